Context: an optimization exercise on an open-source flow, tuned for small area and a short achievable clock period. The choices shown serve that exercise and are no tape-out recipe. Where RTL was checked, it was by simulation tests only, not by an equivalence proof against the original. Runs are listed by start time; runs that overlapped did not see each other's results, and the first one shown may already differ from the original design. Some runs may be left out. An edit can pass the tests and still lose a function that they never use. The RTL of runs 1 and 4 was laid out without a check of its function.

--- design/flow/run.sh ---
#!/bin/bash
# synth_recipe.tcl (not shown) runs the flow's synth.tcl, then flattens the netlist and writes it again
# the make line also repeats each setting of config.mk as NAME=value (left out here)
make -C /OpenROAD-flow-scripts/flow DESIGN_CONFIG=/design/flow/config.mk WORK_HOME=/design/flow/orfs CLKGATE_MAP_FILE= SYNTH_SCRIPT=/design/flow/synth_recipe.tcl finish
--- design/flow/config.mk ---
export PLATFORM = sky130hd
export DESIGN_NAME = PE
export DESIGN_NICKNAME = PE
export VERILOG_FILES = /design/flow/design.v
export SDC_FILE = /design/flow/constraint.sdc
export NUM_CORES = 4
export LEC_CHECK = 0
export CAP_MARGIN = 20
export CORE_MARGIN = 2
export CORE_UTILIZATION = 40
export SLEW_MARGIN = 20
--- design/flow/constraint.sdc ---
create_clock -name core_clock -period 26.5 [get_ports {clk}]
set_input_delay 5.3000 -clock core_clock [delete_from_list [all_inputs] [get_ports {clk}]]
set_output_delay 5.3000 -clock core_clock [all_outputs]
set_load 0.01 [all_outputs]
--- design/flow/design.v ---
`timescale 1ns / 1ps
module CompareAndShift32Bit (
    input [7:0] exp_a,
    input [7:0] exp_b,
    input [23:0] man_a,
    input [23:0] man_b,
    output reg [23:0] al_man_a,
    output reg [23:0] al_man_b,
    output reg [7:0] shift
);
    always @(*) begin
        if (exp_a > exp_b) begin
            shift = exp_a - exp_b;
            al_man_a = man_a;
            al_man_b = man_b >> shift;
        end else begin
            shift = exp_b - exp_a;
            al_man_a = man_a >> shift;
            al_man_b = man_b;
        end
    end
endmodule
`timescale 1ns / 1ps
module Addition32Bit (
    input sign_a,
    input sign_b,
    input [23:0] a,b,
    output reg [24:0] res,
    output reg sign_res
    );
    always @(*) begin
        if (sign_a == sign_b) begin
            sign_res = sign_a;   
            res = a+b;
        end
        else if (a >= b) begin
            res = a - b;
            sign_res = sign_a;
        end
        else begin
            res = b - a;
            sign_res = sign_b;
        end
    end
endmodule
`timescale 1ns / 1ps
module Normalization32Bit (
    input [24:0] res,
    input [7:0] exp_base,
    output reg [23:0] man_res,
    output reg [7:0] exp_res,
    output reg overflow
);
    reg [24:0] normalized_result;
    integer i;
    reg continue_shift;
    always @(*) begin
        normalized_result = res;
        exp_res = exp_base;
        overflow = 0;
        if (normalized_result == 0) begin  
            man_res = 0;
            exp_res = 0;
            overflow = 0;
        end 
        else begin
            if (normalized_result[24]) begin  
                normalized_result = normalized_result >> 1;
                exp_res = exp_base + 1;
                man_res = normalized_result[23:0];
            end 
            else begin  
                repeat (24) begin                
                    if(normalized_result[23] == 0) begin
                        normalized_result = normalized_result << 1;
                        exp_res = exp_res - 1;
                    end
		        end		    
            man_res = normalized_result[23:0];
                if(exp_res==8'b11111111) begin
                     overflow=1;
                end
            end
        end
    end
endmodule
`timescale 1ns / 1ps
module adder_32bit(
    input clk,
    input rst,
    input [31:0] i_a,
    input [31:0] i_b,
    input i_vld,
    output reg [31:0] o_res,
    output reg o_res_vld,
    output reg overflow );
    wire [7:0] shift;
    wire [23:0] al_man_a, al_man_b;
    wire sign_a, sign_b, sign_res;
    wire [7:0] exp_a, exp_b, exp_res;
    wire [23:0] man_a, man_b, man_res;
    wire [24:0] res;
    wire operation_overflow;
    assign sign_a = i_a[31];
    assign sign_b = i_b[31];
    assign exp_a = i_a[30:23];
    assign exp_b = i_b[30:23];
    assign man_a = (exp_a == 8'b0) ? {1'b0, i_a[22:0]} : {1'b1, i_a[22:0]};  
    assign man_b = (exp_b == 8'b0) ? {1'b0, i_b[22:0]} : {1'b1, i_b[22:0]};
    wire is_nan_a = ((exp_a == 8'b11111111) && (man_a[22:0] != 0));  
    wire is_nan_b = ((exp_b == 8'b11111111) && (man_b[22:0] != 0));
    wire is_inf_a = ((exp_a == 8'b11111111) && (man_a[22:0] == 0));
    wire is_inf_b = ((exp_b == 8'b11111111) && (man_b[22:0] == 0));
    wire is_zero_a = ((i_a[30:0] == 0));  
    wire is_zero_b = ((i_b[30:0] == 0));
    CompareAndShift32Bit u_CompareAndShift32Bit (
        .exp_a(exp_a),           
        .exp_b(exp_b),           
        .man_a(man_a),           
        .man_b(man_b),           
        .al_man_a(al_man_a),     
        .al_man_b(al_man_b),     
        .shift(shift)            
    );
    Addition32Bit u_Addition32Bit (
        .sign_a(sign_a),         
        .sign_b(sign_b),         
        .a(al_man_a),            
        .b(al_man_b),            
        .res(res),               
        .sign_res(sign_res)      
    );
    Normalization32Bit u_Normalization32Bit (
        .res(res),                                   
        .exp_base((exp_a > exp_b) ? exp_a : exp_b),  
        .man_res(man_res),                           
        .exp_res(exp_res),                           
        .overflow(operation_overflow)                
    );
    always @(posedge clk or posedge rst) begin
        if (rst) begin
            o_res_vld <= 1'b0;
            o_res <= 32'b0;
            overflow <=0;
        end
        else if (i_vld) begin
            if (is_nan_a || is_nan_b || (is_inf_a && is_inf_b && (sign_a != sign_b))) begin
                o_res <= 32'h7FC00000;  
                overflow <= 1'b1;
            end 
            else if (is_inf_a || is_inf_b) begin
                o_res <= is_inf_a ? i_a : i_b;  
                overflow <= 1'b1;
            end 
            else if (is_zero_a && is_zero_b) begin
                o_res <= 32'b0;  
            end 
            else begin
            o_res <= {sign_res, exp_res, man_res[22:0]};
            o_res_vld <= 1'b1;
            overflow <= operation_overflow;
            end
            o_res_vld <= 1'b1;
        end 
        else begin
            o_res_vld <= 1'b0;
            o_res <= 32'b0;
        end
    end
endmodule
`timescale 1ns / 1ps
module Multiplication32bit(
    input [23:0] man_a,
    input [23:0] man_b,
    input [7:0] exp_a,
    input [7:0] exp_b,
    output [22:0] final_mantissa,
    output [7:0] final_exp,
    output overflow
);
    wire [47:0] product = man_a * man_b;  
    wire norm_shift = product[47];  
    wire [22:0] man_norm = norm_shift ? product[46:24] : product[45:23];  
    wire guard_bit = norm_shift ? product[23] : product[22];  
    wire sticky_bit = norm_shift ? |product[22:0] : |product[21:0];  
    wire round = guard_bit & sticky_bit;  
    wire [23:0] rounded = {1'b0, man_norm} + round;  
    wire carry = rounded[23];  
    assign final_mantissa = carry ? rounded[23:1] : rounded[22:0];  
    wire [9:0] exp_raw = exp_a + exp_b - 8'd127 + norm_shift + carry;  
    assign final_exp = exp_raw[7:0];
    assign overflow = exp_raw > 8'd254;
endmodule
`timescale 1ns / 1ps
module multiplier_32bit (
    input clk,
    input rst,
    input [31:0] i_a,
    input [31:0] i_b,
    input i_vld,
    output reg [31:0] o_res,
    output reg o_res_vld,
    output reg overflow );
    wire sign_a, sign_b, sign_res;
    wire [7:0] exp_a, exp_b, final_exp;
    wire [22:0] final_mantissa;
    wire result_overflow;
    wire [23:0] man_a, man_b;
    assign sign_a = i_a[31];
    assign sign_b = i_b[31];
    assign exp_a = i_a[30:23];
    assign exp_b = i_b[30:23];
    assign man_a = (exp_a == 8'b0) ? {1'b0, i_a[22:0]} : {1'b1, i_a[22:0]};  
    assign man_b = (exp_b == 8'b0) ? {1'b0, i_b[22:0]} : {1'b1, i_b[22:0]};
    wire is_nan_a = ((exp_a == 8'b11111111) && (man_a[22:0] != 0));  
    wire is_nan_b = ((exp_b == 8'b11111111) && (man_b[22:0] != 0));
    wire is_inf_a = ((exp_a == 8'b11111111) && (man_a[22:0] == 0));
    wire is_inf_b = ((exp_b == 8'b11111111) && (man_b[22:0] == 0));
    wire is_zero_a = ((i_a[30:0] == 0));  
    wire is_zero_b = ((i_b[30:0] == 0));
    assign sign_res = sign_a ^ sign_b;
    Multiplication32bit u_Multiplication32bit (
        .man_a(man_a),
        .man_b(man_b),
        .exp_a(exp_a),
        .exp_b(exp_b),
        .final_mantissa(final_mantissa),
        .final_exp(final_exp),
        .overflow(result_overflow) );
    always @(posedge clk or posedge rst) begin
        if (rst) begin
            o_res_vld <= 1'b0;
            o_res <= 32'b0;
            overflow <=0;
        end
        else if (i_vld) begin
            if (is_nan_a || is_nan_b || ((is_inf_a && is_zero_b) || (is_zero_a && is_inf_b))) begin
                o_res <= 32'h7FC00000;  
                overflow <= 1'b1;
            end else if (is_inf_a || is_inf_b) begin
                o_res <= {sign_res, 8'hFF, 23'b0};  
                overflow <= 1'b1;
            end else if (is_zero_a || is_zero_b) begin
                o_res <= {sign_res, 31'b0};  
                overflow <= 1'b0;
            end else if (result_overflow) begin
                o_res <= {sign_res, 8'hFF, 23'b0};  
                overflow <= 1'b1;
            end else begin
                o_res <= {sign_res, final_exp, final_mantissa};
                overflow <= 1'b0;
            end
            o_res_vld <= 1'b1;
        end 
        else begin
            o_res_vld <= 1'b0;
            o_res <= 32'b0;
        end
    end
endmodule
`timescale 1ns / 1ps
module PE(
    input clk, rst, i_vld, bias_add,  
    input [31:0] in0, in1, in2, in3, in4, in5, in6, in7, bias_val, 
    output [31:0] out_node
);
    wire mul0_overflow, mul1_overflow, mul2_overflow, mul3_overflow;
    wire mul0_o_res_vld, mul1_o_res_vld, mul2_o_res_vld, mul3_o_res_vld;
    wire [31:0] mul0_o_res, mul1_o_res, mul2_o_res, mul3_o_res;
    wire add0_overflow, add1_overflow, add2_overflow;
    wire add0_o_res_vld, add1_o_res_vld, add2_o_res_vld;
    wire [31:0] add0_o_res, add1_o_res, add2_o_res;
    wire i_vld_adder0, i_vld_adder1;
    wire add_acc_o_res_vld;
    wire add_acc_overflow;
	 wire [31:0] out_reg_out;
    reg [31:0] out_reg;
	 wire acc_vld;
	 wire [31:0] accumulate_in;
    always @(posedge clk) begin
        if (rst) begin
            out_reg <= 32'd0;
        end else begin
            out_reg <= out_reg_out;
		  end
    end
    multiplier_32bit multiplier0(
        .clk(clk),
        .rst(rst),
        .i_a(in0),
        .i_b(in1),
        .i_vld(i_vld),
        .o_res(mul0_o_res),
        .o_res_vld(mul0_o_res_vld),
        .overflow(mul0_overflow)
    );
    multiplier_32bit multiplier1(
        .clk(clk),
        .rst(rst),
        .i_a(in2),
        .i_b(in3),
        .i_vld(i_vld),
        .o_res(mul1_o_res),
        .o_res_vld(mul1_o_res_vld),
        .overflow(mul1_overflow)
    );
    multiplier_32bit multiplier2(
        .clk(clk),
        .rst(rst),
        .i_a(in4),
        .i_b(in5),
        .i_vld(i_vld),
        .o_res(mul2_o_res),
        .o_res_vld(mul2_o_res_vld),
        .overflow(mul2_overflow)
    );
    multiplier_32bit multiplier3(
        .clk(clk),
        .rst(rst),
        .i_a(in6),
        .i_b(in7),
        .i_vld(i_vld),
        .o_res(mul3_o_res),
        .o_res_vld(mul3_o_res_vld),
        .overflow(mul3_overflow)
    );
    assign i_vld_adder0 = mul0_o_res_vld & mul1_o_res_vld;
    assign i_vld_adder1 = mul2_o_res_vld & mul3_o_res_vld;
    adder_32bit adder0(
        .clk(clk),
        .rst(rst),
        .i_a(mul0_o_res),
        .i_b(mul1_o_res),
        .i_vld(i_vld_adder0),
        .o_res(add0_o_res),
        .o_res_vld(add0_o_res_vld),
        .overflow(add0_overflow)
    );
    adder_32bit adder1(
        .clk(clk),
        .rst(rst),
        .i_a(mul2_o_res),
        .i_b(mul3_o_res),
        .i_vld(i_vld_adder1),
        .o_res(add1_o_res),
        .o_res_vld(add1_o_res_vld),
        .overflow(add1_overflow)
    );
    adder_32bit adder2(
        .clk(clk),
        .rst(rst),
        .i_a(add0_o_res),
        .i_b(add1_o_res),
        .i_vld(add1_o_res_vld),
        .o_res(add2_o_res),
        .o_res_vld(add2_o_res_vld),
        .overflow(add2_overflow)
    );
	 assign accumulate_in = bias_add ? bias_val : add2_o_res;
	 assign acc_vld = bias_add ? bias_add : add2_o_res_vld;
    adder_32bit adder_acumulate(
        .clk(clk),
        .rst(rst),
        .i_a(out_reg),
        .i_b(accumulate_in),
        .i_vld(acc_vld),
        .o_res(out_reg_out),
        .o_res_vld(add_acc_o_res_vld),
        .overflow(add_acc_overflow)
    );
    assign out_node = out_reg_out;
endmodule
==> summary.txt, run 1 <==
Global route
  – Total Routing Usage GR: 26.5%
  – Number of global-route vias before repair: 141k
  – Largest net degree at the start of global routing: 72
  – First-pass GRT wire length: 816,000 µm
  – Total grt overflow: 0
  – Initial antenna violation count: 10

Die
  – Die Width: 619 µm
  – Die area: 384,000 µm²
  – Starting density of the core: 40.2%
  – Rows: 225
  – Die height: 619 µm
  – Core area: 376,000 µm²
  – IO Pins: 324

Place
  – Global placer's final weighted congestion: 0.963
  – Post-DP HPWL: 402,000 µm
  – Pre-CTS setup slack: 1.87 ns
  – Buffers on Ports: 323

STA
  – Max Clk Rate: 41.3 MHz
  – Slew Limit Fails: 0
  – Rel. slew slack: 19.9%
  – Final hold vios: 0
  – Tmin final: 24.21 ns
  – Slew of the pin with the lowest slew margin: 1.19 ns
  – Final setup vio count: 0
  – Fin crit share: 91.3%
  – Post-route worst setup slack: 2.29 ns
  – Clk_skew: 0.0461 ns
  – Setup TNS: 0 ns
  – RSZ-0062 raised after global routing: false

Clock network
  – Clock transition at path regs: 0.06 ns
  – CTS buffer count: 34
  – CTS Hold Buffers Added: 0
  – Post_cts resized: 0
  – H-tree levels: 2
  – Postcts setup bufs: 0
  – CTS tree: built
  – Clk Latency, worst-skew pair: 0.66 ns
  – Max clock buf depth: 3
  – CTS root buf: clkbuf_16
  – Clk sink count: 291

Setup path
  – Crit-path slowest cell: nor4_1
  – RR Startpoint: adder0.o_res[23]
  – Critical Path RT: 26.96 ns
  – Reg2Reg Setup Slack: 3.19 ns
  – Max incr delay on CP: 0.73 ns
  – Critical Path AT: 24.66 ns
  – Critical path launch point type: input port
  – Reg2Reg Depth: 106
  – CP Max Fanout: 37
  – CP dominant cell by count: ha_1
  – Critical Path Start: bias_add
  – Kind of critical path: input port to flop
  – CP endpoint kind: flop
  – Critical path destination: adder_acumulate.o_res[28]
  – RR Endpoint: adder2.o_res[30]

Route
  – Vias/cell: 5.82
  – Total number of vias: 143k
  – 1st-pass router iterations: 9
  – Avg WL per Cell: 21.1 µm
  – # DRC: 0
  – Final antenna-violating net count: 0
  – DRT iter0 DRCs: 12.6k
  – Drt total wl: 518,000 µm

Yosys
  – Synthesized instance count: 19.8k
  – Syn. warnings: 6
  – Post-synth EDFFs: 0
  – Distinct cells, synth: 144
  – XOR/XNOR share of the synthesized area: 5.41%
  – Post-Synth Simple-Gate Area: 22.5%
  – Synthesized flop and latch total: 291
  – Compound-Gate Fraction of Synth Area: 18.1%
  – Leading area contributor after synthesis: fa_1
  – Ranking of synthesized cells by area: fa_1, ha_1, nand2_1
  – Mux share of post-synthesis cell area: 4.26%
  – Mapped Area: 151,000 µm²
  – Syn_nets: 23.3k
  – Seq/Total Area, Yosys: 4.70%
  – Post-synthesis adder-cell area fraction: 35.9%
  – Main combinational cell family by area after synthesis: adder cells
  – Syn Area/Cell: 7.65 µm²
  – Dominant synthesized flop cell: dfrtp_1
  – Most common cell in the synthesized netlist: nand2_1
  – Share of the synthesized area in the top cell type: 25.8%
  – Synth cell count leaders: nand2_1, inv_1, fa_1
  – Asr flop ratio synth: 89.0%

Layout
  – Layout area overhead: 6.60%
  – Reg area: 7120 µm²
  – # fillers: 38.6k
  – Final Util: 42.9%
  – Final #Nets: 23.0k
  – Area of the multi-input gates: 131,000 µm²
  – Ratio of cells with drive above 1 in the final layout: 5.25%

Worst hold path
  – Worst min path class: flop to flop

Outcome
  – Status: complete, no violations

Run
  – Max cap viols: 0
[cell families (layout without fill, tap and decap cells)]
group / count (synthesis) / count (layout)
compound gates: 4114 / 4114
other cells: 0 / 9
simple gates: 7193 / 7193
fa+ha+maj: 3172 / 3172
mux: 560 / 560
xor+xnor: 853 / 853
buf+inv: 3630 / 3381
flops: 291 / 291
[layout by cell type (no fill, tap or decap), types with 374 or more instances in the layout]
cell type	count
xnor2_1	531
a21oi_1	990
nand2_1	2982
ha_1	1207
mux2i_1	374
buf_4	424
fa_1	1956
nand3_1	441
nor2_1	1202
and2_1	866
nor3_1	419
inv_1	2555
o21ai_0	790
[per-layer routing]
| metal | wire (µm) | vias up | global-route usage (%) | share of wire (%) |
|---|---|---|---|---|
| met5 | 12 | - | 0 | 0.0023 |
| met4 | 18500 | 2 | 8.51 | 3.6 |
| met3 | 34000 | 861 | 2.90 | 6.6 |
| met2 | 243000 | 5453 | 44.2 | 47 |
| met1 | 223000 | 70500 | 35.7 | 43 |
| li1 | - | 66200 | - | - |
[stage by stage]
| step | hold slack [ns] | instance area (µm²) | cells |
|---|---|---|---|
| global route | 0.518 | 161000 | 24600 |
| detailed placement | 0.481 | 160000 | 24500 |
| finish | 0.488 | 161000 | 24600 |
| global placement | 0.476 | 160000 | 24500 |
| CTS | 0.494 | 161000 | 24600 |
| floorplan | 0.369 | 151000 | 19800 |
[worst min path at each step]
stage               cells past startpoint                      start                to  slack, ns
global route                            1  adder_acumulate.o_res[11]       out_reg[11]       0.52
finish                                  1  adder_acumulate.o_res[11]       out_reg[11]       0.49
CTS                                     1  adder_acumulate.o_res[11]       out_reg[11]       0.49
global placement                        1  adder_acumulate.o_res[11]       out_reg[11]       0.48
detailed placement                      1  adder_acumulate.o_res[11]       out_reg[11]       0.48
floorplan                               0           adder1.o_res_vld  adder2.o_res_vld       0.37
[cell type report]
cell class / instances / share of cell area [%]
Inverter: 2572 / 5.98
Timing Repair Buffer: 748 / 3.96
Antenna cell: 9 / 0.0139
Clock inverter: 16 / 0.114
Clock buffer: 45 / 0.584
Multi-Input combinational cell: 15900 / 81.1
Tap cell: 4994 / 3.87
Sequential cell: 291 / 4.41
[worst max-delay path, delay by kind of cell]
family,cells,cell delay [ns]
muxes,10,2.82
xor gates and xnor gates,9,2.22
adders and majority gates,16,4.88
AOI/OAI and AO/OA,18,4.96
and+or+nand+nor,22,3.42
buffers and inverters,4,1.00
Power of run 1 is left out: the tool's default activity adds up to more than one toggle a clock period on the data nets, which glitch-free logic cannot reach.
==> run 2: changes to the inputs <==
==> design/flow/design.v (replaced) <==
module lzc24 (
    input  [23:0] x,
    output [4:0]  n
);
    wire [31:0] v = {x, 8'hFF};
    wire z16 = ~|v[31:16];
    wire [15:0] u16 = z16 ? v[15:0] : v[31:16];
    wire z8 = ~|u16[15:8];
    wire [7:0] u8 = z8 ? u16[7:0] : u16[15:8];
    wire z4 = ~|u8[7:4];
    wire [3:0] u4 = z4 ? u8[3:0] : u8[7:4];
    wire z2 = ~|u4[3:2];
    wire [1:0] u2 = z2 ? u4[1:0] : u4[3:2];
    wire z1 = ~u2[1];
    assign n = {z16, z8, z4, z2, z1};
endmodule
module fadd_s1 (
    input  [31:0] a,
    input  [31:0] b,
    output        sub,         
    output [23:0] big,         
    output [23:0] sml,         
    output        far_sign,
    output [7:0]  base,        
    output [23:0] near_res,    
    output        near_sign,
    output        use_near,
    output [1:0]  spec,        
    output        spec_sign    
);
    wire sa = a[31], sb = b[31];
    wire [7:0] ea = a[30:23], eb = b[30:23];
    wire [22:0] fa = a[22:0], fb = b[22:0];
    wire ha = |ea, hb = |eb;
    wire [23:0] ma = {ha, fa}, mb = {hb, fb};
    wire a_max = &ea, b_max = &eb;
    wire fa_z = ~|fa, fb_z = ~|fb;
    wire nan_a = a_max & ~fa_z, nan_b = b_max & ~fb_z;
    wire inf_a = a_max & fa_z, inf_b = b_max & fb_z;
    wire zero_a = ~ha & fa_z, zero_b = ~hb & fb_z;
    wire is_nan = nan_a | nan_b | (inf_a & inf_b & (sa ^ sb));
    wire is_inf = inf_a | inf_b;
    assign spec = is_nan ? 2'd1 : is_inf ? 2'd2 : (zero_a & zero_b) ? 2'd3 : 2'd0;
    assign spec_sign = inf_a ? sa : sb;
    assign sub = sa ^ sb;
    wire [8:0] dab = {1'b0, ea} - {1'b0, eb};
    wire [7:0] dba = eb - ea;
    wire agtb = ~dab[8] & (|dab[7:0]);
    wire [7:0] d = agtb ? dab[7:0] : dba;
    assign big = agtb ? ma : mb;
    wire [23:0] smlu = agtb ? mb : ma;
    assign sml = smlu >> d;
    assign base = agtb ? ea : eb;
    assign far_sign = sub ? (agtb ? sa : sb) : sa;
    wire n_d1 = ea[0] ^ eb[0];
    wire [1:0] dl = ea[1:0] - eb[1:0];
    wire n_agtb = n_d1 & (dl == 2'd1);
    wire n_bgta = n_d1 & ~(dl == 2'd1);
    wire [23:0] na = n_bgta ? {1'b0, ma[23:1]} : ma;
    wire [23:0] nb = n_agtb ? {1'b0, mb[23:1]} : mb;
    wire [24:0] x = {1'b0, na} + {1'b0, sub ? ~nb : nb} + {24'd0, sub};
    wire [23:0] y = nb - na;
    wire a_lt_b = sub & ~x[24];
    assign near_res = a_lt_b ? y : x[23:0];
    assign near_sign = a_lt_b ? sb : sa;
    wire d_le1 = (dab == 9'h000) | (dab == 9'h001) | (dab == 9'h1FF);
    assign use_near = (sub & d_le1) | (~ha & ~hb);
endmodule
module fadd_s2 (
    input         sub,
    input  [23:0] big,
    input  [23:0] sml,
    input         far_sign,
    input  [7:0]  base,
    input  [23:0] near_res,
    input         near_sign,
    input         use_near,
    input  [1:0]  spec,
    input         spec_sign,
    output [31:0] res
);
    wire [24:0] fs = {1'b0, big} + {1'b0, sub ? ~sml : sml} + {24'd0, sub};
    wire [24:0] fsum = sub ? {1'b0, fs[23:0]} : fs;
    wire [22:0] f_man = fsum[24] ? fsum[23:1] : fsum[23] ? fsum[22:0] : {fsum[21:0], 1'b0};
    wire [7:0]  f_exp = fsum[24] ? base + 8'd1 : fsum[23] ? base : base - 8'd1;
    wire [4:0] lz;
    lzc24 u_lzc (.x(near_res), .n(lz));
    wire [23:0] n_sh = near_res << lz;
    wire n_zero = ~|near_res;
    wire [22:0] n_man = n_sh[22:0];
    wire [7:0]  n_exp = n_zero ? 8'd0 : base - {3'd0, lz};
    wire [31:0] r = use_near ? {near_sign, n_exp, n_man} : {far_sign, f_exp, f_man};
    assign res = spec == 2'd1 ? 32'h7FC00000 :
                 spec == 2'd2 ? {spec_sign, 8'hFF, 23'd0} :
                 spec == 2'd3 ? 32'd0 : r;
endmodule
module fadd (
    input  [31:0] a,
    input  [31:0] b,
    output [31:0] res
);
    wire sub, far_sign, near_sign, use_near, spec_sign;
    wire [23:0] big, sml, near_res;
    wire [7:0] base;
    wire [1:0] spec;
    fadd_s1 s1 (.a(a), .b(b), .sub(sub), .big(big), .sml(sml), .far_sign(far_sign),
                .base(base), .near_res(near_res), .near_sign(near_sign),
                .use_near(use_near), .spec(spec), .spec_sign(spec_sign));
    fadd_s2 s2 (.sub(sub), .big(big), .sml(sml), .far_sign(far_sign), .base(base),
                .near_res(near_res), .near_sign(near_sign), .use_near(use_near),
                .spec(spec), .spec_sign(spec_sign), .res(res));
endmodule
module mul24 (
    input  [23:0] a,
    input  [23:0] b,
    output [47:0] p
);
    wire w1 = ~(a[0] & b[0]);
    wire w2 = ~(a[1] & b[0]);
    wire w3 = ~(a[2] & b[0]);
    wire w4 = ~(a[3] & b[0]);
    wire w5 = ~(a[4] & b[0]);
    wire w6 = ~(a[5] & b[0]);
    wire w7 = ~(a[6] & b[0]);
    wire w8 = ~(a[7] & b[0]);
    wire w9 = ~(a[8] & b[0]);
    wire w10 = ~(a[9] & b[0]);
    wire w11 = ~(a[10] & b[0]);
    wire w12 = ~(a[11] & b[0]);
    wire w13 = ~(a[12] & b[0]);
    wire w14 = ~(a[13] & b[0]);
    wire w15 = ~(a[14] & b[0]);
    wire w16 = ~(a[15] & b[0]);
    wire w17 = ~(a[16] & b[0]);
    wire w18 = ~(a[17] & b[0]);
    wire w19 = ~(a[18] & b[0]);
    wire w20 = ~(a[19] & b[0]);
    wire w21 = ~(a[20] & b[0]);
    wire w22 = ~(a[21] & b[0]);
    wire w23 = ~(a[22] & b[0]);
    wire w24 = ~(a[23] & b[0]);
    wire w25 = ~(a[0] & b[1]);
    wire w26 = ~(a[1] & b[1]);
    wire w27 = ~(a[2] & b[1]);
    wire w28 = ~(a[3] & b[1]);
    wire w29 = ~(a[4] & b[1]);
    wire w30 = ~(a[5] & b[1]);
    wire w31 = ~(a[6] & b[1]);
    wire w32 = ~(a[7] & b[1]);
    wire w33 = ~(a[8] & b[1]);
    wire w34 = ~(a[9] & b[1]);
    wire w35 = ~(a[10] & b[1]);
    wire w36 = ~(a[11] & b[1]);
    wire w37 = ~(a[12] & b[1]);
    wire w38 = ~(a[13] & b[1]);
    wire w39 = ~(a[14] & b[1]);
    wire w40 = ~(a[15] & b[1]);
    wire w41 = ~(a[16] & b[1]);
    wire w42 = ~(a[17] & b[1]);
    wire w43 = ~(a[18] & b[1]);
    wire w44 = ~(a[19] & b[1]);
    wire w45 = ~(a[20] & b[1]);
    wire w46 = ~(a[21] & b[1]);
    wire w47 = ~(a[22] & b[1]);
    wire w48 = ~(a[23] & b[1]);
    wire w49 = ~(a[0] & b[2]);
    wire w50 = ~(a[1] & b[2]);
    wire w51 = ~(a[2] & b[2]);
    wire w52 = ~(a[3] & b[2]);
    wire w53 = ~(a[4] & b[2]);
    wire w54 = ~(a[5] & b[2]);
    wire w55 = ~(a[6] & b[2]);
    wire w56 = ~(a[7] & b[2]);
    wire w57 = ~(a[8] & b[2]);
    wire w58 = ~(a[9] & b[2]);
    wire w59 = ~(a[10] & b[2]);
    wire w60 = ~(a[11] & b[2]);
    wire w61 = ~(a[12] & b[2]);
    wire w62 = ~(a[13] & b[2]);
    wire w63 = ~(a[14] & b[2]);
    wire w64 = ~(a[15] & b[2]);
    wire w65 = ~(a[16] & b[2]);
    wire w66 = ~(a[17] & b[2]);
    wire w67 = ~(a[18] & b[2]);
    wire w68 = ~(a[19] & b[2]);
    wire w69 = ~(a[20] & b[2]);
    wire w70 = ~(a[21] & b[2]);
    wire w71 = ~(a[22] & b[2]);
    wire w72 = ~(a[23] & b[2]);
    wire w73 = ~(a[0] & b[3]);
    wire w74 = ~(a[1] & b[3]);
    wire w75 = ~(a[2] & b[3]);
    wire w76 = ~(a[3] & b[3]);
    wire w77 = ~(a[4] & b[3]);
    wire w78 = ~(a[5] & b[3]);
    wire w79 = ~(a[6] & b[3]);
    wire w80 = ~(a[7] & b[3]);
    wire w81 = ~(a[8] & b[3]);
    wire w82 = ~(a[9] & b[3]);
    wire w83 = ~(a[10] & b[3]);
    wire w84 = ~(a[11] & b[3]);
    wire w85 = ~(a[12] & b[3]);
    wire w86 = ~(a[13] & b[3]);
    wire w87 = ~(a[14] & b[3]);
    wire w88 = ~(a[15] & b[3]);
    wire w89 = ~(a[16] & b[3]);
    wire w90 = ~(a[17] & b[3]);
    wire w91 = ~(a[18] & b[3]);
    wire w92 = ~(a[19] & b[3]);
    wire w93 = ~(a[20] & b[3]);
    wire w94 = ~(a[21] & b[3]);
    wire w95 = ~(a[22] & b[3]);
    wire w96 = ~(a[23] & b[3]);
    wire w97 = ~(a[0] & b[4]);
    wire w98 = ~(a[1] & b[4]);
    wire w99 = ~(a[2] & b[4]);
    wire w100 = ~(a[3] & b[4]);
    wire w101 = ~(a[4] & b[4]);
    wire w102 = ~(a[5] & b[4]);
    wire w103 = ~(a[6] & b[4]);
    wire w104 = ~(a[7] & b[4]);
    wire w105 = ~(a[8] & b[4]);
    wire w106 = ~(a[9] & b[4]);
    wire w107 = ~(a[10] & b[4]);
    wire w108 = ~(a[11] & b[4]);
    wire w109 = ~(a[12] & b[4]);
    wire w110 = ~(a[13] & b[4]);
    wire w111 = ~(a[14] & b[4]);
    wire w112 = ~(a[15] & b[4]);
    wire w113 = ~(a[16] & b[4]);
    wire w114 = ~(a[17] & b[4]);
    wire w115 = ~(a[18] & b[4]);
    wire w116 = ~(a[19] & b[4]);
    wire w117 = ~(a[20] & b[4]);
    wire w118 = ~(a[21] & b[4]);
    wire w119 = ~(a[22] & b[4]);
    wire w120 = ~(a[23] & b[4]);
    wire w121 = ~(a[0] & b[5]);
    wire w122 = ~(a[1] & b[5]);
    wire w123 = ~(a[2] & b[5]);
    wire w124 = ~(a[3] & b[5]);
    wire w125 = ~(a[4] & b[5]);
    wire w126 = ~(a[5] & b[5]);
    wire w127 = ~(a[6] & b[5]);
    wire w128 = ~(a[7] & b[5]);
    wire w129 = ~(a[8] & b[5]);
    wire w130 = ~(a[9] & b[5]);
    wire w131 = ~(a[10] & b[5]);
    wire w132 = ~(a[11] & b[5]);
    wire w133 = ~(a[12] & b[5]);
    wire w134 = ~(a[13] & b[5]);
    wire w135 = ~(a[14] & b[5]);
    wire w136 = ~(a[15] & b[5]);
    wire w137 = ~(a[16] & b[5]);
    wire w138 = ~(a[17] & b[5]);
    wire w139 = ~(a[18] & b[5]);
    wire w140 = ~(a[19] & b[5]);
    wire w141 = ~(a[20] & b[5]);
    wire w142 = ~(a[21] & b[5]);
    wire w143 = ~(a[22] & b[5]);
    wire w144 = ~(a[23] & b[5]);
    wire w145 = ~(a[0] & b[6]);
    wire w146 = ~(a[1] & b[6]);
    wire w147 = ~(a[2] & b[6]);
    wire w148 = ~(a[3] & b[6]);
    wire w149 = ~(a[4] & b[6]);
    wire w150 = ~(a[5] & b[6]);
    wire w151 = ~(a[6] & b[6]);
    wire w152 = ~(a[7] & b[6]);
    wire w153 = ~(a[8] & b[6]);
    wire w154 = ~(a[9] & b[6]);
    wire w155 = ~(a[10] & b[6]);
    wire w156 = ~(a[11] & b[6]);
    wire w157 = ~(a[12] & b[6]);
    wire w158 = ~(a[13] & b[6]);
    wire w159 = ~(a[14] & b[6]);
    wire w160 = ~(a[15] & b[6]);
    wire w161 = ~(a[16] & b[6]);
    wire w162 = ~(a[17] & b[6]);
    wire w163 = ~(a[18] & b[6]);
    wire w164 = ~(a[19] & b[6]);
    wire w165 = ~(a[20] & b[6]);
    wire w166 = ~(a[21] & b[6]);
    wire w167 = ~(a[22] & b[6]);
    wire w168 = ~(a[23] & b[6]);
    wire w169 = ~(a[0] & b[7]);
    wire w170 = ~(a[1] & b[7]);
    wire w171 = ~(a[2] & b[7]);
    wire w172 = ~(a[3] & b[7]);
    wire w173 = ~(a[4] & b[7]);
    wire w174 = ~(a[5] & b[7]);
    wire w175 = ~(a[6] & b[7]);
    wire w176 = ~(a[7] & b[7]);
    wire w177 = ~(a[8] & b[7]);
    wire w178 = ~(a[9] & b[7]);
    wire w179 = ~(a[10] & b[7]);
    wire w180 = ~(a[11] & b[7]);
    wire w181 = ~(a[12] & b[7]);
    wire w182 = ~(a[13] & b[7]);
    wire w183 = ~(a[14] & b[7]);
    wire w184 = ~(a[15] & b[7]);
    wire w185 = ~(a[16] & b[7]);
    wire w186 = ~(a[17] & b[7]);
    wire w187 = ~(a[18] & b[7]);
    wire w188 = ~(a[19] & b[7]);
    wire w189 = ~(a[20] & b[7]);
    wire w190 = ~(a[21] & b[7]);
    wire w191 = ~(a[22] & b[7]);
    wire w192 = ~(a[23] & b[7]);
    wire w193 = ~(a[0] & b[8]);
    wire w194 = ~(a[1] & b[8]);
    wire w195 = ~(a[2] & b[8]);
    wire w196 = ~(a[3] & b[8]);
    wire w197 = ~(a[4] & b[8]);
    wire w198 = ~(a[5] & b[8]);
    wire w199 = ~(a[6] & b[8]);
    wire w200 = ~(a[7] & b[8]);
    wire w201 = ~(a[8] & b[8]);
    wire w202 = ~(a[9] & b[8]);
    wire w203 = ~(a[10] & b[8]);
    wire w204 = ~(a[11] & b[8]);
    wire w205 = ~(a[12] & b[8]);
    wire w206 = ~(a[13] & b[8]);
    wire w207 = ~(a[14] & b[8]);
    wire w208 = ~(a[15] & b[8]);
    wire w209 = ~(a[16] & b[8]);
    wire w210 = ~(a[17] & b[8]);
    wire w211 = ~(a[18] & b[8]);
    wire w212 = ~(a[19] & b[8]);
    wire w213 = ~(a[20] & b[8]);
    wire w214 = ~(a[21] & b[8]);
    wire w215 = ~(a[22] & b[8]);
    wire w216 = ~(a[23] & b[8]);
    wire w217 = ~(a[0] & b[9]);
    wire w218 = ~(a[1] & b[9]);
    wire w219 = ~(a[2] & b[9]);
    wire w220 = ~(a[3] & b[9]);
    wire w221 = ~(a[4] & b[9]);
    wire w222 = ~(a[5] & b[9]);
    wire w223 = ~(a[6] & b[9]);
    wire w224 = ~(a[7] & b[9]);
    wire w225 = ~(a[8] & b[9]);
    wire w226 = ~(a[9] & b[9]);
    wire w227 = ~(a[10] & b[9]);
    wire w228 = ~(a[11] & b[9]);
    wire w229 = ~(a[12] & b[9]);
    wire w230 = ~(a[13] & b[9]);
    wire w231 = ~(a[14] & b[9]);
    wire w232 = ~(a[15] & b[9]);
    wire w233 = ~(a[16] & b[9]);
    wire w234 = ~(a[17] & b[9]);
    wire w235 = ~(a[18] & b[9]);
    wire w236 = ~(a[19] & b[9]);
    wire w237 = ~(a[20] & b[9]);
    wire w238 = ~(a[21] & b[9]);
    wire w239 = ~(a[22] & b[9]);
    wire w240 = ~(a[23] & b[9]);
    wire w241 = ~(a[0] & b[10]);
    wire w242 = ~(a[1] & b[10]);
    wire w243 = ~(a[2] & b[10]);
    wire w244 = ~(a[3] & b[10]);
    wire w245 = ~(a[4] & b[10]);
    wire w246 = ~(a[5] & b[10]);
    wire w247 = ~(a[6] & b[10]);
    wire w248 = ~(a[7] & b[10]);
    wire w249 = ~(a[8] & b[10]);
    wire w250 = ~(a[9] & b[10]);
    wire w251 = ~(a[10] & b[10]);
    wire w252 = ~(a[11] & b[10]);
    wire w253 = ~(a[12] & b[10]);
    wire w254 = ~(a[13] & b[10]);
    wire w255 = ~(a[14] & b[10]);
    wire w256 = ~(a[15] & b[10]);
    wire w257 = ~(a[16] & b[10]);
    wire w258 = ~(a[17] & b[10]);
    wire w259 = ~(a[18] & b[10]);
    wire w260 = ~(a[19] & b[10]);
    wire w261 = ~(a[20] & b[10]);
    wire w262 = ~(a[21] & b[10]);
    wire w263 = ~(a[22] & b[10]);
    wire w264 = ~(a[23] & b[10]);
    wire w265 = ~(a[0] & b[11]);
    wire w266 = ~(a[1] & b[11]);
    wire w267 = ~(a[2] & b[11]);
    wire w268 = ~(a[3] & b[11]);
    wire w269 = ~(a[4] & b[11]);
    wire w270 = ~(a[5] & b[11]);
    wire w271 = ~(a[6] & b[11]);
    wire w272 = ~(a[7] & b[11]);
    wire w273 = ~(a[8] & b[11]);
    wire w274 = ~(a[9] & b[11]);
    wire w275 = ~(a[10] & b[11]);
    wire w276 = ~(a[11] & b[11]);
    wire w277 = ~(a[12] & b[11]);
    wire w278 = ~(a[13] & b[11]);
    wire w279 = ~(a[14] & b[11]);
    wire w280 = ~(a[15] & b[11]);
    wire w281 = ~(a[16] & b[11]);
    wire w282 = ~(a[17] & b[11]);
    wire w283 = ~(a[18] & b[11]);
    wire w284 = ~(a[19] & b[11]);
    wire w285 = ~(a[20] & b[11]);
    wire w286 = ~(a[21] & b[11]);
    wire w287 = ~(a[22] & b[11]);
    wire w288 = ~(a[23] & b[11]);
    wire w289 = ~(a[0] & b[12]);
    wire w290 = ~(a[1] & b[12]);
    wire w291 = ~(a[2] & b[12]);
    wire w292 = ~(a[3] & b[12]);
    wire w293 = ~(a[4] & b[12]);
    wire w294 = ~(a[5] & b[12]);
    wire w295 = ~(a[6] & b[12]);
    wire w296 = ~(a[7] & b[12]);
    wire w297 = ~(a[8] & b[12]);
    wire w298 = ~(a[9] & b[12]);
    wire w299 = ~(a[10] & b[12]);
    wire w300 = ~(a[11] & b[12]);
    wire w301 = ~(a[12] & b[12]);
    wire w302 = ~(a[13] & b[12]);
    wire w303 = ~(a[14] & b[12]);
    wire w304 = ~(a[15] & b[12]);
    wire w305 = ~(a[16] & b[12]);
    wire w306 = ~(a[17] & b[12]);
    wire w307 = ~(a[18] & b[12]);
    wire w308 = ~(a[19] & b[12]);
    wire w309 = ~(a[20] & b[12]);
    wire w310 = ~(a[21] & b[12]);
    wire w311 = ~(a[22] & b[12]);
    wire w312 = ~(a[23] & b[12]);
    wire w313 = ~(a[0] & b[13]);
    wire w314 = ~(a[1] & b[13]);
    wire w315 = ~(a[2] & b[13]);
    wire w316 = ~(a[3] & b[13]);
    wire w317 = ~(a[4] & b[13]);
    wire w318 = ~(a[5] & b[13]);
    wire w319 = ~(a[6] & b[13]);
    wire w320 = ~(a[7] & b[13]);
    wire w321 = ~(a[8] & b[13]);
    wire w322 = ~(a[9] & b[13]);
    wire w323 = ~(a[10] & b[13]);
    wire w324 = ~(a[11] & b[13]);
    wire w325 = ~(a[12] & b[13]);
    wire w326 = ~(a[13] & b[13]);
    wire w327 = ~(a[14] & b[13]);
    wire w328 = ~(a[15] & b[13]);
    wire w329 = ~(a[16] & b[13]);
    wire w330 = ~(a[17] & b[13]);
    wire w331 = ~(a[18] & b[13]);
    wire w332 = ~(a[19] & b[13]);
    wire w333 = ~(a[20] & b[13]);
    wire w334 = ~(a[21] & b[13]);
    wire w335 = ~(a[22] & b[13]);
    wire w336 = ~(a[23] & b[13]);
    wire w337 = ~(a[0] & b[14]);
    wire w338 = ~(a[1] & b[14]);
    wire w339 = ~(a[2] & b[14]);
    wire w340 = ~(a[3] & b[14]);
    wire w341 = ~(a[4] & b[14]);
    wire w342 = ~(a[5] & b[14]);
    wire w343 = ~(a[6] & b[14]);
    wire w344 = ~(a[7] & b[14]);
    wire w345 = ~(a[8] & b[14]);
    wire w346 = ~(a[9] & b[14]);
    wire w347 = ~(a[10] & b[14]);
    wire w348 = ~(a[11] & b[14]);
    wire w349 = ~(a[12] & b[14]);
    wire w350 = ~(a[13] & b[14]);
    wire w351 = ~(a[14] & b[14]);
    wire w352 = ~(a[15] & b[14]);
    wire w353 = ~(a[16] & b[14]);
    wire w354 = ~(a[17] & b[14]);
    wire w355 = ~(a[18] & b[14]);
    wire w356 = ~(a[19] & b[14]);
    wire w357 = ~(a[20] & b[14]);
    wire w358 = ~(a[21] & b[14]);
    wire w359 = ~(a[22] & b[14]);
    wire w360 = ~(a[23] & b[14]);
    wire w361 = ~(a[0] & b[15]);
    wire w362 = ~(a[1] & b[15]);
    wire w363 = ~(a[2] & b[15]);
    wire w364 = ~(a[3] & b[15]);
    wire w365 = ~(a[4] & b[15]);
    wire w366 = ~(a[5] & b[15]);
    wire w367 = ~(a[6] & b[15]);
    wire w368 = ~(a[7] & b[15]);
    wire w369 = ~(a[8] & b[15]);
    wire w370 = ~(a[9] & b[15]);
    wire w371 = ~(a[10] & b[15]);
    wire w372 = ~(a[11] & b[15]);
    wire w373 = ~(a[12] & b[15]);
    wire w374 = ~(a[13] & b[15]);
    wire w375 = ~(a[14] & b[15]);
    wire w376 = ~(a[15] & b[15]);
    wire w377 = ~(a[16] & b[15]);
    wire w378 = ~(a[17] & b[15]);
    wire w379 = ~(a[18] & b[15]);
    wire w380 = ~(a[19] & b[15]);
    wire w381 = ~(a[20] & b[15]);
    wire w382 = ~(a[21] & b[15]);
    wire w383 = ~(a[22] & b[15]);
    wire w384 = ~(a[23] & b[15]);
    wire w385 = ~(a[0] & b[16]);
    wire w386 = ~(a[1] & b[16]);
    wire w387 = ~(a[2] & b[16]);
    wire w388 = ~(a[3] & b[16]);
    wire w389 = ~(a[4] & b[16]);
    wire w390 = ~(a[5] & b[16]);
    wire w391 = ~(a[6] & b[16]);
    wire w392 = ~(a[7] & b[16]);
    wire w393 = ~(a[8] & b[16]);
    wire w394 = ~(a[9] & b[16]);
    wire w395 = ~(a[10] & b[16]);
    wire w396 = ~(a[11] & b[16]);
    wire w397 = ~(a[12] & b[16]);
    wire w398 = ~(a[13] & b[16]);
    wire w399 = ~(a[14] & b[16]);
    wire w400 = ~(a[15] & b[16]);
    wire w401 = ~(a[16] & b[16]);
    wire w402 = ~(a[17] & b[16]);
    wire w403 = ~(a[18] & b[16]);
    wire w404 = ~(a[19] & b[16]);
    wire w405 = ~(a[20] & b[16]);
    wire w406 = ~(a[21] & b[16]);
    wire w407 = ~(a[22] & b[16]);
    wire w408 = ~(a[23] & b[16]);
    wire w409 = ~(a[0] & b[17]);
    wire w410 = ~(a[1] & b[17]);
    wire w411 = ~(a[2] & b[17]);
    wire w412 = ~(a[3] & b[17]);
    wire w413 = ~(a[4] & b[17]);
    wire w414 = ~(a[5] & b[17]);
    wire w415 = ~(a[6] & b[17]);
    wire w416 = ~(a[7] & b[17]);
    wire w417 = ~(a[8] & b[17]);
    wire w418 = ~(a[9] & b[17]);
    wire w419 = ~(a[10] & b[17]);
    wire w420 = ~(a[11] & b[17]);
    wire w421 = ~(a[12] & b[17]);
    wire w422 = ~(a[13] & b[17]);
    wire w423 = ~(a[14] & b[17]);
    wire w424 = ~(a[15] & b[17]);
    wire w425 = ~(a[16] & b[17]);
    wire w426 = ~(a[17] & b[17]);
    wire w427 = ~(a[18] & b[17]);
    wire w428 = ~(a[19] & b[17]);
    wire w429 = ~(a[20] & b[17]);
    wire w430 = ~(a[21] & b[17]);
    wire w431 = ~(a[22] & b[17]);
    wire w432 = ~(a[23] & b[17]);
    wire w433 = ~(a[0] & b[18]);
    wire w434 = ~(a[1] & b[18]);
    wire w435 = ~(a[2] & b[18]);
    wire w436 = ~(a[3] & b[18]);
    wire w437 = ~(a[4] & b[18]);
    wire w438 = ~(a[5] & b[18]);
    wire w439 = ~(a[6] & b[18]);
    wire w440 = ~(a[7] & b[18]);
    wire w441 = ~(a[8] & b[18]);
    wire w442 = ~(a[9] & b[18]);
    wire w443 = ~(a[10] & b[18]);
    wire w444 = ~(a[11] & b[18]);
    wire w445 = ~(a[12] & b[18]);
    wire w446 = ~(a[13] & b[18]);
    wire w447 = ~(a[14] & b[18]);
    wire w448 = ~(a[15] & b[18]);
    wire w449 = ~(a[16] & b[18]);
    wire w450 = ~(a[17] & b[18]);
    wire w451 = ~(a[18] & b[18]);
    wire w452 = ~(a[19] & b[18]);
    wire w453 = ~(a[20] & b[18]);
    wire w454 = ~(a[21] & b[18]);
    wire w455 = ~(a[22] & b[18]);
    wire w456 = ~(a[23] & b[18]);
    wire w457 = ~(a[0] & b[19]);
    wire w458 = ~(a[1] & b[19]);
    wire w459 = ~(a[2] & b[19]);
    wire w460 = ~(a[3] & b[19]);
    wire w461 = ~(a[4] & b[19]);
    wire w462 = ~(a[5] & b[19]);
    wire w463 = ~(a[6] & b[19]);
    wire w464 = ~(a[7] & b[19]);
    wire w465 = ~(a[8] & b[19]);
    wire w466 = ~(a[9] & b[19]);
    wire w467 = ~(a[10] & b[19]);
    wire w468 = ~(a[11] & b[19]);
    wire w469 = ~(a[12] & b[19]);
    wire w470 = ~(a[13] & b[19]);
    wire w471 = ~(a[14] & b[19]);
    wire w472 = ~(a[15] & b[19]);
    wire w473 = ~(a[16] & b[19]);
    wire w474 = ~(a[17] & b[19]);
    wire w475 = ~(a[18] & b[19]);
    wire w476 = ~(a[19] & b[19]);
    wire w477 = ~(a[20] & b[19]);
    wire w478 = ~(a[21] & b[19]);
    wire w479 = ~(a[22] & b[19]);
    wire w480 = ~(a[23] & b[19]);
    wire w481 = ~(a[0] & b[20]);
    wire w482 = ~(a[1] & b[20]);
    wire w483 = ~(a[2] & b[20]);
    wire w484 = ~(a[3] & b[20]);
    wire w485 = ~(a[4] & b[20]);
    wire w486 = ~(a[5] & b[20]);
    wire w487 = ~(a[6] & b[20]);
    wire w488 = ~(a[7] & b[20]);
    wire w489 = ~(a[8] & b[20]);
    wire w490 = ~(a[9] & b[20]);
    wire w491 = ~(a[10] & b[20]);
    wire w492 = ~(a[11] & b[20]);
    wire w493 = ~(a[12] & b[20]);
    wire w494 = ~(a[13] & b[20]);
    wire w495 = ~(a[14] & b[20]);
    wire w496 = ~(a[15] & b[20]);
    wire w497 = ~(a[16] & b[20]);
    wire w498 = ~(a[17] & b[20]);
    wire w499 = ~(a[18] & b[20]);
    wire w500 = ~(a[19] & b[20]);
    wire w501 = ~(a[20] & b[20]);
    wire w502 = ~(a[21] & b[20]);
    wire w503 = ~(a[22] & b[20]);
    wire w504 = ~(a[23] & b[20]);
    wire w505 = ~(a[0] & b[21]);
    wire w506 = ~(a[1] & b[21]);
    wire w507 = ~(a[2] & b[21]);
    wire w508 = ~(a[3] & b[21]);
    wire w509 = ~(a[4] & b[21]);
    wire w510 = ~(a[5] & b[21]);
    wire w511 = ~(a[6] & b[21]);
    wire w512 = ~(a[7] & b[21]);
    wire w513 = ~(a[8] & b[21]);
    wire w514 = ~(a[9] & b[21]);
    wire w515 = ~(a[10] & b[21]);
    wire w516 = ~(a[11] & b[21]);
    wire w517 = ~(a[12] & b[21]);
    wire w518 = ~(a[13] & b[21]);
    wire w519 = ~(a[14] & b[21]);
    wire w520 = ~(a[15] & b[21]);
    wire w521 = ~(a[16] & b[21]);
    wire w522 = ~(a[17] & b[21]);
    wire w523 = ~(a[18] & b[21]);
    wire w524 = ~(a[19] & b[21]);
    wire w525 = ~(a[20] & b[21]);
    wire w526 = ~(a[21] & b[21]);
    wire w527 = ~(a[22] & b[21]);
    wire w528 = ~(a[23] & b[21]);
    wire w529 = ~(a[0] & b[22]);
    wire w530 = ~(a[1] & b[22]);
    wire w531 = ~(a[2] & b[22]);
    wire w532 = ~(a[3] & b[22]);
    wire w533 = ~(a[4] & b[22]);
    wire w534 = ~(a[5] & b[22]);
    wire w535 = ~(a[6] & b[22]);
    wire w536 = ~(a[7] & b[22]);
    wire w537 = ~(a[8] & b[22]);
    wire w538 = ~(a[9] & b[22]);
    wire w539 = ~(a[10] & b[22]);
    wire w540 = ~(a[11] & b[22]);
    wire w541 = ~(a[12] & b[22]);
    wire w542 = ~(a[13] & b[22]);
    wire w543 = ~(a[14] & b[22]);
    wire w544 = ~(a[15] & b[22]);
    wire w545 = ~(a[16] & b[22]);
    wire w546 = ~(a[17] & b[22]);
    wire w547 = ~(a[18] & b[22]);
    wire w548 = ~(a[19] & b[22]);
    wire w549 = ~(a[20] & b[22]);
    wire w550 = ~(a[21] & b[22]);
    wire w551 = ~(a[22] & b[22]);
    wire w552 = ~(a[23] & b[22]);
    wire w553 = ~(a[0] & b[23]);
    wire w554 = ~(a[1] & b[23]);
    wire w555 = ~(a[2] & b[23]);
    wire w556 = ~(a[3] & b[23]);
    wire w557 = ~(a[4] & b[23]);
    wire w558 = ~(a[5] & b[23]);
    wire w559 = ~(a[6] & b[23]);
    wire w560 = ~(a[7] & b[23]);
    wire w561 = ~(a[8] & b[23]);
    wire w562 = ~(a[9] & b[23]);
    wire w563 = ~(a[10] & b[23]);
    wire w564 = ~(a[11] & b[23]);
    wire w565 = ~(a[12] & b[23]);
    wire w566 = ~(a[13] & b[23]);
    wire w567 = ~(a[14] & b[23]);
    wire w568 = ~(a[15] & b[23]);
    wire w569 = ~(a[16] & b[23]);
    wire w570 = ~(a[17] & b[23]);
    wire w571 = ~(a[18] & b[23]);
    wire w572 = ~(a[19] & b[23]);
    wire w573 = ~(a[20] & b[23]);
    wire w574 = ~(a[21] & b[23]);
    wire w575 = ~(a[22] & b[23]);
    wire w576 = ~(a[23] & b[23]);
    wire s577, c577;
    hai u577 (.a(w20), .b(w43), .s(s577), .co(c577));
    wire s578, c578;
    fa1 u578 (.a(w21), .b(w44), .c(w67), .s(s578), .co(c578));
    wire s579, c579;
    hai u579 (.a(w90), .b(w113), .s(s579), .co(c579));
    wire s580, c580;
    fa1 u580 (.a(w22), .b(w45), .c(w68), .s(s580), .co(c580));
    wire s581, c581;
    fa1 u581 (.a(w91), .b(w114), .c(w137), .s(s581), .co(c581));
    wire s582, c582;
    hai u582 (.a(w160), .b(w183), .s(s582), .co(c582));
    wire s583, c583;
    fa1 u583 (.a(w23), .b(w46), .c(w69), .s(s583), .co(c583));
    wire s584, c584;
    fa1 u584 (.a(w92), .b(w115), .c(w138), .s(s584), .co(c584));
    wire s585, c585;
    fa1 u585 (.a(w161), .b(w184), .c(w207), .s(s585), .co(c585));
    wire s586, c586;
    hai u586 (.a(w230), .b(w253), .s(s586), .co(c586));
    wire s587, c587;
    fa1 u587 (.a(w24), .b(w47), .c(w70), .s(s587), .co(c587));
    wire s588, c588;
    fa1 u588 (.a(w93), .b(w116), .c(w139), .s(s588), .co(c588));
    wire s589, c589;
    fa1 u589 (.a(w162), .b(w185), .c(w208), .s(s589), .co(c589));
    wire s590, c590;
    fa1 u590 (.a(w231), .b(w254), .c(w277), .s(s590), .co(c590));
    wire s591, c591;
    hai u591 (.a(w300), .b(w323), .s(s591), .co(c591));
    wire s592, c592;
    fa1 u592 (.a(w48), .b(w71), .c(w94), .s(s592), .co(c592));
    wire s593, c593;
    fa1 u593 (.a(w117), .b(w140), .c(w163), .s(s593), .co(c593));
    wire s594, c594;
    fa1 u594 (.a(w186), .b(w209), .c(w232), .s(s594), .co(c594));
    wire s595, c595;
    fa1 u595 (.a(w255), .b(w278), .c(w301), .s(s595), .co(c595));
    wire s596, c596;
    hai u596 (.a(w324), .b(w347), .s(s596), .co(c596));
    wire s597, c597;
    fa1 u597 (.a(w72), .b(w95), .c(w118), .s(s597), .co(c597));
    wire s598, c598;
    fa1 u598 (.a(w141), .b(w164), .c(w187), .s(s598), .co(c598));
    wire s599, c599;
    fa1 u599 (.a(w210), .b(w233), .c(w256), .s(s599), .co(c599));
    wire s600, c600;
    fa1 u600 (.a(w279), .b(w302), .c(w325), .s(s600), .co(c600));
    wire s601, c601;
    fa1 u601 (.a(w96), .b(w119), .c(w142), .s(s601), .co(c601));
    wire s602, c602;
    fa1 u602 (.a(w165), .b(w188), .c(w211), .s(s602), .co(c602));
    wire s603, c603;
    fa1 u603 (.a(w234), .b(w257), .c(w280), .s(s603), .co(c603));
    wire s604, c604;
    fa1 u604 (.a(w120), .b(w143), .c(w166), .s(s604), .co(c604));
    wire s605, c605;
    fa1 u605 (.a(w189), .b(w212), .c(w235), .s(s605), .co(c605));
    wire s606, c606;
    fa1 u606 (.a(w144), .b(w167), .c(w190), .s(s606), .co(c606));
    wire s607, c607;
    hai u607 (.a(w14), .b(w37), .s(s607), .co(c607));
    wire s608, c608;
    fa1 u608 (.a(w15), .b(w38), .c(w61), .s(s608), .co(c608));
    wire s609, c609;
    hai u609 (.a(w84), .b(w107), .s(s609), .co(c609));
    wire s610, c610;
    fa1 u610 (.a(w16), .b(w39), .c(w62), .s(s610), .co(c610));
    wire s611, c611;
    fa1 u611 (.a(w85), .b(w108), .c(w131), .s(s611), .co(c611));
    wire s612, c612;
    hai u612 (.a(w154), .b(w177), .s(s612), .co(c612));
    wire s613, c613;
    fa1 u613 (.a(w17), .b(w40), .c(w63), .s(s613), .co(c613));
    wire s614, c614;
    fa1 u614 (.a(w86), .b(w109), .c(w132), .s(s614), .co(c614));
    wire s615, c615;
    fa1 u615 (.a(w155), .b(w178), .c(w201), .s(s615), .co(c615));
    wire s616, c616;
    hai u616 (.a(w224), .b(w247), .s(s616), .co(c616));
    wire s617, c617;
    fa1 u617 (.a(w18), .b(w41), .c(w64), .s(s617), .co(c617));
    wire s618, c618;
    fa1 u618 (.a(w87), .b(w110), .c(w133), .s(s618), .co(c618));
    wire s619, c619;
    fa1 u619 (.a(w156), .b(w179), .c(w202), .s(s619), .co(c619));
    wire s620, c620;
    fa1 u620 (.a(w225), .b(w248), .c(w271), .s(s620), .co(c620));
    wire s621, c621;
    hai u621 (.a(w294), .b(w317), .s(s621), .co(c621));
    wire s622, c622;
    fa1 u622 (.a(w19), .b(w42), .c(w65), .s(s622), .co(c622));
    wire s623, c623;
    fa1 u623 (.a(w88), .b(w111), .c(w134), .s(s623), .co(c623));
    wire s624, c624;
    fa1 u624 (.a(w157), .b(w180), .c(w203), .s(s624), .co(c624));
    wire s625, c625;
    fa1 u625 (.a(w226), .b(w249), .c(w272), .s(s625), .co(c625));
    wire s626, c626;
    fa1 u626 (.a(w295), .b(w318), .c(w341), .s(s626), .co(c626));
    wire s627, c627;
    hai u627 (.a(w364), .b(w387), .s(s627), .co(c627));
    wire s628, c628;
    fa1 u628 (.a(s577), .b(w66), .c(w89), .s(s628), .co(c628));
    wire s629, c629;
    fa1 u629 (.a(w112), .b(w135), .c(w158), .s(s629), .co(c629));
    wire s630, c630;
    fa1 u630 (.a(w181), .b(w204), .c(w227), .s(s630), .co(c630));
    wire s631, c631;
    fa1 u631 (.a(w250), .b(w273), .c(w296), .s(s631), .co(c631));
    wire s632, c632;
    fa1 u632 (.a(w319), .b(w342), .c(w365), .s(s632), .co(c632));
    wire s633, c633;
    fa1 u633 (.a(w388), .b(w411), .c(w434), .s(s633), .co(c633));
    wire s634, c634;
    fa1 u634 (.a(c577), .b(s578), .c(s579), .s(s634), .co(c634));
    wire s635, c635;
    fa1 u635 (.a(w136), .b(w159), .c(w182), .s(s635), .co(c635));
    wire s636, c636;
    fa1 u636 (.a(w205), .b(w228), .c(w251), .s(s636), .co(c636));
    wire s637, c637;
    fa1 u637 (.a(w274), .b(w297), .c(w320), .s(s637), .co(c637));
    wire s638, c638;
    fa1 u638 (.a(w343), .b(w366), .c(w389), .s(s638), .co(c638));
    wire s639, c639;
    fa1 u639 (.a(w412), .b(w435), .c(w458), .s(s639), .co(c639));
    wire s640, c640;
    fa1 u640 (.a(c578), .b(c579), .c(s580), .s(s640), .co(c640));
    wire s641, c641;
    fa1 u641 (.a(s581), .b(s582), .c(w206), .s(s641), .co(c641));
    wire s642, c642;
    fa1 u642 (.a(w229), .b(w252), .c(w275), .s(s642), .co(c642));
    wire s643, c643;
    fa1 u643 (.a(w298), .b(w321), .c(w344), .s(s643), .co(c643));
    wire s644, c644;
    fa1 u644 (.a(w367), .b(w390), .c(w413), .s(s644), .co(c644));
    wire s645, c645;
    fa1 u645 (.a(w436), .b(w459), .c(w482), .s(s645), .co(c645));
    wire s646, c646;
    fa1 u646 (.a(c580), .b(c581), .c(c582), .s(s646), .co(c646));
    wire s647, c647;
    fa1 u647 (.a(s583), .b(s584), .c(s585), .s(s647), .co(c647));
    wire s648, c648;
    fa1 u648 (.a(s586), .b(w276), .c(w299), .s(s648), .co(c648));
    wire s649, c649;
    fa1 u649 (.a(w322), .b(w345), .c(w368), .s(s649), .co(c649));
    wire s650, c650;
    fa1 u650 (.a(w391), .b(w414), .c(w437), .s(s650), .co(c650));
    wire s651, c651;
    fa1 u651 (.a(w460), .b(w483), .c(w506), .s(s651), .co(c651));
    wire s652, c652;
    fa1 u652 (.a(c583), .b(c584), .c(c585), .s(s652), .co(c652));
    wire s653, c653;
    fa1 u653 (.a(c586), .b(s587), .c(s588), .s(s653), .co(c653));
    wire s654, c654;
    fa1 u654 (.a(s589), .b(s590), .c(s591), .s(s654), .co(c654));
    wire s655, c655;
    fa1 u655 (.a(w346), .b(w369), .c(w392), .s(s655), .co(c655));
    wire s656, c656;
    fa1 u656 (.a(w415), .b(w438), .c(w461), .s(s656), .co(c656));
    wire s657, c657;
    fa1 u657 (.a(w484), .b(w507), .c(w530), .s(s657), .co(c657));
    wire s658, c658;
    fa1 u658 (.a(c587), .b(c588), .c(c589), .s(s658), .co(c658));
    wire s659, c659;
    fa1 u659 (.a(c590), .b(c591), .c(s592), .s(s659), .co(c659));
    wire s660, c660;
    fa1 u660 (.a(s593), .b(s594), .c(s595), .s(s660), .co(c660));
    wire s661, c661;
    fa1 u661 (.a(s596), .b(w370), .c(w393), .s(s661), .co(c661));
    wire s662, c662;
    fa1 u662 (.a(w416), .b(w439), .c(w462), .s(s662), .co(c662));
    wire s663, c663;
    fa1 u663 (.a(w485), .b(w508), .c(w531), .s(s663), .co(c663));
    wire s664, c664;
    fa1 u664 (.a(c592), .b(c593), .c(c594), .s(s664), .co(c664));
    wire s665, c665;
    fa1 u665 (.a(c595), .b(c596), .c(s597), .s(s665), .co(c665));
    wire s666, c666;
    fa1 u666 (.a(s598), .b(s599), .c(s600), .s(s666), .co(c666));
    wire s667, c667;
    fa1 u667 (.a(w348), .b(w371), .c(w394), .s(s667), .co(c667));
    wire s668, c668;
    fa1 u668 (.a(w417), .b(w440), .c(w463), .s(s668), .co(c668));
    wire s669, c669;
    fa1 u669 (.a(w486), .b(w509), .c(w532), .s(s669), .co(c669));
    wire s670, c670;
    fa1 u670 (.a(c597), .b(c598), .c(c599), .s(s670), .co(c670));
    wire s671, c671;
    fa1 u671 (.a(c600), .b(s601), .c(s602), .s(s671), .co(c671));
    wire s672, c672;
    fa1 u672 (.a(s603), .b(w303), .c(w326), .s(s672), .co(c672));
    wire s673, c673;
    fa1 u673 (.a(w349), .b(w372), .c(w395), .s(s673), .co(c673));
    wire s674, c674;
    fa1 u674 (.a(w418), .b(w441), .c(w464), .s(s674), .co(c674));
    wire s675, c675;
    fa1 u675 (.a(w487), .b(w510), .c(w533), .s(s675), .co(c675));
    wire s676, c676;
    fa1 u676 (.a(c601), .b(c602), .c(c603), .s(s676), .co(c676));
    wire s677, c677;
    fa1 u677 (.a(s604), .b(s605), .c(w258), .s(s677), .co(c677));
    wire s678, c678;
    fa1 u678 (.a(w281), .b(w304), .c(w327), .s(s678), .co(c678));
    wire s679, c679;
    fa1 u679 (.a(w350), .b(w373), .c(w396), .s(s679), .co(c679));
    wire s680, c680;
    fa1 u680 (.a(w419), .b(w442), .c(w465), .s(s680), .co(c680));
    wire s681, c681;
    fa1 u681 (.a(w488), .b(w511), .c(w534), .s(s681), .co(c681));
    wire s682, c682;
    fa1 u682 (.a(c604), .b(c605), .c(s606), .s(s682), .co(c682));
    wire s683, c683;
    fa1 u683 (.a(w213), .b(w236), .c(w259), .s(s683), .co(c683));
    wire s684, c684;
    fa1 u684 (.a(w282), .b(w305), .c(w328), .s(s684), .co(c684));
    wire s685, c685;
    fa1 u685 (.a(w351), .b(w374), .c(w397), .s(s685), .co(c685));
    wire s686, c686;
    fa1 u686 (.a(w420), .b(w443), .c(w466), .s(s686), .co(c686));
    wire s687, c687;
    fa1 u687 (.a(w489), .b(w512), .c(w535), .s(s687), .co(c687));
    wire s688, c688;
    fa1 u688 (.a(c606), .b(w168), .c(w191), .s(s688), .co(c688));
    wire s689, c689;
    fa1 u689 (.a(w214), .b(w237), .c(w260), .s(s689), .co(c689));
    wire s690, c690;
    fa1 u690 (.a(w283), .b(w306), .c(w329), .s(s690), .co(c690));
    wire s691, c691;
    fa1 u691 (.a(w352), .b(w375), .c(w398), .s(s691), .co(c691));
    wire s692, c692;
    fa1 u692 (.a(w421), .b(w444), .c(w467), .s(s692), .co(c692));
    wire s693, c693;
    fa1 u693 (.a(w490), .b(w513), .c(w536), .s(s693), .co(c693));
    wire s694, c694;
    fa1 u694 (.a(w192), .b(w215), .c(w238), .s(s694), .co(c694));
    wire s695, c695;
    fa1 u695 (.a(w261), .b(w284), .c(w307), .s(s695), .co(c695));
    wire s696, c696;
    fa1 u696 (.a(w330), .b(w353), .c(w376), .s(s696), .co(c696));
    wire s697, c697;
    fa1 u697 (.a(w399), .b(w422), .c(w445), .s(s697), .co(c697));
    wire s698, c698;
    fa1 u698 (.a(w468), .b(w491), .c(w514), .s(s698), .co(c698));
    wire s699, c699;
    fa1 u699 (.a(w216), .b(w239), .c(w262), .s(s699), .co(c699));
    wire s700, c700;
    fa1 u700 (.a(w285), .b(w308), .c(w331), .s(s700), .co(c700));
    wire s701, c701;
    fa1 u701 (.a(w354), .b(w377), .c(w400), .s(s701), .co(c701));
    wire s702, c702;
    fa1 u702 (.a(w423), .b(w446), .c(w469), .s(s702), .co(c702));
    wire s703, c703;
    fa1 u703 (.a(w240), .b(w263), .c(w286), .s(s703), .co(c703));
    wire s704, c704;
    fa1 u704 (.a(w309), .b(w332), .c(w355), .s(s704), .co(c704));
    wire s705, c705;
    fa1 u705 (.a(w378), .b(w401), .c(w424), .s(s705), .co(c705));
    wire s706, c706;
    fa1 u706 (.a(w264), .b(w287), .c(w310), .s(s706), .co(c706));
    wire s707, c707;
    fa1 u707 (.a(w333), .b(w356), .c(w379), .s(s707), .co(c707));
    wire s708, c708;
    fa1 u708 (.a(w288), .b(w311), .c(w334), .s(s708), .co(c708));
    wire s709, c709;
    hai u709 (.a(w10), .b(w33), .s(s709), .co(c709));
    wire s710, c710;
    fa1 u710 (.a(w11), .b(w34), .c(w57), .s(s710), .co(c710));
    wire s711, c711;
    hai u711 (.a(w80), .b(w103), .s(s711), .co(c711));
    wire s712, c712;
    fa1 u712 (.a(w12), .b(w35), .c(w58), .s(s712), .co(c712));
    wire s713, c713;
    fa1 u713 (.a(w81), .b(w104), .c(w127), .s(s713), .co(c713));
    wire s714, c714;
    hai u714 (.a(w150), .b(w173), .s(s714), .co(c714));
    wire s715, c715;
    fa1 u715 (.a(w13), .b(w36), .c(w59), .s(s715), .co(c715));
    wire s716, c716;
    fa1 u716 (.a(w82), .b(w105), .c(w128), .s(s716), .co(c716));
    wire s717, c717;
    fa1 u717 (.a(w151), .b(w174), .c(w197), .s(s717), .co(c717));
    wire s718, c718;
    hai u718 (.a(w220), .b(w243), .s(s718), .co(c718));
    wire s719, c719;
    fa1 u719 (.a(s607), .b(w60), .c(w83), .s(s719), .co(c719));
    wire s720, c720;
    fa1 u720 (.a(w106), .b(w129), .c(w152), .s(s720), .co(c720));
    wire s721, c721;
    fa1 u721 (.a(w175), .b(w198), .c(w221), .s(s721), .co(c721));
    wire s722, c722;
    fa1 u722 (.a(w244), .b(w267), .c(w290), .s(s722), .co(c722));
    wire s723, c723;
    fa1 u723 (.a(c607), .b(s608), .c(s609), .s(s723), .co(c723));
    wire s724, c724;
    fa1 u724 (.a(w130), .b(w153), .c(w176), .s(s724), .co(c724));
    wire s725, c725;
    fa1 u725 (.a(w199), .b(w222), .c(w245), .s(s725), .co(c725));
    wire s726, c726;
    fa1 u726 (.a(w268), .b(w291), .c(w314), .s(s726), .co(c726));
    wire s727, c727;
    fa1 u727 (.a(c608), .b(c609), .c(s610), .s(s727), .co(c727));
    wire s728, c728;
    fa1 u728 (.a(s611), .b(s612), .c(w200), .s(s728), .co(c728));
    wire s729, c729;
    fa1 u729 (.a(w223), .b(w246), .c(w269), .s(s729), .co(c729));
    wire s730, c730;
    fa1 u730 (.a(w292), .b(w315), .c(w338), .s(s730), .co(c730));
    wire s731, c731;
    fa1 u731 (.a(c610), .b(c611), .c(c612), .s(s731), .co(c731));
    wire s732, c732;
    fa1 u732 (.a(s613), .b(s614), .c(s615), .s(s732), .co(c732));
    wire s733, c733;
    fa1 u733 (.a(s616), .b(w270), .c(w293), .s(s733), .co(c733));
    wire s734, c734;
    fa1 u734 (.a(w316), .b(w339), .c(w362), .s(s734), .co(c734));
    wire s735, c735;
    fa1 u735 (.a(c613), .b(c614), .c(c615), .s(s735), .co(c735));
    wire s736, c736;
    fa1 u736 (.a(c616), .b(s617), .c(s618), .s(s736), .co(c736));
    wire s737, c737;
    fa1 u737 (.a(s619), .b(s620), .c(s621), .s(s737), .co(c737));
    wire s738, c738;
    fa1 u738 (.a(w340), .b(w363), .c(w386), .s(s738), .co(c738));
    wire s739, c739;
    fa1 u739 (.a(c617), .b(c618), .c(c619), .s(s739), .co(c739));
    wire s740, c740;
    fa1 u740 (.a(c620), .b(c621), .c(s622), .s(s740), .co(c740));
    wire s741, c741;
    fa1 u741 (.a(s623), .b(s624), .c(s625), .s(s741), .co(c741));
    wire s742, c742;
    fa1 u742 (.a(s626), .b(s627), .c(w410), .s(s742), .co(c742));
    wire s743, c743;
    fa1 u743 (.a(c622), .b(c623), .c(c624), .s(s743), .co(c743));
    wire s744, c744;
    fa1 u744 (.a(c625), .b(c626), .c(c627), .s(s744), .co(c744));
    wire s745, c745;
    fa1 u745 (.a(s628), .b(s629), .c(s630), .s(s745), .co(c745));
    wire s746, c746;
    fa1 u746 (.a(s631), .b(s632), .c(s633), .s(s746), .co(c746));
    wire s747, c747;
    fa1 u747 (.a(c628), .b(c629), .c(c630), .s(s747), .co(c747));
    wire s748, c748;
    fa1 u748 (.a(c631), .b(c632), .c(c633), .s(s748), .co(c748));
    wire s749, c749;
    fa1 u749 (.a(s634), .b(s635), .c(s636), .s(s749), .co(c749));
    wire s750, c750;
    fa1 u750 (.a(s637), .b(s638), .c(s639), .s(s750), .co(c750));
    wire s751, c751;
    fa1 u751 (.a(c634), .b(c635), .c(c636), .s(s751), .co(c751));
    wire s752, c752;
    fa1 u752 (.a(c637), .b(c638), .c(c639), .s(s752), .co(c752));
    wire s753, c753;
    fa1 u753 (.a(s640), .b(s641), .c(s642), .s(s753), .co(c753));
    wire s754, c754;
    fa1 u754 (.a(s643), .b(s644), .c(s645), .s(s754), .co(c754));
    wire s755, c755;
    fa1 u755 (.a(c640), .b(c641), .c(c642), .s(s755), .co(c755));
    wire s756, c756;
    fa1 u756 (.a(c643), .b(c644), .c(c645), .s(s756), .co(c756));
    wire s757, c757;
    fa1 u757 (.a(s646), .b(s647), .c(s648), .s(s757), .co(c757));
    wire s758, c758;
    fa1 u758 (.a(s649), .b(s650), .c(s651), .s(s758), .co(c758));
    wire s759, c759;
    fa1 u759 (.a(c646), .b(c647), .c(c648), .s(s759), .co(c759));
    wire s760, c760;
    fa1 u760 (.a(c649), .b(c650), .c(c651), .s(s760), .co(c760));
    wire s761, c761;
    fa1 u761 (.a(s652), .b(s653), .c(s654), .s(s761), .co(c761));
    wire s762, c762;
    fa1 u762 (.a(s655), .b(s656), .c(s657), .s(s762), .co(c762));
    wire s763, c763;
    fa1 u763 (.a(c652), .b(c653), .c(c654), .s(s763), .co(c763));
    wire s764, c764;
    fa1 u764 (.a(c655), .b(c656), .c(c657), .s(s764), .co(c764));
    wire s765, c765;
    fa1 u765 (.a(s658), .b(s659), .c(s660), .s(s765), .co(c765));
    wire s766, c766;
    fa1 u766 (.a(s661), .b(s662), .c(s663), .s(s766), .co(c766));
    wire s767, c767;
    fa1 u767 (.a(c658), .b(c659), .c(c660), .s(s767), .co(c767));
    wire s768, c768;
    fa1 u768 (.a(c661), .b(c662), .c(c663), .s(s768), .co(c768));
    wire s769, c769;
    fa1 u769 (.a(s664), .b(s665), .c(s666), .s(s769), .co(c769));
    wire s770, c770;
    fa1 u770 (.a(s667), .b(s668), .c(s669), .s(s770), .co(c770));
    wire s771, c771;
    fa1 u771 (.a(c664), .b(c665), .c(c666), .s(s771), .co(c771));
    wire s772, c772;
    fa1 u772 (.a(c667), .b(c668), .c(c669), .s(s772), .co(c772));
    wire s773, c773;
    fa1 u773 (.a(s670), .b(s671), .c(s672), .s(s773), .co(c773));
    wire s774, c774;
    fa1 u774 (.a(s673), .b(s674), .c(s675), .s(s774), .co(c774));
    wire s775, c775;
    fa1 u775 (.a(c670), .b(c671), .c(c672), .s(s775), .co(c775));
    wire s776, c776;
    fa1 u776 (.a(c673), .b(c674), .c(c675), .s(s776), .co(c776));
    wire s777, c777;
    fa1 u777 (.a(s676), .b(s677), .c(s678), .s(s777), .co(c777));
    wire s778, c778;
    fa1 u778 (.a(s679), .b(s680), .c(s681), .s(s778), .co(c778));
    wire s779, c779;
    fa1 u779 (.a(c676), .b(c677), .c(c678), .s(s779), .co(c779));
    wire s780, c780;
    fa1 u780 (.a(c679), .b(c680), .c(c681), .s(s780), .co(c780));
    wire s781, c781;
    fa1 u781 (.a(s682), .b(s683), .c(s684), .s(s781), .co(c781));
    wire s782, c782;
    fa1 u782 (.a(s685), .b(s686), .c(s687), .s(s782), .co(c782));
    wire s783, c783;
    fa1 u783 (.a(c682), .b(c683), .c(c684), .s(s783), .co(c783));
    wire s784, c784;
    fa1 u784 (.a(c685), .b(c686), .c(c687), .s(s784), .co(c784));
    wire s785, c785;
    fa1 u785 (.a(s688), .b(s689), .c(s690), .s(s785), .co(c785));
    wire s786, c786;
    fa1 u786 (.a(s691), .b(s692), .c(s693), .s(s786), .co(c786));
    wire s787, c787;
    fa1 u787 (.a(c688), .b(c689), .c(c690), .s(s787), .co(c787));
    wire s788, c788;
    fa1 u788 (.a(c691), .b(c692), .c(c693), .s(s788), .co(c788));
    wire s789, c789;
    fa1 u789 (.a(s694), .b(s695), .c(s696), .s(s789), .co(c789));
    wire s790, c790;
    fa1 u790 (.a(s697), .b(s698), .c(w537), .s(s790), .co(c790));
    wire s791, c791;
    fa1 u791 (.a(c694), .b(c695), .c(c696), .s(s791), .co(c791));
    wire s792, c792;
    fa1 u792 (.a(c697), .b(c698), .c(s699), .s(s792), .co(c792));
    wire s793, c793;
    fa1 u793 (.a(s700), .b(s701), .c(s702), .s(s793), .co(c793));
    wire s794, c794;
    fa1 u794 (.a(w492), .b(w515), .c(w538), .s(s794), .co(c794));
    wire s795, c795;
    fa1 u795 (.a(c699), .b(c700), .c(c701), .s(s795), .co(c795));
    wire s796, c796;
    fa1 u796 (.a(c702), .b(s703), .c(s704), .s(s796), .co(c796));
    wire s797, c797;
    fa1 u797 (.a(s705), .b(w447), .c(w470), .s(s797), .co(c797));
    wire s798, c798;
    fa1 u798 (.a(w493), .b(w516), .c(w539), .s(s798), .co(c798));
    wire s799, c799;
    fa1 u799 (.a(c703), .b(c704), .c(c705), .s(s799), .co(c799));
    wire s800, c800;
    fa1 u800 (.a(s706), .b(s707), .c(w402), .s(s800), .co(c800));
    wire s801, c801;
    fa1 u801 (.a(w425), .b(w448), .c(w471), .s(s801), .co(c801));
    wire s802, c802;
    fa1 u802 (.a(w494), .b(w517), .c(w540), .s(s802), .co(c802));
    wire s803, c803;
    fa1 u803 (.a(c706), .b(c707), .c(s708), .s(s803), .co(c803));
    wire s804, c804;
    fa1 u804 (.a(w357), .b(w380), .c(w403), .s(s804), .co(c804));
    wire s805, c805;
    fa1 u805 (.a(w426), .b(w449), .c(w472), .s(s805), .co(c805));
    wire s806, c806;
    fa1 u806 (.a(w495), .b(w518), .c(w541), .s(s806), .co(c806));
    wire s807, c807;
    fa1 u807 (.a(c708), .b(w312), .c(w335), .s(s807), .co(c807));
    wire s808, c808;
    fa1 u808 (.a(w358), .b(w381), .c(w404), .s(s808), .co(c808));
    wire s809, c809;
    fa1 u809 (.a(w427), .b(w450), .c(w473), .s(s809), .co(c809));
    wire s810, c810;
    fa1 u810 (.a(w496), .b(w519), .c(w542), .s(s810), .co(c810));
    wire s811, c811;
    fa1 u811 (.a(w336), .b(w359), .c(w382), .s(s811), .co(c811));
    wire s812, c812;
    fa1 u812 (.a(w405), .b(w428), .c(w451), .s(s812), .co(c812));
    wire s813, c813;
    fa1 u813 (.a(w474), .b(w497), .c(w520), .s(s813), .co(c813));
    wire s814, c814;
    fa1 u814 (.a(w360), .b(w383), .c(w406), .s(s814), .co(c814));
    wire s815, c815;
    fa1 u815 (.a(w429), .b(w452), .c(w475), .s(s815), .co(c815));
    wire s816, c816;
    fa1 u816 (.a(w384), .b(w407), .c(w430), .s(s816), .co(c816));
    wire s817, c817;
    hai u817 (.a(w7), .b(w30), .s(s817), .co(c817));
    wire s818, c818;
    fa1 u818 (.a(w8), .b(w31), .c(w54), .s(s818), .co(c818));
    wire s819, c819;
    hai u819 (.a(w77), .b(w100), .s(s819), .co(c819));
    wire s820, c820;
    fa1 u820 (.a(w9), .b(w32), .c(w55), .s(s820), .co(c820));
    wire s821, c821;
    fa1 u821 (.a(w78), .b(w101), .c(w124), .s(s821), .co(c821));
    wire s822, c822;
    hai u822 (.a(w147), .b(w170), .s(s822), .co(c822));
    wire s823, c823;
    fa1 u823 (.a(s709), .b(w56), .c(w79), .s(s823), .co(c823));
    wire s824, c824;
    fa1 u824 (.a(w102), .b(w125), .c(w148), .s(s824), .co(c824));
    wire s825, c825;
    fa1 u825 (.a(w171), .b(w194), .c(w217), .s(s825), .co(c825));
    wire s826, c826;
    fa1 u826 (.a(c709), .b(s710), .c(s711), .s(s826), .co(c826));
    wire s827, c827;
    fa1 u827 (.a(w126), .b(w149), .c(w172), .s(s827), .co(c827));
    wire s828, c828;
    fa1 u828 (.a(w195), .b(w218), .c(w241), .s(s828), .co(c828));
    wire s829, c829;
    fa1 u829 (.a(c710), .b(c711), .c(s712), .s(s829), .co(c829));
    wire s830, c830;
    fa1 u830 (.a(s713), .b(s714), .c(w196), .s(s830), .co(c830));
    wire s831, c831;
    fa1 u831 (.a(w219), .b(w242), .c(w265), .s(s831), .co(c831));
    wire s832, c832;
    fa1 u832 (.a(c712), .b(c713), .c(c714), .s(s832), .co(c832));
    wire s833, c833;
    fa1 u833 (.a(s715), .b(s716), .c(s717), .s(s833), .co(c833));
    wire s834, c834;
    fa1 u834 (.a(s718), .b(w266), .c(w289), .s(s834), .co(c834));
    wire s835, c835;
    fa1 u835 (.a(c715), .b(c716), .c(c717), .s(s835), .co(c835));
    wire s836, c836;
    fa1 u836 (.a(c718), .b(s719), .c(s720), .s(s836), .co(c836));
    wire s837, c837;
    fa1 u837 (.a(s721), .b(s722), .c(w313), .s(s837), .co(c837));
    wire s838, c838;
    fa1 u838 (.a(c719), .b(c720), .c(c721), .s(s838), .co(c838));
    wire s839, c839;
    fa1 u839 (.a(c722), .b(s723), .c(s724), .s(s839), .co(c839));
    wire s840, c840;
    fa1 u840 (.a(s725), .b(s726), .c(w337), .s(s840), .co(c840));
    wire s841, c841;
    fa1 u841 (.a(c723), .b(c724), .c(c725), .s(s841), .co(c841));
    wire s842, c842;
    fa1 u842 (.a(c726), .b(s727), .c(s728), .s(s842), .co(c842));
    wire s843, c843;
    fa1 u843 (.a(s729), .b(s730), .c(w361), .s(s843), .co(c843));
    wire s844, c844;
    fa1 u844 (.a(c727), .b(c728), .c(c729), .s(s844), .co(c844));
    wire s845, c845;
    fa1 u845 (.a(c730), .b(s731), .c(s732), .s(s845), .co(c845));
    wire s846, c846;
    fa1 u846 (.a(s733), .b(s734), .c(w385), .s(s846), .co(c846));
    wire s847, c847;
    fa1 u847 (.a(c731), .b(c732), .c(c733), .s(s847), .co(c847));
    wire s848, c848;
    fa1 u848 (.a(c734), .b(s735), .c(s736), .s(s848), .co(c848));
    wire s849, c849;
    fa1 u849 (.a(s737), .b(s738), .c(w409), .s(s849), .co(c849));
    wire s850, c850;
    fa1 u850 (.a(c735), .b(c736), .c(c737), .s(s850), .co(c850));
    wire s851, c851;
    fa1 u851 (.a(c738), .b(s739), .c(s740), .s(s851), .co(c851));
    wire s852, c852;
    fa1 u852 (.a(s741), .b(s742), .c(w433), .s(s852), .co(c852));
    wire s853, c853;
    fa1 u853 (.a(c739), .b(c740), .c(c741), .s(s853), .co(c853));
    wire s854, c854;
    fa1 u854 (.a(c742), .b(s743), .c(s744), .s(s854), .co(c854));
    wire s855, c855;
    fa1 u855 (.a(s745), .b(s746), .c(w457), .s(s855), .co(c855));
    wire s856, c856;
    fa1 u856 (.a(c743), .b(c744), .c(c745), .s(s856), .co(c856));
    wire s857, c857;
    fa1 u857 (.a(c746), .b(s747), .c(s748), .s(s857), .co(c857));
    wire s858, c858;
    fa1 u858 (.a(s749), .b(s750), .c(w481), .s(s858), .co(c858));
    wire s859, c859;
    fa1 u859 (.a(c747), .b(c748), .c(c749), .s(s859), .co(c859));
    wire s860, c860;
    fa1 u860 (.a(c750), .b(s751), .c(s752), .s(s860), .co(c860));
    wire s861, c861;
    fa1 u861 (.a(s753), .b(s754), .c(w505), .s(s861), .co(c861));
    wire s862, c862;
    fa1 u862 (.a(c751), .b(c752), .c(c753), .s(s862), .co(c862));
    wire s863, c863;
    fa1 u863 (.a(c754), .b(s755), .c(s756), .s(s863), .co(c863));
    wire s864, c864;
    fa1 u864 (.a(s757), .b(s758), .c(w529), .s(s864), .co(c864));
    wire s865, c865;
    fa1 u865 (.a(c755), .b(c756), .c(c757), .s(s865), .co(c865));
    wire s866, c866;
    fa1 u866 (.a(c758), .b(s759), .c(s760), .s(s866), .co(c866));
    wire s867, c867;
    fa1 u867 (.a(s761), .b(s762), .c(w553), .s(s867), .co(c867));
    wire s868, c868;
    fa1 u868 (.a(c759), .b(c760), .c(c761), .s(s868), .co(c868));
    wire s869, c869;
    fa1 u869 (.a(c762), .b(s763), .c(s764), .s(s869), .co(c869));
    wire s870, c870;
    fa1 u870 (.a(s765), .b(s766), .c(w554), .s(s870), .co(c870));
    wire s871, c871;
    fa1 u871 (.a(c763), .b(c764), .c(c765), .s(s871), .co(c871));
    wire s872, c872;
    fa1 u872 (.a(c766), .b(s767), .c(s768), .s(s872), .co(c872));
    wire s873, c873;
    fa1 u873 (.a(s769), .b(s770), .c(w555), .s(s873), .co(c873));
    wire s874, c874;
    fa1 u874 (.a(c767), .b(c768), .c(c769), .s(s874), .co(c874));
    wire s875, c875;
    fa1 u875 (.a(c770), .b(s771), .c(s772), .s(s875), .co(c875));
    wire s876, c876;
    fa1 u876 (.a(s773), .b(s774), .c(w556), .s(s876), .co(c876));
    wire s877, c877;
    fa1 u877 (.a(c771), .b(c772), .c(c773), .s(s877), .co(c877));
    wire s878, c878;
    fa1 u878 (.a(c774), .b(s775), .c(s776), .s(s878), .co(c878));
    wire s879, c879;
    fa1 u879 (.a(s777), .b(s778), .c(w557), .s(s879), .co(c879));
    wire s880, c880;
    fa1 u880 (.a(c775), .b(c776), .c(c777), .s(s880), .co(c880));
    wire s881, c881;
    fa1 u881 (.a(c778), .b(s779), .c(s780), .s(s881), .co(c881));
    wire s882, c882;
    fa1 u882 (.a(s781), .b(s782), .c(w558), .s(s882), .co(c882));
    wire s883, c883;
    fa1 u883 (.a(c779), .b(c780), .c(c781), .s(s883), .co(c883));
    wire s884, c884;
    fa1 u884 (.a(c782), .b(s783), .c(s784), .s(s884), .co(c884));
    wire s885, c885;
    fa1 u885 (.a(s785), .b(s786), .c(w559), .s(s885), .co(c885));
    wire s886, c886;
    fa1 u886 (.a(c783), .b(c784), .c(c785), .s(s886), .co(c886));
    wire s887, c887;
    fa1 u887 (.a(c786), .b(s787), .c(s788), .s(s887), .co(c887));
    wire s888, c888;
    fa1 u888 (.a(s789), .b(s790), .c(w560), .s(s888), .co(c888));
    wire s889, c889;
    fa1 u889 (.a(c787), .b(c788), .c(c789), .s(s889), .co(c889));
    wire s890, c890;
    fa1 u890 (.a(c790), .b(s791), .c(s792), .s(s890), .co(c890));
    wire s891, c891;
    fa1 u891 (.a(s793), .b(s794), .c(w561), .s(s891), .co(c891));
    wire s892, c892;
    fa1 u892 (.a(c791), .b(c792), .c(c793), .s(s892), .co(c892));
    wire s893, c893;
    fa1 u893 (.a(c794), .b(s795), .c(s796), .s(s893), .co(c893));
    wire s894, c894;
    fa1 u894 (.a(s797), .b(s798), .c(w562), .s(s894), .co(c894));
    wire s895, c895;
    fa1 u895 (.a(c795), .b(c796), .c(c797), .s(s895), .co(c895));
    wire s896, c896;
    fa1 u896 (.a(c798), .b(s799), .c(s800), .s(s896), .co(c896));
    wire s897, c897;
    fa1 u897 (.a(s801), .b(s802), .c(w563), .s(s897), .co(c897));
    wire s898, c898;
    fa1 u898 (.a(c799), .b(c800), .c(c801), .s(s898), .co(c898));
    wire s899, c899;
    fa1 u899 (.a(c802), .b(s803), .c(s804), .s(s899), .co(c899));
    wire s900, c900;
    fa1 u900 (.a(s805), .b(s806), .c(w564), .s(s900), .co(c900));
    wire s901, c901;
    fa1 u901 (.a(c803), .b(c804), .c(c805), .s(s901), .co(c901));
    wire s902, c902;
    fa1 u902 (.a(c806), .b(s807), .c(s808), .s(s902), .co(c902));
    wire s903, c903;
    fa1 u903 (.a(s809), .b(s810), .c(w565), .s(s903), .co(c903));
    wire s904, c904;
    fa1 u904 (.a(c807), .b(c808), .c(c809), .s(s904), .co(c904));
    wire s905, c905;
    fa1 u905 (.a(c810), .b(s811), .c(s812), .s(s905), .co(c905));
    wire s906, c906;
    fa1 u906 (.a(s813), .b(w543), .c(w566), .s(s906), .co(c906));
    wire s907, c907;
    fa1 u907 (.a(c811), .b(c812), .c(c813), .s(s907), .co(c907));
    wire s908, c908;
    fa1 u908 (.a(s814), .b(s815), .c(w498), .s(s908), .co(c908));
    wire s909, c909;
    fa1 u909 (.a(w521), .b(w544), .c(w567), .s(s909), .co(c909));
    wire s910, c910;
    fa1 u910 (.a(c814), .b(c815), .c(s816), .s(s910), .co(c910));
    wire s911, c911;
    fa1 u911 (.a(w453), .b(w476), .c(w499), .s(s911), .co(c911));
    wire s912, c912;
    fa1 u912 (.a(w522), .b(w545), .c(w568), .s(s912), .co(c912));
    wire s913, c913;
    fa1 u913 (.a(c816), .b(w408), .c(w431), .s(s913), .co(c913));
    wire s914, c914;
    fa1 u914 (.a(w454), .b(w477), .c(w500), .s(s914), .co(c914));
    wire s915, c915;
    fa1 u915 (.a(w523), .b(w546), .c(w569), .s(s915), .co(c915));
    wire s916, c916;
    fa1 u916 (.a(w432), .b(w455), .c(w478), .s(s916), .co(c916));
    wire s917, c917;
    fa1 u917 (.a(w501), .b(w524), .c(w547), .s(s917), .co(c917));
    wire s918, c918;
    fa1 u918 (.a(w456), .b(w479), .c(w502), .s(s918), .co(c918));
    wire s919, c919;
    hai u919 (.a(w5), .b(w28), .s(s919), .co(c919));
    wire s920, c920;
    fa1 u920 (.a(w6), .b(w29), .c(w52), .s(s920), .co(c920));
    wire s921, c921;
    hai u921 (.a(w75), .b(w98), .s(s921), .co(c921));
    wire s922, c922;
    fa1 u922 (.a(s817), .b(w53), .c(w76), .s(s922), .co(c922));
    wire s923, c923;
    fa1 u923 (.a(w99), .b(w122), .c(w145), .s(s923), .co(c923));
    wire s924, c924;
    fa1 u924 (.a(c817), .b(s818), .c(s819), .s(s924), .co(c924));
    wire s925, c925;
    fa1 u925 (.a(w123), .b(w146), .c(w169), .s(s925), .co(c925));
    wire s926, c926;
    fa1 u926 (.a(c818), .b(c819), .c(s820), .s(s926), .co(c926));
    wire s927, c927;
    fa1 u927 (.a(s821), .b(s822), .c(w193), .s(s927), .co(c927));
    wire s928, c928;
    fa1 u928 (.a(c820), .b(c821), .c(c822), .s(s928), .co(c928));
    wire s929, c929;
    fa1 u929 (.a(s823), .b(s824), .c(s825), .s(s929), .co(c929));
    wire s930, c930;
    fa1 u930 (.a(c823), .b(c824), .c(c825), .s(s930), .co(c930));
    wire s931, c931;
    fa1 u931 (.a(s826), .b(s827), .c(s828), .s(s931), .co(c931));
    wire s932, c932;
    fa1 u932 (.a(c826), .b(c827), .c(c828), .s(s932), .co(c932));
    wire s933, c933;
    fa1 u933 (.a(s829), .b(s830), .c(s831), .s(s933), .co(c933));
    wire s934, c934;
    fa1 u934 (.a(c829), .b(c830), .c(c831), .s(s934), .co(c934));
    wire s935, c935;
    fa1 u935 (.a(s832), .b(s833), .c(s834), .s(s935), .co(c935));
    wire s936, c936;
    fa1 u936 (.a(c832), .b(c833), .c(c834), .s(s936), .co(c936));
    wire s937, c937;
    fa1 u937 (.a(s835), .b(s836), .c(s837), .s(s937), .co(c937));
    wire s938, c938;
    fa1 u938 (.a(c835), .b(c836), .c(c837), .s(s938), .co(c938));
    wire s939, c939;
    fa1 u939 (.a(s838), .b(s839), .c(s840), .s(s939), .co(c939));
    wire s940, c940;
    fa1 u940 (.a(c838), .b(c839), .c(c840), .s(s940), .co(c940));
    wire s941, c941;
    fa1 u941 (.a(s841), .b(s842), .c(s843), .s(s941), .co(c941));
    wire s942, c942;
    fa1 u942 (.a(c841), .b(c842), .c(c843), .s(s942), .co(c942));
    wire s943, c943;
    fa1 u943 (.a(s844), .b(s845), .c(s846), .s(s943), .co(c943));
    wire s944, c944;
    fa1 u944 (.a(c844), .b(c845), .c(c846), .s(s944), .co(c944));
    wire s945, c945;
    fa1 u945 (.a(s847), .b(s848), .c(s849), .s(s945), .co(c945));
    wire s946, c946;
    fa1 u946 (.a(c847), .b(c848), .c(c849), .s(s946), .co(c946));
    wire s947, c947;
    fa1 u947 (.a(s850), .b(s851), .c(s852), .s(s947), .co(c947));
    wire s948, c948;
    fa1 u948 (.a(c850), .b(c851), .c(c852), .s(s948), .co(c948));
    wire s949, c949;
    fa1 u949 (.a(s853), .b(s854), .c(s855), .s(s949), .co(c949));
    wire s950, c950;
    fa1 u950 (.a(c853), .b(c854), .c(c855), .s(s950), .co(c950));
    wire s951, c951;
    fa1 u951 (.a(s856), .b(s857), .c(s858), .s(s951), .co(c951));
    wire s952, c952;
    fa1 u952 (.a(c856), .b(c857), .c(c858), .s(s952), .co(c952));
    wire s953, c953;
    fa1 u953 (.a(s859), .b(s860), .c(s861), .s(s953), .co(c953));
    wire s954, c954;
    fa1 u954 (.a(c859), .b(c860), .c(c861), .s(s954), .co(c954));
    wire s955, c955;
    fa1 u955 (.a(s862), .b(s863), .c(s864), .s(s955), .co(c955));
    wire s956, c956;
    fa1 u956 (.a(c862), .b(c863), .c(c864), .s(s956), .co(c956));
    wire s957, c957;
    fa1 u957 (.a(s865), .b(s866), .c(s867), .s(s957), .co(c957));
    wire s958, c958;
    fa1 u958 (.a(c865), .b(c866), .c(c867), .s(s958), .co(c958));
    wire s959, c959;
    fa1 u959 (.a(s868), .b(s869), .c(s870), .s(s959), .co(c959));
    wire s960, c960;
    fa1 u960 (.a(c868), .b(c869), .c(c870), .s(s960), .co(c960));
    wire s961, c961;
    fa1 u961 (.a(s871), .b(s872), .c(s873), .s(s961), .co(c961));
    wire s962, c962;
    fa1 u962 (.a(c871), .b(c872), .c(c873), .s(s962), .co(c962));
    wire s963, c963;
    fa1 u963 (.a(s874), .b(s875), .c(s876), .s(s963), .co(c963));
    wire s964, c964;
    fa1 u964 (.a(c874), .b(c875), .c(c876), .s(s964), .co(c964));
    wire s965, c965;
    fa1 u965 (.a(s877), .b(s878), .c(s879), .s(s965), .co(c965));
    wire s966, c966;
    fa1 u966 (.a(c877), .b(c878), .c(c879), .s(s966), .co(c966));
    wire s967, c967;
    fa1 u967 (.a(s880), .b(s881), .c(s882), .s(s967), .co(c967));
    wire s968, c968;
    fa1 u968 (.a(c880), .b(c881), .c(c882), .s(s968), .co(c968));
    wire s969, c969;
    fa1 u969 (.a(s883), .b(s884), .c(s885), .s(s969), .co(c969));
    wire s970, c970;
    fa1 u970 (.a(c883), .b(c884), .c(c885), .s(s970), .co(c970));
    wire s971, c971;
    fa1 u971 (.a(s886), .b(s887), .c(s888), .s(s971), .co(c971));
    wire s972, c972;
    fa1 u972 (.a(c886), .b(c887), .c(c888), .s(s972), .co(c972));
    wire s973, c973;
    fa1 u973 (.a(s889), .b(s890), .c(s891), .s(s973), .co(c973));
    wire s974, c974;
    fa1 u974 (.a(c889), .b(c890), .c(c891), .s(s974), .co(c974));
    wire s975, c975;
    fa1 u975 (.a(s892), .b(s893), .c(s894), .s(s975), .co(c975));
    wire s976, c976;
    fa1 u976 (.a(c892), .b(c893), .c(c894), .s(s976), .co(c976));
    wire s977, c977;
    fa1 u977 (.a(s895), .b(s896), .c(s897), .s(s977), .co(c977));
    wire s978, c978;
    fa1 u978 (.a(c895), .b(c896), .c(c897), .s(s978), .co(c978));
    wire s979, c979;
    fa1 u979 (.a(s898), .b(s899), .c(s900), .s(s979), .co(c979));
    wire s980, c980;
    fa1 u980 (.a(c898), .b(c899), .c(c900), .s(s980), .co(c980));
    wire s981, c981;
    fa1 u981 (.a(s901), .b(s902), .c(s903), .s(s981), .co(c981));
    wire s982, c982;
    fa1 u982 (.a(c901), .b(c902), .c(c903), .s(s982), .co(c982));
    wire s983, c983;
    fa1 u983 (.a(s904), .b(s905), .c(s906), .s(s983), .co(c983));
    wire s984, c984;
    fa1 u984 (.a(c904), .b(c905), .c(c906), .s(s984), .co(c984));
    wire s985, c985;
    fa1 u985 (.a(s907), .b(s908), .c(s909), .s(s985), .co(c985));
    wire s986, c986;
    fa1 u986 (.a(c907), .b(c908), .c(c909), .s(s986), .co(c986));
    wire s987, c987;
    fa1 u987 (.a(s910), .b(s911), .c(s912), .s(s987), .co(c987));
    wire s988, c988;
    fa1 u988 (.a(c910), .b(c911), .c(c912), .s(s988), .co(c988));
    wire s989, c989;
    fa1 u989 (.a(s913), .b(s914), .c(s915), .s(s989), .co(c989));
    wire s990, c990;
    fa1 u990 (.a(c913), .b(c914), .c(c915), .s(s990), .co(c990));
    wire s991, c991;
    fa1 u991 (.a(s916), .b(s917), .c(w570), .s(s991), .co(c991));
    wire s992, c992;
    fa1 u992 (.a(c916), .b(c917), .c(s918), .s(s992), .co(c992));
    wire s993, c993;
    fa1 u993 (.a(w525), .b(w548), .c(w571), .s(s993), .co(c993));
    wire s994, c994;
    fa1 u994 (.a(c918), .b(w480), .c(w503), .s(s994), .co(c994));
    wire s995, c995;
    fa1 u995 (.a(w526), .b(w549), .c(w572), .s(s995), .co(c995));
    wire s996, c996;
    fa1 u996 (.a(w504), .b(w527), .c(w550), .s(s996), .co(c996));
    wire s997, c997;
    hai u997 (.a(w4), .b(w27), .s(s997), .co(c997));
    wire s998, c998;
    fa1 u998 (.a(s919), .b(w51), .c(w74), .s(s998), .co(c998));
    wire s999, c999;
    fa1 u999 (.a(c919), .b(s920), .c(s921), .s(s999), .co(c999));
    wire s1000, c1000;
    fa1 u1000 (.a(c920), .b(c921), .c(s922), .s(s1000), .co(c1000));
    wire s1001, c1001;
    fa1 u1001 (.a(c922), .b(c923), .c(s924), .s(s1001), .co(c1001));
    wire s1002, c1002;
    fa1 u1002 (.a(c924), .b(c925), .c(s926), .s(s1002), .co(c1002));
    wire s1003, c1003;
    fa1 u1003 (.a(c926), .b(c927), .c(s928), .s(s1003), .co(c1003));
    wire s1004, c1004;
    fa1 u1004 (.a(c928), .b(c929), .c(s930), .s(s1004), .co(c1004));
    wire s1005, c1005;
    fa1 u1005 (.a(c930), .b(c931), .c(s932), .s(s1005), .co(c1005));
    wire s1006, c1006;
    fa1 u1006 (.a(c932), .b(c933), .c(s934), .s(s1006), .co(c1006));
    wire s1007, c1007;
    fa1 u1007 (.a(c934), .b(c935), .c(s936), .s(s1007), .co(c1007));
    wire s1008, c1008;
    fa1 u1008 (.a(c936), .b(c937), .c(s938), .s(s1008), .co(c1008));
    wire s1009, c1009;
    fa1 u1009 (.a(c938), .b(c939), .c(s940), .s(s1009), .co(c1009));
    wire s1010, c1010;
    fa1 u1010 (.a(c940), .b(c941), .c(s942), .s(s1010), .co(c1010));
    wire s1011, c1011;
    fa1 u1011 (.a(c942), .b(c943), .c(s944), .s(s1011), .co(c1011));
    wire s1012, c1012;
    fa1 u1012 (.a(c944), .b(c945), .c(s946), .s(s1012), .co(c1012));
    wire s1013, c1013;
    fa1 u1013 (.a(c946), .b(c947), .c(s948), .s(s1013), .co(c1013));
    wire s1014, c1014;
    fa1 u1014 (.a(c948), .b(c949), .c(s950), .s(s1014), .co(c1014));
    wire s1015, c1015;
    fa1 u1015 (.a(c950), .b(c951), .c(s952), .s(s1015), .co(c1015));
    wire s1016, c1016;
    fa1 u1016 (.a(c952), .b(c953), .c(s954), .s(s1016), .co(c1016));
    wire s1017, c1017;
    fa1 u1017 (.a(c954), .b(c955), .c(s956), .s(s1017), .co(c1017));
    wire s1018, c1018;
    fa1 u1018 (.a(c956), .b(c957), .c(s958), .s(s1018), .co(c1018));
    wire s1019, c1019;
    fa1 u1019 (.a(c958), .b(c959), .c(s960), .s(s1019), .co(c1019));
    wire s1020, c1020;
    fa1 u1020 (.a(c960), .b(c961), .c(s962), .s(s1020), .co(c1020));
    wire s1021, c1021;
    fa1 u1021 (.a(c962), .b(c963), .c(s964), .s(s1021), .co(c1021));
    wire s1022, c1022;
    fa1 u1022 (.a(c964), .b(c965), .c(s966), .s(s1022), .co(c1022));
    wire s1023, c1023;
    fa1 u1023 (.a(c966), .b(c967), .c(s968), .s(s1023), .co(c1023));
    wire s1024, c1024;
    fa1 u1024 (.a(c968), .b(c969), .c(s970), .s(s1024), .co(c1024));
    wire s1025, c1025;
    fa1 u1025 (.a(c970), .b(c971), .c(s972), .s(s1025), .co(c1025));
    wire s1026, c1026;
    fa1 u1026 (.a(c972), .b(c973), .c(s974), .s(s1026), .co(c1026));
    wire s1027, c1027;
    fa1 u1027 (.a(c974), .b(c975), .c(s976), .s(s1027), .co(c1027));
    wire s1028, c1028;
    fa1 u1028 (.a(c976), .b(c977), .c(s978), .s(s1028), .co(c1028));
    wire s1029, c1029;
    fa1 u1029 (.a(c978), .b(c979), .c(s980), .s(s1029), .co(c1029));
    wire s1030, c1030;
    fa1 u1030 (.a(c980), .b(c981), .c(s982), .s(s1030), .co(c1030));
    wire s1031, c1031;
    fa1 u1031 (.a(c982), .b(c983), .c(s984), .s(s1031), .co(c1031));
    wire s1032, c1032;
    fa1 u1032 (.a(c984), .b(c985), .c(s986), .s(s1032), .co(c1032));
    wire s1033, c1033;
    fa1 u1033 (.a(c986), .b(c987), .c(s988), .s(s1033), .co(c1033));
    wire s1034, c1034;
    fa1 u1034 (.a(c988), .b(c989), .c(s990), .s(s1034), .co(c1034));
    wire s1035, c1035;
    fa1 u1035 (.a(c990), .b(c991), .c(s992), .s(s1035), .co(c1035));
    wire s1036, c1036;
    fa1 u1036 (.a(c992), .b(c993), .c(s994), .s(s1036), .co(c1036));
    wire s1037, c1037;
    fa1 u1037 (.a(c994), .b(c995), .c(s996), .s(s1037), .co(c1037));
    wire s1038, c1038;
    fa1 u1038 (.a(c996), .b(w528), .c(w551), .s(s1038), .co(c1038));
    wire s1039, c1039;
    hai u1039 (.a(w3), .b(w26), .s(s1039), .co(c1039));
    wire s1040, c1040;
    fa1 u1040 (.a(s997), .b(w50), .c(w73), .s(s1040), .co(c1040));
    wire s1041, c1041;
    fa1 u1041 (.a(c997), .b(s998), .c(w97), .s(s1041), .co(c1041));
    wire s1042, c1042;
    fa1 u1042 (.a(c998), .b(s999), .c(w121), .s(s1042), .co(c1042));
    wire s1043, c1043;
    fa1 u1043 (.a(c999), .b(s1000), .c(s923), .s(s1043), .co(c1043));
    wire s1044, c1044;
    fa1 u1044 (.a(c1000), .b(s1001), .c(s925), .s(s1044), .co(c1044));
    wire s1045, c1045;
    fa1 u1045 (.a(c1001), .b(s1002), .c(s927), .s(s1045), .co(c1045));
    wire s1046, c1046;
    fa1 u1046 (.a(c1002), .b(s1003), .c(s929), .s(s1046), .co(c1046));
    wire s1047, c1047;
    fa1 u1047 (.a(c1003), .b(s1004), .c(s931), .s(s1047), .co(c1047));
    wire s1048, c1048;
    fa1 u1048 (.a(c1004), .b(s1005), .c(s933), .s(s1048), .co(c1048));
    wire s1049, c1049;
    fa1 u1049 (.a(c1005), .b(s1006), .c(s935), .s(s1049), .co(c1049));
    wire s1050, c1050;
    fa1 u1050 (.a(c1006), .b(s1007), .c(s937), .s(s1050), .co(c1050));
    wire s1051, c1051;
    fa1 u1051 (.a(c1007), .b(s1008), .c(s939), .s(s1051), .co(c1051));
    wire s1052, c1052;
    fa1 u1052 (.a(c1008), .b(s1009), .c(s941), .s(s1052), .co(c1052));
    wire s1053, c1053;
    fa1 u1053 (.a(c1009), .b(s1010), .c(s943), .s(s1053), .co(c1053));
    wire s1054, c1054;
    fa1 u1054 (.a(c1010), .b(s1011), .c(s945), .s(s1054), .co(c1054));
    wire s1055, c1055;
    fa1 u1055 (.a(c1011), .b(s1012), .c(s947), .s(s1055), .co(c1055));
    wire s1056, c1056;
    fa1 u1056 (.a(c1012), .b(s1013), .c(s949), .s(s1056), .co(c1056));
    wire s1057, c1057;
    fa1 u1057 (.a(c1013), .b(s1014), .c(s951), .s(s1057), .co(c1057));
    wire s1058, c1058;
    fa1 u1058 (.a(c1014), .b(s1015), .c(s953), .s(s1058), .co(c1058));
    wire s1059, c1059;
    fa1 u1059 (.a(c1015), .b(s1016), .c(s955), .s(s1059), .co(c1059));
    wire s1060, c1060;
    fa1 u1060 (.a(c1016), .b(s1017), .c(s957), .s(s1060), .co(c1060));
    wire s1061, c1061;
    fa1 u1061 (.a(c1017), .b(s1018), .c(s959), .s(s1061), .co(c1061));
    wire s1062, c1062;
    fa1 u1062 (.a(c1018), .b(s1019), .c(s961), .s(s1062), .co(c1062));
    wire s1063, c1063;
    fa1 u1063 (.a(c1019), .b(s1020), .c(s963), .s(s1063), .co(c1063));
    wire s1064, c1064;
    fa1 u1064 (.a(c1020), .b(s1021), .c(s965), .s(s1064), .co(c1064));
    wire s1065, c1065;
    fa1 u1065 (.a(c1021), .b(s1022), .c(s967), .s(s1065), .co(c1065));
    wire s1066, c1066;
    fa1 u1066 (.a(c1022), .b(s1023), .c(s969), .s(s1066), .co(c1066));
    wire s1067, c1067;
    fa1 u1067 (.a(c1023), .b(s1024), .c(s971), .s(s1067), .co(c1067));
    wire s1068, c1068;
    fa1 u1068 (.a(c1024), .b(s1025), .c(s973), .s(s1068), .co(c1068));
    wire s1069, c1069;
    fa1 u1069 (.a(c1025), .b(s1026), .c(s975), .s(s1069), .co(c1069));
    wire s1070, c1070;
    fa1 u1070 (.a(c1026), .b(s1027), .c(s977), .s(s1070), .co(c1070));
    wire s1071, c1071;
    fa1 u1071 (.a(c1027), .b(s1028), .c(s979), .s(s1071), .co(c1071));
    wire s1072, c1072;
    fa1 u1072 (.a(c1028), .b(s1029), .c(s981), .s(s1072), .co(c1072));
    wire s1073, c1073;
    fa1 u1073 (.a(c1029), .b(s1030), .c(s983), .s(s1073), .co(c1073));
    wire s1074, c1074;
    fa1 u1074 (.a(c1030), .b(s1031), .c(s985), .s(s1074), .co(c1074));
    wire s1075, c1075;
    fa1 u1075 (.a(c1031), .b(s1032), .c(s987), .s(s1075), .co(c1075));
    wire s1076, c1076;
    fa1 u1076 (.a(c1032), .b(s1033), .c(s989), .s(s1076), .co(c1076));
    wire s1077, c1077;
    fa1 u1077 (.a(c1033), .b(s1034), .c(s991), .s(s1077), .co(c1077));
    wire s1078, c1078;
    fa1 u1078 (.a(c1034), .b(s1035), .c(s993), .s(s1078), .co(c1078));
    wire s1079, c1079;
    fa1 u1079 (.a(c1035), .b(s1036), .c(s995), .s(s1079), .co(c1079));
    wire s1080, c1080;
    fa1 u1080 (.a(c1036), .b(s1037), .c(w573), .s(s1080), .co(c1080));
    wire s1081, c1081;
    fa1 u1081 (.a(c1037), .b(s1038), .c(w574), .s(s1081), .co(c1081));
    wire s1082, c1082;
    fa1 u1082 (.a(c1038), .b(w552), .c(w575), .s(s1082), .co(c1082));
    wire [47:0] r0 = {1'b1, c1082, c1081, c1080, c1079, c1078, c1077, c1076, c1075, c1074, c1073, c1072, c1071, c1070, c1069, c1068, c1067, c1066, c1065, c1064, c1063, c1062, c1061, c1060, c1059, c1058, c1057, c1056, c1055, c1054, c1053, c1052, c1051, c1050, c1049, c1048, c1047, c1046, c1045, c1044, c1043, c1042, c1041, c1040, c1039, s1039, w2, w1};
    wire [47:0] r1 = {1'b1, w576, s1082, s1081, s1080, s1079, s1078, s1077, s1076, s1075, s1074, s1073, s1072, s1071, s1070, s1069, s1068, s1067, s1066, s1065, s1064, s1063, s1062, s1061, s1060, s1059, s1058, s1057, s1056, s1055, s1054, s1053, s1052, s1051, s1050, s1049, s1048, s1047, s1046, s1045, s1044, s1043, s1042, s1041, s1040, w49, w25, 1'b1};
    wire [47:0] sn = r0 + r1 + 48'd1;
    assign p = ~sn;
endmodule
module fa1 (input a, input b, input c, output s, output co);
    assign s = a ^ b ^ c;
    assign co = (a & b) | (a & c) | (b & c);
endmodule
module ha1 (input a, input b, output s, output co);
    assign s = a ^ b;
    assign co = a & b;
endmodule
module hai (input a, input b, output s, output co);
    assign s = ~(a ^ b);
    assign co = a | b;
endmodule
module hac (input a, input b, output s, output co);
    assign s = ~(a ^ b);
    assign co = a | b;
endmodule
module bsel (input a, input am, input one, input two, input neg, output s);
    assign s = ((a & one) | (am & two)) ^ neg;
endmodule
module fmul_pre (
    input  [31:0] a,
    input  [31:0] b,
    output        sign,
    output [9:0]  esum,     
    output [1:0]  cls,
    output [23:0] ma,
    output [23:0] mb
);
    wire [7:0] ea = a[30:23], eb = b[30:23];
    wire fa_z = ~|a[22:0], fb_z = ~|b[22:0];
    wire nan_a = (&ea) & ~fa_z, nan_b = (&eb) & ~fb_z;
    wire inf_a = (&ea) & fa_z, inf_b = (&eb) & fb_z;
    wire zero_a = ~|ea & fa_z, zero_b = ~|eb & fb_z;
    assign sign = a[31] ^ b[31];
    assign esum = {2'b00, ea} + {2'b00, eb} - 10'd127;
    assign cls = (nan_a | nan_b | (inf_a & zero_b) | (zero_a & inf_b)) ? 2'd1 :
                 (inf_a | inf_b) ? 2'd2 :
                 (zero_a | zero_b) ? 2'd3 : 2'd0;
    assign ma = {|ea, a[22:0]};
    assign mb = {|eb, b[22:0]};
endmodule
module fmul_core (
    input  [9:0]  esum,
    input  [23:0] ma,
    input  [23:0] mb,
    output [9:0]  enorm,      
    output [22:0] man_norm,
    output        rnd
);
    wire [47:0] p;
    mul24 u_mul (.a(ma), .b(mb), .p(p));
    wire norm = p[47];
    assign man_norm = norm ? p[46:24] : p[45:23];
    wire guard = norm ? p[23] : p[22];
    wire sticky = norm ? |p[22:0] : |p[21:0];
    assign rnd = guard & sticky;
    assign enorm = esum + {9'd0, norm};
endmodule
module fmul_post (
    input         sign,
    input  [1:0]  cls,
    input  [9:0]  enorm,
    input  [22:0] man_norm,
    input         rnd,
    output [31:0] res
);
    wire [23:0] rounded = {1'b0, man_norm} + {23'd0, rnd};
    wire carry = rounded[23];
    wire [22:0] man = carry ? rounded[23:1] : rounded[22:0];
    wire [9:0] exp_raw = enorm + {9'd0, carry};
    wire ovf = exp_raw > 10'd254;
    assign res = (cls == 2'd1) ? 32'h7FC00000 :
                 (cls == 2'd2 || (cls == 2'd0 && ovf)) ? {sign, 8'hFF, 23'd0} :
                 (cls == 2'd3) ? {sign, 31'd0} :
                 {sign, exp_raw[7:0], man};
endmodule
`timescale 1ns / 1ps
module PE(
    input clk, rst, i_vld, bias_add,
    input [31:0] in0, in1, in2, in3, in4, in5, in6, in7, bias_val,
    output [31:0] out_node
);
    reg v1, v2, v3, acc_vld;
    always @(posedge clk or posedge rst) begin
        if (rst) begin
            v1 <= 1'b0;
            v2 <= 1'b0;
            v3 <= 1'b0;
            acc_vld <= 1'b0;
        end else begin
            v1 <= i_vld;
            v2 <= v1;
            v3 <= v2;
            acc_vld <= bias_add | v3;
        end
    end
    wire [31:0] opa [0:3];
    wire [31:0] opb [0:3];
    assign opa[0] = in0; assign opb[0] = in1;
    assign opa[1] = in2; assign opb[1] = in3;
    assign opa[2] = in4; assign opb[2] = in5;
    assign opa[3] = in6; assign opb[3] = in7;
    wire [31:0] prod [0:3];
    genvar k;
    generate
        for (k = 0; k < 4; k = k + 1) begin : mul
            wire        sign_w;
            wire [9:0]  esum_w;
            wire [1:0]  cls_w;
            wire [23:0] ma_w, mb_w;
            fmul_pre u_pre (.a(opa[k]), .b(opb[k]), .sign(sign_w), .esum(esum_w),
                            .cls(cls_w), .ma(ma_w), .mb(mb_w));
            reg        a_sign;
            reg [9:0]  a_esum;
            reg [1:0]  a_cls;
            reg [23:0] a_ma, a_mb;
            always @(posedge clk) begin
                a_sign <= sign_w;
                a_esum <= esum_w;
                a_cls  <= cls_w;
                a_ma   <= ma_w;
                a_mb   <= mb_w;
            end
            wire [9:0]  enorm_w;
            wire [22:0] man_w;
            wire        rnd_w;
            fmul_core u_core (.esum(a_esum), .ma(a_ma), .mb(a_mb),
                              .enorm(enorm_w), .man_norm(man_w), .rnd(rnd_w));
            reg        b_sign;
            reg [1:0]  b_cls;
            reg [9:0]  b_enorm;
            reg [22:0] b_man;
            reg        b_rnd;
            always @(posedge clk) begin
                b_sign  <= a_sign;
                b_cls   <= a_cls;
                b_enorm <= enorm_w;
                b_man   <= man_w;
                b_rnd   <= rnd_w;
            end
            fmul_post u_post (.sign(b_sign), .cls(b_cls), .enorm(b_enorm),
                              .man_norm(b_man), .rnd(b_rnd), .res(prod[k]));
        end
    endgenerate
    wire [31:0] s01_w, s23_w;
    reg  [31:0] s01, s23;
    fadd add0 (.a(prod[0]), .b(prod[1]), .res(s01_w));
    fadd add1 (.a(prod[2]), .b(prod[3]), .res(s23_w));
    always @(posedge clk) begin
        s01 <= s01_w;
        s23 <= s23_w;
    end
    wire [31:0] tree;
    fadd add2 (.a(s01), .b(s23), .res(tree));
    reg  [31:0] acc_r;                       
    wire [31:0] acc_x = bias_add ? bias_val : tree;
    wire        h_sub, h_far_sign, h_near_sign, h_use_near, h_spec_sign;
    wire [23:0] h_big, h_sml, h_near_res;
    wire [7:0]  h_base;
    wire [1:0]  h_spec;
    fadd_s1 acc_s1 (.a(acc_r), .b(acc_x), .sub(h_sub), .big(h_big), .sml(h_sml),
                    .far_sign(h_far_sign), .base(h_base), .near_res(h_near_res),
                    .near_sign(h_near_sign), .use_near(h_use_near), .spec(h_spec),
                    .spec_sign(h_spec_sign));
    reg         q_sub, q_far_sign, q_near_sign, q_use_near, q_spec_sign;
    reg  [23:0] q_big, q_sml, q_near_res;
    reg  [7:0]  q_base;
    reg  [1:0]  q_spec;
    always @(posedge clk) begin
        q_sub       <= h_sub;
        q_big       <= h_big;
        q_sml       <= h_sml;
        q_far_sign  <= h_far_sign;
        q_base      <= h_base;
        q_near_res  <= h_near_res;
        q_near_sign <= h_near_sign;
        q_use_near  <= h_use_near;
        q_spec      <= h_spec;
        q_spec_sign <= h_spec_sign;
    end
    wire [31:0] acc_sum;
    fadd_s2 acc_s2 (.sub(q_sub), .big(q_big), .sml(q_sml), .far_sign(q_far_sign),
                    .base(q_base), .near_res(q_near_res), .near_sign(q_near_sign),
                    .use_near(q_use_near), .spec(q_spec), .spec_sign(q_spec_sign),
                    .res(acc_sum));
    assign out_node = acc_vld ? acc_sum : 32'd0;
    always @(posedge clk) begin
        if (rst)
            acc_r <= 32'd0;
        else
            acc_r <= out_node;
    end
endmodule
--- a/design/flow/config.mk
+++ b/design/flow/config.mk
@@ -8,4 +8,5 @@
 export CAP_MARGIN = 20
 export CORE_MARGIN = 2
-export CORE_UTILIZATION = 40
+export CORE_UTILIZATION = 50
 export SLEW_MARGIN = 20
+export SYNTH_HIERARCHICAL = 1
==> run 2 against run 1 <==
Compared with the run above:
- still clean
- cell area is 16% lower
- first-iteration DRC count is 23% lower
- sequential share of layout area is 4.2 points higher
- maximum frequency is 56% higher
- core utilization is 10 points higher
- area after synthesis is 15% lower
- critical path depth is 31 lower
==> summary.txt, run 2 <==
Outcome
  – Status: complete, no violations

STA
  – RSZ-0062 raised after global routing: false
  – Slew Limit Fails: 0
  – Tmin final: 15.51 ns
  – Final hold vios: 0
  – Clk_skew: 0.0542 ns
  – Max Clk Rate: 64.5 MHz
  – Slew of the pin with the lowest slew margin: 1.17 ns
  – Final setup vio count: 0
  – Fin crit share: 58.5%
  – Rel. slew slack: 21.5%
  – Setup TNS: 0 ns

Clock network
  – Clk Latency, worst-skew pair: 0.73 ns
  – Clock transition at path regs: 0.06 ns
  – Max clock buf depth: 3
  – CTS Hold Buffers Added: 0
  – CTS buffer count: 73
  – Post_cts resized: 0
  – H-tree levels: 3
  – CTS root buf: clkbuf_16
  – Postcts setup bufs: 0
  – CTS tree: built
  – Clk sink count: 579

Yosys
  – Synthesized instance count: 14.9k
  – Dominant synthesized flop cell: dfxtp_1
  – Leading area contributor after synthesis: fa_1
  – Syn_nets: 17.9k
  – Mapped Area: 128,000 µm²
  – Asr flop ratio synth: 0.691%
  – Distinct cells, synth: 122
  – Share of the synthesized area in the top cell type: 30.7%
  – Seq/Total Area, Yosys: 9.07%
  – Synthesized flop and latch total: 579
  – Most common cell in the synthesized netlist: nand2_1
  – Post-synth EDFFs: 0
  – Ranking of synthesized cells by area: fa_1, nand2_1, dfxtp_1
  – Synth cell count leaders: nand2_1, fa_1, inv_1
  – Syn. warnings: 7
  – Syn Area/Cell: 8.60 µm²

Global route
  – Total Routing Usage GR: 33.9%
  – First-pass GRT wire length: 691,000 µm
  – Largest net degree at the start of global routing: 65
  – Number of global-route vias before repair: 118k
  – Total grt overflow: 0
  – Initial antenna violation count: 12

Layout
  – Cell area after layout: 135,000 µm²
  – Final #Nets: 17.6k
  – Largest regs: mul.a_ma: 96 flops, mul.a_mb: 96 flops, mul.b_man: 92 flops
  – Commonest non-fill, non-tap cell in the layout: nand2_1
  – Most frequent cells in the layout: nand2_1, fa_1, inv_1
  – Layout area overhead: 5.77%
  – Ratio of cells with drive above 1 in the final layout: 8.40%

Worst hold path
  – Hold endpoint: mul[2].b_cls[0]
  – Worst min path class: flop to flop
  – Hold wc startpoint: mul[2].a_cls[0]
  – Hold Path Depth: 0

Die
  – IO Pins: 324
  – Rows: 185
  – Starting density of the core: 50.3%
  – Core area: 254,000 µm²
  – Die height: 510 µm
  – Die area: 260,000 µm²
  – Die Width: 510 µm

Route
  – Drt total wl: 443,000 µm
  – # DRC: 0
  – Total number of vias: 113k
  – Vias/cell: 6.30
  – Final antenna-violating net count: 0
  – 1st-pass router iterations: 8
  – Avg WL per Cell: 24.7 µm
  – DRT iter0 DRCs: 9,663

Setup path
  – Kind of critical path: flop to flop
  – Crit-path slowest cell: o41ai_4
  – Critical Path RT: 27.12 ns
  – Critical path launch point type: flop
  – CP Max Fanout: 42
  – Max incr delay on CP: 0.81 ns
  – CP endpoint kind: flop
  – RR Startpoint: s01[23]
  – Reg2Reg Depth: 48
  – Reg2Reg Setup Slack: 10.99 ns
  – RR Endpoint: q_near_res[5]
  – Critical Path AT: 16.12 ns

Place
  – Global placer's final weighted congestion: 0.972
  – Area after DPL: 133,000 µm²
  – Post-DP HPWL: 333,000 µm
  – Buffers on Ports: 323

Run
  – Max cap viols: 0
[run 2: changes by cell type after synthesis, moves of 178 or more]
cell      previous run  this run
mux2_2             129       307
nand2_1           2982      3284
nor3_1             420       184
dfrtp_1            259         4
ha_1              1211       736
inv_1             2556       789
nand3_1            441       260
o21ai_0            793       476
dfxtp_1             32       575
clkbuf_1           917       609
a21oi_1            992       684
buf_4               15       220
and2_1             866       124
nor2_1            1204       568
[run 2: layout make-up]
cell class | count | area (µm²)
inverter | 809 | 3040
multi-input combinational | 12400 | 108000
antenna | 3 | 7.51
fill | 23500 | 119000
timing repair buffer | 664 | 5790
sequential | 579 | 11600
clock inverter | 32 | 422
tap | 3366 | 4210
clock buffer | 94 | 1990
[run 2: per-layer routing]
layer  track usage [%]  share of wire, %  wire length, µm  up-vias
met4              14.8               4.9            21900        6
met1              43.6                40           178000    56400
met2              55.8                46           206000     5525
met3              6.08               8.5            37900     1211
li1                  -                 -                -    50000
met5                 0            0.0088               39        -
[run 2: per-module statistics from Yosys, one instance, submodules excluded, a selection]
module	cells inside	flops+latches	times used	area (µm²)
fadd_s1	919	0	4	6350
mul24	1041	0	4	5130
lzc24	51	0	4	369
fmul_pre	132	0	4	980
fadd_s2	572	0	4	4020
fmul_post	179	0	4	1180
hai	5	0	92	27.5
fmul_core	56	0	4	507
PE	690	579	1	12700
[run 2: cell families after synthesis]
kind of cell / share of synthesized area (%)
AO/OA/AOI/OAI: 15.0
XOR/XNOR: 5.60
adder cells (fa/ha/maj): 37.9
buffers and inverters: 6.55
flip-flops: 9.07
multiplexers: 6.45
AND/OR/NAND/NOR: 19.4
[run 2: per-stage QoR]
stage                     hold slack, ns  cells  util (%)  worst slack, ns
after floorplan                    0.310  14900         -            13.54
after global placement             0.315  17900      52.3            11.29
after detailed placement           0.313  17900      52.3            11.16
after CTS                          0.326  18000      53.2            11.11
after global routing               0.328  18000      53.2             9.98
final                              0.324  18000      53.2            10.99
[run 2: how the worst max path moves through the flow]
stage	start	endpoint	slack [ns]	cells past startpoint
finish	s01[23]	q_near_res[5]	10.99	48
global route	s01[23]	q_near_res[5]	9.98	48
CTS	s01[23]	q_near_res[5]	11.11	48
detailed placement	s01[23]	q_near_res[5]	11.16	48
global placement	s01[23]	q_near_res[5]	11.29	48
floorplan	s01[23]	q_near_res[23]	13.54	53
[run 2: critical path: cells and delay by family, from the launching register on]
family | cells | cell delay (ns)
muxes | 5 | 1.74
xor gates and xnor gates | 1 | 0.17
and+or+nand+nor | 6 | 1.80
DFF | 1 | 0.40
adders and majority gates | 7 | 3.09
buffers and inverters | 7 | 2.06
AOI/OAI and AO/OA | 22 | 6.12
Power of run 2 is left out for the same reason.
==> run 3: changes to the inputs <==
--- a/design/flow/design.v
+++ b/design/flow/design.v
@@ -1,31 +1,40 @@
+module lzc8 (
+    input  [7:0] x,
+    output [3:0] n       
+);
+    wire z_hi = ~|x[7:4];
+    wire [3:0] q = z_hi ? x[3:0] : x[7:4];
+    wire z2 = ~|q[3:2];
+    wire [1:0] r = z2 ? q[1:0] : q[3:2];
+    assign n = (~|x) ? 4'd8 : {1'b0, z_hi, z2, ~r[1]};
+endmodule
 module lzc24 (
     input  [23:0] x,
     output [4:0]  n
 );
-    wire [31:0] v = {x, 8'hFF};
-    wire z16 = ~|v[31:16];
-    wire [15:0] u16 = z16 ? v[15:0] : v[31:16];
-    wire z8 = ~|u16[15:8];
-    wire [7:0] u8 = z8 ? u16[7:0] : u16[15:8];
-    wire z4 = ~|u8[7:4];
-    wire [3:0] u4 = z4 ? u8[3:0] : u8[7:4];
-    wire z2 = ~|u4[3:2];
-    wire [1:0] u2 = z2 ? u4[1:0] : u4[3:2];
-    wire z1 = ~u2[1];
-    assign n = {z16, z8, z4, z2, z1};
+    wire [3:0] n2, n1, n0;
+    lzc8 u2 (.x(x[23:16]), .n(n2));
+    lzc8 u1 (.x(x[15:8]),  .n(n1));
+    lzc8 u0 (.x(x[7:0]),   .n(n0));
+    wire z2 = n2[3], z1 = n1[3];
+    assign n = ~z2 ? {2'b00, n2[2:0]} :
+               ~z1 ? {2'b01, n1[2:0]} :
+                     ({1'b1, n0} );
 endmodule
-module fadd_s1 (
+module lshift24 (
+    input  [23:0] x,
+    input  [4:0]  n,
+    output [23:0] y
+);
+    wire [23:0] s4 = n[4] ? {x[7:0], 16'd0} : x;
+    wire [23:0] s3 = n[3] ? {s4[15:0], 8'd0} : s4;
+    wire [23:0] s2 = n[2] ? {s3[19:0], 4'd0} : s3;
+    wire [23:0] s1 = n[1] ? {s2[21:0], 2'd0} : s2;
+    assign y = n[0] ? {s1[22:0], 1'b0} : s1;
+endmodule
+module fadd_ctl (
     input  [31:0] a,
     input  [31:0] b,
-    output        sub,         
-    output [23:0] big,         
-    output [23:0] sml,         
-    output        far_sign,
-    output [7:0]  base,        
-    output [23:0] near_res,    
-    output        near_sign,
-    output        use_near,
-    output [1:0]  spec,        
-    output        spec_sign    
+    output [30:0] ctl
 );
     wire sa = a[31], sb = b[31];
@@ -33,5 +42,4 @@
     wire [22:0] fa = a[22:0], fb = b[22:0];
     wire ha = |ea, hb = |eb;
-    wire [23:0] ma = {ha, fa}, mb = {hb, fb};
     wire a_max = &ea, b_max = &eb;
     wire fa_z = ~|fa, fb_z = ~|fb;
@@ -41,20 +49,50 @@
     wire is_nan = nan_a | nan_b | (inf_a & inf_b & (sa ^ sb));
     wire is_inf = inf_a | inf_b;
-    assign spec = is_nan ? 2'd1 : is_inf ? 2'd2 : (zero_a & zero_b) ? 2'd3 : 2'd0;
-    assign spec_sign = inf_a ? sa : sb;
-    assign sub = sa ^ sb;
+    wire [1:0] spec = is_nan ? 2'd1 : is_inf ? 2'd2 : (zero_a & zero_b) ? 2'd3 : 2'd0;
+    wire spec_sign = inf_a ? sa : sb;
     wire [8:0] dab = {1'b0, ea} - {1'b0, eb};
     wire [7:0] dba = eb - ea;
     wire agtb = ~dab[8] & (|dab[7:0]);
-    wire [7:0] d = agtb ? dab[7:0] : dba;
+    wire [7:0] base = agtb ? ea : eb;
+    wire n_d1 = ea[0] ^ eb[0];
+    wire n_agtb = n_d1 & (ea[1] ^ eb[1] ^ ea[0]);
+    wire n_bgta = n_d1 & ~(ea[1] ^ eb[1] ^ ea[0]);
+    wire d_le1 = (dab == 9'h000) | (dab == 9'h001) | (dab == 9'h1FF);
+    wire use_near = ((sa ^ sb) & d_le1) | (~ha & ~hb);
+    assign ctl = {spec_sign, spec, use_near, n_bgta, n_agtb, base, agtb, dba, dab[7:0]};
+endmodule
+module fadd_s1 (
+    input  [31:0] a,
+    input  [31:0] b,
+    input  [30:0] ctl,
+    output        sub,         
+    output [23:0] big,         
+    output [23:0] sml,         
+    output        far_sign,
+    output [7:0]  base,        
+    output [23:0] near_res,    
+    output        near_sign,
+    output        use_near,
+    output [1:0]  spec,        
+    output        spec_sign    
+);
+    wire [7:0] dab = ctl[7:0];
+    wire [7:0] dba = ctl[15:8];
+    wire agtb = ctl[16];
+    assign base = ctl[24:17];
+    wire n_agtb = ctl[25];
+    wire n_bgta = ctl[26];
+    assign use_near = ctl[27];
+    assign spec = ctl[29:28];
+    assign spec_sign = ctl[30];
+    wire sa = a[31], sb = b[31];
+    wire [23:0] ma = {|a[30:23], a[22:0]};
+    wire [23:0] mb = {|b[30:23], b[22:0]};
+    assign sub = sa ^ sb;
+    wire [23:0] shb = mb >> dab;
+    wire [23:0] sha = ma >> dba;
     assign big = agtb ? ma : mb;
-    wire [23:0] smlu = agtb ? mb : ma;
-    assign sml = smlu >> d;
-    assign base = agtb ? ea : eb;
+    assign sml = agtb ? shb : sha;
     assign far_sign = sub ? (agtb ? sa : sb) : sa;
-    wire n_d1 = ea[0] ^ eb[0];
-    wire [1:0] dl = ea[1:0] - eb[1:0];
-    wire n_agtb = n_d1 & (dl == 2'd1);
-    wire n_bgta = n_d1 & ~(dl == 2'd1);
     wire [23:0] na = n_bgta ? {1'b0, ma[23:1]} : ma;
     wire [23:0] nb = n_agtb ? {1'b0, mb[23:1]} : mb;
@@ -64,6 +102,4 @@
     assign near_res = a_lt_b ? y : x[23:0];
     assign near_sign = a_lt_b ? sb : sa;
-    wire d_le1 = (dab == 9'h000) | (dab == 9'h001) | (dab == 9'h1FF);
-    assign use_near = (sub & d_le1) | (~ha & ~hb);
 endmodule
 module fadd_s2 (
@@ -86,5 +122,6 @@
     wire [4:0] lz;
     lzc24 u_lzc (.x(near_res), .n(lz));
-    wire [23:0] n_sh = near_res << lz;
+    wire [23:0] n_sh;
+    lshift24 u_sh (.x(near_res), .n(lz), .y(n_sh));
     wire n_zero = ~|near_res;
     wire [22:0] n_man = n_sh[22:0];
@@ -104,5 +141,24 @@
     wire [7:0] base;
     wire [1:0] spec;
-    fadd_s1 s1 (.a(a), .b(b), .sub(sub), .big(big), .sml(sml), .far_sign(far_sign),
+    wire [30:0] ctl;
+    fadd_ctl c0 (.a(a), .b(b), .ctl(ctl));
+    fadd_s1 s1 (.a(a), .b(b), .ctl(ctl), .sub(sub), .big(big), .sml(sml), .far_sign(far_sign),
+                .base(base), .near_res(near_res), .near_sign(near_sign),
+                .use_near(use_near), .spec(spec), .spec_sign(spec_sign));
+    fadd_s2 s2 (.sub(sub), .big(big), .sml(sml), .far_sign(far_sign), .base(base),
+                .near_res(near_res), .near_sign(near_sign), .use_near(use_near),
+                .spec(spec), .spec_sign(spec_sign), .res(res));
+endmodule
+module fadd_pc (
+    input  [31:0] a,
+    input  [31:0] b,
+    input  [30:0] ctl,
+    output [31:0] res
+);
+    wire sub, far_sign, near_sign, use_near, spec_sign;
+    wire [23:0] big, sml, near_res;
+    wire [7:0] base;
+    wire [1:0] spec;
+    fadd_s1 s1 (.a(a), .b(b), .ctl(ctl), .sub(sub), .big(big), .sml(sml), .far_sign(far_sign),
                 .base(base), .near_res(near_res), .near_sign(near_sign),
                 .use_near(use_near), .spec(spec), .spec_sign(spec_sign));
@@ -1837,30 +1893,29 @@
             fmul_core u_core (.esum(a_esum), .ma(a_ma), .mb(a_mb),
                               .enorm(enorm_w), .man_norm(man_w), .rnd(rnd_w));
-            reg        b_sign;
-            reg [1:0]  b_cls;
-            reg [9:0]  b_enorm;
-            reg [22:0] b_man;
-            reg        b_rnd;
-            always @(posedge clk) begin
-                b_sign  <= a_sign;
-                b_cls   <= a_cls;
-                b_enorm <= enorm_w;
-                b_man   <= man_w;
-                b_rnd   <= rnd_w;
-            end
-            fmul_post u_post (.sign(b_sign), .cls(b_cls), .enorm(b_enorm),
-                              .man_norm(b_man), .rnd(b_rnd), .res(prod[k]));
+            fmul_post u_post (.sign(a_sign), .cls(a_cls), .enorm(enorm_w),
+                              .man_norm(man_w), .rnd(rnd_w), .res(prod[k]));
         end
     endgenerate
+    reg [31:0] p0, p1, p2, p3;
+    always @(posedge clk) begin
+        p0 <= prod[0];
+        p1 <= prod[1];
+        p2 <= prod[2];
+        p3 <= prod[3];
+    end
     wire [31:0] s01_w, s23_w;
     reg  [31:0] s01, s23;
-    fadd add0 (.a(prod[0]), .b(prod[1]), .res(s01_w));
-    fadd add1 (.a(prod[2]), .b(prod[3]), .res(s23_w));
+    fadd add0 (.a(p0), .b(p1), .res(s01_w));
+    fadd add1 (.a(p2), .b(p3), .res(s23_w));
+    wire [30:0] ctl2_w;
+    reg  [30:0] ctl2;
+    fadd_ctl add2_ctl (.a(s01_w), .b(s23_w), .ctl(ctl2_w));
     always @(posedge clk) begin
-        s01 <= s01_w;
-        s23 <= s23_w;
+        s01  <= s01_w;
+        s23  <= s23_w;
+        ctl2 <= ctl2_w;
     end
     wire [31:0] tree;
-    fadd add2 (.a(s01), .b(s23), .res(tree));
+    fadd_pc add2 (.a(s01), .b(s23), .ctl(ctl2), .res(tree));
     reg  [31:0] acc_r;                       
     wire [31:0] acc_x = bias_add ? bias_val : tree;
@@ -1869,5 +1924,7 @@
     wire [7:0]  h_base;
     wire [1:0]  h_spec;
-    fadd_s1 acc_s1 (.a(acc_r), .b(acc_x), .sub(h_sub), .big(h_big), .sml(h_sml),
+    wire [30:0] h_ctl;
+    fadd_ctl acc_ctl (.a(acc_r), .b(acc_x), .ctl(h_ctl));
+    fadd_s1 acc_s1 (.a(acc_r), .b(acc_x), .ctl(h_ctl), .sub(h_sub), .big(h_big), .sml(h_sml),
                     .far_sign(h_far_sign), .base(h_base), .near_res(h_near_res),
                     .near_sign(h_near_sign), .use_near(h_use_near), .spec(h_spec),
==> run 3 against run 2 <==
Compared with the run above:
- still clean
- global-route usage shrank 2.2 points
- cell count grew 3.2%
- cell area grew 3.8%
- critical endpoint is now q_near_res[1]
==> summary.txt, run 3 <==
Die
  – Starting density of the core: 50.3%
  – Die area: 271,000 µm²
  – Die height: 521 µm
  – Die Width: 521 µm
  – Core area: 265,000 µm²
  – Rows: 189
  – IO Pins: 324

Yosys
  – Syn_nets: 18.3k
  – Syn Area/Cell: 8.68 µm²
  – Syn. warnings: 7
  – Synthesized instance count: 15.4k
  – Mapped Area: 133,000 µm²

STA
  – Worst hold slack: 0.356 ns
  – Slew Limit Fails: 0
  – Final setup vio count: 0
  – Slew of the pin with the lowest slew margin: 1.16 ns
  – Final hold vios: 0
  – Tmin final: 11.34 ns
  – Fin crit share: 42.8%
  – Max Clk Rate: 88.2 MHz
  – Setup TNS: 0 ns
  – Clk_skew: 0.0761 ns
  – Rel. slew slack: 22.9%
  – RSZ-0062 raised after global routing: false

Clock network
  – H-tree levels: 3
  – Post_cts resized: 0
  – Postcts setup bufs: 0
  – Max clock buf depth: 4
  – Clock transition at path regs: 0.06 ns
  – Clk Latency, worst-skew pair: 0.83 ns
  – CTS tree: built
  – CTS Hold Buffers Added: 0
  – CTS buffer count: 82
  – Clk sink count: 590
  – CTS root buf: clkbuf_16

Place
  – Post-DP HPWL: 330,000 µm
  – Buffers on Ports: 323
  – Global placer's final weighted congestion: 0.989

Global route
  – Total grt overflow: 0
  – First-pass GRT wire length: 680,000 µm
  – Number of global-route vias before repair: 116k
  – Largest net degree at the start of global routing: 67
  – Total Routing Usage GR: 31.7%
  – Initial antenna violation count: 9

Route
  – Final antenna-violating net count: 0
  – DRT iter0 DRCs: 9,427
  – Avg WL per Cell: 23.3 µm
  – Vias/cell: 6.13
  – 1st-pass router iterations: 8
  – # DRC: 0
  – Total number of vias: 114k
  – Drt total wl: 433,000 µm

Setup path
  – Critical Path RT: 27.22 ns
  – Crit-path slowest cell: dfxtp_2
  – Critical Path AT: 12.06 ns
  – CP endpoint kind: flop
  – CP bufs+invs: 7
  – CP Max Fanout: 33
  – Critical path launch point type: flop
  – Kind of critical path: flop to flop
  – Crit-path leading delay family: adder cells
  – Max incr delay on CP: 0.73 ns

Run
  – Max cap viols: 0

Layout
  – Largest regs: mul.a_ma: 96 flops, mul.a_mb: 96 flops, mul.a_esum: 40 flops
  – Final #Nets: 17.9k
  – Layout area overhead: 5.37%
  – Most frequent cells in the layout: nand2_1, fa_1, inv_1
  – Ratio of cells with drive above 1 in the final layout: 8.96%
  – Commonest non-fill, non-tap cell in the layout: nand2_1

Outcome
  – Status: complete, no violations

Worst hold path
  – Worst min path class: flop to flop
==> run 3: final cells by class <==
type	count	area, µm²
antenna	5	12.5
clock buffer	99	2240
clock inverter	46	472
fill	25200	125000
inverter	829	3130
multi-input combinational	12900	113000
sequential	590	11900
tap	3533	4420
timing repair buffer	612	5400
==> run 3: path summary, 6_finish.rpt <==
kind | to | start | slack [ns] | cells after the start
worst max register to register | q_near_res[1] | ctl2[25] | 15.16 | 40
min in group asynchronous | v1 | rst | 4.63 | 2
worst min-delay path | v3 | v2 | 0.36 | 0
worst min register to register | v3 | v2 | 0.36 | 0
max in group asynchronous | v2 | rst | 21.71 | 2
worst max-delay path | q_near_res[1] | ctl2[25] | 15.16 | 40
==> run 3: stage by stage <==
step / cells / setup slack, ns / instance area, µm² / utilization, %
after floorplan: 15400 / 16.45 / 133000 / -
after global placement: 18400 / 14.86 / 138000 / 51.9
after detailed placement: 18400 / 14.91 / 138000 / 51.9
after CTS: 18600 / 14.88 / 141000 / 53.0
after global routing: 18600 / 14.48 / 141000 / 53.0
final: 18600 / 15.16 / 141000 / 53.0
==> run 3: metal layers <==
metal	GRT usage [%]	up-vias	part of all wire (%)
met4	11.2	4	3.9
li1	-	51700	-
met1	43.4	56500	43
met3	5.66	880	8.3
met2	50.5	4759	45
met5	0	-	0.0055
Power of run 3 is left out for the same reason.
==> run 4: changes to the inputs <==
--- a/design/flow/design.v
+++ b/design/flow/design.v
@@ -167,4 +167,46 @@
                 .spec(spec), .spec_sign(spec_sign), .res(res));
 endmodule
+module fadd_lean (
+    input  [31:0] a,
+    input  [31:0] b,
+    output [31:0] res
+);
+    wire sa = a[31], sb = b[31];
+    wire [7:0] ea = a[30:23], eb = b[30:23];
+    wire [22:0] fa = a[22:0], fb = b[22:0];
+    wire ha = |ea, hb = |eb;
+    wire [23:0] ma = {ha, fa}, mb = {hb, fb};
+    wire a_max = &ea, b_max = &eb;
+    wire fa_z = ~|fa, fb_z = ~|fb;
+    wire nan_a = a_max & ~fa_z, nan_b = b_max & ~fb_z;
+    wire inf_a = a_max & fa_z, inf_b = b_max & fb_z;
+    wire zero_a = ~ha & fa_z, zero_b = ~hb & fb_z;
+    wire is_nan = nan_a | nan_b | (inf_a & inf_b & (sa ^ sb));
+    wire is_inf = inf_a | inf_b;
+    wire sub = sa ^ sb;
+    wire [8:0] dab = {1'b0, ea} - {1'b0, eb};
+    wire [7:0] dba = eb - ea;
+    wire agtb = ~dab[8] & (|dab[7:0]);
+    wire aeqb = ~|dab;
+    wire a_big = agtb | (aeqb & (ma >= mb));
+    wire [7:0] d = agtb ? dab[7:0] : dba;
+    wire [23:0] big = a_big ? ma : mb;
+    wire [23:0] smlu = a_big ? mb : ma;
+    wire [23:0] sml = smlu >> d;
+    wire [7:0] base = agtb ? ea : eb;
+    wire sign = (sub & ~a_big) ? sb : sa;
+    wire [24:0] sum = {1'b0, big} + {1'b0, sub ? ~sml : sml} + {24'd0, sub};
+    wire [24:0] s = sub ? {1'b0, sum[23:0]} : sum;
+    wire [4:0] lz;
+    lzc24 u_lzc (.x(s[23:0]), .n(lz));
+    wire [23:0] sh;
+    lshift24 u_sh (.x(s[23:0]), .n(lz), .y(sh));
+    wire zero = ~|s;
+    wire [22:0] man = s[24] ? s[23:1] : sh[22:0];
+    wire [7:0] exp = zero ? 8'd0 : s[24] ? base + 8'd1 : base - {3'd0, lz};
+    assign res = is_nan ? 32'h7FC00000 :
+                 is_inf ? {inf_a ? sa : sb, 8'hFF, 23'd0} :
+                 (zero_a & zero_b) ? 32'd0 : {sign, exp, man};
+endmodule
 module mul24 (
     input  [23:0] a,
--- a/design/flow/config.mk
+++ b/design/flow/config.mk
@@ -8,5 +8,5 @@
 export CAP_MARGIN = 20
 export CORE_MARGIN = 2
-export CORE_UTILIZATION = 50
+export CORE_UTILIZATION = 70
 export SLEW_MARGIN = 20
 export SYNTH_HIERARCHICAL = 1
==> run 4 against run 3 <==
Compared with the run above:
- core utilization up 20 points
- flip-flop and latch count is the same
- routed wire length up 11%
- maximum frequency shrank 6.1%
- register-to-register slack worse by 0.74 ns
- first-iteration DRC count rose by 88%
- synthesized cell count unchanged
- via count up 10%
- non-clock buffer count down 33
- clock skew decreased by 0.037 ns
- critical path depth shrank 10
- worst setup slack worse by 0.74 ns
- highest routed layer unchanged
==> summary.txt, run 4 <==
Setup path
  – CP Max Fanout: 26
  – Max incr delay on CP: 1.13 ns
  – CP endpoint kind: flop
  – Critical Path AT: 12.67 ns
  – Crit-path slowest cell: dfxtp_1
  – Critical Path RT: 27.10 ns
  – Critical path launch point type: flop
  – Kind of critical path: flop to flop
  – CP dominant cell by count: fa_1

STA
  – RSZ-0062 raised after global routing: false
  – Slew of the pin with the lowest slew margin: 1.30 ns
  – Clk_skew: 0.0392 ns
  – Tmin final: 12.07 ns
  – Setup TNS: 0 ns
  – Final setup vio count: 0
  – Slew Limit Fails: 0
  – Max Clk Rate: 82.8 MHz
  – Worst hold slack: 0.350 ns
  – Rel. slew slack: 13.1%
  – Fin crit share: 45.6%
  – Final hold vios: 0

Worst hold path
  – Worst min path class: flop to flop

Clock network
  – Post_cts resized: 0
  – Clk Latency, worst-skew pair: 0.75 ns
  – CTS buffer count: 72
  – Clk sink count: 590
  – Clock transition at path regs: 0.06 ns
  – CTS root buf: clkbuf_16
  – Max clock buf depth: 3
  – H-tree levels: 3
  – CTS Hold Buffers Added: 0
  – Postcts setup bufs: 0
  – CTS tree: built

Global route
  – Number of global-route vias before repair: 130k
  – Largest net degree at the start of global routing: 67
  – First-pass GRT wire length: 733,000 µm
  – Total Routing Usage GR: 48.6%
  – Initial antenna violation count: 23
  – Total grt overflow: 0

Layout
  – Final Util: 73.2%
  – Post-route insts no fill: 17.5k
  – Layout area overhead: 4.15%
  – Commonest non-fill, non-tap cell in the layout: nand2_1
  – Largest regs: mul.a_ma: 96 flops, mul.a_mb: 96 flops, mul.a_esum: 40 flops
  – Ratio of cells with drive above 1 in the final layout: 8.70%
  – Most frequent cells in the layout: nand2_1, fa_1, inv_1
  – Final #Nets: 17.9k

Die
  – Rows: 160
  – Starting density of the core: 70.3%
  – IO Pins: 324
  – Die area: 194,000 µm²
  – Die Width: 441 µm
  – Die height: 441 µm
  – Core area: 190,000 µm²

Route
  – # DRC: 0
  – Vias/cell: 7.15
  – Avg WL per Cell: 27.3 µm
  – DRT iter0 DRCs: 17.7k
  – Final antenna-violating net count: 0
  – Drt total wl: 479,000 µm
  – 1st-pass router iterations: 17
  – Total number of vias: 125k

Run
  – Max cap viols: 0

Place
  – Placed cells: 17.4k
  – Post-DP HPWL: 354,000 µm
  – Global placer's final weighted congestion: 1.06
  – Buffers on Ports: 323

Yosys
  – Mapped Area: 133,000 µm²
  – Syn_nets: 18.3k
  – Syn Area/Cell: 8.68 µm²
  – Synthesized instance count: 15.4k
  – Syn. warnings: 7

Outcome
  – Status: complete, no violations
==> run 4: metal layers <==
layer	GRT usage (%)	wire (µm)	vias to the layer above
li1	-	-	51500
met1	59.2	166000	59000
met2	71.5	201000	10900
met3	18.6	70100	3761
met4	32.3	41600	8
met5	0.347	86	-
==> run 4: critical path, delay by kind of cell (launching register included) <==
kind / cells / cell delay, ns
adder cells (fa/ha/maj): 10 / 4.61
AND/OR/NAND/NOR: 7 / 2.45
AO/OA/AOI/OAI: 11 / 3.13
buffers and inverters: 1 / 0.26
multiplexers: 1 / 0.28
flip-flops: 1 / 1.13
==> run 4: metrics by stage <==
| stage | instance area (µm²) | setup WS [ns] |
|---|---|---|
| 2_1_floorplan | 133000 | 16.45 |
| 3_3_place_gp | 136000 | 15.10 |
| 3_5_place_dp | 136000 | 14.79 |
| 4_1_cts | 139000 | 14.76 |
| 5_1_grt | 139000 | 13.78 |
| 6_report | 139000 | 14.43 |
==> run 4: worst paths after layout <==
path,from,endpoint,slack (ns),depth (start not counted)
worst max register to register,mul[2].a_mb[6],p2[7],14.43,30
max in group asynchronous,rst,acc_vld,21.57,2
worst max-delay path,mul[2].a_mb[6],p2[7],14.43,30
worst min-delay path,v2,v3,0.35,0
worst min register to register,v2,v3,0.35,0
min in group asynchronous,rst,v1,4.77,2
==> run 4: layout make-up <==
type                       count  area [µm²]
antenna                       17        42.5
multi-input combinational  12900      113000
clock buffer                  91        2030
clock inverter                40         563
inverter                     829        3130
sequential                   590       11900
tap                         2511        3140
timing repair buffer         579        5140
fill                       13200       50800
Power of run 4 is left out for the same reason.
==> run 5: changes to the inputs <==
==> design/flow/design.v (replaced) <==
module lzc8 (
    input  [7:0] x,
    output [3:0] n       
);
    wire z_hi = ~|x[7:4];
    wire [3:0] q = z_hi ? x[3:0] : x[7:4];
    wire z2 = ~|q[3:2];
    wire [1:0] r = z2 ? q[1:0] : q[3:2];
    assign n = (~|x) ? 4'd8 : {1'b0, z_hi, z2, ~r[1]};
endmodule
module lzc24 (
    input  [23:0] x,
    output [4:0]  n
);
    wire [3:0] n2, n1, n0;
    lzc8 u2 (.x(x[23:16]), .n(n2));
    lzc8 u1 (.x(x[15:8]),  .n(n1));
    lzc8 u0 (.x(x[7:0]),   .n(n0));
    wire z2 = n2[3], z1 = n1[3];
    assign n = ~z2 ? {2'b00, n2[2:0]} :
               ~z1 ? {2'b01, n1[2:0]} :
                     ({1'b1, n0} );
endmodule
module lshift24 (
    input  [23:0] x,
    input  [4:0]  n,
    output [23:0] y
);
    wire [23:0] s4 = n[4] ? {x[7:0], 16'd0} : x;
    wire [23:0] s3 = n[3] ? {s4[15:0], 8'd0} : s4;
    wire [23:0] s2 = n[2] ? {s3[19:0], 4'd0} : s3;
    wire [23:0] s1 = n[1] ? {s2[21:0], 2'd0} : s2;
    assign y = n[0] ? {s1[22:0], 1'b0} : s1;
endmodule
module esub (
    input  [7:0] base,
    input  [4:0] n,
    output [7:0] d
);
    wire [3:0] lo = {1'b0, base[2:0]} - {1'b0, n[2:0]};
    wire [4:0] hi0 = base[7:3] - {3'd0, n[4:3]};
    wire [4:0] hi1 = hi0 - 5'd1;
    assign d = {lo[3] ? hi1 : hi0, lo[2:0]};
endmodule
module fadd_ctl (
    input  [31:0] a,
    input  [31:0] b,
    output [30:0] ctl
);
    wire sa = a[31], sb = b[31];
    wire [7:0] ea = a[30:23], eb = b[30:23];
    wire [22:0] fa = a[22:0], fb = b[22:0];
    wire ha = |ea, hb = |eb;
    wire a_max = &ea, b_max = &eb;
    wire fa_z = ~|fa, fb_z = ~|fb;
    wire nan_a = a_max & ~fa_z, nan_b = b_max & ~fb_z;
    wire inf_a = a_max & fa_z, inf_b = b_max & fb_z;
    wire zero_a = ~ha & fa_z, zero_b = ~hb & fb_z;
    wire is_nan = nan_a | nan_b | (inf_a & inf_b & (sa ^ sb));
    wire is_inf = inf_a | inf_b;
    wire [1:0] spec = is_nan ? 2'd1 : is_inf ? 2'd2 : (zero_a & zero_b) ? 2'd3 : 2'd0;
    wire spec_sign = inf_a ? sa : sb;
    wire [8:0] dab = {1'b0, ea} - {1'b0, eb};
    wire [7:0] dba = eb - ea;
    wire agtb = ~dab[8] & (|dab[7:0]);
    wire [7:0] base = agtb ? ea : eb;
    wire n_d1 = ea[0] ^ eb[0];
    wire n_agtb = n_d1 & (ea[1] ^ eb[1] ^ ea[0]);
    wire n_bgta = n_d1 & ~(ea[1] ^ eb[1] ^ ea[0]);
    wire d_le1 = (dab == 9'h000) | (dab == 9'h001) | (dab == 9'h1FF);
    wire use_near = ((sa ^ sb) & d_le1) | (~ha & ~hb);
    assign ctl = {spec_sign, spec, use_near, n_bgta, n_agtb, base, agtb, dba, dab[7:0]};
endmodule
module fadd_s1 #(parameter DUAL_SHIFT = 0) (
    input  [31:0] a,
    input  [31:0] b,
    input  [30:0] ctl,
    output        sub,         
    output [23:0] big,         
    output [23:0] sml,         
    output        far_sign,
    output [7:0]  base,        
    output [23:0] near_x,      
    output [23:0] near_y,      
    output        near_lt,     
    output        near_sx,     
    output        near_sy,     
    output        use_near,
    output [1:0]  spec,        
    output        spec_sign    
);
    wire [7:0] dab = ctl[7:0];
    wire [7:0] dba = ctl[15:8];
    wire agtb = ctl[16];
    assign base = ctl[24:17];
    assign use_near = ctl[27];
    assign spec = ctl[29:28];
    assign spec_sign = ctl[30];
    wire sa = a[31], sb = b[31];
    wire [23:0] ma = {|a[30:23], a[22:0]};
    wire [23:0] mb = {|b[30:23], b[22:0]};
    assign sub = sa ^ sb;
    assign big = agtb ? ma : mb;
    generate
        if (DUAL_SHIFT) begin : g_dual
            wire [23:0] shb = mb >> dab;
            wire [23:0] sha = ma >> dba;
            assign sml = agtb ? shb : sha;
        end else begin : g_swap
            wire [7:0] d = agtb ? dab : dba;
            wire [23:0] smlu = agtb ? mb : ma;
            assign sml = smlu >> d;
        end
    endgenerate
    assign far_sign = sub ? (agtb ? sa : sb) : sa;
    wire [23:0] na, nb;
    wire [24:0] ma_e = {1'b0, ma}, mb_e = {1'b0, mb};
    genvar g;
    generate
        for (g = 0; g < 4; g = g + 1) begin : g_nal
            wire sh_a, sh_b;
            nctl u_nctl (.ea(a[24:23]), .eb(b[24:23]), .sh_a(sh_a), .sh_b(sh_b));
            assign na[6*g+5:6*g] = sh_a ? ma_e[6*g+6:6*g+1] : ma_e[6*g+5:6*g];
            assign nb[6*g+5:6*g] = sh_b ? mb_e[6*g+6:6*g+1] : mb_e[6*g+5:6*g];
        end
    endgenerate
    wire [24:0] xw = {1'b0, na} + {1'b0, sub ? ~nb : nb} + {24'd0, sub};
    wire [24:0] yw = {1'b0, nb} + {1'b0, ~na} + 25'd1;
    assign near_lt = sub & ~xw[24];
    assign near_x = xw[23:0];
    assign near_y = yw[23:0];
    assign near_sx = sa;
    assign near_sy = sb;
endmodule
module fadd_s2 (
    input         sub,
    input  [23:0] big,
    input  [23:0] sml,
    input         far_sign,
    input  [7:0]  base,
    input  [23:0] near_x,
    input  [23:0] near_y,
    input         near_lt,
    input         near_sx,
    input         near_sy,
    input         use_near,
    input  [1:0]  spec,
    input         spec_sign,
    output [31:0] res
);
    wire [24:0] fs = {1'b0, big} + {1'b0, sub ? ~sml : sml} + {24'd0, sub};
    wire [24:0] fsum = sub ? {1'b0, fs[23:0]} : fs;
    wire [22:0] f_man = fsum[24] ? fsum[23:1] : fsum[23] ? fsum[22:0] : {fsum[21:0], 1'b0};
    wire [7:0]  f_exp = fsum[24] ? base + 8'd1 : fsum[23] ? base : base - 8'd1;
    wire [4:0] lzx, lzy;
    lzc24 u_lzx (.x(near_x), .n(lzx));
    lzc24 u_lzy (.x(near_y), .n(lzy));
    wire [4:0] lz = near_lt ? lzy : lzx;
    wire [23:0] n_val = near_lt ? near_y : near_x;
    wire near_sign = near_lt ? near_sy : near_sx;
    wire [23:0] n_sh;
    lshift24 u_sh (.x(n_val), .n(lz), .y(n_sh));
    wire n_zero = lz[4] & lz[3];             
    wire [22:0] n_man = n_sh[22:0];
    wire [7:0]  n_e;
    esub u_esub (.base(base), .n(lz), .d(n_e));
    wire [7:0]  n_exp = n_zero ? 8'd0 : n_e;
    wire [31:0] r = use_near ? {near_sign, n_exp, n_man} : {far_sign, f_exp, f_man};
    assign res = spec == 2'd1 ? 32'h7FC00000 :
                 spec == 2'd2 ? {spec_sign, 8'hFF, 23'd0} :
                 spec == 2'd3 ? 32'd0 : r;
endmodule
module fadd (
    input  [31:0] a,
    input  [31:0] b,
    output [31:0] res
);
    wire sub, far_sign, near_sx, near_sy, near_lt, use_near, spec_sign;
    wire [23:0] big, sml, near_x, near_y;
    wire [7:0] base;
    wire [1:0] spec;
    wire [30:0] ctl;
    fadd_ctl c0 (.a(a), .b(b), .ctl(ctl));
    fadd_s1 s1 (.a(a), .b(b), .ctl(ctl), .sub(sub), .big(big), .sml(sml), .far_sign(far_sign),
                .base(base), .near_x(near_x), .near_y(near_y), .near_lt(near_lt),
                .near_sx(near_sx), .near_sy(near_sy),
                .use_near(use_near), .spec(spec), .spec_sign(spec_sign));
    fadd_s2 s2 (.sub(sub), .big(big), .sml(sml), .far_sign(far_sign), .base(base),
                .near_x(near_x), .near_y(near_y), .near_lt(near_lt),
                .near_sx(near_sx), .near_sy(near_sy), .use_near(use_near),
                .spec(spec), .spec_sign(spec_sign), .res(res));
endmodule
module fadd_pc (
    input  [31:0] a,
    input  [31:0] b,
    input  [30:0] ctl,
    output [31:0] res
);
    wire sub, far_sign, near_sx, near_sy, near_lt, use_near, spec_sign;
    wire [23:0] big, sml, near_x, near_y;
    wire [7:0] base;
    wire [1:0] spec;
    fadd_s1 s1 (.a(a), .b(b), .ctl(ctl), .sub(sub), .big(big), .sml(sml), .far_sign(far_sign),
                .base(base), .near_x(near_x), .near_y(near_y), .near_lt(near_lt),
                .near_sx(near_sx), .near_sy(near_sy),
                .use_near(use_near), .spec(spec), .spec_sign(spec_sign));
    fadd_s2 s2 (.sub(sub), .big(big), .sml(sml), .far_sign(far_sign), .base(base),
                .near_x(near_x), .near_y(near_y), .near_lt(near_lt),
                .near_sx(near_sx), .near_sy(near_sy), .use_near(use_near),
                .spec(spec), .spec_sign(spec_sign), .res(res));
endmodule
module nctl (
    input  [1:0] ea,
    input  [1:0] eb,
    output       sh_a,
    output       sh_b
);
    wire d1 = ea[0] ^ eb[0];
    wire k = ea[1] ^ eb[1] ^ ea[0];
    assign sh_a = d1 & ~k;
    assign sh_b = d1 & k;
endmodule
module mul24 (
    input  [23:0] a,
    input  [23:0] b,
    output [47:0] p
);
    wire w1 = ~(a[0] & b[0]);
    wire w2 = ~(a[1] & b[0]);
    wire w3 = ~(a[2] & b[0]);
    wire w4 = ~(a[3] & b[0]);
    wire w5 = ~(a[4] & b[0]);
    wire w6 = ~(a[5] & b[0]);
    wire w7 = ~(a[6] & b[0]);
    wire w8 = ~(a[7] & b[0]);
    wire w9 = ~(a[8] & b[0]);
    wire w10 = ~(a[9] & b[0]);
    wire w11 = ~(a[10] & b[0]);
    wire w12 = ~(a[11] & b[0]);
    wire w13 = ~(a[12] & b[0]);
    wire w14 = ~(a[13] & b[0]);
    wire w15 = ~(a[14] & b[0]);
    wire w16 = ~(a[15] & b[0]);
    wire w17 = ~(a[16] & b[0]);
    wire w18 = ~(a[17] & b[0]);
    wire w19 = ~(a[18] & b[0]);
    wire w20 = ~(a[19] & b[0]);
    wire w21 = ~(a[20] & b[0]);
    wire w22 = ~(a[21] & b[0]);
    wire w23 = ~(a[22] & b[0]);
    wire w24 = ~(a[23] & b[0]);
    wire w25 = ~(a[0] & b[1]);
    wire w26 = ~(a[1] & b[1]);
    wire w27 = ~(a[2] & b[1]);
    wire w28 = ~(a[3] & b[1]);
    wire w29 = ~(a[4] & b[1]);
    wire w30 = ~(a[5] & b[1]);
    wire w31 = ~(a[6] & b[1]);
    wire w32 = ~(a[7] & b[1]);
    wire w33 = ~(a[8] & b[1]);
    wire w34 = ~(a[9] & b[1]);
    wire w35 = ~(a[10] & b[1]);
    wire w36 = ~(a[11] & b[1]);
    wire w37 = ~(a[12] & b[1]);
    wire w38 = ~(a[13] & b[1]);
    wire w39 = ~(a[14] & b[1]);
    wire w40 = ~(a[15] & b[1]);
    wire w41 = ~(a[16] & b[1]);
    wire w42 = ~(a[17] & b[1]);
    wire w43 = ~(a[18] & b[1]);
    wire w44 = ~(a[19] & b[1]);
    wire w45 = ~(a[20] & b[1]);
    wire w46 = ~(a[21] & b[1]);
    wire w47 = ~(a[22] & b[1]);
    wire w48 = ~(a[23] & b[1]);
    wire w49 = ~(a[0] & b[2]);
    wire w50 = ~(a[1] & b[2]);
    wire w51 = ~(a[2] & b[2]);
    wire w52 = ~(a[3] & b[2]);
    wire w53 = ~(a[4] & b[2]);
    wire w54 = ~(a[5] & b[2]);
    wire w55 = ~(a[6] & b[2]);
    wire w56 = ~(a[7] & b[2]);
    wire w57 = ~(a[8] & b[2]);
    wire w58 = ~(a[9] & b[2]);
    wire w59 = ~(a[10] & b[2]);
    wire w60 = ~(a[11] & b[2]);
    wire w61 = ~(a[12] & b[2]);
    wire w62 = ~(a[13] & b[2]);
    wire w63 = ~(a[14] & b[2]);
    wire w64 = ~(a[15] & b[2]);
    wire w65 = ~(a[16] & b[2]);
    wire w66 = ~(a[17] & b[2]);
    wire w67 = ~(a[18] & b[2]);
    wire w68 = ~(a[19] & b[2]);
    wire w69 = ~(a[20] & b[2]);
    wire w70 = ~(a[21] & b[2]);
    wire w71 = ~(a[22] & b[2]);
    wire w72 = ~(a[23] & b[2]);
    wire w73 = ~(a[0] & b[3]);
    wire w74 = ~(a[1] & b[3]);
    wire w75 = ~(a[2] & b[3]);
    wire w76 = ~(a[3] & b[3]);
    wire w77 = ~(a[4] & b[3]);
    wire w78 = ~(a[5] & b[3]);
    wire w79 = ~(a[6] & b[3]);
    wire w80 = ~(a[7] & b[3]);
    wire w81 = ~(a[8] & b[3]);
    wire w82 = ~(a[9] & b[3]);
    wire w83 = ~(a[10] & b[3]);
    wire w84 = ~(a[11] & b[3]);
    wire w85 = ~(a[12] & b[3]);
    wire w86 = ~(a[13] & b[3]);
    wire w87 = ~(a[14] & b[3]);
    wire w88 = ~(a[15] & b[3]);
    wire w89 = ~(a[16] & b[3]);
    wire w90 = ~(a[17] & b[3]);
    wire w91 = ~(a[18] & b[3]);
    wire w92 = ~(a[19] & b[3]);
    wire w93 = ~(a[20] & b[3]);
    wire w94 = ~(a[21] & b[3]);
    wire w95 = ~(a[22] & b[3]);
    wire w96 = ~(a[23] & b[3]);
    wire w97 = ~(a[0] & b[4]);
    wire w98 = ~(a[1] & b[4]);
    wire w99 = ~(a[2] & b[4]);
    wire w100 = ~(a[3] & b[4]);
    wire w101 = ~(a[4] & b[4]);
    wire w102 = ~(a[5] & b[4]);
    wire w103 = ~(a[6] & b[4]);
    wire w104 = ~(a[7] & b[4]);
    wire w105 = ~(a[8] & b[4]);
    wire w106 = ~(a[9] & b[4]);
    wire w107 = ~(a[10] & b[4]);
    wire w108 = ~(a[11] & b[4]);
    wire w109 = ~(a[12] & b[4]);
    wire w110 = ~(a[13] & b[4]);
    wire w111 = ~(a[14] & b[4]);
    wire w112 = ~(a[15] & b[4]);
    wire w113 = ~(a[16] & b[4]);
    wire w114 = ~(a[17] & b[4]);
    wire w115 = ~(a[18] & b[4]);
    wire w116 = ~(a[19] & b[4]);
    wire w117 = ~(a[20] & b[4]);
    wire w118 = ~(a[21] & b[4]);
    wire w119 = ~(a[22] & b[4]);
    wire w120 = ~(a[23] & b[4]);
    wire w121 = ~(a[0] & b[5]);
    wire w122 = ~(a[1] & b[5]);
    wire w123 = ~(a[2] & b[5]);
    wire w124 = ~(a[3] & b[5]);
    wire w125 = ~(a[4] & b[5]);
    wire w126 = ~(a[5] & b[5]);
    wire w127 = ~(a[6] & b[5]);
    wire w128 = ~(a[7] & b[5]);
    wire w129 = ~(a[8] & b[5]);
    wire w130 = ~(a[9] & b[5]);
    wire w131 = ~(a[10] & b[5]);
    wire w132 = ~(a[11] & b[5]);
    wire w133 = ~(a[12] & b[5]);
    wire w134 = ~(a[13] & b[5]);
    wire w135 = ~(a[14] & b[5]);
    wire w136 = ~(a[15] & b[5]);
    wire w137 = ~(a[16] & b[5]);
    wire w138 = ~(a[17] & b[5]);
    wire w139 = ~(a[18] & b[5]);
    wire w140 = ~(a[19] & b[5]);
    wire w141 = ~(a[20] & b[5]);
    wire w142 = ~(a[21] & b[5]);
    wire w143 = ~(a[22] & b[5]);
    wire w144 = ~(a[23] & b[5]);
    wire w145 = ~(a[0] & b[6]);
    wire w146 = ~(a[1] & b[6]);
    wire w147 = ~(a[2] & b[6]);
    wire w148 = ~(a[3] & b[6]);
    wire w149 = ~(a[4] & b[6]);
    wire w150 = ~(a[5] & b[6]);
    wire w151 = ~(a[6] & b[6]);
    wire w152 = ~(a[7] & b[6]);
    wire w153 = ~(a[8] & b[6]);
    wire w154 = ~(a[9] & b[6]);
    wire w155 = ~(a[10] & b[6]);
    wire w156 = ~(a[11] & b[6]);
    wire w157 = ~(a[12] & b[6]);
    wire w158 = ~(a[13] & b[6]);
    wire w159 = ~(a[14] & b[6]);
    wire w160 = ~(a[15] & b[6]);
    wire w161 = ~(a[16] & b[6]);
    wire w162 = ~(a[17] & b[6]);
    wire w163 = ~(a[18] & b[6]);
    wire w164 = ~(a[19] & b[6]);
    wire w165 = ~(a[20] & b[6]);
    wire w166 = ~(a[21] & b[6]);
    wire w167 = ~(a[22] & b[6]);
    wire w168 = ~(a[23] & b[6]);
    wire w169 = ~(a[0] & b[7]);
    wire w170 = ~(a[1] & b[7]);
    wire w171 = ~(a[2] & b[7]);
    wire w172 = ~(a[3] & b[7]);
    wire w173 = ~(a[4] & b[7]);
    wire w174 = ~(a[5] & b[7]);
    wire w175 = ~(a[6] & b[7]);
    wire w176 = ~(a[7] & b[7]);
    wire w177 = ~(a[8] & b[7]);
    wire w178 = ~(a[9] & b[7]);
    wire w179 = ~(a[10] & b[7]);
    wire w180 = ~(a[11] & b[7]);
    wire w181 = ~(a[12] & b[7]);
    wire w182 = ~(a[13] & b[7]);
    wire w183 = ~(a[14] & b[7]);
    wire w184 = ~(a[15] & b[7]);
    wire w185 = ~(a[16] & b[7]);
    wire w186 = ~(a[17] & b[7]);
    wire w187 = ~(a[18] & b[7]);
    wire w188 = ~(a[19] & b[7]);
    wire w189 = ~(a[20] & b[7]);
    wire w190 = ~(a[21] & b[7]);
    wire w191 = ~(a[22] & b[7]);
    wire w192 = ~(a[23] & b[7]);
    wire w193 = ~(a[0] & b[8]);
    wire w194 = ~(a[1] & b[8]);
    wire w195 = ~(a[2] & b[8]);
    wire w196 = ~(a[3] & b[8]);
    wire w197 = ~(a[4] & b[8]);
    wire w198 = ~(a[5] & b[8]);
    wire w199 = ~(a[6] & b[8]);
    wire w200 = ~(a[7] & b[8]);
    wire w201 = ~(a[8] & b[8]);
    wire w202 = ~(a[9] & b[8]);
    wire w203 = ~(a[10] & b[8]);
    wire w204 = ~(a[11] & b[8]);
    wire w205 = ~(a[12] & b[8]);
    wire w206 = ~(a[13] & b[8]);
    wire w207 = ~(a[14] & b[8]);
    wire w208 = ~(a[15] & b[8]);
    wire w209 = ~(a[16] & b[8]);
    wire w210 = ~(a[17] & b[8]);
    wire w211 = ~(a[18] & b[8]);
    wire w212 = ~(a[19] & b[8]);
    wire w213 = ~(a[20] & b[8]);
    wire w214 = ~(a[21] & b[8]);
    wire w215 = ~(a[22] & b[8]);
    wire w216 = ~(a[23] & b[8]);
    wire w217 = ~(a[0] & b[9]);
    wire w218 = ~(a[1] & b[9]);
    wire w219 = ~(a[2] & b[9]);
    wire w220 = ~(a[3] & b[9]);
    wire w221 = ~(a[4] & b[9]);
    wire w222 = ~(a[5] & b[9]);
    wire w223 = ~(a[6] & b[9]);
    wire w224 = ~(a[7] & b[9]);
    wire w225 = ~(a[8] & b[9]);
    wire w226 = ~(a[9] & b[9]);
    wire w227 = ~(a[10] & b[9]);
    wire w228 = ~(a[11] & b[9]);
    wire w229 = ~(a[12] & b[9]);
    wire w230 = ~(a[13] & b[9]);
    wire w231 = ~(a[14] & b[9]);
    wire w232 = ~(a[15] & b[9]);
    wire w233 = ~(a[16] & b[9]);
    wire w234 = ~(a[17] & b[9]);
    wire w235 = ~(a[18] & b[9]);
    wire w236 = ~(a[19] & b[9]);
    wire w237 = ~(a[20] & b[9]);
    wire w238 = ~(a[21] & b[9]);
    wire w239 = ~(a[22] & b[9]);
    wire w240 = ~(a[23] & b[9]);
    wire w241 = ~(a[0] & b[10]);
    wire w242 = ~(a[1] & b[10]);
    wire w243 = ~(a[2] & b[10]);
    wire w244 = ~(a[3] & b[10]);
    wire w245 = ~(a[4] & b[10]);
    wire w246 = ~(a[5] & b[10]);
    wire w247 = ~(a[6] & b[10]);
    wire w248 = ~(a[7] & b[10]);
    wire w249 = ~(a[8] & b[10]);
    wire w250 = ~(a[9] & b[10]);
    wire w251 = ~(a[10] & b[10]);
    wire w252 = ~(a[11] & b[10]);
    wire w253 = ~(a[12] & b[10]);
    wire w254 = ~(a[13] & b[10]);
    wire w255 = ~(a[14] & b[10]);
    wire w256 = ~(a[15] & b[10]);
    wire w257 = ~(a[16] & b[10]);
    wire w258 = ~(a[17] & b[10]);
    wire w259 = ~(a[18] & b[10]);
    wire w260 = ~(a[19] & b[10]);
    wire w261 = ~(a[20] & b[10]);
    wire w262 = ~(a[21] & b[10]);
    wire w263 = ~(a[22] & b[10]);
    wire w264 = ~(a[23] & b[10]);
    wire w265 = ~(a[0] & b[11]);
    wire w266 = ~(a[1] & b[11]);
    wire w267 = ~(a[2] & b[11]);
    wire w268 = ~(a[3] & b[11]);
    wire w269 = ~(a[4] & b[11]);
    wire w270 = ~(a[5] & b[11]);
    wire w271 = ~(a[6] & b[11]);
    wire w272 = ~(a[7] & b[11]);
    wire w273 = ~(a[8] & b[11]);
    wire w274 = ~(a[9] & b[11]);
    wire w275 = ~(a[10] & b[11]);
    wire w276 = ~(a[11] & b[11]);
    wire w277 = ~(a[12] & b[11]);
    wire w278 = ~(a[13] & b[11]);
    wire w279 = ~(a[14] & b[11]);
    wire w280 = ~(a[15] & b[11]);
    wire w281 = ~(a[16] & b[11]);
    wire w282 = ~(a[17] & b[11]);
    wire w283 = ~(a[18] & b[11]);
    wire w284 = ~(a[19] & b[11]);
    wire w285 = ~(a[20] & b[11]);
    wire w286 = ~(a[21] & b[11]);
    wire w287 = ~(a[22] & b[11]);
    wire w288 = ~(a[23] & b[11]);
    wire w289 = ~(a[0] & b[12]);
    wire w290 = ~(a[1] & b[12]);
    wire w291 = ~(a[2] & b[12]);
    wire w292 = ~(a[3] & b[12]);
    wire w293 = ~(a[4] & b[12]);
    wire w294 = ~(a[5] & b[12]);
    wire w295 = ~(a[6] & b[12]);
    wire w296 = ~(a[7] & b[12]);
    wire w297 = ~(a[8] & b[12]);
    wire w298 = ~(a[9] & b[12]);
    wire w299 = ~(a[10] & b[12]);
    wire w300 = ~(a[11] & b[12]);
    wire w301 = ~(a[12] & b[12]);
    wire w302 = ~(a[13] & b[12]);
    wire w303 = ~(a[14] & b[12]);
    wire w304 = ~(a[15] & b[12]);
    wire w305 = ~(a[16] & b[12]);
    wire w306 = ~(a[17] & b[12]);
    wire w307 = ~(a[18] & b[12]);
    wire w308 = ~(a[19] & b[12]);
    wire w309 = ~(a[20] & b[12]);
    wire w310 = ~(a[21] & b[12]);
    wire w311 = ~(a[22] & b[12]);
    wire w312 = ~(a[23] & b[12]);
    wire w313 = ~(a[0] & b[13]);
    wire w314 = ~(a[1] & b[13]);
    wire w315 = ~(a[2] & b[13]);
    wire w316 = ~(a[3] & b[13]);
    wire w317 = ~(a[4] & b[13]);
    wire w318 = ~(a[5] & b[13]);
    wire w319 = ~(a[6] & b[13]);
    wire w320 = ~(a[7] & b[13]);
    wire w321 = ~(a[8] & b[13]);
    wire w322 = ~(a[9] & b[13]);
    wire w323 = ~(a[10] & b[13]);
    wire w324 = ~(a[11] & b[13]);
    wire w325 = ~(a[12] & b[13]);
    wire w326 = ~(a[13] & b[13]);
    wire w327 = ~(a[14] & b[13]);
    wire w328 = ~(a[15] & b[13]);
    wire w329 = ~(a[16] & b[13]);
    wire w330 = ~(a[17] & b[13]);
    wire w331 = ~(a[18] & b[13]);
    wire w332 = ~(a[19] & b[13]);
    wire w333 = ~(a[20] & b[13]);
    wire w334 = ~(a[21] & b[13]);
    wire w335 = ~(a[22] & b[13]);
    wire w336 = ~(a[23] & b[13]);
    wire w337 = ~(a[0] & b[14]);
    wire w338 = ~(a[1] & b[14]);
    wire w339 = ~(a[2] & b[14]);
    wire w340 = ~(a[3] & b[14]);
    wire w341 = ~(a[4] & b[14]);
    wire w342 = ~(a[5] & b[14]);
    wire w343 = ~(a[6] & b[14]);
    wire w344 = ~(a[7] & b[14]);
    wire w345 = ~(a[8] & b[14]);
    wire w346 = ~(a[9] & b[14]);
    wire w347 = ~(a[10] & b[14]);
    wire w348 = ~(a[11] & b[14]);
    wire w349 = ~(a[12] & b[14]);
    wire w350 = ~(a[13] & b[14]);
    wire w351 = ~(a[14] & b[14]);
    wire w352 = ~(a[15] & b[14]);
    wire w353 = ~(a[16] & b[14]);
    wire w354 = ~(a[17] & b[14]);
    wire w355 = ~(a[18] & b[14]);
    wire w356 = ~(a[19] & b[14]);
    wire w357 = ~(a[20] & b[14]);
    wire w358 = ~(a[21] & b[14]);
    wire w359 = ~(a[22] & b[14]);
    wire w360 = ~(a[23] & b[14]);
    wire w361 = ~(a[0] & b[15]);
    wire w362 = ~(a[1] & b[15]);
    wire w363 = ~(a[2] & b[15]);
    wire w364 = ~(a[3] & b[15]);
    wire w365 = ~(a[4] & b[15]);
    wire w366 = ~(a[5] & b[15]);
    wire w367 = ~(a[6] & b[15]);
    wire w368 = ~(a[7] & b[15]);
    wire w369 = ~(a[8] & b[15]);
    wire w370 = ~(a[9] & b[15]);
    wire w371 = ~(a[10] & b[15]);
    wire w372 = ~(a[11] & b[15]);
    wire w373 = ~(a[12] & b[15]);
    wire w374 = ~(a[13] & b[15]);
    wire w375 = ~(a[14] & b[15]);
    wire w376 = ~(a[15] & b[15]);
    wire w377 = ~(a[16] & b[15]);
    wire w378 = ~(a[17] & b[15]);
    wire w379 = ~(a[18] & b[15]);
    wire w380 = ~(a[19] & b[15]);
    wire w381 = ~(a[20] & b[15]);
    wire w382 = ~(a[21] & b[15]);
    wire w383 = ~(a[22] & b[15]);
    wire w384 = ~(a[23] & b[15]);
    wire w385 = ~(a[0] & b[16]);
    wire w386 = ~(a[1] & b[16]);
    wire w387 = ~(a[2] & b[16]);
    wire w388 = ~(a[3] & b[16]);
    wire w389 = ~(a[4] & b[16]);
    wire w390 = ~(a[5] & b[16]);
    wire w391 = ~(a[6] & b[16]);
    wire w392 = ~(a[7] & b[16]);
    wire w393 = ~(a[8] & b[16]);
    wire w394 = ~(a[9] & b[16]);
    wire w395 = ~(a[10] & b[16]);
    wire w396 = ~(a[11] & b[16]);
    wire w397 = ~(a[12] & b[16]);
    wire w398 = ~(a[13] & b[16]);
    wire w399 = ~(a[14] & b[16]);
    wire w400 = ~(a[15] & b[16]);
    wire w401 = ~(a[16] & b[16]);
    wire w402 = ~(a[17] & b[16]);
    wire w403 = ~(a[18] & b[16]);
    wire w404 = ~(a[19] & b[16]);
    wire w405 = ~(a[20] & b[16]);
    wire w406 = ~(a[21] & b[16]);
    wire w407 = ~(a[22] & b[16]);
    wire w408 = ~(a[23] & b[16]);
    wire w409 = ~(a[0] & b[17]);
    wire w410 = ~(a[1] & b[17]);
    wire w411 = ~(a[2] & b[17]);
    wire w412 = ~(a[3] & b[17]);
    wire w413 = ~(a[4] & b[17]);
    wire w414 = ~(a[5] & b[17]);
    wire w415 = ~(a[6] & b[17]);
    wire w416 = ~(a[7] & b[17]);
    wire w417 = ~(a[8] & b[17]);
    wire w418 = ~(a[9] & b[17]);
    wire w419 = ~(a[10] & b[17]);
    wire w420 = ~(a[11] & b[17]);
    wire w421 = ~(a[12] & b[17]);
    wire w422 = ~(a[13] & b[17]);
    wire w423 = ~(a[14] & b[17]);
    wire w424 = ~(a[15] & b[17]);
    wire w425 = ~(a[16] & b[17]);
    wire w426 = ~(a[17] & b[17]);
    wire w427 = ~(a[18] & b[17]);
    wire w428 = ~(a[19] & b[17]);
    wire w429 = ~(a[20] & b[17]);
    wire w430 = ~(a[21] & b[17]);
    wire w431 = ~(a[22] & b[17]);
    wire w432 = ~(a[23] & b[17]);
    wire w433 = ~(a[0] & b[18]);
    wire w434 = ~(a[1] & b[18]);
    wire w435 = ~(a[2] & b[18]);
    wire w436 = ~(a[3] & b[18]);
    wire w437 = ~(a[4] & b[18]);
    wire w438 = ~(a[5] & b[18]);
    wire w439 = ~(a[6] & b[18]);
    wire w440 = ~(a[7] & b[18]);
    wire w441 = ~(a[8] & b[18]);
    wire w442 = ~(a[9] & b[18]);
    wire w443 = ~(a[10] & b[18]);
    wire w444 = ~(a[11] & b[18]);
    wire w445 = ~(a[12] & b[18]);
    wire w446 = ~(a[13] & b[18]);
    wire w447 = ~(a[14] & b[18]);
    wire w448 = ~(a[15] & b[18]);
    wire w449 = ~(a[16] & b[18]);
    wire w450 = ~(a[17] & b[18]);
    wire w451 = ~(a[18] & b[18]);
    wire w452 = ~(a[19] & b[18]);
    wire w453 = ~(a[20] & b[18]);
    wire w454 = ~(a[21] & b[18]);
    wire w455 = ~(a[22] & b[18]);
    wire w456 = ~(a[23] & b[18]);
    wire w457 = ~(a[0] & b[19]);
    wire w458 = ~(a[1] & b[19]);
    wire w459 = ~(a[2] & b[19]);
    wire w460 = ~(a[3] & b[19]);
    wire w461 = ~(a[4] & b[19]);
    wire w462 = ~(a[5] & b[19]);
    wire w463 = ~(a[6] & b[19]);
    wire w464 = ~(a[7] & b[19]);
    wire w465 = ~(a[8] & b[19]);
    wire w466 = ~(a[9] & b[19]);
    wire w467 = ~(a[10] & b[19]);
    wire w468 = ~(a[11] & b[19]);
    wire w469 = ~(a[12] & b[19]);
    wire w470 = ~(a[13] & b[19]);
    wire w471 = ~(a[14] & b[19]);
    wire w472 = ~(a[15] & b[19]);
    wire w473 = ~(a[16] & b[19]);
    wire w474 = ~(a[17] & b[19]);
    wire w475 = ~(a[18] & b[19]);
    wire w476 = ~(a[19] & b[19]);
    wire w477 = ~(a[20] & b[19]);
    wire w478 = ~(a[21] & b[19]);
    wire w479 = ~(a[22] & b[19]);
    wire w480 = ~(a[23] & b[19]);
    wire w481 = ~(a[0] & b[20]);
    wire w482 = ~(a[1] & b[20]);
    wire w483 = ~(a[2] & b[20]);
    wire w484 = ~(a[3] & b[20]);
    wire w485 = ~(a[4] & b[20]);
    wire w486 = ~(a[5] & b[20]);
    wire w487 = ~(a[6] & b[20]);
    wire w488 = ~(a[7] & b[20]);
    wire w489 = ~(a[8] & b[20]);
    wire w490 = ~(a[9] & b[20]);
    wire w491 = ~(a[10] & b[20]);
    wire w492 = ~(a[11] & b[20]);
    wire w493 = ~(a[12] & b[20]);
    wire w494 = ~(a[13] & b[20]);
    wire w495 = ~(a[14] & b[20]);
    wire w496 = ~(a[15] & b[20]);
    wire w497 = ~(a[16] & b[20]);
    wire w498 = ~(a[17] & b[20]);
    wire w499 = ~(a[18] & b[20]);
    wire w500 = ~(a[19] & b[20]);
    wire w501 = ~(a[20] & b[20]);
    wire w502 = ~(a[21] & b[20]);
    wire w503 = ~(a[22] & b[20]);
    wire w504 = ~(a[23] & b[20]);
    wire w505 = ~(a[0] & b[21]);
    wire w506 = ~(a[1] & b[21]);
    wire w507 = ~(a[2] & b[21]);
    wire w508 = ~(a[3] & b[21]);
    wire w509 = ~(a[4] & b[21]);
    wire w510 = ~(a[5] & b[21]);
    wire w511 = ~(a[6] & b[21]);
    wire w512 = ~(a[7] & b[21]);
    wire w513 = ~(a[8] & b[21]);
    wire w514 = ~(a[9] & b[21]);
    wire w515 = ~(a[10] & b[21]);
    wire w516 = ~(a[11] & b[21]);
    wire w517 = ~(a[12] & b[21]);
    wire w518 = ~(a[13] & b[21]);
    wire w519 = ~(a[14] & b[21]);
    wire w520 = ~(a[15] & b[21]);
    wire w521 = ~(a[16] & b[21]);
    wire w522 = ~(a[17] & b[21]);
    wire w523 = ~(a[18] & b[21]);
    wire w524 = ~(a[19] & b[21]);
    wire w525 = ~(a[20] & b[21]);
    wire w526 = ~(a[21] & b[21]);
    wire w527 = ~(a[22] & b[21]);
    wire w528 = ~(a[23] & b[21]);
    wire w529 = ~(a[0] & b[22]);
    wire w530 = ~(a[1] & b[22]);
    wire w531 = ~(a[2] & b[22]);
    wire w532 = ~(a[3] & b[22]);
    wire w533 = ~(a[4] & b[22]);
    wire w534 = ~(a[5] & b[22]);
    wire w535 = ~(a[6] & b[22]);
    wire w536 = ~(a[7] & b[22]);
    wire w537 = ~(a[8] & b[22]);
    wire w538 = ~(a[9] & b[22]);
    wire w539 = ~(a[10] & b[22]);
    wire w540 = ~(a[11] & b[22]);
    wire w541 = ~(a[12] & b[22]);
    wire w542 = ~(a[13] & b[22]);
    wire w543 = ~(a[14] & b[22]);
    wire w544 = ~(a[15] & b[22]);
    wire w545 = ~(a[16] & b[22]);
    wire w546 = ~(a[17] & b[22]);
    wire w547 = ~(a[18] & b[22]);
    wire w548 = ~(a[19] & b[22]);
    wire w549 = ~(a[20] & b[22]);
    wire w550 = ~(a[21] & b[22]);
    wire w551 = ~(a[22] & b[22]);
    wire w552 = ~(a[23] & b[22]);
    wire w553 = ~(a[0] & b[23]);
    wire w554 = ~(a[1] & b[23]);
    wire w555 = ~(a[2] & b[23]);
    wire w556 = ~(a[3] & b[23]);
    wire w557 = ~(a[4] & b[23]);
    wire w558 = ~(a[5] & b[23]);
    wire w559 = ~(a[6] & b[23]);
    wire w560 = ~(a[7] & b[23]);
    wire w561 = ~(a[8] & b[23]);
    wire w562 = ~(a[9] & b[23]);
    wire w563 = ~(a[10] & b[23]);
    wire w564 = ~(a[11] & b[23]);
    wire w565 = ~(a[12] & b[23]);
    wire w566 = ~(a[13] & b[23]);
    wire w567 = ~(a[14] & b[23]);
    wire w568 = ~(a[15] & b[23]);
    wire w569 = ~(a[16] & b[23]);
    wire w570 = ~(a[17] & b[23]);
    wire w571 = ~(a[18] & b[23]);
    wire w572 = ~(a[19] & b[23]);
    wire w573 = ~(a[20] & b[23]);
    wire w574 = ~(a[21] & b[23]);
    wire w575 = ~(a[22] & b[23]);
    wire w576 = ~(a[23] & b[23]);
    wire s577;
    xnx u577 (.a(w20), .b(w43), .s(s577));
    wire s578;
    orx u578 (.a(w20), .b(w43), .s(s578));
    wire s579, c579;
    fa1 u579 (.a(w21), .b(w44), .c(w67), .s(s579), .co(c579));
    wire s580;
    xnx u580 (.a(w90), .b(w113), .s(s580));
    wire s581;
    orx u581 (.a(w90), .b(w113), .s(s581));
    wire s582, c582;
    fa1 u582 (.a(w22), .b(w45), .c(w68), .s(s582), .co(c582));
    wire s583, c583;
    fa1 u583 (.a(w91), .b(w114), .c(w137), .s(s583), .co(c583));
    wire s584;
    xnx u584 (.a(w160), .b(w183), .s(s584));
    wire s585;
    orx u585 (.a(w160), .b(w183), .s(s585));
    wire s586, c586;
    fa1 u586 (.a(w23), .b(w46), .c(w69), .s(s586), .co(c586));
    wire s587, c587;
    fa1 u587 (.a(w92), .b(w115), .c(w138), .s(s587), .co(c587));
    wire s588, c588;
    fa1 u588 (.a(w161), .b(w184), .c(w207), .s(s588), .co(c588));
    wire s589;
    xnx u589 (.a(w230), .b(w253), .s(s589));
    wire s590;
    orx u590 (.a(w230), .b(w253), .s(s590));
    wire s591, c591;
    fa1 u591 (.a(w24), .b(w47), .c(w70), .s(s591), .co(c591));
    wire s592, c592;
    fa1 u592 (.a(w93), .b(w116), .c(w139), .s(s592), .co(c592));
    wire s593, c593;
    fa1 u593 (.a(w162), .b(w185), .c(w208), .s(s593), .co(c593));
    wire s594, c594;
    fa1 u594 (.a(w231), .b(w254), .c(w277), .s(s594), .co(c594));
    wire s595;
    xnx u595 (.a(w300), .b(w323), .s(s595));
    wire s596;
    orx u596 (.a(w300), .b(w323), .s(s596));
    wire s597, c597;
    fa1 u597 (.a(w48), .b(w71), .c(w94), .s(s597), .co(c597));
    wire s598, c598;
    fa1 u598 (.a(w117), .b(w140), .c(w163), .s(s598), .co(c598));
    wire s599, c599;
    fa1 u599 (.a(w186), .b(w209), .c(w232), .s(s599), .co(c599));
    wire s600, c600;
    fa1 u600 (.a(w255), .b(w278), .c(w301), .s(s600), .co(c600));
    wire s601;
    xnx u601 (.a(w324), .b(w347), .s(s601));
    wire s602;
    orx u602 (.a(w324), .b(w347), .s(s602));
    wire s603, c603;
    fa1 u603 (.a(w72), .b(w95), .c(w118), .s(s603), .co(c603));
    wire s604, c604;
    fa1 u604 (.a(w141), .b(w164), .c(w187), .s(s604), .co(c604));
    wire s605, c605;
    fa1 u605 (.a(w210), .b(w233), .c(w256), .s(s605), .co(c605));
    wire s606, c606;
    fa1 u606 (.a(w279), .b(w302), .c(w325), .s(s606), .co(c606));
    wire s607, c607;
    fa1 u607 (.a(w96), .b(w119), .c(w142), .s(s607), .co(c607));
    wire s608, c608;
    fa1 u608 (.a(w165), .b(w188), .c(w211), .s(s608), .co(c608));
    wire s609, c609;
    fa1 u609 (.a(w234), .b(w257), .c(w280), .s(s609), .co(c609));
    wire s610, c610;
    fa1 u610 (.a(w120), .b(w143), .c(w166), .s(s610), .co(c610));
    wire s611, c611;
    fa1 u611 (.a(w189), .b(w212), .c(w235), .s(s611), .co(c611));
    wire s612, c612;
    fa1 u612 (.a(w144), .b(w167), .c(w190), .s(s612), .co(c612));
    wire s613;
    xnx u613 (.a(w14), .b(w37), .s(s613));
    wire s614;
    orx u614 (.a(w14), .b(w37), .s(s614));
    wire s615, c615;
    fa1 u615 (.a(w15), .b(w38), .c(w61), .s(s615), .co(c615));
    wire s616;
    xnx u616 (.a(w84), .b(w107), .s(s616));
    wire s617;
    orx u617 (.a(w84), .b(w107), .s(s617));
    wire s618, c618;
    fa1 u618 (.a(w16), .b(w39), .c(w62), .s(s618), .co(c618));
    wire s619, c619;
    fa1 u619 (.a(w85), .b(w108), .c(w131), .s(s619), .co(c619));
    wire s620;
    xnx u620 (.a(w154), .b(w177), .s(s620));
    wire s621;
    orx u621 (.a(w154), .b(w177), .s(s621));
    wire s622, c622;
    fa1 u622 (.a(w17), .b(w40), .c(w63), .s(s622), .co(c622));
    wire s623, c623;
    fa1 u623 (.a(w86), .b(w109), .c(w132), .s(s623), .co(c623));
    wire s624, c624;
    fa1 u624 (.a(w155), .b(w178), .c(w201), .s(s624), .co(c624));
    wire s625;
    xnx u625 (.a(w224), .b(w247), .s(s625));
    wire s626;
    orx u626 (.a(w224), .b(w247), .s(s626));
    wire s627, c627;
    fa1 u627 (.a(w18), .b(w41), .c(w64), .s(s627), .co(c627));
    wire s628, c628;
    fa1 u628 (.a(w87), .b(w110), .c(w133), .s(s628), .co(c628));
    wire s629, c629;
    fa1 u629 (.a(w156), .b(w179), .c(w202), .s(s629), .co(c629));
    wire s630, c630;
    fa1 u630 (.a(w225), .b(w248), .c(w271), .s(s630), .co(c630));
    wire s631;
    xnx u631 (.a(w294), .b(w317), .s(s631));
    wire s632;
    orx u632 (.a(w294), .b(w317), .s(s632));
    wire s633, c633;
    fa1 u633 (.a(w19), .b(w42), .c(w65), .s(s633), .co(c633));
    wire s634, c634;
    fa1 u634 (.a(w88), .b(w111), .c(w134), .s(s634), .co(c634));
    wire s635, c635;
    fa1 u635 (.a(w157), .b(w180), .c(w203), .s(s635), .co(c635));
    wire s636, c636;
    fa1 u636 (.a(w226), .b(w249), .c(w272), .s(s636), .co(c636));
    wire s637, c637;
    fa1 u637 (.a(w295), .b(w318), .c(w341), .s(s637), .co(c637));
    wire s638;
    xnx u638 (.a(w364), .b(w387), .s(s638));
    wire s639;
    orx u639 (.a(w364), .b(w387), .s(s639));
    wire s640, c640;
    fa1 u640 (.a(s577), .b(w66), .c(w89), .s(s640), .co(c640));
    wire s641, c641;
    fa1 u641 (.a(w112), .b(w135), .c(w158), .s(s641), .co(c641));
    wire s642, c642;
    fa1 u642 (.a(w181), .b(w204), .c(w227), .s(s642), .co(c642));
    wire s643, c643;
    fa1 u643 (.a(w250), .b(w273), .c(w296), .s(s643), .co(c643));
    wire s644, c644;
    fa1 u644 (.a(w319), .b(w342), .c(w365), .s(s644), .co(c644));
    wire s645, c645;
    fa1 u645 (.a(w388), .b(w411), .c(w434), .s(s645), .co(c645));
    wire s646, c646;
    fa1 u646 (.a(s578), .b(s579), .c(s580), .s(s646), .co(c646));
    wire s647, c647;
    fa1 u647 (.a(w136), .b(w159), .c(w182), .s(s647), .co(c647));
    wire s648, c648;
    fa1 u648 (.a(w205), .b(w228), .c(w251), .s(s648), .co(c648));
    wire s649, c649;
    fa1 u649 (.a(w274), .b(w297), .c(w320), .s(s649), .co(c649));
    wire s650, c650;
    fa1 u650 (.a(w343), .b(w366), .c(w389), .s(s650), .co(c650));
    wire s651, c651;
    fa1 u651 (.a(w412), .b(w435), .c(w458), .s(s651), .co(c651));
    wire s652, c652;
    fa1 u652 (.a(c579), .b(s581), .c(s582), .s(s652), .co(c652));
    wire s653, c653;
    fa1 u653 (.a(s583), .b(s584), .c(w206), .s(s653), .co(c653));
    wire s654, c654;
    fa1 u654 (.a(w229), .b(w252), .c(w275), .s(s654), .co(c654));
    wire s655, c655;
    fa1 u655 (.a(w298), .b(w321), .c(w344), .s(s655), .co(c655));
    wire s656, c656;
    fa1 u656 (.a(w367), .b(w390), .c(w413), .s(s656), .co(c656));
    wire s657, c657;
    fa1 u657 (.a(w436), .b(w459), .c(w482), .s(s657), .co(c657));
    wire s658, c658;
    fa1 u658 (.a(c582), .b(c583), .c(s585), .s(s658), .co(c658));
    wire s659, c659;
    fa1 u659 (.a(s586), .b(s587), .c(s588), .s(s659), .co(c659));
    wire s660, c660;
    fa1 u660 (.a(s589), .b(w276), .c(w299), .s(s660), .co(c660));
    wire s661, c661;
    fa1 u661 (.a(w322), .b(w345), .c(w368), .s(s661), .co(c661));
    wire s662, c662;
    fa1 u662 (.a(w391), .b(w414), .c(w437), .s(s662), .co(c662));
    wire s663, c663;
    fa1 u663 (.a(w460), .b(w483), .c(w506), .s(s663), .co(c663));
    wire s664, c664;
    fa1 u664 (.a(c586), .b(c587), .c(c588), .s(s664), .co(c664));
    wire s665, c665;
    fa1 u665 (.a(s590), .b(s591), .c(s592), .s(s665), .co(c665));
    wire s666, c666;
    fa1 u666 (.a(s593), .b(s594), .c(s595), .s(s666), .co(c666));
    wire s667, c667;
    fa1 u667 (.a(w346), .b(w369), .c(w392), .s(s667), .co(c667));
    wire s668, c668;
    fa1 u668 (.a(w415), .b(w438), .c(w461), .s(s668), .co(c668));
    wire s669, c669;
    fa1 u669 (.a(w484), .b(w507), .c(w530), .s(s669), .co(c669));
    wire s670, c670;
    fa1 u670 (.a(c591), .b(c592), .c(c593), .s(s670), .co(c670));
    wire s671, c671;
    fa1 u671 (.a(c594), .b(s596), .c(s597), .s(s671), .co(c671));
    wire s672, c672;
    fa1 u672 (.a(s598), .b(s599), .c(s600), .s(s672), .co(c672));
    wire s673, c673;
    fa1 u673 (.a(s601), .b(w370), .c(w393), .s(s673), .co(c673));
    wire s674, c674;
    fa1 u674 (.a(w416), .b(w439), .c(w462), .s(s674), .co(c674));
    wire s675, c675;
    fa1 u675 (.a(w485), .b(w508), .c(w531), .s(s675), .co(c675));
    wire s676, c676;
    fa1 u676 (.a(c597), .b(c598), .c(c599), .s(s676), .co(c676));
    wire s677, c677;
    fa1 u677 (.a(c600), .b(s602), .c(s603), .s(s677), .co(c677));
    wire s678, c678;
    fa1 u678 (.a(s604), .b(s605), .c(s606), .s(s678), .co(c678));
    wire s679, c679;
    fa1 u679 (.a(w348), .b(w371), .c(w394), .s(s679), .co(c679));
    wire s680, c680;
    fa1 u680 (.a(w417), .b(w440), .c(w463), .s(s680), .co(c680));
    wire s681, c681;
    fa1 u681 (.a(w486), .b(w509), .c(w532), .s(s681), .co(c681));
    wire s682, c682;
    fa1 u682 (.a(c603), .b(c604), .c(c605), .s(s682), .co(c682));
    wire s683, c683;
    fa1 u683 (.a(c606), .b(s607), .c(s608), .s(s683), .co(c683));
    wire s684, c684;
    fa1 u684 (.a(s609), .b(w303), .c(w326), .s(s684), .co(c684));
    wire s685, c685;
    fa1 u685 (.a(w349), .b(w372), .c(w395), .s(s685), .co(c685));
    wire s686, c686;
    fa1 u686 (.a(w418), .b(w441), .c(w464), .s(s686), .co(c686));
    wire s687, c687;
    fa1 u687 (.a(w487), .b(w510), .c(w533), .s(s687), .co(c687));
    wire s688, c688;
    fa1 u688 (.a(c607), .b(c608), .c(c609), .s(s688), .co(c688));
    wire s689, c689;
    fa1 u689 (.a(s610), .b(s611), .c(w258), .s(s689), .co(c689));
    wire s690, c690;
    fa1 u690 (.a(w281), .b(w304), .c(w327), .s(s690), .co(c690));
    wire s691, c691;
    fa1 u691 (.a(w350), .b(w373), .c(w396), .s(s691), .co(c691));
    wire s692, c692;
    fa1 u692 (.a(w419), .b(w442), .c(w465), .s(s692), .co(c692));
    wire s693, c693;
    fa1 u693 (.a(w488), .b(w511), .c(w534), .s(s693), .co(c693));
    wire s694, c694;
    fa1 u694 (.a(c610), .b(c611), .c(s612), .s(s694), .co(c694));
    wire s695, c695;
    fa1 u695 (.a(w213), .b(w236), .c(w259), .s(s695), .co(c695));
    wire s696, c696;
    fa1 u696 (.a(w282), .b(w305), .c(w328), .s(s696), .co(c696));
    wire s697, c697;
    fa1 u697 (.a(w351), .b(w374), .c(w397), .s(s697), .co(c697));
    wire s698, c698;
    fa1 u698 (.a(w420), .b(w443), .c(w466), .s(s698), .co(c698));
    wire s699, c699;
    fa1 u699 (.a(w489), .b(w512), .c(w535), .s(s699), .co(c699));
    wire s700, c700;
    fa1 u700 (.a(c612), .b(w168), .c(w191), .s(s700), .co(c700));
    wire s701, c701;
    fa1 u701 (.a(w214), .b(w237), .c(w260), .s(s701), .co(c701));
    wire s702, c702;
    fa1 u702 (.a(w283), .b(w306), .c(w329), .s(s702), .co(c702));
    wire s703, c703;
    fa1 u703 (.a(w352), .b(w375), .c(w398), .s(s703), .co(c703));
    wire s704, c704;
    fa1 u704 (.a(w421), .b(w444), .c(w467), .s(s704), .co(c704));
    wire s705, c705;
    fa1 u705 (.a(w490), .b(w513), .c(w536), .s(s705), .co(c705));
    wire s706, c706;
    fa1 u706 (.a(w192), .b(w215), .c(w238), .s(s706), .co(c706));
    wire s707, c707;
    fa1 u707 (.a(w261), .b(w284), .c(w307), .s(s707), .co(c707));
    wire s708, c708;
    fa1 u708 (.a(w330), .b(w353), .c(w376), .s(s708), .co(c708));
    wire s709, c709;
    fa1 u709 (.a(w399), .b(w422), .c(w445), .s(s709), .co(c709));
    wire s710, c710;
    fa1 u710 (.a(w468), .b(w491), .c(w514), .s(s710), .co(c710));
    wire s711, c711;
    fa1 u711 (.a(w216), .b(w239), .c(w262), .s(s711), .co(c711));
    wire s712, c712;
    fa1 u712 (.a(w285), .b(w308), .c(w331), .s(s712), .co(c712));
    wire s713, c713;
    fa1 u713 (.a(w354), .b(w377), .c(w400), .s(s713), .co(c713));
    wire s714, c714;
    fa1 u714 (.a(w423), .b(w446), .c(w469), .s(s714), .co(c714));
    wire s715, c715;
    fa1 u715 (.a(w240), .b(w263), .c(w286), .s(s715), .co(c715));
    wire s716, c716;
    fa1 u716 (.a(w309), .b(w332), .c(w355), .s(s716), .co(c716));
    wire s717, c717;
    fa1 u717 (.a(w378), .b(w401), .c(w424), .s(s717), .co(c717));
    wire s718, c718;
    fa1 u718 (.a(w264), .b(w287), .c(w310), .s(s718), .co(c718));
    wire s719, c719;
    fa1 u719 (.a(w333), .b(w356), .c(w379), .s(s719), .co(c719));
    wire s720, c720;
    fa1 u720 (.a(w288), .b(w311), .c(w334), .s(s720), .co(c720));
    wire s721;
    xnx u721 (.a(w10), .b(w33), .s(s721));
    wire s722;
    orx u722 (.a(w10), .b(w33), .s(s722));
    wire s723, c723;
    fa1 u723 (.a(w11), .b(w34), .c(w57), .s(s723), .co(c723));
    wire s724;
    xnx u724 (.a(w80), .b(w103), .s(s724));
    wire s725;
    orx u725 (.a(w80), .b(w103), .s(s725));
    wire s726, c726;
    fa1 u726 (.a(w12), .b(w35), .c(w58), .s(s726), .co(c726));
    wire s727, c727;
    fa1 u727 (.a(w81), .b(w104), .c(w127), .s(s727), .co(c727));
    wire s728;
    xnx u728 (.a(w150), .b(w173), .s(s728));
    wire s729;
    orx u729 (.a(w150), .b(w173), .s(s729));
    wire s730, c730;
    fa1 u730 (.a(w13), .b(w36), .c(w59), .s(s730), .co(c730));
    wire s731, c731;
    fa1 u731 (.a(w82), .b(w105), .c(w128), .s(s731), .co(c731));
    wire s732, c732;
    fa1 u732 (.a(w151), .b(w174), .c(w197), .s(s732), .co(c732));
    wire s733;
    xnx u733 (.a(w220), .b(w243), .s(s733));
    wire s734;
    orx u734 (.a(w220), .b(w243), .s(s734));
    wire s735, c735;
    fa1 u735 (.a(s613), .b(w60), .c(w83), .s(s735), .co(c735));
    wire s736, c736;
    fa1 u736 (.a(w106), .b(w129), .c(w152), .s(s736), .co(c736));
    wire s737, c737;
    fa1 u737 (.a(w175), .b(w198), .c(w221), .s(s737), .co(c737));
    wire s738, c738;
    fa1 u738 (.a(w244), .b(w267), .c(w290), .s(s738), .co(c738));
    wire s739, c739;
    fa1 u739 (.a(s614), .b(s615), .c(s616), .s(s739), .co(c739));
    wire s740, c740;
    fa1 u740 (.a(w130), .b(w153), .c(w176), .s(s740), .co(c740));
    wire s741, c741;
    fa1 u741 (.a(w199), .b(w222), .c(w245), .s(s741), .co(c741));
    wire s742, c742;
    fa1 u742 (.a(w268), .b(w291), .c(w314), .s(s742), .co(c742));
    wire s743, c743;
    fa1 u743 (.a(c615), .b(s617), .c(s618), .s(s743), .co(c743));
    wire s744, c744;
    fa1 u744 (.a(s619), .b(s620), .c(w200), .s(s744), .co(c744));
    wire s745, c745;
    fa1 u745 (.a(w223), .b(w246), .c(w269), .s(s745), .co(c745));
    wire s746, c746;
    fa1 u746 (.a(w292), .b(w315), .c(w338), .s(s746), .co(c746));
    wire s747, c747;
    fa1 u747 (.a(c618), .b(c619), .c(s621), .s(s747), .co(c747));
    wire s748, c748;
    fa1 u748 (.a(s622), .b(s623), .c(s624), .s(s748), .co(c748));
    wire s749, c749;
    fa1 u749 (.a(s625), .b(w270), .c(w293), .s(s749), .co(c749));
    wire s750, c750;
    fa1 u750 (.a(w316), .b(w339), .c(w362), .s(s750), .co(c750));
    wire s751, c751;
    fa1 u751 (.a(c622), .b(c623), .c(c624), .s(s751), .co(c751));
    wire s752, c752;
    fa1 u752 (.a(s626), .b(s627), .c(s628), .s(s752), .co(c752));
    wire s753, c753;
    fa1 u753 (.a(s629), .b(s630), .c(s631), .s(s753), .co(c753));
    wire s754, c754;
    fa1 u754 (.a(w340), .b(w363), .c(w386), .s(s754), .co(c754));
    wire s755, c755;
    fa1 u755 (.a(c627), .b(c628), .c(c629), .s(s755), .co(c755));
    wire s756, c756;
    fa1 u756 (.a(c630), .b(s632), .c(s633), .s(s756), .co(c756));
    wire s757, c757;
    fa1 u757 (.a(s634), .b(s635), .c(s636), .s(s757), .co(c757));
    wire s758, c758;
    fa1 u758 (.a(s637), .b(s638), .c(w410), .s(s758), .co(c758));
    wire s759, c759;
    fa1 u759 (.a(c633), .b(c634), .c(c635), .s(s759), .co(c759));
    wire s760, c760;
    fa1 u760 (.a(c636), .b(c637), .c(s639), .s(s760), .co(c760));
    wire s761, c761;
    fa1 u761 (.a(s640), .b(s641), .c(s642), .s(s761), .co(c761));
    wire s762, c762;
    fa1 u762 (.a(s643), .b(s644), .c(s645), .s(s762), .co(c762));
    wire s763, c763;
    fa1 u763 (.a(c640), .b(c641), .c(c642), .s(s763), .co(c763));
    wire s764, c764;
    fa1 u764 (.a(c643), .b(c644), .c(c645), .s(s764), .co(c764));
    wire s765, c765;
    fa1 u765 (.a(s646), .b(s647), .c(s648), .s(s765), .co(c765));
    wire s766, c766;
    fa1 u766 (.a(s649), .b(s650), .c(s651), .s(s766), .co(c766));
    wire s767, c767;
    fa1 u767 (.a(c646), .b(c647), .c(c648), .s(s767), .co(c767));
    wire s768, c768;
    fa1 u768 (.a(c649), .b(c650), .c(c651), .s(s768), .co(c768));
    wire s769, c769;
    fa1 u769 (.a(s652), .b(s653), .c(s654), .s(s769), .co(c769));
    wire s770, c770;
    fa1 u770 (.a(s655), .b(s656), .c(s657), .s(s770), .co(c770));
    wire s771, c771;
    fa1 u771 (.a(c652), .b(c653), .c(c654), .s(s771), .co(c771));
    wire s772, c772;
    fa1 u772 (.a(c655), .b(c656), .c(c657), .s(s772), .co(c772));
    wire s773, c773;
    fa1 u773 (.a(s658), .b(s659), .c(s660), .s(s773), .co(c773));
    wire s774, c774;
    fa1 u774 (.a(s661), .b(s662), .c(s663), .s(s774), .co(c774));
    wire s775, c775;
    fa1 u775 (.a(c658), .b(c659), .c(c660), .s(s775), .co(c775));
    wire s776, c776;
    fa1 u776 (.a(c661), .b(c662), .c(c663), .s(s776), .co(c776));
    wire s777, c777;
    fa1 u777 (.a(s664), .b(s665), .c(s666), .s(s777), .co(c777));
    wire s778, c778;
    fa1 u778 (.a(s667), .b(s668), .c(s669), .s(s778), .co(c778));
    wire s779, c779;
    fa1 u779 (.a(c664), .b(c665), .c(c666), .s(s779), .co(c779));
    wire s780, c780;
    fa1 u780 (.a(c667), .b(c668), .c(c669), .s(s780), .co(c780));
    wire s781, c781;
    fa1 u781 (.a(s670), .b(s671), .c(s672), .s(s781), .co(c781));
    wire s782, c782;
    fa1 u782 (.a(s673), .b(s674), .c(s675), .s(s782), .co(c782));
    wire s783, c783;
    fa1 u783 (.a(c670), .b(c671), .c(c672), .s(s783), .co(c783));
    wire s784, c784;
    fa1 u784 (.a(c673), .b(c674), .c(c675), .s(s784), .co(c784));
    wire s785, c785;
    fa1 u785 (.a(s676), .b(s677), .c(s678), .s(s785), .co(c785));
    wire s786, c786;
    fa1 u786 (.a(s679), .b(s680), .c(s681), .s(s786), .co(c786));
    wire s787, c787;
    fa1 u787 (.a(c676), .b(c677), .c(c678), .s(s787), .co(c787));
    wire s788, c788;
    fa1 u788 (.a(c679), .b(c680), .c(c681), .s(s788), .co(c788));
    wire s789, c789;
    fa1 u789 (.a(s682), .b(s683), .c(s684), .s(s789), .co(c789));
    wire s790, c790;
    fa1 u790 (.a(s685), .b(s686), .c(s687), .s(s790), .co(c790));
    wire s791, c791;
    fa1 u791 (.a(c682), .b(c683), .c(c684), .s(s791), .co(c791));
    wire s792, c792;
    fa1 u792 (.a(c685), .b(c686), .c(c687), .s(s792), .co(c792));
    wire s793, c793;
    fa1 u793 (.a(s688), .b(s689), .c(s690), .s(s793), .co(c793));
    wire s794, c794;
    fa1 u794 (.a(s691), .b(s692), .c(s693), .s(s794), .co(c794));
    wire s795, c795;
    fa1 u795 (.a(c688), .b(c689), .c(c690), .s(s795), .co(c795));
    wire s796, c796;
    fa1 u796 (.a(c691), .b(c692), .c(c693), .s(s796), .co(c796));
    wire s797, c797;
    fa1 u797 (.a(s694), .b(s695), .c(s696), .s(s797), .co(c797));
    wire s798, c798;
    fa1 u798 (.a(s697), .b(s698), .c(s699), .s(s798), .co(c798));
    wire s799, c799;
    fa1 u799 (.a(c694), .b(c695), .c(c696), .s(s799), .co(c799));
    wire s800, c800;
    fa1 u800 (.a(c697), .b(c698), .c(c699), .s(s800), .co(c800));
    wire s801, c801;
    fa1 u801 (.a(s700), .b(s701), .c(s702), .s(s801), .co(c801));
    wire s802, c802;
    fa1 u802 (.a(s703), .b(s704), .c(s705), .s(s802), .co(c802));
    wire s803, c803;
    fa1 u803 (.a(c700), .b(c701), .c(c702), .s(s803), .co(c803));
    wire s804, c804;
    fa1 u804 (.a(c703), .b(c704), .c(c705), .s(s804), .co(c804));
    wire s805, c805;
    fa1 u805 (.a(s706), .b(s707), .c(s708), .s(s805), .co(c805));
    wire s806, c806;
    fa1 u806 (.a(s709), .b(s710), .c(w537), .s(s806), .co(c806));
    wire s807, c807;
    fa1 u807 (.a(c706), .b(c707), .c(c708), .s(s807), .co(c807));
    wire s808, c808;
    fa1 u808 (.a(c709), .b(c710), .c(s711), .s(s808), .co(c808));
    wire s809, c809;
    fa1 u809 (.a(s712), .b(s713), .c(s714), .s(s809), .co(c809));
    wire s810, c810;
    fa1 u810 (.a(w492), .b(w515), .c(w538), .s(s810), .co(c810));
    wire s811, c811;
    fa1 u811 (.a(c711), .b(c712), .c(c713), .s(s811), .co(c811));
    wire s812, c812;
    fa1 u812 (.a(c714), .b(s715), .c(s716), .s(s812), .co(c812));
    wire s813, c813;
    fa1 u813 (.a(s717), .b(w447), .c(w470), .s(s813), .co(c813));
    wire s814, c814;
    fa1 u814 (.a(w493), .b(w516), .c(w539), .s(s814), .co(c814));
    wire s815, c815;
    fa1 u815 (.a(c715), .b(c716), .c(c717), .s(s815), .co(c815));
    wire s816, c816;
    fa1 u816 (.a(s718), .b(s719), .c(w402), .s(s816), .co(c816));
    wire s817, c817;
    fa1 u817 (.a(w425), .b(w448), .c(w471), .s(s817), .co(c817));
    wire s818, c818;
    fa1 u818 (.a(w494), .b(w517), .c(w540), .s(s818), .co(c818));
    wire s819, c819;
    fa1 u819 (.a(c718), .b(c719), .c(s720), .s(s819), .co(c819));
    wire s820, c820;
    fa1 u820 (.a(w357), .b(w380), .c(w403), .s(s820), .co(c820));
    wire s821, c821;
    fa1 u821 (.a(w426), .b(w449), .c(w472), .s(s821), .co(c821));
    wire s822, c822;
    fa1 u822 (.a(w495), .b(w518), .c(w541), .s(s822), .co(c822));
    wire s823, c823;
    fa1 u823 (.a(c720), .b(w312), .c(w335), .s(s823), .co(c823));
    wire s824, c824;
    fa1 u824 (.a(w358), .b(w381), .c(w404), .s(s824), .co(c824));
    wire s825, c825;
    fa1 u825 (.a(w427), .b(w450), .c(w473), .s(s825), .co(c825));
    wire s826, c826;
    fa1 u826 (.a(w496), .b(w519), .c(w542), .s(s826), .co(c826));
    wire s827, c827;
    fa1 u827 (.a(w336), .b(w359), .c(w382), .s(s827), .co(c827));
    wire s828, c828;
    fa1 u828 (.a(w405), .b(w428), .c(w451), .s(s828), .co(c828));
    wire s829, c829;
    fa1 u829 (.a(w474), .b(w497), .c(w520), .s(s829), .co(c829));
    wire s830, c830;
    fa1 u830 (.a(w360), .b(w383), .c(w406), .s(s830), .co(c830));
    wire s831, c831;
    fa1 u831 (.a(w429), .b(w452), .c(w475), .s(s831), .co(c831));
    wire s832, c832;
    fa1 u832 (.a(w384), .b(w407), .c(w430), .s(s832), .co(c832));
    wire s833;
    xnx u833 (.a(w7), .b(w30), .s(s833));
    wire s834;
    orx u834 (.a(w7), .b(w30), .s(s834));
    wire s835, c835;
    fa1 u835 (.a(w8), .b(w31), .c(w54), .s(s835), .co(c835));
    wire s836;
    xnx u836 (.a(w77), .b(w100), .s(s836));
    wire s837;
    orx u837 (.a(w77), .b(w100), .s(s837));
    wire s838, c838;
    fa1 u838 (.a(w9), .b(w32), .c(w55), .s(s838), .co(c838));
    wire s839, c839;
    fa1 u839 (.a(w78), .b(w101), .c(w124), .s(s839), .co(c839));
    wire s840;
    xnx u840 (.a(w147), .b(w170), .s(s840));
    wire s841;
    orx u841 (.a(w147), .b(w170), .s(s841));
    wire s842, c842;
    fa1 u842 (.a(s721), .b(w56), .c(w79), .s(s842), .co(c842));
    wire s843, c843;
    fa1 u843 (.a(w102), .b(w125), .c(w148), .s(s843), .co(c843));
    wire s844, c844;
    fa1 u844 (.a(w171), .b(w194), .c(w217), .s(s844), .co(c844));
    wire s845, c845;
    fa1 u845 (.a(s722), .b(s723), .c(s724), .s(s845), .co(c845));
    wire s846, c846;
    fa1 u846 (.a(w126), .b(w149), .c(w172), .s(s846), .co(c846));
    wire s847, c847;
    fa1 u847 (.a(w195), .b(w218), .c(w241), .s(s847), .co(c847));
    wire s848, c848;
    fa1 u848 (.a(c723), .b(s725), .c(s726), .s(s848), .co(c848));
    wire s849, c849;
    fa1 u849 (.a(s727), .b(s728), .c(w196), .s(s849), .co(c849));
    wire s850, c850;
    fa1 u850 (.a(w219), .b(w242), .c(w265), .s(s850), .co(c850));
    wire s851, c851;
    fa1 u851 (.a(c726), .b(c727), .c(s729), .s(s851), .co(c851));
    wire s852, c852;
    fa1 u852 (.a(s730), .b(s731), .c(s732), .s(s852), .co(c852));
    wire s853, c853;
    fa1 u853 (.a(s733), .b(w266), .c(w289), .s(s853), .co(c853));
    wire s854, c854;
    fa1 u854 (.a(c730), .b(c731), .c(c732), .s(s854), .co(c854));
    wire s855, c855;
    fa1 u855 (.a(s734), .b(s735), .c(s736), .s(s855), .co(c855));
    wire s856, c856;
    fa1 u856 (.a(s737), .b(s738), .c(w313), .s(s856), .co(c856));
    wire s857, c857;
    fa1 u857 (.a(c735), .b(c736), .c(c737), .s(s857), .co(c857));
    wire s858, c858;
    fa1 u858 (.a(c738), .b(s739), .c(s740), .s(s858), .co(c858));
    wire s859, c859;
    fa1 u859 (.a(s741), .b(s742), .c(w337), .s(s859), .co(c859));
    wire s860, c860;
    fa1 u860 (.a(c739), .b(c740), .c(c741), .s(s860), .co(c860));
    wire s861, c861;
    fa1 u861 (.a(c742), .b(s743), .c(s744), .s(s861), .co(c861));
    wire s862, c862;
    fa1 u862 (.a(s745), .b(s746), .c(w361), .s(s862), .co(c862));
    wire s863, c863;
    fa1 u863 (.a(c743), .b(c744), .c(c745), .s(s863), .co(c863));
    wire s864, c864;
    fa1 u864 (.a(c746), .b(s747), .c(s748), .s(s864), .co(c864));
    wire s865, c865;
    fa1 u865 (.a(s749), .b(s750), .c(w385), .s(s865), .co(c865));
    wire s866, c866;
    fa1 u866 (.a(c747), .b(c748), .c(c749), .s(s866), .co(c866));
    wire s867, c867;
    fa1 u867 (.a(c750), .b(s751), .c(s752), .s(s867), .co(c867));
    wire s868, c868;
    fa1 u868 (.a(s753), .b(s754), .c(w409), .s(s868), .co(c868));
    wire s869, c869;
    fa1 u869 (.a(c751), .b(c752), .c(c753), .s(s869), .co(c869));
    wire s870, c870;
    fa1 u870 (.a(c754), .b(s755), .c(s756), .s(s870), .co(c870));
    wire s871, c871;
    fa1 u871 (.a(s757), .b(s758), .c(w433), .s(s871), .co(c871));
    wire s872, c872;
    fa1 u872 (.a(c755), .b(c756), .c(c757), .s(s872), .co(c872));
    wire s873, c873;
    fa1 u873 (.a(c758), .b(s759), .c(s760), .s(s873), .co(c873));
    wire s874, c874;
    fa1 u874 (.a(s761), .b(s762), .c(w457), .s(s874), .co(c874));
    wire s875, c875;
    fa1 u875 (.a(c759), .b(c760), .c(c761), .s(s875), .co(c875));
    wire s876, c876;
    fa1 u876 (.a(c762), .b(s763), .c(s764), .s(s876), .co(c876));
    wire s877, c877;
    fa1 u877 (.a(s765), .b(s766), .c(w481), .s(s877), .co(c877));
    wire s878, c878;
    fa1 u878 (.a(c763), .b(c764), .c(c765), .s(s878), .co(c878));
    wire s879, c879;
    fa1 u879 (.a(c766), .b(s767), .c(s768), .s(s879), .co(c879));
    wire s880, c880;
    fa1 u880 (.a(s769), .b(s770), .c(w505), .s(s880), .co(c880));
    wire s881, c881;
    fa1 u881 (.a(c767), .b(c768), .c(c769), .s(s881), .co(c881));
    wire s882, c882;
    fa1 u882 (.a(c770), .b(s771), .c(s772), .s(s882), .co(c882));
    wire s883, c883;
    fa1 u883 (.a(s773), .b(s774), .c(w529), .s(s883), .co(c883));
    wire s884, c884;
    fa1 u884 (.a(c771), .b(c772), .c(c773), .s(s884), .co(c884));
    wire s885, c885;
    fa1 u885 (.a(c774), .b(s775), .c(s776), .s(s885), .co(c885));
    wire s886, c886;
    fa1 u886 (.a(s777), .b(s778), .c(w553), .s(s886), .co(c886));
    wire s887, c887;
    fa1 u887 (.a(c775), .b(c776), .c(c777), .s(s887), .co(c887));
    wire s888, c888;
    fa1 u888 (.a(c778), .b(s779), .c(s780), .s(s888), .co(c888));
    wire s889, c889;
    fa1 u889 (.a(s781), .b(s782), .c(w554), .s(s889), .co(c889));
    wire s890, c890;
    fa1 u890 (.a(c779), .b(c780), .c(c781), .s(s890), .co(c890));
    wire s891, c891;
    fa1 u891 (.a(c782), .b(s783), .c(s784), .s(s891), .co(c891));
    wire s892, c892;
    fa1 u892 (.a(s785), .b(s786), .c(w555), .s(s892), .co(c892));
    wire s893, c893;
    fa1 u893 (.a(c783), .b(c784), .c(c785), .s(s893), .co(c893));
    wire s894, c894;
    fa1 u894 (.a(c786), .b(s787), .c(s788), .s(s894), .co(c894));
    wire s895, c895;
    fa1 u895 (.a(s789), .b(s790), .c(w556), .s(s895), .co(c895));
    wire s896, c896;
    fa1 u896 (.a(c787), .b(c788), .c(c789), .s(s896), .co(c896));
    wire s897, c897;
    fa1 u897 (.a(c790), .b(s791), .c(s792), .s(s897), .co(c897));
    wire s898, c898;
    fa1 u898 (.a(s793), .b(s794), .c(w557), .s(s898), .co(c898));
    wire s899, c899;
    fa1 u899 (.a(c791), .b(c792), .c(c793), .s(s899), .co(c899));
    wire s900, c900;
    fa1 u900 (.a(c794), .b(s795), .c(s796), .s(s900), .co(c900));
    wire s901, c901;
    fa1 u901 (.a(s797), .b(s798), .c(w558), .s(s901), .co(c901));
    wire s902, c902;
    fa1 u902 (.a(c795), .b(c796), .c(c797), .s(s902), .co(c902));
    wire s903, c903;
    fa1 u903 (.a(c798), .b(s799), .c(s800), .s(s903), .co(c903));
    wire s904, c904;
    fa1 u904 (.a(s801), .b(s802), .c(w559), .s(s904), .co(c904));
    wire s905, c905;
    fa1 u905 (.a(c799), .b(c800), .c(c801), .s(s905), .co(c905));
    wire s906, c906;
    fa1 u906 (.a(c802), .b(s803), .c(s804), .s(s906), .co(c906));
    wire s907, c907;
    fa1 u907 (.a(s805), .b(s806), .c(w560), .s(s907), .co(c907));
    wire s908, c908;
    fa1 u908 (.a(c803), .b(c804), .c(c805), .s(s908), .co(c908));
    wire s909, c909;
    fa1 u909 (.a(c806), .b(s807), .c(s808), .s(s909), .co(c909));
    wire s910, c910;
    fa1 u910 (.a(s809), .b(s810), .c(w561), .s(s910), .co(c910));
    wire s911, c911;
    fa1 u911 (.a(c807), .b(c808), .c(c809), .s(s911), .co(c911));
    wire s912, c912;
    fa1 u912 (.a(c810), .b(s811), .c(s812), .s(s912), .co(c912));
    wire s913, c913;
    fa1 u913 (.a(s813), .b(s814), .c(w562), .s(s913), .co(c913));
    wire s914, c914;
    fa1 u914 (.a(c811), .b(c812), .c(c813), .s(s914), .co(c914));
    wire s915, c915;
    fa1 u915 (.a(c814), .b(s815), .c(s816), .s(s915), .co(c915));
    wire s916, c916;
    fa1 u916 (.a(s817), .b(s818), .c(w563), .s(s916), .co(c916));
    wire s917, c917;
    fa1 u917 (.a(c815), .b(c816), .c(c817), .s(s917), .co(c917));
    wire s918, c918;
    fa1 u918 (.a(c818), .b(s819), .c(s820), .s(s918), .co(c918));
    wire s919, c919;
    fa1 u919 (.a(s821), .b(s822), .c(w564), .s(s919), .co(c919));
    wire s920, c920;
    fa1 u920 (.a(c819), .b(c820), .c(c821), .s(s920), .co(c920));
    wire s921, c921;
    fa1 u921 (.a(c822), .b(s823), .c(s824), .s(s921), .co(c921));
    wire s922, c922;
    fa1 u922 (.a(s825), .b(s826), .c(w565), .s(s922), .co(c922));
    wire s923, c923;
    fa1 u923 (.a(c823), .b(c824), .c(c825), .s(s923), .co(c923));
    wire s924, c924;
    fa1 u924 (.a(c826), .b(s827), .c(s828), .s(s924), .co(c924));
    wire s925, c925;
    fa1 u925 (.a(s829), .b(w543), .c(w566), .s(s925), .co(c925));
    wire s926, c926;
    fa1 u926 (.a(c827), .b(c828), .c(c829), .s(s926), .co(c926));
    wire s927, c927;
    fa1 u927 (.a(s830), .b(s831), .c(w498), .s(s927), .co(c927));
    wire s928, c928;
    fa1 u928 (.a(w521), .b(w544), .c(w567), .s(s928), .co(c928));
    wire s929, c929;
    fa1 u929 (.a(c830), .b(c831), .c(s832), .s(s929), .co(c929));
    wire s930, c930;
    fa1 u930 (.a(w453), .b(w476), .c(w499), .s(s930), .co(c930));
    wire s931, c931;
    fa1 u931 (.a(w522), .b(w545), .c(w568), .s(s931), .co(c931));
    wire s932, c932;
    fa1 u932 (.a(c832), .b(w408), .c(w431), .s(s932), .co(c932));
    wire s933, c933;
    fa1 u933 (.a(w454), .b(w477), .c(w500), .s(s933), .co(c933));
    wire s934, c934;
    fa1 u934 (.a(w523), .b(w546), .c(w569), .s(s934), .co(c934));
    wire s935, c935;
    fa1 u935 (.a(w432), .b(w455), .c(w478), .s(s935), .co(c935));
    wire s936, c936;
    fa1 u936 (.a(w501), .b(w524), .c(w547), .s(s936), .co(c936));
    wire s937, c937;
    fa1 u937 (.a(w456), .b(w479), .c(w502), .s(s937), .co(c937));
    wire s938;
    xnx u938 (.a(w5), .b(w28), .s(s938));
    wire s939;
    orx u939 (.a(w5), .b(w28), .s(s939));
    wire s940, c940;
    fa1 u940 (.a(w6), .b(w29), .c(w52), .s(s940), .co(c940));
    wire s941;
    xnx u941 (.a(w75), .b(w98), .s(s941));
    wire s942;
    orx u942 (.a(w75), .b(w98), .s(s942));
    wire s943, c943;
    fa1 u943 (.a(s833), .b(w53), .c(w76), .s(s943), .co(c943));
    wire s944, c944;
    fa1 u944 (.a(w99), .b(w122), .c(w145), .s(s944), .co(c944));
    wire s945, c945;
    fa1 u945 (.a(s834), .b(s835), .c(s836), .s(s945), .co(c945));
    wire s946, c946;
    fa1 u946 (.a(w123), .b(w146), .c(w169), .s(s946), .co(c946));
    wire s947, c947;
    fa1 u947 (.a(c835), .b(s837), .c(s838), .s(s947), .co(c947));
    wire s948, c948;
    fa1 u948 (.a(s839), .b(s840), .c(w193), .s(s948), .co(c948));
    wire s949, c949;
    fa1 u949 (.a(c838), .b(c839), .c(s841), .s(s949), .co(c949));
    wire s950, c950;
    fa1 u950 (.a(s842), .b(s843), .c(s844), .s(s950), .co(c950));
    wire s951, c951;
    fa1 u951 (.a(c842), .b(c843), .c(c844), .s(s951), .co(c951));
    wire s952, c952;
    fa1 u952 (.a(s845), .b(s846), .c(s847), .s(s952), .co(c952));
    wire s953, c953;
    fa1 u953 (.a(c845), .b(c846), .c(c847), .s(s953), .co(c953));
    wire s954, c954;
    fa1 u954 (.a(s848), .b(s849), .c(s850), .s(s954), .co(c954));
    wire s955, c955;
    fa1 u955 (.a(c848), .b(c849), .c(c850), .s(s955), .co(c955));
    wire s956, c956;
    fa1 u956 (.a(s851), .b(s852), .c(s853), .s(s956), .co(c956));
    wire s957, c957;
    fa1 u957 (.a(c851), .b(c852), .c(c853), .s(s957), .co(c957));
    wire s958, c958;
    fa1 u958 (.a(s854), .b(s855), .c(s856), .s(s958), .co(c958));
    wire s959, c959;
    fa1 u959 (.a(c854), .b(c855), .c(c856), .s(s959), .co(c959));
    wire s960, c960;
    fa1 u960 (.a(s857), .b(s858), .c(s859), .s(s960), .co(c960));
    wire s961, c961;
    fa1 u961 (.a(c857), .b(c858), .c(c859), .s(s961), .co(c961));
    wire s962, c962;
    fa1 u962 (.a(s860), .b(s861), .c(s862), .s(s962), .co(c962));
    wire s963, c963;
    fa1 u963 (.a(c860), .b(c861), .c(c862), .s(s963), .co(c963));
    wire s964, c964;
    fa1 u964 (.a(s863), .b(s864), .c(s865), .s(s964), .co(c964));
    wire s965, c965;
    fa1 u965 (.a(c863), .b(c864), .c(c865), .s(s965), .co(c965));
    wire s966, c966;
    fa1 u966 (.a(s866), .b(s867), .c(s868), .s(s966), .co(c966));
    wire s967, c967;
    fa1 u967 (.a(c866), .b(c867), .c(c868), .s(s967), .co(c967));
    wire s968, c968;
    fa1 u968 (.a(s869), .b(s870), .c(s871), .s(s968), .co(c968));
    wire s969, c969;
    fa1 u969 (.a(c869), .b(c870), .c(c871), .s(s969), .co(c969));
    wire s970, c970;
    fa1 u970 (.a(s872), .b(s873), .c(s874), .s(s970), .co(c970));
    wire s971, c971;
    fa1 u971 (.a(c872), .b(c873), .c(c874), .s(s971), .co(c971));
    wire s972, c972;
    fa1 u972 (.a(s875), .b(s876), .c(s877), .s(s972), .co(c972));
    wire s973, c973;
    fa1 u973 (.a(c875), .b(c876), .c(c877), .s(s973), .co(c973));
    wire s974, c974;
    fa1 u974 (.a(s878), .b(s879), .c(s880), .s(s974), .co(c974));
    wire s975, c975;
    fa1 u975 (.a(c878), .b(c879), .c(c880), .s(s975), .co(c975));
    wire s976, c976;
    fa1 u976 (.a(s881), .b(s882), .c(s883), .s(s976), .co(c976));
    wire s977, c977;
    fa1 u977 (.a(c881), .b(c882), .c(c883), .s(s977), .co(c977));
    wire s978, c978;
    fa1 u978 (.a(s884), .b(s885), .c(s886), .s(s978), .co(c978));
    wire s979, c979;
    fa1 u979 (.a(c884), .b(c885), .c(c886), .s(s979), .co(c979));
    wire s980, c980;
    fa1 u980 (.a(s887), .b(s888), .c(s889), .s(s980), .co(c980));
    wire s981, c981;
    fa1 u981 (.a(c887), .b(c888), .c(c889), .s(s981), .co(c981));
    wire s982, c982;
    fa1 u982 (.a(s890), .b(s891), .c(s892), .s(s982), .co(c982));
    wire s983, c983;
    fa1 u983 (.a(c890), .b(c891), .c(c892), .s(s983), .co(c983));
    wire s984, c984;
    fa1 u984 (.a(s893), .b(s894), .c(s895), .s(s984), .co(c984));
    wire s985, c985;
    fa1 u985 (.a(c893), .b(c894), .c(c895), .s(s985), .co(c985));
    wire s986, c986;
    fa1 u986 (.a(s896), .b(s897), .c(s898), .s(s986), .co(c986));
    wire s987, c987;
    fa1 u987 (.a(c896), .b(c897), .c(c898), .s(s987), .co(c987));
    wire s988, c988;
    fa1 u988 (.a(s899), .b(s900), .c(s901), .s(s988), .co(c988));
    wire s989, c989;
    fa1 u989 (.a(c899), .b(c900), .c(c901), .s(s989), .co(c989));
    wire s990, c990;
    fa1 u990 (.a(s902), .b(s903), .c(s904), .s(s990), .co(c990));
    wire s991, c991;
    fa1 u991 (.a(c902), .b(c903), .c(c904), .s(s991), .co(c991));
    wire s992, c992;
    fa1 u992 (.a(s905), .b(s906), .c(s907), .s(s992), .co(c992));
    wire s993, c993;
    fa1 u993 (.a(c905), .b(c906), .c(c907), .s(s993), .co(c993));
    wire s994, c994;
    fa1 u994 (.a(s908), .b(s909), .c(s910), .s(s994), .co(c994));
    wire s995, c995;
    fa1 u995 (.a(c908), .b(c909), .c(c910), .s(s995), .co(c995));
    wire s996, c996;
    fa1 u996 (.a(s911), .b(s912), .c(s913), .s(s996), .co(c996));
    wire s997, c997;
    fa1 u997 (.a(c911), .b(c912), .c(c913), .s(s997), .co(c997));
    wire s998, c998;
    fa1 u998 (.a(s914), .b(s915), .c(s916), .s(s998), .co(c998));
    wire s999, c999;
    fa1 u999 (.a(c914), .b(c915), .c(c916), .s(s999), .co(c999));
    wire s1000, c1000;
    fa1 u1000 (.a(s917), .b(s918), .c(s919), .s(s1000), .co(c1000));
    wire s1001, c1001;
    fa1 u1001 (.a(c917), .b(c918), .c(c919), .s(s1001), .co(c1001));
    wire s1002, c1002;
    fa1 u1002 (.a(s920), .b(s921), .c(s922), .s(s1002), .co(c1002));
    wire s1003, c1003;
    fa1 u1003 (.a(c920), .b(c921), .c(c922), .s(s1003), .co(c1003));
    wire s1004, c1004;
    fa1 u1004 (.a(s923), .b(s924), .c(s925), .s(s1004), .co(c1004));
    wire s1005, c1005;
    fa1 u1005 (.a(c923), .b(c924), .c(c925), .s(s1005), .co(c1005));
    wire s1006, c1006;
    fa1 u1006 (.a(s926), .b(s927), .c(s928), .s(s1006), .co(c1006));
    wire s1007, c1007;
    fa1 u1007 (.a(c926), .b(c927), .c(c928), .s(s1007), .co(c1007));
    wire s1008, c1008;
    fa1 u1008 (.a(s929), .b(s930), .c(s931), .s(s1008), .co(c1008));
    wire s1009, c1009;
    fa1 u1009 (.a(c929), .b(c930), .c(c931), .s(s1009), .co(c1009));
    wire s1010, c1010;
    fa1 u1010 (.a(s932), .b(s933), .c(s934), .s(s1010), .co(c1010));
    wire s1011, c1011;
    fa1 u1011 (.a(c932), .b(c933), .c(c934), .s(s1011), .co(c1011));
    wire s1012, c1012;
    fa1 u1012 (.a(s935), .b(s936), .c(w570), .s(s1012), .co(c1012));
    wire s1013, c1013;
    fa1 u1013 (.a(c935), .b(c936), .c(s937), .s(s1013), .co(c1013));
    wire s1014, c1014;
    fa1 u1014 (.a(w525), .b(w548), .c(w571), .s(s1014), .co(c1014));
    wire s1015, c1015;
    fa1 u1015 (.a(c937), .b(w480), .c(w503), .s(s1015), .co(c1015));
    wire s1016, c1016;
    fa1 u1016 (.a(w526), .b(w549), .c(w572), .s(s1016), .co(c1016));
    wire s1017, c1017;
    fa1 u1017 (.a(w504), .b(w527), .c(w550), .s(s1017), .co(c1017));
    wire s1018;
    xnx u1018 (.a(w4), .b(w27), .s(s1018));
    wire s1019;
    orx u1019 (.a(w4), .b(w27), .s(s1019));
    wire s1020, c1020;
    fa1 u1020 (.a(s938), .b(w51), .c(w74), .s(s1020), .co(c1020));
    wire s1021, c1021;
    fa1 u1021 (.a(s939), .b(s940), .c(s941), .s(s1021), .co(c1021));
    wire s1022, c1022;
    fa1 u1022 (.a(c940), .b(s942), .c(s943), .s(s1022), .co(c1022));
    wire s1023, c1023;
    fa1 u1023 (.a(c943), .b(c944), .c(s945), .s(s1023), .co(c1023));
    wire s1024, c1024;
    fa1 u1024 (.a(c945), .b(c946), .c(s947), .s(s1024), .co(c1024));
    wire s1025, c1025;
    fa1 u1025 (.a(c947), .b(c948), .c(s949), .s(s1025), .co(c1025));
    wire s1026, c1026;
    fa1 u1026 (.a(c949), .b(c950), .c(s951), .s(s1026), .co(c1026));
    wire s1027, c1027;
    fa1 u1027 (.a(c951), .b(c952), .c(s953), .s(s1027), .co(c1027));
    wire s1028, c1028;
    fa1 u1028 (.a(c953), .b(c954), .c(s955), .s(s1028), .co(c1028));
    wire s1029, c1029;
    fa1 u1029 (.a(c955), .b(c956), .c(s957), .s(s1029), .co(c1029));
    wire s1030, c1030;
    fa1 u1030 (.a(c957), .b(c958), .c(s959), .s(s1030), .co(c1030));
    wire s1031, c1031;
    fa1 u1031 (.a(c959), .b(c960), .c(s961), .s(s1031), .co(c1031));
    wire s1032, c1032;
    fa1 u1032 (.a(c961), .b(c962), .c(s963), .s(s1032), .co(c1032));
    wire s1033, c1033;
    fa1 u1033 (.a(c963), .b(c964), .c(s965), .s(s1033), .co(c1033));
    wire s1034, c1034;
    fa1 u1034 (.a(c965), .b(c966), .c(s967), .s(s1034), .co(c1034));
    wire s1035, c1035;
    fa1 u1035 (.a(c967), .b(c968), .c(s969), .s(s1035), .co(c1035));
    wire s1036, c1036;
    fa1 u1036 (.a(c969), .b(c970), .c(s971), .s(s1036), .co(c1036));
    wire s1037, c1037;
    fa1 u1037 (.a(c971), .b(c972), .c(s973), .s(s1037), .co(c1037));
    wire s1038, c1038;
    fa1 u1038 (.a(c973), .b(c974), .c(s975), .s(s1038), .co(c1038));
    wire s1039, c1039;
    fa1 u1039 (.a(c975), .b(c976), .c(s977), .s(s1039), .co(c1039));
    wire s1040, c1040;
    fa1 u1040 (.a(c977), .b(c978), .c(s979), .s(s1040), .co(c1040));
    wire s1041, c1041;
    fa1 u1041 (.a(c979), .b(c980), .c(s981), .s(s1041), .co(c1041));
    wire s1042, c1042;
    fa1 u1042 (.a(c981), .b(c982), .c(s983), .s(s1042), .co(c1042));
    wire s1043, c1043;
    fa1 u1043 (.a(c983), .b(c984), .c(s985), .s(s1043), .co(c1043));
    wire s1044, c1044;
    fa1 u1044 (.a(c985), .b(c986), .c(s987), .s(s1044), .co(c1044));
    wire s1045, c1045;
    fa1 u1045 (.a(c987), .b(c988), .c(s989), .s(s1045), .co(c1045));
    wire s1046, c1046;
    fa1 u1046 (.a(c989), .b(c990), .c(s991), .s(s1046), .co(c1046));
    wire s1047, c1047;
    fa1 u1047 (.a(c991), .b(c992), .c(s993), .s(s1047), .co(c1047));
    wire s1048, c1048;
    fa1 u1048 (.a(c993), .b(c994), .c(s995), .s(s1048), .co(c1048));
    wire s1049, c1049;
    fa1 u1049 (.a(c995), .b(c996), .c(s997), .s(s1049), .co(c1049));
    wire s1050, c1050;
    fa1 u1050 (.a(c997), .b(c998), .c(s999), .s(s1050), .co(c1050));
    wire s1051, c1051;
    fa1 u1051 (.a(c999), .b(c1000), .c(s1001), .s(s1051), .co(c1051));
    wire s1052, c1052;
    fa1 u1052 (.a(c1001), .b(c1002), .c(s1003), .s(s1052), .co(c1052));
    wire s1053, c1053;
    fa1 u1053 (.a(c1003), .b(c1004), .c(s1005), .s(s1053), .co(c1053));
    wire s1054, c1054;
    fa1 u1054 (.a(c1005), .b(c1006), .c(s1007), .s(s1054), .co(c1054));
    wire s1055, c1055;
    fa1 u1055 (.a(c1007), .b(c1008), .c(s1009), .s(s1055), .co(c1055));
    wire s1056, c1056;
    fa1 u1056 (.a(c1009), .b(c1010), .c(s1011), .s(s1056), .co(c1056));
    wire s1057, c1057;
    fa1 u1057 (.a(c1011), .b(c1012), .c(s1013), .s(s1057), .co(c1057));
    wire s1058, c1058;
    fa1 u1058 (.a(c1013), .b(c1014), .c(s1015), .s(s1058), .co(c1058));
    wire s1059, c1059;
    fa1 u1059 (.a(c1015), .b(c1016), .c(s1017), .s(s1059), .co(c1059));
    wire s1060, c1060;
    fa1 u1060 (.a(c1017), .b(w528), .c(w551), .s(s1060), .co(c1060));
    wire s1061;
    xnx u1061 (.a(w3), .b(w26), .s(s1061));
    wire s1062;
    orx u1062 (.a(w3), .b(w26), .s(s1062));
    wire s1063, c1063;
    fa1 u1063 (.a(s1018), .b(w50), .c(w73), .s(s1063), .co(c1063));
    wire s1064, c1064;
    fa1 u1064 (.a(s1019), .b(s1020), .c(w97), .s(s1064), .co(c1064));
    wire s1065, c1065;
    fa1 u1065 (.a(c1020), .b(s1021), .c(w121), .s(s1065), .co(c1065));
    wire s1066, c1066;
    fa1 u1066 (.a(c1021), .b(s1022), .c(s944), .s(s1066), .co(c1066));
    wire s1067, c1067;
    fa1 u1067 (.a(c1022), .b(s1023), .c(s946), .s(s1067), .co(c1067));
    wire s1068, c1068;
    fa1 u1068 (.a(c1023), .b(s1024), .c(s948), .s(s1068), .co(c1068));
    wire s1069, c1069;
    fa1 u1069 (.a(c1024), .b(s1025), .c(s950), .s(s1069), .co(c1069));
    wire s1070, c1070;
    fa1 u1070 (.a(c1025), .b(s1026), .c(s952), .s(s1070), .co(c1070));
    wire s1071, c1071;
    fa1 u1071 (.a(c1026), .b(s1027), .c(s954), .s(s1071), .co(c1071));
    wire s1072, c1072;
    fa1 u1072 (.a(c1027), .b(s1028), .c(s956), .s(s1072), .co(c1072));
    wire s1073, c1073;
    fa1 u1073 (.a(c1028), .b(s1029), .c(s958), .s(s1073), .co(c1073));
    wire s1074, c1074;
    fa1 u1074 (.a(c1029), .b(s1030), .c(s960), .s(s1074), .co(c1074));
    wire s1075, c1075;
    fa1 u1075 (.a(c1030), .b(s1031), .c(s962), .s(s1075), .co(c1075));
    wire s1076, c1076;
    fa1 u1076 (.a(c1031), .b(s1032), .c(s964), .s(s1076), .co(c1076));
    wire s1077, c1077;
    fa1 u1077 (.a(c1032), .b(s1033), .c(s966), .s(s1077), .co(c1077));
    wire s1078, c1078;
    fa1 u1078 (.a(c1033), .b(s1034), .c(s968), .s(s1078), .co(c1078));
    wire s1079, c1079;
    fa1 u1079 (.a(c1034), .b(s1035), .c(s970), .s(s1079), .co(c1079));
    wire s1080, c1080;
    fa1 u1080 (.a(c1035), .b(s1036), .c(s972), .s(s1080), .co(c1080));
    wire s1081, c1081;
    fa1 u1081 (.a(c1036), .b(s1037), .c(s974), .s(s1081), .co(c1081));
    wire s1082, c1082;
    fa1 u1082 (.a(c1037), .b(s1038), .c(s976), .s(s1082), .co(c1082));
    wire s1083, c1083;
    fa1 u1083 (.a(c1038), .b(s1039), .c(s978), .s(s1083), .co(c1083));
    wire s1084, c1084;
    fa1 u1084 (.a(c1039), .b(s1040), .c(s980), .s(s1084), .co(c1084));
    wire s1085, c1085;
    fa1 u1085 (.a(c1040), .b(s1041), .c(s982), .s(s1085), .co(c1085));
    wire s1086, c1086;
    fa1 u1086 (.a(c1041), .b(s1042), .c(s984), .s(s1086), .co(c1086));
    wire s1087, c1087;
    fa1 u1087 (.a(c1042), .b(s1043), .c(s986), .s(s1087), .co(c1087));
    wire s1088, c1088;
    fa1 u1088 (.a(c1043), .b(s1044), .c(s988), .s(s1088), .co(c1088));
    wire s1089, c1089;
    fa1 u1089 (.a(c1044), .b(s1045), .c(s990), .s(s1089), .co(c1089));
    wire s1090, c1090;
    fa1 u1090 (.a(c1045), .b(s1046), .c(s992), .s(s1090), .co(c1090));
    wire s1091, c1091;
    fa1 u1091 (.a(c1046), .b(s1047), .c(s994), .s(s1091), .co(c1091));
    wire s1092, c1092;
    fa1 u1092 (.a(c1047), .b(s1048), .c(s996), .s(s1092), .co(c1092));
    wire s1093, c1093;
    fa1 u1093 (.a(c1048), .b(s1049), .c(s998), .s(s1093), .co(c1093));
    wire s1094, c1094;
    fa1 u1094 (.a(c1049), .b(s1050), .c(s1000), .s(s1094), .co(c1094));
    wire s1095, c1095;
    fa1 u1095 (.a(c1050), .b(s1051), .c(s1002), .s(s1095), .co(c1095));
    wire s1096, c1096;
    fa1 u1096 (.a(c1051), .b(s1052), .c(s1004), .s(s1096), .co(c1096));
    wire s1097, c1097;
    fa1 u1097 (.a(c1052), .b(s1053), .c(s1006), .s(s1097), .co(c1097));
    wire s1098, c1098;
    fa1 u1098 (.a(c1053), .b(s1054), .c(s1008), .s(s1098), .co(c1098));
    wire s1099, c1099;
    fa1 u1099 (.a(c1054), .b(s1055), .c(s1010), .s(s1099), .co(c1099));
    wire s1100, c1100;
    fa1 u1100 (.a(c1055), .b(s1056), .c(s1012), .s(s1100), .co(c1100));
    wire s1101, c1101;
    fa1 u1101 (.a(c1056), .b(s1057), .c(s1014), .s(s1101), .co(c1101));
    wire s1102, c1102;
    fa1 u1102 (.a(c1057), .b(s1058), .c(s1016), .s(s1102), .co(c1102));
    wire s1103, c1103;
    fa1 u1103 (.a(c1058), .b(s1059), .c(w573), .s(s1103), .co(c1103));
    wire s1104, c1104;
    fa1 u1104 (.a(c1059), .b(s1060), .c(w574), .s(s1104), .co(c1104));
    wire s1105, c1105;
    fa1 u1105 (.a(c1060), .b(w552), .c(w575), .s(s1105), .co(c1105));
    wire [47:0] r0 = {1'b1, c1105, c1104, c1103, c1102, c1101, c1100, c1099, c1098, c1097, c1096, c1095, c1094, c1093, c1092, c1091, c1090, c1089, c1088, c1087, c1086, c1085, c1084, c1083, c1082, c1081, c1080, c1079, c1078, c1077, c1076, c1075, c1074, c1073, c1072, c1071, c1070, c1069, c1068, c1067, c1066, c1065, c1064, c1063, s1062, s1061, w2, w1};
    wire [47:0] r1 = {1'b1, w576, s1105, s1104, s1103, s1102, s1101, s1100, s1099, s1098, s1097, s1096, s1095, s1094, s1093, s1092, s1091, s1090, s1089, s1088, s1087, s1086, s1085, s1084, s1083, s1082, s1081, s1080, s1079, s1078, s1077, s1076, s1075, s1074, s1073, s1072, s1071, s1070, s1069, s1068, s1067, s1066, s1065, s1064, s1063, w49, w25, 1'b1};
    wire [47:0] sn = r0 + r1 + 48'd1;
    assign p = ~sn;
endmodule
module fa1 (input a, input b, input c, output s, output co);
    assign s = a ^ b ^ c;
    assign co = (a & b) | (a & c) | (b & c);
endmodule
module ha1 (input a, input b, output s, output co);
    assign s = a ^ b;
    assign co = a & b;
endmodule
module ao22 (input a, input b, input c, input d, output s);
    assign s = (a & b) | (c & d);
endmodule
module xo2 (input a, input b, output s);
    assign s = a ^ b;
endmodule
module orx (input a, input b, output s);
    assign s = a | b;
endmodule
module xnx (input a, input b, output s);
    assign s = ~(a ^ b);
endmodule
module fmul_pre (
    input  [31:0] a,
    input  [31:0] b,
    output        sign,
    output [9:0]  esum,     
    output [1:0]  cls,
    output [23:0] ma,
    output [23:0] mb
);
    wire [7:0] ea = a[30:23], eb = b[30:23];
    wire fa_z = ~|a[22:0], fb_z = ~|b[22:0];
    wire nan_a = (&ea) & ~fa_z, nan_b = (&eb) & ~fb_z;
    wire inf_a = (&ea) & fa_z, inf_b = (&eb) & fb_z;
    wire zero_a = ~|ea & fa_z, zero_b = ~|eb & fb_z;
    assign sign = a[31] ^ b[31];
    assign esum = {2'b00, ea} + {2'b00, eb} - 10'd127;
    assign cls = (nan_a | nan_b | (inf_a & zero_b) | (zero_a & inf_b)) ? 2'd1 :
                 (inf_a | inf_b) ? 2'd2 :
                 (zero_a | zero_b) ? 2'd3 : 2'd0;
    assign ma = {|ea, a[22:0]};
    assign mb = {|eb, b[22:0]};
endmodule
module fmul_core (
    input  [9:0]  esum,
    input  [23:0] ma,
    input  [23:0] mb,
    output        norm,       
    output [22:0] man_norm,
    output        rnd
);
    wire [47:0] p;
    mul24 u_mul (.a(ma), .b(mb), .p(p));
    assign norm = p[47];
    assign man_norm = norm ? p[46:24] : p[45:23];
    wire guard = norm ? p[23] : p[22];
    wire sticky = norm ? |p[22:0] : |p[21:0];
    assign rnd = guard & sticky;
endmodule
module fmul_post (
    input         sign,
    input  [1:0]  cls,
    input  [9:0]  esum,
    input         norm,
    input  [22:0] man_norm,
    input         rnd,
    output [31:0] res
);
    wire [23:0] rounded = {1'b0, man_norm} + {23'd0, rnd};
    wire carry = rnd & (&man_norm);
    wire [22:0] man = carry ? 23'h400000 : rounded[22:0];
    wire [9:0] e1 = esum + 10'd1;
    wire [9:0] e2 = esum + 10'd2;
    wire ov0 = esum > 10'd254;
    wire ov1 = e1 > 10'd254;
    wire ov2 = e2 > 10'd254;
    wire [1:0] inc = {1'b0, norm} + {1'b0, carry};
    wire [7:0] exp = inc[1] ? e2[7:0] : inc[0] ? e1[7:0] : esum[7:0];
    wire ovf = inc[1] ? ov2 : inc[0] ? ov1 : ov0;
    assign res = (cls == 2'd1) ? 32'h7FC00000 :
                 (cls == 2'd2 || (cls == 2'd0 && ovf)) ? {sign, 8'hFF, 23'd0} :
                 (cls == 2'd3) ? {sign, 31'd0} :
                 {sign, exp, man};
endmodule
`timescale 1ns / 1ps
module PE(
    input clk, rst, i_vld, bias_add,
    input [31:0] in0, in1, in2, in3, in4, in5, in6, in7, bias_val,
    output [31:0] out_node
);
    reg v1, v2, v3, acc_vld;
    always @(posedge clk or posedge rst) begin
        if (rst) begin
            v1 <= 1'b0;
            v2 <= 1'b0;
            v3 <= 1'b0;
            acc_vld <= 1'b0;
        end else begin
            v1 <= i_vld;
            v2 <= v1;
            v3 <= v2;
            acc_vld <= bias_add | v3;
        end
    end
    wire [31:0] opa [0:3];
    wire [31:0] opb [0:3];
    assign opa[0] = in0; assign opb[0] = in1;
    assign opa[1] = in2; assign opb[1] = in3;
    assign opa[2] = in4; assign opb[2] = in5;
    assign opa[3] = in6; assign opb[3] = in7;
    wire [31:0] prod [0:3];
    genvar k;
    generate
        for (k = 0; k < 4; k = k + 1) begin : mul
            wire        sign_w;
            wire [9:0]  esum_w;
            wire [1:0]  cls_w;
            wire [23:0] ma_w, mb_w;
            fmul_pre u_pre (.a(opa[k]), .b(opb[k]), .sign(sign_w), .esum(esum_w),
                            .cls(cls_w), .ma(ma_w), .mb(mb_w));
            reg        a_sign;
            reg [9:0]  a_esum;
            reg [1:0]  a_cls;
            reg [23:0] a_ma, a_mb;
            always @(posedge clk) begin
                a_sign <= sign_w;
                a_esum <= esum_w;
                a_cls  <= cls_w;
                a_ma   <= ma_w;
                a_mb   <= mb_w;
            end
            wire        norm_w;
            wire [22:0] man_w;
            wire        rnd_w;
            fmul_core u_core (.esum(a_esum), .ma(a_ma), .mb(a_mb),
                              .norm(norm_w), .man_norm(man_w), .rnd(rnd_w));
            fmul_post u_post (.sign(a_sign), .cls(a_cls), .esum(a_esum), .norm(norm_w),
                              .man_norm(man_w), .rnd(rnd_w), .res(prod[k]));
        end
    endgenerate
    reg [31:0] p0, p1, p2, p3;
    always @(posedge clk) begin
        p0 <= prod[0];
        p1 <= prod[1];
        p2 <= prod[2];
        p3 <= prod[3];
    end
    wire [31:0] s01_w, s23_w;
    reg  [31:0] s01, s23;
    fadd add0 (.a(p0), .b(p1), .res(s01_w));
    fadd add1 (.a(p2), .b(p3), .res(s23_w));
    wire [30:0] ctl2_w;
    reg  [30:0] ctl2;
    fadd_ctl add2_ctl (.a(s01_w), .b(s23_w), .ctl(ctl2_w));
    always @(posedge clk) begin
        s01  <= s01_w;
        s23  <= s23_w;
        ctl2 <= ctl2_w;
    end
    wire [31:0] tree;
    fadd_pc add2 (.a(s01), .b(s23), .ctl(ctl2), .res(tree));
    reg  [31:0] acc_r;                       
    wire [31:0] acc_x = bias_add ? bias_val : tree;
    wire        h_sub, h_far_sign, h_near_sx, h_near_sy, h_near_lt, h_use_near, h_spec_sign;
    wire [23:0] h_big, h_sml, h_near_x, h_near_y;
    wire [7:0]  h_base;
    wire [1:0]  h_spec;
    wire [30:0] h_ctl;
    fadd_ctl acc_ctl (.a(acc_r), .b(acc_x), .ctl(h_ctl));
    fadd_s1 #(.DUAL_SHIFT(1)) acc_s1 (.a(acc_r), .b(acc_x), .ctl(h_ctl), .sub(h_sub), .big(h_big), .sml(h_sml),
                    .far_sign(h_far_sign), .base(h_base), .near_x(h_near_x),
                    .near_y(h_near_y), .near_lt(h_near_lt), .near_sx(h_near_sx),
                    .near_sy(h_near_sy), .use_near(h_use_near), .spec(h_spec),
                    .spec_sign(h_spec_sign));
    reg         q_sub, q_far_sign, q_near_sx, q_near_sy, q_near_lt, q_use_near, q_spec_sign;
    reg  [23:0] q_big, q_sml, q_near_x, q_near_y;
    reg  [7:0]  q_base;
    reg  [1:0]  q_spec;
    always @(posedge clk) begin
        q_sub       <= h_sub;
        q_big       <= h_big;
        q_sml       <= h_sml;
        q_far_sign  <= h_far_sign;
        q_base      <= h_base;
        q_near_x    <= h_near_x;
        q_near_y    <= h_near_y;
        q_near_lt   <= h_near_lt;
        q_near_sx   <= h_near_sx;
        q_near_sy   <= h_near_sy;
        q_use_near  <= h_use_near;
        q_spec      <= h_spec;
        q_spec_sign <= h_spec_sign;
    end
    wire [31:0] acc_sum;
    fadd_s2 acc_s2 (.sub(q_sub), .big(q_big), .sml(q_sml), .far_sign(q_far_sign),
                    .base(q_base), .near_x(q_near_x), .near_y(q_near_y),
                    .near_lt(q_near_lt), .near_sx(q_near_sx), .near_sy(q_near_sy),
                    .use_near(q_use_near), .spec(q_spec), .spec_sign(q_spec_sign),
                    .res(acc_sum));
    assign out_node = acc_vld ? acc_sum : 32'd0;
    always @(posedge clk) begin
        if (rst)
            acc_r <= 32'd0;
        else
            acc_r <= out_node;
    end
endmodule
--- a/design/flow/config.mk
+++ b/design/flow/config.mk
@@ -8,5 +8,5 @@
 export CAP_MARGIN = 20
 export CORE_MARGIN = 2
-export CORE_UTILIZATION = 70
+export CORE_UTILIZATION = 50
 export SLEW_MARGIN = 20
 export SYNTH_HIERARCHICAL = 1
==> run 5 against run 4 <==
Compared with the run above:
- core utilization down 20 points
- cell area up 0.99%
- critical path depth up 9
==> summary.txt, run 5 <==
Clock network
  – CTS root buf: clkbuf_16
  – H-tree levels: 3
  – Post_cts resized: 0
  – Postcts setup bufs: 0
  – Clk sink count: 614
  – Clock transition at path regs: 0.06 ns
  – CTS Hold Buffers Added: 0
  – Max clock buf depth: 4
  – CTS tree: built
  – Clk Latency, worst-skew pair: 0.81 ns
  – CTS buffer count: 84

STA
  – Clk_skew: 0.0393 ns
  – Slew of the pin with the lowest slew margin: 1.03 ns
  – Final hold vios: 0
  – Setup TNS: 0 ns
  – Rel. slew slack: 29.5%
  – Tmin final: 12.13 ns
  – RSZ-0062 raised after global routing: false
  – Fin crit share: 45.8%
  – Max Clk Rate: 82.4 MHz
  – Final setup vio count: 0
  – Slew Limit Fails: 0

Setup path
  – Critical Path RT: 27.20 ns
  – Max incr delay on CP: 0.89 ns
  – Critical path launch point type: flop
  – CP Max Fanout: 33
  – CP endpoint kind: flop
  – Kind of critical path: flop to flop
  – Crit-path slowest cell: mux2i_1
  – Critical Path AT: 12.83 ns

Place
  – Placed cells: 18.1k
  – Buffers on Ports: 323
  – Global placer's final weighted congestion: 0.968
  – Post-DP HPWL: 323,000 µm
  – Area after DPL: 137,000 µm²

Die
  – Rows: 189
  – Die area: 271,000 µm²
  – Die Width: 521 µm
  – Starting density of the core: 50.3%
  – IO Pins: 324
  – Core area: 265,000 µm²
  – Die height: 521 µm

Yosys
  – Synthesized instance count: 15.1k
  – Syn Area/Cell: 8.82 µm²
  – Mapped Area: 134,000 µm²
  – Syn_nets: 18.1k
  – Syn. warnings: 7

Global route
  – Initial antenna violation count: 8
  – First-pass GRT wire length: 667,000 µm
  – Largest net degree at the start of global routing: 76
  – Total Routing Usage GR: 31.2%
  – Total grt overflow: 0
  – Number of global-route vias before repair: 114k

Route
  – Avg WL per Cell: 23.3 µm
  – Top layer used by detailed routing: met4
  – Final antenna-violating net count: 0
  – Met3 routed WL: 39,000 µm
  – M1 WL: 188,000 µm
  – 1st-pass router iterations: 7
  – # DRC: 0
  – Drt total wl: 427,000 µm
  – Routed wl met2: 187,000 µm
  – Total number of vias: 112k
  – Vias/cell: 6.13
  – DRT iter0 DRCs: 10.0k

Layout
  – Cell area after layout: 140,000 µm²
  – Post-route insts no fill: 18.3k
  – Largest regs: mul.a_ma: 96 flops, mul.a_mb: 96 flops, mul.a_esum: 40 flops
  – Commonest non-fill, non-tap cell in the layout: nand2_1
  – Layout area overhead: 5.06%
  – Final #Nets: 17.6k
  – Ratio of cells with drive above 1 in the final layout: 10.1%
  – Most frequent cells in the layout: nand2_1, fa_1, a21oi_1

Outcome
  – Status: complete, no violations

Run
  – Max cap viols: 0

Worst hold path
  – Worst min path class: flop to flop
run 5: per-layer routing:
layer / global-route usage [%] / vias up
met5: 0.0878 / -
met4: 8.66 / 0
met3: 5.91 / 780
met2: 48.1 / 4937
met1: 44.6 / 55700
li1: - / 50800
run 5: stage by stage:
step	hold slack [ns]	setup WS (ns)	utilization, %
global placement	0.333	14.63	51.8
CTS	0.348	14.56	52.9
detailed placement	0.338	14.60	51.8
finish	0.346	14.37	52.9
floorplan	0.331	16.82	-
global route	0.351	13.51	52.9
run 5: final timing paths:
path,from,endpoint,slack [ns],depth (start not counted)
setup / recovery,s23[24],q_near_y[21],14.37,39
hold / removal,v2,v3,0.35,0
setup reg to reg,s23[24],q_near_y[21],14.37,39
hold reg to reg,v2,v3,0.35,0
max in group asynchronous,rst,v1,21.67,2
min in group asynchronous,rst,acc_vld,4.64,2
run 5: area by class of cell:
type / instances / area (µm²)
Antenna cell: 5 / 12.5
Clock buffer: 102 / 2260
Clock inverter: 45 / 534
Fill cell: 25100 / 125000
Inverter: 493 / 1860
Multi-Input combinational cell: 12900 / 114000
Sequential cell: 614 / 12300
Tap cell: 3533 / 4420
Timing Repair Buffer: 584 / 5180
run 5: worst max-delay path: cells and delay by family (launching register included):
| kind | cells | cell delay, ns |
|---|---|---|
| and+or+nand+nor | 9 | 2.41 |
| AOI/OAI and AO/OA | 12 | 2.85 |
| adders and majority gates | 4 | 1.53 |
| DFF | 1 | 0.46 |
| muxes | 6 | 3.43 |
| xor gates and xnor gates | 5 | 1.08 |
| buffers and inverters | 3 | 0.23 |
Power of run 5 is left out for the same reason.
==> run 6: changes to the inputs <==
--- a/design/flow/design.v
+++ b/design/flow/design.v
@@ -114,15 +114,8 @@
     endgenerate
     assign far_sign = sub ? (agtb ? sa : sb) : sa;
-    wire [23:0] na, nb;
-    wire [24:0] ma_e = {1'b0, ma}, mb_e = {1'b0, mb};
-    genvar g;
-    generate
-        for (g = 0; g < 4; g = g + 1) begin : g_nal
-            wire sh_a, sh_b;
-            nctl u_nctl (.ea(a[24:23]), .eb(b[24:23]), .sh_a(sh_a), .sh_b(sh_b));
-            assign na[6*g+5:6*g] = sh_a ? ma_e[6*g+6:6*g+1] : ma_e[6*g+5:6*g];
-            assign nb[6*g+5:6*g] = sh_b ? mb_e[6*g+6:6*g+1] : mb_e[6*g+5:6*g];
-        end
-    endgenerate
+    wire n_agtb = ctl[25];
+    wire n_bgta = ctl[26];
+    wire [23:0] na = n_bgta ? {1'b0, ma[23:1]} : ma;
+    wire [23:0] nb = n_agtb ? {1'b0, mb[23:1]} : mb;
     wire [24:0] xw = {1'b0, na} + {1'b0, sub ? ~nb : nb} + {24'd0, sub};
     wire [24:0] yw = {1'b0, nb} + {1'b0, ~na} + 25'd1;
@@ -210,15 +203,4 @@
                 .spec(spec), .spec_sign(spec_sign), .res(res));
 endmodule
-module nctl (
-    input  [1:0] ea,
-    input  [1:0] eb,
-    output       sh_a,
-    output       sh_b
-);
-    wire d1 = ea[0] ^ eb[0];
-    wire k = ea[1] ^ eb[1] ^ ea[0];
-    assign sh_a = d1 & ~k;
-    assign sh_b = d1 & k;
-endmodule
 module mul24 (
     input  [23:0] a,
@@ -1954,5 +1936,5 @@
     output [31:0] out_node
 );
-    reg v1, v2, v3, acc_vld;
+    reg v1, v2, v3;
     always @(posedge clk or posedge rst) begin
         if (rst) begin
@@ -1960,10 +1942,8 @@
             v2 <= 1'b0;
             v3 <= 1'b0;
-            acc_vld <= 1'b0;
         end else begin
             v1 <= i_vld;
             v2 <= v1;
             v3 <= v2;
-            acc_vld <= bias_add | v3;
         end
     end
@@ -2054,7 +2034,12 @@
         q_near_sy   <= h_near_sy;
         q_use_near  <= h_use_near;
-        q_spec      <= h_spec;
         q_spec_sign <= h_spec_sign;
     end
+    always @(posedge clk or posedge rst) begin
+        if (rst)
+            q_spec <= 2'd3;
+        else
+            q_spec <= (bias_add | v3) ? h_spec : 2'd3;
+    end
     wire [31:0] acc_sum;
     fadd_s2 acc_s2 (.sub(q_sub), .big(q_big), .sml(q_sml), .far_sign(q_far_sign),
@@ -2063,5 +2048,5 @@
                     .use_near(q_use_near), .spec(q_spec), .spec_sign(q_spec_sign),
                     .res(acc_sum));
-    assign out_node = acc_vld ? acc_sum : 32'd0;
+    assign out_node = acc_sum;
     always @(posedge clk) begin
         if (rst)
==> run 6 against run 5 <==
Compared with the run above:
- still clean on timing, DRC and antenna
- synthesized cell count is 0.53% lower
- first-iteration DRC count is 0.49% higher
- worst hold slack better by 0.0049 ns
- maximum frequency is 4.4% higher
- clock skew is 0.034 ns higher
- global-route usage is 0.29 points lower
- count of clock-buffer cells in the layout is 3 lower
- via count is 1.2% lower
- critical endpoint is now ctl2[24]
- highest routed layer unchanged
==> summary.txt, run 6 <==
Layout
  – Commonest non-fill, non-tap cell in the layout: nand2_1
  – Final #Nets: 17.5k
  – Ratio of cells with drive above 1 in the final layout: 10.4%
  – # fillers: 24.9k
  – Layout area overhead: 5.17%
  – Largest regs: mul.a_ma: 96 flops, mul.a_mb: 96 flops, mul.a_esum: 40 flops
  – Most frequent cells in the layout: nand2_1, fa_1, a21oi_1
  – Post-route insts no fill: 18.2k

Run
  – Max cap viols: 0

Route
  – # DRC: 0
  – Final antenna-violating net count: 0
  – DRT iter0 DRCs: 10.1k
  – Vias/cell: 6.08
  – 1st-pass router iterations: 9
  – Total number of vias: 111k
  – Drt total wl: 420,000 µm
  – Avg WL per Cell: 23.0 µm

Setup path
  – RR Startpoint: p0[23]
  – Reg2Reg Setup Slack: 14.88 ns
  – Reg2Reg Depth: 38
  – Critical path launch point type: flop
  – CP dominant cell by count: ha_1
  – Kind of critical path: flop to flop
  – Critical Path AT: 12.34 ns
  – CP endpoint kind: flop
  – Crit-path slowest cell: clkinv_1
  – Critical Path RT: 27.22 ns
  – Max incr delay on CP: 0.85 ns
  – RR Endpoint: ctl2[24]
  – CP Max Fanout: 37

Yosys
  – Syn_nets: 18.0k
  – Syn Area/Cell: 8.81 µm²
  – Synthesized instance count: 15.1k
  – Syn. warnings: 7
  – Mapped Area: 133,000 µm²

Global route
  – Total grt overflow: 0
  – First-pass GRT wire length: 661,000 µm
  – Number of global-route vias before repair: 114k
  – Largest net degree at the start of global routing: 82
  – Total Routing Usage GR: 30.9%
  – Initial antenna violation count: 4

STA
  – Setup TNS: 0 ns
  – Max Clk Rate: 86.1 MHz
  – RSZ-0062 raised after global routing: false
  – Fin crit share: 43.8%
  – Clk_skew: 0.0735 ns
  – Final hold vios: 0
  – Rel. slew slack: 23.0%
  – Tmin final: 11.62 ns
  – Slew Limit Fails: 0
  – Slew of the pin with the lowest slew margin: 1.15 ns
  – Final setup vio count: 0

Clock network
  – H-tree levels: 3
  – Clk Latency, worst-skew pair: 0.86 ns
  – Clk sink count: 615
  – CTS tree: built
  – CTS root buf: clkbuf_16
  – Postcts setup bufs: 0
  – CTS Hold Buffers Added: 0
  – Post_cts resized: 0
  – Clock transition at path regs: 0.07 ns
  – CTS buffer count: 79
  – Max clock buf depth: 4

Worst hold path
  – Hold endpoint: v3
  – Hold wc startpoint: v2
  – Worst min path class: flop to flop
  – Hold Path Depth: 0

Die
  – Die Width: 519 µm
  – Rows: 189
  – Core area: 265,000 µm²
  – Die area: 270,000 µm²
  – Die height: 519 µm
  – Starting density of the core: 50.2%
  – IO Pins: 324

Place
  – Global placer's final weighted congestion: 0.942
  – Placed cells: 18.1k
  – Buffers on Ports: 323
  – Post-DP HPWL: 319,000 µm

Outcome
  – Status: complete, no violations
-- run 6: changes by cell type in the layout (fill, tap and decap cells not counted), moves of 12 or more --
cell / delta
mux2i_1: -70
nand2b_1: -37
and3b_1: -31
nor2_1: +30
buf_4: +18
and2_1: -17
a21oi_1: +16
and2b_1: +16
o211ai_1: -16
nand2_1: -12
o21ai_0: +12
-- run 6: worst max-delay path by stage --
| stage | to | cells after the start | start |
|---|---|---|---|
| 6_report | ctl2[24] | 38 | p0[23] |
| 5_1_grt | ctl2[24] | 38 | p0[23] |
| 4_1_cts | ctl2[24] | 38 | p0[23] |
| 3_5_place_dp | ctl2[24] | 38 | p0[23] |
| 3_3_place_gp | ctl2[24] | 38 | p0[23] |
| 2_1_floorplan | q_near_x[21] | 43 | ctl2[25] |
-- run 6: metrics by stage --
step | instance area, µm² | utilization [%] | hold slack, ns | setup WS (ns)
finish | 140000 | 52.7 | 0.351 | 14.88
global route | 140000 | 52.7 | 0.370 | 14.22
floorplan | 133000 | - | 0.331 | 16.23
detailed placement | 137000 | 51.7 | 0.341 | 15.05
CTS | 140000 | 52.7 | 0.355 | 15.04
global placement | 137000 | 51.7 | 0.335 | 15.19
-- run 6: critical path: cells and delay by family, from the launching register on --
family                   cells  cell delay, ns
AO/OA/AOI/OAI               15            3.67
adder cells (fa/ha/maj)      7            2.56
buffers and inverters        6            2.03
AND/OR/NAND/NOR              5            1.64
multiplexers                 4            0.94
flip-flops                   1            0.43
XOR/XNOR                     1            0.22
-- run 6: cell type report --
type	count	area (µm²)	area share (%)
inverter	503	1900	1.36
clock buffer	99	2160	1.55
sequential	615	12300	8.85
clock inverter	37	484	0.347
multi-input combinational	12800	113000	80.9
timing repair buffer	602	5320	3.81
antenna	2	5.00	0.00359
tap	3533	4420	3.17
-- run 6: routing by layer --
layer | vias up | share of wire [%] | track usage [%]
met5 | - | 0 | 0
met4 | 0 | 3.3 | 9.36
met3 | 792 | 8.8 | 6.22
met2 | 4553 | 44 | 47.7
met1 | 55000 | 44 | 43.6
li1 | 50600 | - | -
Power of run 6 is left out for the same reason.
==> run 7: changes to the inputs <==
--- a/design/flow/design.v
+++ b/design/flow/design.v
@@ -63,5 +63,5 @@
     wire [8:0] dab = {1'b0, ea} - {1'b0, eb};
     wire [7:0] dba = eb - ea;
-    wire agtb = ~dab[8] & (|dab[7:0]);
+    wire agtb = ea > eb;
     wire [7:0] base = agtb ? ea : eb;
     wire n_d1 = ea[0] ^ eb[0];
@@ -116,11 +116,23 @@
     wire n_agtb = ctl[25];
     wire n_bgta = ctl[26];
-    wire [23:0] na = n_bgta ? {1'b0, ma[23:1]} : ma;
-    wire [23:0] nb = n_agtb ? {1'b0, mb[23:1]} : mb;
-    wire [24:0] xw = {1'b0, na} + {1'b0, sub ? ~nb : nb} + {24'd0, sub};
-    wire [24:0] yw = {1'b0, nb} + {1'b0, ~na} + 25'd1;
-    assign near_lt = sub & ~xw[24];
-    assign near_x = xw[23:0];
-    assign near_y = yw[23:0];
+    generate
+        if (DUAL_SHIFT) begin : g_near3
+            wire [24:0] x0 = {1'b0, ma} + {1'b0, sub ? ~mb : mb} + {24'd0, sub};
+            wire [24:0] y0 = {1'b0, mb} + {1'b0, ~ma} + 25'd1;
+            wire [24:0] x1 = {1'b0, ma} + {2'b11, ~mb[23:1]} + 25'd1;
+            wire [24:0] y2 = {1'b0, mb} + {2'b11, ~ma[23:1]} + 25'd1;
+            assign near_x = n_agtb ? x1[23:0] : x0[23:0];
+            assign near_y = n_bgta ? y2[23:0] : y0[23:0];
+            assign near_lt = n_bgta | (sub & ~x0[24] & ~n_agtb);
+        end else begin : g_near1
+            wire [23:0] na = n_bgta ? {1'b0, ma[23:1]} : ma;
+            wire [23:0] nb = n_agtb ? {1'b0, mb[23:1]} : mb;
+            wire [24:0] xw = {1'b0, na} + {1'b0, sub ? ~nb : nb} + {24'd0, sub};
+            wire [24:0] yw = {1'b0, nb} + {1'b0, ~na} + 25'd1;
+            assign near_lt = sub & ~xw[24];
+            assign near_x = xw[23:0];
+            assign near_y = yw[23:0];
+        end
+    endgenerate
     assign near_sx = sa;
     assign near_sy = sb;
==> run 7 against run 6 <==
Compared with the run above:
- critical path type is now flop to primary output
- via count increased by 2.4%
- critical path depth decreased by 23
- largest cell class unchanged
- core utilization increased by 0.24 points
- synthesized cell count increased by 2.0%
- flip-flop and latch count unchanged
- register-to-register slack improved by 0.87 ns
- count of clock-buffer cells in the layout increased by 2
- highest routed layer unchanged
- global-route usage increased by 1.0 points
- still clean
- sequential share of layout area about the same
- clock skew decreased by 0.030 ns
- first-iteration DRC count decreased by 7.9%
- area after synthesis increased by 0.56%
==> summary.txt, run 7 <==
Place
  – Pre-CTS setup slack: 15.59 ns
  – Buffers on Ports: 323
  – Global placer's final weighted congestion: 0.966
  – Post-DP HPWL: 332,000 µm
  – Placed cells: 18.4k

Route
  – Total number of vias: 114k
  – Avg WL per Cell: 23.5 µm
  – Drt total wl: 436,000 µm
  – DRT iter0 DRCs: 9,289
  – # DRC: 0
  – Final antenna-violating net count: 0
  – 1st-pass router iterations: 8
  – Vias/cell: 6.13

Yosys
  – Synthesized instance count: 15.4k
  – Syn Area/Cell: 8.68 µm²
  – Syn. warnings: 7
  – Syn_nets: 18.3k
  – Mapped Area: 133,000 µm²

Global route
  – Total Routing Usage GR: 32.0%
  – Number of global-route vias before repair: 115k
  – Total grt overflow: 0
  – Largest net degree at the start of global routing: 75
  – Initial antenna violation count: 1
  – First-pass GRT wire length: 683,000 µm

STA
  – Fin crit share: 41.2%
  – Setup TNS: 0 ns
  – Post-route worst setup slack: 15.57 ns
  – RSZ-0062 raised after global routing: false
  – Clk_skew: 0.0440 ns
  – Rel. slew slack: 23.1%
  – Final setup vio count: 0
  – Slew Limit Fails: 0
  – Max Clk Rate: 91.5 MHz
  – Tmin final: 10.93 ns
  – Final hold vios: 0
  – Slew of the pin with the lowest slew margin: 1.15 ns

Clock network
  – Clk Latency, worst-skew pair: 0.83 ns
  – CTS Hold Buffers Added: 0
  – CTS tree: built
  – Clock transition at path regs: 0.07 ns
  – Max clock buf depth: 4
  – CTS buffer count: 83
  – CTS root buf: clkbuf_16
  – Clk sink count: 615
  – Post_cts resized: 0
  – H-tree levels: 3
  – Postcts setup bufs: 0

Layout
  – Layout area overhead: 5.34%
  – Commonest non-fill, non-tap cell in the layout: nand2_1
  – Post-route insts no fill: 18.5k
  – Most frequent cells in the layout: nand2_1, fa_1, a21oi_1
  – Final #Nets: 17.9k
  – Ratio of cells with drive above 1 in the final layout: 9.01%
  – Largest regs: mul.a_ma: 96 flops, mul.a_mb: 96 flops, mul.a_esum: 40 flops

Worst hold path
  – Worst min path class: flop to flop

Setup path
  – CP Max Fanout: 19
  – Kind of critical path: flop to primary output
  – Critical path launch point type: flop
  – Critical Path AT: 5.63 ns
  – CP endpoint kind: primary output
  – Critical Path RT: 21.20 ns

Run
  – Max cap viols: 0

Die
  – Die area: 271,000 µm²
  – Die Width: 521 µm
  – Core area: 265,000 µm²
  – Rows: 189
  – IO Pins: 324
  – Starting density of the core: 50.3%
  – Die height: 521 µm

Outcome
  – Status: complete, no violations
-- run 7: per-stage QoR --
| stage | util [%] | hold WS [ns] | area, µm² |
|---|---|---|---|
| final | 53.0 | 0.354 | 141000 |
| after global routing | 53.0 | 0.359 | 141000 |
| after CTS | 53.0 | 0.353 | 141000 |
| after detailed placement | 51.9 | 0.342 | 138000 |
| after global placement | 51.9 | 0.336 | 138000 |
| after floorplan | - | 0.331 | 133000 |
-- run 7: worst max-delay path: stages (launching register included) --
cell and delay [ns]:
dfxtp_1 0.34, or4_4 0.57, nor4_4 0.48, nor2_1 0.18
a21oi_1 0.17, mux2_2 0.52, inv_1 0.26, ha_1 0.40
a21oi_2 0.15, o21ai_2 0.13, nor2_2 0.16, nand3_1 0.11
xnor2_1 0.17, nand2_1 0.06, a221oi_1 0.44, clkdlybuf4s50_1 0.65
-- run 7: layout make-up --
type	count	area [µm²]
Clock buffer	101	2250
Inverter	511	1920
Clock inverter	47	639
Antenna cell	1	2.50
Fill cell	25000	125000
Sequential cell	615	12400
Tap cell	3533	4420
Timing Repair Buffer	594	5280
Multi-Input combinational cell	13100	114000
-- run 7: metal layers --
metal	GRT usage, %	wire length, µm	vias to the layer above
met5	0	0	-
met4	11.7	17400	0
met3	4.86	32800	917
met2	52.1	201000	4723
met1	43.0	185000	56300
li1	-	-	51600
-- run 7: final timing paths --
path / endpoint / depth (start not counted) / from / slack (ns)
max in group asynchronous: q_spec[0] / 2 / rst / 21.59
max: out_node[30] / 15 / q_near_y[21] / 15.57
min reg2reg: v3 / 0 / v2 / 0.35
min: v3 / 0 / v2 / 0.35
max reg2reg: p2[6] / 29 / mul[2].a_mb[4] / 15.75
min in group asynchronous: v2 / 2 / rst / 4.67
Power of run 7 is left out for the same reason.
==> run 8: changes to the inputs <==
==> design/flow/flow/run.sh (new file) <==
#!/bin/bash
# Layout: the standard ORFS flow (standard.sh: the standard synthesis,
# floorplan, placement, CTS, routing), with one setting changed: the timing
# repair of each stage (floorplan, CTS, global route) works until the setup
# slack at the design's clock period is at least SETUP_SLACK_MARGIN ns,
# instead of stopping at non-negative slack. The clock, its period and the
# input/output constraints are the design's, unchanged.
set -euo pipefail
cd "$(dirname "$0")/.."
bash standard.sh SETUP_SLACK_MARGIN=16.5 finish > layout_orfs_make.log 2>&1
==> design/flow/standard.sh (new file) <==
#!/bin/bash
# synth_recipe.tcl (not shown) runs the flow's synth.tcl, then flattens the netlist and writes it again
# the make line also repeats each setting of config.mk as NAME=value (left out here)
make -C /OpenROAD-flow-scripts/flow DESIGN_CONFIG=/design/flow/config.mk WORK_HOME=/design/flow/orfs CLKGATE_MAP_FILE= SYNTH_SCRIPT=/design/flow/synth_recipe.tcl "${@:-finish}"
removed: design/flow/run.sh
==> run 8 against run 7 <==
Compared with the run above:
- still clean on timing, DRC and antenna
- critical path depth up 1
- count of clock-buffer cells in the layout is the same
- routed wire length is 1.3% higher
- sequential share of layout area decreased by 0.11 points
- maximum frequency increased by 9.7%
- register-to-register slack better by 1.0 ns
- area after synthesis is the same
- cell count is 0.66% higher
- largest cell class unchanged
==> summary.txt, run 8 <==
Outcome
  – Status: complete, no violations

Layout
  – Layout area overhead: 7.20%
  – N_diodes: 0
  – Largest regs: mul.a_ma: 96 flops, mul.a_mb: 96 flops, mul.a_esum: 40 flops
  – Commonest non-fill, non-tap cell in the layout: nand2_1
  – # fillers: 24.8k
  – Ratio of cells with drive above 1 in the final layout: 10.7%
  – Final #Nets: 18.0k
  – Most frequent cells in the layout: nand2_1, fa_1, a21oi_1

Die
  – Die Width: 521 µm
  – Die height: 521 µm
  – Starting density of the core: 50.3%
  – Die area: 271,000 µm²
  – Core area: 265,000 µm²
  – Rows: 189
  – IO Pins: 324

STA
  – RSZ-0062 raised after global routing: true
  – Final hold vios: 0
  – Clk_skew: 0.0422 ns
  – Rel. slew slack: 27.8%
  – Final setup vio count: 0
  – Fin crit share: 37.6%
  – Slew Limit Fails: 0
  – Slew of the pin with the lowest slew margin: 1.08 ns
  – Setup TNS: 0 ns
  – Tmin final: 9.96 ns
  – Max Clk Rate: 100 MHz

Yosys
  – Syn_nets: 18.3k
  – Mapped Area: 133,000 µm²
  – Synthesized instance count: 15.4k
  – Syn Area/Cell: 8.68 µm²
  – Syn. warnings: 7

Clock network
  – CTS tree: built
  – Max clock buf depth: 4
  – Clock transition at path regs: 0.06 ns
  – H-tree levels: 3
  – Clk Latency, worst-skew pair: 0.83 ns
  – CTS root buf: clkbuf_16
  – CTS buffer count: 83
  – CTS Hold Buffers Added: 0
  – Clk sink count: 615

Global route
  – Largest net degree at the start of global routing: 75
  – First-pass GRT wire length: 688,000 µm
  – Total Routing Usage GR: 32.2%
  – Total grt overflow: 0
  – Initial antenna violation count: 1
  – Number of global-route vias before repair: 116k

Setup path
  – Critical Path RT: 21.20 ns
  – CP endpoint kind: primary output
  – Critical Path AT: 4.66 ns
  – CP Max Fanout: 26
  – Critical path launch point type: flop
  – Reg2Reg Setup Slack: 16.79 ns
  – Kind of critical path: flop to primary output

Route
  – Avg WL per Cell: 23.7 µm
  – Drt total wl: 442,000 µm
  – DRT iter0 DRCs: 9,875
  – 1st-pass router iterations: 7
  – # DRC: 0
  – Total number of vias: 115k
  – Final antenna-violating net count: 0
  – Vias/cell: 6.16

Worst hold path
  – Worst min path class: flop to flop

Place
  – Global placer's final weighted congestion: 0.966
  – Buffers on Ports: 323
  – Post-DP HPWL: 332,000 µm

Run
  – Max cap viols: 0
[run 8: through the flow]
| stage | std cells | hold WS (ns) | setup WS, ns | util, % | area (µm²) |
|---|---|---|---|---|---|
| 6_report | 18600 | 0.353 | 16.54 | 53.9 | 143000 |
| 5_1_grt | 18600 | 0.359 | 16.40 | 53.9 | 143000 |
| 4_1_cts | 18600 | 0.353 | 16.38 | 53.4 | 142000 |
| 3_5_place_dp | 18400 | 0.342 | 15.59 | 51.9 | 138000 |
| 3_3_place_gp | 18400 | 0.336 | 15.59 | 51.9 | 138000 |
| 2_1_floorplan | 15400 | 0.331 | 17.23 | - | 133000 |
[run 8: worst paths after layout]
path                                startpoint          end  depth (start not counted)
worst max-delay path                     q_sub  out_node[3]                         16
worst min-delay path                        v2           v3                          0
worst max register to register  mul[2].a_mb[2]       p2[29]                         29
worst min register to register              v2           v3                          0
max in group asynchronous                  rst    q_spec[0]                          2
min in group asynchronous                  rst           v2                          2
[run 8: timing repair]
item / 4_1_cts / 5_1_grt
resized for setup: 127 / 251
pin swaps: 24 / 35
endpoints found under the setup margin: 208 / 213
setup buffers: 49 / 62
gates cloned: 10 / 5
[run 8: final cells by class]
class                           instances  area [µm²]  area share [%]
Clock buffer                          101        2250            1.57
Clock inverter                         47         639           0.447
Inverter                              511        1940            1.36
Multi-Input combinational cell      13100      115000            80.2
Sequential cell                       615       12400            8.68
Tap cell                             3533        4420            3.09
Timing Repair Buffer                  707        6670            4.66
[run 8: per-layer routing]
layer | global-route usage (%) | vias to the layer above | share of wire, %
met2 | 52.5 | 4934 | 46
met4 | 11.8 | 0 | 4.1
met1 | 43.4 | 57000 | 42
met3 | 4.81 | 964 | 7.8
met5 | 0 | - | 0
li1 | - | 51900 | -
[run 8: critical path, cell delays in order (launching register included)]
cell	delay, ns
dfxtp_2	0.39
buf_12	0.18
buf_12	0.13
xor2_2	0.20
ha_1	0.34
and3_1	0.23
and3_1	0.20
o211ai_2	0.09
a21boi_2	0.11
a221o_1	0.38
buf_4	0.16
xor2_2	0.14
buf_8	0.18
nor2_1	0.11
a21oi_1	0.05
o211ai_1	0.30
clkdlybuf4s50_1	0.61
Power of run 8 is left out for the same reason.
==> run 9: changes to the inputs <==
==> design/flow/flow/run.sh (replaced) <==
#!/bin/bash
# Layout: the standard ORFS flow (standard.sh: the standard synthesis,
# floorplan, placement, CTS, routing), with two settings changed:
#  - the timing repair of each stage (floorplan, CTS, global route) works
#    until the setup slack at the design's clock period is at least
#    SETUP_SLACK_MARGIN ns, instead of stopping at non-negative slack;
#  - every input and output port still gets its own buffer, but a buf_4
#    rather than the delay cell buffer_ports picks by default.
# The clock, its period and the input/output constraints are the design's,
# unchanged.
set -euo pipefail
cd "$(dirname "$0")/.."
bash standard.sh "BUFFER_PORTS_ARGS=-buffer_cell sky130_fd_sc_hd__buf_4" \
    SETUP_SLACK_MARGIN=17 finish > layout_orfs_make.log 2>&1
==> run 9 against run 8 <==
Compared with the run above:
- critical path depth down 1
- first-iteration DRC count is 0.87% higher
- cell area is 1.3% higher
- worst hold slack got worse by 0.0029 ns
- critical path type unchanged
- critical endpoint is now out_node[10]
==> summary.txt, run 9 <==
Outcome
  – Status: complete, no violations

Route
  – DRT iter0 DRCs: 9,961
  – 1st-pass router iterations: 9
  – # DRC: 0
  – Final antenna-violating net count: 0
  – Drt total wl: 449,000 µm
  – Avg WL per Cell: 24.0 µm
  – Vias/cell: 6.18
  – Total number of vias: 116k

STA
  – Max Clk Rate: 102 MHz
  – Slew of the pin with the lowest slew margin: 1.15 ns
  – Slew Limit Fails: 0
  – Rel. slew slack: 21.1%
  – Post-route worst setup slack: 16.73 ns
  – Final setup vio count: 0
  – Final hold vios: 0
  – Tmin final: 9.77 ns
  – Setup TNS: 0 ns
  – RSZ-0062 raised after global routing: true
  – Clk_skew: 0.0508 ns
  – Fin crit share: 36.9%

Setup path
  – CP endpoint kind: primary output
  – Critical Path Start: q_near_y[13]
  – Max incr delay on CP: 0.55 ns
  – Reg2Reg Setup Slack: 16.98 ns
  – Critical Path RT: 21.20 ns
  – Crit-path slowest cell: or4_4
  – Critical path launch point type: flop
  – Critical path destination: out_node[10]
  – Critical Path AT: 4.47 ns
  – RR Endpoint: ctl2[27]
  – Critical path, cell by cell: or4_4 -> nor4_4 -> buf_4 -> buf_4 -> mux2i_1 -> a21oi_1 -> mux2_4 -> buf_4 -> clkinvlp_4 -> mux2_2 -> mux2i_1 -> o211ai_1 -> a32oi_1 -> o21ai_0 -> buf_4
  – Reg2Reg Depth: 38
  – CP Max Fanout: 5
  – RR Startpoint: p0[24]
  – Kind of critical path: flop to primary output
  – CP dominant cell by count: buf_4

Global route
  – Total Routing Usage GR: 32.7%
  – Number of global-route vias before repair: 118k
  – Total grt overflow: 0
  – Initial antenna violation count: 4
  – Largest net degree at the start of global routing: 75
  – First-pass GRT wire length: 697,000 µm

Die
  – Die height: 521 µm
  – IO Pins: 324
  – Core area: 265,000 µm²
  – Die area: 271,000 µm²
  – Starting density of the core: 50.3%
  – Die Width: 521 µm
  – Rows: 189

Place
  – Buffers on Ports: 323
  – Global placer's final weighted congestion: 0.965
  – Post-DP HPWL: 333,000 µm
  – Area after DPL: 137,000 µm²
  – Pre-CTS setup slack: 15.65 ns

Yosys
  – Syn_nets: 18.3k
  – Syn. warnings: 7
  – Syn Area/Cell: 8.68 µm²
  – Synthesized instance count: 15.4k
  – Mapped Area: 133,000 µm²

Clock network
  – H-tree levels: 3
  – Clock transition at path regs: 0.06 ns
  – Max clock buf depth: 4
  – Clk sink count: 615
  – CTS tree: built
  – CTS Hold Buffers Added: 0
  – Clk Latency, worst-skew pair: 0.84 ns
  – CTS buffer count: 82
  – CTS root buf: clkbuf_16

Layout
  – Final Util: 54.6%
  – Layout area overhead: 8.55%
  – Largest regs: mul.a_ma: 96 flops, mul.a_mb: 96 flops, mul.a_esum: 40 flops
  – Cell area after layout: 145,000 µm²
  – Most frequent cells in the layout: nand2_1, fa_1, nor2_1
  – Commonest non-fill, non-tap cell in the layout: nand2_1
  – Ratio of cells with drive above 1 in the final layout: 14.6%
  – Final #Nets: 18.1k

Run
  – Max cap viols: 0

Worst hold path
  – Hold Path Depth: 0
  – Worst min path class: flop to flop
[run 9: area by class of cell]
class | instances | area [µm²]
fillers | 24600 | 120000
multi-input cells | 13100 | 116000
flip-flops and latches | 615 | 12400
repair buffers | 807 | 7230
well taps | 3533 | 4420
clock buffers | 101 | 2260
inverters | 511 | 1940
clock inverters | 46 | 613
diodes | 1 | 2.50
[run 9: critical path: cells and delay by family, from the launching register on]
kind | cells | cell delay (ns)
flip-flops | 1 | 0.34
multiplexers | 4 | 1.07
AO/OA/AOI/OAI | 4 | 0.63
buffers and inverters | 5 | 0.82
AND/OR/NAND/NOR | 2 | 0.80
[run 9: worst min path at each step]
stage | start | end | slack (ns)
3_5_place_dp | v2 | v3 | 0.34
3_3_place_gp | v2 | v3 | 0.33
2_1_floorplan | v1 | v2 | 0.33
6_report | v2 | v3 | 0.35
4_1_cts | v2 | v3 | 0.35
5_1_grt | v2 | v3 | 0.36
[run 9: through the flow]
step | instances | hold slack [ns]
final | 18700 | 0.351
after global routing | 18700 | 0.365
after CTS | 18600 | 0.355
after detailed placement | 18400 | 0.339
after global placement | 18400 | 0.335
after floorplan | 15400 | 0.331
[run 9: timing repair]
action	in CTS	in global routing
resized for setup	342	377
setup buffers	100	104
setup endpoints to repair	247	217
pin swaps	72	75
cloned	20	13
[run 9: metal layers]
layer | vias up | wire, µm | track usage, %
li1 | 52200 | - | -
met1 | 57500 | 186000 | 43.8
met5 | - | 0 | 0
met4 | 0 | 19700 | 12.2
met3 | 1063 | 36000 | 5.15
met2 | 5224 | 207000 | 53.2
Power of run 9 is left out for the same reason.
==> run 10: changes to the inputs <==
--- a/design/flow/design.v
+++ b/design/flow/design.v
@@ -138,5 +138,5 @@
     assign near_sy = sb;
 endmodule
-module fadd_s2 (
+module fadd_s2 #(parameter FAST_EXP = 0) (
     input         sub,
     input  [23:0] big,
@@ -169,5 +169,14 @@
     wire [22:0] n_man = n_sh[22:0];
     wire [7:0]  n_e;
-    esub u_esub (.base(base), .n(lz), .d(n_e));
+    generate
+        if (FAST_EXP) begin : g_fexp
+            wire [7:0] n_ex, n_ey;
+            esub u_esx (.base(base), .n(lzx), .d(n_ex));
+            esub u_esy (.base(base), .n(lzy), .d(n_ey));
+            assign n_e = near_lt ? n_ey : n_ex;
+        end else begin : g_exp
+            esub u_esub (.base(base), .n(lz), .d(n_e));
+        end
+    endgenerate
     wire [7:0]  n_exp = n_zero ? 8'd0 : n_e;
     wire [31:0] r = use_near ? {near_sign, n_exp, n_man} : {far_sign, f_exp, f_man};
@@ -2055,5 +2064,5 @@
     end
     wire [31:0] acc_sum;
-    fadd_s2 acc_s2 (.sub(q_sub), .big(q_big), .sml(q_sml), .far_sign(q_far_sign),
+    fadd_s2 #(.FAST_EXP(1)) acc_s2 (.sub(q_sub), .big(q_big), .sml(q_sml), .far_sign(q_far_sign),
                     .base(q_base), .near_x(q_near_x), .near_y(q_near_y),
                     .near_lt(q_near_lt), .near_sx(q_near_sx), .near_sy(q_near_sy),
==> run 10 against run 9 <==
Compared with the run above:
- global-route usage decreased by 0.12 points
- core utilization about the same
- sequential share of layout area decreased by 0.076 points
- first-iteration DRC count decreased by 3.2%
- clock skew decreased by 0.0034 ns
- maximum frequency decreased by 1.1%
- worst setup slack got worse by 0.11 ns
- die area increased by 0.76%
- critical path depth unchanged
- worst hold slack improved by 0.0047 ns
- still clean on timing, DRC and antenna
- cell count increased by 0.77%
==> summary.txt, run 10 <==
Yosys
  – Syn_nets: 18.4k
  – Syn Area/Cell: 8.69 µm²
  – Syn. warnings: 7
  – Mapped Area: 134,000 µm²
  – Synthesized instance count: 15.5k

Layout
  – Ratio of cells with drive above 1 in the final layout: 14.6%
  – Most frequent cells in the layout: nand2_1, fa_1, nor2_1
  – Largest regs: mul.a_ma: 96 flops, mul.a_mb: 96 flops, mul.a_esum: 40 flops
  – Commonest non-fill, non-tap cell in the layout: nand2_1
  – Layout area overhead: 8.59%
  – Final #Nets: 18.2k

Route
  – Drt total wl: 450,000 µm
  – # DRC: 0
  – Avg WL per Cell: 23.8 µm
  – Final antenna-violating net count: 0
  – Total number of vias: 116k
  – DRT iter0 DRCs: 9,640
  – 1st-pass router iterations: 8
  – Vias/cell: 6.14

Clock network
  – CTS buffer count: 82
  – Clk Latency, worst-skew pair: 0.85 ns
  – Clock transition at path regs: 0.07 ns
  – CTS root buf: clkbuf_16
  – H-tree levels: 3
  – Max clock buf depth: 4
  – Clk sink count: 615
  – CTS tree: built

STA
  – Final hold vios: 0
  – Rel. slew slack: 22.1%
  – Max Clk Rate: 101 MHz
  – Slew of the pin with the lowest slew margin: 1.14 ns
  – Setup TNS: 0 ns
  – Fin crit share: 37.3%
  – Clk_skew: 0.0474 ns
  – Final setup vio count: 0
  – Tmin final: 9.88 ns
  – Slew Limit Fails: 0
  – RSZ-0062 raised after global routing: true

Die
  – Starting density of the core: 50.2%
  – IO Pins: 324
  – Core area: 268,000 µm²
  – Die Width: 523 µm
  – Die height: 523 µm
  – Rows: 190
  – Die area: 273,000 µm²

Setup path
  – CP Max Fanout: 6
  – Kind of critical path: flop to primary output
  – Critical Path AT: 4.58 ns
  – Critical Path RT: 21.20 ns
  – RR Startpoint: p2[25]
  – CP endpoint kind: primary output
  – Critical Path Start: q_near_y[20]
  – Critical path launch point type: flop

Global route
  – Largest net degree at the start of global routing: 75
  – Total Routing Usage GR: 32.5%
  – First-pass GRT wire length: 698,000 µm
  – Initial antenna violation count: 3
  – Number of global-route vias before repair: 118k
  – Total grt overflow: 0

Outcome
  – Status: complete, no violations

Worst hold path
  – Worst min path class: flop to flop
  – Hold wc startpoint: v1

Place
  – Global placer's final weighted congestion: 0.966
  – Post-DP HPWL: 337,000 µm
  – Buffers on Ports: 323

Run
  – Max cap viols: 0
## run 10: through the flow
step	instances	hold slack (ns)	instance area [µm²]	utilization [%]	setup slack, ns
2_1_floorplan	15500	0.331	134000	-	17.30
3_3_place_gp	18500	0.339	138000	51.5	15.83
3_5_place_dp	18500	0.347	138000	51.5	15.74
4_1_cts	18800	0.360	143000	53.4	16.64
5_1_grt	18900	0.365	146000	54.6	16.51
6_report	18900	0.355	146000	54.6	16.62
## run 10: area by class of cell
type / instances / area, µm²
Timing Repair Buffer: 825 / 7510
Multi-Input combinational cell: 13200 / 117000
Clock buffer: 101 / 2220
Tap cell: 3552 / 4440
Sequential cell: 615 / 12400
Inverter: 541 / 2040
Clock inverter: 46 / 569
Fill cell: 25000 / 122000
Antenna cell: 2 / 5.00
## run 10: repair_timing
item                                    4_1_cts  5_1_grt
gates cloned                                 13       10
endpoints found under the hold margin         0        0
pin swaps                                    86       77
buffers inserted                            119      111
hold buffers                                  0        0
gates resized for setup                     301      450
endpoints found under the setup margin      248      221
## run 10: worst paths after layout
kind | endpoint | slack [ns] | cells after the start
worst max register to register | ctl2[27] | 17.13 | 34
max in group asynchronous | q_spec[0] | 21.73 | 2
worst min register to register | v2 | 0.36 | 0
worst max-delay path | out_node[20] | 16.62 | 15
min in group asynchronous | v2 | 4.53 | 2
worst min-delay path | v2 | 0.36 | 0
## run 10: worst max-delay path: stages, from the launching register on
cell and delay (ns):
dfxtp_4 0.36, or4_4 0.55, nor4_4 0.22, a21boi_4 0.32
mux2i_2 0.13, inv_2 0.15, buf_12 0.12, buf_16 0.11
buf_6 0.12, buf_6 0.09, nor2b_1 0.03, mux4_2 0.52
mux4_2 0.56, a31oi_4 0.23, o21ai_2 0.10, buf_6 0.13
## run 10: per-layer routing
metal	vias to the layer above	GRT usage [%]	wire, µm
met5	-	0	13
met4	2	13.8	22200
met3	1088	4.67	33000
met2	4803	52.9	207000
met1	57400	43.2	188000
li1	52700	-	-
Power of run 10 is left out for the same reason.

==> what the ideal ports hide <==
No port has a modelled driver above. Below, the same layouts with a new extraction and two added sets of constraints.
Step 1: set_driving_cell puts a clkbuf_16 on clk and a buf_2 on each other input, an assumption about the parent block.
Step 2 moves the port delays by t, midway between the first and last clock arrival at a register: inputs arrive t later, outputs are due t later. That takes back most of the time a late clock gives input paths.
Slacks: ideal ports / drivers / drivers and shift; pairs: ideal ports / drivers.
run | t (ns) | setup slack, ns | worst register clock-pin slew, ns
run 1 | 0.719 | 2.294 / 2.358 / 1.639 | 0.10 / 0.10
run 2 | 0.795 | 10.994 / 10.994 / 10.994 | 0.08 / 0.08
run 3 | 0.900 | 15.162 / 15.110 / 15.162 | 0.07 / 0.07
run 4 | 0.851 | 14.427 / 14.427 / 14.427 | 0.09 / 0.09
run 5 | 0.897 | 14.371 / 14.371 / 14.371 | 0.07 / 0.07
run 6 | 0.910 | 14.883 / 14.883 / 14.883 | 0.07 / 0.07
run 7 | 0.900 | 15.572 / 15.476 / 15.752 | 0.07 / 0.07
run 8 | 0.905 | 16.537 / 16.440 / 16.513 | 0.07 / 0.07
run 9 | 0.911 | 16.731 / 16.630 / 16.560 | 0.07 / 0.07
run 10 | 0.923 | 16.623 / 16.522 / 16.590 | 0.07 / 0.07
After both steps every run listed still meets setup and hold. The setup slack of run 1, which loses most, moves by +0.064 ns with the drivers and by -0.655 ns with both steps.
